This design comes from an exercise in tuning for a short achievable clock period and few clock cycles on the open sky130 flow, not from production work.
RTL that was checked went through simulation tests only; none was proved equivalent to the original.
Runs are listed by start time; runs that overlapped did not see each other's results, and the first one shown may already differ from the original design.
The series may have gaps, and a smaller design here may also do less where the tests do not look.
Function not checked in runs 3 to 9, 12 to 15, 17 to 27 and 32: the RTL went through the layout flow alone.
Power figures rest on the tool's default switching activity, not on a simulated workload.

<file path="flow/design.v">
`timescale 1ns / 1ps
module io_reg (
    input clk, input rst,
    input wr_en, input logic [7:0] data_in,
    output logic [7:0] io_data
);
    logic wr_en_q;
    logic [7:0] io_data_d;
    logic [7:0] io_data_q;
    always_ff @(posedge clk or posedge rst) begin
        if (rst) begin
            io_data_q <= 8'b0;
            wr_en_q <= 0;
        end else begin
            io_data_q <= io_data_d;  
            wr_en_q <= wr_en;
        end
    end
    always_comb begin
        io_data = io_data_q;  
        if (wr_en_q) begin
            io_data_d = data_in;
        end else begin
            io_data_d = io_data_q;  
        end
    end
endmodule
`timescale 1ns / 1ps
module program_counter (
    input clk, input rst,
    input inc_en, input jmp_en,  
    input call_en, input ret_en,
    input logic [7:0] ld_count,  
    output logic [7:0] count
);
    logic [7:0] count_q; logic [7:0] return_reg_q;
    logic [7:0] count_d; logic [7:0] return_reg_d;
    always_ff @(posedge clk or posedge rst) begin
        if (rst) begin
            count_q <= 8'b0; return_reg_q <= 8'b0;
        end else begin
            count_q <= count_d;
            return_reg_q <= return_reg_d;
        end
    end
    always_comb begin
        count = count_q;
        if (inc_en) begin
            count_d = count_q + 1;
            return_reg_d = return_reg_q;
        end else if (jmp_en) begin
            count_d = ld_count;
            return_reg_d = return_reg_q;
        end else if (call_en) begin
            return_reg_d = count_q + 1;
            count_d = ld_count;
        end else if (ret_en) begin
            count_d = return_reg_q;
            return_reg_d = return_reg_q; 
        end else begin
            count_d = count_q;
            return_reg_d = return_reg_q;
        end
    end
endmodule
`timescale 1ns / 1ps
module register_file (
    input clk, input rst,
    input wr_en, input logic [1:0] wr_addr,
    input logic [1:0] rd_addr, input logic [1:0] rr_addr,
    input logic [7:0] wr_data,
    output logic [7:0] rd_data,
    output logic [7:0] rr_data
);
    logic [7:0] reg_data_q [0:3];
    logic [7:0] reg_data_d [0:3];
    logic wr_en_q; logic [1:0] wr_addr_q;
    logic [1:0] rd_addr_q; logic [1:0] rr_addr_q;
    logic [7:0] wr_data_q;
    logic [1:0] rd_addr_d; logic [1:0] rr_addr_d;
    logic [7:0] wr_data_d; logic [1:0] wr_addr_d;
    always_ff @(posedge clk or posedge rst) begin
        if (rst) begin
            reg_data_q[0] <= 8'b0;
            reg_data_q[1] <= 8'b0;
            reg_data_q[2] <= 8'b0;
            reg_data_q[3] <= 8'b0;
            wr_en_q <= 0;
            wr_addr_q <= 2'b0; wr_data_q <= 8'b0;
            rd_addr_q <= 2'b0; rr_addr_q <= 2'b0;
        end else begin
            wr_en_q <= wr_en;
            reg_data_q[0] <= reg_data_d[0]; reg_data_q[1] <= reg_data_d[1];
            reg_data_q[2] <= reg_data_d[2]; reg_data_q[3] <= reg_data_d[3];
            wr_data_q <= wr_data_d; wr_addr_q <= wr_addr_d;
            rd_addr_q <= rd_addr_d; rr_addr_q <= rr_addr_d;
        end
    end
    always_comb begin
        rd_addr_d = rd_addr; rr_addr_d = rr_addr;
        wr_data_d = wr_data; wr_addr_d = wr_addr;
    end
    always_comb begin
        reg_data_d[0] = (wr_en_q && wr_addr_q == 2'b00) ? wr_data_q : reg_data_q[0];
        reg_data_d[1] = (wr_en_q && wr_addr_q == 2'b01) ? wr_data_q : reg_data_q[1];
        reg_data_d[2] = (wr_en_q && wr_addr_q == 2'b10) ? wr_data_q : reg_data_q[2];
        reg_data_d[3] = (wr_en_q && wr_addr_q == 2'b11) ? wr_data_q : reg_data_q[3];
    end
    always_comb begin
        rd_data = reg_data_q[rd_addr_q];
        rr_data = reg_data_q[rr_addr_q];
    end
endmodule
`timescale 1ns / 1ps
module alu(
    input clk,
    input rst,
    input ci,
    input logic [7:0] data_rd,
    input logic [7:0] data_rr,
    input logic [7:0] opcode,
    output logic [15:0] data_o,
    output logic co,
    output logic zo,
    output logic no 
 );
  logic [7:0] opcode_q;  
  logic [7:0] data_rd_q;  
  logic [7:0] data_rr_q;  
  logic ci_q;  
  logic [15:0] d_data_o;
  logic d_co;
  logic d_zo;
  logic d_no;
  always_ff @(posedge clk or posedge rst) begin
    if (rst) begin
        opcode_q <= 8'b0;
        data_rd_q <= 8'b0;
        data_rr_q <= 8'b0;
        ci_q <= 1'b0;
        data_o <= 16'b0;
        co <= 1'b0;
        zo <= 1'b0;
        no <= 1'b0;
    end else begin
        opcode_q <= opcode;
        data_rd_q <= data_rd;
        data_rr_q <= data_rr;
        ci_q <= ci;
        data_o <= d_data_o;
        co <= d_co;
        zo <= d_zo;
        no <= d_no;
    end
  end
  always_comb begin
    d_zo = zo;
    d_no = no;
    d_co = co;
    casez (opcode_q)
        8'b0000????: 
            begin
                d_data_o[7:0] = data_rd_q & data_rr_q; 
                d_no = d_data_o[7];
                d_zo = ~(d_data_o[7] | d_data_o[6] | d_data_o[5]| d_data_o[4]| d_data_o[3]| d_data_o[2]| d_data_o[1] | d_data_o[0]);  
                d_co = d_co + 0;
                d_data_o[15:8] = 8'b0;  
            end
        8'b0001????: 
            begin
                d_data_o[7:0] = data_rd_q | data_rr_q;
                d_no = d_data_o[7];
                d_zo = ~(d_data_o[7] | d_data_o[6] | d_data_o[5]| d_data_o[4]| d_data_o[3]| d_data_o[2]| d_data_o[1] | d_data_o[0]);  
                d_co = d_co;
                d_data_o[15:8] = 8'b0;  
            end
        8'b0010????:
            begin
                d_data_o[7:0] = data_rd_q ^ data_rr_q;
                d_no = d_data_o[7];
                d_zo = ~(d_data_o[7] | d_data_o[6] | d_data_o[5]| d_data_o[4]| d_data_o[3]| d_data_o[2]| d_data_o[1] | d_data_o[0]);  
                d_co = d_co;
                d_data_o[15:8] = 8'b0;  
            end
        8'b0011????:
            begin
                d_data_o = data_rd_q * data_rr_q;
                d_zo = ~(d_data_o[15] | d_data_o[14] | d_data_o[13]| d_data_o[12]| d_data_o[11]| d_data_o[10]| d_data_o[9] | d_data_o[8] |
                d_data_o[7] | d_data_o[6] | d_data_o[5] | d_data_o[4] | d_data_o[3] | d_data_o[2] | d_data_o[1] | d_data_o[0]);  
                d_co = d_data_o[15];
            end
        8'b0100????:
            begin
                d_data_o[7:0] = data_rd_q + data_rr_q;
                d_no = d_data_o[7];
                d_zo = ~(d_data_o[7] | d_data_o[6] | d_data_o[5]| d_data_o[4]| d_data_o[3]| d_data_o[2]| d_data_o[1] | d_data_o[0]);
                d_co = (data_rd_q[7] & ~d_data_o[7]) | (data_rr_q[7] & ~d_data_o[7]) | (data_rr_q[7] & data_rd_q[7]);
                d_data_o[15:8] = 8'b0;  
            end
        8'b0101????:
            begin
                d_data_o[7:0] = data_rd_q + data_rr_q + ci_q;
                d_no = d_data_o[7];
                d_zo = ~(d_data_o[7] | d_data_o[6] | d_data_o[5]| d_data_o[4]| d_data_o[3]| d_data_o[2]| d_data_o[1] | d_data_o[0]);
                d_co = (data_rd_q[7] & ~d_data_o[7]) | (data_rr_q[7] & ~d_data_o[7]) | (data_rr_q[7] & data_rd_q[7]);
                d_data_o[15:8] = 8'b0;  
            end
        8'b0110????:
            begin
                d_data_o[7:0] = data_rd_q - data_rr_q;
                d_no = d_data_o[7];
                d_zo = ~(d_data_o[7] | d_data_o[6] | d_data_o[5]| d_data_o[4]| d_data_o[3]| d_data_o[2]| d_data_o[1] | d_data_o[0]);
                if (data_rr_q > data_rd_q) begin
                    d_co = 1'b1;  
                end else begin
                    d_co = (~data_rd_q[7] & data_rr_q[7]) | (~data_rd_q[7] & d_data_o[7]) | (data_rr_q[7] & d_data_o[7]);  
                end
                 d_data_o[15:8] = 8'b0;  
            end
        8'b0111????:
            begin
                d_data_o[7:0] = data_rd_q - data_rr_q - ci_q;
                d_no = d_data_o[7];
                d_zo = ~(d_data_o[7] | d_data_o[6] | d_data_o[5]| d_data_o[4]| d_data_o[3]| d_data_o[2]| d_data_o[1] | d_data_o[0]);
                if ((data_rr_q == data_rd_q) & (ci_q == 1'b1)) begin
                    d_co = 1'b1;
                end else if (data_rr_q > data_rd_q) begin
                    d_co = 1'b1;
                end else begin
                    d_co = (~data_rd_q[7] & data_rr_q[7]) | (~data_rd_q[7] & d_data_o[7]) | (data_rr_q[7] & d_data_o[7]);
                end
                d_data_o[15:8] = 8'b0;  
            end
        8'b1000??00:
            begin
                d_co = data_rd_q[7];
                d_data_o[7:0] = data_rd_q << 1;
                d_zo = ~(d_data_o[7] | d_data_o[6] | d_data_o[5]| d_data_o[4]| d_data_o[3]| d_data_o[2]| d_data_o[1] | d_data_o[0]);
                d_no = d_data_o[7];
                d_data_o[15:8] = 8'b0;            
            end
        8'b1000??01:
            begin
                d_co = data_rd_q[0];
                d_data_o[7:0] = {data_rd_q[7], data_rd_q[7:1]};
                d_zo = ~(d_data_o[7] | d_data_o[6] | d_data_o[5]| d_data_o[4]| d_data_o[3]| d_data_o[2]| d_data_o[1] | d_data_o[0]);
                d_no = d_data_o[7];
                d_data_o[15:8] = 8'b0;
            end
        8'b1000??10:
            begin
                d_data_o[7:0] = {data_rd_q[6:0], ci_q};
                d_zo = ~(d_data_o[7] | d_data_o[6] | d_data_o[5]| d_data_o[4]| d_data_o[3]| d_data_o[2]| d_data_o[1] | d_data_o[0]);
                d_no = d_data_o[7];
                d_co = data_rd_q[7];
                d_data_o[15:8] = 8'b0;
            end
        8'b1000??11:
            begin
                d_data_o[7:0] = {ci_q, data_rd_q[7:1]};
                d_zo = ~(d_data_o[7] | d_data_o[6] | d_data_o[5]| d_data_o[4]| d_data_o[3]| d_data_o[2]| d_data_o[1] | d_data_o[0]);
                d_no = d_data_o[7];
                d_co = data_rd_q[0];
                d_data_o[15:8] = 8'b0;
            end
        8'b1001??00:
            begin
                d_data_o[7:0] = ~data_rd_q + 1;
                d_zo = ~(d_data_o[7] | d_data_o[6] | d_data_o[5]| d_data_o[4]| d_data_o[3]| d_data_o[2]| d_data_o[1] | d_data_o[0]);
                d_no = d_data_o[7];
                d_data_o[15:8] = 8'b0;
                d_co = ~d_data_o[7] & ~data_rd_q[7];
            end
        default: 
            begin 
                d_data_o = data_o;
                d_zo = zo;
                d_no = no;
                d_co = co;
            end
    endcase
  end
endmodule
`timescale 1ns / 1ps
module control_logic(
    input clk, input rst,
    input zo_flag, input co_flag,
    input no_flag, input logic [7:0] instruction,
    output logic [1:0] select,  
    output logic wr_en_regFile, output logic wr_en_dmem, output logic wr_en_io,
    output logic inc_en, output logic jmp_en, output logic call_en, output logic ret_en,  
    output logic use_strd_addr,  
    output logic [1:0] wr_addr,  
    output logic [7:0] opcode,  
    output logic halted  
);
    logic no_q; logic no_d;
    logic co_q; logic co_d;
    logic zo_q; logic zo_d;
    logic alu_op_q; logic alu_op_d;  
    logic [1:0] c_flow_reg_q; logic [1:0] c_flow_reg_d;  
    logic wr_en_rf_q; logic wr_en_rf_d; 
    logic wr_en_dmem_q; logic wr_en_dmem_d;
    logic wr_en_io_q; logic wr_en_io_d;
    logic inc_en_q; logic inc_en_d;
    logic jmp_en_q; logic jmp_en_d;
    logic call_en_q; logic call_en_d;
    logic ret_en_q; logic ret_en_d;
    logic [1:0] wr_addr_d; logic [1:0] wr_addr_q;
    logic use_strd_addr_d; logic use_strd_addr_q;
    logic [7:0] opcode_reg_q; logic [7:0] opcode_reg_d;
    logic [2:0] state_reg_q; logic [2:0] state_reg_d;
    logic [1:0] select_q; logic [1:0] select_d;
    logic [1:0] down_count_q; logic [1:0] down_count_d;
    enum {clear, reset, decode, wait_state, setup1, setup2, write_back, write, writeIO, control_flow}curr_state, next_state;
    always_ff @(posedge clk or posedge rst) begin
        if (rst) begin
            no_q <= 0; zo_q <= 0; co_q <= 0; alu_op_q <=0;
            select_q <= 2'b0;
            c_flow_reg_q <= 0;
            state_reg_q <= 3'b0; down_count_q <=2'b0;
            opcode_reg_q <= 8'b0; wr_addr_q <= 0;
            use_strd_addr_q <= 0;
            wr_en_rf_q <= 0; wr_en_io_q <= 0;
            wr_en_dmem_q <= 0;
            inc_en_q <= 0; jmp_en_q <= 0;
            call_en_q <= 0; ret_en_q <= 0;
            curr_state <= reset;  
        end else begin
            no_q <= no_d; zo_q <= zo_d; co_q <= co_d; alu_op_q <= alu_op_d;
            select_q <= select_d;
            c_flow_reg_q <= c_flow_reg_d;
            state_reg_q <= state_reg_d; down_count_q <= down_count_d;
            opcode_reg_q <= opcode_reg_d; wr_addr_q <= wr_addr_d;
            use_strd_addr_q <= use_strd_addr_d;
            curr_state <= next_state; 
            wr_en_rf_q <= wr_en_rf_d; wr_en_io_q <= wr_en_io_d;
            wr_en_dmem_q <= wr_en_dmem_d;
            inc_en_q <= inc_en_d; jmp_en_q <= jmp_en_d;
            call_en_q <= call_en_d; ret_en_q <= ret_en_d;
        end
    end
    always_comb begin
        opcode = opcode_reg_q;
        wr_addr = wr_addr_q;
        use_strd_addr = use_strd_addr_q;
        select = select_q;
        opcode_reg_d = instruction;
        wr_en_regFile = wr_en_rf_q;
        wr_en_io = wr_en_io_q; wr_en_dmem = wr_en_dmem_q;
        inc_en = inc_en_q; jmp_en = jmp_en_q;
        call_en = call_en_q; ret_en = ret_en_q;
        halted = (curr_state == decode) && (opcode_reg_q == 8'hFF);
    end
    always_comb begin
        alu_op_d = alu_op_q;
        if (alu_op_q) begin
            no_d = no_flag; co_d = co_flag; zo_d = zo_flag;
        end else begin
            no_d = no_q; co_d = co_q; zo_d = zo_q; 
        end
        use_strd_addr_d = use_strd_addr_q; 
        wr_addr_d = wr_addr_q;
        down_count_d = down_count_q;
        state_reg_d = state_reg_q;
        c_flow_reg_d = c_flow_reg_q;
        select_d = select_q;
        wr_en_rf_d = wr_en_rf_q;
        wr_en_dmem_d = wr_en_dmem_q; wr_en_io_d = wr_en_io_q;
        inc_en_d = inc_en_q; jmp_en_d = jmp_en_q; call_en_d = call_en_q;
        ret_en_d = ret_en_q;
        next_state = curr_state;  
        case (curr_state)
            reset: 
                begin
                    next_state = wait_state;
                    state_reg_d = 3'b000;
                end
            clear:
                begin
                    wr_en_rf_d = 0; wr_en_dmem_d = 0;
                    wr_en_io_d = 0;  
                    c_flow_reg_d = 2'b0; alu_op_d = 0;
                    next_state = decode;
                end
            decode: 
                begin
                    casez (opcode_reg_q)
                        8'b1001??11: begin  
                            inc_en_d = 1;  
                            next_state = setup2;
                            select_d = 2'b10;  
                            wr_addr_d = opcode_reg_q[3:2];
                        end
                        8'b1010????: begin  
                            inc_en_d = 1;
                            wr_en_dmem_d = 1;  
                            next_state = write;
                        end
                        8'b1011????: begin  
                            inc_en_d = 1;  
                            next_state = setup2;
                            select_d = 2'b01;  
                        end
                        8'b11000000: begin  
                             inc_en_d = 1;
                             c_flow_reg_d = 2'b11; 
                             down_count_d = 2'b11;
                             state_reg_d = 3'b111; 
                             next_state = wait_state;
                        end
                        8'b11001???: begin  
                            if (zo_q & opcode_reg_q[1]) begin  
                                inc_en_d = 1;
                                c_flow_reg_d = 2'b11; 
                                down_count_d = 2'b11;
                                state_reg_d = 3'b111; 
                                next_state = wait_state;
                            end else if (co_q & opcode_reg_q[2]) begin  
                                inc_en_d = 1;
                                c_flow_reg_d = 2'b11; 
                                down_count_d = 2'b11;
                                state_reg_d = 3'b111; 
                                next_state = wait_state;
                            end else if (no_q & opcode_reg_q[0]) begin  
                                inc_en_d = 1;
                                c_flow_reg_d = 2'b11; 
                                down_count_d = 2'b11;
                                state_reg_d = 3'b111; 
                                next_state = wait_state;
                            end else begin
                                inc_en_d = 1;  
                                c_flow_reg_d = 2'b00; 
                                down_count_d = 2'b11;  
                                state_reg_d = 3'b111; 
                                next_state = wait_state;
                            end
                        end
                        8'b11010000: begin  
                             inc_en_d = 1;
                             c_flow_reg_d = 2'b01; 
                             down_count_d = 2'b11;
                             state_reg_d = 3'b111; 
                             next_state = wait_state;
                        end
                        8'b11011000: begin  
                            c_flow_reg_d = 2'b10;  
                            ret_en_d = 1; 
                            next_state = control_flow;
                        end
                        8'b111000??: begin  
                            inc_en_d = 1;
                            next_state = setup2;
                        end
                        8'b11110000: begin  
                            inc_en_d = 1;  
                            down_count_d = 2'b11;  
                            state_reg_d = 3'b000;  
                            next_state = wait_state;
                        end
                        8'b11111111: begin  
                            inc_en_d = 0;
                            next_state = curr_state;  
                        end
                        default: begin
                            inc_en_d = 1;  
                            next_state = setup1;  
                        end
                    endcase
                end
            wait_state: 
                begin
                    inc_en_d = 0;
                    if (down_count_q != 2'b0) begin
                        down_count_d = down_count_q - 1;
                        next_state = wait_state;
                    end else begin
                        case (state_reg_q)
                            3'b000: begin  
                                next_state = clear;  
                            end
                            3'b001: begin  
                                next_state = wait_state;
                            end
                            3'b010: begin
                                next_state = setup1;  
                            end
                            3'b011: begin  
                                next_state = setup2;
                            end
                            3'b100: begin
                                next_state = write_back;
                                wr_en_rf_d = 1;  
                            end
                            3'b101: begin
                                next_state = write;
                            end
                            3'b110: begin
                                wr_en_io_d = 1;  
                                next_state = writeIO;
                            end
                            3'b111: begin
                                case (c_flow_reg_q)
                                    2'b11: begin
                                        jmp_en_d = 1;
                                    end
                                    2'b01: begin
                                        call_en_d = 1;
                                    end
                                    2'b00: begin
                                        inc_en_d = 1;
                                    end
                                endcase
                                next_state = control_flow;
                            end
                            default: begin
                                next_state = clear;
                            end
                        endcase
                    end
                end
            setup1: 
                begin
                    inc_en_d = 0;
                    select_d = 2'b00;  
                    alu_op_d = 1'b1;
                    state_reg_d = 3'b100;  
                    next_state = wait_state;
                end
            setup2: 
                begin
                    inc_en_d = 0;
                    if (opcode_reg_q[7:2] == 6'b111000) begin  
                        next_state = wait_state;
                        state_reg_d = 3'b110;  
                    end else begin
                        case (select_q)
                            2'b01: begin  
                                next_state = wait_state;
                                state_reg_d = 3'b100;  
                            end
                            2'b10: begin  
                                state_reg_d = 3'b100;  
                                next_state = wait_state;
                                down_count_d = 2'b10;
                                use_strd_addr_d = 1; 
                            end
                            default: begin
                                down_count_d = 2'b11;
                                state_reg_d = 3'b000;  
                                next_state = wait_state;
                            end
                        endcase
                    end
                end
            write_back: 
                begin
                    wr_en_rf_d = 0;  
                    use_strd_addr_d = 0; 
                    state_reg_d = 3'b000;  
                    next_state = wait_state;
                    if (select_q == 2'b10) begin
                        inc_en_d = 1;
                        down_count_d = 2'b11;
                    end else begin
                    end
                end
            write: 
                begin
                    inc_en_d = 0;
                    wr_en_dmem_d = 0;
                    next_state = wait_state;
                    state_reg_d = 3'b000; 
                    down_count_d = 2'b01;
                end
            writeIO: 
                begin
                    wr_en_io_d = 0;
                    next_state = wait_state;
                    state_reg_d = 3'b000;
                end
            control_flow: 
                begin
                    next_state = wait_state;
                    down_count_d = 2'b10;  
                    state_reg_d = 3'b000;  
                    jmp_en_d = 0; call_en_d = 0; ret_en_d = 0; inc_en_d = 0;
                end
        endcase
    end
endmodule
`timescale 1ns / 1ps
module cpu_wrapper(
    clk, rst, carry_in,
    imem_addr, imem_data,
    dmem_addr, dmem_we, dmem_wdata, dmem_rdata,
    io_out, halted
    );
    input clk; input rst;
    input carry_in;  
    output wire [7:0] imem_addr;   
    input wire [7:0] imem_data;    
    output wire [7:0] dmem_addr;   
    output wire dmem_we;           
    output wire [7:0] dmem_wdata;  
    input wire [7:0] dmem_rdata;   
    output wire [7:0] io_out;      
    output wire halted;            
    wire [7:0] opcode;  
    wire inc_en; wire jmp_en; wire call_en; wire ret_en;
    wire [7:0] count;
    program_counter inst_pc(
        .clk(clk), .rst(rst), .inc_en(inc_en), .jmp_en(jmp_en),
        .call_en(call_en), .ret_en(ret_en), .ld_count(opcode),
        .count(count)
    );
    reg [7:0] instruction;
    assign imem_addr = count;
    always @(posedge clk or posedge rst) begin
        if (rst) instruction <= 8'b0;
        else instruction <= imem_data;
    end
    wire wr_en_rf; reg [1:0] wr_addr_rf;
    reg [7:0] wr_data; wire [7:0] rd_data; wire [7:0] rr_data;  
    register_file inst_regFile(
        .clk(clk), .rst(rst), .wr_en(wr_en_rf), .wr_data(wr_data),
        .rd_addr(opcode[3:2]), .rr_addr(opcode[1:0]), .wr_addr(wr_addr_rf),  
        .rd_data(rd_data), .rr_data(rr_data)
    );
    wire [15:0] alu_result;
    wire co; wire no; wire zo;
    alu inst_alu(
        .clk(clk), .rst(rst), .opcode(opcode),
        .data_rd(rd_data), .data_rr(rr_data), .ci(carry_in),
        .data_o(alu_result), .co(co), .no(no), .zo(zo)
    );
    wire wr_en_dmem; reg [7:0] dmem_data;
    assign dmem_we = wr_en_dmem;
    assign dmem_wdata = rd_data;
    assign dmem_addr = rr_data;
    always @(posedge clk or posedge rst) begin
        if (rst) dmem_data <= 8'b0;
        else dmem_data <= dmem_rdata;
    end
    wire wr_en_io; wire [7:0] io_data;
    io_reg inst_io_reg(
        .clk(clk), .rst(rst), .wr_en(wr_en_io), .data_in(dmem_data),
        .io_data(io_data)
    );
    assign io_out = io_data;
    wire [1:0] select; wire use_strd_addr; wire [1:0] wr_addr;
    control_logic inst_control(
        .clk(clk), .rst(rst), .zo_flag(zo), .no_flag(no),
        .co_flag(co), .instruction(instruction),
        .select(select), .wr_en_regFile(wr_en_rf), .wr_en_dmem(wr_en_dmem),
        .wr_en_io(wr_en_io), .jmp_en(jmp_en), .call_en(call_en), .inc_en(inc_en),
        .ret_en(ret_en), .use_strd_addr(use_strd_addr), .wr_addr(wr_addr),
        .opcode(opcode), .halted(halted)
    );
    always @(*) begin
        case (select)
            2'b00: begin  
                wr_data = alu_result[7:0];
            end
            2'b01: begin  
                wr_data = dmem_data;
            end
            2'b10: begin  
                wr_data = opcode;
            end
            default: begin  
                wr_data = opcode;
            end
        endcase
        if (use_strd_addr) begin
            wr_addr_rf = wr_addr;
        end else begin
            wr_addr_rf = opcode[3:2];
        end
    end
endmodule
</file>
<file path="flow/run.sh">
#!/bin/bash
# synth_recipe.tcl (not shown) runs the flow's synth.tcl, then flattens the netlist and writes it again
# the make line also repeats each setting of config.mk as NAME=value (left out here)
make -C /OpenROAD-flow-scripts/flow DESIGN_CONFIG=/design/flow/config.mk WORK_HOME=/design/flow/orfs CLKGATE_MAP_FILE= SYNTH_SCRIPT=/design/flow/synth_recipe.tcl finish
</file>
<file path="flow/config.mk">
export PLATFORM = sky130hd
export DESIGN_NAME = cpu_wrapper
export DESIGN_NICKNAME = cpu_wrapper
export VERILOG_FILES = /design/flow/design.v
export SDC_FILE = /design/flow/constraint.sdc
export NUM_CORES = 4
export LEC_CHECK = 0
export CAP_MARGIN = 20
export CORE_MARGIN = 2
export CORE_UTILIZATION = 40
export SLEW_MARGIN = 20
</file>
<file path="flow/constraint.sdc">
create_clock -name core_clock -period 6.5 [get_ports {clk}]
set_input_delay 1.3000 -clock core_clock [delete_from_list [all_inputs] [get_ports {clk}]]
set_output_delay 1.3000 -clock core_clock [all_outputs]
set_load 0.01 [all_outputs]
</file>
==> results of run 1 <==
logic make-up (layout without fill, tap and decap cells):
group	after synthesis	in the layout	share of synthesized area, %
xor+xnor	40	40	3.32
simple gates	351	351	15.4
fa+ha+maj	111	111	15.6
mux	81	81	9.95
buf+inv	136	180	4.95
compound gates	245	245	14.8
flops	155	155	36.0
worst paths after layout:
path | to | cells past startpoint | startpoint | slack [ns]
worst max-delay path | inst_alu.zo | 17 | inst_alu.data_rd_q[3] | 0.80
worst min-delay path | inst_control.opcode_reg_q[0] | 0 | instruction[0] | 0.35
worst max register to register | inst_alu.zo | 17 | inst_alu.data_rd_q[3] | 0.80
worst min register to register | inst_control.opcode_reg_q[0] | 0 | instruction[0] | 0.35
max in group asynchronous | inst_control.select_q[1] | 3 | rst | 4.01
min in group asynchronous | inst_regFile.reg_data_q[3][0] | 2 | rst | 1.44
final cells by class:
cell class | instances | area, um^2 | share of cell area (%)
clock buffer | 19 | 443 | 3.64
clock inverter | 12 | 140 | 1.15
inverter | 92 | 353 | 2.90
multi-input combinational | 828 | 6380 | 52.4
sequential | 155 | 3880 | 31.9
tap | 341 | 427 | 3.50
timing repair buffer | 57 | 558 | 4.58
state kept, by name, indices dropped and copies added, names as in the netlist, 2 cells and up:
signal and cells:
inst_control.down_count_q 2, inst_pc.return_reg_q 8, inst_regFile.reg_data_q 32, instruction 8, inst_control.state_reg_q 3, dmem_data 8
inst_pc.count_q 8, inst_regFile.wr_addr_q 2, inst_alu.opcode_q 8, inst_io_reg.io_data_q 8, inst_alu.data_rr_q 8, inst_alu.data_o 8
inst_control.opcode_reg_q 8, inst_control.wr_addr_q 2, inst_control.select_q 2, inst_regFile.wr_data_q 8, inst_control.curr_state 4, inst_control.c_flow_reg_q 2
inst_alu.data_rd_q 8
cells in the final DEF (no fill, tap or decap), types with 17 or more instances in the layout:
master	n
clkdlybuf4s50_1	52
ha_1	72
nor2_1	124
xnor2_1	25
clkbuf_16	17
a21oi_1	66
dfrtp_1	154
nand2_1	100
a31oi_1	18
o21ai_0	55
nor3_1	22
nand3_1	22
mux2_2	50
inv_1	86
fa_1	39
layer usage:
layer	vias up	GRT usage [%]
li1	4038	-
met1	4229	28.8
met2	303	34.2
met3	75	4.23
met4	0	9.78
met5	-	0
metrics by stage:
stage	setup WS, ns	cell area, um^2
after global routing	0.307	12200
after global placement	0.977	11600
final	0.798	12200
after floorplan	1.02	10800
after detailed placement	0.722	11600
after CTS	0.713	12200
worst reg2reg max path, stage by stage (launching register included):
cell and delay (ns):
dfrtp_1 0.54, clkinv_1 0.37, nor2_1 0.24, fa_1 0.41, inv_1 0.08, fa_1 0.43
fa_1 0.51, fa_1 0.54, inv_1 0.04, ha_1 0.34, a2111oi_0 0.55, o21ai_0 0.26
a31o_2 0.25, a21o_1 0.17, a21oi_1 0.16, xnor2_1 0.15, or4b_1 0.48, nand4b_1 0.11
==> impl_metrics.ini, run 1 <==
[sta]
finalSetupTns_ns = 0
drv_slew = 0
relSlewSlack_pct = 30.6
report.final.hold_viol_count = 0
skew_ns = 0.0141
rsz0062_at_grt = no
period_minus_slack_ns = 5.70
fin_crit_sh_pct = 87.7
finalSetupViolCount = 0
clock.fmax_mhz = 175
worstMarginPinSlew_ns = 1.04
whs_ns = 0.349

[detailed_routing]
post_drt_wl_per_cell_um = 19.7
dr.max_layer_used = met4
routed-wl-met2_um = 13500
via_per_inst = 5.75
vias = 8645
post-route-drc-count = 0
drtIter0Drc = 740
drt_first_pass_iters = 7
drt-total-wl_um = 29600
met1Wirelength_um = 13200
ant_nets = 0
wl_met3_um = 1700

[logic_synthesis]
syn_area_per_cell_um2 = 9.64
yosys.cell_count.top_type = dfrtp_1
ys.flop_type = dfrtp_1
syn_area_mm2 = 0.0108
synth-seq-cells = 155
syn_inst = 1119
async_reset_ff_share_pct = 100
yosysWarnings = 8
synth_top_area_share_pct = 35.7
synthTopCellsByArea = dfrtp_1, ha_1, fa_1
synth_commonest_cells = dfrtp_1, nor2_1, nand2_1
synth_edf_count = 0
synth_cell_types = 80
synth_seq_area_share_pct = 36.0
syn_nets = 1249
synth_area_leader_cell = dfrtp_1

[clock_tree]
ctsHtreeMaxLevel = 4
clk_path_buf_depth = 2
clock_latency_ns = 0.43
cts.sinks = 155
cts_tree = yes
cts-root-buf = clkbuf_16
cts_hold_buffers = 0
cts-resized-gates = 0
cts_made_buffers = 17
clkTransAtPathRegs_ns = 0.06
post-cts-setup-buffer-count = 0

[global_routing]
track_usage_pct = 21.6
first_global_vias = 8705
antenna_found_initial = 0
overflow = 0
grt_pass1_wl_um = 47800
grt_max_degree = 114

[finish]
antenna_cells = 0
final_nets = 1281
fillerInstances = 2593
final_cells = 1504
drive_gt1_share_pct = 10.3
finish.utilization_pct = 45.6
area_delta_synth_final_pct = 12.9

[setup_path]
crit_slowest_cell = a2111oi_0
path_buf_inv = 3
critical-path-top-delay-family = adder cells
cp-start-kind = register
required_ns = 6.86
cp.arrival_ns = 6.06
cpPeakStageDelay_ns = 0.55
path_class = register to register
path_max_fanout = 10
cp_common_cell = fa_1
cp-end-kind = register
path_cells = clkinv_1, nor2_1, fa_1, inv_1, fa_1, fa_1, fa_1, inv_1, ha_1, a2111oi_0, o21ai_0, a31o_2, a21o_1, a21oi_1, xnor2_1, or4b_1, nand4b_1

[job]
cap_violations = 0

[floorplanning]
chipHeight_um = 168
die_width_um = 168
io_pins = 53
rows = 60
die_area_mm2 = 0.0283
start_util_pct = 40.4
core-area_mm2 = 0.0267

[place]
dpl.cell_count = 1473
place_congestion = 0.987
post-dp-hpwl_um = 22300
portBuffers = 52

[hold_path]
hold_class = register to register

[status]
status = timing/DRC/antenna clean
Testbench counts, summed over its fixed seeds: cycles 103,388.
Power of run 1 is not shown: the default activity estimate is doubtful for this run.
==> run 2, diff against run 1 <==
==> flow/design.v (replaced) <==
`timescale 1ns / 1ps
module cpu_wrapper(
    clk, rst, carry_in,
    imem_addr, imem_data,
    dmem_addr, dmem_we, dmem_wdata, dmem_rdata,
    io_out, halted
    );
    input clk; input rst;
    input carry_in;
    output wire [7:0] imem_addr;
    input wire [7:0] imem_data;
    output wire [7:0] dmem_addr;
    output wire dmem_we;
    output wire [7:0] dmem_wdata;
    input wire [7:0] dmem_rdata;
    output wire [7:0] io_out;
    output wire halted;
    reg [7:0] fa_q;      
    reg       dv_q;      
    reg [7:0] ir_q;      
    reg       ir_v;      
    reg [7:0] r0, r1, r2, r3;
    reg       z_q, c_q, n_q;
    reg [7:0] ret_q;
    reg [7:0] io_q;
    reg       ld_pend;   
    reg [1:0] ld_dst;
    reg       io_pend;   
    reg       ci_q;      
    wire [1:0] fd = ir_q[3:2];
    wire [1:0] fr = ir_q[1:0];
    wire op_alu2  = ~ir_q[7];                                    
    wire op_shift = (ir_q[7:4] == 4'b1000);
    wire op_neg   = (ir_q[7:4] == 4'b1001) & (ir_q[1:0] == 2'b00);
    wire op_ld    = (ir_q[7:4] == 4'b1001) & (ir_q[1:0] == 2'b11);
    wire op_wr    = (ir_q[7:4] == 4'b1010);
    wire op_rd    = (ir_q[7:4] == 4'b1011);
    wire op_jmp   = (ir_q[7:3] == 5'b11000);
    wire op_jcc   = (ir_q[7:3] == 5'b11001);
    wire op_call  = (ir_q[7:3] == 5'b11010);
    wire op_wrio  = (ir_q[7:4] == 4'b1110);
    wire op_brk   = (ir_q == 8'hFF);
    wire op_two   = op_ld | op_jmp | op_jcc | op_call;
    reg [7:0] rd_val, rr_val;
    always @(*) begin
        case (fd)
            2'd0: rd_val = r0; 2'd1: rd_val = r1; 2'd2: rd_val = r2; default: rd_val = r3;
        endcase
        case (fr)
            2'd0: rr_val = r0; 2'd1: rr_val = r1; 2'd2: rr_val = r2; default: rr_val = r3;
        endcase
    end
    wire uses_rd = op_alu2 | op_shift | op_neg | op_wr;
    wire uses_rr = op_alu2 | op_wr | op_rd | op_wrio;
    wire hazard  = ld_pend & ((uses_rd & (fd == ld_dst)) | (uses_rr & (fr == ld_dst)));
    wire exec  = ir_v & ~hazard & ~op_brk;
    wire stall = ir_v & (hazard | op_brk);
    wire       is_sub = ir_q[5];                  
    wire       use_ci = ir_q[4] & ci_q;           
    wire [7:0] b_op   = is_sub ? ~rr_val : rr_val;
    wire [8:0] sum    = {1'b0, rd_val} + {1'b0, b_op} + {8'b0, is_sub ^ use_ci};
    wire [15:0] prod  = rd_val * rr_val;
    wire [7:0] negv   = ~rd_val + 8'd1;
    reg [7:0] alu_y;
    reg       alu_c;
    always @(*) begin
        alu_c = c_q;
        alu_y = sum[7:0];
        if (op_alu2) begin
            case (ir_q[6:4])
                3'd0: alu_y = rd_val & rr_val;
                3'd1: alu_y = rd_val | rr_val;
                3'd2: alu_y = rd_val ^ rr_val;
                3'd3: begin alu_y = prod[7:0]; alu_c = prod[15]; end
                default: begin alu_y = sum[7:0]; alu_c = sum[8] ^ is_sub; end
            endcase
        end else if (op_shift) begin
            case (ir_q[1:0])
                2'd0: begin alu_y = {rd_val[6:0], 1'b0};   alu_c = rd_val[7]; end
                2'd1: begin alu_y = {rd_val[7], rd_val[7:1]}; alu_c = rd_val[0]; end
                2'd2: begin alu_y = {rd_val[6:0], ci_q};   alu_c = rd_val[7]; end
                default: begin alu_y = {ci_q, rd_val[7:1]}; alu_c = rd_val[0]; end
            endcase
        end else begin
            alu_y = negv;
            alu_c = ~negv[7] & ~rd_val[7];
        end
    end
    wire is_mult = op_alu2 & (ir_q[6:4] == 3'd3);
    wire alu_z   = is_mult ? ((rd_val == 8'd0) | (rr_val == 8'd0)) : (alu_y == 8'd0);
    wire alu_n   = is_mult ? n_q : alu_y[7];
    wire alu_we  = exec & (op_alu2 | op_shift | op_neg);
    wire taken = exec & (op_jmp | op_call |
                 (op_jcc & ((z_q & ir_q[1]) | (c_q & ir_q[2]) | (n_q & ir_q[0]))));
    wire accept   = dv_q & ~stall & ~(exec & op_two);
    wire early_ret = accept & (imem_data == 8'hD8);
    wire [7:0] fa_seq = fa_q + 8'd1;
    assign imem_addr = taken     ? imem_data :
                       stall     ? fa_q      :
                       early_ret ? ret_q     : fa_seq;
    assign dmem_addr  = rr_val;
    assign dmem_wdata = rd_val;
    assign dmem_we    = exec & op_wr;
    assign io_out     = io_q;
    assign halted     = ir_v & op_brk & ~io_pend;
    wire       ld_we = exec & op_ld;
    wire [7:0] wb_val = ld_we ? imem_data : alu_y;
    wire       wb_en  = alu_we | ld_we;
    always @(posedge clk or posedge rst) begin
        if (rst) begin
            fa_q <= 8'hFF; dv_q <= 1'b0;
            ir_q <= 8'h00; ir_v <= 1'b0;
            r0 <= 8'h00; r1 <= 8'h00; r2 <= 8'h00; r3 <= 8'h00;
            z_q <= 1'b0; c_q <= 1'b0; n_q <= 1'b0;
            ret_q <= 8'h00; io_q <= 8'h00;
            ld_pend <= 1'b0; ld_dst <= 2'd0; io_pend <= 1'b0;
            ci_q <= 1'b0;
        end else begin
            ci_q <= carry_in;
            fa_q <= imem_addr;
            dv_q <= stall ? dv_q : 1'b1;
            if (!stall) begin
                ir_q <= imem_data;
                ir_v <= accept;
            end
            if (exec & op_call) ret_q <= fa_seq;
            if (alu_we) begin
                z_q <= alu_z; n_q <= alu_n; c_q <= alu_c;
            end
            if (wb_en && fd == 2'd0) r0 <= wb_val; else if (ld_pend && ld_dst == 2'd0) r0 <= dmem_rdata;
            if (wb_en && fd == 2'd1) r1 <= wb_val; else if (ld_pend && ld_dst == 2'd1) r1 <= dmem_rdata;
            if (wb_en && fd == 2'd2) r2 <= wb_val; else if (ld_pend && ld_dst == 2'd2) r2 <= dmem_rdata;
            if (wb_en && fd == 2'd3) r3 <= wb_val; else if (ld_pend && ld_dst == 2'd3) r3 <= dmem_rdata;
            ld_pend <= exec & op_rd;
            ld_dst  <= fd;
            io_pend <= exec & op_wrio;
            if (io_pend) io_q <= dmem_rdata;
        end
    end
endmodule
==> impl_metrics.ini, run 2 <==
[status]
status = timing/DRC/antenna clean

[floorplanning]
core-area_mm2 = 0.0180
chipHeight_um = 139
io_pins = 53
die_width_um = 139
rows = 49
start_util_pct = 40.8
die_area_mm2 = 0.0194

[logic_synthesis]
synth_xor_area_share_pct = 3.23
synthTopCellsByArea = dfrtp_1, ha_1, mux2i_1
synth_adder_area_share_pct = 21.0
synth_edf_count = 0
syn_inst = 761
ys.flop_type = dfrtp_1
synth_top_area_share_pct = 22.5
synth_commonest_cells = inv_1, mux2i_1, nand2_1
synth-seq-cells = 74
yosysWarnings = 1
synth_top_family_by_area = adder cells
yosys.cell_count.top_type = inv_1
syn_area_mm2 = 0.00733
post_synth_mux_area_share_pct = 19.6
syn_area_per_cell_um2 = 9.63
synth_cell_types = 75
synth_area_leader_cell = dfrtp_1
syn_nets = 880
async_reset_ff_share_pct = 100
synth_simple_gate_area_share_pct = 13.9
synth_seq_area_share_pct = 25.4
synth-compound-area-share_pct = 9.85

[global_routing]
grt_max_degree = 75
first_global_vias = 5822
overflow = 0
grt_pass1_wl_um = 32400
track_usage_pct = 21.3
antenna_found_initial = 0

[clock_tree]
clk_path_buf_depth = 2
clock_latency_ns = 0.34
cts-resized-gates = 0
post-cts-setup-buffer-count = 0
cts_made_buffers = 9
cts.sinks = 74
cts-root-buf = clkbuf_16
cts_tree = yes
clkTransAtPathRegs_ns = 0.06
ctsHtreeMaxLevel = 3
cts_hold_buffers = 0

[setup_path]
rr_startpoint = ir_q[3]
cp-end-kind = register
cp-start-kind = register
path_buf_inv = 3
cp_common_cell = fa_1
r2r_end = c_q
required_ns = 6.75
crit_start = ir_q[3]
critical-path-top-delay-family = adder cells
r2r_cells = 15
cpPeakStageDelay_ns = 0.83
path_max_fanout = 19
cp.arrival_ns = 6.12
crit_end = c_q
path_cells = mux4_2, clkinv_1, nor2_1, fa_1, fa_1, fa_1, inv_1, fa_1, inv_1, ha_1, a2111oi_0, o211ai_1, xnor2_1, o221ai_1, o21ai_0
path_class = register to register
crit_cells = 15
crit_slowest_cell = dfrtp_1
reg2reg_slack_ns = 0.63

[detailed_routing]
drt-total-wl_um = 20200
met1Wirelength_um = 9200
routed-wl-met2_um = 9490
wl_met3_um = 1090
post_drt_wl_per_cell_um = 19.7
ant_nets = 0
drt_first_pass_iters = 5
via_per_inst = 5.67
post-route-drc-count = 0
drtIter0Drc = 378
vias = 5823
dr.max_layer_used = met4

[finish]
area_delta_synth_final_pct = 14.5
final_common_cell = inv_1
antenna_cells = 0
finish.utilization_pct = 46.7
fillerInstances = 1753
drive_gt1_share_pct = 10.4
layout_common_cells = inv_1, mux2i_1, nand2_1
final_cell_area_mm2 = 0.00839
final_nets = 912

[sta]
clock.fmax_mhz = 170
worstMarginPinSlew_ns = 0.932
period_minus_slack_ns = 5.87
finalSetupViolCount = 0
drv_slew = 0
fin_ws_ns = 0.635
report.final.hold_viol_count = 0
finalSetupTns_ns = 0
rsz0062_at_grt = no
relSlewSlack_pct = 37.9
skew_ns = 0.00641
fin_crit_sh_pct = 90.2

[place]
portBuffers = 52
pre_cts_ws_ns = 0.641
place_congestion = 0.931
post-dp-hpwl_um = 15200
place_area_mm2 = 0.00803

[job]
cap_violations = 0

[hold_path]
worstHoldPathCells = 1
hold_class = register to register
-- run 2: changes by cell type after synthesis, sizes merged, moves of 27 or more --
cell | previous run | this run
nor2 | 125 | 55
mux2 | 50 | 18
dfrtp | 154 | 66
o21ai | 56 | 25
nand2 | 101 | 74
a21oi | 66 | 16
mux2i | 15 | 78
-- run 2: worst min path at each step --
stage	slack, ns	from	to
floorplan	0.35	ir_q[3]	ld_dst[1]
global placement	0.47	ret_q[7]	ret_q[7]
detailed placement	0.48	ret_q[7]	ret_q[7]
CTS	0.49	ret_q[7]	ret_q[7]
global route	0.52	dv_q	dv_q
finish	0.49	ret_q[7]	ret_q[7]
-- run 2: through the flow --
stage | hold slack, ns | cells
after floorplan | 0.349 | 761
after global placement | 0.474 | 1011
after detailed placement | 0.481 | 1011
after CTS | 0.494 | 1027
after global routing | 0.516 | 1027
final | 0.494 | 1027
-- run 2: cells by family (layout without fill, tap and decap cells) --
| group | count (synthesis) | after routing |
|---|---|---|
| AOI/OAI and AO/OA | 105 | 105 |
| xor gates and xnor gates | 27 | 27 |
| adders and majority gates | 100 | 100 |
| buffers and inverters | 129 | 166 |
| DFF | 74 | 74 |
| muxes | 116 | 116 |
| and+or+nand+nor | 210 | 210 |
-- run 2: worst register-to-register path, cell delays in order (launching register included) --
cell       delay (ns)
dfrtp_1          0.83
mux4_2           0.56
clkinv_1         0.37
nor2_1           0.21
fa_1             0.47
fa_1             0.52
fa_1             0.54
inv_1            0.08
fa_1             0.53
inv_1            0.04
ha_1             0.21
a2111oi_0        0.54
o211ai_1         0.24
xnor2_1          0.30
o221ai_1         0.18
o21ai_0          0.18
-- run 2: cell type report --
type / count / area, um^2 / share of cell area (%)
clock inverter: 7 / 141 / 1.68
inverter: 89 / 334 / 3.98
tap: 229 / 287 / 3.41
sequential: 74 / 1860 / 22.2
multi-input combinational: 558 / 4950 / 59.0
clock buffer: 9 / 225 / 2.68
timing repair buffer: 61 / 588 / 7.01
-- run 2: layer usage --
layer	GRT usage (%)	up-vias
li1	-	2720
met1	29.8	2878
met2	34.0	195
met3	3.27	30
met4	7.07	0
met5	0	-
Testbench counts for the RTL of run 2, summed over its fixed seeds: cycles 19,247.
Power of run 2 is not shown: the default activity estimate is doubtful for this run.
==> run 3, diff against run 2 <==
--- a/flow/design.v
+++ b/flow/design.v
@@ -28,4 +28,7 @@
     reg       io_pend;   
     reg       ci_q;      
+    reg  [15:0] mul_s, mul_c;
+    reg         mul_z;
+    reg         mul_ph;    
     wire [1:0] fd = ir_q[3:2];
     wire [1:0] fr = ir_q[1:0];
@@ -42,4 +45,5 @@
     wire op_brk   = (ir_q == 8'hFF);
     wire op_two   = op_ld | op_jmp | op_jcc | op_call;
+    wire is_mult  = op_alu2 & (ir_q[6:4] == 3'd3);
     reg [7:0] rd_val, rr_val;
     always @(*) begin
@@ -53,40 +57,57 @@
     wire uses_rd = op_alu2 | op_shift | op_neg | op_wr;
     wire uses_rr = op_alu2 | op_wr | op_rd | op_wrio;
-    wire hazard  = ld_pend & ((uses_rd & (fd == ld_dst)) | (uses_rr & (fr == ld_dst)));
+    wire hazard  = (ld_pend & ((uses_rd & (fd == ld_dst)) | (uses_rr & (fr == ld_dst)))) |
+                   (is_mult & ~mul_ph);
     wire exec  = ir_v & ~hazard & ~op_brk;
     wire stall = ir_v & (hazard | op_brk);
-    wire       is_sub = ir_q[5];                  
-    wire       use_ci = ir_q[4] & ci_q;           
-    wire [7:0] b_op   = is_sub ? ~rr_val : rr_val;
-    wire [8:0] sum    = {1'b0, rd_val} + {1'b0, b_op} + {8'b0, is_sub ^ use_ci};
-    wire [15:0] prod  = rd_val * rr_val;
-    wire [7:0] negv   = ~rd_val + 8'd1;
+    wire       is_sub  = ir_q[5];                 
+    wire       use_ci  = ir_q[4] & ci_q;          
+    wire [7:0] b_op    = is_sub ? ~rr_val : rr_val;
+    wire       cin     = is_sub ^ use_ci;
+    wire [8:0] sum     = {1'b0, rd_val} + {1'b0, b_op} + {8'b0, cin};
+    wire       sum_z   = ((rd_val ^ b_op) == {rd_val[6:0] | b_op[6:0], cin});
+    wire [15:0] pp0 = rr_val[0] ? {8'b0, rd_val}       : 16'd0;
+    wire [15:0] pp1 = rr_val[1] ? {7'b0, rd_val, 1'b0} : 16'd0;
+    wire [15:0] pp2 = rr_val[2] ? {6'b0, rd_val, 2'b0} : 16'd0;
+    wire [15:0] pp3 = rr_val[3] ? {5'b0, rd_val, 3'b0} : 16'd0;
+    wire [15:0] pp4 = rr_val[4] ? {4'b0, rd_val, 4'b0} : 16'd0;
+    wire [15:0] pp5 = rr_val[5] ? {3'b0, rd_val, 5'b0} : 16'd0;
+    wire [15:0] pp6 = rr_val[6] ? {2'b0, rd_val, 6'b0} : 16'd0;
+    wire [15:0] pp7 = rr_val[7] ? {1'b0, rd_val, 7'b0} : 16'd0;
+    wire [15:0] s1a = pp0 ^ pp1 ^ pp2, c1a = ((pp0 & pp1) | (pp0 & pp2) | (pp1 & pp2)) << 1;
+    wire [15:0] s1b = pp3 ^ pp4 ^ pp5, c1b = ((pp3 & pp4) | (pp3 & pp5) | (pp4 & pp5)) << 1;
+    wire [15:0] s2a = s1a ^ c1a ^ s1b, c2a = ((s1a & c1a) | (s1a & s1b) | (c1a & s1b)) << 1;
+    wire [15:0] s2b = c1b ^ pp6 ^ pp7, c2b = ((c1b & pp6) | (c1b & pp7) | (pp6 & pp7)) << 1;
+    wire [15:0] s3  = s2a ^ c2a ^ s2b, c3  = ((s2a & c2a) | (s2a & s2b) | (c2a & s2b)) << 1;
+    wire [15:0] s4  = s3 ^ c3 ^ c2b,   c4  = ((s3 & c3) | (s3 & c2b) | (c3 & c2b)) << 1;
+    wire [15:0] prod = mul_s + mul_c;
     reg [7:0] alu_y;
     reg       alu_c;
+    reg       alu_z;
     always @(*) begin
         alu_c = c_q;
         alu_y = sum[7:0];
+        alu_z = sum_z;
         if (op_alu2) begin
             case (ir_q[6:4])
-                3'd0: alu_y = rd_val & rr_val;
-                3'd1: alu_y = rd_val | rr_val;
-                3'd2: alu_y = rd_val ^ rr_val;
-                3'd3: begin alu_y = prod[7:0]; alu_c = prod[15]; end
-                default: begin alu_y = sum[7:0]; alu_c = sum[8] ^ is_sub; end
+                3'd0: begin alu_y = rd_val & rr_val; alu_z = ((rd_val & rr_val) == 8'd0); end
+                3'd1: begin alu_y = rd_val | rr_val; alu_z = ((rd_val | rr_val) == 8'd0); end
+                3'd2: begin alu_y = rd_val ^ rr_val; alu_z = (rd_val == rr_val); end
+                3'd3: begin alu_y = prod[7:0]; alu_c = prod[15]; alu_z = mul_z; end
+                default: begin alu_y = sum[7:0]; alu_c = sum[8] ^ is_sub; alu_z = sum_z; end
             endcase
         end else if (op_shift) begin
             case (ir_q[1:0])
-                2'd0: begin alu_y = {rd_val[6:0], 1'b0};   alu_c = rd_val[7]; end
-                2'd1: begin alu_y = {rd_val[7], rd_val[7:1]}; alu_c = rd_val[0]; end
-                2'd2: begin alu_y = {rd_val[6:0], ci_q};   alu_c = rd_val[7]; end
-                default: begin alu_y = {ci_q, rd_val[7:1]}; alu_c = rd_val[0]; end
+                2'd0: begin alu_y = {rd_val[6:0], 1'b0};      alu_c = rd_val[7]; alu_z = (rd_val[6:0] == 7'd0); end
+                2'd1: begin alu_y = {rd_val[7], rd_val[7:1]}; alu_c = rd_val[0]; alu_z = (rd_val[7:1] == 7'd0); end
+                2'd2: begin alu_y = {rd_val[6:0], ci_q};      alu_c = rd_val[7]; alu_z = (rd_val[6:0] == 7'd0) & ~ci_q; end
+                default: begin alu_y = {ci_q, rd_val[7:1]};   alu_c = rd_val[0]; alu_z = (rd_val[7:1] == 7'd0) & ~ci_q; end
             endcase
         end else begin
-            alu_y = negv;
-            alu_c = ~negv[7] & ~rd_val[7];
+            alu_y = ~rd_val + 8'd1;
+            alu_c = ~alu_y[7] & ~rd_val[7];
+            alu_z = (rd_val == 8'd0);
         end
     end
-    wire is_mult = op_alu2 & (ir_q[6:4] == 3'd3);
-    wire alu_z   = is_mult ? ((rd_val == 8'd0) | (rr_val == 8'd0)) : (alu_y == 8'd0);
     wire alu_n   = is_mult ? n_q : alu_y[7];
     wire alu_we  = exec & (op_alu2 | op_shift | op_neg);
@@ -116,5 +137,8 @@
             ld_pend <= 1'b0; ld_dst <= 2'd0; io_pend <= 1'b0;
             ci_q <= 1'b0;
+            mul_s <= 16'd0; mul_c <= 16'd0; mul_z <= 1'b0; mul_ph <= 1'b0;
         end else begin
+            mul_s <= s4; mul_c <= c4; mul_z <= (rd_val == 8'd0) | (rr_val == 8'd0);
+            mul_ph <= ir_v & is_mult & ~mul_ph & ~(ld_pend & ((fd == ld_dst) | (fr == ld_dst)));
             ci_q <= carry_in;
             fa_q <= imem_addr;
--- a/flow/config.mk
+++ b/flow/config.mk
@@ -6,6 +6,8 @@
 export NUM_CORES = 4
 export LEC_CHECK = 0
+export ABC_CLOCK_PERIOD_IN_PS = 4000
 export CAP_MARGIN = 20
 export CORE_MARGIN = 2
 export CORE_UTILIZATION = 40
+export SETUP_SLACK_MARGIN = 2.5
 export SLEW_MARGIN = 20
==> impl_metrics.ini, run 3 <==
[floorplanning]
rows = 52
chipHeight_um = 148
start_util_pct = 40.9
die_width_um = 148
io_pins = 53
core-area_mm2 = 0.0203
die_area_mm2 = 0.0219

[detailed_routing]
drtIter0Drc = 555
post-route-drc-count = 0
drt_first_pass_iters = 5
vias = 6529
ant_nets = 0
wl_met3_um = 1150
routed-wl-met2_um = 11200
met1Wirelength_um = 10800
post_drt_wl_per_cell_um = 20.6
dr.max_layer_used = met4
drt-total-wl_um = 23700
via_per_inst = 5.67

[finish]
final_nets = 994
layout_common_cells = nand2_1, dfrtp_1, mux2i_1
drive_gt1_share_pct = 18.3
antenna_cells = 0
area_delta_synth_final_pct = 17.6
max_flop_register = mul_s
largest_register_ff_count = 15
reg.largest.list = mul_s x15, mul_c x11

[logic_synthesis]
synth_seq_area_share_pct = 30.9
async_reset_ff_share_pct = 100
synth_area_leader_cell = dfrtp_1
synth-seq-cells = 102
synth_commonest_cells = dfrtp_1, nand2_1, mux2i_1
syn_inst = 820
syn_area_per_cell_um2 = 10.1
ys.flop_type = dfrtp_1
yosysWarnings = 1
synth_edf_count = 0
synth_cell_types = 73
synthTopCellsByArea = dfrtp_1, fa_1, mux2i_1
yosys.cell_count.top_type = dfrtp_1
syn_nets = 938
synth_top_area_share_pct = 28.3
syn_area_mm2 = 0.00830

[sta]
fin_crit_sh_pct = 68.4
worstMarginPinSlew_ns = 1.04
period_minus_slack_ns = 4.44
finalSetupViolCount = 0
finalSetupTns_ns = 0
skew_ns = 0.0123
drv_slew = 0
rsz0062_at_grt = yes
clock.fmax_mhz = 225
relSlewSlack_pct = 30.4
report.final.hold_viol_count = 0

[global_routing]
track_usage_pct = 22.2
antenna_found_initial = 0
grt_pass1_wl_um = 37400
overflow = 0
first_global_vias = 6583
grt_max_degree = 58

[setup_path]
path_buf_inv = 3
path_cells = buf_8, nor4bb_4, nand4_1, a211oi_4, buf_6, mux2_4, mux2_4, mux2_4, buf_6
cp.arrival_ns = 3.14
critical-path-top-delay-family = multiplexers
path_max_fanout = 2
path_class = input port to output port
required_ns = 5.20
cpPeakStageDelay_ns = 0.29
crit_slowest_cell = mux2_4
cp_common_cell = mux2_4
cp-end-kind = output port
cp-start-kind = input port

[clock_tree]
cts_made_buffers = 9
cts.sinks = 102
clk_path_buf_depth = 2
cts-root-buf = clkbuf_16
clkTransAtPathRegs_ns = 0.08
ctsHtreeMaxLevel = 3
cts_tree = yes
clock_latency_ns = 0.36

[status]
status = timing/DRC/antenna clean

[place]
portBuffers = 52
place_congestion = 0.880
post-dp-hpwl_um = 16800

[job]
cap_violations = 0

[hold_path]
hold_class = register to register
==> run 3: cell types whose count changed in the layout (fill, tap and decap cells not counted), moves of 7 or more <==
cell,before,now
buf_2,0,8
buf_4,9,37
buf_6,0,10
clkdlybuf4s50_1,52,36
dfrtp_1,66,88
inv_1,83,70
mux2_4,0,11
nand2_1,74,88
nor3_1,8,15
xnor2_1,14,26
xor2_1,13,4
==> run 3: cells by family (layout without fill, tap and decap cells) <==
kind of cell             count (synthesis)  count (layout)  share of synthesized area [%]
AND/OR/NAND/NOR                        228             228                           13.2
flip-flops                             102             102                           30.9
adder cells (fa/ha/maj)                 99              99                           18.6
AO/OA/AOI/OAI                          114             114                           9.70
multiplexers                           117             117                           18.0
XOR/XNOR                                31              31                           3.27
buffers and inverters                  129             190                           6.36
==> run 3: repair_timing <==
item                                    4_1_cts  5_1_grt
buffers inserted                             22       14
endpoints found under the setup margin       65       29
hold buffers                                  0        0
hold endpoints to repair                      0        0
pin swaps                                     8       13
gates resized for setup                      77       27
==> run 3: path summary, 6_finish.rpt <==
kind                            slack [ns]            to          from  cells past startpoint
worst max-delay path                  2.06  imem_addr[1]  imem_data[5]                      9
worst min-delay path                  0.46        mul_ph        mul_ph                      1
worst max register to register        2.62         r2[6]       ir_q[2]                     11
worst min register to register        0.46        mul_ph        mul_ph                      1
max in group asynchronous             3.86       ir_q[0]           rst                      3
min in group asynchronous             1.35       io_q[5]           rst                      2
==> run 3: worst reg2reg max path: stages (launching register included) <==
cell and delay [ns]:
dfrtp_4 0.43, buf_4 0.27, mux4_2 0.77, fa_2 0.46, inv_1 0.10, fa_1 0.23
nor2b_2 0.06, o2111a_1 0.25, or3_1 0.32, a311o_1 0.41, a31oi_4 0.29, mux2i_1 0.12
==> run 3: final cells by class <==
type / instances / area [um^2]
multi-input combinational: 589 / 5340
clock inverter: 7 / 88.8
timing repair buffer: 99 / 897
sequential: 102 / 2580
fill: 1941 / 10500
inverter: 75 / 295
tap: 270 / 338
clock buffer: 9 / 225
==> run 3: metal layers <==
| metal | vias up | GRT usage, % |
|---|---|---|
| li1 | 2973 | - |
| met1 | 3349 | 30.9 |
| met2 | 178 | 35.5 |
| met3 | 29 | 4.36 |
| met4 | 0 | 6.52 |
| met5 | - | 0 |
==> run 3: through the flow <==
step | cell area, um^2 | hold slack, ns | util [%] | setup WS (ns) | std cells
3_5_place_dp | 9030 | 0.449 | 44.5 | 0.995 | 1099
4_1_cts | 9590 | 0.462 | 47.2 | 1.95 | 1137
3_3_place_gp | 9030 | 0.435 | 44.5 | 1.02 | 1099
6_report | 9760 | 0.461 | 48.1 | 2.06 | 1151
2_1_floorplan | 8340 | 0.374 | - | 2.38 | 820
5_1_grt | 9760 | 0.489 | 48.1 | 1.99 | 1151
Power of run 3 is not shown: the default activity estimate is doubtful for this run.
==> run 4, diff against run 3 <==
--- a/flow/config.mk
+++ b/flow/config.mk
@@ -6,8 +6,8 @@
 export NUM_CORES = 4
 export LEC_CHECK = 0
-export ABC_CLOCK_PERIOD_IN_PS = 4000
+export ABC_CLOCK_PERIOD_IN_PS = 3000
 export CAP_MARGIN = 20
 export CORE_MARGIN = 2
 export CORE_UTILIZATION = 40
-export SETUP_SLACK_MARGIN = 2.5
+export SETUP_SLACK_MARGIN = 3.5
 export SLEW_MARGIN = 20
==> impl_metrics.ini, run 4 <==
[finish]
finish.utilization_pct = 57.6
ff_latch_area_mm2 = 0.00258
largest_register_ff_count = 15
area_delta_synth_final_pct = 40.7
reg.largest.list = mul_s x15, mul_c x11
final_common_cell = dfrtp_1
final_cells = 1253
multiInputGateArea_mm2 = 0.00613
antenna_cells = 0
max_flop_register = mul_s
fillerInstances = 1693
drive_gt1_share_pct = 42.0
layout_common_cells = dfrtp_1, buf_4, nand2_1
final_nets = 1096

[global_routing]
overflow = 0
first_global_vias = 7258
track_usage_pct = 26.0
grt_max_degree = 47
antenna_found_initial = 0
grt_pass1_wl_um = 43000

[hold_path]
min_to = mul_ph
worstHoldStart = mul_ph
worstHoldPathCells = 1
hold_class = register to register

[job]
cap_violations = 0

[logic_synthesis]
syn_nets = 938
synth_area_leader_cell = dfrtp_1
async_reset_ff_share_pct = 100
yosys.cell_count.top_type = dfrtp_1
synthTopCellsByArea = dfrtp_1, fa_1, mux2i_1
syn_area_per_cell_um2 = 10.1
synth_edf_count = 0
ys.flop_type = dfrtp_1
yosysWarnings = 1
syn_area_mm2 = 0.00830
syn_inst = 820
synth_seq_area_share_pct = 30.9
synth_top_area_share_pct = 28.3
synth_cell_types = 73
synth-seq-cells = 102
synth_commonest_cells = dfrtp_1, nand2_1, mux2i_1

[setup_path]
cp_common_cell = mux2_4
cp.arrival_ns = 3.26
path_max_fanout = 3
cp-start-kind = input port
reg2reg_slack_ns = 2.65
cpPeakStageDelay_ns = 0.29
r2r_end = mul_s[5]
crit_slowest_cell = dlygate4sd2_1
cp-end-kind = output port
path_cells = dlygate4sd2_1, nor2_1, nand4_1, a211oi_4, buf_4, mux2_4, mux2_4, mux2_4, buf_6
path_class = input port to output port
required_ns = 5.20
rr_startpoint = ir_q[0]
r2r_cells = 15

[floorplanning]
core-area_mm2 = 0.0203
io_pins = 53
die_area_mm2 = 0.0219
chipHeight_um = 148
die_width_um = 148
start_util_pct = 40.9
rows = 52

[clock_tree]
clk_path_buf_depth = 2
cts_tree = yes
clock_latency_ns = 0.38
clkTransAtPathRegs_ns = 0.08
cts.sinks = 102
cts-root-buf = clkbuf_16
cts_made_buffers = 9
cts_hold_buffers = 0
ctsHtreeMaxLevel = 3

[place]
portBuffers = 52
place_congestion = 0.882
post-dp-hpwl_um = 17000
dpl.cell_count = 1099

[detailed_routing]
drt-total-wl_um = 28500
post_drt_wl_per_cell_um = 22.7
post-route-drc-count = 0
ant_nets = 0
drt_first_pass_iters = 6
drtIter0Drc = 683
via_per_inst = 5.83
vias = 7304

[sta]
rsz0062_at_grt = yes
finalSetupViolCount = 0
drv_slew = 0
worstMarginPinSlew_ns = 0.681
relSlewSlack_pct = 54.5
report.final.hold_viol_count = 0
fin_crit_sh_pct = 70.2
period_minus_slack_ns = 4.56
clock.fmax_mhz = 219
skew_ns = 0.0127
finalSetupTns_ns = 0
whs_ns = 0.491

[status]
status = timing/DRC/antenna clean
-- run 4: cell type report --
type,count,share of cell area (%)
inverters,75,2.84
multi-input cells,590,52.4
well taps,270,2.89
clock inverters,6,0.578
repair buffers,200,17.2
clock buffers,10,1.96
flip-flops and latches,102,22.1
-- run 4: what timing repair did --
item,in CTS,in global routing
gates cloned,5,0
setup buffers,108,25
gates resized for setup,277,101
endpoints found under the setup margin,98,90
pin swaps,60,59
-- run 4: worst max-delay path by stage --
| stage | depth (start not counted) | end | slack, ns | start |
|---|---|---|---|---|
| 4_1_cts | 9 | imem_addr[1] | 1.88 | imem_data[0] |
| 3_5_place_dp | 9 | imem_addr[5] | 0.96 | imem_data[6] |
| 5_1_grt | 9 | imem_addr[1] | 1.87 | imem_data[5] |
| 3_3_place_gp | 9 | imem_addr[5] | 0.92 | imem_data[6] |
| 6_report | 9 | imem_addr[1] | 1.94 | imem_data[2] |
| 2_1_floorplan | 6 | imem_addr[1] | 2.38 | imem_data[5] |
-- run 4: cell families (layout without fill, tap and decap cells) --
kind of cell	Yosys count	in the layout	share of synthesized area (%)
compound gates	114	114	9.70
flops	102	102	30.9
mux	117	118	18.0
buf+inv	129	291	6.36
xor+xnor	31	31	3.27
fa+ha+maj	99	99	18.6
simple gates	228	228	13.2
-- run 4: layer usage --
layer / vias to the layer above / part of all wire (%) / GRT usage [%]
met5: - / 0 / 0
met4: 0 / 3.8 / 10.0
met3: 74 / 8.0 / 5.98
met2: 351 / 46 / 39.9
met1: 3681 / 42 / 35.8
li1: 3198 / - / -
-- run 4: critical path, delay by kind of cell --
kind            cells  cell delay (ns)
mux                 3             0.80
buf+inv             3             0.58
simple gates        2             0.30
compound gates      1             0.27
-- run 4: per-stage QoR --
step           cell area, um^2  setup slack, ns
2_1_floorplan             8650             2.38
3_3_place_gp              9230            0.924
3_5_place_dp              9230            0.959
4_1_cts                  11200             1.88
5_1_grt                  11700             1.87
6_report                 11700             1.94
Power of run 4 is not shown: the default activity estimate is doubtful for this run.
==> run 5, diff against run 4 <==
==> flow/design.v (replaced) <==
`timescale 1ns / 1ps
module cpu_wrapper(
    clk, rst, carry_in,
    imem_addr, imem_data,
    dmem_addr, dmem_we, dmem_wdata, dmem_rdata,
    io_out, halted
    );
    input clk; input rst;
    input carry_in;
    output wire [7:0] imem_addr;
    input wire [7:0] imem_data;
    output wire [7:0] dmem_addr;
    output wire dmem_we;
    output wire [7:0] dmem_wdata;
    input wire [7:0] dmem_rdata;
    output wire [7:0] io_out;
    output wire halted;
    reg [7:0] fa_q;      
    reg [7:0] fa1_q;     
    reg [7:0] alt_q;     
    reg       dv_q;      
    reg [7:0] ir_q;      
    reg       ir_v;      
    reg [7:0] opa, opb;  
    reg [7:0] r0, r1, r2, r3;
    reg       z_q, c_q, n_q;
    reg [7:0] ret_q;
    reg [7:0] io_q;
    reg       hz_q;      
    reg       pend_v;    
    reg       pend_mul;  
    reg [1:0] pend_dst;
    reg       io_pend;   
    reg       ci_q;      
    reg [15:0] mul_s, mul_c;
    reg        mul_z;
    reg k_alu;     
    reg k_cwe;     
    reg k_mult, k_ld, k_wr, k_rd, k_jmp, k_jcc, k_call, k_ret, k_wrio, k_brk, k_two;
    reg k_and, k_or, k_xor, k_sum, k_shl, k_shr, k_neg;
    reg k_sub, k_usec, k_fillc;
    wire [7:0] b = imem_data;
    wire b_alu2  = ~b[7];
    wire b_mult  = (b[7:4] == 4'b0011);
    wire b_shift = (b[7:4] == 4'b1000);
    wire b_neg   = (b[7:4] == 4'b1001) & (b[1:0] == 2'b00);
    wire b_ld    = (b[7:4] == 4'b1001) & (b[1:0] == 2'b11);
    wire b_wr    = (b[7:4] == 4'b1010);
    wire b_rd    = (b[7:4] == 4'b1011);
    wire b_jmp   = (b[7:3] == 5'b11000);
    wire b_jcc   = (b[7:3] == 5'b11001);
    wire b_call  = (b[7:3] == 5'b11010);
    wire b_ret   = (b[7:3] == 5'b11011);
    wire b_wrio  = (b[7:4] == 4'b1110);
    wire b_brk   = (b == 8'hFF);
    wire b_rdrd  = b_alu2 | b_shift | b_neg | b_wr;         
    wire b_rdrr  = b_alu2 | b_wr | b_rd | b_wrio;           
    wire [1:0] fd = ir_q[3:2];
    wire exec  = ir_v & ~hz_q & ~k_brk;
    wire stall = ir_v & (hz_q | k_brk);
    wire       cin   = k_sub ^ (k_usec & ci_q);
    wire [7:0] b_op  = k_sub ? ~opb : opb;
    wire [8:0] sum   = {1'b0, opa} + {1'b0, b_op} + {8'b0, cin};
    wire       sum_z = ((opa ^ b_op) == {opa[6:0] | b_op[6:0], cin});
    wire [7:0] negv  = ~opa + 8'd1;
    wire       fill  = k_fillc ? ci_q : 1'b0;                  
    wire       fillr = k_fillc ? ci_q : opa[7];                
    wire [7:0] shl   = {opa[6:0], fill};
    wire [7:0] shr   = {fillr, opa[7:1]};
    wire [7:0] alu_y = ({8{k_and}} & (opa & opb)) |
                       ({8{k_or }} & (opa | opb)) |
                       ({8{k_xor}} & (opa ^ opb)) |
                       ({8{k_sum}} & sum[7:0]) |
                       ({8{k_shl}} & shl) |
                       ({8{k_shr}} & shr) |
                       ({8{k_neg}} & negv);
    wire alu_z = (k_and & ((opa & opb) == 8'd0)) |
                 (k_or  & ((opa | opb) == 8'd0)) |
                 (k_xor & (opa == opb)) |
                 (k_sum & sum_z) |
                 (k_shl & (shl == 8'd0)) |
                 (k_shr & (shr == 8'd0)) |
                 (k_neg & (opa == 8'd0));
    wire alu_c = (k_sum & (sum[8] ^ k_sub)) |
                 (k_shl & opa[7]) |
                 (k_shr & opa[0]) |
                 (k_neg & ~negv[7] & ~opa[7]);
    wire alu_we = exec & k_alu;
    wire [15:0] pp0 = opb[0] ? {8'b0, opa}       : 16'd0;
    wire [15:0] pp1 = opb[1] ? {7'b0, opa, 1'b0} : 16'd0;
    wire [15:0] pp2 = opb[2] ? {6'b0, opa, 2'b0} : 16'd0;
    wire [15:0] pp3 = opb[3] ? {5'b0, opa, 3'b0} : 16'd0;
    wire [15:0] pp4 = opb[4] ? {4'b0, opa, 4'b0} : 16'd0;
    wire [15:0] pp5 = opb[5] ? {3'b0, opa, 5'b0} : 16'd0;
    wire [15:0] pp6 = opb[6] ? {2'b0, opa, 6'b0} : 16'd0;
    wire [15:0] pp7 = opb[7] ? {1'b0, opa, 7'b0} : 16'd0;
    wire [15:0] s1a = pp0 ^ pp1 ^ pp2, c1a = ((pp0 & pp1) | (pp0 & pp2) | (pp1 & pp2)) << 1;
    wire [15:0] s1b = pp3 ^ pp4 ^ pp5, c1b = ((pp3 & pp4) | (pp3 & pp5) | (pp4 & pp5)) << 1;
    wire [15:0] s2a = s1a ^ c1a ^ s1b, c2a = ((s1a & c1a) | (s1a & s1b) | (c1a & s1b)) << 1;
    wire [15:0] s2b = c1b ^ pp6 ^ pp7, c2b = ((c1b & pp6) | (c1b & pp7) | (pp6 & pp7)) << 1;
    wire [15:0] s3  = s2a ^ c2a ^ s2b, c3  = ((s2a & c2a) | (s2a & s2b) | (c2a & s2b)) << 1;
    wire [15:0] s4  = s3 ^ c3 ^ c2b,   c4  = ((s3 & c3) | (s3 & c2b) | (c3 & c2b)) << 1;
    wire [15:0] prod = mul_s + mul_c;
    wire taken = exec & (k_jmp | k_call |
                 (k_jcc & ((z_q & ir_q[1]) | (c_q & ir_q[2]) | (n_q & ir_q[0]))));
    wire late_ret = exec & k_ret;
    wire accept = dv_q & ~stall & ~(exec & k_two) & ~late_ret;
    assign imem_addr = taken ? imem_data : alt_q;
    assign dmem_addr  = opb;
    assign dmem_wdata = opa;
    assign dmem_we    = exec & k_wr;
    assign io_out     = io_q;
    assign halted     = ir_v & k_brk & ~io_pend;
    wire       ld_we    = exec & k_ld;
    wire [7:0] wb_val   = ld_we ? imem_data : alu_y;
    wire       wb_en    = alu_we | ld_we;
    wire [7:0] pend_val = pend_mul ? prod[7:0] : dmem_rdata;
    wire [7:0] r0_n = (wb_en && fd == 2'd0) ? wb_val : (pend_v && pend_dst == 2'd0) ? pend_val : r0;
    wire [7:0] r1_n = (wb_en && fd == 2'd1) ? wb_val : (pend_v && pend_dst == 2'd1) ? pend_val : r1;
    wire [7:0] r2_n = (wb_en && fd == 2'd2) ? wb_val : (pend_v && pend_dst == 2'd2) ? pend_val : r2;
    wire [7:0] r3_n = (wb_en && fd == 2'd3) ? wb_val : (pend_v && pend_dst == 2'd3) ? pend_val : r3;
    wire [7:0] nir = stall ? ir_q : imem_data;
    reg  [7:0] opa_n, opb_n;
    always @(*) begin
        case (nir[3:2])
            2'd0: opa_n = r0_n; 2'd1: opa_n = r1_n; 2'd2: opa_n = r2_n; default: opa_n = r3_n;
        endcase
        case (nir[1:0])
            2'd0: opb_n = r0_n; 2'd1: opb_n = r1_n; 2'd2: opb_n = r2_n; default: opb_n = r3_n;
        endcase
    end
    wire       pend_v_n = exec & (k_rd | k_mult);
    wire       hz_n  = ~stall & accept & pend_v_n &
                       ((b_rdrd & (b[3:2] == fd)) | (b_rdrr & (b[1:0] == fd)) | (k_mult & b_jcc));
    wire       ir_v_n  = stall ? ir_v : accept;
    wire       brk_n   = stall ? k_brk : b_brk;
    wire       ret_n   = stall ? k_ret : b_ret;
    wire       stall_n = ir_v_n & (hz_n | brk_n);
    wire       lret_n  = ir_v_n & ~hz_n & ~brk_n & ret_n;
    wire [7:0] ret_nq  = (exec & k_call) ? fa1_q : ret_q;
    wire [7:0] fa1_n   = imem_addr + 8'd1;
    wire [7:0] alt_n   = stall_n ? imem_addr : lret_n ? ret_nq : fa1_n;
    always @(posedge clk or posedge rst) begin
        if (rst) begin
            fa_q <= 8'hFF; fa1_q <= 8'h00; alt_q <= 8'h00; dv_q <= 1'b0;
            ir_q <= 8'h00; ir_v <= 1'b0; opa <= 8'h00; opb <= 8'h00;
            r0 <= 8'h00; r1 <= 8'h00; r2 <= 8'h00; r3 <= 8'h00;
            z_q <= 1'b0; c_q <= 1'b0; n_q <= 1'b0;
            ret_q <= 8'h00; io_q <= 8'h00; hz_q <= 1'b0;
            pend_v <= 1'b0; pend_mul <= 1'b0; pend_dst <= 2'd0; io_pend <= 1'b0;
            ci_q <= 1'b0;
            mul_s <= 16'd0; mul_c <= 16'd0; mul_z <= 1'b0;
            k_alu <= 1'b0; k_cwe <= 1'b0; k_mult <= 1'b0; k_ld <= 1'b0; k_wr <= 1'b0;
            k_rd <= 1'b0; k_jmp <= 1'b0; k_jcc <= 1'b0; k_call <= 1'b0; k_ret <= 1'b0;
            k_wrio <= 1'b0; k_brk <= 1'b0; k_two <= 1'b0;
            k_and <= 1'b0; k_or <= 1'b0; k_xor <= 1'b0; k_sum <= 1'b0; k_shl <= 1'b0;
            k_shr <= 1'b0; k_neg <= 1'b0; k_sub <= 1'b0; k_usec <= 1'b0; k_fillc <= 1'b0;
        end else begin
            ci_q  <= carry_in;
            fa_q  <= imem_addr;
            fa1_q <= fa1_n;
            alt_q <= alt_n;
            dv_q  <= stall ? dv_q : 1'b1;
            ir_v  <= ir_v_n;
            hz_q  <= hz_n;
            opa   <= opa_n;
            opb   <= opb_n;
            if (!stall) begin
                ir_q    <= imem_data;
                k_alu   <= (b_alu2 & ~b_mult) | b_shift | b_neg;
                k_cwe   <= (b_alu2 & (b[6:4] >= 3'd4)) | b_shift | b_neg;
                k_mult  <= b_mult;
                k_ld    <= b_ld;
                k_wr    <= b_wr;
                k_rd    <= b_rd;
                k_jmp   <= b_jmp;
                k_jcc   <= b_jcc;
                k_call  <= b_call;
                k_ret   <= b_ret;
                k_wrio  <= b_wrio;
                k_brk   <= b_brk;
                k_two   <= b_ld | b_jmp | b_jcc | b_call;
                k_and   <= b_alu2 & (b[6:4] == 3'd0);
                k_or    <= b_alu2 & (b[6:4] == 3'd1);
                k_xor   <= b_alu2 & (b[6:4] == 3'd2);
                k_sum   <= b_alu2 & (b[6:4] >= 3'd4);
                k_shl   <= b_shift & ~b[0];
                k_shr   <= b_shift & b[0];
                k_neg   <= b_neg;
                k_sub   <= b[5];
                k_usec  <= b[4];
                k_fillc <= b[1];
            end
            if (exec & k_call) ret_q <= fa1_q;
            if (alu_we) begin z_q <= alu_z; n_q <= alu_y[7]; end
            else if (pend_v & pend_mul) z_q <= mul_z;
            if (alu_we & k_cwe) c_q <= alu_c;
            else if (pend_v & pend_mul) c_q <= prod[15];
            r0 <= r0_n; r1 <= r1_n; r2 <= r2_n; r3 <= r3_n;
            pend_v   <= pend_v_n;
            pend_mul <= k_mult;
            pend_dst <= fd;
            io_pend  <= exec & k_wrio;
            if (io_pend) io_q <= dmem_rdata;
            mul_s <= s4; mul_c <= c4; mul_z <= (opa == 8'd0) | (opb == 8'd0);
        end
    end
endmodule
--- a/flow/config.mk
+++ b/flow/config.mk
@@ -6,8 +6,8 @@
 export NUM_CORES = 4
 export LEC_CHECK = 0
-export ABC_CLOCK_PERIOD_IN_PS = 3000
+export ABC_CLOCK_PERIOD_IN_PS = 2500
 export CAP_MARGIN = 20
 export CORE_MARGIN = 2
 export CORE_UTILIZATION = 40
-export SETUP_SLACK_MARGIN = 3.5
+export SETUP_SLACK_MARGIN = 4.0
 export SLEW_MARGIN = 20
==> impl_metrics.ini, run 5 <==
[status]
status = timing/DRC/antenna clean

[power]
intPower_mw = 4.09
p_clk_share_pct = 15.0
vdd_drop_max_mv = 0.272
p_seq_share_pct = 20.6
switching_share_pct = 42.5
netSwitchingPower_mw = 3.02
pwr-share-comb_pct = 64.4
power_density_mw_per_mm2 = 494
p_leak_nw = 6.31

[logic_synthesis]
synthTopCellsByArea = dfrtp_1, fa_1, ha_1
yosys.cell_count.top_type = dfrtp_1
ys.flop_type = dfrtp_1
async_reset_ff_share_pct = 100
synth_cell_types = 80
syn_area_per_cell_um2 = 9.66
synth-seq-cells = 146
syn_inst = 1009
synth_area_leader_cell = dfrtp_1
synth_edf_count = 0
synth_seq_area_share_pct = 37.5
synth_top_area_share_pct = 37.5
yosysWarnings = 1
syn_nets = 1125
synth_commonest_cells = dfrtp_1, nor2_1, nand2_1
syn_area_mm2 = 0.00975

[clock_tree]
ctsHtreeMaxLevel = 4
clk_path_buf_depth = 2
cts_tree = yes
cts_made_buffers = 17
clkTransAtPathRegs_ns = 0.06
cts-root-buf = clkbuf_16
cts.sinks = 146
clock_latency_ns = 0.43
cts_hold_buffers = 0

[global_routing]
antenna_found_initial = 0
overflow = 0
first_global_vias = 8951
grt_pass1_wl_um = 51200
track_usage_pct = 25.7
grt_max_degree = 65

[finish]
area_delta_synth_final_pct = 47.8
antenna_cells = 0
final_nets = 1335
final_common_cell = dfrtp_1
drive_gt1_share_pct = 45.4
largest_register_ff_count = 15
layout_common_cells = dfrtp_1, buf_4, buf_6
max_flop_register = mul_s
final_cell_area_mm2 = 0.0144
reg.largest.list = mul_s x15, mul_c x11

[sta]
worstMarginPinSlew_ns = 0.897
clock.fmax_mhz = 279
drv_slew = 0
skew_ns = 0.0116
report.final.hold_viol_count = 0
fin_crit_sh_pct = 55.2
finalSetupViolCount = 0
rsz0062_at_grt = yes
period_minus_slack_ns = 3.59
whs_ns = 0.459
finalSetupTns_ns = 0
relSlewSlack_pct = 40.1

[hold_path]
worstHoldPathCells = 2
hold_class = register to register
min_to = k_jcc
worstHoldStart = k_jcc

[detailed_routing]
ant_nets = 0
drt-total-wl_um = 34800
via_per_inst = 5.92
vias = 9209
drtIter0Drc = 975
drt_first_pass_iters = 7
post-route-drc-count = 0
post_drt_wl_per_cell_um = 22.3

[floorplanning]
io_pins = 53
die_width_um = 160
die_area_mm2 = 0.0256
start_util_pct = 40.5
chipHeight_um = 160
core-area_mm2 = 0.0241
rows = 57

[place]
portBuffers = 52
place_congestion = 0.869
place_area_mm2 = 0.0107
post-dp-hpwl_um = 19800

[setup_path]
r2r_end = alt_q[6]
path_max_fanout = 5
rr_startpoint = ir_q[2]
crit_slowest_cell = dfrtp_2
cp-start-kind = register
r2r_cells = 23
required_ns = 5.20
cp-end-kind = output port
path_class = register to output port
path_buf_inv = 4
reg2reg_slack_ns = 3.16
critical-path-top-delay-family = compound AO/OA/AOI/OAI gates
cp.arrival_ns = 2.29
path_cells = a222oi_1, nor2b_1, o31ai_4, buf_6, buf_16, buf_6, mux2_4, buf_6
cpPeakStageDelay_ns = 0.43
cp_common_cell = buf_6

[job]
cap_violations = 0
==> run 5: how the worst max path moves through the flow <==
stage | depth (start not counted) | slack, ns | start | endpoint
5_1_grt | 8 | 2.82 | ir_q[2] | imem_addr[2]
2_1_floorplan | 3 | 3.31 | imem_data[7] | imem_addr[7]
3_3_place_gp | 3 | 2.16 | imem_data[4] | imem_addr[4]
4_1_cts | 8 | 2.88 | ir_q[2] | imem_addr[2]
6_report | 8 | 2.91 | ir_q[2] | imem_addr[2]
3_5_place_dp | 3 | 2.13 | imem_data[4] | imem_addr[4]
==> run 5: logic make-up (layout without fill, tap and decap cells) <==
group / after synthesis / after routing / share of synthesized area (%)
simple gates: 309 / 309 / 15.0
compound gates: 201 / 201 / 14.6
mux: 72 / 72 / 7.92
buf+inv: 147 / 370 / 6.06
flops: 146 / 146 / 37.5
xor+xnor: 37 / 37 / 3.32
fa+ha+maj: 97 / 97 / 15.6
==> run 5: worst reg2reg max path, delay by kind of cell (launching register included) <==
kind | cells | cell delay (ns)
DFF | 1 | 0.43
muxes | 1 | 0.28
xor gates and xnor gates | 1 | 0.12
adders and majority gates | 1 | 0.16
buffers and inverters | 11 | 1.20
and+or+nand+nor | 6 | 0.37
AOI/OAI and AO/OA | 3 | 0.67
==> run 5: what timing repair did <==
item | 4_1_cts | 5_1_grt
endpoints found under the setup margin | 126 | 229
cloned | 2 | 0
buffers inserted | 145 | 33
gates resized for setup | 437 | 128
pin swaps | 100 | 67
==> run 5: final cells by class <==
cell class,count,area (um^2)
Fill cell,1933,9700
Multi-Input combinational cell,716,6920
Sequential cell,146,3690
Timing Repair Buffer,244,2350
Clock buffer,17,425
Inverter,94,424
Tap cell,324,405
Clock inverter,15,198
==> run 5: power by group through the flow <==
stage / Clock [mW] / Sequential [mW] / Combinational (mW)
6_report: 1.07 / 1.46 / 4.58
5_1_grt: 1.12 / 1.49 / 4.93
4_1_cts: 1.08 / 1.47 / 3.86
3_5_place_dp: 0 / 1.55 / 2.63
3_3_place_gp: 0 / 1.54 / 2.58
2_1_floorplan: 0 / 1.41 / 1.98
==> run 5: routing by layer <==
layer,vias to the layer above,global-route usage (%),wire length (um)
li1,3928,-,-
met1,4581,34.1,14000
met4,0,9.34,1850
met5,-,0,0
met2,538,41.6,16200
met3,162,5.66,2770
==> run 5: stage by stage <==
| stage | instances | util, % | setup WS (ns) | power [mW] |
|---|---|---|---|---|
| global route | 1556 | 59.8 | 2.82 | 7.54 |
| global placement | 1344 | 44.5 | 2.16 | 4.12 |
| detailed placement | 1344 | 44.5 | 2.13 | 4.18 |
| finish | 1556 | 59.8 | 2.91 | 7.11 |
| CTS | 1523 | 56.5 | 2.88 | 6.40 |
| floorplan | 1009 | - | 3.31 | 3.39 |
==> run 6, diff against run 5 <==
--- a/flow/config.mk
+++ b/flow/config.mk
@@ -6,8 +6,8 @@
 export NUM_CORES = 4
 export LEC_CHECK = 0
-export ABC_CLOCK_PERIOD_IN_PS = 2500
+export ABC_CLOCK_PERIOD_IN_PS = 3000
 export CAP_MARGIN = 20
 export CORE_MARGIN = 2
 export CORE_UTILIZATION = 40
-export SETUP_SLACK_MARGIN = 4.0
+export SETUP_SLACK_MARGIN = 3.5
 export SLEW_MARGIN = 20
==> impl_metrics.ini, run 6 <==
[hold_path]
hold_class = register to register
worstHoldStart = k_jcc

[setup_path]
cp-end-kind = output port
cp-start-kind = input port
path_class = input port to output port
rr_startpoint = k_sub
required_ns = 5.20
path_max_fanout = 10
crit_start = imem_data[3]
cp.arrival_ns = 2.29

[finish]
fillerInstances = 2151
antenna_cells = 0
final_common_cell = dfrtp_1
drive_gt1_share_pct = 31.2
final_nets = 1267
ff_latch_area_mm2 = 0.00368
max_flop_register = mul_s
largest_register_ff_count = 15
area_delta_synth_final_pct = 32.5
layout_common_cells = dfrtp_1, buf_4, nor2_1
multiInputGateArea_mm2 = 0.00622
reg.largest.list = mul_s x15, mul_c x11

[sta]
clock.fmax_mhz = 278
finalSetupViolCount = 0
drv_slew = 0
whs_ns = 0.466
fin_crit_sh_pct = 55.3
finalSetupTns_ns = 0
skew_ns = 0.0120
worstMarginPinSlew_ns = 0.925
period_minus_slack_ns = 3.59
rsz0062_at_grt = yes
report.final.hold_viol_count = 0
relSlewSlack_pct = 38.3

[clock_tree]
cts-root-buf = clkbuf_16
clkTransAtPathRegs_ns = 0.06
cts_tree = yes
cts_made_buffers = 17
ctsHtreeMaxLevel = 4
cts_hold_buffers = 0
cts.sinks = 146
clock_latency_ns = 0.43
clk_path_buf_depth = 2

[job]
cap_violations = 0

[detailed_routing]
post-route-drc-count = 0
post_drt_wl_per_cell_um = 20.3
ant_nets = 0
via_per_inst = 5.71
vias = 8486
drtIter0Drc = 670
drt-total-wl_um = 30200
drt_first_pass_iters = 6

[power]
power_density_mw_per_mm2 = 465
p_leak_nw = 5.76
vdd_drop_max_mv = 0.267

[logic_synthesis]
ys.flop_type = dfrtp_1
synth_seq_area_share_pct = 37.5
syn_nets = 1125
syn_inst = 1009
syn_area_per_cell_um2 = 9.66
synth_top_area_share_pct = 37.5
synth_cell_types = 80
syn_area_mm2 = 0.00975
yosysWarnings = 1
yosys.cell_count.top_type = dfrtp_1
async_reset_ff_share_pct = 100
synth_commonest_cells = dfrtp_1, nor2_1, nand2_1
synthTopCellsByArea = dfrtp_1, fa_1, ha_1
synth_edf_count = 0
synth-seq-cells = 146
synth_area_leader_cell = dfrtp_1

[floorplanning]
die_width_um = 160
core-area_mm2 = 0.0241
start_util_pct = 40.5
chipHeight_um = 160
io_pins = 53
die_area_mm2 = 0.0256
rows = 57

[global_routing]
antenna_found_initial = 0
first_global_vias = 8632
overflow = 0
track_usage_pct = 24.0
grt_max_degree = 147
grt_pass1_wl_um = 47800

[place]
place_congestion = 0.922
post-dp-hpwl_um = 19500
portBuffers = 52

[status]
status = timing/DRC/antenna clean
==> run 6: cell counts after synthesis <==
No cell type changed its count.
==> run 6: cells by family (layout without fill, tap and decap cells) <==
family	after synthesis	count (layout)	share of synthesized area, %
multiplexers	72	72	7.92
flip-flops	146	146	37.5
XOR/XNOR	37	37	3.32
adder cells (fa/ha/maj)	97	97	15.6
AND/OR/NAND/NOR	309	309	15.0
buffers and inverters	147	301	6.06
AO/OA/AOI/OAI	201	201	14.6
==> run 6: routing by layer <==
metal,GRT usage [%],routed length (um),vias to the layer above
li1,-,-,3804
met1,31.3,12600,4207
met2,39.0,14400,376
met3,4.36,2050,99
met4,11.1,1240,0
met5,0,0,-
==> run 6: final timing paths <==
path | end | depth (start not counted) | slack [ns]
worst max-delay path | imem_addr[3] | 3 | 2.91
worst min-delay path | k_jcc | 2 | 0.47
worst max register to register | opa[4] | 11 | 3.35
worst min register to register | k_jcc | 2 | 0.47
max in group asynchronous | opa[2] | 3 | 4.32
min in group asynchronous | ci_q | 3 | 1.32
==> run 6: per-stage QoR <==
step           setup WS [ns]  instances  total power, mW  instance area [um^2]  util (%)
6_report                2.91       1487             6.01                 12900      53.6
5_1_grt                 2.86       1487             6.44                 12900      53.6
4_1_cts                 2.93       1458             5.66                 12300      51.1
3_5_place_dp            2.16       1342             4.11                 10600      43.9
3_3_place_gp            2.19       1342             4.05                 10600      43.9
2_1_floorplan           3.31       1009             3.29                  9870         -
==> run 6: power by group <==
part           leakage (nW)  switching [mW]  internal [mW]
clock                 0.272           0.402          0.603
combinational          3.68            1.85           1.67
sequential             1.80           0.238           1.24
==> run 6: repair_timing <==
action / 4_1_cts / 5_1_grt
gates resized for setup: 181 / 76
setup buffers: 85 / 29
pin swaps: 24 / 50
setup endpoints to repair: 77 / 40
==> run 6: cell type report <==
cell class | count | area share, %
tap | 324 | 3.14
clock inverter | 12 | 1.23
timing repair buffer | 176 | 12.6
inverter | 94 | 3.12
sequential | 146 | 28.5
multi-input combinational | 716 | 48.1
clock buffer | 19 | 3.35
==> run 6: critical path, stage by stage <==
cell             delay (ns)
clkdlybuf4s15_1        0.45
mux2_4                 0.42
buf_6                  0.12
==> run 7, diff against run 6 <==
--- a/flow/design.v
+++ b/flow/design.v
@@ -19,4 +19,6 @@
     reg [7:0] fa1_q;     
     reg [7:0] alt_q;     
+    reg       we_q;      
+    reg       halt_q;    
     reg       dv_q;      
     reg [7:0] ir_q;      
@@ -106,28 +108,36 @@
     wire late_ret = exec & k_ret;
     wire accept = dv_q & ~stall & ~(exec & k_two) & ~late_ret;
-    assign imem_addr = taken ? imem_data : alt_q;
+    assign imem_addr = alt_q;
     assign dmem_addr  = opb;
     assign dmem_wdata = opa;
-    assign dmem_we    = exec & k_wr;
+    assign dmem_we    = we_q;
     assign io_out     = io_q;
-    assign halted     = ir_v & k_brk & ~io_pend;
+    assign halted     = halt_q;
     wire       ld_we    = exec & k_ld;
-    wire [7:0] wb_val   = ld_we ? imem_data : alu_y;
-    wire       wb_en    = alu_we | ld_we;
     wire [7:0] pend_val = pend_mul ? prod[7:0] : dmem_rdata;
-    wire [7:0] r0_n = (wb_en && fd == 2'd0) ? wb_val : (pend_v && pend_dst == 2'd0) ? pend_val : r0;
-    wire [7:0] r1_n = (wb_en && fd == 2'd1) ? wb_val : (pend_v && pend_dst == 2'd1) ? pend_val : r1;
-    wire [7:0] r2_n = (wb_en && fd == 2'd2) ? wb_val : (pend_v && pend_dst == 2'd2) ? pend_val : r2;
-    wire [7:0] r3_n = (wb_en && fd == 2'd3) ? wb_val : (pend_v && pend_dst == 2'd3) ? pend_val : r3;
+    wire [3:0] wsel = {fd == 2'd3, fd == 2'd2, fd == 2'd1, fd == 2'd0};
+    wire [3:0] psel = {4{pend_v}} & {pend_dst == 2'd3, pend_dst == 2'd2, pend_dst == 2'd1, pend_dst == 2'd0};
+    wire [3:0] asel = {4{alu_we}} & wsel;
+    wire [3:0] lsel = {4{ld_we}} & wsel;
+    wire [7:0] r0_o = lsel[0] ? imem_data : psel[0] ? pend_val : r0;
+    wire [7:0] r1_o = lsel[1] ? imem_data : psel[1] ? pend_val : r1;
+    wire [7:0] r2_o = lsel[2] ? imem_data : psel[2] ? pend_val : r2;
+    wire [7:0] r3_o = lsel[3] ? imem_data : psel[3] ? pend_val : r3;
+    wire [7:0] r0_n = asel[0] ? alu_y : r0_o;
+    wire [7:0] r1_n = asel[1] ? alu_y : r1_o;
+    wire [7:0] r2_n = asel[2] ? alu_y : r2_o;
+    wire [7:0] r3_n = asel[3] ? alu_y : r3_o;
     wire [7:0] nir = stall ? ir_q : imem_data;
-    reg  [7:0] opa_n, opb_n;
+    reg  [7:0] opa_o, opb_o;
     always @(*) begin
         case (nir[3:2])
-            2'd0: opa_n = r0_n; 2'd1: opa_n = r1_n; 2'd2: opa_n = r2_n; default: opa_n = r3_n;
+            2'd0: opa_o = r0_o; 2'd1: opa_o = r1_o; 2'd2: opa_o = r2_o; default: opa_o = r3_o;
         endcase
         case (nir[1:0])
-            2'd0: opb_n = r0_n; 2'd1: opb_n = r1_n; 2'd2: opb_n = r2_n; default: opb_n = r3_n;
+            2'd0: opb_o = r0_o; 2'd1: opb_o = r1_o; 2'd2: opb_o = r2_o; default: opb_o = r3_o;
         endcase
     end
+    wire [7:0] opa_n = (alu_we & (fd == nir[3:2])) ? alu_y : opa_o;
+    wire [7:0] opb_n = (alu_we & (fd == nir[1:0])) ? alu_y : opb_o;
     wire       pend_v_n = exec & (k_rd | k_mult);
     wire       hz_n  = ~stall & accept & pend_v_n &
@@ -140,8 +150,10 @@
     wire [7:0] ret_nq  = (exec & k_call) ? fa1_q : ret_q;
     wire [7:0] fa1_n   = imem_addr + 8'd1;
-    wire [7:0] alt_n   = stall_n ? imem_addr : lret_n ? ret_nq : fa1_n;
+    wire [7:0] alt_n   = taken ? imem_data : stall_n ? imem_addr : lret_n ? ret_nq : fa1_n;
+    wire       exec_n  = ir_v_n & ~hz_n & ~brk_n;
+    wire       wr_n    = stall ? k_wr : b_wr;
     always @(posedge clk or posedge rst) begin
         if (rst) begin
-            fa_q <= 8'hFF; fa1_q <= 8'h00; alt_q <= 8'h00; dv_q <= 1'b0;
+            fa_q <= 8'hFF; fa1_q <= 8'h00; alt_q <= 8'h00; dv_q <= 1'b0; we_q <= 1'b0; halt_q <= 1'b0;
             ir_q <= 8'h00; ir_v <= 1'b0; opa <= 8'h00; opb <= 8'h00;
             r0 <= 8'h00; r1 <= 8'h00; r2 <= 8'h00; r3 <= 8'h00;
@@ -161,5 +173,7 @@
             fa1_q <= fa1_n;
             alt_q <= alt_n;
-            dv_q  <= stall ? dv_q : 1'b1;
+            dv_q  <= stall ? dv_q : ~taken;
+            we_q  <= exec_n & wr_n;
+            halt_q <= ir_v_n & brk_n & ~(exec & k_wrio);
             ir_v  <= ir_v_n;
             hz_q  <= hz_n;
--- a/flow/config.mk
+++ b/flow/config.mk
@@ -6,8 +6,8 @@
 export NUM_CORES = 4
 export LEC_CHECK = 0
-export ABC_CLOCK_PERIOD_IN_PS = 3000
+export ABC_CLOCK_PERIOD_IN_PS = 2500
 export CAP_MARGIN = 20
 export CORE_MARGIN = 2
 export CORE_UTILIZATION = 40
-export SETUP_SLACK_MARGIN = 3.5
+export SETUP_SLACK_MARGIN = 4.0
 export SLEW_MARGIN = 20
==> impl_metrics.ini, run 7 <==
[sta]
whs_ns = 0.471
drv_slew = 0
report.final.hold_viol_count = 0
fin_crit_sh_pct = 44.7
finalSetupViolCount = 0
clock.fmax_mhz = 344
skew_ns = 0.0142
period_minus_slack_ns = 2.91
worstMarginPinSlew_ns = 0.925
relSlewSlack_pct = 38.3
finalSetupTns_ns = 0
rsz0062_at_grt = yes

[place]
post-dp-hpwl_um = 20400
portBuffers = 52
place_congestion = 0.917

[floorplanning]
io_pins = 53
start_util_pct = 40.6
die_area_mm2 = 0.0258
core-area_mm2 = 0.0242
rows = 57
die_width_um = 161
chipHeight_um = 161

[setup_path]
r2r_end = opa[6]
path_buf_inv = 2
cp-end-kind = register
path_max_fanout = 6
reg2reg_slack_ns = 3.59
crit_cells = 11
path_class = register to register
cp-start-kind = register
rr_startpoint = k_sub
critical-path-top-delay-family = compound AO/OA/AOI/OAI gates
r2r_cells = 11
cp.arrival_ns = 3.19
cpPeakStageDelay_ns = 0.58
crit_slowest_cell = dfrtp_4
required_ns = 6.78
path_cells = xor2_4, fa_2, inv_2, fa_2, a21o_1, a211oi_2, nor2_1, mux2_4, a221oi_4, buf_6, o221ai_2
cp_common_cell = fa_2

[global_routing]
antenna_found_initial = 1
first_global_vias = 8543
track_usage_pct = 24.0
grt_max_degree = 64
overflow = 0
grt_pass1_wl_um = 47600

[hold_path]
min_to = k_wrio
worstHoldPathCells = 2
worstHoldStart = k_wrio
hold_class = register to register

[logic_synthesis]
yosysWarnings = 1
syn_nets = 1130
yosys.cell_count.top_type = dfrtp_1
async_reset_ff_share_pct = 100
synth_edf_count = 0
syn_inst = 1014
syn_area_mm2 = 0.00982
ys.flop_type = dfrtp_1
synth_seq_area_share_pct = 37.7
synth_area_leader_cell = dfrtp_1
synthTopCellsByArea = dfrtp_1, fa_1, ha_1
synth_top_area_share_pct = 37.7
synth_cell_types = 68
syn_area_per_cell_um2 = 9.68
synth_commonest_cells = dfrtp_1, nand2_1, nor2_1
synth-seq-cells = 148

[finish]
antenna_cells = 0
layout_common_cells = dfrtp_1, nand2_1, nor2_1
max_flop_register = mul_s
reg.largest.list = mul_s x15, mul_c x11
area_delta_synth_final_pct = 28.5
largest_register_ff_count = 15
drive_gt1_share_pct = 29.6
final_nets = 1243
final_common_cell = dfrtp_1

[clock_tree]
clkTransAtPathRegs_ns = 0.06
clock_latency_ns = 0.43
cts.sinks = 148
clk_path_buf_depth = 2
cts_hold_buffers = 0
cts-root-buf = clkbuf_16
ctsHtreeMaxLevel = 4
cts_made_buffers = 17
cts_tree = yes

[detailed_routing]
drt_first_pass_iters = 7
post-route-drc-count = 0
via_per_inst = 5.62
drt-total-wl_um = 30300
ant_nets = 0
vias = 8231
post_drt_wl_per_cell_um = 20.7
drtIter0Drc = 635

[status]
status = timing/DRC/antenna clean

[job]
cap_violations = 0
[run 7: tightest hold or removal path, delay by kind of cell, from the launching register on]
kind / cells / cell delay, ns
and+or+nand+nor: 1 / 0.05
DFF: 1 / 0.33
AOI/OAI and AO/OA: 1 / 0.06
[run 7: through the flow]
stage / cell area (um^2) / setup WS, ns / instances / util [%]
finish: 12600 / 3.59 / 1464 / 52.2
global route: 12600 / 3.50 / 1464 / 52.2
CTS: 12300 / 3.60 / 1449 / 51.1
detailed placement: 10600 / 2.61 / 1329 / 43.8
global placement: 10600 / 2.70 / 1329 / 43.8
floorplan: 10000 / 3.34 / 1014 / -
[run 7: kinds of logic after synthesis]
family / synth area share, %
DFF: 37.7
muxes: 8.43
adders and majority gates: 15.5
AOI/OAI and AO/OA: 15.5
buffers and inverters: 5.95
and+or+nand+nor: 13.5
xor gates and xnor gates: 3.39
[run 7: final cells by class]
| type | instances | area [um^2] |
|---|---|---|
| clock buffer | 19 | 443 |
| clock inverter | 13 | 140 |
| fill | 2112 | 11600 |
| inverter | 79 | 323 |
| multi-input combinational | 723 | 6140 |
| sequential | 148 | 3740 |
| tap | 324 | 405 |
| timing repair buffer | 157 | 1420 |
| timing repair inverter | 1 | 7.51 |
[run 7: worst max-delay path by stage]
stage,to,start
2_1_floorplan,alt_q[0],rst
3_3_place_gp,alt_q[3],imem_data[6]
3_5_place_dp,alt_q[4],imem_data[6]
4_1_cts,opa[6],k_sub
5_1_grt,opa[6],k_sub
6_report,opa[6],k_sub
[run 7: what timing repair did]
item | 4_1_cts | 5_1_grt
cloned | 1 | 0
buffers inserted | 87 | 15
gates resized for setup | 276 | 47
pin swaps | 52 | 20
endpoints found under the setup margin | 243 | 152
[run 7: per-layer routing]
layer  vias to the layer above  wire length, um  GRT usage, %
met5                         -                0             0
met1                      4130            12800          29.9
li1                       3756                -             -
met2                       290            15200          41.7
met3                        55             1620          4.44
met4                         0              754          8.44
Power of run 7 is not shown: the default activity estimate is doubtful for this run.
==> run 8, diff against run 7 <==
==> flow/design.v (replaced) <==
`timescale 1ns / 1ps
module cpu_wrapper(
    clk, rst, carry_in,
    imem_addr, imem_data,
    dmem_addr, dmem_we, dmem_wdata, dmem_rdata,
    io_out, halted
    );
    input clk; input rst;
    input carry_in;
    output wire [7:0] imem_addr;
    input wire [7:0] imem_data;
    output wire [7:0] dmem_addr;
    output wire dmem_we;
    output wire [7:0] dmem_wdata;
    input wire [7:0] dmem_rdata;
    output wire [7:0] io_out;
    output wire halted;
    reg [7:0] alt_q;     
    reg [7:0] fa1_q;     
    reg       we_q;      
    reg       halt_q;    
    reg       dv_q;      
    reg       ir_v;      
    reg       hz_q;      
    reg [7:0] r0, r1, r2, r3;
    reg       z_q, c_q, n_q;
    reg [7:0] ret_q;
    reg [7:0] io_q;
    reg       pend_v;    
    reg       io_pend;   
    reg [7:0] ir_q;      
    reg [7:0] opa, opb;  
    reg [7:0] ma, mb;    
    reg [7:0] da_q, dw_q;  
    reg       pend_mul;  
    reg [1:0] pend_dst;
    reg [15:0] mul_s, mul_c;
    reg        mul_z;
    reg k_alu;     
    reg k_cwe;     
    reg k_mult, k_ld, k_wr, k_rd, k_jmp, k_jcc, k_call, k_ret, k_wrio, k_brk, k_two;
    reg k_and, k_or, k_xor, k_add, k_sub, k_shl, k_shr, k_neg;
    reg k_ca;      
    reg k_cs;      
    reg k_fl;      
    reg k_ror;     
    wire [7:0] b = imem_data;
    wire b_alu2  = ~b[7];
    wire b_mult  = (b[7:4] == 4'b0011);
    wire b_shift = (b[7:4] == 4'b1000);
    wire b_neg   = (b[7:4] == 4'b1001) & (b[1:0] == 2'b00);
    wire b_ld    = (b[7:4] == 4'b1001) & (b[1:0] == 2'b11);
    wire b_wr    = (b[7:4] == 4'b1010);
    wire b_rd    = (b[7:4] == 4'b1011);
    wire b_jmp   = (b[7:3] == 5'b11000);
    wire b_jcc   = (b[7:3] == 5'b11001);
    wire b_call  = (b[7:3] == 5'b11010);
    wire b_ret   = (b[7:3] == 5'b11011);
    wire b_wrio  = (b[7:4] == 4'b1110);
    wire b_brk   = (b == 8'hFF);
    wire b_rdrd  = b_alu2 | b_shift | b_neg | b_wr;         
    wire b_rdrr  = b_alu2 | b_wr | b_rd | b_wrio;           
    wire [1:0] fd = ir_q[3:2];
    wire exec  = ir_v & ~hz_q & ~k_brk;
    wire stall = ir_v & (hz_q | k_brk);
    wire [8:0] sa  = {1'b0, opa} + {1'b0, opb} + {8'b0, k_ca};
    wire [8:0] ss  = {1'b0, opa} + {1'b0, ~opb} + {8'b0, k_cs};
    wire       za  = ((opa ^ opb)  == {opa[6:0] | opb[6:0], k_ca});
    wire       zs  = ((opa ^ ~opb) == {opa[6:0] | ~opb[6:0], k_cs});
    wire [7:0] negv = ~opa + 8'd1;
    wire [7:0] shl  = {opa[6:0], k_fl};
    wire [7:0] shr  = {k_ror ? k_fl : opa[7], opa[7:1]};
    wire [7:0] alu_y = ({8{k_and}} & (opa & opb)) |
                       ({8{k_or }} & (opa | opb)) |
                       ({8{k_xor}} & (opa ^ opb)) |
                       ({8{k_add}} & sa[7:0]) |
                       ({8{k_sub}} & ss[7:0]) |
                       ({8{k_shl}} & shl) |
                       ({8{k_shr}} & shr) |
                       ({8{k_neg}} & negv);
    wire alu_z = (k_and & ((opa & opb) == 8'd0)) |
                 (k_or  & ((opa | opb) == 8'd0)) |
                 (k_xor & (opa == opb)) |
                 (k_add & za) |
                 (k_sub & zs) |
                 (k_shl & (shl == 8'd0)) |
                 (k_shr & (shr == 8'd0)) |
                 (k_neg & (opa == 8'd0));
    wire alu_c = (k_add & sa[8]) |
                 (k_sub & ~ss[8]) |
                 (k_shl & opa[7]) |
                 (k_shr & opa[0]) |
                 (k_neg & ~negv[7] & ~opa[7]);
    wire alu_we = exec & k_alu;
    wire [15:0] pp0 = mb[0] ? {8'b0, ma}       : 16'd0;
    wire [15:0] pp1 = mb[1] ? {7'b0, ma, 1'b0} : 16'd0;
    wire [15:0] pp2 = mb[2] ? {6'b0, ma, 2'b0} : 16'd0;
    wire [15:0] pp3 = mb[3] ? {5'b0, ma, 3'b0} : 16'd0;
    wire [15:0] pp4 = mb[4] ? {4'b0, ma, 4'b0} : 16'd0;
    wire [15:0] pp5 = mb[5] ? {3'b0, ma, 5'b0} : 16'd0;
    wire [15:0] pp6 = mb[6] ? {2'b0, ma, 6'b0} : 16'd0;
    wire [15:0] pp7 = mb[7] ? {1'b0, ma, 7'b0} : 16'd0;
    wire [15:0] s1a = pp0 ^ pp1 ^ pp2, c1a = ((pp0 & pp1) | (pp0 & pp2) | (pp1 & pp2)) << 1;
    wire [15:0] s1b = pp3 ^ pp4 ^ pp5, c1b = ((pp3 & pp4) | (pp3 & pp5) | (pp4 & pp5)) << 1;
    wire [15:0] s2a = s1a ^ c1a ^ s1b, c2a = ((s1a & c1a) | (s1a & s1b) | (c1a & s1b)) << 1;
    wire [15:0] s2b = c1b ^ pp6 ^ pp7, c2b = ((c1b & pp6) | (c1b & pp7) | (pp6 & pp7)) << 1;
    wire [15:0] s3  = s2a ^ c2a ^ s2b, c3  = ((s2a & c2a) | (s2a & s2b) | (c2a & s2b)) << 1;
    wire [15:0] s4  = s3 ^ c3 ^ c2b,   c4  = ((s3 & c3) | (s3 & c2b) | (c3 & c2b)) << 1;
    wire [15:0] prod = mul_s + mul_c;
    wire taken = exec & (k_jmp | k_call |
                 (k_jcc & ((z_q & ir_q[1]) | (c_q & ir_q[2]) | (n_q & ir_q[0]))));
    wire late_ret = exec & k_ret;
    wire accept = dv_q & ~stall & ~(exec & k_two) & ~late_ret;
    assign imem_addr  = alt_q;
    assign dmem_addr  = da_q;
    assign dmem_wdata = dw_q;
    assign dmem_we    = we_q;
    assign io_out     = io_q;
    assign halted     = halt_q;
    wire       ld_we    = exec & k_ld;
    wire [7:0] pend_val = pend_mul ? prod[7:0] : dmem_rdata;
    wire [3:0] wsel = {fd == 2'd3, fd == 2'd2, fd == 2'd1, fd == 2'd0};
    wire [3:0] psel = {4{pend_v}} & {pend_dst == 2'd3, pend_dst == 2'd2, pend_dst == 2'd1, pend_dst == 2'd0};
    wire [3:0] asel = {4{alu_we}} & wsel;
    wire [3:0] lsel = {4{ld_we}} & wsel;
    wire [7:0] r0_o = lsel[0] ? imem_data : psel[0] ? pend_val : r0;
    wire [7:0] r1_o = lsel[1] ? imem_data : psel[1] ? pend_val : r1;
    wire [7:0] r2_o = lsel[2] ? imem_data : psel[2] ? pend_val : r2;
    wire [7:0] r3_o = lsel[3] ? imem_data : psel[3] ? pend_val : r3;
    wire [7:0] r0_n = asel[0] ? alu_y : r0_o;
    wire [7:0] r1_n = asel[1] ? alu_y : r1_o;
    wire [7:0] r2_n = asel[2] ? alu_y : r2_o;
    wire [7:0] r3_n = asel[3] ? alu_y : r3_o;
    wire [7:0] nir = stall ? ir_q : imem_data;
    reg  [7:0] opa_o, opb_o;
    always @(*) begin
        case (nir[3:2])
            2'd0: opa_o = r0_o; 2'd1: opa_o = r1_o; 2'd2: opa_o = r2_o; default: opa_o = r3_o;
        endcase
        case (nir[1:0])
            2'd0: opb_o = r0_o; 2'd1: opb_o = r1_o; 2'd2: opb_o = r2_o; default: opb_o = r3_o;
        endcase
    end
    wire [7:0] opa_n = (alu_we & (fd == nir[3:2])) ? alu_y : opa_o;
    wire [7:0] opb_n = (alu_we & (fd == nir[1:0])) ? alu_y : opb_o;
    wire       pend_v_n = exec & (k_rd | k_mult);
    wire       hz_n  = ~stall & accept & pend_v_n &
                       ((b_rdrd & (b[3:2] == fd)) | (b_rdrr & (b[1:0] == fd)) | (k_mult & b_jcc));
    wire       ir_v_n  = stall ? ir_v : accept;
    wire       brk_n   = stall ? k_brk : b_brk;
    wire       ret_n   = stall ? k_ret : b_ret;
    wire       stall_n = ir_v_n & (hz_n | brk_n);
    wire       lret_n  = ir_v_n & ~hz_n & ~brk_n & ret_n;
    wire [7:0] ret_nq  = (exec & k_call) ? alt_q : ret_q;
    wire [7:0] alt_n   = taken ? imem_data : stall_n ? alt_q : lret_n ? ret_nq : fa1_q;
    wire       exec_n  = ir_v_n & ~hz_n & ~brk_n;
    wire       wr_n    = stall ? k_wr : b_wr;
    wire       mem_n   = stall ? (k_wr | k_rd | k_wrio) : (b_wr | b_rd | b_wrio);
    always @(posedge clk or posedge rst) begin
        if (rst) begin
            alt_q <= 8'h00; fa1_q <= 8'h01; we_q <= 1'b0; halt_q <= 1'b0; dv_q <= 1'b0;
            ir_v <= 1'b0; hz_q <= 1'b0;
            r0 <= 8'h00; r1 <= 8'h00; r2 <= 8'h00; r3 <= 8'h00;
            z_q <= 1'b0; c_q <= 1'b0; n_q <= 1'b0;
            ret_q <= 8'h00; io_q <= 8'h00;
            pend_v <= 1'b0; io_pend <= 1'b0;
        end else begin
            alt_q <= alt_n;
            fa1_q <= alt_n + 8'd1;
            dv_q  <= stall ? dv_q : ~taken;
            we_q  <= exec_n & wr_n;
            halt_q <= ir_v_n & brk_n & ~(exec & k_wrio);
            ir_v  <= ir_v_n;
            hz_q  <= hz_n;
            if (exec & k_call) ret_q <= alt_q;
            if (alu_we) begin z_q <= alu_z; n_q <= alu_y[7]; end
            else if (pend_v & pend_mul) z_q <= mul_z;
            if (alu_we & k_cwe) c_q <= alu_c;
            else if (pend_v & pend_mul) c_q <= prod[15];
            r0 <= r0_n; r1 <= r1_n; r2 <= r2_n; r3 <= r3_n;
            pend_v  <= pend_v_n;
            io_pend <= exec & k_wrio;
            if (io_pend) io_q <= dmem_rdata;
        end
    end
    always @(posedge clk) begin
        opa <= opa_n; opb <= opb_n;
        ma  <= opa_n; mb  <= opb_n;
        if (mem_n) begin da_q <= opb_n; dw_q <= opa_n; end
        pend_mul <= k_mult;
        pend_dst <= fd;
        mul_s <= s4; mul_c <= c4; mul_z <= (ma == 8'd0) | (mb == 8'd0);
        if (!stall) begin
            ir_q    <= imem_data;
            k_alu   <= (b_alu2 & ~b_mult) | b_shift | b_neg;
            k_cwe   <= (b_alu2 & (b[6:4] >= 3'd4)) | b_shift | b_neg;
            k_mult  <= b_mult;
            k_ld    <= b_ld;
            k_wr    <= b_wr;
            k_rd    <= b_rd;
            k_jmp   <= b_jmp;
            k_jcc   <= b_jcc;
            k_call  <= b_call;
            k_ret   <= b_ret;
            k_wrio  <= b_wrio;
            k_brk   <= b_brk;
            k_two   <= b_ld | b_jmp | b_jcc | b_call;
            k_and   <= b_alu2 & (b[6:4] == 3'd0);
            k_or    <= b_alu2 & (b[6:4] == 3'd1);
            k_xor   <= b_alu2 & (b[6:4] == 3'd2);
            k_add   <= b_alu2 & (b[6:5] == 2'b10);
            k_sub   <= b_alu2 & (b[6:5] == 2'b11);
            k_ca    <= b[4] & carry_in;
            k_cs    <= ~(b[4] & carry_in);
            k_shl   <= b_shift & ~b[0];
            k_shr   <= b_shift & b[0];
            k_neg   <= b_neg;
            k_fl    <= b[1] & carry_in;
            k_ror   <= b[1];
        end
    end
endmodule
==> impl_metrics.ini, run 8 <==
[logic_synthesis]
synth_cell_types = 75
synth_top_area_share_pct = 17.8
syn_area_per_cell_um2 = 9.54
yosysWarnings = 1
async_reset_ff_share_pct = 44.8
syn_inst = 1074
ys.flop_type = dfrtp_1
synthTopCellsByArea = dfrtp_1, edfxtp_1, dfxtp_1
synth_area_leader_cell = dfrtp_1
synth_commonest_cells = nor2_1, nand2_1, inv_1
synth_edf_count = 38
syn_area_mm2 = 0.0102
synth-seq-cells = 165
synth_seq_area_share_pct = 39.6
syn_nets = 1192
yosys.cell_count.top_type = nor2_1

[setup_path]
path_class = input port to register
cp-end-kind = register
crit_slowest_cell = or4_4
cp_common_cell = buf_4
path_cells = buf_12, or4_4, a211o_1, a31o_4, inv_6, o21ai_4, a31oi_4, o2111ai_4, buf_4, buf_4, buf_4, xnor2_1
required_ns = 6.87
cpPeakStageDelay_ns = 0.53
reg2reg_slack_ns = 3.64
rr_startpoint = hz_q
cp.arrival_ns = 3.61
r2r_end = fa1_q[3]
cp-start-kind = input port
r2r_cells = 10
path_max_fanout = 5

[clock_tree]
cts_hold_buffers = 0
clock_latency_ns = 0.45
clkTransAtPathRegs_ns = 0.08
cts_made_buffers = 17
cts.sinks = 165
ctsHtreeMaxLevel = 4
cts_tree = yes
clk_path_buf_depth = 2
cts-root-buf = clkbuf_16

[sta]
skew_ns = 0.0134
report.final.hold_viol_count = 0
fin_crit_sh_pct = 49.8
fin_ws_ns = 3.26
finalSetupTns_ns = 0
rsz0062_at_grt = yes
worstMarginPinSlew_ns = 0.753
drv_slew = 0
whs_ns = 0.490
finalSetupViolCount = 0
period_minus_slack_ns = 3.24
clock.fmax_mhz = 309
relSlewSlack_pct = 49.7

[floorplanning]
die_area_mm2 = 0.0269
rows = 58
die_width_um = 164
io_pins = 53
chipHeight_um = 164
start_util_pct = 40.7
core-area_mm2 = 0.0252

[finish]
max_flop_register = mul_s
area_delta_synth_final_pct = 44.5
layout_common_cells = buf_4, nand2_1, nor2_1
final_common_cell = buf_4
final_cells = 1614
multiInputGateArea_mm2 = 0.00700
reg.largest.list = mul_s x15, mul_c x11
final_nets = 1389
drive_gt1_share_pct = 41.3
ff_latch_area_mm2 = 0.00412
fillerInstances = 1986
largest_register_ff_count = 15
antenna_cells = 0

[global_routing]
overflow = 0
track_usage_pct = 26.3
first_global_vias = 9493
grt_max_degree = 45
grt_pass1_wl_um = 53200
antenna_found_initial = 0

[hold_path]
hold_class = register to register
worstHoldStart = k_mult
min_to = pend_mul
worstHoldPathCells = 0

[place]
portBuffers = 52
dpl.cell_count = 1407
post-dp-hpwl_um = 22600
pre_cts_ws_ns = 1.84
place_congestion = 0.940

[detailed_routing]
ant_nets = 0
drtIter0Drc = 816
post_drt_wl_per_cell_um = 22.0
drt_first_pass_iters = 8
drt-total-wl_um = 35400
vias = 9278
post-route-drc-count = 0
via_per_inst = 5.75

[job]
cap_violations = 0

[status]
status = timing/DRC/antenna clean
==> run 8: cell types whose count changed after synthesis, moves of 19 or more <==
cell / delta
edfxtp_1: +38
nand2_1: -19
mux2i_1: -21
dfxtp_1: +53
dfrtp_1: -75
nor2_1: +32
==> run 8: cell type report <==
class                           instances  share of cell area, %
Multi-Input combinational cell        764                   47.3
Inverter                               88                   3.38
Tap cell                              330                   2.79
Clock buffer                           18                   2.97
Timing Repair inverter                  2                 0.0845
Timing Repair Buffer                  233                   14.5
Sequential cell                       165                   27.8
Clock inverter                         14                   1.24
==> run 8: kinds of logic (layout without fill, tap and decap cells) <==
family / after synthesis / after routing / share of synthesized area, %
simple gates: 328 / 328 / 14.3
xor+xnor: 41 / 41 / 3.50
compound gates: 239 / 239 / 16.2
buf+inv: 145 / 355 / 5.40
mux: 57 / 57 / 5.80
flops: 165 / 165 / 39.6
fa+ha+maj: 99 / 99 / 15.2
==> run 8: worst max path at each step <==
| stage | startpoint | end | slack [ns] | cells past startpoint |
|---|---|---|---|---|
| 2_1_floorplan | imem_data[6] | fa1_q[7] | 3.08 | 10 |
| 3_3_place_gp | imem_data[7] | fa1_q[7] | 1.90 | 10 |
| 3_5_place_dp | imem_data[7] | fa1_q[7] | 1.84 | 10 |
| 4_1_cts | imem_data[1] | fa1_q[7] | 3.27 | 11 |
| 5_1_grt | imem_data[1] | fa1_q[3] | 3.23 | 12 |
| 6_report | imem_data[1] | fa1_q[3] | 3.26 | 12 |
==> run 8: worst max-delay path: cells and delay by family <==
family                 cells  cell delay (ns)
XOR/XNOR                   1             0.15
AO/OA/AOI/OAI              5             1.02
buffers and inverters      5             0.60
AND/OR/NAND/NOR            1             0.53
==> run 8: metrics by stage <==
step | utilization (%) | instance area [um^2]
2_1_floorplan | - | 10800
3_3_place_gp | 45.3 | 11400
3_5_place_dp | 45.3 | 11400
4_1_cts | 55.4 | 13900
5_1_grt | 58.8 | 14800
6_report | 58.8 | 14800
==> run 8: layer usage <==
layer  track usage [%]  routed length [um]  share of wire [%]  up-vias
met5                 0                   0                  0        -
met3              6.46                2780                7.8      126
met2              44.5               17400                 49      470
met4              12.0                1520                4.3        0
met1              31.7               13700                 39     4534
li1                  -                   -                  -     4148
==> run 8: repair_timing <==
item,CTS,global route
setup buffers,128,43
resized for setup,323,126
endpoints found under the setup margin,167,149
pin swaps,86,56
cloned,2,2
Power of run 8 is not shown: the default activity estimate is doubtful for this run.
==> run 9, diff against run 8 <==
--- a/flow/config.mk
+++ b/flow/config.mk
@@ -6,8 +6,8 @@
 export NUM_CORES = 4
 export LEC_CHECK = 0
-export ABC_CLOCK_PERIOD_IN_PS = 2500
+export ABC_CLOCK_PERIOD_IN_PS = 2000
 export CAP_MARGIN = 20
 export CORE_MARGIN = 2
 export CORE_UTILIZATION = 40
-export SETUP_SLACK_MARGIN = 4.0
+export SETUP_SLACK_MARGIN = 4.4
 export SLEW_MARGIN = 20
==> impl_metrics.ini, run 9 <==
[finish]
layout_common_cells = buf_4, nand2_1, nor2_1
final_common_cell = buf_4
largest_register_ff_count = 15
multiInputGateArea_mm2 = 0.00749
antenna_cells = 0
ff_latch_area_mm2 = 0.00412
fillerInstances = 1854
max_flop_register = mul_s
reg.largest.list = mul_s x15, mul_c x11
drive_gt1_share_pct = 50.6
final_nets = 1459
area_delta_synth_final_pct = 56.2

[floorplanning]
io_pins = 53
die_area_mm2 = 0.0269
start_util_pct = 40.7
core-area_mm2 = 0.0252
rows = 58
die_width_um = 164
chipHeight_um = 164

[global_routing]
use_met2_pct = 46.0
grtUsageMet1_pct = 38.0
busiest_layer = met2
grt_use_met3_pct = 8.28
grt_pass1_wl_um = 58700
grt_max_degree = 35
track_usage_pct = 29.5
overflow = 0
antenna_found_initial = 0
first_global_vias = 9859

[detailed_routing]
drt-total-wl_um = 39500
post-route-drc-count = 0
post_drt_wl_per_cell_um = 23.5
drtIter0Drc = 1145
via_per_inst = 5.81
ant_nets = 0
vias = 9787
drt_first_pass_iters = 8

[setup_path]
path_max_fanout = 15
reg2reg_slack_ns = 3.66
cp.arrival_ns = 3.50
required_ns = 6.83
path_class = input port to register
cp-start-kind = input port
cp-end-kind = register

[sta]
period_minus_slack_ns = 3.17
finalSetupViolCount = 0
finalSetupTns_ns = 0
relSlewSlack_pct = 52.3
drv_slew = 0
fin_crit_sh_pct = 48.7
whs_ns = 0.481
skew_ns = 0.0122
worstMarginPinSlew_ns = 0.711
report.final.hold_viol_count = 0
rsz0062_at_grt = yes
clock.fmax_mhz = 316

[clock_tree]
cts.sinks = 165
cts-root-buf = clkbuf_16
clk_path_buf_depth = 2
clkTransAtPathRegs_ns = 0.08
clock_latency_ns = 0.44
cts_tree = yes
cts_made_buffers = 17
ctsHtreeMaxLevel = 4

[logic_synthesis]
synthTopCellsByArea = dfrtp_1, edfxtp_1, dfxtp_1
synth_area_leader_cell = dfrtp_1
synth-seq-cells = 165
yosys.cell_count.top_type = nor2_1
ys.flop_type = dfrtp_1
synth_edf_count = 38
synth_cell_types = 75
synth_top_area_share_pct = 17.8
synth_seq_area_share_pct = 39.6
synth_commonest_cells = nor2_1, nand2_1, inv_1
syn_nets = 1192
syn_area_mm2 = 0.0102
async_reset_ff_share_pct = 44.8
yosysWarnings = 1
syn_inst = 1074
syn_area_per_cell_um2 = 9.54

[status]
status = timing/DRC/antenna clean

[place]
place_congestion = 0.927
portBuffers = 52
post-dp-hpwl_um = 23400

[hold_path]
hold_class = register to register

[job]
cap_violations = 0
run 9: cell count changes in the layout (fill, tap and decap cells not counted), moves of 8 or more:
cell and delta:
ha_4 +11, nand2_1 -8, buf_2 +30, nor2_4 +8
dlygate4sd2_1 -33, buf_4 +19, nor2_1 -8, buf_6 +40
a211oi_1 -11, ha_1 -8, buf_8 +10
run 9: timing repair:
action	in CTS	in global routing
cloned	6	0
endpoints found under the setup margin	220	160
resized for setup	522	123
pin swaps	96	73
hold buffers	0	0
buffers inserted	183	56
run 9: critical path, stage by stage:
cell     delay [ns]
buf_8          0.16
nand3_1        0.11
or4_4          0.54
a21oi_4        0.28
buf_6          0.15
mux2i_1        0.07
o21ai_1        0.27
o21a_1         0.22
ha_4           0.17
nand4_1        0.09
xnor2_1        0.14
run 9: through the flow:
stage	std cells	util (%)	setup WS (ns)	area, um^2
6_report	1684	63.6	3.33	16000
4_1_cts	1628	59.3	3.32	14900
3_5_place_dp	1407	46.2	1.81	11600
5_1_grt	1684	63.6	3.26	16000
2_1_floorplan	1074	-	3.08	11100
3_3_place_gp	1407	46.2	1.89	11600
run 9: cell families (layout without fill, tap and decap cells):
logic type      Yosys count  count (layout)  share of synthesized area [%]
simple gates            328             328                           14.3
compound gates          239             239                           16.2
flops                   165             165                           39.6
buf+inv                 145             425                           5.40
fa+ha+maj                99              99                           15.2
mux                      57              57                           5.80
xor+xnor                 41              41                           3.50
run 9: path summary, 6_finish.rpt:
check                        startpoint  endpoint  cells past startpoint
min                                 n_q       n_q                      2
min in group asynchronous           rst     r3[4]                      2
min reg2reg                         n_q       n_q                      2
max reg2reg                       mb[0]   dw_q[4]                     12
max                        imem_data[4]  fa1_q[6]                     11
max in group asynchronous           rst       z_q                      2
run 9: cell type report:
class                   instances  share of cell area (%)
flip-flops and latches        165                    25.7
repair inverters                3                   0.109
clock buffers                  17                    2.66
clock inverters                15                   0.969
well taps                     330                    2.58
repair buffers                302                    18.0
inverters                      88                    3.17
multi-input cells             764                    46.8
run 9: per-layer routing:
layer / wire length (um) / part of all wire (%)
met1: 15700 / 40
met2: 18100 / 46
met3: 3970 / 10
met4: 1770 / 4.5
met5: 0 / 0
Power of run 9 is not shown: the default activity estimate is doubtful for this run.
==> run 10, diff against run 9 <==
==> flow/design.v (replaced) <==
`timescale 1ns / 1ps
module cpu_wrapper(
    clk, rst, carry_in,
    imem_addr, imem_data,
    dmem_addr, dmem_we, dmem_wdata, dmem_rdata,
    io_out, halted
    );
    input clk; input rst;
    input carry_in;
    output wire [7:0] imem_addr;
    input wire [7:0] imem_data;
    output wire [7:0] dmem_addr;
    output wire dmem_we;
    output wire [7:0] dmem_wdata;
    input wire [7:0] dmem_rdata;
    output wire [7:0] io_out;
    output wire halted;
    reg [7:0] fa_q;      
    reg [7:0] fa1_q;     
    reg [7:0] alt_q;     
    reg       we_q;      
    reg       halt_q;    
    reg       dv_q;      
    reg [7:0] ir_q;      
    reg       ir_v;      
    reg [7:0] opa, opb;  
    reg [7:0] r0, r1, r2, r3;
    reg       z_q, c_q, n_q;
    reg [7:0] ret_q;
    reg [7:0] io_q;
    reg       hz_q;      
    reg       pend_v;    
    reg       pend_mul;  
    reg [1:0] pend_dst;
    reg       io_pend;   
    reg       ci_q;      
    reg [15:0] mul_s, mul_c;
    reg        mul_z;
    reg k_alu;     
    reg k_cwe;     
    reg k_mult, k_ld, k_wr, k_rd, k_jmp, k_jcc, k_call, k_ret, k_wrio, k_brk, k_two;
    reg k_and, k_or, k_xor, k_sum, k_shl, k_shr, k_neg;
    reg k_sub, k_usec, k_fillc;
    wire [7:0] b = imem_data;
    wire b_alu2  = ~b[7];
    wire b_mult  = (b[7:4] == 4'b0011);
    wire b_shift = (b[7:4] == 4'b1000);
    wire b_neg   = (b[7:4] == 4'b1001) & (b[1:0] == 2'b00);
    wire b_ld    = (b[7:4] == 4'b1001) & (b[1:0] == 2'b11);
    wire b_wr    = (b[7:4] == 4'b1010);
    wire b_rd    = (b[7:4] == 4'b1011);
    wire b_jmp   = (b[7:3] == 5'b11000);
    wire b_jcc   = (b[7:3] == 5'b11001);
    wire b_call  = (b[7:3] == 5'b11010);
    wire b_ret   = (b[7:3] == 5'b11011);
    wire b_wrio  = (b[7:4] == 4'b1110);
    wire b_brk   = (b == 8'hFF);
    wire b_rdrd  = b_alu2 | b_shift | b_neg | b_wr;         
    wire b_rdrr  = b_alu2 | b_wr | b_rd | b_wrio;           
    wire [1:0] fd = ir_q[3:2];
    wire exec  = ir_v & ~hz_q & ~k_brk;
    wire stall = ir_v & (hz_q | k_brk);
    wire       cin   = k_sub ^ (k_usec & ci_q);
    wire [7:0] b_op  = k_sub ? ~opb : opb;
    wire [8:0] sum   = {1'b0, opa} + {1'b0, b_op} + {8'b0, cin};
    wire       sum_z = ((opa ^ b_op) == {opa[6:0] | b_op[6:0], cin});
    wire [7:0] negv  = ~opa + 8'd1;
    wire       fill  = k_fillc ? ci_q : 1'b0;                  
    wire       fillr = k_fillc ? ci_q : opa[7];                
    wire [7:0] shl   = {opa[6:0], fill};
    wire [7:0] shr   = {fillr, opa[7:1]};
    wire [7:0] alu_y = ({8{k_and}} & (opa & opb)) |
                       ({8{k_or }} & (opa | opb)) |
                       ({8{k_xor}} & (opa ^ opb)) |
                       ({8{k_sum}} & sum[7:0]) |
                       ({8{k_shl}} & shl) |
                       ({8{k_shr}} & shr) |
                       ({8{k_neg}} & negv);
    wire alu_z = (k_and & ((opa & opb) == 8'd0)) |
                 (k_or  & ((opa | opb) == 8'd0)) |
                 (k_xor & (opa == opb)) |
                 (k_sum & sum_z) |
                 (k_shl & (shl == 8'd0)) |
                 (k_shr & (shr == 8'd0)) |
                 (k_neg & (opa == 8'd0));
    wire alu_c = (k_sum & (sum[8] ^ k_sub)) |
                 (k_shl & opa[7]) |
                 (k_shr & opa[0]) |
                 (k_neg & ~negv[7] & ~opa[7]);
    wire alu_we = exec & k_alu;
    wire [15:0] pp0 = opb[0] ? {8'b0, opa}       : 16'd0;
    wire [15:0] pp1 = opb[1] ? {7'b0, opa, 1'b0} : 16'd0;
    wire [15:0] pp2 = opb[2] ? {6'b0, opa, 2'b0} : 16'd0;
    wire [15:0] pp3 = opb[3] ? {5'b0, opa, 3'b0} : 16'd0;
    wire [15:0] pp4 = opb[4] ? {4'b0, opa, 4'b0} : 16'd0;
    wire [15:0] pp5 = opb[5] ? {3'b0, opa, 5'b0} : 16'd0;
    wire [15:0] pp6 = opb[6] ? {2'b0, opa, 6'b0} : 16'd0;
    wire [15:0] pp7 = opb[7] ? {1'b0, opa, 7'b0} : 16'd0;
    wire [15:0] s1a = pp0 ^ pp1 ^ pp2, c1a = ((pp0 & pp1) | (pp0 & pp2) | (pp1 & pp2)) << 1;
    wire [15:0] s1b = pp3 ^ pp4 ^ pp5, c1b = ((pp3 & pp4) | (pp3 & pp5) | (pp4 & pp5)) << 1;
    wire [15:0] s2a = s1a ^ c1a ^ s1b, c2a = ((s1a & c1a) | (s1a & s1b) | (c1a & s1b)) << 1;
    wire [15:0] s2b = c1b ^ pp6 ^ pp7, c2b = ((c1b & pp6) | (c1b & pp7) | (pp6 & pp7)) << 1;
    wire [15:0] s3  = s2a ^ c2a ^ s2b, c3  = ((s2a & c2a) | (s2a & s2b) | (c2a & s2b)) << 1;
    wire [15:0] s4  = s3 ^ c3 ^ c2b,   c4  = ((s3 & c3) | (s3 & c2b) | (c3 & c2b)) << 1;
    wire [15:0] prod = mul_s + mul_c;
    reg  tk_a, tk_z, tk_c, tk_n;    
    wire taken = tk_a | (tk_z & z_q) | (tk_c & c_q) | (tk_n & n_q);
    wire late_ret = exec & k_ret;
    wire accept = dv_q & ~stall & ~(exec & k_two) & ~late_ret;
    assign imem_addr = taken ? imem_data : alt_q;
    assign dmem_addr  = opb;
    assign dmem_wdata = opa;
    assign dmem_we    = we_q;
    assign io_out     = io_q;
    assign halted     = halt_q;
    wire       ld_we    = exec & k_ld;
    wire [7:0] pend_val = pend_mul ? prod[7:0] : dmem_rdata;
    wire [3:0] wsel = {fd == 2'd3, fd == 2'd2, fd == 2'd1, fd == 2'd0};
    wire [3:0] psel = {4{pend_v}} & {pend_dst == 2'd3, pend_dst == 2'd2, pend_dst == 2'd1, pend_dst == 2'd0};
    wire [3:0] asel = {4{alu_we}} & wsel;
    wire [3:0] lsel = {4{ld_we}} & wsel;
    wire [7:0] r0_o = lsel[0] ? imem_data : psel[0] ? pend_val : r0;
    wire [7:0] r1_o = lsel[1] ? imem_data : psel[1] ? pend_val : r1;
    wire [7:0] r2_o = lsel[2] ? imem_data : psel[2] ? pend_val : r2;
    wire [7:0] r3_o = lsel[3] ? imem_data : psel[3] ? pend_val : r3;
    wire [7:0] r0_n = asel[0] ? alu_y : r0_o;
    wire [7:0] r1_n = asel[1] ? alu_y : r1_o;
    wire [7:0] r2_n = asel[2] ? alu_y : r2_o;
    wire [7:0] r3_n = asel[3] ? alu_y : r3_o;
    wire [7:0] nir = stall ? ir_q : imem_data;
    reg  [7:0] opa_o, opb_o;
    always @(*) begin
        case (nir[3:2])
            2'd0: opa_o = r0_o; 2'd1: opa_o = r1_o; 2'd2: opa_o = r2_o; default: opa_o = r3_o;
        endcase
        case (nir[1:0])
            2'd0: opb_o = r0_o; 2'd1: opb_o = r1_o; 2'd2: opb_o = r2_o; default: opb_o = r3_o;
        endcase
    end
    wire [7:0] opa_n = (alu_we & (fd == nir[3:2])) ? alu_y : opa_o;
    wire [7:0] opb_n = (alu_we & (fd == nir[1:0])) ? alu_y : opb_o;
    wire       pend_v_n = exec & (k_rd | k_mult);
    wire       hz_n  = ~stall & accept & pend_v_n &
                       ((b_rdrd & (b[3:2] == fd)) | (b_rdrr & (b[1:0] == fd)) | (k_mult & b_jcc));
    wire       ir_v_n  = stall ? ir_v : accept;
    wire       brk_n   = stall ? k_brk : b_brk;
    wire       ret_n   = stall ? k_ret : b_ret;
    wire       stall_n = ir_v_n & (hz_n | brk_n);
    wire       lret_n  = ir_v_n & ~hz_n & ~brk_n & ret_n;
    wire [7:0] ret_nq  = (exec & k_call) ? fa1_q : ret_q;
    wire [7:0] fa1_n   = imem_addr + 8'd1;
    wire [7:0] alt_n   = stall_n ? imem_addr : lret_n ? ret_nq : fa1_n;
    wire       exec_n  = ir_v_n & ~hz_n & ~brk_n;
    wire       wr_n    = stall ? k_wr : b_wr;
    always @(posedge clk or posedge rst) begin
        if (rst) begin
            fa_q <= 8'hFF; fa1_q <= 8'h00; alt_q <= 8'h00; dv_q <= 1'b0; we_q <= 1'b0; halt_q <= 1'b0;
            tk_a <= 1'b0; tk_z <= 1'b0; tk_c <= 1'b0; tk_n <= 1'b0;
            ir_q <= 8'h00; ir_v <= 1'b0; opa <= 8'h00; opb <= 8'h00;
            r0 <= 8'h00; r1 <= 8'h00; r2 <= 8'h00; r3 <= 8'h00;
            z_q <= 1'b0; c_q <= 1'b0; n_q <= 1'b0;
            ret_q <= 8'h00; io_q <= 8'h00; hz_q <= 1'b0;
            pend_v <= 1'b0; pend_mul <= 1'b0; pend_dst <= 2'd0; io_pend <= 1'b0;
            ci_q <= 1'b0;
            mul_s <= 16'd0; mul_c <= 16'd0; mul_z <= 1'b0;
            k_alu <= 1'b0; k_cwe <= 1'b0; k_mult <= 1'b0; k_ld <= 1'b0; k_wr <= 1'b0;
            k_rd <= 1'b0; k_jmp <= 1'b0; k_jcc <= 1'b0; k_call <= 1'b0; k_ret <= 1'b0;
            k_wrio <= 1'b0; k_brk <= 1'b0; k_two <= 1'b0;
            k_and <= 1'b0; k_or <= 1'b0; k_xor <= 1'b0; k_sum <= 1'b0; k_shl <= 1'b0;
            k_shr <= 1'b0; k_neg <= 1'b0; k_sub <= 1'b0; k_usec <= 1'b0; k_fillc <= 1'b0;
        end else begin
            ci_q  <= carry_in;
            fa_q  <= imem_addr;
            fa1_q <= fa1_n;
            alt_q <= alt_n;
            dv_q  <= stall ? dv_q : 1'b1;
            tk_a <= exec_n & ((stall ? k_jmp : b_jmp) | (stall ? k_call : b_call));
            tk_z <= exec_n & (stall ? k_jcc : b_jcc) & nir[1];
            tk_c <= exec_n & (stall ? k_jcc : b_jcc) & nir[2];
            tk_n <= exec_n & (stall ? k_jcc : b_jcc) & nir[0];
            we_q  <= exec_n & wr_n;
            halt_q <= ir_v_n & brk_n & ~(exec & k_wrio);
            ir_v  <= ir_v_n;
            hz_q  <= hz_n;
            opa   <= opa_n;
            opb   <= opb_n;
            if (!stall) begin
                ir_q    <= imem_data;
                k_alu   <= (b_alu2 & ~b_mult) | b_shift | b_neg;
                k_cwe   <= (b_alu2 & (b[6:4] >= 3'd4)) | b_shift | b_neg;
                k_mult  <= b_mult;
                k_ld    <= b_ld;
                k_wr    <= b_wr;
                k_rd    <= b_rd;
                k_jmp   <= b_jmp;
                k_jcc   <= b_jcc;
                k_call  <= b_call;
                k_ret   <= b_ret;
                k_wrio  <= b_wrio;
                k_brk   <= b_brk;
                k_two   <= b_ld | b_jmp | b_jcc | b_call;
                k_and   <= b_alu2 & (b[6:4] == 3'd0);
                k_or    <= b_alu2 & (b[6:4] == 3'd1);
                k_xor   <= b_alu2 & (b[6:4] == 3'd2);
                k_sum   <= b_alu2 & (b[6:4] >= 3'd4);
                k_shl   <= b_shift & ~b[0];
                k_shr   <= b_shift & b[0];
                k_neg   <= b_neg;
                k_sub   <= b[5];
                k_usec  <= b[4];
                k_fillc <= b[1];
            end
            if (exec & k_call) ret_q <= fa1_q;
            if (alu_we) begin z_q <= alu_z; n_q <= alu_y[7]; end
            else if (pend_v & pend_mul) z_q <= mul_z;
            if (alu_we & k_cwe) c_q <= alu_c;
            else if (pend_v & pend_mul) c_q <= prod[15];
            r0 <= r0_n; r1 <= r1_n; r2 <= r2_n; r3 <= r3_n;
            pend_v   <= pend_v_n;
            pend_mul <= k_mult;
            pend_dst <= fd;
            io_pend  <= exec & k_wrio;
            if (io_pend) io_q <= dmem_rdata;
            mul_s <= s4; mul_c <= c4; mul_z <= (opa == 8'd0) | (opb == 8'd0);
        end
    end
endmodule
--- a/flow/config.mk
+++ b/flow/config.mk
@@ -6,8 +6,8 @@
 export NUM_CORES = 4
 export LEC_CHECK = 0
-export ABC_CLOCK_PERIOD_IN_PS = 2000
+export ABC_CLOCK_PERIOD_IN_PS = 3000
 export CAP_MARGIN = 20
 export CORE_MARGIN = 2
 export CORE_UTILIZATION = 40
-export SETUP_SLACK_MARGIN = 4.4
+export SETUP_SLACK_MARGIN = 3.5
 export SLEW_MARGIN = 20
==> impl_metrics.ini, run 10 <==
[sta]
rsz0062_at_grt = yes
period_minus_slack_ns = 3.10
relSlewSlack_pct = 43.3
finalSetupViolCount = 0
report.final.hold_viol_count = 0
fin_crit_sh_pct = 47.7
whs_ns = 0.481
finalSetupTns_ns = 0
fin_ws_ns = 3.40
skew_ns = 0.0147
worstMarginPinSlew_ns = 0.850
drv_slew = 0
clock.fmax_mhz = 322

[logic_synthesis]
synth_seq_area_share_pct = 37.8
synth_area_leader_cell = dfrtp_1
syn_area_mm2 = 0.0101
yosys.cell_count.top_type = dfrtp_1
async_reset_ff_share_pct = 100
synth_commonest_cells = dfrtp_1, nand2_1, nor2_1
ys.flop_type = dfrtp_1
syn_inst = 1050
synth-seq-cells = 152
syn_nets = 1166
synth_edf_count = 0
synth_cell_types = 74
synth_top_area_share_pct = 37.8
syn_area_per_cell_um2 = 9.59
synthTopCellsByArea = dfrtp_1, fa_1, ha_1
yosysWarnings = 1

[setup_path]
path_max_fanout = 2
cp-start-kind = input port
cpPeakStageDelay_ns = 0.27
path_cells = buf_12, mux2_4, buf_6
critical-path-top-delay-family = multiplexers
crit_start = imem_data[2]
cp-end-kind = output port
required_ns = 5.20
path_buf_inv = 2
path_class = input port to output port
rr_startpoint = opa[4]
crit_slowest_cell = mux2_4
cp.arrival_ns = 1.80

[finish]
reg.largest.list = mul_s x15, mul_c x11
largest_register_ff_count = 15
area_delta_synth_final_pct = 20.0
max_flop_register = mul_s
drive_gt1_share_pct = 16.4
final_nets = 1230
antenna_cells = 0
final_common_cell = dfrtp_1
finish.utilization_pct = 48.4
layout_common_cells = dfrtp_1, nand2_1, nor2_1

[floorplanning]
rows = 58
die_area_mm2 = 0.0265
io_pins = 53
die_width_um = 163
core-area_mm2 = 0.0250
start_util_pct = 40.3
chipHeight_um = 163

[detailed_routing]
drt-total-wl_um = 31000
post-route-drc-count = 0
post_drt_wl_per_cell_um = 21.3
via_per_inst = 5.71
ant_nets = 0
drt_first_pass_iters = 7
drtIter0Drc = 725
vias = 8324

[place]
portBuffers = 52
post-dp-hpwl_um = 21400
pre_cts_ws_ns = 2.07
place_congestion = 0.909

[clock_tree]
cts_made_buffers = 17
ctsHtreeMaxLevel = 4
cts.sinks = 152
clk_path_buf_depth = 2
clkTransAtPathRegs_ns = 0.08
cts-root-buf = clkbuf_16
cts_tree = yes
clock_latency_ns = 0.43

[global_routing]
grt_max_degree = 153
overflow = 0
antenna_found_initial = 0
first_global_vias = 8055
grt_pass1_wl_um = 47200
track_usage_pct = 23.6

[hold_path]
hold_class = register to register
worstHoldStart = k_wr

[job]
cap_violations = 0

[power]
vdd_drop_max_mv = 0.312
p_leak_nw = 5.42
power_density_mw_per_mm2 = 494
power_mw = 5.97

[status]
status = timing/DRC/antenna clean
==> run 10: cell types whose count changed in the layout (fill, tap and decap cells not counted), moves of 24 or more <==
cell	change
buf_4	-101
buf_6	-70
dfrtp_1	+65
edfxtp_1	-38
dfxtp_1	-34
clkdlybuf4s50_1	+33
nand2_1	+32
a21oi_2	-31
a21oi_1	+30
buf_2	-29
nor2_4	-27
fa_2	-25
o21ai_0	+25
inv_1	+24
==> run 10: tightest hold or removal path: cells and delay by family, from the launching register on <==
kind,cells,cell delay (ns)
AND/OR/NAND/NOR,1,0.05
flip-flops,1,0.33
AO/OA/AOI/OAI,1,0.07
==> run 10: power breakdown <==
part	internal (mW)	total, mW	leakage (nW)	switching (mW)
combinational	1.48	3.37	3.26	1.89
sequential	1.31	1.61	1.87	0.301
clock	0.515	0.987	0.282	0.473
total	3.31	5.97	5.42	2.66
==> run 10: stage by stage <==
step	cells	area [um^2]
floorplan	1050	10200
global placement	1375	10800
detailed placement	1376	10800
CTS	1437	11800
global route	1457	12100
finish	1457	12100
==> run 10: what timing repair did <==
item / in CTS / in global routing
hold buffers: 0 / 0
setup buffers: 29 / 19
pin swaps: 4 / 6
resized for setup: 143 / 20
setup endpoints to repair: 89 / 36
cloned: 0 / 1
==> run 10: final timing paths <==
path / endpoint / slack (ns) / cells after the start
worst max register to register: mul_s[8] / 3.58 / 7
min in group asynchronous: r0[0] / 1.42 / 3
worst max-delay path: imem_addr[2] / 3.40 / 3
max in group asynchronous: opa[2] / 4.36 / 3
worst min-delay path: k_wr / 0.48 / 2
worst min register to register: k_wr / 0.48 / 2
==> run 10: cell type report <==
type                    count  area, um^2
well taps                 330         413
inverters                  76         304
flip-flops and latches    152        3830
fillers                  2339       12900
clock inverters            14         154
clock buffers              18         429
multi-input cells         758        5870
repair buffers            109        1080
==> run 10: kinds of logic after synthesis <==
family,count (synthesis),share of synthesized area [%]
compound gates,218,14.7
xor+xnor,42,3.65
fa+ha+maj,97,15.1
buf+inv,141,5.63
flops,152,37.8
mux,81,8.54
simple gates,319,14.6
==> run 10: per-layer routing <==
metal  wire (um)  up-vias  GRT usage [%]  part of all wire [%]
li1            -     3779              -                     -
met1       13400     4110           31.9                    43
met2       14300      378           37.5                    46
met3        2380       57           4.63                   7.7
met4         929        0           9.41                   3.0
met5           0        -              0                     0
Testbench counts for the RTL of run 10, summed over its fixed seeds: cycles 19,688.
==> run 11, diff against run 10 <==
==> flow/design.v (replaced) <==
`timescale 1ns / 1ps
module cpu_wrapper(
    clk, rst, carry_in,
    imem_addr, imem_data,
    dmem_addr, dmem_we, dmem_wdata, dmem_rdata,
    io_out, halted
    );
    input clk; input rst;
    input carry_in;
    output wire [7:0] imem_addr;
    input wire [7:0] imem_data;
    output wire [7:0] dmem_addr;
    output wire dmem_we;
    output wire [7:0] dmem_wdata;
    input wire [7:0] dmem_rdata;
    output wire [7:0] io_out;
    output wire halted;
    reg [7:0] alt_q;     
    reg       we_q;      
    reg       halt_q;    
    reg       dv_q;      
    reg       ir_v;      
    reg       hz_q;      
    reg [7:0] r0, r1, r2, r3;
    reg       z_q, c_q, n_q;
    reg [7:0] ret_q;
    reg [7:0] io_q;
    reg       pend_v;    
    reg       io_pend;   
    reg [7:0] ir_q;      
    reg [7:0] opa, opb;  
    reg [7:0] ma_n, mb_n;  
    reg [7:0] da_n, dw_n;  
    wire [7:0] ma = ~ma_n, mb = ~mb_n;
    reg       pend_mul;  
    reg [1:0] pend_dst;
    reg [15:0] mul_s, mul_c;
    reg        mul_z;
    reg k_alu;     
    reg k_cwe;     
    reg k_mult, k_ld, k_wr, k_rd, k_jmp, k_jcc, k_call, k_ret, k_wrio, k_brk, k_two;
    reg k_and, k_or, k_xor, k_add, k_sub, k_shl, k_shr, k_neg;
    reg k_ca;      
    reg k_cs;      
    reg k_fl;      
    reg k_ror;     
    wire [7:0] b = imem_data;
    wire b_alu2  = ~b[7];
    wire b_mult  = (b[7:4] == 4'b0011);
    wire b_shift = (b[7:4] == 4'b1000);
    wire b_neg   = (b[7:4] == 4'b1001) & (b[1:0] == 2'b00);
    wire b_ld    = (b[7:4] == 4'b1001) & (b[1:0] == 2'b11);
    wire b_wr    = (b[7:4] == 4'b1010);
    wire b_rd    = (b[7:4] == 4'b1011);
    wire b_jmp   = (b[7:3] == 5'b11000);
    wire b_jcc   = (b[7:3] == 5'b11001);
    wire b_call  = (b[7:3] == 5'b11010);
    wire b_ret   = (b[7:3] == 5'b11011);
    wire b_wrio  = (b[7:4] == 4'b1110);
    wire b_brk   = (b == 8'hFF);
    wire b_rdrd  = b_alu2 | b_shift | b_neg | b_wr;         
    wire b_rdrr  = b_alu2 | b_wr | b_rd | b_wrio;           
    wire [1:0] fd = ir_q[3:2];
    wire [7:0] nir;
    wire n_alu2  = ~nir[7];
    wire n_mult  = (nir[7:4] == 4'b0011);
    wire n_shift = (nir[7:4] == 4'b1000);
    wire n_neg   = (nir[7:4] == 4'b1001) & (nir[1:0] == 2'b00);
    wire n_ld    = (nir[7:4] == 4'b1001) & (nir[1:0] == 2'b11);
    wire n_wr    = (nir[7:4] == 4'b1010);
    wire n_rd    = (nir[7:4] == 4'b1011);
    wire n_jmp   = (nir[7:3] == 5'b11000);
    wire n_jcc   = (nir[7:3] == 5'b11001);
    wire n_call  = (nir[7:3] == 5'b11010);
    wire n_ret   = (nir[7:3] == 5'b11011);
    wire n_wrio  = (nir[7:4] == 4'b1110);
    wire n_brk   = (nir == 8'hFF);
    wire exec  = ir_v & ~hz_q & ~k_brk;
    wire stall = ir_v & (hz_q | k_brk);
    wire [8:0] sa  = {1'b0, opa} + {1'b0, opb} + {8'b0, k_ca};
    wire [8:0] ss  = {1'b0, opa} + {1'b0, ~opb} + {8'b0, k_cs};
    wire       za  = ((opa ^ opb)  == {opa[6:0] | opb[6:0], k_ca});
    wire       zs  = ((opa ^ ~opb) == {opa[6:0] | ~opb[6:0], k_cs});
    wire [7:0] lo_or = {|opa[6:0], |opa[5:0], |opa[4:0], |opa[3:0], |opa[2:0], |opa[1:0], opa[0], 1'b0};
    wire [7:0] negv = opa ^ lo_or;
    wire [7:0] shl  = {opa[6:0], k_fl};
    wire [7:0] shr  = {k_ror ? k_fl : opa[7], opa[7:1]};
    wire [7:0] alu_o = ({8{k_and}} & (opa & opb)) |
                       ({8{k_or }} & (opa | opb)) |
                       ({8{k_xor}} & (opa ^ opb)) |
                       ({8{k_shl}} & shl) |
                       ({8{k_shr}} & shr) |
                       ({8{k_neg}} & negv);
    wire [7:0] alu_y = k_add ? sa[7:0] : k_sub ? ss[7:0] : alu_o;
    wire alu_z = (k_and & ((opa & opb) == 8'd0)) |
                 (k_or  & ((opa | opb) == 8'd0)) |
                 (k_xor & (opa == opb)) |
                 (k_add & za) |
                 (k_sub & zs) |
                 (k_shl & (shl == 8'd0)) |
                 (k_shr & (shr == 8'd0)) |
                 (k_neg & (opa == 8'd0));
    wire alu_c = (k_add & sa[8]) |
                 (k_sub & ~ss[8]) |
                 (k_shl & opa[7]) |
                 (k_shr & opa[0]) |
                 (k_neg & ~negv[7] & ~opa[7]);
    wire alu_we = exec & k_alu;
    wire [15:0] pp0 = mb[0] ? {8'b0, ma}       : 16'd0;
    wire [15:0] pp1 = mb[1] ? {7'b0, ma, 1'b0} : 16'd0;
    wire [15:0] pp2 = mb[2] ? {6'b0, ma, 2'b0} : 16'd0;
    wire [15:0] pp3 = mb[3] ? {5'b0, ma, 3'b0} : 16'd0;
    wire [15:0] pp4 = mb[4] ? {4'b0, ma, 4'b0} : 16'd0;
    wire [15:0] pp5 = mb[5] ? {3'b0, ma, 5'b0} : 16'd0;
    wire [15:0] pp6 = mb[6] ? {2'b0, ma, 6'b0} : 16'd0;
    wire [15:0] pp7 = mb[7] ? {1'b0, ma, 7'b0} : 16'd0;
    wire [15:0] s1a = pp0 ^ pp1 ^ pp2, c1a = ((pp0 & pp1) | (pp0 & pp2) | (pp1 & pp2)) << 1;
    wire [15:0] s1b = pp3 ^ pp4 ^ pp5, c1b = ((pp3 & pp4) | (pp3 & pp5) | (pp4 & pp5)) << 1;
    wire [15:0] s2a = s1a ^ c1a ^ s1b, c2a = ((s1a & c1a) | (s1a & s1b) | (c1a & s1b)) << 1;
    wire [15:0] s2b = c1b ^ pp6 ^ pp7, c2b = ((c1b & pp6) | (c1b & pp7) | (pp6 & pp7)) << 1;
    wire [15:0] s3  = s2a ^ c2a ^ s2b, c3  = ((s2a & c2a) | (s2a & s2b) | (c2a & s2b)) << 1;
    wire [15:0] s4  = s3 ^ c3 ^ c2b,   c4  = ((s3 & c3) | (s3 & c2b) | (c3 & c2b)) << 1;
    wire [15:0] prod = mul_s + mul_c;
    wire taken = exec & (k_jmp | k_call |
                 (k_jcc & ((z_q & ir_q[1]) | (c_q & ir_q[2]) | (n_q & ir_q[0]))));
    wire late_ret = exec & k_ret;
    wire accept = dv_q & ~stall & ~(exec & k_two) & ~late_ret;
    assign imem_addr  = alt_q;
    assign dmem_addr  = ~da_n;
    assign dmem_wdata = ~dw_n;
    assign dmem_we    = we_q;
    assign io_out     = io_q;
    assign halted     = halt_q;
    wire       ld_we    = exec & k_ld;
    wire [7:0] pend_val = pend_mul ? prod[7:0] : dmem_rdata;
    wire [3:0] wsel = {fd == 2'd3, fd == 2'd2, fd == 2'd1, fd == 2'd0};
    wire [3:0] psel = {4{pend_v}} & {pend_dst == 2'd3, pend_dst == 2'd2, pend_dst == 2'd1, pend_dst == 2'd0};
    wire [3:0] asel = {4{alu_we}} & wsel;
    wire [3:0] lsel = {4{ld_we}} & wsel;
    wire [7:0] r0_o = lsel[0] ? imem_data : psel[0] ? pend_val : r0;
    wire [7:0] r1_o = lsel[1] ? imem_data : psel[1] ? pend_val : r1;
    wire [7:0] r2_o = lsel[2] ? imem_data : psel[2] ? pend_val : r2;
    wire [7:0] r3_o = lsel[3] ? imem_data : psel[3] ? pend_val : r3;
    wire [7:0] r0_n = asel[0] ? alu_y : r0_o;
    wire [7:0] r1_n = asel[1] ? alu_y : r1_o;
    wire [7:0] r2_n = asel[2] ? alu_y : r2_o;
    wire [7:0] r3_n = asel[3] ? alu_y : r3_o;
    assign nir = stall ? ir_q : imem_data;
    reg  [7:0] opa_o, opb_o;
    always @(*) begin
        case (nir[3:2])
            2'd0: opa_o = r0_o; 2'd1: opa_o = r1_o; 2'd2: opa_o = r2_o; default: opa_o = r3_o;
        endcase
        case (nir[1:0])
            2'd0: opb_o = r0_o; 2'd1: opb_o = r1_o; 2'd2: opb_o = r2_o; default: opb_o = r3_o;
        endcase
    end
    wire [7:0] opa_n = (alu_we & (fd == nir[3:2])) ? alu_y : opa_o;
    wire [7:0] opb_n = (alu_we & (fd == nir[1:0])) ? alu_y : opb_o;
    wire       pend_v_n = exec & (k_rd | k_mult);
    wire [3:0] pd    = {4{pend_v_n}} & wsel;       
    wire       hz_n  = accept & ((b_rdrd & pd[b[3:2]]) | (b_rdrr & pd[b[1:0]]) | (exec & k_mult & b_jcc));
    wire       ir_v_n  = stall ? ir_v : accept;
    wire       brk_n   = stall ? k_brk : b_brk;
    wire       ret_n   = stall ? k_ret : b_ret;
    wire       stall_n = ir_v_n & (hz_n | brk_n);
    wire       lret_n  = ir_v_n & ~hz_n & ~brk_n & ret_n;
    wire [7:0] ret_nq  = (exec & k_call) ? alt_q : ret_q;
    wire       hold_n  = (stall & k_brk) | (accept & (hz_n | b_brk));
    wire       sret_n  = accept & b_ret;
    wire [7:0] alt_n   = taken ? imem_data : hold_n ? alt_q : sret_n ? ret_nq : alt_q + 8'd1;
    wire       exec_n  = ir_v_n & ~hz_n & ~brk_n;
    wire       wr_n    = stall ? k_wr : b_wr;
    always @(posedge clk or posedge rst) begin
        if (rst) begin
            alt_q <= 8'h00; we_q <= 1'b0; halt_q <= 1'b0; dv_q <= 1'b0;
            ir_v <= 1'b0; hz_q <= 1'b0;
            r0 <= 8'h00; r1 <= 8'h00; r2 <= 8'h00; r3 <= 8'h00;
            z_q <= 1'b0; c_q <= 1'b0; n_q <= 1'b0;
            ret_q <= 8'h00; io_q <= 8'h00;
            pend_v <= 1'b0; io_pend <= 1'b0;
        end else begin
            alt_q <= alt_n;
            dv_q  <= stall ? dv_q : ~taken;
            we_q  <= exec_n & wr_n;
            halt_q <= ir_v_n & brk_n & ~(exec & k_wrio);
            ir_v  <= ir_v_n;
            hz_q  <= hz_n;
            if (exec & k_call) ret_q <= alt_q;
            if (alu_we) begin z_q <= alu_z; n_q <= alu_y[7]; end
            else if (pend_v & pend_mul) z_q <= mul_z;
            if (alu_we & k_cwe) c_q <= alu_c;
            else if (pend_v & pend_mul) c_q <= prod[15];
            r0 <= r0_n; r1 <= r1_n; r2 <= r2_n; r3 <= r3_n;
            pend_v  <= pend_v_n;
            io_pend <= exec & k_wrio;
            if (io_pend) io_q <= dmem_rdata;
        end
    end
    always @(posedge clk) begin
        opa <= opa_n; opb <= opb_n;
        ma_n <= ~opa_n; mb_n <= ~opb_n;
        da_n <= ~opb_n; dw_n <= ~opa_n;
        pend_mul <= k_mult;
        pend_dst <= fd;
        mul_s <= s4; mul_c <= c4; mul_z <= (ma == 8'd0) | (mb == 8'd0);
        ir_q    <= nir;
        k_alu   <= (n_alu2 & ~n_mult) | n_shift | n_neg;
        k_cwe   <= (n_alu2 & (nir[6:4] >= 3'd4)) | n_shift | n_neg;
        k_mult  <= n_mult;
        k_ld    <= n_ld;
        k_wr    <= n_wr;
        k_rd    <= n_rd;
        k_jmp   <= n_jmp;
        k_jcc   <= n_jcc;
        k_call  <= n_call;
        k_ret   <= n_ret;
        k_wrio  <= n_wrio;
        k_brk   <= n_brk;
        k_two   <= n_ld | n_jmp | n_jcc | n_call;
        k_and   <= n_alu2 & (nir[6:4] == 3'd0);
        k_or    <= n_alu2 & (nir[6:4] == 3'd1);
        k_xor   <= n_alu2 & (nir[6:4] == 3'd2);
        k_add   <= n_alu2 & (nir[6:5] == 2'b10);
        k_sub   <= n_alu2 & (nir[6:5] == 2'b11);
        k_ca    <= nir[4] & carry_in;
        k_cs    <= ~(nir[4] & carry_in);
        k_shl   <= n_shift & ~nir[0];
        k_shr   <= n_shift & nir[0];
        k_neg   <= n_neg;
        k_fl    <= nir[1] & carry_in;
        k_ror   <= nir[1];
    end
endmodule
--- a/flow/config.mk
+++ b/flow/config.mk
@@ -6,8 +6,8 @@
 export NUM_CORES = 4
 export LEC_CHECK = 0
-export ABC_CLOCK_PERIOD_IN_PS = 3000
+export ABC_CLOCK_PERIOD_IN_PS = 2200
 export CAP_MARGIN = 20
 export CORE_MARGIN = 2
 export CORE_UTILIZATION = 40
-export SETUP_SLACK_MARGIN = 3.5
+export SETUP_SLACK_MARGIN = 4.2
 export SLEW_MARGIN = 20
==> impl_metrics.ini, run 11 <==
[detailed_routing]
post-route-drc-count = 0
drt_first_pass_iters = 5
drt-total-wl_um = 35000
vias = 9521
post_drt_wl_per_cell_um = 21.5
drtIter0Drc = 767
ant_nets = 0
via_per_inst = 5.86

[setup_path]
cp-start-kind = register
path_max_fanout = 4
path_class = register to register
required_ns = 6.88
cp-end-kind = register
cp.arrival_ns = 3.03
reg2reg_slack_ns = 3.85

[logic_synthesis]
synth_seq_area_share_pct = 34.4
yosysWarnings = 1
synthTopCellsByArea = dfxtp_1, dfrtp_1, fa_1
ys.flop_type = dfxtp_1
synth-compound-area-share_pct = 16.1
syn_nets = 1245
syn_inst = 1125
synth-seq-cells = 160
yosys.cell_count.top_type = nand2_1
synth_top_family_by_area = simple AND/OR/NAND/NOR gates
synth_edf_count = 0
async_reset_ff_share_pct = 41.3
synth_adder_area_share_pct = 15.4
post_synth_mux_area_share_pct = 8.86
synth_top_area_share_pct = 18.3
syn_area_per_cell_um2 = 9.13
synth_cell_types = 75
synth_commonest_cells = nand2_1, nor2_1, dfxtp_1
synth_simple_gate_area_share_pct = 16.4
synth_xor_area_share_pct = 2.89
syn_area_mm2 = 0.0103
synth_area_leader_cell = dfxtp_1

[finish]
drive_gt1_share_pct = 41.1
final_cell_area_mm2 = 0.0145
final_nets = 1401
antenna_cells = 0
multiInputGateArea_mm2 = 0.00754
max_flop_register = mul_s
area_delta_synth_final_pct = 40.9
ff_latch_area_mm2 = 0.00363
reg.largest.list = mul_s x15, mul_c x11
largest_register_ff_count = 15
final_common_cell = buf_4
finish.utilization_pct = 57.5
fillerInstances = 2080
layout_common_cells = buf_4, nand2_1, nor2_1

[floorplanning]
die_area_mm2 = 0.0270
core-area_mm2 = 0.0252
die_width_um = 164
chipHeight_um = 164
io_pins = 53
rows = 58
start_util_pct = 40.8

[global_routing]
track_usage_pct = 25.6
first_global_vias = 9366
overflow = 0
antenna_found_initial = 0
grt_pass1_wl_um = 52800
grt_max_degree = 67

[clock_tree]
clock_latency_ns = 0.44
cts_tree = yes
cts.sinks = 160
cts_made_buffers = 17
ctsHtreeMaxLevel = 4
clk_path_buf_depth = 2
cts-root-buf = clkbuf_16
clkTransAtPathRegs_ns = 0.07
cts_hold_buffers = 0

[status]
status = timing/DRC/antenna clean

[place]
post-dp-hpwl_um = 22600
place_congestion = 0.892
place_area_mm2 = 0.0114
portBuffers = 52

[sta]
finalSetupViolCount = 0
skew_ns = 0.0150
fin_crit_sh_pct = 40.8
report.final.hold_viol_count = 0
clock.fmax_mhz = 377
relSlewSlack_pct = 49.9
finalSetupTns_ns = 0
whs_ns = 0.387
worstMarginPinSlew_ns = 0.746
drv_slew = 0
rsz0062_at_grt = yes
period_minus_slack_ns = 2.65

[power]
vdd_drop_max_mv = 0.223
power_mw = 7.29
power_density_mw_per_mm2 = 504
p_leak_nw = 6.14

[job]
cap_violations = 0

[hold_path]
hold_class = register to register
==> run 11: logic make-up (layout without fill, tap and decap cells) <==
kind of cell    after synthesis  count (layout)
simple gates                357             359
compound gates              232             233
flops                       160             160
buf+inv                     155             321
fa+ha+maj                   101             101
mux                          87              87
xor+xnor                     33              33
==> run 11: layout make-up <==
type | instances | share of cell area, %
multi-input combinational | 813 | 52.1
sequential | 160 | 25.1
timing repair buffer | 199 | 12.7
clock buffer | 20 | 3.22
inverter | 89 | 2.93
tap | 330 | 2.85
clock inverter | 12 | 1.02
timing repair inverter | 1 | 0.0519
==> run 11: final timing paths <==
path                       startpoint  endpoint  cells after the start
setup / recovery              dw_n[2]  mul_s[7]                      7
hold / removal                 k_mult  pend_mul                      0
setup reg to reg              dw_n[2]  mul_s[7]                      7
hold reg to reg                k_mult  pend_mul                      0
max in group asynchronous         rst      hz_q                      3
min in group asynchronous         rst     r2[1]                      3
==> run 11: timing repair <==
action,CTS,global route
setup endpoints to repair,157,111
gates resized for setup,442,121
buffers inserted,105,34
pin swaps,72,70
gates cloned,3,2
hold endpoints to repair,0,0
==> run 11: where the power goes <==
part	switching [mW]	internal (mW)
Combinational	2.38	2.18
Clock	0.441	0.607
Sequential	0.283	1.40
Total	3.11	4.19
==> run 11: metrics by stage <==
stage	std cells	setup slack, ns
2_1_floorplan	1125	3.81
3_3_place_gp	1448	2.28
3_5_place_dp	1448	2.24
4_1_cts	1588	3.82
5_1_grt	1624	3.77
6_report	1624	3.85
==> run 11: metal layers <==
| layer | track usage (%) | vias up | part of all wire (%) |
|---|---|---|---|
| li1 | - | 4287 | - |
| met1 | 35.1 | 4721 | 43 |
| met2 | 40.9 | 421 | 47 |
| met3 | 3.43 | 92 | 6.2 |
| met4 | 10.5 | 0 | 3.8 |
| met5 | 0 | - | 0 |
==> run 11: worst max-delay path, stage by stage, from the launching register on <==
cell and delay (ns):
dfxtp_4 0.37, inv_6 0.08, nand2_4 0.05, fa_1 0.56, fa_2 0.45, fa_1 0.51, inv_2 0.05, fa_2 0.53
Testbench counts for the RTL of run 11, summed over its fixed seeds: cycles 21,532.
==> run 12, diff against run 11 <==
--- a/flow/design.v
+++ b/flow/design.v
@@ -25,4 +25,13 @@
     reg       z_q, c_q, n_q;
     reg [7:0] ret_q;
+    localparam NE = 8;
+    reg [NE-1:0] e_v;                    
+    reg [7:0]    e_tag [0:NE-1];
+    reg [7:0]    e_tgt [0:NE-1];
+    reg [NE-1:0] e_ret;                  
+    reg [NE-1:0] e_jcc;                  
+    reg [NE-1:0] e_t;                    
+    reg [2:0]    e_wp;                   
+    reg          pq_q;                   
     reg [7:0] io_q;
     reg       pend_v;    
@@ -35,6 +44,12 @@
     reg       pend_mul;  
     reg [1:0] pend_dst;
+    reg [7:0] pa_q;      
+    reg [7:0] ipa_q;     
+    reg [7:0] pq_oth, ir_oth;   
+    reg       pq_dir, ir_dir;   
+    reg [NE-1:0] pq_mv, ir_mv;  
     reg [15:0] mul_s, mul_c;
     reg        mul_z;
+    reg k_p;       
     reg k_alu;     
     reg k_cwe;     
@@ -122,8 +137,13 @@
     wire [15:0] s4  = s3 ^ c3 ^ c2b,   c4  = ((s3 & c3) | (s3 & c2b) | (c3 & c2b)) << 1;
     wire [15:0] prod = mul_s + mul_c;
-    wire taken = exec & (k_jmp | k_call |
-                 (k_jcc & ((z_q & ir_q[1]) | (c_q & ir_q[2]) | (n_q & ir_q[0]))));
-    wire late_ret = exec & k_ret;
-    wire accept = dv_q & ~stall & ~(exec & k_two) & ~late_ret;
+    wire cond  = (z_q & ir_q[1]) | (c_q & ir_q[2]) | (n_q & ir_q[0]);
+    wire taken = exec & ~k_p & (k_jmp | k_call | (k_jcc & cond));
+    wire late_ret = exec & ~k_p & k_ret;
+    wire mis_jcc = exec & k_p & k_jcc & (cond != ir_dir);
+    wire mis_ret = exec & k_p & k_ret & (ir_oth != ret_q);
+    wire mispred = mis_jcc | mis_ret;
+    wire accept = dv_q & ~stall & ~(exec & k_two) & ~late_ret & ~mispred;
+    wire pok    = pq_q & accept;
+    wire recov  = pq_q & ~accept;
     assign imem_addr  = alt_q;
     assign dmem_addr  = ~da_n;
@@ -166,8 +186,30 @@
     wire       stall_n = ir_v_n & (hz_n | brk_n);
     wire       lret_n  = ir_v_n & ~hz_n & ~brk_n & ret_n;
-    wire [7:0] ret_nq  = (exec & k_call) ? alt_q : ret_q;
+    wire [7:0] ipa2    = ipa_q + 8'd2;
+    wire [7:0] ret_nq  = (exec & k_call) ? ipa2 : ret_q;
+    reg  [NE-1:0] mv;
+    reg  [7:0]    m_tgt;
+    reg           m_ret, m_jcc, m_t;
+    integer i;
+    always @(*) begin
+        m_tgt = 8'd0; m_ret = 1'b0; m_jcc = 1'b0; m_t = 1'b0;
+        for (i = 0; i < NE; i = i + 1) begin
+            mv[i] = e_v[i] & (e_tag[i] == alt_q);
+            m_tgt = m_tgt | ({8{mv[i]}} & e_tgt[i]);
+            m_ret = m_ret | (mv[i] & e_ret[i]);
+            m_jcc = m_jcc | (mv[i] & e_jcc[i]);
+            m_t   = m_t   | (mv[i] & e_t[i]);
+        end
+    end
+    wire       hit     = |mv;
+    wire [7:0] alt2    = alt_q + 8'd2;
+    wire [7:0] p_addr  = m_ret ? ret_nq : (m_jcc & ~m_t) ? alt2 : m_tgt;
+    wire [7:0] p_oth   = m_ret ? ret_nq : m_t ? alt2 : m_tgt;
     wire       hold_n  = (stall & k_brk) | (accept & (hz_n | b_brk));
-    wire       sret_n  = accept & b_ret;
-    wire [7:0] alt_n   = taken ? imem_data : hold_n ? alt_q : sret_n ? ret_nq : alt_q + 8'd1;
+    wire       sret_n  = accept & b_ret & ~pq_q;
+    wire       redir   = taken | mispred | recov;
+    wire [7:0] redir_a = taken ? imem_data : mis_jcc ? ir_oth : mis_ret ? ret_q : pa_q + 8'd1;
+    wire       use_p   = hit & ~redir & ~hold_n & ~sret_n;
+    wire [7:0] alt_n   = redir ? redir_a : hold_n ? alt_q : sret_n ? ret_nq : hit ? p_addr : alt_q + 8'd1;
     wire       exec_n  = ir_v_n & ~hz_n & ~brk_n;
     wire       wr_n    = stall ? k_wr : b_wr;
@@ -180,12 +222,18 @@
             ret_q <= 8'h00; io_q <= 8'h00;
             pend_v <= 1'b0; io_pend <= 1'b0;
+            e_v <= {NE{1'b0}}; e_wp <= 3'd0; pq_q <= 1'b0;
         end else begin
             alt_q <= alt_n;
-            dv_q  <= stall ? dv_q : ~taken;
+            dv_q  <= stall ? dv_q : ~redir;
+            pq_q  <= use_p;
             we_q  <= exec_n & wr_n;
             halt_q <= ir_v_n & brk_n & ~(exec & k_wrio);
             ir_v  <= ir_v_n;
             hz_q  <= hz_n;
-            if (exec & k_call) ret_q <= alt_q;
+            if (exec & k_call) ret_q <= ipa2;
+            if (exec & ~k_p & (k_jmp | k_call | k_jcc | k_ret)) begin
+                e_v[e_wp] <= 1'b1;
+                e_wp <= e_wp + 3'd1;
+            end             
             if (alu_we) begin z_q <= alu_z; n_q <= alu_y[7]; end
             else if (pend_v & pend_mul) z_q <= mul_z;
@@ -206,4 +254,23 @@
         mul_s <= s4; mul_c <= c4; mul_z <= (ma == 8'd0) | (mb == 8'd0);
         ir_q    <= nir;
+        pa_q    <= alt_q;
+        if (!stall) begin
+            ipa_q  <= pa_q;
+            ir_oth <= pq_oth;
+            ir_dir <= pq_dir;
+            ir_mv  <= pq_mv;
+        end
+        pq_oth <= p_oth;
+        pq_dir <= m_t;
+        pq_mv  <= mv;
+        k_p     <= stall ? k_p : pok;
+        if (exec & ~k_p & (k_jmp | k_call | k_jcc | k_ret)) begin
+            e_tag[e_wp] <= ipa_q;
+            e_tgt[e_wp] <= imem_data;
+            e_ret[e_wp] <= k_ret;
+            e_jcc[e_wp] <= k_jcc;
+            e_t[e_wp]   <= cond;
+        end
+        if (exec & k_p & k_jcc) e_t <= (e_t & ~ir_mv) | ({NE{cond}} & ir_mv);
         k_alu   <= (n_alu2 & ~n_mult) | n_shift | n_neg;
         k_cwe   <= (n_alu2 & (nir[6:4] >= 3'd4)) | n_shift | n_neg;
@@ -218,5 +285,5 @@
         k_wrio  <= n_wrio;
         k_brk   <= n_brk;
-        k_two   <= n_ld | n_jmp | n_jcc | n_call;
+        k_two   <= n_ld | ((n_jmp | n_jcc | n_call) & ~(stall ? k_p : pok));
         k_and   <= n_alu2 & (nir[6:4] == 3'd0);
         k_or    <= n_alu2 & (nir[6:4] == 3'd1);
==> impl_metrics.ini, run 12 <==
[floorplanning]
rows = 79
core-area_mm2 = 0.0468
die_width_um = 222
chipHeight_um = 222
io_pins = 53
die_area_mm2 = 0.0494
start_util_pct = 40.7

[hold_path]
worstHoldPathCells = 0
worstHoldStart = k_mult
min_to = pend_mul
hold_class = register to register

[finish]
area_delta_synth_final_pct = 42.5
reg.largest.list = e_tag x64, e_tgt x64, mul_s x15
finish.utilization_pct = 58.1
final_cells = 2788
antenna_cells = 0
layout_common_cells = buf_4, edfxtp_1, nand2_1
drive_gt1_share_pct = 41.8
final_nets = 2275
final_common_cell = buf_4

[global_routing]
grt_max_degree = 49
track_usage_pct = 24.7
grt_pass1_wl_um = 93800
antenna_found_initial = 1
overflow = 0
first_global_vias = 15500

[place]
post-dp-hpwl_um = 37100
dpl.cell_count = 2403
place_congestion = 0.912
portBuffers = 52

[setup_path]
path_max_fanout = 8
rr_startpoint = alt_q[1]
r2r_cells = 13
r2r_end = alt_q[3]
required_ns = 5.20
path_class = register to output port
cp.arrival_ns = 1.43
reg2reg_slack_ns = 3.78
cp-end-kind = output port
cp-start-kind = register

[sta]
fin_crit_sh_pct = 42.0
report.final.hold_viol_count = 0
finalSetupViolCount = 0
clock.fmax_mhz = 366
relSlewSlack_pct = 35.0
finalSetupTns_ns = 0
drv_slew = 0
whs_ns = 0.391
skew_ns = 0.0349
period_minus_slack_ns = 2.73
worstMarginPinSlew_ns = 0.969
rsz0062_at_grt = yes

[power]
p_clk_share_pct = 19.0
netSwitchingPower_mw = 4.98
pwr-share-comb_pct = 51.0
p_leak_nw = 10.8
power_density_mw_per_mm2 = 463
p_seq_share_pct = 29.9
vdd_drop_max_mv = 0.371
switching_share_pct = 39.6
intPower_mw = 7.60

[clock_tree]
cts-root-buf = clkbuf_16
clk_path_buf_depth = 3
ctsHtreeMaxLevel = 2
cts_hold_buffers = 0
cts_tree = yes
cts.sinks = 375
clock_latency_ns = 0.60
cts_made_buffers = 42
clkTransAtPathRegs_ns = 0.06

[logic_synthesis]
synth-seq-cells = 375
syn_area_per_cell_um2 = 10.4
synth_edf_count = 177
syn_nets = 1956
synthTopCellsByArea = edfxtp_1, dfxtp_1, dfrtp_1
syn_area_mm2 = 0.0190
ys.flop_type = edfxtp_1
synth_top_area_share_pct = 27.9
yosys.cell_count.top_type = nand2_1
yosysWarnings = 1
async_reset_ff_share_pct = 20.8
synth_area_leader_cell = edfxtp_1
synth_cell_types = 77
synth_commonest_cells = nand2_1, edfxtp_1, nor2_1
syn_inst = 1829
synth_seq_area_share_pct = 50.8

[job]
cap_violations = 0

[detailed_routing]
drtIter0Drc = 1666
wl_met3_um = 5350
routed-wl-met2_um = 30300
via_per_inst = 5.75
post-route-drc-count = 0
met1Wirelength_um = 26900
drt_first_pass_iters = 5
ant_nets = 0
post_drt_wl_per_cell_um = 23.2
drt-total-wl_um = 64700
vias = 16000
dr.max_layer_used = met5

[status]
status = timing/DRC/antenna clean
run 12: cell types whose count changed after synthesis, moves of 26 or more:
cell	change
xnor2_1	+79
o21ai_0	+40
edfxtp_1	+177
a22oi_1	+44
nand2_1	+65
a21oi_1	+57
nand3_1	+28
dfxtp_1	+26
nor2_1	+63
clkbuf_1	+45
run 12: per-stage QoR:
step | power, mW | setup slack (ns) | area [um^2]
3_3_place_gp | 7.76 | 2.46 | 20600
4_1_cts | 11.6 | 3.81 | 25300
2_1_floorplan | 6.61 | 3.40 | 19800
6_report | 12.6 | 3.77 | 27100
3_5_place_dp | 7.84 | 2.39 | 20600
5_1_grt | 13.3 | 3.72 | 27100
run 12: worst max-delay path by stage:
stage | startpoint | endpoint | slack [ns]
final | alt_q[7] | imem_addr[7] | 3.77
after detailed placement | imem_data[6] | alt_q[5] | 2.39
after CTS | dw_n[5] | mul_s[7] | 3.81
after global placement | imem_data[3] | alt_q[5] | 2.46
after global routing | alt_q[1] | alt_q[3] | 3.72
after floorplan | hz_q | e_tag[0][0] | 3.40
run 12: logic make-up (layout without fill, tap and decap cells):
kind of cell	count (synthesis)	count (layout)	synth area share, %
DFF	375	375	50.8
buffers and inverters	214	557	4.36
and+or+nand+nor	542	548	12.8
muxes	73	74	4.05
adders and majority gates	108	108	8.79
xor gates and xnor gates	124	124	5.70
AOI/OAI and AO/OA	393	395	13.5
run 12: routing by layer:
layer | track usage, % | vias to the layer above
li1 | - | 7130
met1 | 34.1 | 7967
met2 | 39.0 | 777
met3 | 4.40 | 154
met4 | 9.18 | 2
met5 | 0 | -
run 12: repair_timing:
action / in CTS / in global routing
hold endpoints to repair: 0 / 0
setup buffers: 196 / 97
pin swaps: 149 / 118
setup endpoints to repair: 388 / 300
gates cloned: 10 / 5
gates resized for setup: 626 / 234
run 12: power by group through the flow:
stage	sequential [mW]	combinational [mW]	clock, mW
final	3.77	6.42	2.39
after floorplan	3.43	3.18	0
after global routing	3.82	6.93	2.53
after detailed placement	3.92	3.92	0
after CTS	3.76	5.44	2.43
after global placement	3.91	3.85	0
run 12: critical path, stage by stage, from the launching register on:
cell     delay (ns)
dfrtp_4        0.56
buf_4          0.16
buf_6          0.11
run 12: area by class of cell:
type	count	area, um^2
well taps	607	759
repair inverters	3	22.5
clock inverters	19	221
inverters	104	507
clock buffers	58	1170
multi-input cells	1249	10900
flip-flops and latches	375	9810
repair buffers	373	3720
fillers	3733	19600
==> run 13, diff against run 12 <==
--- a/flow/design.v
+++ b/flow/design.v
@@ -39,7 +39,5 @@
     reg [7:0] ir_q;      
     reg [7:0] opa, opb;  
-    reg [7:0] ma_n, mb_n;  
     reg [7:0] da_n, dw_n;  
-    wire [7:0] ma = ~ma_n, mb = ~mb_n;
     reg       pend_mul;  
     reg [1:0] pend_dst;
@@ -77,4 +75,5 @@
     wire b_rdrr  = b_alu2 | b_wr | b_rd | b_wrio;           
     wire [1:0] fd = ir_q[3:2];
+    reg  [7:0] opa_o, opb_o;      
     wire [7:0] nir;
     wire n_alu2  = ~nir[7];
@@ -122,16 +121,18 @@
                  (k_neg & ~negv[7] & ~opa[7]);
     wire alu_we = exec & k_alu;
-    wire [15:0] pp0 = mb[0] ? {8'b0, ma}       : 16'd0;
-    wire [15:0] pp1 = mb[1] ? {7'b0, ma, 1'b0} : 16'd0;
-    wire [15:0] pp2 = mb[2] ? {6'b0, ma, 2'b0} : 16'd0;
-    wire [15:0] pp3 = mb[3] ? {5'b0, ma, 3'b0} : 16'd0;
-    wire [15:0] pp4 = mb[4] ? {4'b0, ma, 4'b0} : 16'd0;
-    wire [15:0] pp5 = mb[5] ? {3'b0, ma, 5'b0} : 16'd0;
-    wire [15:0] pp6 = mb[6] ? {2'b0, ma, 6'b0} : 16'd0;
-    wire [15:0] pp7 = mb[7] ? {1'b0, ma, 7'b0} : 16'd0;
-    wire [15:0] s1a = pp0 ^ pp1 ^ pp2, c1a = ((pp0 & pp1) | (pp0 & pp2) | (pp1 & pp2)) << 1;
-    wire [15:0] s1b = pp3 ^ pp4 ^ pp5, c1b = ((pp3 & pp4) | (pp3 & pp5) | (pp4 & pp5)) << 1;
+    wire [7:0]  ma_o = opa_o, mb_o = opb_o;
+    wire [15:0] pp0 = mb_o[0] ? {8'b0, ma_o}       : 16'd0;
+    wire [15:0] pp1 = mb_o[1] ? {7'b0, ma_o, 1'b0} : 16'd0;
+    wire [15:0] pp2 = mb_o[2] ? {6'b0, ma_o, 2'b0} : 16'd0;
+    wire [15:0] pp3 = mb_o[3] ? {5'b0, ma_o, 3'b0} : 16'd0;
+    wire [15:0] pp4 = mb_o[4] ? {4'b0, ma_o, 4'b0} : 16'd0;
+    wire [15:0] pp5 = mb_o[5] ? {3'b0, ma_o, 5'b0} : 16'd0;
+    wire [15:0] pp6 = mb_o[6] ? {2'b0, ma_o, 6'b0} : 16'd0;
+    wire [15:0] pp7 = mb_o[7] ? {1'b0, ma_o, 7'b0} : 16'd0;
+    wire [15:0] s1a_n = pp0 ^ pp1 ^ pp2, c1a_n = ((pp0 & pp1) | (pp0 & pp2) | (pp1 & pp2)) << 1;
+    wire [15:0] s1b_n = pp3 ^ pp4 ^ pp5, c1b_n = ((pp3 & pp4) | (pp3 & pp5) | (pp4 & pp5)) << 1;
+    reg  [15:0] s1a, c1a, s1b, c1b, p6, p7;
     wire [15:0] s2a = s1a ^ c1a ^ s1b, c2a = ((s1a & c1a) | (s1a & s1b) | (c1a & s1b)) << 1;
-    wire [15:0] s2b = c1b ^ pp6 ^ pp7, c2b = ((c1b & pp6) | (c1b & pp7) | (pp6 & pp7)) << 1;
+    wire [15:0] s2b = c1b ^ p6 ^ p7,   c2b = ((c1b & p6) | (c1b & p7) | (p6 & p7)) << 1;
     wire [15:0] s3  = s2a ^ c2a ^ s2b, c3  = ((s2a & c2a) | (s2a & s2b) | (c2a & s2b)) << 1;
     wire [15:0] s4  = s3 ^ c3 ^ c2b,   c4  = ((s3 & c3) | (s3 & c2b) | (c3 & c2b)) << 1;
@@ -167,5 +168,4 @@
     wire [7:0] r3_n = asel[3] ? alu_y : r3_o;
     assign nir = stall ? ir_q : imem_data;
-    reg  [7:0] opa_o, opb_o;
     always @(*) begin
         case (nir[3:2])
@@ -180,5 +180,6 @@
     wire       pend_v_n = exec & (k_rd | k_mult);
     wire [3:0] pd    = {4{pend_v_n}} & wsel;       
-    wire       hz_n  = accept & ((b_rdrd & pd[b[3:2]]) | (b_rdrr & pd[b[1:0]]) | (exec & k_mult & b_jcc));
+    wire       hz_n  = accept & ((b_rdrd & pd[b[3:2]]) | (b_rdrr & pd[b[1:0]]) | (exec & k_mult & b_jcc) |
+                                 (b_mult & alu_we & ((b[3:2] == fd) | (b[1:0] == fd))));
     wire       ir_v_n  = stall ? ir_v : accept;
     wire       brk_n   = stall ? k_brk : b_brk;
@@ -248,9 +249,9 @@
     always @(posedge clk) begin
         opa <= opa_n; opb <= opb_n;
-        ma_n <= ~opa_n; mb_n <= ~opb_n;
+        s1a <= s1a_n; c1a <= c1a_n; s1b <= s1b_n; c1b <= c1b_n; p6 <= pp6; p7 <= pp7;
         da_n <= ~opb_n; dw_n <= ~opa_n;
         pend_mul <= k_mult;
         pend_dst <= fd;
-        mul_s <= s4; mul_c <= c4; mul_z <= (ma == 8'd0) | (mb == 8'd0);
+        mul_s <= s4; mul_c <= c4; mul_z <= (opa == 8'd0) | (opb == 8'd0);
         ir_q    <= nir;
         pa_q    <= alt_q;
==> flow/flow/run.sh (new file) <==
#!/bin/bash
# The standard layout (standard.sh), with one change: synthesis leaves
# adders as plain gates for abc instead of mapping them onto the library's
# full/half adder cells (ADDER_MAP_FILE empty), which gives faster carry logic.
# Registers are the standard synthesis's: the adder step never touches them.
set -euo pipefail
bash standard.sh ADDER_MAP_FILE= finish > standard_finish.log 2>&1
==> flow/standard.sh (new file) <==
#!/bin/bash
# synth_recipe.tcl (not shown) runs the flow's synth.tcl, then flattens the netlist and writes it again
# the make line also repeats each setting of config.mk as NAME=value (left out here)
make -C /OpenROAD-flow-scripts/flow DESIGN_CONFIG=/design/flow/config.mk WORK_HOME=/design/flow/orfs CLKGATE_MAP_FILE= SYNTH_SCRIPT=/design/flow/synth_recipe.tcl "${@:-finish}"
removed: flow/run.sh
==> impl_metrics.ini, run 13 <==
[status]
status = timing/DRC/antenna clean

[floorplanning]
core-area_mm2 = 0.0527
die_area_mm2 = 0.0552
io_pins = 53
rows = 84
start_util_pct = 40.5
chipHeight_um = 235
die_width_um = 235

[logic_synthesis]
yosysWarnings = 1
syn_area_mm2 = 0.0213
yosys.cell_count.top_type = nand2_1
synth_edf_count = 177
synth_top_area_share_pct = 24.9
synthTopCellsByArea = edfxtp_1, dfxtp_1, dfrtp_1
syn_inst = 1988
ys.flop_type = edfxtp_1
synth-seq-cells = 427
synth_commonest_cells = nand2_1, edfxtp_1, dfxtp_1
synth_cell_types = 100
syn_nets = 2007
synth_area_leader_cell = edfxtp_1
synth_seq_area_share_pct = 50.2
syn_area_per_cell_um2 = 10.7
async_reset_ff_share_pct = 18.3

[place]
dpl.cell_count = 2653
place_area_mm2 = 0.0229
pre_cts_ws_ns = 2.15
place_congestion = 0.918
portBuffers = 52
post-dp-hpwl_um = 40900

[clock_tree]
cts_tree = yes
cts.sinks = 427
cts-root-buf = clkbuf_16
clock_latency_ns = 0.61
clk_path_buf_depth = 3
cts_hold_buffers = 0
clkTransAtPathRegs_ns = 0.07
cts_made_buffers = 46
ctsHtreeMaxLevel = 2

[hold_path]
hold_class = register to register
min_to = mul_s[0]
worstHoldPathCells = 0
worstHoldStart = s1a[0]

[global_routing]
grt_max_degree = 54
track_usage_pct = 23.9
first_global_vias = 16900
antenna_found_initial = 0
grt_pass1_wl_um = 103000
overflow = 0

[setup_path]
crit_cells = 13
reg2reg_slack_ns = 3.36
cp_common_cell = buf_12
cp-end-kind = register
r2r_end = alt_q[5]
cp-start-kind = register
path_max_fanout = 6
path_class = register to register
required_ns = 6.99
cp.arrival_ns = 3.63
cpPeakStageDelay_ns = 0.45
rr_startpoint = alt_q[5]
path_cells = buf_12, buf_8, xor2_4, nor4_4, nand4_1, and4_4, a2111oi_4, buf_4, buf_12, buf_6, nand4b_1, a21oi_2, o31ai_1
path_buf_inv = 5
crit_slowest_cell = dfrtp_2
critical-path-top-delay-family = simple AND/OR/NAND/NOR gates
r2r_cells = 13

[sta]
rsz0062_at_grt = yes
skew_ns = 0.0261
fin_ws_ns = 3.36
relSlewSlack_pct = 31.9
finalSetupViolCount = 0
drv_slew = 0
report.final.hold_viol_count = 0
period_minus_slack_ns = 3.14
finalSetupTns_ns = 0
worstMarginPinSlew_ns = 1.02
whs_ns = 0.328
clock.fmax_mhz = 319
fin_crit_sh_pct = 48.3

[detailed_routing]
post_drt_wl_per_cell_um = 22.8
routed-wl-met2_um = 32500
ant_nets = 0
dr.max_layer_used = met4
drtIter0Drc = 1601
met1Wirelength_um = 28800
drt_first_pass_iters = 8
wl_met3_um = 5820
post-route-drc-count = 0
via_per_inst = 5.73
drt-total-wl_um = 69000
vias = 17300

[power]
vdd_drop_max_mv = 0.275
power_mw = 13.3
p_clk_share_pct = 20.1
p_seq_share_pct = 31.5
intPower_mw = 8.26
p_leak_nw = 11.7
netSwitchingPower_mw = 5.09
power_density_mw_per_mm2 = 456
pwr-share-comb_pct = 48.4
switching_share_pct = 38.1

[finish]
ff_latch_area_mm2 = 0.0108
area_delta_synth_final_pct = 37.4
final_cells = 3028
final_nets = 2320
reg.largest.list = e_tag x64, e_tgt x64, mul_s x15
final_common_cell = buf_4
layout_common_cells = buf_4, edfxtp_1, nand2_1
fillerInstances = 4174
multiInputGateArea_mm2 = 0.0121
final_cell_area_mm2 = 0.0293
drive_gt1_share_pct = 39.6
finish.utilization_pct = 55.6

[job]
cap_violations = 0
==> run 13: final cells by class <==
type                       instances  share of cell area [%]
inverter                          71                    1.01
tap                              688                    2.94
timing repair inverter             2                  0.0342
timing repair buffer             362                    12.6
multi-input combinational       1391                    41.3
clock buffer                      63                    4.51
clock inverter                    23                   0.744
antenna                            1                 0.00855
sequential                       427                    36.8
==> run 13: worst max path at each step <==
stage | slack, ns | to | startpoint
4_1_cts | 3.41 | alt_q[3] | alt_q[1]
3_3_place_gp | 2.32 | alt_q[1] | imem_data[5]
5_1_grt | 3.25 | alt_q[5] | alt_q[5]
2_1_floorplan | 3.45 | s1a[7] | imem_data[1]
3_5_place_dp | 2.15 | alt_q[1] | imem_data[5]
6_report | 3.36 | alt_q[5] | alt_q[5]
==> run 13: kinds of logic (layout without fill, tap and decap cells) <==
logic type	Yosys count	count (layout)	share of synthesized area [%]
fa+ha+maj	30	30	1.41
xor+xnor	216	216	9.01
compound gates	360	361	11.8
buf+inv	176	521	3.67
mux	188	192	9.42
flops	427	427	50.2
simple gates	591	592	14.4
other cells	0	1	0
==> run 13: what timing repair did <==
action / CTS / global route
setup buffers: 217 / 59
pin swaps: 112 / 70
resized for setup: 599 / 182
cloned: 10 / 2
setup endpoints to repair: 432 / 267
==> run 13: power groups by stage <==
stage	Clock [mW]	Combinational (mW)	Sequential, mW
after global placement	0	4.13	4.27
after CTS	2.71	5.75	4.17
after detailed placement	0	4.22	4.28
after floorplan	0	3.42	3.88
after global routing	2.83	6.89	4.28
final	2.68	6.47	4.20
==> run 13: routing by layer <==
layer | track usage (%) | vias to the layer above
met2 | 38.4 | 768
li1 | - | 7858
met3 | 4.65 | 146
met5 | 0 | -
met1 | 32.6 | 8567
met4 | 7.46 | 0
==> run 14, diff against run 13 <==
--- a/flow/config.mk
+++ b/flow/config.mk
@@ -6,8 +6,8 @@
 export NUM_CORES = 4
 export LEC_CHECK = 0
-export ABC_CLOCK_PERIOD_IN_PS = 2200
+export ABC_CLOCK_PERIOD_IN_PS = 1800
 export CAP_MARGIN = 20
 export CORE_MARGIN = 2
 export CORE_UTILIZATION = 40
-export SETUP_SLACK_MARGIN = 4.2
+export SETUP_SLACK_MARGIN = 4.5
 export SLEW_MARGIN = 20
==> impl_metrics.ini, run 14 <==
[status]
status = timing/DRC/antenna clean

[setup_path]
required_ns = 7.02
cpPeakStageDelay_ns = 0.52
crit_start = alt_q[5]
r2r_end = alt_q[2]
path_cells = buf_6, xnor2_2, nand4_1, or3_4, o2111a_2, buf_6, a2111oi_4, buf_4, mux2i_4, o221ai_2, o21ai_1
cp-end-kind = register
rr_startpoint = alt_q[5]
r2r_cells = 11
cp-start-kind = register
path_class = register to register
cp_common_cell = buf_6
path_max_fanout = 4
crit_slowest_cell = dfrtp_4
cp.arrival_ns = 3.56
crit_end = alt_q[2]
reg2reg_slack_ns = 3.46

[place]
place_congestion = 0.889
portBuffers = 52
pre_cts_ws_ns = 2.19
post-dp-hpwl_um = 41100

[sta]
worstMarginPinSlew_ns = 0.783
skew_ns = 0.0315
clock.fmax_mhz = 329
relSlewSlack_pct = 47.7
whs_ns = 0.333
finalSetupTns_ns = 0
fin_crit_sh_pct = 46.8
finalSetupViolCount = 0
drv_slew = 0
report.final.hold_viol_count = 0
fin_ws_ns = 3.46
rsz0062_at_grt = yes
period_minus_slack_ns = 3.04

[logic_synthesis]
syn_area_mm2 = 0.0213
synth_commonest_cells = nand2_1, edfxtp_1, dfxtp_1
synth_seq_area_share_pct = 50.2
synth_top_area_share_pct = 24.9
synth_edf_count = 177
yosysWarnings = 1
async_reset_ff_share_pct = 18.3
synth-compound-area-share_pct = 11.8
synth_simple_gate_area_share_pct = 14.4
synth_cell_types = 100
synthTopCellsByArea = edfxtp_1, dfxtp_1, dfrtp_1
synth_top_family_by_area = simple AND/OR/NAND/NOR gates
synth_area_leader_cell = edfxtp_1
syn_nets = 2007
syn_inst = 1988
synth_xor_area_share_pct = 9.01
post_synth_mux_area_share_pct = 9.42
synth_adder_area_share_pct = 1.41
syn_area_per_cell_um2 = 10.7
synth-seq-cells = 427
ys.flop_type = edfxtp_1
yosys.cell_count.top_type = nand2_1

[floorplanning]
rows = 84
core-area_mm2 = 0.0527
die_width_um = 235
die_area_mm2 = 0.0552
start_util_pct = 40.5
chipHeight_um = 235
io_pins = 53

[clock_tree]
cts_tree = yes
clk_path_buf_depth = 3
cts-root-buf = clkbuf_16
clock_latency_ns = 0.62
clkTransAtPathRegs_ns = 0.06
cts_made_buffers = 48
cts.sinks = 427
ctsHtreeMaxLevel = 2

[global_routing]
overflow = 0
grt_max_degree = 58
track_usage_pct = 25.6
first_global_vias = 17800
grt_pass1_wl_um = 109000
antenna_found_initial = 0

[detailed_routing]
via_per_inst = 5.92
post-route-drc-count = 0
drt_first_pass_iters = 6
routed-wl-met2_um = 35800
drt-total-wl_um = 78200
ant_nets = 0
drtIter0Drc = 2127
wl_met3_um = 7580
post_drt_wl_per_cell_um = 24.8
met1Wirelength_um = 31500
vias = 18700
dr.max_layer_used = met4

[power]
p_clk_share_pct = 19.5
p_leak_nw = 12.6
netSwitchingPower_mw = 5.53
p_seq_share_pct = 29.8
vdd_drop_max_mv = 0.249
intPower_mw = 8.79
pwr-share-comb_pct = 50.6
power_density_mw_per_mm2 = 456
power_mw = 14.3
switching_share_pct = 38.6

[hold_path]
hold_class = register to register

[finish]
area_delta_synth_final_pct = 47.4
layout_common_cells = buf_4, edfxtp_1, buf_6
final_common_cell = buf_4
final_nets = 2445
drive_gt1_share_pct = 46.1
reg.largest.list = e_tag x64, e_tgt x64, mul_s x15
antenna_cells = 0

[job]
cap_violations = 0
[run 14: layer usage]
metal	track usage, %	vias up
met2	40.2	1033
met4	8.13	0
met3	6.34	264
met1	34.6	9260
met5	0	-
li1	-	8107
[run 14: layout make-up]
class | instances | area, um^2
Fill cell | 3925 | 21200
Multi-Input combinational cell | 1401 | 12800
Sequential cell | 427 | 10800
Timing Repair Buffer | 472 | 4960
Clock buffer | 64 | 1290
Tap cell | 688 | 861
Clock inverter | 26 | 313
Inverter | 71 | 309
Timing Repair inverter | 5 | 35.0
[run 14: critical path: cells and delay by family (launching register included)]
| kind | cells | cell delay (ns) |
|---|---|---|
| AOI/OAI and AO/OA | 4 | 0.94 |
| and+or+nand+nor | 2 | 0.64 |
| DFF | 1 | 0.52 |
| buffers and inverters | 3 | 0.51 |
| muxes | 1 | 0.24 |
| xor gates and xnor gates | 1 | 0.12 |
[run 14: worst min path at each step]
| stage | cells after the start | to | slack [ns] | startpoint |
|---|---|---|---|---|
| finish | 0 | mul_s[0] | 0.33 | s1a[0] |
| global route | 0 | mul_s[0] | 0.35 | s1a[0] |
| floorplan | 0 | mul_s[0] | 0.31 | s1a[0] |
| global placement | 0 | mul_s[0] | 0.32 | s1a[0] |
| detailed placement | 0 | mul_s[0] | 0.32 | s1a[0] |
| CTS | 0 | mul_s[0] | 0.34 | s1a[0] |
[run 14: cell families (layout without fill, tap and decap cells)]
group	after synthesis	after routing
AO/OA/AOI/OAI	360	363
XOR/XNOR	216	216
adder cells (fa/ha/maj)	30	30
buffers and inverters	176	638
flip-flops	427	427
multiplexers	188	193
AND/OR/NAND/NOR	591	599
[run 14: power by group through the flow]
stage / logic (mW) / registers (mW) / clock network, mW
finish: 7.25 / 4.27 / 2.80
floorplan: 3.47 / 3.88 / 0
CTS: 6.18 / 4.22 / 2.82
global placement: 4.14 / 4.30 / 0
detailed placement: 4.23 / 4.31 / 0
global route: 7.61 / 4.34 / 2.94
[run 14: timing repair]
| action | in CTS | in global routing |
|---|---|---|
| resized for setup | 739 | 227 |
| hold buffers | 0 | 0 |
| setup buffers | 279 | 104 |
| pin swaps | 141 | 107 |
| setup endpoints to repair | 479 | 370 |
| gates cloned | 26 | 5 |
[run 14: stage by stage]
| step | cells | cell area (um^2) | utilization, % |
|---|---|---|---|
| 5_1_grt | 3154 | 31400 | 59.7 |
| 2_1_floorplan | 1988 | 22200 | - |
| 3_3_place_gp | 2650 | 23100 | 43.8 |
| 3_5_place_dp | 2650 | 23100 | 43.8 |
| 4_1_cts | 3045 | 29500 | 56.0 |
| 6_report | 3154 | 31400 | 59.7 |
==> run 15, diff against run 14 <==
--- a/flow/design.v
+++ b/flow/design.v
@@ -16,5 +16,7 @@
     output wire [7:0] io_out;
     output wire halted;
-    reg [7:0] alt_q;     
+    reg [7:0] ia_q;      
+    reg [7:0] alt_i;     
+    wire [7:0] alt_q = ~alt_i;
     reg       we_q;      
     reg       halt_q;    
@@ -38,6 +40,7 @@
     reg       io_pend;   
     reg [7:0] ir_q;      
-    reg [7:0] opa, opb;  
-    reg [7:0] da_n, dw_n;  
+    reg [7:0] opa_i, opb_i;  
+    wire [7:0] opa = ~opa_i, opb = ~opb_i;
+    reg [7:0] da_q, dw_q;  
     reg       pend_mul;  
     reg [1:0] pend_dst;
@@ -147,7 +150,7 @@
     wire pok    = pq_q & accept;
     wire recov  = pq_q & ~accept;
-    assign imem_addr  = alt_q;
-    assign dmem_addr  = ~da_n;
-    assign dmem_wdata = ~dw_n;
+    assign imem_addr  = ia_q;
+    assign dmem_addr  = da_q;
+    assign dmem_wdata = dw_q;
     assign dmem_we    = we_q;
     assign io_out     = io_q;
@@ -189,20 +192,30 @@
     wire [7:0] ipa2    = ipa_q + 8'd2;
     wire [7:0] ret_nq  = (exec & k_call) ? ipa2 : ret_q;
-    reg  [NE-1:0] mv;
-    reg  [7:0]    m_tgt;
-    reg           m_ret, m_jcc, m_t;
+    wire [7:0] alt1 = alt_q + 8'd1;
+    wire [7:0] alt2 = alt_q + 8'd2;
+    reg  [NE-1:0] l1_mv, l2_mv;
+    reg  [7:0]    l1_tgt, l2_tgt;
+    reg           l1_ret, l1_jcc, l1_t, l2_ret, l2_jcc, l2_t;
     integer i;
     always @(*) begin
-        m_tgt = 8'd0; m_ret = 1'b0; m_jcc = 1'b0; m_t = 1'b0;
+        l1_tgt = 8'd0; l1_ret = 1'b0; l1_jcc = 1'b0; l1_t = 1'b0;
+        l2_tgt = 8'd0; l2_ret = 1'b0; l2_jcc = 1'b0; l2_t = 1'b0;
         for (i = 0; i < NE; i = i + 1) begin
-            mv[i] = e_v[i] & (e_tag[i] == alt_q);
-            m_tgt = m_tgt | ({8{mv[i]}} & e_tgt[i]);
-            m_ret = m_ret | (mv[i] & e_ret[i]);
-            m_jcc = m_jcc | (mv[i] & e_jcc[i]);
-            m_t   = m_t   | (mv[i] & e_t[i]);
+            l1_mv[i] = e_v[i] & (e_tag[i] == alt1);
+            l1_tgt = l1_tgt | ({8{l1_mv[i]}} & e_tgt[i]);
+            l1_ret = l1_ret | (l1_mv[i] & e_ret[i]);
+            l1_jcc = l1_jcc | (l1_mv[i] & e_jcc[i]);
+            l1_t   = l1_t   | (l1_mv[i] & e_t[i]);
+            l2_mv[i] = e_v[i] & (e_tag[i] == alt2);
+            l2_tgt = l2_tgt | ({8{l2_mv[i]}} & e_tgt[i]);
+            l2_ret = l2_ret | (l2_mv[i] & e_ret[i]);
+            l2_jcc = l2_jcc | (l2_mv[i] & e_jcc[i]);
+            l2_t   = l2_t   | (l2_mv[i] & e_t[i]);
         end
     end
+    reg  [NE-1:0] mv;
+    reg  [7:0]    m_tgt;
+    reg           m_ret, m_jcc, m_t;
     wire       hit     = |mv;
-    wire [7:0] alt2    = alt_q + 8'd2;
     wire [7:0] p_addr  = m_ret ? ret_nq : (m_jcc & ~m_t) ? alt2 : m_tgt;
     wire [7:0] p_oth   = m_ret ? ret_nq : m_t ? alt2 : m_tgt;
@@ -212,10 +225,12 @@
     wire [7:0] redir_a = taken ? imem_data : mis_jcc ? ir_oth : mis_ret ? ret_q : pa_q + 8'd1;
     wire       use_p   = hit & ~redir & ~hold_n & ~sret_n;
-    wire [7:0] alt_n   = redir ? redir_a : hold_n ? alt_q : sret_n ? ret_nq : hit ? p_addr : alt_q + 8'd1;
+    wire [7:0] alt_n   = redir ? redir_a : hold_n ? alt_q : sret_n ? ret_nq : hit ? p_addr : alt1;
+    wire       seq_n   = ~redir & ~hold_n & ~sret_n & ~hit;      
+    wire       skip_n  = use_p & m_jcc & ~m_t;                    
     wire       exec_n  = ir_v_n & ~hz_n & ~brk_n;
     wire       wr_n    = stall ? k_wr : b_wr;
     always @(posedge clk or posedge rst) begin
         if (rst) begin
-            alt_q <= 8'h00; we_q <= 1'b0; halt_q <= 1'b0; dv_q <= 1'b0;
+            ia_q <= 8'h00; alt_i <= 8'hFF; we_q <= 1'b0; halt_q <= 1'b0; dv_q <= 1'b0;
             ir_v <= 1'b0; hz_q <= 1'b0;
             r0 <= 8'h00; r1 <= 8'h00; r2 <= 8'h00; r3 <= 8'h00;
@@ -223,9 +238,11 @@
             ret_q <= 8'h00; io_q <= 8'h00;
             pend_v <= 1'b0; io_pend <= 1'b0;
-            e_v <= {NE{1'b0}}; e_wp <= 3'd0; pq_q <= 1'b0;
+            e_v <= {NE{1'b0}}; e_wp <= 3'd0; pq_q <= 1'b0; mv <= {NE{1'b0}};
         end else begin
-            alt_q <= alt_n;
+            ia_q  <= alt_n;
+            alt_i <= ~alt_n;
             dv_q  <= stall ? dv_q : ~redir;
             pq_q  <= use_p;
+            if (!hold_n) mv <= seq_n ? l1_mv : skip_n ? l2_mv : {NE{1'b0}};
             we_q  <= exec_n & wr_n;
             halt_q <= ir_v_n & brk_n & ~(exec & k_wrio);
@@ -248,7 +265,7 @@
     end
     always @(posedge clk) begin
-        opa <= opa_n; opb <= opb_n;
+        opa_i <= ~opa_n; opb_i <= ~opb_n;
         s1a <= s1a_n; c1a <= c1a_n; s1b <= s1b_n; c1b <= c1b_n; p6 <= pp6; p7 <= pp7;
-        da_n <= ~opb_n; dw_n <= ~opa_n;
+        da_q <= opb_n; dw_q <= opa_n;
         pend_mul <= k_mult;
         pend_dst <= fd;
@@ -265,4 +282,10 @@
         pq_dir <= m_t;
         pq_mv  <= mv;
+        if (!hold_n) begin
+            m_tgt <= skip_n ? l2_tgt : l1_tgt;
+            m_ret <= skip_n ? l2_ret : l1_ret;
+            m_jcc <= skip_n ? l2_jcc : l1_jcc;
+            m_t   <= skip_n ? l2_t   : l1_t;
+        end
         k_p     <= stall ? k_p : pok;
         if (exec & ~k_p & (k_jmp | k_call | k_jcc | k_ret)) begin
--- a/flow/config.mk
+++ b/flow/config.mk
@@ -6,8 +6,8 @@
 export NUM_CORES = 4
 export LEC_CHECK = 0
-export ABC_CLOCK_PERIOD_IN_PS = 1800
+export ABC_CLOCK_PERIOD_IN_PS = 2200
 export CAP_MARGIN = 20
 export CORE_MARGIN = 2
 export CORE_UTILIZATION = 40
-export SETUP_SLACK_MARGIN = 4.5
+export SETUP_SLACK_MARGIN = 4.2
 export SLEW_MARGIN = 20
==> impl_metrics.ini, run 15 <==
[floorplanning]
rows = 90
io_pins = 53
chipHeight_um = 251
core-area_mm2 = 0.0604
start_util_pct = 40.5
die_width_um = 251
die_area_mm2 = 0.0631

[logic_synthesis]
synth_commonest_cells = nand2_1, edfxtp_1, dfxtp_1
yosys.cell_count.top_type = nand2_1
synth_seq_area_share_pct = 46.9
async_reset_ff_share_pct = 20.7
synth_cell_types = 107
syn_inst = 2445
yosysWarnings = 1
ys.flop_type = edfxtp_1
synthTopCellsByArea = edfxtp_1, dfxtp_1, dfrtp_1
syn_area_per_cell_um2 = 9.99
syn_area_mm2 = 0.0244
syn_nets = 2464
synth_area_leader_cell = edfxtp_1
synth_top_area_share_pct = 23.1
synth_edf_count = 188
synth-seq-cells = 454

[power]
vdd_drop_max_mv = 0.282
switching_share_pct = 42.1
power_density_mw_per_mm2 = 478
netSwitchingPower_mw = 7.08
p_leak_nw = 13.7
intPower_mw = 9.72
power_mw = 16.8
pwr-share-comb_pct = 53.8
p_seq_share_pct = 28.6
p_clk_share_pct = 17.5

[sta]
fin_crit_sh_pct = 49.8
whs_ns = 0.328
rsz0062_at_grt = yes
fin_ws_ns = 3.27
clock.fmax_mhz = 309
relSlewSlack_pct = 26.2
drv_slew = 0
report.final.hold_viol_count = 0
period_minus_slack_ns = 3.23
finalSetupTns_ns = 0
finalSetupViolCount = 0
skew_ns = 0.0591
worstMarginPinSlew_ns = 1.11

[global_routing]
track_usage_pct = 27.8
antenna_found_initial = 1
grt_max_degree = 48
first_global_vias = 21800
overflow = 0
grt_pass1_wl_um = 134000

[clock_tree]
clk_path_buf_depth = 3
cts_made_buffers = 51
cts_hold_buffers = 0
cts-root-buf = clkbuf_16
cts.sinks = 454
ctsHtreeMaxLevel = 2
cts_tree = yes
clkTransAtPathRegs_ns = 0.06
clock_latency_ns = 0.64

[finish]
final_common_cell = buf_4
drive_gt1_share_pct = 40.5
final_cell_area_mm2 = 0.0351
reg.largest.list = e_tag x64, e_tgt x64, mul_s x15
layout_common_cells = buf_4, nand2_1, edfxtp_1
finish.utilization_pct = 58.2
antenna_cells = 0
fillerInstances = 4688
final_cells = 3703
final_nets = 2897
area_delta_synth_final_pct = 43.8

[status]
status = timing/DRC/antenna clean

[place]
post-dp-hpwl_um = 52400
dpl.cell_count = 3167
place_area_mm2 = 0.0258
pre_cts_ws_ns = 1.61
place_congestion = 0.910
portBuffers = 52

[setup_path]
cp.arrival_ns = 3.61
cp-end-kind = register
path_class = register to register
required_ns = 6.88
path_max_fanout = 8
cp-start-kind = register

[detailed_routing]
via_per_inst = 6.25
post-route-drc-count = 0
drt-total-wl_um = 96800
ant_nets = 0
vias = 23100
drt_first_pass_iters = 5
post_drt_wl_per_cell_um = 26.1
drtIter0Drc = 3041

[hold_path]
hold_class = register to register

[job]
cap_violations = 0
run 15: final timing paths:
path                       startpoint       end  slack [ns]  cells past startpoint
max                          alt_i[3]  m_tgt[5]        3.27                     11
min                            s1a[0]  mul_s[0]        0.33                      0
max reg2reg                  alt_i[3]  m_tgt[5]        3.27                     11
min reg2reg                    s1a[0]  mul_s[0]        0.33                      0
max in group asynchronous         rst   io_q[2]        4.41                      3
min in group asynchronous         rst    e_v[2]        1.15                      2
run 15: power by group through the flow:
stage               Clock (mW)  Combinational [mW]  Sequential (mW)
detailed placement           0                5.49             4.85
CTS                       2.95                7.67             4.76
finish                    2.94                9.04             4.81
global placement             0                5.38             4.82
floorplan                    0                4.39             4.29
global route              3.08                9.52             4.87
run 15: critical path: stages, from the launching register on:
cell     delay, ns
dfstp_4       0.50
buf_12        0.15
or4_4         0.64
or3_1         0.41
nand3_1       0.10
a21oi_2       0.08
o21a_4        0.25
buf_4         0.15
buf_4         0.13
a22oi_1       0.15
nand4_1       0.15
mux2_2        0.29
run 15: layer usage:
metal | GRT usage, % | share of wire [%]
met2 | 45.6 | 47
met3 | 5.42 | 10
met4 | 11.9 | 5.6
met5 | 0 | 0
met1 | 35.9 | 38
run 15: kinds of logic after synthesis:
group | Yosys count | share of synthesized area, %
adders and majority gates | 19 | 0.779
xor gates and xnor gates | 238 | 8.73
buffers and inverters | 210 | 3.80
and+or+nand+nor | 771 | 16.0
DFF | 454 | 46.9
AOI/OAI and AO/OA | 590 | 16.7
muxes | 163 | 7.10
run 15: final cells by class:
class                      instances  area, um^2  area share, %
clock buffer                      72        1500           4.26
multi-input combinational       1796       15300           43.5
inverter                          65         359           1.02
timing repair inverter             6        52.6          0.150
clock inverter                    24         213          0.606
sequential                       454       11500           32.9
tap                              782         978           2.79
timing repair buffer             504        5220           14.9
run 15: timing repair:
| item | in CTS | in global routing |
|---|---|---|
| cloned | 27 | 4 |
| pin swaps | 162 | 138 |
| resized for setup | 793 | 256 |
| setup endpoints to repair | 462 | 259 |
| setup buffers | 255 | 154 |
==> run 16, diff against run 15 <==
==> flow/design.v: back to that of run 11 <==
==> impl_metrics.ini, run 16 <==
[sta]
rsz0062_at_grt = yes
drv_slew = 0
clock.fmax_mhz = 409
fin_ws_ns = 4.05
worstMarginPinSlew_ns = 0.887
report.final.hold_viol_count = 0
relSlewSlack_pct = 40.9
whs_ns = 0.391
finalSetupTns_ns = 0
period_minus_slack_ns = 2.45
skew_ns = 0.0134
finalSetupViolCount = 0
fin_crit_sh_pct = 37.6

[detailed_routing]
drt_first_pass_iters = 5
via_per_inst = 6.02
drtIter0Drc = 1091
ant_nets = 0
drt-total-wl_um = 37100
post_drt_wl_per_cell_um = 20.6
vias = 10900
post-route-drc-count = 0

[setup_path]
path_max_fanout = 6
cp-start-kind = input port
path_cells = buf_12, xnor2_2, nand2_2, o32ai_2, o21ai_1, a21o_2, clkinvlp_4, o31a_1, a21oi_1
critical-path-top-delay-family = compound AO/OA/AOI/OAI gates
cp-end-kind = register
path_buf_inv = 2
required_ns = 6.87
path_class = input port to register
cp.arrival_ns = 2.82
crit_slowest_cell = o31a_1
cpPeakStageDelay_ns = 0.33

[clock_tree]
cts.sinks = 160
ctsHtreeMaxLevel = 4
cts_tree = yes
clock_latency_ns = 0.44
cts_hold_buffers = 0
cts-root-buf = clkbuf_16
clkTransAtPathRegs_ns = 0.07
cts_made_buffers = 17
clk_path_buf_depth = 2

[floorplanning]
die_width_um = 169
start_util_pct = 40.7
core-area_mm2 = 0.0269
die_area_mm2 = 0.0287
io_pins = 53
chipHeight_um = 169
rows = 60

[logic_synthesis]
synth_top_area_share_pct = 17.2
synth_area_leader_cell = dfxtp_1
syn_inst = 1339
post_synth_mux_area_share_pct = 9.44
synth_cell_types = 89
synthTopCellsByArea = dfxtp_1, dfrtp_1, xnor2_1
synth_edf_count = 0
synth_adder_area_share_pct = 2.59
synth_commonest_cells = nor2_1, nand2_1, dfxtp_1
async_reset_ff_share_pct = 41.3
ys.flop_type = dfxtp_1
syn_nets = 1358
synth-seq-cells = 160
syn_area_per_cell_um2 = 8.17
synth_xor_area_share_pct = 9.64
yosys.cell_count.top_type = nor2_1
yosysWarnings = 1
synth_simple_gate_area_share_pct = 19.4
synth_seq_area_share_pct = 32.3
syn_area_mm2 = 0.0109
synth_top_family_by_area = compound AO/OA/AOI/OAI gates
synth-compound-area-share_pct = 20.9

[finish]
largest_register_ff_count = 15
ff_latch_area_mm2 = 0.00365
final_nets = 1468
drive_gt1_share_pct = 34.8
final_common_cell = nor2_1
area_delta_synth_final_pct = 32.4
antenna_cells = 0
finish.utilization_pct = 53.9
max_flop_register = mul_s
multiInputGateArea_mm2 = 0.00792
layout_common_cells = nor2_1, nand2_1, buf_4
fillerInstances = 2437
reg.largest.list = mul_s x15, mul_c x11

[hold_path]
hold_class = register to register

[status]
status = timing/DRC/antenna clean

[global_routing]
track_usage_pct = 24.8
overflow = 0
use_met2_pct = 41.5
grt_pass1_wl_um = 55800
busiest_layer = met2
antenna_found_initial = 0
grt_max_degree = 67
grt_use_met3_pct = 4.29
grtUsageMet1_pct = 32.7
first_global_vias = 9974

[power]
vdd_drop_max_mv = 0.494
power_density_mw_per_mm2 = 530
p_leak_nw = 5.79

[place]
portBuffers = 52
place_congestion = 0.912
post-dp-hpwl_um = 23300
pre_cts_ws_ns = 2.32

[job]
cap_violations = 0
## run 16: worst paths after layout
check | from | endpoint | slack [ns] | cells after the start
worst min-delay path | k_mult | pend_mul | 0.39 | 0
worst max register to register | hz_q | dw_n[3] | 4.12 | 9
min in group asynchronous | rst | io_q[0] | 1.41 | 3
worst min register to register | k_mult | pend_mul | 0.39 | 0
worst max-delay path | imem_data[3] | alt_q[1] | 4.05 | 9
max in group asynchronous | rst | ir_v | 4.60 | 3
## run 16: metrics by stage
| stage | cell area [um^2] | std cells | total power, mW |
|---|---|---|---|
| after global routing | 14500 | 1803 | 8.14 |
| final | 14500 | 1803 | 7.67 |
| after detailed placement | 11600 | 1641 | 5.47 |
| after global placement | 11600 | 1641 | 5.42 |
| after CTS | 13600 | 1755 | 7.02 |
| after floorplan | 11200 | 1339 | 4.62 |
## run 16: power breakdown
| part | switching, mW | internal (mW) | total, mW |
|---|---|---|---|
| Clock | 0.453 | 0.541 | 0.994 |
| Sequential | 0.404 | 1.41 | 1.81 |
| Combinational | 2.57 | 2.29 | 4.87 |
| Total | 3.43 | 4.24 | 7.67 |
## run 16: kinds of logic after synthesis
family,count (synthesis)
AO/OA/AOI/OAI,335
XOR/XNOR,113
adder cells (fa/ha/maj),28
buffers and inverters,152
flip-flops,160
multiplexers,95
AND/OR/NAND/NOR,456
## run 16: timing repair
| action | in CTS | in global routing |
|---|---|---|
| endpoints found under the setup margin | 153 | 104 |
| resized for setup | 462 | 139 |
| pin swaps | 56 | 76 |
| cloned | 3 | 4 |
| buffers inserted | 79 | 44 |
## run 16: routing by layer
layer	vias to the layer above	share of wire, %	wire length (um)
met1	5240	42	15600
met3	88	7.1	2610
li1	5021	-	-
met4	0	3.0	1110
met5	-	0	0
met2	501	48	17700
## run 16: cell type report
cell class	instances	share of cell area, %
multi-input combinational	1029	54.7
sequential	160	25.2
timing repair buffer	183	11.4
clock buffer	18	2.97
tap	341	2.95
inverter	55	1.60
clock inverter	14	0.985
timing repair inverter	3	0.138
Testbench counts for the RTL of run 16, summed over its fixed seeds: cycles 21,532.
==> run 17, diff against run 16 <==
--- a/flow/design.v
+++ b/flow/design.v
@@ -16,5 +16,7 @@
     output wire [7:0] io_out;
     output wire halted;
-    reg [7:0] alt_q;     
+    reg [7:0] ia_q;      
+    reg [7:0] alt_i;     
+    wire [7:0] alt_q = ~alt_i;
     reg       we_q;      
     reg       halt_q;    
@@ -25,16 +27,32 @@
     reg       z_q, c_q, n_q;
     reg [7:0] ret_q;
+    localparam NE = 8;
+    reg [NE-1:0] e_v;                    
+    reg [7:0]    e_tag [0:NE-1];
+    reg [7:0]    e_tm1 [0:NE-1];         
+    reg [7:0]    e_tm2 [0:NE-1];         
+    reg [7:0]    e_tgt [0:NE-1];
+    reg [NE-1:0] e_ret;                  
+    reg [NE-1:0] e_jcc;                  
+    reg [NE-1:0] e_t;                    
+    reg [2:0]    e_wp;                   
+    reg          pq_q;                   
     reg [7:0] io_q;
     reg       pend_v;    
     reg       io_pend;   
     reg [7:0] ir_q;      
-    reg [7:0] opa, opb;  
-    reg [7:0] ma_n, mb_n;  
-    reg [7:0] da_n, dw_n;  
-    wire [7:0] ma = ~ma_n, mb = ~mb_n;
+    reg [7:0] opa_i, opb_i;  
+    wire [7:0] opa = ~opa_i, opb = ~opb_i;
+    reg [7:0] da_q, dw_q;  
     reg       pend_mul;  
     reg [1:0] pend_dst;
+    reg [7:0] pa_q;      
+    reg [7:0] ipa_q;     
+    reg [7:0] pq_oth, ir_oth;   
+    reg       pq_dir, ir_dir;   
+    reg [NE-1:0] pq_mv, ir_mv;  
     reg [15:0] mul_s, mul_c;
     reg        mul_z;
+    reg k_p;       
     reg k_alu;     
     reg k_cwe;     
@@ -62,4 +80,5 @@
     wire b_rdrr  = b_alu2 | b_wr | b_rd | b_wrio;           
     wire [1:0] fd = ir_q[3:2];
+    reg  [7:0] opa_o, opb_o;      
     wire [7:0] nir;
     wire n_alu2  = ~nir[7];
@@ -107,26 +126,33 @@
                  (k_neg & ~negv[7] & ~opa[7]);
     wire alu_we = exec & k_alu;
-    wire [15:0] pp0 = mb[0] ? {8'b0, ma}       : 16'd0;
-    wire [15:0] pp1 = mb[1] ? {7'b0, ma, 1'b0} : 16'd0;
-    wire [15:0] pp2 = mb[2] ? {6'b0, ma, 2'b0} : 16'd0;
-    wire [15:0] pp3 = mb[3] ? {5'b0, ma, 3'b0} : 16'd0;
-    wire [15:0] pp4 = mb[4] ? {4'b0, ma, 4'b0} : 16'd0;
-    wire [15:0] pp5 = mb[5] ? {3'b0, ma, 5'b0} : 16'd0;
-    wire [15:0] pp6 = mb[6] ? {2'b0, ma, 6'b0} : 16'd0;
-    wire [15:0] pp7 = mb[7] ? {1'b0, ma, 7'b0} : 16'd0;
-    wire [15:0] s1a = pp0 ^ pp1 ^ pp2, c1a = ((pp0 & pp1) | (pp0 & pp2) | (pp1 & pp2)) << 1;
-    wire [15:0] s1b = pp3 ^ pp4 ^ pp5, c1b = ((pp3 & pp4) | (pp3 & pp5) | (pp4 & pp5)) << 1;
+    wire [7:0]  ma_o = opa_o, mb_o = opb_o;
+    wire [15:0] pp0 = mb_o[0] ? {8'b0, ma_o}       : 16'd0;
+    wire [15:0] pp1 = mb_o[1] ? {7'b0, ma_o, 1'b0} : 16'd0;
+    wire [15:0] pp2 = mb_o[2] ? {6'b0, ma_o, 2'b0} : 16'd0;
+    wire [15:0] pp3 = mb_o[3] ? {5'b0, ma_o, 3'b0} : 16'd0;
+    wire [15:0] pp4 = mb_o[4] ? {4'b0, ma_o, 4'b0} : 16'd0;
+    wire [15:0] pp5 = mb_o[5] ? {3'b0, ma_o, 5'b0} : 16'd0;
+    wire [15:0] pp6 = mb_o[6] ? {2'b0, ma_o, 6'b0} : 16'd0;
+    wire [15:0] pp7 = mb_o[7] ? {1'b0, ma_o, 7'b0} : 16'd0;
+    wire [15:0] s1a_n = pp0 ^ pp1 ^ pp2, c1a_n = ((pp0 & pp1) | (pp0 & pp2) | (pp1 & pp2)) << 1;
+    wire [15:0] s1b_n = pp3 ^ pp4 ^ pp5, c1b_n = ((pp3 & pp4) | (pp3 & pp5) | (pp4 & pp5)) << 1;
+    reg  [15:0] s1a, c1a, s1b, c1b, p6, p7;
     wire [15:0] s2a = s1a ^ c1a ^ s1b, c2a = ((s1a & c1a) | (s1a & s1b) | (c1a & s1b)) << 1;
-    wire [15:0] s2b = c1b ^ pp6 ^ pp7, c2b = ((c1b & pp6) | (c1b & pp7) | (pp6 & pp7)) << 1;
+    wire [15:0] s2b = c1b ^ p6 ^ p7,   c2b = ((c1b & p6) | (c1b & p7) | (p6 & p7)) << 1;
     wire [15:0] s3  = s2a ^ c2a ^ s2b, c3  = ((s2a & c2a) | (s2a & s2b) | (c2a & s2b)) << 1;
     wire [15:0] s4  = s3 ^ c3 ^ c2b,   c4  = ((s3 & c3) | (s3 & c2b) | (c3 & c2b)) << 1;
     wire [15:0] prod = mul_s + mul_c;
-    wire taken = exec & (k_jmp | k_call |
-                 (k_jcc & ((z_q & ir_q[1]) | (c_q & ir_q[2]) | (n_q & ir_q[0]))));
-    wire late_ret = exec & k_ret;
-    wire accept = dv_q & ~stall & ~(exec & k_two) & ~late_ret;
-    assign imem_addr  = alt_q;
-    assign dmem_addr  = ~da_n;
-    assign dmem_wdata = ~dw_n;
+    wire cond  = (z_q & ir_q[1]) | (c_q & ir_q[2]) | (n_q & ir_q[0]);
+    wire taken = exec & ~k_p & (k_jmp | k_call | (k_jcc & cond));
+    wire late_ret = exec & ~k_p & k_ret;
+    wire mis_jcc = exec & k_p & k_jcc & (cond != ir_dir);
+    wire mis_ret = exec & k_p & k_ret & (ir_oth != ret_q);
+    wire mispred = mis_jcc | mis_ret;
+    wire accept = dv_q & ~stall & ~(exec & k_two) & ~late_ret & ~mispred;
+    wire pok    = pq_q & accept;
+    wire recov  = pq_q & ~accept;
+    assign imem_addr  = ia_q;
+    assign dmem_addr  = da_q;
+    assign dmem_wdata = dw_q;
     assign dmem_we    = we_q;
     assign io_out     = io_q;
@@ -147,5 +173,4 @@
     wire [7:0] r3_n = asel[3] ? alu_y : r3_o;
     assign nir = stall ? ir_q : imem_data;
-    reg  [7:0] opa_o, opb_o;
     always @(*) begin
         case (nir[3:2])
@@ -160,5 +185,6 @@
     wire       pend_v_n = exec & (k_rd | k_mult);
     wire [3:0] pd    = {4{pend_v_n}} & wsel;       
-    wire       hz_n  = accept & ((b_rdrd & pd[b[3:2]]) | (b_rdrr & pd[b[1:0]]) | (exec & k_mult & b_jcc));
+    wire       hz_n  = accept & ((b_rdrd & pd[b[3:2]]) | (b_rdrr & pd[b[1:0]]) | (exec & k_mult & b_jcc) |
+                                 (b_mult & alu_we & ((b[3:2] == fd) | (b[1:0] == fd))));
     wire       ir_v_n  = stall ? ir_v : accept;
     wire       brk_n   = stall ? k_brk : b_brk;
@@ -166,13 +192,59 @@
     wire       stall_n = ir_v_n & (hz_n | brk_n);
     wire       lret_n  = ir_v_n & ~hz_n & ~brk_n & ret_n;
-    wire [7:0] ret_nq  = (exec & k_call) ? alt_q : ret_q;
+    wire [7:0] ipa2    = ipa_q + 8'd2;
+    wire [7:0] ret_nq  = (exec & k_call) ? ipa2 : ret_q;
+    wire [7:0] alt1 = alt_q + 8'd1;
+    wire [7:0] alt2 = alt_q + 8'd2;
+    reg  [NE-1:0] l0_mv, l1_mv, l2_mv;
+    reg  [7:0]    l0_tgt, l1_tgt, l2_tgt;
+    reg           l0_ret, l0_jcc, l0_t, l1_ret, l1_jcc, l1_t, l2_ret, l2_jcc, l2_t;
+    integer i;
+    always @(*) begin
+        l0_tgt = 8'd0; l0_ret = 1'b0; l0_jcc = 1'b0; l0_t = 1'b0;
+        l1_tgt = 8'd0; l1_ret = 1'b0; l1_jcc = 1'b0; l1_t = 1'b0;
+        l2_tgt = 8'd0; l2_ret = 1'b0; l2_jcc = 1'b0; l2_t = 1'b0;
+        for (i = 0; i < NE; i = i + 1) begin
+            l0_mv[i] = e_v[i] & (e_tag[i] == alt_q);
+            l0_tgt = l0_tgt | ({8{l0_mv[i]}} & e_tgt[i]);
+            l0_ret = l0_ret | (l0_mv[i] & e_ret[i]);
+            l0_jcc = l0_jcc | (l0_mv[i] & e_jcc[i]);
+            l0_t   = l0_t   | (l0_mv[i] & e_t[i]);
+            l1_mv[i] = e_v[i] & (e_tm1[i] == alt_q);
+            l1_tgt = l1_tgt | ({8{l1_mv[i]}} & e_tgt[i]);
+            l1_ret = l1_ret | (l1_mv[i] & e_ret[i]);
+            l1_jcc = l1_jcc | (l1_mv[i] & e_jcc[i]);
+            l1_t   = l1_t   | (l1_mv[i] & e_t[i]);
+            l2_mv[i] = e_v[i] & (e_tm2[i] == alt_q);
+            l2_tgt = l2_tgt | ({8{l2_mv[i]}} & e_tgt[i]);
+            l2_ret = l2_ret | (l2_mv[i] & e_ret[i]);
+            l2_jcc = l2_jcc | (l2_mv[i] & e_jcc[i]);
+            l2_t   = l2_t   | (l2_mv[i] & e_t[i]);
+        end
+    end
+    reg  [NE-1:0] q0_mv, q1_mv, q2_mv;
+    reg  [7:0]    q0_tgt, q1_tgt, q2_tgt;
+    reg           q0_ret, q0_jcc, q0_t, q1_ret, q1_jcc, q1_t, q2_ret, q2_jcc, q2_t;
+    reg  [2:0]    qsel;      
+    wire [NE-1:0] mv    = ({NE{qsel[0]}} & q0_mv) | ({NE{qsel[1]}} & q1_mv) | ({NE{qsel[2]}} & q2_mv);
+    wire [7:0]    m_tgt = ({8{qsel[0]}} & q0_tgt) | ({8{qsel[1]}} & q1_tgt) | ({8{qsel[2]}} & q2_tgt);
+    wire          m_ret = (qsel[0] & q0_ret) | (qsel[1] & q1_ret) | (qsel[2] & q2_ret);
+    wire          m_jcc = (qsel[0] & q0_jcc) | (qsel[1] & q1_jcc) | (qsel[2] & q2_jcc);
+    wire          m_t   = (qsel[0] & q0_t)   | (qsel[1] & q1_t)   | (qsel[2] & q2_t);
+    wire       hit     = |mv;
+    wire [7:0] p_addr  = m_ret ? ret_nq : (m_jcc & ~m_t) ? alt2 : m_tgt;
+    wire [7:0] p_oth   = m_ret ? ret_nq : m_t ? alt2 : m_tgt;
     wire       hold_n  = (stall & k_brk) | (accept & (hz_n | b_brk));
-    wire       sret_n  = accept & b_ret;
-    wire [7:0] alt_n   = taken ? imem_data : hold_n ? alt_q : sret_n ? ret_nq : alt_q + 8'd1;
+    wire       sret_n  = accept & b_ret & ~pq_q;
+    wire       redir   = taken | mispred | recov;
+    wire [7:0] redir_a = taken ? imem_data : mis_jcc ? ir_oth : mis_ret ? ret_q : pa_q + 8'd1;
+    wire       use_p   = hit & ~redir & ~hold_n & ~sret_n;
+    wire [7:0] alt_n   = redir ? redir_a : hold_n ? alt_q : sret_n ? ret_nq : hit ? p_addr : alt1;
+    wire       seq_n   = ~redir & ~hold_n & ~sret_n & ~hit;      
+    wire       skip_n  = use_p & m_jcc & ~m_t;                    
     wire       exec_n  = ir_v_n & ~hz_n & ~brk_n;
     wire       wr_n    = stall ? k_wr : b_wr;
     always @(posedge clk or posedge rst) begin
         if (rst) begin
-            alt_q <= 8'h00; we_q <= 1'b0; halt_q <= 1'b0; dv_q <= 1'b0;
+            ia_q <= 8'h00; alt_i <= 8'hFF; we_q <= 1'b0; halt_q <= 1'b0; dv_q <= 1'b0;
             ir_v <= 1'b0; hz_q <= 1'b0;
             r0 <= 8'h00; r1 <= 8'h00; r2 <= 8'h00; r3 <= 8'h00;
@@ -180,12 +252,20 @@
             ret_q <= 8'h00; io_q <= 8'h00;
             pend_v <= 1'b0; io_pend <= 1'b0;
+            e_v <= {NE{1'b0}}; e_wp <= 3'd0; pq_q <= 1'b0; qsel <= 3'b000;
         end else begin
-            alt_q <= alt_n;
-            dv_q  <= stall ? dv_q : ~taken;
+            ia_q  <= alt_n;
+            alt_i <= ~alt_n;
+            dv_q  <= stall ? dv_q : ~redir;
+            pq_q  <= use_p;
+            qsel <= {skip_n, seq_n, ~redir & hold_n};
             we_q  <= exec_n & wr_n;
             halt_q <= ir_v_n & brk_n & ~(exec & k_wrio);
             ir_v  <= ir_v_n;
             hz_q  <= hz_n;
-            if (exec & k_call) ret_q <= alt_q;
+            if (exec & k_call) ret_q <= ipa2;
+            if (exec & ~k_p & (k_jmp | k_call | k_jcc | k_ret)) begin
+                e_v[e_wp] <= 1'b1;
+                e_wp <= e_wp + 3'd1;
+            end             
             if (alu_we) begin z_q <= alu_z; n_q <= alu_y[7]; end
             else if (pend_v & pend_mul) z_q <= mul_z;
@@ -199,11 +279,35 @@
     end
     always @(posedge clk) begin
-        opa <= opa_n; opb <= opb_n;
-        ma_n <= ~opa_n; mb_n <= ~opb_n;
-        da_n <= ~opb_n; dw_n <= ~opa_n;
+        opa_i <= ~opa_n; opb_i <= ~opb_n;
+        s1a <= s1a_n; c1a <= c1a_n; s1b <= s1b_n; c1b <= c1b_n; p6 <= pp6; p7 <= pp7;
+        da_q <= opb_n; dw_q <= opa_n;
         pend_mul <= k_mult;
         pend_dst <= fd;
-        mul_s <= s4; mul_c <= c4; mul_z <= (ma == 8'd0) | (mb == 8'd0);
+        mul_s <= s4; mul_c <= c4; mul_z <= (opa == 8'd0) | (opb == 8'd0);
         ir_q    <= nir;
+        pa_q    <= alt_q;
+        if (!stall) begin
+            ipa_q  <= pa_q;
+            ir_oth <= pq_oth;
+            ir_dir <= pq_dir;
+            ir_mv  <= pq_mv;
+        end
+        pq_oth <= p_oth;
+        pq_dir <= m_t;
+        pq_mv  <= mv;
+        q0_mv <= l0_mv; q0_tgt <= l0_tgt; q0_ret <= l0_ret; q0_jcc <= l0_jcc; q0_t <= l0_t;
+        q1_mv <= l1_mv; q1_tgt <= l1_tgt; q1_ret <= l1_ret; q1_jcc <= l1_jcc; q1_t <= l1_t;
+        q2_mv <= l2_mv; q2_tgt <= l2_tgt; q2_ret <= l2_ret; q2_jcc <= l2_jcc; q2_t <= l2_t;
+        k_p     <= stall ? k_p : pok;
+        if (exec & ~k_p & (k_jmp | k_call | k_jcc | k_ret)) begin
+            e_tag[e_wp] <= ipa_q;
+            e_tm1[e_wp] <= ipa_q - 8'd1;
+            e_tm2[e_wp] <= ipa_q - 8'd2;
+            e_tgt[e_wp] <= imem_data;
+            e_ret[e_wp] <= k_ret;
+            e_jcc[e_wp] <= k_jcc;
+            e_t[e_wp]   <= cond;
+        end
+        if (exec & k_p & k_jcc) e_t <= (e_t & ~ir_mv) | ({NE{cond}} & ir_mv);
         k_alu   <= (n_alu2 & ~n_mult) | n_shift | n_neg;
         k_cwe   <= (n_alu2 & (nir[6:4] >= 3'd4)) | n_shift | n_neg;
@@ -218,5 +322,5 @@
         k_wrio  <= n_wrio;
         k_brk   <= n_brk;
-        k_two   <= n_ld | n_jmp | n_jcc | n_call;
+        k_two   <= n_ld | ((n_jmp | n_jcc | n_call) & ~(stall ? k_p : pok));
         k_and   <= n_alu2 & (nir[6:4] == 3'd0);
         k_or    <= n_alu2 & (nir[6:4] == 3'd1);
==> impl_metrics.ini, run 17 <==
[status]
status = timing/DRC/antenna clean

[logic_synthesis]
synth_seq_area_share_pct = 55.0
synth_commonest_cells = edfxtp_1, dfxtp_1, nand2_1
syn_area_per_cell_um2 = 11.1
syn_inst = 2575
yosysWarnings = 1
ys.flop_type = edfxtp_1
synth_edf_count = 297
syn_area_mm2 = 0.0286
synth_area_leader_cell = edfxtp_1
async_reset_ff_share_pct = 14.5
synth_top_area_share_pct = 31.1
syn_nets = 2594
yosys.cell_count.top_type = edfxtp_1
synth_cell_types = 85
synth-seq-cells = 615
synthTopCellsByArea = edfxtp_1, dfxtp_1, dfrtp_1

[sta]
drv_slew = 0
clock.fmax_mhz = 340
rsz0062_at_grt = yes
report.final.hold_viol_count = 0
relSlewSlack_pct = 25.8
fin_crit_sh_pct = 45.2
finalSetupTns_ns = 0
period_minus_slack_ns = 2.94
finalSetupViolCount = 0
skew_ns = 0.0361
worstMarginPinSlew_ns = 1.11
whs_ns = 0.343

[clock_tree]
cts_hold_buffers = 0
cts-root-buf = clkbuf_16
ctsHtreeMaxLevel = 3
cts_made_buffers = 69
clock_latency_ns = 0.63
cts_tree = yes
cts.sinks = 615
clkTransAtPathRegs_ns = 0.06
clk_path_buf_depth = 3

[setup_path]
crit_start = n_q
cp.arrival_ns = 3.48
rr_startpoint = n_q
path_max_fanout = 5
r2r_end = alt_i[4]
required_ns = 7.04
cp-end-kind = register
reg2reg_slack_ns = 3.56
crit_end = alt_i[4]
cp-start-kind = register
r2r_cells = 7
path_class = register to register

[power]
vdd_drop_max_mv = 0.330
power_density_mw_per_mm2 = 484
p_leak_nw = 14.7

[detailed_routing]
drt_first_pass_iters = 9
via_per_inst = 5.98
drt-total-wl_um = 100000
post-route-drc-count = 0
vias = 23500
post_drt_wl_per_cell_um = 25.5
ant_nets = 0
drtIter0Drc = 2622

[floorplanning]
io_pins = 53
die_width_um = 272
rows = 98
chipHeight_um = 272
core-area_mm2 = 0.0711
die_area_mm2 = 0.0737
start_util_pct = 40.3

[finish]
final_common_cell = edfxtp_1
final_nets = 2932
final_cell_area_mm2 = 0.0388
final_cells = 3920
finish.utilization_pct = 54.5
layout_common_cells = edfxtp_1, buf_4, dfxtp_1
drive_gt1_share_pct = 34.4
area_delta_synth_final_pct = 35.4
reg.largest.list = e_tag x64, e_tgt x64, e_tm1 x64

[place]
portBuffers = 52
place_area_mm2 = 0.0307
post-dp-hpwl_um = 58500
dpl.cell_count = 3469
place_congestion = 0.900

[hold_path]
hold_class = register to register

[job]
cap_violations = 0

[global_routing]
antenna_found_initial = 2
grt_pass1_wl_um = 144000
overflow = 0
grt_max_degree = 51
track_usage_pct = 25.6
first_global_vias = 22900
[run 17: cell types whose count changed after synthesis, moves of 60 or more]
cell | previous run | this run
xnor2_1 | 73 | 133
edfxtp_1 | 0 | 297
xor2_1 | 35 | 205
dfxtp_1 | 94 | 229
a22oi_1 | 6 | 106
nand2_1 | 135 | 208
[run 17: worst min path at each step]
| stage | from | to | slack, ns | cells after the start |
|---|---|---|---|---|
| floorplan | s1a[0] | mul_s[0] | 0.31 | 0 |
| global placement | s1a[0] | mul_s[0] | 0.34 | 0 |
| detailed placement | s1a[1] | mul_s[1] | 0.33 | 0 |
| CTS | s1a[1] | mul_s[1] | 0.35 | 0 |
| global route | s1a[1] | mul_s[1] | 0.35 | 0 |
| finish | s1a[1] | mul_s[1] | 0.34 | 0 |
[run 17: cells by family after synthesis]
group | Yosys count | synth area share [%]
fa+ha+maj | 22 | 0.769
buf+inv | 228 | 3.20
compound gates | 579 | 14.2
simple gates | 654 | 11.2
xor+xnor | 340 | 10.5
mux | 137 | 5.15
flops | 615 | 55.0
[run 17: timing repair]
action,4_1_cts,5_1_grt
resized for setup,645,214
setup buffers,165,134
pin swaps,95,100
setup endpoints to repair,691,476
gates cloned,14,10
[run 17: critical path, cell delays in order, from the launching register on]
cell and delay, ns:
dfrtp_1 0.38, a222oi_1 0.65, xor2_1 0.29, nor2_4 0.08
or3_4 0.36, or4_4 0.57, a22o_1 0.24, a221o_1 0.29
[run 17: layout make-up]
cell class,instances,area [um^2]
well taps,950,1190
fillers,5856,32400
diodes,1,2.50
repair inverters,4,36.3
inverters,68,292
repair buffers,416,4350
clock buffers,97,2050
flip-flops and latches,615,15800
clock inverters,30,393
multi-input cells,1739,14600
[run 17: metrics by stage]
stage | setup slack [ns] | power (mW)
global route | 3.48 | 19.6
detailed placement | 1.62 | 12.0
floorplan | 3.41 | 10.1
finish | 3.56 | 18.8
global placement | 1.73 | 11.8
CTS | 3.59 | 17.5
[run 17: report_power, final]
part | internal [mW] | switching, mW | total, mW
logic | 3.96 | 4.64 | 8.60
registers | 5.14 | 0.891 | 6.03
clock network | 2.47 | 1.66 | 4.13
total | 11.6 | 7.18 | 18.8
[run 17: per-layer routing]
layer / global-route usage, % / vias to the layer above / share of wire [%]
li1: - / 10200 / -
met1: 33.8 / 11700 / 40
met2: 41.4 / 1275 / 47
met3: 5.21 / 304 / 9.2
met4: 10.1 / 4 / 4.1
met5: 0 / - / 0.026
==> run 18, diff against run 17 <==
--- a/flow/config.mk
+++ b/flow/config.mk
@@ -6,8 +6,8 @@
 export NUM_CORES = 4
 export LEC_CHECK = 0
-export ABC_CLOCK_PERIOD_IN_PS = 2200
+export ABC_CLOCK_PERIOD_IN_PS = 1800
 export CAP_MARGIN = 20
 export CORE_MARGIN = 2
-export CORE_UTILIZATION = 40
-export SETUP_SLACK_MARGIN = 4.2
+export CORE_UTILIZATION = 50
+export SETUP_SLACK_MARGIN = 4.5
 export SLEW_MARGIN = 20
==> impl_metrics.ini, run 18 <==
[setup_path]
required_ns = 7.05
r2r_end = alt_i[4]
rr_startpoint = n_q
crit_start = n_q
reg2reg_slack_ns = 3.33
path_max_fanout = 5
cp-start-kind = register
path_class = register to register
cp-end-kind = register
crit_end = alt_i[4]
cp.arrival_ns = 3.72
r2r_cells = 7

[finish]
final_cell_area_mm2 = 0.0409
final_nets = 3069
fillerInstances = 3684
final_common_cell = edfxtp_1
finish.utilization_pct = 72.5
ff_latch_area_mm2 = 0.0159
reg.largest.list = e_tag x64, e_tgt x64, e_tm1 x64
antenna_cells = 0
drive_gt1_share_pct = 41.7
multiInputGateArea_mm2 = 0.0156
layout_common_cells = edfxtp_1, buf_4, buf_6
area_delta_synth_final_pct = 43.0
final_cells = 3858

[power]
p_leak_nw = 15.8
power_mw = 19.8
power_density_mw_per_mm2 = 482
vdd_drop_max_mv = 0.366

[logic_synthesis]
async_reset_ff_share_pct = 14.5
synth_cell_types = 85
synth_edf_count = 297
synth_seq_area_share_pct = 55.0
synth_commonest_cells = edfxtp_1, dfxtp_1, nand2_1
syn_nets = 2594
synth-seq-cells = 615
syn_area_per_cell_um2 = 11.1
yosys.cell_count.top_type = edfxtp_1
synth_area_leader_cell = edfxtp_1
synth_top_area_share_pct = 31.1
syn_area_mm2 = 0.0286
yosysWarnings = 1
syn_inst = 2575
ys.flop_type = edfxtp_1
synthTopCellsByArea = edfxtp_1, dfxtp_1, dfrtp_1

[detailed_routing]
post_drt_wl_per_cell_um = 29.0
vias = 24800
ant_nets = 0
drtIter0Drc = 3149
drt_first_pass_iters = 7
via_per_inst = 6.43
drt-total-wl_um = 112000
post-route-drc-count = 0

[hold_path]
hold_class = register to register
worstHoldPathCells = 0

[floorplanning]
core-area_mm2 = 0.0565
die_width_um = 243
rows = 87
start_util_pct = 50.7
die_area_mm2 = 0.0592
io_pins = 53
chipHeight_um = 243

[status]
status = timing/DRC/antenna clean

[sta]
relSlewSlack_pct = 41.2
fin_crit_sh_pct = 48.7
period_minus_slack_ns = 3.17
finalSetupTns_ns = 0
clock.fmax_mhz = 316
worstMarginPinSlew_ns = 0.882
drv_slew = 0
finalSetupViolCount = 0
skew_ns = 0.0330
report.final.hold_viol_count = 0
rsz0062_at_grt = yes

[global_routing]
grt_pass1_wl_um = 156000
antenna_found_initial = 2
first_global_vias = 23600
overflow = 0
grt_max_degree = 50
track_usage_pct = 35.6

[clock_tree]
cts.sinks = 615
cts_tree = yes
cts_made_buffers = 67
clkTransAtPathRegs_ns = 0.07
cts-root-buf = clkbuf_16
clk_path_buf_depth = 3
ctsHtreeMaxLevel = 3
clock_latency_ns = 0.63

[place]
post-dp-hpwl_um = 59100
portBuffers = 52
dpl.cell_count = 3282
place_congestion = 0.943
place_area_mm2 = 0.0307

[job]
cap_violations = 0
run 18: cell types whose count changed in the layout (fill, tap and decap cells not counted), moves of 12 or more:
| cell | delta |
|---|---|
| buf_8 | +12 |
| o21ai_0 | -14 |
| buf_6 | +100 |
| nor3_4 | +14 |
| nor2_1 | -13 |
| nor3_1 | -14 |
| buf_12 | +15 |
| a22oi_2 | +24 |
| buf_4 | +17 |
| a21oi_1 | -13 |
| nand2_1 | -21 |
| a22oi_1 | -24 |
run 18: worst max-delay path: stages (launching register included):
cell      delay [ns]
dfrtp_1         0.39
a222oi_1        0.80
xor2_1          0.28
nor2_4          0.08
or3_4           0.34
or4_4           0.61
a22o_4          0.30
a221o_1         0.30
run 18: area by class of cell:
class | instances | area share, %
repair buffers | 557 | 14.9
flip-flops and latches | 615 | 38.7
multi-input cells | 1739 | 38.0
well taps | 756 | 2.31
clock inverters | 23 | 0.550
repair inverters | 2 | 0.0336
clock buffers | 98 | 4.81
inverters | 68 | 0.746
run 18: worst min-delay path by stage:
stage               end  startpoint  slack [ns]
2_1_floorplan  mul_s[0]      s1a[0]        0.31
3_3_place_gp   mul_s[1]      s1a[1]        0.32
3_5_place_dp   mul_s[0]      s1a[0]        0.32
4_1_cts        mul_s[0]      s1a[0]        0.33
5_1_grt        mul_s[0]      s1a[0]        0.35
6_report       mul_s[0]      s1a[0]        0.33
run 18: metrics by stage:
step	worst slack, ns	hold WS (ns)
2_1_floorplan	3.43	0.310
3_3_place_gp	1.88	0.317
3_5_place_dp	1.76	0.319
4_1_cts	3.44	0.326
5_1_grt	3.38	0.347
6_report	3.33	0.329
run 18: repair_timing:
action | in CTS | in global routing
resized for setup | 847 | 305
hold buffers | 0 | 0
pin swaps | 167 | 149
setup buffers | 320 | 108
gates cloned | 24 | 3
setup endpoints to repair | 741 | 633
run 18: logic make-up after synthesis:
kind of cell,synth area share (%)
flip-flops,55.0
AND/OR/NAND/NOR,11.2
XOR/XNOR,10.5
AO/OA/AOI/OAI,14.2
adder cells (fa/ha/maj),0.769
multiplexers,5.15
buffers and inverters,3.20
run 18: metal layers:
layer | vias to the layer above | track usage, % | share of wire [%]
met5 | - | 0 | 0.011
met4 | 2 | 18.9 | 7.1
met3 | 491 | 10.1 | 11
met2 | 1695 | 56.2 | 46
met1 | 12200 | 44.3 | 36
li1 | 10400 | - | -
run 18: power breakdown:
group          switching [mW]  internal [mW]  total [mW]
logic                    5.29           4.62        9.91
clock network            1.58           2.26        3.84
registers               0.860           5.15        6.01
total                    7.73           12.0        19.8
==> run 19, diff against run 18 <==
--- a/flow/design.v
+++ b/flow/design.v
@@ -149,7 +149,8 @@
     wire mis_ret = exec & k_p & k_ret & (ir_oth != ret_q);
     wire mispred = mis_jcc | mis_ret;
-    wire accept = dv_q & ~stall & ~(exec & k_two) & ~late_ret & ~mispred;
+    wire a_nm   = dv_q & ~stall & ~(exec & k_two) & ~late_ret;
+    wire accept = a_nm & ~mispred;
     wire pok    = pq_q & accept;
-    wire recov  = pq_q & ~accept;
+    wire recov  = pq_q & ~a_nm;
     assign imem_addr  = ia_q;
     assign dmem_addr  = da_q;
@@ -185,5 +186,5 @@
     wire       pend_v_n = exec & (k_rd | k_mult);
     wire [3:0] pd    = {4{pend_v_n}} & wsel;       
-    wire       hz_n  = accept & ((b_rdrd & pd[b[3:2]]) | (b_rdrr & pd[b[1:0]]) | (exec & k_mult & b_jcc) |
+    wire       hz_n  = a_nm & ((b_rdrd & pd[b[3:2]]) | (b_rdrr & pd[b[1:0]]) | (exec & k_mult & b_jcc) |
                                  (b_mult & alu_we & ((b[3:2] == fd) | (b[1:0] == fd))));
     wire       ir_v_n  = stall ? ir_v : accept;
@@ -234,10 +235,11 @@
     wire [7:0] p_addr  = m_ret ? ret_nq : (m_jcc & ~m_t) ? alt2 : m_tgt;
     wire [7:0] p_oth   = m_ret ? ret_nq : m_t ? alt2 : m_tgt;
-    wire       hold_n  = (stall & k_brk) | (accept & (hz_n | b_brk));
-    wire       sret_n  = accept & b_ret & ~pq_q;
+    wire       hold_n  = (stall & k_brk) | (a_nm & (hz_n | b_brk));
+    wire       sret_n  = a_nm & b_ret & ~pq_q;
     wire       redir   = taken | mispred | recov;
     wire [7:0] redir_a = taken ? imem_data : mis_jcc ? ir_oth : mis_ret ? ret_q : pa_q + 8'd1;
     wire       use_p   = hit & ~redir & ~hold_n & ~sret_n;
-    wire [7:0] alt_n   = redir ? redir_a : hold_n ? alt_q : sret_n ? ret_nq : hit ? p_addr : alt1;
+    wire [7:0] alt_s   = hold_n ? alt_q : sret_n ? ret_nq : hit ? p_addr : alt1;
+    wire [7:0] alt_n   = taken ? imem_data : mis_jcc ? ir_oth : mis_ret ? ret_q : recov ? pa_q + 8'd1 : alt_s;
     wire       seq_n   = ~redir & ~hold_n & ~sret_n & ~hit;      
     wire       skip_n  = use_p & m_jcc & ~m_t;                    
--- a/flow/config.mk
+++ b/flow/config.mk
@@ -6,8 +6,8 @@
 export NUM_CORES = 4
 export LEC_CHECK = 0
-export ABC_CLOCK_PERIOD_IN_PS = 1800
+export ABC_CLOCK_PERIOD_IN_PS = 2200
 export CAP_MARGIN = 20
 export CORE_MARGIN = 2
-export CORE_UTILIZATION = 50
-export SETUP_SLACK_MARGIN = 4.5
+export CORE_UTILIZATION = 40
+export SETUP_SLACK_MARGIN = 4.2
 export SLEW_MARGIN = 20
==> impl_metrics.ini, run 19 <==
[status]
status = timing/DRC/antenna clean

[clock_tree]
cts-root-buf = clkbuf_16
clk_path_buf_depth = 3
cts.sinks = 615
clkTransAtPathRegs_ns = 0.06
cts_hold_buffers = 0
clock_latency_ns = 0.63
ctsHtreeMaxLevel = 3
cts_made_buffers = 68
cts_tree = yes

[sta]
finalSetupTns_ns = 0
clock.fmax_mhz = 340
relSlewSlack_pct = 27.3
fin_ws_ns = 3.56
period_minus_slack_ns = 2.94
drv_slew = 0
whs_ns = 0.326
skew_ns = 0.0380
worstMarginPinSlew_ns = 1.09
fin_crit_sh_pct = 45.2
finalSetupViolCount = 0
rsz0062_at_grt = yes
report.final.hold_viol_count = 0

[setup_path]
required_ns = 7.03
reg2reg_slack_ns = 3.56
path_max_fanout = 5
crit_start = hz_q
rr_startpoint = hz_q
cp-start-kind = register
cp-end-kind = register
path_class = register to register
cp.arrival_ns = 3.47

[finish]
area_delta_synth_final_pct = 39.4
layout_common_cells = edfxtp_1, buf_4, dfxtp_1
final_cells = 4014
final_cell_area_mm2 = 0.0401
multiInputGateArea_mm2 = 0.0150
ff_latch_area_mm2 = 0.0158
fillerInstances = 5653
final_common_cell = edfxtp_1
finish.utilization_pct = 56.3
reg.largest.list = e_tag x64, e_tgt x64, e_tm1 x64
drive_gt1_share_pct = 37.2
final_nets = 3026

[power]
vdd_drop_max_mv = 0.315
p_leak_nw = 15.3
power_mw = 19.5
power_density_mw_per_mm2 = 485

[place]
portBuffers = 52
dpl.cell_count = 3480
place_congestion = 0.897
pre_cts_ws_ns = 1.74
place_area_mm2 = 0.0306
post-dp-hpwl_um = 58400

[logic_synthesis]
synth_area_leader_cell = edfxtp_1
yosys.cell_count.top_type = edfxtp_1
ys.flop_type = edfxtp_1
synth_edf_count = 297
synth_top_area_share_pct = 31.0
syn_area_mm2 = 0.0288
synth_cell_types = 96
synth_seq_area_share_pct = 54.7
syn_area_per_cell_um2 = 11.1
synthTopCellsByArea = edfxtp_1, dfxtp_1, dfrtp_1
async_reset_ff_share_pct = 14.5
syn_inst = 2588
synth_commonest_cells = edfxtp_1, dfxtp_1, nand2_1
synth-seq-cells = 615
yosysWarnings = 1
syn_nets = 2607

[detailed_routing]
drt-total-wl_um = 107000
drt_first_pass_iters = 8
ant_nets = 0
vias = 24500
post-route-drc-count = 0
drtIter0Drc = 2756
post_drt_wl_per_cell_um = 26.8
via_per_inst = 6.09

[global_routing]
antenna_found_initial = 2
first_global_vias = 23500
grt_pass1_wl_um = 149000
grt_max_degree = 63
overflow = 0
track_usage_pct = 26.5

[floorplanning]
io_pins = 53
core-area_mm2 = 0.0714
die_area_mm2 = 0.0742
chipHeight_um = 272
die_width_um = 272
rows = 98
start_util_pct = 40.4

[hold_path]
hold_class = register to register
worstHoldStart = s1a[0]

[job]
cap_violations = 0
-- run 19: cell types whose count changed in the layout (fill, tap and decap cells not counted), sizes merged, moves of 6 or more --
| cell | before | now |
|---|---|---|
| a22oi | 106 | 95 |
| clkbuf | 100 | 108 |
| nor3 | 45 | 55 |
| mux2i | 73 | 85 |
| nand3 | 74 | 86 |
| a32oi | 2 | 9 |
| buf | 547 | 470 |
| mux2 | 64 | 54 |
| inv | 64 | 70 |
| a22o | 26 | 34 |
| a21oi | 81 | 95 |
| o21ai | 114 | 107 |
| a31oi | 33 | 17 |
-- run 19: area by class of cell --
class                           instances  area share [%]
Multi-Input combinational cell       1759            37.3
Clock inverter                         32            1.03
Timing Repair Buffer                  489            13.4
Timing Repair inverter                  3          0.0561
Clock buffer                           94            5.04
Inverter                               71           0.804
Sequential cell                       615            39.5
Antenna cell                            1         0.00623
Tap cell                              950            2.96
-- run 19: worst paths after layout --
| path | end | depth (start not counted) |
|---|---|---|
| max in group asynchronous | io_q[0] | 3 |
| max reg2reg | s1a[3] | 13 |
| min in group asynchronous | n_q | 2 |
| min | mul_s[0] | 0 |
| min reg2reg | mul_s[0] | 0 |
| max | s1a[3] | 13 |
-- run 19: kinds of logic (layout without fill, tap and decap cells) --
kind of cell,after synthesis,count (layout),share of synthesized area (%)
simple gates,681,688,11.7
flops,615,615,54.7
compound gates,572,575,14.1
xor+xnor,339,339,10.4
buf+inv,225,689,3.25
mux,138,139,5.27
fa+ha+maj,18,18,0.634
other cells,0,1,0
-- run 19: critical path, cell delays in order, from the launching register on --
cell and delay (ns):
dfrtp_2 0.42, buf_6 0.13, and4bb_4 0.43, buf_12 0.13
nand3_4 0.15, buf_12 0.21, buf_6 0.12, mux2i_1 0.21
mux2i_1 0.10, mux2_4 0.34, buf_12 0.18, nand2_8 0.07
xor2_2 0.18, xnor2_1 0.18
-- run 19: layer usage --
metal  track usage [%]  vias to the layer above  share of wire, %  routed length (um)
met5                 0                        -             0.012                  13
met4              10.9                        2               5.6                5990
met3              5.91                      395                10               10900
met2              43.1                     1541                46               49800
met1              34.2                    12100                38               40700
li1                  -                    10400                 -                   -
-- run 19: power by group --
part	leakage, nW	switching (mW)	total (mW)	internal (mW)
Clock	1.19	1.69	4.12	2.42
Combinational	8.43	5.09	9.36	4.27
Sequential	5.68	0.852	5.98	5.13
Total	15.3	7.64	19.5	11.8
-- run 19: repair_timing --
action                     in CTS  in global routing
setup buffers                 259                113
setup endpoints to repair     638                501
pin swaps                     114                116
gates resized for setup       747                239
gates cloned                   18                 17
==> run 20, diff against run 19 <==
--- a/flow/design.v
+++ b/flow/design.v
@@ -95,6 +95,5 @@
     wire n_wrio  = (nir[7:4] == 4'b1110);
     wire n_brk   = (nir == 8'hFF);
-    wire exec  = ir_v & ~hz_q & ~k_brk;
-    wire stall = ir_v & (hz_q | k_brk);
+    reg  exec, stall;
     wire [8:0] sa  = {1'b0, opa} + {1'b0, opb} + {8'b0, k_ca};
     wire [8:0] ss  = {1'b0, opa} + {1'b0, ~opb} + {8'b0, k_cs};
@@ -126,5 +125,5 @@
                  (k_neg & ~negv[7] & ~opa[7]);
     wire alu_we = exec & k_alu;
-    wire [7:0]  ma_o = opa_o, mb_o = opb_o;
+    reg  [7:0]  ma_o, mb_o;
     wire [15:0] pp0 = mb_o[0] ? {8'b0, ma_o}       : 16'd0;
     wire [15:0] pp1 = mb_o[1] ? {7'b0, ma_o, 1'b0} : 16'd0;
@@ -169,4 +168,8 @@
     wire [7:0] r2_o = lsel[2] ? imem_data : psel[2] ? pend_val : r2;
     wire [7:0] r3_o = lsel[3] ? imem_data : psel[3] ? pend_val : r3;
+    wire [7:0] r0_m = lsel[0] ? imem_data : (psel[0] & ~pend_mul) ? dmem_rdata : r0;
+    wire [7:0] r1_m = lsel[1] ? imem_data : (psel[1] & ~pend_mul) ? dmem_rdata : r1;
+    wire [7:0] r2_m = lsel[2] ? imem_data : (psel[2] & ~pend_mul) ? dmem_rdata : r2;
+    wire [7:0] r3_m = lsel[3] ? imem_data : (psel[3] & ~pend_mul) ? dmem_rdata : r3;
     wire [7:0] r0_n = asel[0] ? alu_y : r0_o;
     wire [7:0] r1_n = asel[1] ? alu_y : r1_o;
@@ -181,4 +184,10 @@
             2'd0: opb_o = r0_o; 2'd1: opb_o = r1_o; 2'd2: opb_o = r2_o; default: opb_o = r3_o;
         endcase
+        case (nir[3:2])
+            2'd0: ma_o = r0_m; 2'd1: ma_o = r1_m; 2'd2: ma_o = r2_m; default: ma_o = r3_m;
+        endcase
+        case (nir[1:0])
+            2'd0: mb_o = r0_m; 2'd1: mb_o = r1_m; 2'd2: mb_o = r2_m; default: mb_o = r3_m;
+        endcase
     end
     wire [7:0] opa_n = (alu_we & (fd == nir[3:2])) ? alu_y : opa_o;
@@ -186,6 +195,9 @@
     wire       pend_v_n = exec & (k_rd | k_mult);
     wire [3:0] pd    = {4{pend_v_n}} & wsel;       
-    wire       hz_n  = a_nm & ((b_rdrd & pd[b[3:2]]) | (b_rdrr & pd[b[1:0]]) | (exec & k_mult & b_jcc) |
-                                 (b_mult & alu_we & ((b[3:2] == fd) | (b[1:0] == fd))));
+    wire       hz_a  = a_nm & ((b_rdrd & pd[b[3:2]]) | (b_rdrr & pd[b[1:0]]) | (exec & k_mult & b_jcc) |
+                                 (b_mult & alu_we & ((b[3:2] == fd) | (b[1:0] == fd))) |
+                                 (b_mult & pend_v & pend_mul & ((b[3:2] == pend_dst) | (b[1:0] == pend_dst))));
+    wire       hzs   = stall & k_mult & pend_v & pend_mul & ((fd == pend_dst) | (ir_q[1:0] == pend_dst));
+    wire       hz_n  = hz_a | hzs;
     wire       ir_v_n  = stall ? ir_v : accept;
     wire       brk_n   = stall ? k_brk : b_brk;
@@ -232,8 +244,10 @@
     wire          m_jcc = (qsel[0] & q0_jcc) | (qsel[1] & q1_jcc) | (qsel[2] & q2_jcc);
     wire          m_t   = (qsel[0] & q0_t)   | (qsel[1] & q1_t)   | (qsel[2] & q2_t);
-    wire       hit     = |mv;
-    wire [7:0] p_addr  = m_ret ? ret_nq : (m_jcc & ~m_t) ? alt2 : m_tgt;
-    wire [7:0] p_oth   = m_ret ? ret_nq : m_t ? alt2 : m_tgt;
-    wire       hold_n  = (stall & k_brk) | (a_nm & (hz_n | b_brk));
+    reg  [7:0]    q0_pa, q1_pa, q2_pa;
+    reg           q0_hit, q1_hit, q2_hit;
+    wire       hit     = (qsel[0] & q0_hit) | (qsel[1] & q1_hit) | (qsel[2] & q2_hit);
+    wire [7:0] p_addr  = ({8{qsel[0]}} & q0_pa) | ({8{qsel[1]}} & q1_pa) | ({8{qsel[2]}} & q2_pa);
+    wire [7:0] p_oth   = m_ret ? p_addr : m_t ? alt2 : m_tgt;    
+    wire       hold_n  = (stall & (k_brk | hzs)) | (a_nm & (hz_a | b_brk));
     wire       sret_n  = a_nm & b_ret & ~pq_q;
     wire       redir   = taken | mispred | recov;
@@ -249,5 +263,5 @@
         if (rst) begin
             ia_q <= 8'h00; alt_i <= 8'hFF; we_q <= 1'b0; halt_q <= 1'b0; dv_q <= 1'b0;
-            ir_v <= 1'b0; hz_q <= 1'b0;
+            ir_v <= 1'b0; hz_q <= 1'b0; exec <= 1'b0; stall <= 1'b0;
             r0 <= 8'h00; r1 <= 8'h00; r2 <= 8'h00; r3 <= 8'h00;
             z_q <= 1'b0; c_q <= 1'b0; n_q <= 1'b0;
@@ -262,4 +276,6 @@
             qsel <= {skip_n, seq_n, ~redir & hold_n};
             we_q  <= exec_n & wr_n;
+            exec  <= exec_n;
+            stall <= stall_n;
             halt_q <= ir_v_n & brk_n & ~(exec & k_wrio);
             ir_v  <= ir_v_n;
@@ -298,4 +314,8 @@
         pq_dir <= m_t;
         pq_mv  <= mv;
+        q0_hit <= |l0_mv; q1_hit <= |l1_mv; q2_hit <= |l2_mv;
+        q0_pa <= l0_ret ? ret_nq : (l0_jcc & ~l0_t) ? alt2 : l0_tgt;
+        q1_pa <= l1_ret ? ret_nq : (l1_jcc & ~l1_t) ? alt_q + 8'd3 : l1_tgt;
+        q2_pa <= l2_ret ? ret_nq : (l2_jcc & ~l2_t) ? alt_q + 8'd4 : l2_tgt;
         q0_mv <= l0_mv; q0_tgt <= l0_tgt; q0_ret <= l0_ret; q0_jcc <= l0_jcc; q0_t <= l0_t;
         q1_mv <= l1_mv; q1_tgt <= l1_tgt; q1_ret <= l1_ret; q1_jcc <= l1_jcc; q1_t <= l1_t;
==> impl_metrics.ini, run 20 <==
[power]
power_mw = 20.2
power_density_mw_per_mm2 = 473
p_leak_nw = 16.4
vdd_drop_max_mv = 0.289

[logic_synthesis]
synth_cell_types = 110
syn_area_mm2 = 0.0313
syn_area_per_cell_um2 = 10.8
synth_top_area_share_pct = 28.5
synth-seq-cells = 643
synthTopCellsByArea = edfxtp_1, dfxtp_1, dfrtp_1
synth_seq_area_share_pct = 52.1
syn_nets = 2916
yosysWarnings = 1
yosys.cell_count.top_type = edfxtp_1
synth_edf_count = 297
syn_inst = 2897
ys.flop_type = edfxtp_1
synth_commonest_cells = edfxtp_1, nand2_1, dfxtp_1
async_reset_ff_share_pct = 14.0
synth_area_leader_cell = edfxtp_1

[sta]
rsz0062_at_grt = yes
worstMarginPinSlew_ns = 0.935
drv_slew = 0
clock.fmax_mhz = 342
skew_ns = 0.0420
report.final.hold_viol_count = 0
period_minus_slack_ns = 2.92
relSlewSlack_pct = 37.2
finalSetupTns_ns = 0
finalSetupViolCount = 0
fin_crit_sh_pct = 44.9

[floorplanning]
start_util_pct = 40.4
core-area_mm2 = 0.0775
die_width_um = 284
io_pins = 53
die_area_mm2 = 0.0804
rows = 102
chipHeight_um = 284

[place]
post-dp-hpwl_um = 68300
portBuffers = 52
place_congestion = 0.932

[setup_path]
crit_slowest_cell = or4_4
cp.arrival_ns = 3.44
crit_start = imem_data[2]
path_class = input port to register
cpPeakStageDelay_ns = 0.56
cp-start-kind = input port
required_ns = 7.02
cp-end-kind = register
path_max_fanout = 5
reg2reg_slack_ns = 3.67
path_cells = buf_8, buf_12, xnor2_4, nand4_1, a21oi_1, or4_4, o21ai_4, buf_6, nand3_4, nor4b_4, nor3b_2

[global_routing]
first_global_vias = 25300
antenna_found_initial = 2
overflow = 0
track_usage_pct = 26.8
grt_max_degree = 56
grt_pass1_wl_um = 164000

[clock_tree]
cts.sinks = 643
cts_made_buffers = 71
cts-root-buf = clkbuf_16
clkTransAtPathRegs_ns = 0.06
cts_tree = yes
ctsHtreeMaxLevel = 3
clock_latency_ns = 0.63
clk_path_buf_depth = 3

[job]
cap_violations = 0

[finish]
fillerInstances = 6309
antenna_cells = 0
drive_gt1_share_pct = 36.0
area_delta_synth_final_pct = 36.8
final_nets = 3291
final_common_cell = edfxtp_1
layout_common_cells = edfxtp_1, nand2_1, buf_4
reg.largest.list = e_tag x64, e_tgt x64, e_tm1 x64

[status]
status = timing/DRC/antenna clean

[hold_path]
hold_class = register to register
worstHoldStart = s1a[0]

[detailed_routing]
via_per_inst = 5.97
post_drt_wl_per_cell_um = 25.9
drt_first_pass_iters = 8
post-route-drc-count = 0
drtIter0Drc = 2922
vias = 26100
drt-total-wl_um = 113000
ant_nets = 0
[run 20: worst max-delay path, delay by kind of cell]
family	cells	cell delay (ns)
AOI/OAI and AO/OA	2	0.31
and+or+nand+nor	5	1.29
xor gates and xnor gates	1	0.13
buffers and inverters	3	0.38
[run 20: what timing repair did]
action                                  4_1_cts  5_1_grt
gates resized for setup                     785      289
hold buffers                                  0        0
endpoints found under the hold margin         0        0
endpoints found under the setup margin      644      328
buffers inserted                            261       94
pin swaps                                   156      144
cloned                                       16        2
[run 20: layer usage]
metal / vias to the layer above / wire [um] / global-route usage [%]
met5: - / 18 / 0
met4: 2 / 6380 / 12.3
met3: 389 / 9150 / 4.08
met2: 1430 / 53900 / 44.9
met1: 12900 / 43800 / 34.2
li1: 11400 / - / -
[run 20: cell families (layout without fill, tap and decap cells)]
family | count (synthesis) | after routing | share of synthesized area (%)
AO/OA/AOI/OAI | 638 | 639 | 14.1
XOR/XNOR | 348 | 348 | 9.75
adder cells (fa/ha/maj) | 30 | 30 | 0.980
buffers and inverters | 251 | 677 | 3.71
flip-flops | 643 | 643 | 52.1
multiplexers | 186 | 187 | 6.47
AND/OR/NAND/NOR | 801 | 807 | 12.8
[run 20: cell type report]
class | count | area, um^2 | area share, %
Timing Repair Buffer | 465 | 5230 | 12.2
Timing Repair inverter | 2 | 16.3 | 0.0380
Tap cell | 1040 | 1300 | 3.04
Sequential cell | 643 | 16400 | 38.4
Multi-Input combinational cell | 2011 | 16900 | 39.6
Clock buffer | 97 | 2040 | 4.77
Inverter | 78 | 345 | 0.807
Clock inverter | 35 | 485 | 1.13
[run 20: stage by stage]
stage | setup slack [ns] | util [%] | cells | hold WS (ns) | area (um^2)
after global routing | 3.54 | 55.2 | 4371 | 0.348 | 42800
after floorplan | 3.43 | - | 2897 | 0.310 | 31900
after detailed placement | 1.57 | 42.7 | 3866 | 0.318 | 33100
final | 3.58 | 55.2 | 4371 | 0.335 | 42800
after CTS | 3.67 | 52.5 | 4275 | 0.339 | 40700
after global placement | 1.78 | 42.7 | 3863 | 0.327 | 33000
[run 20: path summary, 6_finish.rpt]
path / to / cells past startpoint
min in group asynchronous: e_wp[0] / 2
max in group asynchronous: io_q[7] / 3
min: mul_s[0] / 0
max: qsel[2] / 11
min reg2reg: mul_s[0] / 0
max reg2reg: q0_pa[6] / 11
[run 20: report_power, final]
part	switching, mW	internal (mW)	leakage, nW	total, mW
sequential	1.00	5.38	5.92	6.38
combinational	5.11	4.41	9.26	9.51
clock	1.73	2.62	1.24	4.35
==> run 21, diff against run 20 <==
--- a/flow/design.v
+++ b/flow/design.v
@@ -27,5 +27,5 @@
     reg       z_q, c_q, n_q;
     reg [7:0] ret_q;
-    localparam NE = 8;
+    localparam NE = 2;
     reg [NE-1:0] e_v;                    
     reg [7:0]    e_tag [0:NE-1];
@@ -36,5 +36,5 @@
     reg [NE-1:0] e_jcc;                  
     reg [NE-1:0] e_t;                    
-    reg [2:0]    e_wp;                   
+    reg [0:0]    e_wp;                   
     reg          pq_q;                   
     reg [7:0] io_q;
@@ -268,5 +268,5 @@
             ret_q <= 8'h00; io_q <= 8'h00;
             pend_v <= 1'b0; io_pend <= 1'b0;
-            e_v <= {NE{1'b0}}; e_wp <= 3'd0; pq_q <= 1'b0; qsel <= 3'b000;
+            e_v <= {NE{1'b0}}; e_wp <= 1'd0; pq_q <= 1'b0; qsel <= 3'b000;
         end else begin
             ia_q  <= alt_n;
@@ -284,5 +284,5 @@
             if (exec & ~k_p & (k_jmp | k_call | k_jcc | k_ret)) begin
                 e_v[e_wp] <= 1'b1;
-                e_wp <= e_wp + 3'd1;
+                e_wp <= e_wp + 1'd1;
             end             
             if (alu_we) begin z_q <= alu_z; n_q <= alu_y[7]; end
==> impl_metrics.ini, run 21 <==
[status]
status = timing/DRC/antenna clean

[setup_path]
cp-end-kind = register
path_class = input port to register
cp.arrival_ns = 3.23
required_ns = 7.02
path_max_fanout = 6
cp-start-kind = input port

[logic_synthesis]
ys.flop_type = dfxtp_1
synth_commonest_cells = nand2_1, dfxtp_1, nor2_1
synthTopCellsByArea = dfxtp_1, edfxtp_1, dfrtp_1
yosysWarnings = 1
synth-seq-cells = 401
syn_inst = 2246
syn_area_mm2 = 0.0208
syn_area_per_cell_um2 = 9.24
synth_cell_types = 94
synth_top_area_share_pct = 22.4
synth_edf_count = 87
synth_area_leader_cell = dfxtp_1
synth_seq_area_share_pct = 44.9
async_reset_ff_share_pct = 20.4
syn_nets = 2265
yosys.cell_count.top_type = nand2_1

[clock_tree]
clock_latency_ns = 0.60
ctsHtreeMaxLevel = 2
cts_hold_buffers = 0
cts.sinks = 401
cts_tree = yes
cts-root-buf = clkbuf_16
cts_made_buffers = 46
clk_path_buf_depth = 3
clkTransAtPathRegs_ns = 0.06

[power]
switching_share_pct = 41.2
power_density_mw_per_mm2 = 479
netSwitchingPower_mw = 5.63
vdd_drop_max_mv = 0.300
pwr-share-comb_pct = 50.0
p_seq_share_pct = 31.3
intPower_mw = 8.05
p_leak_nw = 11.2
p_clk_share_pct = 18.7

[floorplanning]
chipHeight_um = 232
io_pins = 53
start_util_pct = 40.5
core-area_mm2 = 0.0513
die_area_mm2 = 0.0537
rows = 83
die_width_um = 232

[sta]
clock.fmax_mhz = 369
relSlewSlack_pct = 16.0
finalSetupViolCount = 0
skew_ns = 0.0260
finalSetupTns_ns = 0
drv_slew = 0
rsz0062_at_grt = yes
fin_crit_sh_pct = 41.7
worstMarginPinSlew_ns = 1.26
report.final.hold_viol_count = 0
period_minus_slack_ns = 2.71

[job]
cap_violations = 0

[finish]
reg.largest.list = e_tag x16, e_tgt x16, e_tm1 x16
final_cell_area_mm2 = 0.0286
final_nets = 2514
final_common_cell = nand2_1
drive_gt1_share_pct = 34.7
area_delta_synth_final_pct = 37.7
finish.utilization_pct = 55.7
fillerInstances = 4389
layout_common_cells = nand2_1, dfxtp_1, buf_4
antenna_cells = 0

[detailed_routing]
post-route-drc-count = 0
drtIter0Drc = 1674
via_per_inst = 5.96
drt-total-wl_um = 74500
post_drt_wl_per_cell_um = 23.2
drt_first_pass_iters = 5
vias = 19200
ant_nets = 0

[global_routing]
antenna_found_initial = 0
grt_pass1_wl_um = 108000
track_usage_pct = 26.1
grt_max_degree = 47
first_global_vias = 18500
overflow = 0

[hold_path]
hold_class = register to register

[place]
place_congestion = 0.952
portBuffers = 52
post-dp-hpwl_um = 45600
place_area_mm2 = 0.0222
[run 21: through the flow]
step,setup WS (ns),std cells,total power [mW],hold slack (ns)
2_1_floorplan,3.56,2246,7.91,0.310
3_3_place_gp,1.93,2864,9.22,0.314
3_5_place_dp,1.86,2865,9.37,0.322
4_1_cts,3.88,3137,13.0,0.336
5_1_grt,3.78,3213,14.4,0.331
6_report,3.79,3213,13.7,0.327
[run 21: power by group through the flow]
stage	clock (mW)	sequential, mW	combinational, mW
after global placement	0	4.34	4.88
after global routing	2.70	4.35	7.34
after floorplan	0	3.81	4.10
after CTS	2.60	4.27	6.09
final	2.56	4.28	6.84
after detailed placement	0	4.36	5.01
[run 21: worst paths after layout]
path                              start        to  slack (ns)  cells past startpoint
max reg2reg                       k_ret  register        3.92                      7
min                              s1a[0]  mul_s[0]        0.33                      0
max in group asynchronous           rst    pend_v        4.37                      3
min in group asynchronous           rst      exec        1.25                      2
min reg2reg                      s1a[0]  mul_s[0]        0.33                      0
max                        imem_data[5]  register        3.79                     10
[run 21: timing repair]
item,CTS,global route
pin swaps,127,124
endpoints found under the hold margin,0,0
gates resized for setup,636,239
gates cloned,13,6
endpoints found under the setup margin,358,261
setup buffers,173,70
[run 21: critical path: stages]
cell and delay, ns:
buf_6 0.09, buf_12 0.13, nor4bb_4 0.15, and2_1 0.17, a32oi_2 0.23, a41o_1 0.26
o21ai_4 0.12, and3_4 0.25, buf_8 0.15, a2111o_1 0.36
[run 21: routing by layer]
layer  up-vias  global-route usage [%]  part of all wire (%)
met5         -                       0                     0
met4         0                    12.8                   5.4
met3       256                    2.82                   6.6
met2       884                    44.7                    48
met1      9414                    32.7                    40
li1       8604                       -                     -
[run 21: kinds of logic after synthesis]
| group | share of synthesized area, % |
|---|---|
| and+or+nand+nor | 16.3 |
| AOI/OAI and AO/OA | 19.1 |
| DFF | 44.9 |
| xor gates and xnor gates | 9.07 |
| buffers and inverters | 4.10 |
| muxes | 5.45 |
| adders and majority gates | 1.11 |
[run 21: layout make-up]
type	instances	area (um^2)	area share, %
multi-input combinational	1650	13000	45.6
timing repair inverter	5	38.8	0.136
clock buffer	71	1360	4.75
tap	680	851	2.98
sequential	401	9430	33.0
inverter	59	300	1.05
clock inverter	15	125	0.438
timing repair buffer	332	3450	12.1
==> run 22, diff against run 21 <==
--- a/flow/design.v
+++ b/flow/design.v
@@ -195,7 +195,7 @@
     wire       pend_v_n = exec & (k_rd | k_mult);
     wire [3:0] pd    = {4{pend_v_n}} & wsel;       
-    wire       hz_a  = a_nm & ((b_rdrd & pd[b[3:2]]) | (b_rdrr & pd[b[1:0]]) | (exec & k_mult & b_jcc) |
-                                 (b_mult & alu_we & ((b[3:2] == fd) | (b[1:0] == fd))) |
-                                 (b_mult & pend_v & pend_mul & ((b[3:2] == pend_dst) | (b[1:0] == pend_dst))));
+    wire [3:0] pdm   = pd | asel | ({4{pend_mul}} & psel);
+    wire [3:0] hv    = b_mult ? pdm : pd;
+    wire       hz_a  = a_nm & ((b_rdrd & hv[b[3:2]]) | (b_rdrr & hv[b[1:0]]) | (exec & k_mult & b_jcc));
     wire       hzs   = stall & k_mult & pend_v & pend_mul & ((fd == pend_dst) | (ir_q[1:0] == pend_dst));
     wire       hz_n  = hz_a | hzs;
==> impl_metrics.ini, run 22 <==
[status]
status = timing/DRC/antenna clean

[finish]
final_common_cell = nand2_1
drive_gt1_share_pct = 33.6
reg.largest.list = e_tag x16, e_tgt x16, e_tm1 x16
antenna_cells = 0
layout_common_cells = nand2_1, dfxtp_1, buf_4
final_cells = 3184
area_delta_synth_final_pct = 35.5
final_nets = 2486
fillerInstances = 4440

[global_routing]
grt_max_degree = 43
first_global_vias = 18300
overflow = 0
grt_pass1_wl_um = 106000
track_usage_pct = 25.2
antenna_found_initial = 0

[logic_synthesis]
async_reset_ff_share_pct = 20.4
syn_area_mm2 = 0.0209
yosys.cell_count.top_type = nand2_1
syn_nets = 2260
synth-seq-cells = 401
ys.flop_type = dfxtp_1
syn_inst = 2241
synth_top_area_share_pct = 22.2
synthTopCellsByArea = dfxtp_1, edfxtp_1, dfrtp_1
synth_seq_area_share_pct = 44.5
synth_cell_types = 102
yosysWarnings = 1
synth_commonest_cells = nand2_1, dfxtp_1, nor2_1
synth_edf_count = 87
synth_area_leader_cell = dfxtp_1
syn_area_per_cell_um2 = 9.34

[setup_path]
cp-end-kind = register
cp.arrival_ns = 3.47
path_class = input port to register
path_max_fanout = 5
required_ns = 7.00
cp-start-kind = input port

[floorplanning]
rows = 83
core-area_mm2 = 0.0515
die_area_mm2 = 0.0542
die_width_um = 233
io_pins = 53
chipHeight_um = 233
start_util_pct = 40.6

[sta]
drv_slew = 0
skew_ns = 0.0357
worstMarginPinSlew_ns = 0.845
relSlewSlack_pct = 43.3
rsz0062_at_grt = yes
clock.fmax_mhz = 337
period_minus_slack_ns = 2.97
finalSetupTns_ns = 0
fin_crit_sh_pct = 45.7
report.final.hold_viol_count = 0
finalSetupViolCount = 0

[place]
post-dp-hpwl_um = 43600
place_congestion = 0.911
dpl.cell_count = 2871
portBuffers = 52

[detailed_routing]
via_per_inst = 5.79
post-route-drc-count = 0
drtIter0Drc = 1888
ant_nets = 0
post_drt_wl_per_cell_um = 22.4
vias = 18400
drt-total-wl_um = 71400
drt_first_pass_iters = 8

[clock_tree]
ctsHtreeMaxLevel = 2
clk_path_buf_depth = 3
cts_tree = yes
clkTransAtPathRegs_ns = 0.06
cts_hold_buffers = 0
clock_latency_ns = 0.59
cts-root-buf = clkbuf_16
cts.sinks = 401
cts_made_buffers = 46

[hold_path]
hold_class = register to register

[job]
cap_violations = 0
-- run 22: cell type report --
| type | count | area (um^2) | area share [%] |
|---|---|---|---|
| multi-input cells | 1631 | 12800 | 45.0 |
| flip-flops and latches | 401 | 9430 | 33.3 |
| repair buffers | 308 | 3260 | 11.5 |
| clock buffers | 67 | 1450 | 5.10 |
| well taps | 680 | 851 | 3.00 |
| inverters | 75 | 342 | 1.20 |
| clock inverters | 18 | 205 | 0.724 |
| repair inverters | 4 | 46.3 | 0.163 |
-- run 22: worst max-delay path, stage by stage --
cell and delay, ns:
buf_12 0.11, and4bb_4 0.35, o21ai_1 0.09, nor3b_1 0.15, a311o_1 0.32, o22ai_4 0.18
o22ai_4 0.11, buf_12 0.16, a221oi_4 0.29, a211oi_2 0.07, a2111o_1 0.32
-- run 22: cells by family after synthesis --
family / share of synthesized area [%]
AOI/OAI and AO/OA: 17.5
muxes: 7.35
DFF: 44.5
and+or+nand+nor: 15.7
buffers and inverters: 4.50
adders and majority gates: 1.46
xor gates and xnor gates: 9.00
-- run 22: repair_timing --
item                                    in CTS  in global routing
gates resized for setup                    604                222
cloned                                      11                  3
pin swaps                                  130                112
endpoints found under the hold margin        0                  0
buffers inserted                           161                 53
endpoints found under the setup margin     323                208
-- run 22: routing by layer --
metal	part of all wire (%)	GRT usage [%]	vias up
met4	4.3	9.36	0
met2	49	43.6	738
met1	40	31.5	9072
met3	6.5	3.91	189
met5	0	0	-
li1	-	-	8447
-- run 22: path summary, 6_finish.rpt --
path | start | to | slack (ns) | depth (start not counted)
max | imem_data[7] | register | 3.53 | 11
max in group asynchronous | rst | r0[7] | 4.39 | 3
max reg2reg | exec | register | 3.64 | 8
min | s1a[1] | mul_s[1] | 0.33 | 0
min in group asynchronous | rst | we_q | 1.28 | 2
min reg2reg | s1a[1] | mul_s[1] | 0.33 | 0
-- run 22: per-stage QoR --
step | hold slack (ns) | instance area [um^2] | utilization (%) | setup slack [ns]
after floorplan | 0.310 | 21500 | - | 3.31
after global placement | 0.315 | 22300 | 43.3 | 1.87
after detailed placement | 0.316 | 22300 | 43.3 | 1.79
after CTS | 0.334 | 26900 | 52.2 | 3.54
after global routing | 0.335 | 28400 | 55.0 | 3.50
final | 0.331 | 28400 | 55.0 | 3.53
Power of run 22 is not shown: the default activity estimate is doubtful for this run.
==> run 23, diff against run 22 <==
--- a/flow/design.v
+++ b/flow/design.v
@@ -197,5 +197,7 @@
     wire [3:0] pdm   = pd | asel | ({4{pend_mul}} & psel);
     wire [3:0] hv    = b_mult ? pdm : pd;
-    wire       hz_a  = a_nm & ((b_rdrd & hv[b[3:2]]) | (b_rdrr & hv[b[1:0]]) | (exec & k_mult & b_jcc));
+    wire       q_rdrd = ~b[7] | ~b[6];
+    wire       q_rdrr = ~b[7] | (b[7:5] == 3'b101) | (b[7:4] == 4'b1110);
+    wire       hz_a  = a_nm & ((q_rdrd & hv[b[3:2]]) | (q_rdrr & hv[b[1:0]]) | (exec & k_mult & b_jcc));
     wire       hzs   = stall & k_mult & pend_v & pend_mul & ((fd == pend_dst) | (ir_q[1:0] == pend_dst));
     wire       hz_n  = hz_a | hzs;
==> impl_metrics.ini, run 23 <==
[detailed_routing]
post-route-drc-count = 0
ant_nets = 0
drt-total-wl_um = 76500
drtIter0Drc = 1942
drt_first_pass_iters = 6
vias = 19600
post_drt_wl_per_cell_um = 23.5
via_per_inst = 6.01

[logic_synthesis]
async_reset_ff_share_pct = 20.4
syn_nets = 2301
syn_inst = 2282
yosysWarnings = 1
syn_area_mm2 = 0.0210
synth_seq_area_share_pct = 44.4
synth_commonest_cells = nand2_1, dfxtp_1, nor2_1
synth_edf_count = 87
synth_area_leader_cell = dfxtp_1
synthTopCellsByArea = dfxtp_1, edfxtp_1, dfrtp_1
yosys.cell_count.top_type = nand2_1
synth_top_area_share_pct = 22.1
ys.flop_type = dfxtp_1
synth_cell_types = 92
syn_area_per_cell_um2 = 9.21
synth-seq-cells = 401

[setup_path]
cp.arrival_ns = 3.53
crit_slowest_cell = nor4_4
cp-start-kind = input port
cp-end-kind = register
r2r_cells = 9
cpPeakStageDelay_ns = 0.34
path_max_fanout = 5
path_cells = buf_6, buf_12, nand4bb_4, nor4_4, buf_4, a2111oi_4, nor3_2, a211oi_4, buf_6, buf_6, buf_6, o21a_1, and2_4, nor2b_4
path_class = input port to register
crit_end = we_q
crit_start = imem_data[7]
required_ns = 6.98
rr_startpoint = ir_q[2]
cp_common_cell = buf_6
reg2reg_slack_ns = 3.65

[global_routing]
grt_max_degree = 75
track_usage_pct = 26.9
overflow = 0
antenna_found_initial = 1
grt_pass1_wl_um = 112000
first_global_vias = 19200

[sta]
skew_ns = 0.0275
relSlewSlack_pct = 43.8
rsz0062_at_grt = yes
fin_crit_sh_pct = 47.0
finalSetupTns_ns = 0
clock.fmax_mhz = 327
report.final.hold_viol_count = 0
drv_slew = 0
worstMarginPinSlew_ns = 0.837
finalSetupViolCount = 0
period_minus_slack_ns = 3.06

[place]
portBuffers = 52
place_congestion = 0.898
post-dp-hpwl_um = 45000

[clock_tree]
cts_made_buffers = 45
ctsHtreeMaxLevel = 2
clock_latency_ns = 0.61
clkTransAtPathRegs_ns = 0.06
cts-root-buf = clkbuf_16
cts.sinks = 401
clk_path_buf_depth = 3
cts_tree = yes

[job]
cap_violations = 0

[finish]
layout_common_cells = nand2_1, dfxtp_1, buf_4
multiInputGateArea_mm2 = 0.0132
drive_gt1_share_pct = 33.9
area_delta_synth_final_pct = 38.5
fillerInstances = 4249
ff_latch_area_mm2 = 0.00944
final_common_cell = nand2_1
antenna_cells = 0
reg.largest.list = e_tag x16, e_tgt x16, e_tm1 x16
final_nets = 2562

[floorplanning]
chipHeight_um = 233
core-area_mm2 = 0.0516
rows = 83
io_pins = 53
die_width_um = 233
start_util_pct = 40.7
die_area_mm2 = 0.0544

[hold_path]
hold_class = register to register

[status]
status = timing/DRC/antenna clean
-- run 23: cell count changes after synthesis, moves of 10 or more --
cell      before  now
clkbuf_1      67   94
o21ai_1       14    4
nor2_1       151  163
buf_2         44   34
nand2_1      288  275
buf_4         16    3
o21ai_0      129  139
mux2i_1      123  102
-- run 23: what timing repair did --
action,CTS,global route
setup buffers,187,70
gates resized for setup,649,195
gates cloned,16,1
pin swaps,141,83
setup endpoints to repair,269,192
hold buffers,0,0
-- run 23: worst max-delay path: cells and delay by family --
kind,cells,cell delay (ns)
simple gates,5,1.14
compound gates,3,0.32
buf+inv,6,0.78
-- run 23: routing by layer --
metal	up-vias	global-route usage [%]	part of all wire, %
met2	977	44.8	48
li1	8749	-	-
met1	9613	33.0	39
met4	2	12.8	5.2
met5	-	0	0.014
met3	267	5.74	7.9
-- run 23: worst min-delay path by stage --
stage	endpoint	cells after the start	startpoint
5_1_grt	mul_s[1]	0	s1a[1]
2_1_floorplan	mul_s[0]	0	s1a[0]
3_3_place_gp	mul_s[1]	0	s1a[1]
3_5_place_dp	mul_s[1]	0	s1a[1]
4_1_cts	mul_s[1]	0	s1a[1]
6_report	mul_s[1]	0	s1a[1]
-- run 23: cell type report --
type / count / area share, %
clock buffer: 64 / 4.65
sequential: 401 / 32.4
timing repair inverter: 6 / 0.211
inverter: 69 / 1.16
timing repair buffer: 353 / 12.5
clock inverter: 20 / 0.709
tap: 680 / 2.92
multi-input combinational: 1667 / 45.5
-- run 23: stage by stage --
step	setup WS [ns]	std cells	utilization, %	instance area [um^2]	hold WS [ns]
after floorplan	3.36	2282	-	21800	0.310
after global placement	1.96	2902	43.7	22600	0.313
after detailed placement	1.89	2902	43.7	22600	0.317
after CTS	3.50	3189	53.6	27700	0.331
after global routing	3.37	3260	56.4	29100	0.346
final	3.44	3260	56.4	29100	0.330
-- run 23: logic make-up (layout without fill, tap and decap cells) --
group / count (synthesis) / count (layout) / synth area share, %
AND/OR/NAND/NOR: 719 / 720 / 16.3
AO/OA/AOI/OAI: 585 / 587 / 19.1
flip-flops: 401 / 401 / 44.4
buffers and inverters: 218 / 512 / 4.26
XOR/XNOR: 210 / 210 / 8.76
multiplexers: 127 / 128 / 6.20
adder cells (fa/ha/maj): 22 / 22 / 1.05
Power of run 23 is not shown: the default activity estimate is doubtful for this run.
==> run 24, diff against run 23 <==
==> flow/design.v (replaced) <==
`timescale 1ns / 1ps
module cpu_wrapper(
    clk, rst, carry_in,
    imem_addr, imem_data,
    dmem_addr, dmem_we, dmem_wdata, dmem_rdata,
    io_out, halted
    );
    input clk; input rst;
    input carry_in;
    output wire [7:0] imem_addr;
    input wire [7:0] imem_data;
    output wire [7:0] dmem_addr;
    output wire dmem_we;
    output wire [7:0] dmem_wdata;
    input wire [7:0] dmem_rdata;
    output wire [7:0] io_out;
    output wire halted;
    reg [7:0] ia_q;      
    reg [7:0] alt_i;     
    wire [7:0] alt_q = ~alt_i;
    reg       we_q;      
    reg       halt_q;    
    reg       dv_q;      
    reg       ir_v;      
    reg       hz_q;      
    reg [7:0] r0, r1, r2, r3;
    reg       z_q, c_q, n_q;
    reg [7:0] ret_q;
    reg [7:0] io_q;
    reg       pend_v;    
    reg       io_pend;   
    reg [7:0] ir_q;      
    reg [7:0] opa_i, opb_i;  
    wire [7:0] opa = ~opa_i, opb = ~opb_i;
    reg [7:0] da_q, dw_q;  
    wire [7:0] ma = opa, mb = opb;
    reg       pend_mul;  
    reg [1:0] pend_dst;
    reg [15:0] mul_s, mul_c;
    reg        mul_z;
    reg k_alu;     
    reg k_cwe;     
    reg k_mult, k_ld, k_wr, k_rd, k_jmp, k_jcc, k_call, k_ret, k_wrio, k_brk, k_two;
    reg k_and, k_or, k_xor, k_add, k_sub, k_shl, k_shr, k_neg;
    reg k_ca;      
    reg k_cs;      
    reg k_fl;      
    reg k_ror;     
    wire [7:0] b = imem_data;
    wire b_alu2  = ~b[7];
    wire b_mult  = (b[7:4] == 4'b0011);
    wire b_shift = (b[7:4] == 4'b1000);
    wire b_neg   = (b[7:4] == 4'b1001) & (b[1:0] == 2'b00);
    wire b_ld    = (b[7:4] == 4'b1001) & (b[1:0] == 2'b11);
    wire b_wr    = (b[7:4] == 4'b1010);
    wire b_rd    = (b[7:4] == 4'b1011);
    wire b_jmp   = (b[7:3] == 5'b11000);
    wire b_jcc   = (b[7:3] == 5'b11001);
    wire b_call  = (b[7:3] == 5'b11010);
    wire b_ret   = (b[7:3] == 5'b11011);
    wire b_wrio  = (b[7:4] == 4'b1110);
    wire b_brk   = (b == 8'hFF);
    wire b_rdrd  = b_alu2 | b_shift | b_neg | b_wr;         
    wire b_rdrr  = b_alu2 | b_wr | b_rd | b_wrio;           
    wire [1:0] fd = ir_q[3:2];
    wire [7:0] nir;
    wire n_alu2  = ~nir[7];
    wire n_mult  = (nir[7:4] == 4'b0011);
    wire n_shift = (nir[7:4] == 4'b1000);
    wire n_neg   = (nir[7:4] == 4'b1001) & (nir[1:0] == 2'b00);
    wire n_ld    = (nir[7:4] == 4'b1001) & (nir[1:0] == 2'b11);
    wire n_wr    = (nir[7:4] == 4'b1010);
    wire n_rd    = (nir[7:4] == 4'b1011);
    wire n_jmp   = (nir[7:3] == 5'b11000);
    wire n_jcc   = (nir[7:3] == 5'b11001);
    wire n_call  = (nir[7:3] == 5'b11010);
    wire n_ret   = (nir[7:3] == 5'b11011);
    wire n_wrio  = (nir[7:4] == 4'b1110);
    wire n_brk   = (nir == 8'hFF);
    reg  exec, stall;
    wire [8:0] sa  = {1'b0, opa} + {1'b0, opb} + {8'b0, k_ca};
    wire [8:0] ss  = {1'b0, opa} + {1'b0, ~opb} + {8'b0, k_cs};
    wire       za  = ((opa ^ opb)  == {opa[6:0] | opb[6:0], k_ca});
    wire       zs  = ((opa ^ ~opb) == {opa[6:0] | ~opb[6:0], k_cs});
    wire [7:0] lo_or = {|opa[6:0], |opa[5:0], |opa[4:0], |opa[3:0], |opa[2:0], |opa[1:0], opa[0], 1'b0};
    wire [7:0] negv = opa ^ lo_or;
    wire [7:0] shl  = {opa[6:0], k_fl};
    wire [7:0] shr  = {k_ror ? k_fl : opa[7], opa[7:1]};
    wire [7:0] alu_o = ({8{k_and}} & (opa & opb)) |
                       ({8{k_or }} & (opa | opb)) |
                       ({8{k_xor}} & (opa ^ opb)) |
                       ({8{k_shl}} & shl) |
                       ({8{k_shr}} & shr) |
                       ({8{k_neg}} & negv);
    wire [7:0] alu_y = k_add ? sa[7:0] : k_sub ? ss[7:0] : alu_o;
    wire alu_z = (k_and & ((opa & opb) == 8'd0)) |
                 (k_or  & ((opa | opb) == 8'd0)) |
                 (k_xor & (opa == opb)) |
                 (k_add & za) |
                 (k_sub & zs) |
                 (k_shl & (shl == 8'd0)) |
                 (k_shr & (shr == 8'd0)) |
                 (k_neg & (opa == 8'd0));
    wire alu_c = (k_add & sa[8]) |
                 (k_sub & ~ss[8]) |
                 (k_shl & opa[7]) |
                 (k_shr & opa[0]) |
                 (k_neg & ~negv[7] & ~opa[7]);
    wire alu_we = exec & k_alu;
    wire [15:0] pp0 = mb[0] ? {8'b0, ma}       : 16'd0;
    wire [15:0] pp1 = mb[1] ? {7'b0, ma, 1'b0} : 16'd0;
    wire [15:0] pp2 = mb[2] ? {6'b0, ma, 2'b0} : 16'd0;
    wire [15:0] pp3 = mb[3] ? {5'b0, ma, 3'b0} : 16'd0;
    wire [15:0] pp4 = mb[4] ? {4'b0, ma, 4'b0} : 16'd0;
    wire [15:0] pp5 = mb[5] ? {3'b0, ma, 5'b0} : 16'd0;
    wire [15:0] pp6 = mb[6] ? {2'b0, ma, 6'b0} : 16'd0;
    wire [15:0] pp7 = mb[7] ? {1'b0, ma, 7'b0} : 16'd0;
    wire [15:0] s1a = pp0 ^ pp1 ^ pp2, c1a = ((pp0 & pp1) | (pp0 & pp2) | (pp1 & pp2)) << 1;
    wire [15:0] s1b = pp3 ^ pp4 ^ pp5, c1b = ((pp3 & pp4) | (pp3 & pp5) | (pp4 & pp5)) << 1;
    wire [15:0] s2a = s1a ^ c1a ^ s1b, c2a = ((s1a & c1a) | (s1a & s1b) | (c1a & s1b)) << 1;
    wire [15:0] s2b = c1b ^ pp6 ^ pp7, c2b = ((c1b & pp6) | (c1b & pp7) | (pp6 & pp7)) << 1;
    wire [15:0] s3  = s2a ^ c2a ^ s2b, c3  = ((s2a & c2a) | (s2a & s2b) | (c2a & s2b)) << 1;
    wire [15:0] s4  = s3 ^ c3 ^ c2b,   c4  = ((s3 & c3) | (s3 & c2b) | (c3 & c2b)) << 1;
    wire [15:0] prod = mul_s + mul_c;
    wire taken = exec & (k_jmp | k_call |
                 (k_jcc & ((z_q & ir_q[1]) | (c_q & ir_q[2]) | (n_q & ir_q[0]))));
    wire late_ret = exec & k_ret;
    wire accept = dv_q & ~stall & ~(exec & k_two) & ~late_ret;
    assign imem_addr  = ia_q;
    assign dmem_addr  = da_q;
    assign dmem_wdata = dw_q;
    assign dmem_we    = we_q;
    assign io_out     = io_q;
    assign halted     = halt_q;
    wire       ld_we    = exec & k_ld;
    wire [7:0] pend_val = pend_mul ? prod[7:0] : dmem_rdata;
    wire [3:0] wsel = {fd == 2'd3, fd == 2'd2, fd == 2'd1, fd == 2'd0};
    wire [3:0] psel = {4{pend_v}} & {pend_dst == 2'd3, pend_dst == 2'd2, pend_dst == 2'd1, pend_dst == 2'd0};
    wire [3:0] asel = {4{alu_we}} & wsel;
    wire [3:0] lsel = {4{ld_we}} & wsel;
    wire [7:0] r0_o = lsel[0] ? imem_data : psel[0] ? pend_val : r0;
    wire [7:0] r1_o = lsel[1] ? imem_data : psel[1] ? pend_val : r1;
    wire [7:0] r2_o = lsel[2] ? imem_data : psel[2] ? pend_val : r2;
    wire [7:0] r3_o = lsel[3] ? imem_data : psel[3] ? pend_val : r3;
    wire [7:0] r0_n = asel[0] ? alu_y : r0_o;
    wire [7:0] r1_n = asel[1] ? alu_y : r1_o;
    wire [7:0] r2_n = asel[2] ? alu_y : r2_o;
    wire [7:0] r3_n = asel[3] ? alu_y : r3_o;
    assign nir = stall ? ir_q : imem_data;
    reg  [7:0] opa_o, opb_o;
    always @(*) begin
        case (nir[3:2])
            2'd0: opa_o = r0_o; 2'd1: opa_o = r1_o; 2'd2: opa_o = r2_o; default: opa_o = r3_o;
        endcase
        case (nir[1:0])
            2'd0: opb_o = r0_o; 2'd1: opb_o = r1_o; 2'd2: opb_o = r2_o; default: opb_o = r3_o;
        endcase
    end
    wire [7:0] opa_n = (alu_we & (fd == nir[3:2])) ? alu_y : opa_o;
    wire [7:0] opb_n = (alu_we & (fd == nir[1:0])) ? alu_y : opb_o;
    wire       pend_v_n = exec & (k_rd | k_mult);
    wire [3:0] pd    = {4{pend_v_n}} & wsel;       
    wire       hz_n  = accept & ((b_rdrd & pd[b[3:2]]) | (b_rdrr & pd[b[1:0]]) | (exec & k_mult & b_jcc));
    wire       ir_v_n  = stall ? ir_v : accept;
    wire       brk_n   = stall ? k_brk : b_brk;
    wire       ret_n   = stall ? k_ret : b_ret;
    wire       stall_n = ir_v_n & (hz_n | brk_n);
    wire       lret_n  = ir_v_n & ~hz_n & ~brk_n & ret_n;
    wire [7:0] ret_nq  = (exec & k_call) ? alt_q : ret_q;
    wire       hold_n  = (stall & k_brk) | (accept & (hz_n | b_brk));
    wire       sret_n  = accept & b_ret;
    wire [7:0] alt_n   = taken ? imem_data : hold_n ? alt_q : sret_n ? ret_nq : alt_q + 8'd1;
    wire       exec_n  = ir_v_n & ~hz_n & ~brk_n;
    wire       wr_n    = stall ? k_wr : b_wr;
    always @(posedge clk or posedge rst) begin
        if (rst) begin
            ia_q <= 8'h00; alt_i <= 8'hFF; we_q <= 1'b0; halt_q <= 1'b0; dv_q <= 1'b0;
            ir_v <= 1'b0; hz_q <= 1'b0; exec <= 1'b0; stall <= 1'b0;
            r0 <= 8'h00; r1 <= 8'h00; r2 <= 8'h00; r3 <= 8'h00;
            z_q <= 1'b0; c_q <= 1'b0; n_q <= 1'b0;
            ret_q <= 8'h00; io_q <= 8'h00;
            pend_v <= 1'b0; io_pend <= 1'b0;
        end else begin
            ia_q  <= alt_n;
            alt_i <= ~alt_n;
            dv_q  <= stall ? dv_q : ~taken;
            we_q  <= exec_n & wr_n;
            exec  <= exec_n;
            stall <= stall_n;
            halt_q <= ir_v_n & brk_n & ~(exec & k_wrio);
            ir_v  <= ir_v_n;
            hz_q  <= hz_n;
            if (exec & k_call) ret_q <= alt_q;
            if (alu_we) begin z_q <= alu_z; n_q <= alu_y[7]; end
            else if (pend_v & pend_mul) z_q <= mul_z;
            if (alu_we & k_cwe) c_q <= alu_c;
            else if (pend_v & pend_mul) c_q <= prod[15];
            r0 <= r0_n; r1 <= r1_n; r2 <= r2_n; r3 <= r3_n;
            pend_v  <= pend_v_n;
            io_pend <= exec & k_wrio;
            if (io_pend) io_q <= dmem_rdata;
        end
    end
    always @(posedge clk) begin
        opa_i <= ~opa_n; opb_i <= ~opb_n;
        da_q <= opb_n; dw_q <= opa_n;
        pend_mul <= k_mult;
        pend_dst <= fd;
        mul_s <= s4; mul_c <= c4; mul_z <= (ma == 8'd0) | (mb == 8'd0);
        ir_q    <= nir;
        k_alu   <= (n_alu2 & ~n_mult) | n_shift | n_neg;
        k_cwe   <= (n_alu2 & (nir[6:4] >= 3'd4)) | n_shift | n_neg;
        k_mult  <= n_mult;
        k_ld    <= n_ld;
        k_wr    <= n_wr;
        k_rd    <= n_rd;
        k_jmp   <= n_jmp;
        k_jcc   <= n_jcc;
        k_call  <= n_call;
        k_ret   <= n_ret;
        k_wrio  <= n_wrio;
        k_brk   <= n_brk;
        k_two   <= n_ld | n_jmp | n_jcc | n_call;
        k_and   <= n_alu2 & (nir[6:4] == 3'd0);
        k_or    <= n_alu2 & (nir[6:4] == 3'd1);
        k_xor   <= n_alu2 & (nir[6:4] == 3'd2);
        k_add   <= n_alu2 & (nir[6:5] == 2'b10);
        k_sub   <= n_alu2 & (nir[6:5] == 2'b11);
        k_ca    <= nir[4] & carry_in;
        k_cs    <= ~(nir[4] & carry_in);
        k_shl   <= n_shift & ~nir[0];
        k_shr   <= n_shift & nir[0];
        k_neg   <= n_neg;
        k_fl    <= nir[1] & carry_in;
        k_ror   <= nir[1];
    end
endmodule
--- a/flow/config.mk
+++ b/flow/config.mk
@@ -6,8 +6,8 @@
 export NUM_CORES = 4
 export LEC_CHECK = 0
-export ABC_CLOCK_PERIOD_IN_PS = 2200
+export ABC_CLOCK_PERIOD_IN_PS = 2400
 export CAP_MARGIN = 20
 export CORE_MARGIN = 2
 export CORE_UTILIZATION = 40
-export SETUP_SLACK_MARGIN = 4.2
+export SETUP_SLACK_MARGIN = 4.0
 export SLEW_MARGIN = 20
==> impl_metrics.ini, run 24 <==
[global_routing]
grt_pass1_wl_um = 51700
track_usage_pct = 23.4
overflow = 0
grt_use_met3_pct = 3.59
busiest_layer = met2
antenna_found_initial = 0
grt_max_degree = 76
first_global_vias = 9210
grtUsageMet1_pct = 31.9
use_met2_pct = 37.8

[setup_path]
r2r_cells = 11
r2r_end = dw_q[7]
cp-end-kind = register
path_max_fanout = 5
required_ns = 6.89
rr_startpoint = opa_i[0]
cp-start-kind = input port
crit_start = imem_data[5]
path_class = input port to register
cp.arrival_ns = 3.07
reg2reg_slack_ns = 3.98

[logic_synthesis]
async_reset_ff_share_pct = 44.4
synth_seq_area_share_pct = 35.7
synth-seq-cells = 169
synth_edf_count = 0
syn_area_per_cell_um2 = 8.33
yosysWarnings = 1
yosys.cell_count.top_type = nor2_1
syn_inst = 1268
synthTopCellsByArea = dfxtp_1, dfrtp_1, xnor2_1
synth_area_leader_cell = dfxtp_1
ys.flop_type = dfxtp_1
syn_area_mm2 = 0.0106
synth_cell_types = 81
synth_top_area_share_pct = 17.8
synth_commonest_cells = nor2_1, nand2_1, dfxtp_1
syn_nets = 1287

[hold_path]
worstHoldStart = k_mult
min_to = pend_mul
hold_class = register to register
worstHoldPathCells = 0

[clock_tree]
cts.sinks = 169
cts-root-buf = clkbuf_16
cts_made_buffers = 17
cts_tree = yes
clk_path_buf_depth = 2
cts_hold_buffers = 0
ctsHtreeMaxLevel = 4
clkTransAtPathRegs_ns = 0.08
clock_latency_ns = 0.45

[finish]
reg.largest.list = mul_s x15, mul_c x11
largest_register_ff_count = 15
drive_gt1_share_pct = 23.4
max_flop_register = mul_s
final_common_cell = nor2_1
layout_common_cells = nor2_1, nand2_1, xnor2_1
antenna_cells = 0
final_nets = 1349
area_delta_synth_final_pct = 25.1

[floorplanning]
chipHeight_um = 167
core-area_mm2 = 0.0260
die_area_mm2 = 0.0277
start_util_pct = 40.7
io_pins = 53
die_width_um = 167
rows = 59

[sta]
worstMarginPinSlew_ns = 1.06
whs_ns = 0.389
rsz0062_at_grt = yes
finalSetupTns_ns = 0
clock.fmax_mhz = 373
skew_ns = 0.0170
fin_crit_sh_pct = 41.2
relSlewSlack_pct = 29.0
period_minus_slack_ns = 2.68
finalSetupViolCount = 0
report.final.hold_viol_count = 0
drv_slew = 0

[place]
place_congestion = 0.941
post-dp-hpwl_um = 21300
portBuffers = 52

[status]
status = timing/DRC/antenna clean

[detailed_routing]
post_drt_wl_per_cell_um = 19.7
ant_nets = 0
drt_first_pass_iters = 7
drt-total-wl_um = 33100
post-route-drc-count = 0
drtIter0Drc = 1032
via_per_inst = 5.80
vias = 9732

[power]
vdd_drop_max_mv = 0.242
p_leak_nw = 5.32
power_mw = 7.08
power_density_mw_per_mm2 = 536

[job]
cap_violations = 0
-- run 24: cell types whose count changed after synthesis, moves of 47 or more --
cell	change
nand2_1	-131
dfxtp_1	-138
clkbuf_1	-47
o21ai_0	-64
edfxtp_1	-87
xor2_1	-72
-- run 24: worst max-delay path: stages --
cell,delay [ns]
buf_12,0.10
buf_6,0.10
a21boi_4,0.13
o2111ai_2,0.25
a31oi_4,0.14
a221oi_4,0.31
buf_12,0.16
buf_6,0.10
o21ai_4,0.05
a22oi_2,0.23
mux2_4,0.18
-- run 24: cells by family after synthesis --
logic type / count (synthesis) / synth area share, %
compound gates: 305 / 19.1
xor+xnor: 117 / 9.83
fa+ha+maj: 31 / 3.06
buf+inv: 120 / 4.94
flops: 169 / 35.7
mux: 96 / 9.51
simple gates: 430 / 17.9
-- run 24: worst max path at each step --
stage	end	cells after the start	slack [ns]
5_1_grt	ia_q[5]	11	3.74
4_1_cts	ia_q[1]	11	3.86
6_report	ia_q[5]	11	3.82
3_5_place_dp	register	9	2.22
3_3_place_gp	ia_q[5]	9	2.24
2_1_floorplan	opb_i[4]	8	3.59
-- run 24: layout make-up --
class / instances / area (um^2)
Fill cell: 2356 / 12800
Multi-Input combinational cell: 980 / 7000
Inverter: 34 / 131
Sequential cell: 169 / 3820
Clock inverter: 15 / 218
Tap cell: 335 / 419
Clock buffer: 17 / 425
Timing Repair Buffer: 128 / 1210
-- run 24: per-layer routing --
layer / up-vias / share of wire, %
met3: 66 / 6.6
li1: 4581 / -
met5: - / 0
met4: 0 / 2.6
met1: 4687 / 44
met2: 398 / 46
-- run 24: repair_timing --
| action | in CTS | in global routing |
|---|---|---|
| gates cloned | 3 | 2 |
| pin swaps | 21 | 33 |
| buffers inserted | 37 | 21 |
| resized for setup | 199 | 75 |
| setup endpoints to repair | 149 | 66 |
-- run 24: metrics by stage --
step	setup WS, ns	utilization [%]	instance area [um^2]	std cells
2_1_floorplan	3.59	-	10800	1268
5_1_grt	3.74	50.9	13200	1678
3_3_place_gp	2.24	43.8	11400	1583
4_1_cts	3.86	49.2	12800	1655
3_5_place_dp	2.22	43.8	11400	1583
6_report	3.82	50.9	13200	1678
-- run 24: where the power goes --
part,leakage [nW],total (mW),switching [mW],internal [mW]
Clock,0.311,1.11,0.564,0.545
Sequential,1.68,1.83,0.350,1.48
Combinational,3.33,4.14,2.24,1.90
Total,5.32,7.08,3.15,3.93
==> run 25, diff against run 24 <==
--- a/flow/config.mk
+++ b/flow/config.mk
@@ -6,8 +6,8 @@
 export NUM_CORES = 4
 export LEC_CHECK = 0
-export ABC_CLOCK_PERIOD_IN_PS = 2400
+export ABC_CLOCK_PERIOD_IN_PS = 2200
 export CAP_MARGIN = 20
 export CORE_MARGIN = 2
 export CORE_UTILIZATION = 40
-export SETUP_SLACK_MARGIN = 4.0
+export SETUP_SLACK_MARGIN = 4.2
 export SLEW_MARGIN = 20
==> impl_metrics.ini, run 25 <==
[logic_synthesis]
synth_area_leader_cell = dfxtp_1
syn_inst = 1268
synth_cell_types = 81
synth_commonest_cells = nor2_1, nand2_1, dfxtp_1
synth_seq_area_share_pct = 35.7
yosys.cell_count.top_type = nor2_1
synth_top_area_share_pct = 17.8
synth-seq-cells = 169
synth_edf_count = 0
syn_area_per_cell_um2 = 8.33
synthTopCellsByArea = dfxtp_1, dfrtp_1, xnor2_1
async_reset_ff_share_pct = 44.4
syn_nets = 1287
ys.flop_type = dfxtp_1
syn_area_mm2 = 0.0106
yosysWarnings = 1

[clock_tree]
clk_path_buf_depth = 2
cts_hold_buffers = 0
cts_tree = yes
cts-root-buf = clkbuf_16
cts.sinks = 169
clkTransAtPathRegs_ns = 0.08
cts_made_buffers = 17
clock_latency_ns = 0.44
ctsHtreeMaxLevel = 4

[sta]
report.final.hold_viol_count = 0
finalSetupTns_ns = 0
relSlewSlack_pct = 41.2
drv_slew = 0
skew_ns = 0.0140
rsz0062_at_grt = yes
finalSetupViolCount = 0
worstMarginPinSlew_ns = 0.879
fin_ws_ns = 3.95
clock.fmax_mhz = 392
period_minus_slack_ns = 2.55
fin_crit_sh_pct = 39.3

[global_routing]
track_usage_pct = 23.6
grt_max_degree = 54
first_global_vias = 9630
antenna_found_initial = 0
overflow = 0
grt_pass1_wl_um = 52600

[detailed_routing]
ant_nets = 0
post-route-drc-count = 0
post_drt_wl_per_cell_um = 19.7
via_per_inst = 5.79
drtIter0Drc = 1013
vias = 9812
drt-total-wl_um = 33400
drt_first_pass_iters = 6

[place]
pre_cts_ws_ns = 2.65
place_congestion = 0.912
post-dp-hpwl_um = 21600
place_area_mm2 = 0.0114
portBuffers = 52

[floorplanning]
core-area_mm2 = 0.0260
start_util_pct = 40.7
die_area_mm2 = 0.0277
die_width_um = 167
chipHeight_um = 167
rows = 59
io_pins = 53

[hold_path]
worstHoldStart = k_mult
hold_class = register to register
min_to = pend_mul
worstHoldPathCells = 0

[setup_path]
cp-end-kind = register
path_max_fanout = 11
cp-start-kind = input port
crit_start = imem_data[6]
r2r_cells = 8
reg2reg_slack_ns = 3.99
r2r_end = ia_q[7]
required_ns = 6.83
path_class = input port to register
cp.arrival_ns = 2.88

[job]
cap_violations = 0

[power]
power_density_mw_per_mm2 = 539
power_mw = 7.42
p_leak_nw = 5.50
vdd_drop_max_mv = 0.294

[finish]
drive_gt1_share_pct = 31.6
fillerInstances = 2307
layout_common_cells = nand2_1, nor2_1, xnor2_1, dfxtp_1, dfrtp_1
area_delta_synth_final_pct = 30.2
final_nets = 1367
multiInputGateArea_mm2 = 0.00735
final_cell_area_mm2 = 0.0138
largest_register_ff_count = 15
antenna_cells = 0
reg.largest.list = mul_s x15, mul_c x11
max_flop_register = mul_s
ff_latch_area_mm2 = 0.00382

[status]
status = timing/DRC/antenna clean
==> run 25: how the worst max path moves through the flow <==
| stage | endpoint | slack, ns | cells after the start |
|---|---|---|---|
| 2_1_floorplan | opb_i[4] | 3.59 | 8 |
| 3_3_place_gp | ia_q[4] | 2.76 | 7 |
| 3_5_place_dp | ia_q[3] | 2.65 | 7 |
| 4_1_cts | ia_q[1] | 4.01 | 10 |
| 5_1_grt | ia_q[7] | 3.87 | 8 |
| 6_report | ia_q[1] | 3.95 | 10 |
==> run 25: kinds of logic after synthesis <==
| kind of cell | count (synthesis) | share of synthesized area, % |
|---|---|---|
| buffers and inverters | 120 | 4.94 |
| XOR/XNOR | 117 | 9.83 |
| flip-flops | 169 | 35.7 |
| multiplexers | 96 | 9.51 |
| AO/OA/AOI/OAI | 305 | 19.1 |
| AND/OR/NAND/NOR | 430 | 17.9 |
| adder cells (fa/ha/maj) | 31 | 3.06 |
==> run 25: metal layers <==
metal | up-vias | global-route usage, % | routed length (um)
met4 | 0 | 8.28 | 964
met5 | - | 0 | 0
li1 | 4619 | - | -
met1 | 4768 | 31.9 | 14600
met3 | 62 | 4.18 | 2140
met2 | 363 | 38.0 | 15700
==> run 25: final cells by class <==
class	count	area share, %
repair buffers	146	10.1
inverters	34	1.01
clock inverters	15	1.53
well taps	335	3.05
clock buffers	17	3.09
multi-input cells	980	53.4
flip-flops and latches	169	27.8
==> run 25: per-stage QoR <==
stage / util (%) / hold WS [ns] / cells
2_1_floorplan: - / 0.326 / 1268
3_3_place_gp: 44.0 / 0.395 / 1589
3_5_place_dp: 44.0 / 0.390 / 1589
4_1_cts: 50.8 / 0.400 / 1679
5_1_grt: 52.9 / 0.426 / 1696
6_report: 52.9 / 0.398 / 1696
==> run 25: worst max-delay path: stages <==
cell	delay, ns
buf_8	0.14
nand2_2	0.09
nor3_4	0.19
nand4b_1	0.19
a31oi_4	0.28
a221oi_4	0.06
buf_6	0.18
a21boi_2	0.13
a21oi_2	0.05
mux2_4	0.26
==> run 25: report_power, final <==
group	leakage [nW]	total, mW	internal, mW	switching (mW)
clock	0.309	1.08	0.566	0.518
combinational	3.52	4.53	2.09	2.45
sequential	1.68	1.80	1.49	0.308
==> run 25: repair_timing <==
action	in CTS	in global routing
setup buffers	53	15
cloned	5	2
resized for setup	391	95
endpoints found under the setup margin	217	100
pin swaps	48	37
==> run 26, diff against run 25 <==
--- a/flow/design.v
+++ b/flow/design.v
@@ -16,7 +16,5 @@
     output wire [7:0] io_out;
     output wire halted;
-    reg [7:0] ia_q;      
-    reg [7:0] alt_i;     
-    wire [7:0] alt_q = ~alt_i;
+    reg [7:0] alt_q;     
     reg       we_q;      
     reg       halt_q;    
@@ -31,8 +29,8 @@
     reg       io_pend;   
     reg [7:0] ir_q;      
-    reg [7:0] opa_i, opb_i;  
-    wire [7:0] opa = ~opa_i, opb = ~opb_i;
-    reg [7:0] da_q, dw_q;  
-    wire [7:0] ma = opa, mb = opb;
+    reg [7:0] opa, opb;  
+    reg [7:0] ma_n, mb_n;  
+    reg [7:0] da_n, dw_n;  
+    wire [7:0] ma = ~ma_n, mb = ~mb_n;
     reg       pend_mul;  
     reg [1:0] pend_dst;
@@ -78,5 +76,6 @@
     wire n_wrio  = (nir[7:4] == 4'b1110);
     wire n_brk   = (nir == 8'hFF);
-    reg  exec, stall;
+    wire exec  = ir_v & ~hz_q & ~k_brk;
+    wire stall = ir_v & (hz_q | k_brk);
     wire [8:0] sa  = {1'b0, opa} + {1'b0, opb} + {8'b0, k_ca};
     wire [8:0] ss  = {1'b0, opa} + {1'b0, ~opb} + {8'b0, k_cs};
@@ -127,7 +126,7 @@
     wire late_ret = exec & k_ret;
     wire accept = dv_q & ~stall & ~(exec & k_two) & ~late_ret;
-    assign imem_addr  = ia_q;
-    assign dmem_addr  = da_q;
-    assign dmem_wdata = dw_q;
+    assign imem_addr  = alt_q;
+    assign dmem_addr  = ~da_n;
+    assign dmem_wdata = ~dw_n;
     assign dmem_we    = we_q;
     assign io_out     = io_q;
@@ -168,5 +167,5 @@
     wire       lret_n  = ir_v_n & ~hz_n & ~brk_n & ret_n;
     wire [7:0] ret_nq  = (exec & k_call) ? alt_q : ret_q;
-    wire       hold_n  = (stall & k_brk) | (accept & (hz_n | b_brk));
+    wire       hold_n  = accept & hz_n;
     wire       sret_n  = accept & b_ret;
     wire [7:0] alt_n   = taken ? imem_data : hold_n ? alt_q : sret_n ? ret_nq : alt_q + 8'd1;
@@ -175,6 +174,6 @@
     always @(posedge clk or posedge rst) begin
         if (rst) begin
-            ia_q <= 8'h00; alt_i <= 8'hFF; we_q <= 1'b0; halt_q <= 1'b0; dv_q <= 1'b0;
-            ir_v <= 1'b0; hz_q <= 1'b0; exec <= 1'b0; stall <= 1'b0;
+            alt_q <= 8'h00; we_q <= 1'b0; halt_q <= 1'b0; dv_q <= 1'b0;
+            ir_v <= 1'b0; hz_q <= 1'b0;
             r0 <= 8'h00; r1 <= 8'h00; r2 <= 8'h00; r3 <= 8'h00;
             z_q <= 1'b0; c_q <= 1'b0; n_q <= 1'b0;
@@ -182,10 +181,7 @@
             pend_v <= 1'b0; io_pend <= 1'b0;
         end else begin
-            ia_q  <= alt_n;
-            alt_i <= ~alt_n;
+            alt_q <= alt_n;
             dv_q  <= stall ? dv_q : ~taken;
             we_q  <= exec_n & wr_n;
-            exec  <= exec_n;
-            stall <= stall_n;
             halt_q <= ir_v_n & brk_n & ~(exec & k_wrio);
             ir_v  <= ir_v_n;
@@ -203,6 +199,7 @@
     end
     always @(posedge clk) begin
-        opa_i <= ~opa_n; opb_i <= ~opb_n;
-        da_q <= opb_n; dw_q <= opa_n;
+        opa <= opa_n; opb <= opb_n;
+        ma_n <= ~opa_n; mb_n <= ~opb_n;
+        da_n <= ~opb_n; dw_n <= ~opa_n;
         pend_mul <= k_mult;
         pend_dst <= fd;
--- a/flow/config.mk
+++ b/flow/config.mk
@@ -9,5 +9,5 @@
 export CAP_MARGIN = 20
 export CORE_MARGIN = 2
-export CORE_UTILIZATION = 40
+export CORE_UTILIZATION = 55
 export SETUP_SLACK_MARGIN = 4.2
 export SLEW_MARGIN = 20
==> impl_metrics.ini, run 26 <==
[logic_synthesis]
synth_cell_types = 79
async_reset_ff_share_pct = 41.3
synth-seq-cells = 160
yosys.cell_count.top_type = nor2_1
synth_edf_count = 0
synth_top_area_share_pct = 18.3
syn_nets = 1299
syn_inst = 1280
synth_commonest_cells = nor2_1, nand2_1, dfxtp_1
synthTopCellsByArea = dfxtp_1, dfrtp_1, xnor2_1
synth_area_leader_cell = dfxtp_1
ys.flop_type = dfxtp_1
syn_area_mm2 = 0.0103
synth_seq_area_share_pct = 34.4
syn_area_per_cell_um2 = 8.02
yosysWarnings = 1

[sta]
worstMarginPinSlew_ns = 0.779
finalSetupViolCount = 0
rsz0062_at_grt = yes
drv_slew = 0
finalSetupTns_ns = 0
period_minus_slack_ns = 2.63
skew_ns = 0.0107
clock.fmax_mhz = 380
relSlewSlack_pct = 48.0
report.final.hold_viol_count = 0
fin_crit_sh_pct = 40.4

[setup_path]
cp-end-kind = register
required_ns = 6.83
cpPeakStageDelay_ns = 0.30
crit_start = imem_data[0]
rr_startpoint = opb[0]
path_max_fanout = 4
crit_end = alt_q[0]
reg2reg_slack_ns = 4.03
path_buf_inv = 2
crit_slowest_cell = o31a_1
critical-path-top-delay-family = compound AO/OA/AOI/OAI gates
cp-start-kind = input port
path_cells = buf_12, o31a_1, o21ai_1, o2bb2ai_1, nand2_1, a21oi_4, buf_6, mux2i_1, o21ai_1, o21a_1
r2r_cells = 10
cp.arrival_ns = 2.96
crit_cells = 10
cp_common_cell = o21ai_1
r2r_end = r2[7]
path_class = input port to register

[clock_tree]
ctsHtreeMaxLevel = 4
clk_path_buf_depth = 2
clkTransAtPathRegs_ns = 0.07
cts.sinks = 160
cts_tree = yes
cts-root-buf = clkbuf_16
cts_made_buffers = 17
clock_latency_ns = 0.43

[detailed_routing]
drt_first_pass_iters = 6
post-route-drc-count = 0
drtIter0Drc = 1044
post_drt_wl_per_cell_um = 20.3
vias = 10200
ant_nets = 0
via_per_inst = 6.19
drt-total-wl_um = 33600

[finish]
area_delta_synth_final_pct = 35.6
finish.utilization_pct = 76.7
multiInputGateArea_mm2 = 0.00749
antenna_cells = 0
final_common_cell = nor2_1
layout_common_cells = nor2_1, nand2_1, buf_4
reg.largest.list = mul_s x15, mul_c x11
ff_latch_area_mm2 = 0.00363
drive_gt1_share_pct = 36.5
final_nets = 1432
final_cells = 1655
largest_register_ff_count = 15
max_flop_register = mul_s
fillerInstances = 1304

[place]
portBuffers = 52
post-dp-hpwl_um = 20500
dpl.cell_count = 1487
place_congestion = 0.953

[power]
p_seq_share_pct = 22.7
intPower_mw = 4.34
pwr-share-comb_pct = 64.6
power_density_mw_per_mm2 = 564
p_clk_share_pct = 12.7
vdd_drop_max_mv = 0.405
power_mw = 7.85
netSwitchingPower_mw = 3.51
switching_share_pct = 44.7
p_leak_nw = 5.64

[floorplanning]
die_area_mm2 = 0.0198
chipHeight_um = 141
core-area_mm2 = 0.0181
start_util_pct = 56.6
io_pins = 53
die_width_um = 141
rows = 49

[global_routing]
grt_max_degree = 67
first_global_vias = 9540
grt_pass1_wl_um = 51600
track_usage_pct = 32.9
antenna_found_initial = 0
overflow = 0

[hold_path]
worstHoldStart = k_mult
hold_class = register to register

[status]
status = timing/DRC/antenna clean

[job]
cap_violations = 0
[run 26: area by class of cell]
| class | count | area share, % |
|---|---|---|
| Multi-Input combinational cell | 994 | 53.8 |
| Sequential cell | 160 | 26.1 |
| Timing Repair Buffer | 194 | 12.3 |
| Clock buffer | 20 | 3.51 |
| Tap cell | 229 | 2.06 |
| Inverter | 45 | 1.41 |
| Clock inverter | 12 | 0.692 |
| Timing Repair inverter | 1 | 0.0360 |
[run 26: how the worst min path moves through the flow]
stage             endpoint  depth (start not counted)
2_1_floorplan  pend_dst[1]                          0
3_3_place_gp      pend_mul                          0
3_5_place_dp      pend_mul                          0
4_1_cts           pend_mul                          0
5_1_grt           pend_mul                          0
6_report          pend_mul                          0
[run 26: per-stage QoR]
step / setup slack, ns / instance area [um^2] / hold WS [ns]
2_1_floorplan: 3.70 / 10500 / 0.326
3_3_place_gp: 2.77 / 10900 / 0.390
3_5_place_dp: 2.70 / 10900 / 0.384
4_1_cts: 4.00 / 13000 / 0.393
5_1_grt: 3.80 / 13900 / 0.412
6_report: 3.87 / 13900 / 0.392
[run 26: what timing repair did]
action	in CTS	in global routing
resized for setup	446	152
pin swaps	55	50
buffers inserted	98	33
gates cloned	4	1
endpoints found under the setup margin	150	103
hold buffers	0	0
[run 26: power by group through the flow]
| stage | registers, mW | clock network (mW) | logic [mW] |
|---|---|---|---|
| floorplan | 1.56 | 0 | 3.08 |
| global placement | 1.87 | 0 | 3.57 |
| detailed placement | 1.87 | 0 | 3.61 |
| CTS | 1.74 | 1.00 | 4.48 |
| global route | 1.81 | 1.05 | 5.49 |
| finish | 1.78 | 0.999 | 5.07 |
[run 26: metal layers]
metal	track usage [%]	share of wire [%]	vias up
met2	51.0	46	463
met3	7.24	7.6	79
met4	11.0	3.1	0
met5	0	0	-
met1	45.9	44	4930
li1	-	-	4771
[run 26: logic make-up after synthesis]
family	count (synthesis)	synth area share, %
adders and majority gates	25	2.47
muxes	69	7.18
AOI/OAI and AO/OA	338	21.8
xor gates and xnor gates	118	10.2
and+or+nand+nor	443	19.0
buffers and inverters	127	4.89
DFF	160	34.4
==> run 27, diff against run 26 <==
--- a/flow/config.mk
+++ b/flow/config.mk
@@ -9,5 +9,5 @@
 export CAP_MARGIN = 20
 export CORE_MARGIN = 2
-export CORE_UTILIZATION = 55
+export CORE_UTILIZATION = 40
 export SETUP_SLACK_MARGIN = 4.2
 export SLEW_MARGIN = 20
==> impl_metrics.ini, run 27 <==
[status]
status = timing/DRC/antenna clean

[logic_synthesis]
syn_area_per_cell_um2 = 8.02
async_reset_ff_share_pct = 41.3
synth_seq_area_share_pct = 34.4
syn_inst = 1280
syn_nets = 1299
synth_edf_count = 0
syn_area_mm2 = 0.0103
synth_area_leader_cell = dfxtp_1
synth_top_area_share_pct = 18.3
synthTopCellsByArea = dfxtp_1, dfrtp_1, xnor2_1
ys.flop_type = dfxtp_1
yosys.cell_count.top_type = nor2_1
yosysWarnings = 1
synth-seq-cells = 160
synth_commonest_cells = nor2_1, nand2_1, dfxtp_1
synth_cell_types = 79

[power]
power_density_mw_per_mm2 = 557
p_leak_nw = 5.55
power_mw = 7.74
vdd_drop_max_mv = 0.297

[floorplanning]
chipHeight_um = 164
start_util_pct = 40.8
rows = 58
die_area_mm2 = 0.0270
die_width_um = 164
io_pins = 53
core-area_mm2 = 0.0252

[sta]
fin_ws_ns = 4.00
finalSetupViolCount = 0
rsz0062_at_grt = yes
worstMarginPinSlew_ns = 0.725
fin_crit_sh_pct = 38.5
period_minus_slack_ns = 2.50
whs_ns = 0.396
finalSetupTns_ns = 0
skew_ns = 0.0149
clock.fmax_mhz = 400
drv_slew = 0
relSlewSlack_pct = 51.6
report.final.hold_viol_count = 0

[hold_path]
hold_class = register to register

[global_routing]
grt_use_met3_pct = 6.26
overflow = 0
antenna_found_initial = 0
grt_pass1_wl_um = 52600
first_global_vias = 9596
busiest_layer = met2
grt_max_degree = 67
use_met2_pct = 38.2
track_usage_pct = 25.0
grtUsageMet1_pct = 33.8

[finish]
layout_common_cells = nor2_1, nand2_1, buf_4
largest_register_ff_count = 15
antenna_cells = 0
final_nets = 1433
final_common_cell = nor2_1
area_delta_synth_final_pct = 35.2
finish.utilization_pct = 55.1
final_cells = 1757
drive_gt1_share_pct = 35.7
reg.largest.list = mul_s x15, mul_c x11
final_cell_area_mm2 = 0.0139
max_flop_register = mul_s

[place]
portBuffers = 52
place_area_mm2 = 0.0110
post-dp-hpwl_um = 21600
pre_cts_ws_ns = 2.69
dpl.cell_count = 1590
place_congestion = 0.935

[detailed_routing]
post-route-drc-count = 0
drt_first_pass_iters = 5
drtIter0Drc = 865
ant_nets = 0
vias = 10100
post_drt_wl_per_cell_um = 19.3
drt-total-wl_um = 33800
via_per_inst = 5.76

[setup_path]
cpPeakStageDelay_ns = 0.41
required_ns = 6.79
cp-end-kind = register
r2r_cells = 10
path_buf_inv = 2
crit_slowest_cell = a2111o_1
reg2reg_slack_ns = 4.00
crit_cells = 10
cp-start-kind = register
path_class = register to register
r2r_end = r2[7]
rr_startpoint = opb[0]
path_cells = o21bai_4, a31oi_4, a221oi_2, nor2_2, maj3_2, a2111o_1, a211oi_4, buf_4, buf_12, mux2i_1
crit_start = opb[0]
crit_end = r2[7]
cp.arrival_ns = 2.78
path_max_fanout = 5
critical-path-top-delay-family = compound AO/OA/AOI/OAI gates

[clock_tree]
cts_hold_buffers = 0
cts_made_buffers = 17
ctsHtreeMaxLevel = 4
clk_path_buf_depth = 2
clkTransAtPathRegs_ns = 0.06
cts_tree = yes
cts-root-buf = clkbuf_16
cts.sinks = 160
clock_latency_ns = 0.43

[job]
cap_violations = 0
==> run 27: cell count changes in the layout (fill, tap and decap cells not counted), sizes merged <==
cell,delta
bufinv,+2
clkdlybuf4s15,-1
clkinv,-2
buf,+4
clkbuf,-4
dlygate4sd2,+1
clkinvlp,+1
==> run 27: report_power, final <==
| group | total, mW | switching [mW] | internal (mW) |
|---|---|---|---|
| sequential | 1.78 | 0.361 | 1.42 |
| combinational | 4.97 | 2.63 | 2.33 |
| clock | 0.993 | 0.427 | 0.567 |
==> run 27: cell type report <==
type / instances / area (um^2)
timing repair buffer: 195 / 1680
fill: 2243 / 11300
timing repair inverter: 1 / 5.00
clock buffer: 19 / 433
tap: 330 / 413
inverter: 45 / 191
sequential: 160 / 3640
clock inverter: 13 / 135
multi-input combinational: 994 / 7390
==> run 27: routing by layer <==
layer	wire length, um	vias up
li1	-	4778
met1	15200	4900
met2	15300	368
met5	0	-
met3	2190	69
met4	1110	0
==> run 27: how the worst min path moves through the flow <==
| stage | startpoint | endpoint | slack [ns] | cells after the start |
|---|---|---|---|---|
| after global placement | k_mult | pend_mul | 0.39 | 0 |
| after global routing | k_mult | pend_mul | 0.40 | 0 |
| after CTS | k_mult | pend_mul | 0.39 | 0 |
| after detailed placement | k_mult | pend_mul | 0.38 | 0 |
| final | k_mult | pend_mul | 0.40 | 0 |
| after floorplan | ir_q[3] | pend_dst[1] | 0.33 | 0 |
==> run 27: repair_timing <==
| item | in CTS | in global routing |
|---|---|---|
| gates resized for setup | 445 | 140 |
| buffers inserted | 102 | 28 |
| pin swaps | 60 | 45 |
| endpoints found under the setup margin | 151 | 103 |
| cloned | 5 | 0 |
==> run 27: cell families (layout without fill, tap and decap cells) <==
logic type | Yosys count | in the layout | share of synthesized area [%]
adder cells (fa/ha/maj) | 25 | 25 | 2.47
flip-flops | 160 | 160 | 34.4
XOR/XNOR | 118 | 118 | 10.2
multiplexers | 69 | 69 | 7.18
AO/OA/AOI/OAI | 338 | 338 | 21.8
buffers and inverters | 127 | 273 | 4.89
AND/OR/NAND/NOR | 443 | 444 | 19.0
==> run 28, diff against run 27 <==
--- a/flow/design.v
+++ b/flow/design.v
@@ -167,5 +167,5 @@
     wire       lret_n  = ir_v_n & ~hz_n & ~brk_n & ret_n;
     wire [7:0] ret_nq  = (exec & k_call) ? alt_q : ret_q;
-    wire       hold_n  = accept & hz_n;
+    wire       hold_n  = (stall & k_brk) | (accept & (hz_n | b_brk));
     wire       sret_n  = accept & b_ret;
     wire [7:0] alt_n   = taken ? imem_data : hold_n ? alt_q : sret_n ? ret_nq : alt_q + 8'd1;
--- a/flow/config.mk
+++ b/flow/config.mk
@@ -9,5 +9,6 @@
 export CAP_MARGIN = 20
 export CORE_MARGIN = 2
-export CORE_UTILIZATION = 40
-export SETUP_SLACK_MARGIN = 4.2
+export CORE_UTILIZATION = 35
+export PLACE_DENSITY_LB_ADDON = 0.2
+export SETUP_SLACK_MARGIN = 4.3
 export SLEW_MARGIN = 20
==> impl_metrics.ini, run 28 <==
[status]
status = timing/DRC/antenna clean

[global_routing]
grt_max_degree = 67
grt_pass1_wl_um = 58400
track_usage_pct = 22.6
overflow = 0
antenna_found_initial = 0
first_global_vias = 10200

[clock_tree]
cts-root-buf = clkbuf_16
clk_path_buf_depth = 2
cts_tree = yes
cts.sinks = 160
clock_latency_ns = 0.44
cts_made_buffers = 17
cts_hold_buffers = 0
clkTransAtPathRegs_ns = 0.07
ctsHtreeMaxLevel = 4

[logic_synthesis]
yosys.cell_count.top_type = nor2_1
synth_xor_area_share_pct = 9.64
synth-seq-cells = 160
syn_area_mm2 = 0.0109
synthTopCellsByArea = dfxtp_1, dfrtp_1, xnor2_1
yosysWarnings = 1
synth_area_leader_cell = dfxtp_1
syn_inst = 1339
synth_edf_count = 0
synth_adder_area_share_pct = 2.59
synth-compound-area-share_pct = 20.9
synth_simple_gate_area_share_pct = 19.4
syn_nets = 1358
post_synth_mux_area_share_pct = 9.44
ys.flop_type = dfxtp_1
syn_area_per_cell_um2 = 8.17
synth_top_area_share_pct = 17.2
synth_commonest_cells = nor2_1, nand2_1, dfxtp_1
async_reset_ff_share_pct = 41.3
synth_cell_types = 89
synth_top_family_by_area = compound AO/OA/AOI/OAI gates
synth_seq_area_share_pct = 32.3

[place]
portBuffers = 52
post-dp-hpwl_um = 23800
place_congestion = 0.856

[finish]
final_common_cell = buf_4
antenna_cells = 0
max_flop_register = mul_s
area_delta_synth_final_pct = 42.3
drive_gt1_share_pct = 40.6
reg.largest.list = mul_s x15, mul_c x11
layout_common_cells = buf_4, nand2_1, nor2_1
final_nets = 1521
fillerInstances = 2749
largest_register_ff_count = 15

[floorplanning]
die_width_um = 181
start_util_pct = 35.6
chipHeight_um = 181
core-area_mm2 = 0.0307
die_area_mm2 = 0.0327
io_pins = 53
rows = 64

[detailed_routing]
via_per_inst = 5.70
post_drt_wl_per_cell_um = 20.0
ant_nets = 0
drtIter0Drc = 944
drt-total-wl_um = 38200
drt_first_pass_iters = 6
post-route-drc-count = 0
vias = 10900

[setup_path]
cp-end-kind = register
r2r_cells = 8
cp-start-kind = input port
crit_start = imem_data[3]
rr_startpoint = hz_q
path_class = input port to register
cp.arrival_ns = 2.80
path_max_fanout = 6
required_ns = 6.81
crit_end = alt_q[5]
reg2reg_slack_ns = 4.08
r2r_end = opa[2]

[sta]
drv_slew = 0
report.final.hold_viol_count = 0
finalSetupViolCount = 0
finalSetupTns_ns = 0
period_minus_slack_ns = 2.49
skew_ns = 0.0167
rsz0062_at_grt = yes
fin_crit_sh_pct = 38.3
relSlewSlack_pct = 50.1
worstMarginPinSlew_ns = 0.748
clock.fmax_mhz = 401

[power]
power_mw = 8.34
p_leak_nw = 6.29
power_density_mw_per_mm2 = 536
vdd_drop_max_mv = 0.476

[job]
cap_violations = 0

[hold_path]
hold_class = register to register
==> run 28: how the worst min path moves through the flow <==
stage                        from     endpoint  depth (start not counted)
after floorplan           ir_q[3]  pend_dst[1]                          0
after global placement     k_mult     pend_mul                          0
after detailed placement   k_mult     pend_mul                          0
after CTS                  k_mult     pend_mul                          0
after global routing       k_mult     pend_mul                          0
final                      k_mult     pend_mul                          0
==> run 28: logic make-up (layout without fill, tap and decap cells) <==
| family | count (synthesis) | in the layout |
|---|---|---|
| AO/OA/AOI/OAI | 335 | 335 |
| XOR/XNOR | 113 | 114 |
| adder cells (fa/ha/maj) | 28 | 28 |
| buffers and inverters | 152 | 326 |
| flip-flops | 160 | 160 |
| multiplexers | 95 | 95 |
| AND/OR/NAND/NOR | 456 | 457 |
==> run 28: area by class of cell <==
| cell class | count | area [um^2] | area share [%] |
|---|---|---|---|
| Clock inverter | 9 | 120 | 0.772 |
| Timing Repair inverter | 3 | 22.5 | 0.145 |
| Clock buffer | 23 | 500 | 3.22 |
| Inverter | 55 | 241 | 1.55 |
| Timing Repair Buffer | 236 | 2190 | 14.1 |
| Multi-Input combinational cell | 1029 | 8340 | 53.6 |
| Sequential cell | 160 | 3650 | 23.5 |
| Tap cell | 396 | 495 | 3.18 |
==> run 28: per-stage QoR <==
| stage | utilization [%] | setup slack [ns] | instances | hold slack (ns) | instance area [um^2] |
|---|---|---|---|---|---|
| 5_1_grt | 50.7 | 3.93 | 1911 | 0.400 | 15600 |
| 2_1_floorplan | - | 3.72 | 1339 | 0.329 | 11200 |
| 3_5_place_dp | 38.3 | 2.40 | 1695 | 0.393 | 11700 |
| 4_1_cts | 47.0 | 4.11 | 1854 | 0.400 | 14400 |
| 3_3_place_gp | 38.3 | 2.42 | 1695 | 0.393 | 11700 |
| 6_report | 50.7 | 4.01 | 1911 | 0.395 | 15600 |
==> run 28: routing by layer <==
metal / global-route usage (%) / vias to the layer above / wire [um]
met5: 0 / - / 0
met4: 6.81 / 0 / 1060
met3: 3.83 / 81 / 2480
met2: 36.1 / 443 / 17900
met1: 31.2 / 5276 / 16700
li1: - / 5100 / -
==> run 28: power by group <==
| group | switching (mW) | internal (mW) | total, mW |
|---|---|---|---|
| sequential | 0.428 | 1.41 | 1.84 |
| clock | 0.428 | 0.629 | 1.06 |
| combinational | 2.77 | 2.68 | 5.44 |
| total | 3.62 | 4.72 | 8.34 |
==> run 28: timing repair <==
action | 4_1_cts | 5_1_grt
setup endpoints to repair | 156 | 194
setup buffers | 123 | 56
gates resized for setup | 561 | 148
pin swaps | 101 | 78
gates cloned | 4 | 1
==> run 28: critical path, stage by stage <==
cell and delay [ns]:
buf_12 0.12, xnor2_4 0.11, nand2_2 0.12, o32ai_2 0.09, o21ai_1 0.16, a21o_2 0.25, clkinvlp_4 0.22, o31ai_1 0.32
a22oi_1 0.11
Testbench counts for the RTL of run 28, summed over its fixed seeds: cycles 21,532.
==> run 29, diff against run 28 <==
==> flow/config.mk (replaced) <==
export PLATFORM = sky130hd
export DESIGN_NAME = cpu_wrapper
export DESIGN_NICKNAME = cpu_wrapper
export VERILOG_FILES = /design/flow/design.v
export SDC_FILE = /design/flow/constraint.sdc
export NUM_CORES = 4
export LEC_CHECK = 0
export ABC_CLOCK_PERIOD_IN_PS = 1800
export CAP_MARGIN = 20
export CORE_MARGIN = 2
export CORE_UTILIZATION = 40
export SETUP_SLACK_MARGIN = 4.6
export SLEW_MARGIN = 20
==> impl_metrics.ini, run 29 <==
[finish]
reg.largest.list = mul_s x15, mul_c x11
max_flop_register = mul_s
layout_common_cells = buf_4, nand2_1, nor2_1
area_delta_synth_final_pct = 51.3
antenna_cells = 0
final_common_cell = buf_4
final_nets = 1559
fillerInstances = 2143
final_cell_area_mm2 = 0.0165
largest_register_ff_count = 15
drive_gt1_share_pct = 47.8
final_cells = 1894

[sta]
report.final.hold_viol_count = 0
fin_crit_sh_pct = 38.5
skew_ns = 0.0103
relSlewSlack_pct = 54.5
rsz0062_at_grt = yes
worstMarginPinSlew_ns = 0.678
period_minus_slack_ns = 2.50
whs_ns = 0.409
finalSetupTns_ns = 0
clock.fmax_mhz = 399
drv_slew = 0
finalSetupViolCount = 0

[hold_path]
worstHoldStart = k_mult
hold_class = register to register

[logic_synthesis]
yosysWarnings = 1
synth_area_leader_cell = dfxtp_1
synth_seq_area_share_pct = 32.3
ys.flop_type = dfxtp_1
synth_cell_types = 89
synth_edf_count = 0
synth_commonest_cells = nor2_1, nand2_1, dfxtp_1
synth_top_area_share_pct = 17.2
synthTopCellsByArea = dfxtp_1, dfrtp_1, xnor2_1
syn_area_per_cell_um2 = 8.17
yosys.cell_count.top_type = nor2_1
async_reset_ff_share_pct = 41.3
syn_area_mm2 = 0.0109
syn_nets = 1358
syn_inst = 1339
synth-seq-cells = 160

[detailed_routing]
drt_first_pass_iters = 8
ant_nets = 0
via_per_inst = 6.08
wl_met3_um = 3080
met1Wirelength_um = 16600
post-route-drc-count = 0
post_drt_wl_per_cell_um = 21.3
dr.max_layer_used = met4
vias = 11500
drt-total-wl_um = 40400
routed-wl-met2_um = 19400
drtIter0Drc = 1313

[place]
place_congestion = 0.920
place_area_mm2 = 0.0120
post-dp-hpwl_um = 23600
dpl.cell_count = 1640
portBuffers = 52

[setup_path]
cp-start-kind = input port
cpPeakStageDelay_ns = 0.30
cp-end-kind = register
crit_slowest_cell = mux2_4
reg2reg_slack_ns = 4.12
required_ns = 6.81
path_buf_inv = 1
critical-path-top-delay-family = multiplexers
cp.arrival_ns = 2.81
path_max_fanout = 4
rr_startpoint = hz_q
path_class = input port to register
path_cells = buf_6, mux2_4, mux2_4, mux2i_4, nand2_1, nand3_1, nand3_1, a21boi_2
crit_start = dmem_rdata[1]

[global_routing]
grt_max_degree = 67
first_global_vias = 11000
antenna_found_initial = 0
grt_pass1_wl_um = 61200
overflow = 0
track_usage_pct = 27.3

[job]
cap_violations = 0

[floorplanning]
rows = 60
die_area_mm2 = 0.0287
io_pins = 53
chipHeight_um = 169
core-area_mm2 = 0.0269
die_width_um = 169
start_util_pct = 40.7

[clock_tree]
clkTransAtPathRegs_ns = 0.07
clock_latency_ns = 0.44
ctsHtreeMaxLevel = 4
cts.sinks = 160
cts_made_buffers = 17
clk_path_buf_depth = 2
cts_tree = yes
cts_hold_buffers = 0
cts-root-buf = clkbuf_16

[power]
p_leak_nw = 6.62
power_density_mw_per_mm2 = 546
vdd_drop_max_mv = 0.613

[status]
status = timing/DRC/antenna clean
## run 29: cell counts after synthesis
No cell type changed its count.
## run 29: worst paths after layout
| kind | endpoint | cells after the start |
|---|---|---|
| hold / removal | pend_mul | 0 |
| hold reg to reg | pend_mul | 0 |
| setup reg to reg | opa[1] | 9 |
| min in group asynchronous | io_q[4] | 3 |
| max in group asynchronous | hz_q | 3 |
| setup / recovery | opa[1] | 8 |
## run 29: repair_timing
| item | CTS | global route |
|---|---|---|
| gates cloned | 7 | 0 |
| setup endpoints to repair | 231 | 141 |
| gates resized for setup | 641 | 147 |
| hold endpoints to repair | 0 | 0 |
| buffers inserted | 167 | 48 |
| pin swaps | 159 | 88 |
## run 29: area by class of cell
type / instances / area [um^2] / area share (%)
Clock buffer: 20 / 457 / 2.76
Clock inverter: 12 / 121 / 0.734
Inverter: 55 / 256 / 1.55
Multi-Input combinational cell: 1030 / 8930 / 54.0
Sequential cell: 160 / 3650 / 22.1
Tap cell: 341 / 427 / 2.58
Timing Repair Buffer: 273 / 2680 / 16.2
Timing Repair inverter: 3 / 20.0 / 0.121
## run 29: per-stage QoR
| stage | setup slack, ns | util (%) | power, mW |
|---|---|---|---|
| after detailed placement | 2.27 | 44.6 | 5.77 |
| after global placement | 2.43 | 44.5 | 5.72 |
| final | 4.00 | 61.5 | 9.03 |
| after global routing | 4.00 | 61.5 | 9.51 |
| after floorplan | 3.72 | - | 4.97 |
| after CTS | 4.15 | 57.5 | 8.19 |
## run 29: kinds of logic (layout without fill, tap and decap cells)
group	Yosys count	after routing	synth area share, %
AND/OR/NAND/NOR	456	458	19.4
buffers and inverters	152	363	5.65
multiplexers	95	95	9.44
AO/OA/AOI/OAI	335	336	20.9
XOR/XNOR	113	113	9.64
flip-flops	160	160	32.3
adder cells (fa/ha/maj)	28	28	2.59
## run 29: power breakdown
group | leakage, nW | total (mW) | internal [mW] | switching [mW]
sequential | 1.59 | 1.84 | 1.41 | 0.424
combinational | 4.75 | 6.19 | 3.08 | 3.11
clock | 0.281 | 1.00 | 0.557 | 0.446
total | 6.62 | 9.03 | 5.05 | 3.98
## run 29: metal layers
metal	vias to the layer above	GRT usage (%)
met5	-	0
met4	0	9.51
met3	108	4.59
met2	578	44.7
met1	5638	36.4
li1	5191	-
==> run 30, diff against run 29 <==
--- a/flow/config.mk
+++ b/flow/config.mk
@@ -10,4 +10,4 @@
 export CORE_MARGIN = 2
 export CORE_UTILIZATION = 40
-export SETUP_SLACK_MARGIN = 4.6
+export SETUP_SLACK_MARGIN = 4.4
 export SLEW_MARGIN = 20
==> impl_metrics.ini, run 30 <==
[power]
p_leak_nw = 6.69
vdd_drop_max_mv = 0.541
p_seq_share_pct = 20.2
power_mw = 9.04
intPower_mw = 5.04
p_clk_share_pct = 10.9
switching_share_pct = 44.2
pwr-share-comb_pct = 68.9
power_density_mw_per_mm2 = 547
netSwitchingPower_mw = 4.00

[sta]
relSlewSlack_pct = 46.3
rsz0062_at_grt = yes
finalSetupViolCount = 0
worstMarginPinSlew_ns = 0.804
clock.fmax_mhz = 412
fin_ws_ns = 4.07
skew_ns = 0.0147
whs_ns = 0.382
report.final.hold_viol_count = 0
fin_crit_sh_pct = 37.4
finalSetupTns_ns = 0
drv_slew = 0
period_minus_slack_ns = 2.43

[status]
status = timing/DRC/antenna clean

[finish]
largest_register_ff_count = 15
area_delta_synth_final_pct = 51.1
max_flop_register = mul_s
final_cells = 1900
final_common_cell = buf_4
ff_latch_area_mm2 = 0.00365
antenna_cells = 0
final_cell_area_mm2 = 0.0165
layout_common_cells = buf_4, nand2_1, nor2_1
fillerInstances = 2098
finish.utilization_pct = 61.5
multiInputGateArea_mm2 = 0.00888
reg.largest.list = mul_s x15, mul_c x11
drive_gt1_share_pct = 47.2
final_nets = 1565

[detailed_routing]
vias = 11500
drtIter0Drc = 1040
drt_first_pass_iters = 5
via_per_inst = 6.04
ant_nets = 0
drt-total-wl_um = 40700
post-route-drc-count = 0
post_drt_wl_per_cell_um = 21.4

[global_routing]
first_global_vias = 10700
overflow = 0
track_usage_pct = 26.5
grt_max_degree = 67
grt_pass1_wl_um = 59700
antenna_found_initial = 0

[logic_synthesis]
synth_area_leader_cell = dfxtp_1
ys.flop_type = dfxtp_1
synth_cell_types = 89
synth-seq-cells = 160
synth_edf_count = 0
syn_inst = 1339
synthTopCellsByArea = dfxtp_1, dfrtp_1, xnor2_1
synth_seq_area_share_pct = 32.3
yosys.cell_count.top_type = nor2_1
syn_area_per_cell_um2 = 8.17
synth_commonest_cells = nor2_1, nand2_1, dfxtp_1
synth_top_area_share_pct = 17.2
async_reset_ff_share_pct = 41.3
yosysWarnings = 1
syn_nets = 1358
syn_area_mm2 = 0.0109

[floorplanning]
core-area_mm2 = 0.0269
chipHeight_um = 169
die_width_um = 169
io_pins = 53
die_area_mm2 = 0.0287
start_util_pct = 40.7
rows = 60

[place]
portBuffers = 52
pre_cts_ws_ns = 2.34
place_congestion = 0.915
dpl.cell_count = 1640
post-dp-hpwl_um = 23300
place_area_mm2 = 0.0117

[clock_tree]
ctsHtreeMaxLevel = 4
cts_made_buffers = 17
cts.sinks = 160
cts_tree = yes
clock_latency_ns = 0.45
clk_path_buf_depth = 2
cts-root-buf = clkbuf_16
clkTransAtPathRegs_ns = 0.07
cts_hold_buffers = 0

[setup_path]
path_max_fanout = 4
cp.arrival_ns = 2.75
path_class = input port to register
required_ns = 6.82
cp-end-kind = register
cp-start-kind = input port

[job]
cap_violations = 0

[hold_path]
hold_class = register to register
## run 30: cell counts after synthesis
No cell type changed its count.
## run 30: critical path, cell delays in order
cell,delay [ns]
buf_6,0.09
mux2_4,0.30
mux2_4,0.29
mux2i_4,0.20
nand2_1,0.13
o211ai_1,0.15
nand3_4,0.10
a21boi_2,0.16
## run 30: cell type report
type,instances,area share (%)
multi-input cells,1028,53.8
flip-flops and latches,160,22.1
repair buffers,283,16.5
clock buffers,19,2.74
well taps,341,2.58
inverters,55,1.55
clock inverters,13,0.697
repair inverters,1,0.0530
## run 30: metal layers
metal	wire length, um	share of wire (%)	up-vias	track usage (%)
met5	0	0	-	0
met4	1550	3.8	0	10.4
li1	-	-	5198	-
met2	19600	48	536	43.1
met3	2910	7.2	123	4.64
met1	16700	41	5613	35.2
## run 30: final timing paths
| check | depth (start not counted) | slack, ns | start | endpoint |
|---|---|---|---|---|
| setup / recovery | 8 | 4.07 | dmem_rdata[1] | opb[1] |
| hold reg to reg | 0 | 0.38 | k_mult | pend_mul |
| setup reg to reg | 10 | 4.16 | hz_q | da_n[5] |
| hold / removal | 0 | 0.38 | k_mult | pend_mul |
| min in group asynchronous | 3 | 1.39 | rst | io_q[4] |
| max in group asynchronous | 3 | 4.60 | rst | hz_q |
## run 30: power groups by stage
stage | clock (mW) | sequential [mW] | combinational (mW)
after floorplan | 0 | 1.55 | 3.11
after global placement | 0 | 1.92 | 3.53
after detailed placement | 0 | 1.92 | 3.59
after CTS | 0.991 | 1.79 | 5.16
after global routing | 1.04 | 1.85 | 6.62
final | 0.987 | 1.83 | 6.23
## run 30: timing repair
action,CTS,global route
resized for setup,650,188
pin swaps,148,100
cloned,3,3
setup endpoints to repair,228,131
buffers inserted,149,73
endpoints found under the hold margin,0,0
## run 30: cell families (layout without fill, tap and decap cells)
| logic type | Yosys count | in the layout | synth area share (%) |
|---|---|---|---|
| compound gates | 335 | 336 | 20.9 |
| xor+xnor | 113 | 113 | 9.64 |
| fa+ha+maj | 28 | 28 | 2.59 |
| flops | 160 | 160 | 32.3 |
| simple gates | 456 | 456 | 19.4 |
| mux | 95 | 95 | 9.44 |
| buf+inv | 152 | 371 | 5.65 |
==> run 31, diff against run 30 <==
--- a/flow/config.mk
+++ b/flow/config.mk
@@ -6,5 +6,5 @@
 export NUM_CORES = 4
 export LEC_CHECK = 0
-export ABC_CLOCK_PERIOD_IN_PS = 1800
+export ABC_CLOCK_PERIOD_IN_PS = 2000
 export CAP_MARGIN = 20
 export CORE_MARGIN = 2
==> impl_metrics.ini, run 31 <==
[logic_synthesis]
synth_xor_area_share_pct = 9.64
syn_area_mm2 = 0.0109
synth_seq_area_share_pct = 32.3
syn_area_per_cell_um2 = 8.17
post_synth_mux_area_share_pct = 9.44
synthTopCellsByArea = dfxtp_1, dfrtp_1, xnor2_1
async_reset_ff_share_pct = 41.3
synth_commonest_cells = nor2_1, nand2_1, dfxtp_1
synth-seq-cells = 160
synth_cell_types = 89
synth_edf_count = 0
synth_top_family_by_area = compound AO/OA/AOI/OAI gates
synth_area_leader_cell = dfxtp_1
syn_nets = 1358
ys.flop_type = dfxtp_1
yosysWarnings = 1
synth-compound-area-share_pct = 20.9
synth_top_area_share_pct = 17.2
synth_simple_gate_area_share_pct = 19.4
synth_adder_area_share_pct = 2.59
syn_inst = 1339
yosys.cell_count.top_type = nor2_1

[sta]
finalSetupTns_ns = 0
finalSetupViolCount = 0
clock.fmax_mhz = 412
drv_slew = 0
worstMarginPinSlew_ns = 0.804
rsz0062_at_grt = yes
fin_crit_sh_pct = 37.4
skew_ns = 0.0147
relSlewSlack_pct = 46.3
period_minus_slack_ns = 2.43
fin_ws_ns = 4.07
report.final.hold_viol_count = 0

[power]
vdd_drop_max_mv = 0.541
pwr-share-comb_pct = 68.9
p_seq_share_pct = 20.2
p_leak_nw = 6.69
switching_share_pct = 44.2
power_density_mw_per_mm2 = 547
intPower_mw = 5.04
netSwitchingPower_mw = 4.00
p_clk_share_pct = 10.9

[global_routing]
grt_max_degree = 67
antenna_found_initial = 0
track_usage_pct = 26.5
grt_pass1_wl_um = 59700
overflow = 0
first_global_vias = 10700

[setup_path]
r2r_end = da_n[5]
crit_end = opb[1]
rr_startpoint = hz_q
path_cells = buf_6, mux2_4, mux2_4, mux2i_4, nand2_1, o211ai_1, nand3_4, a21boi_2
cp.arrival_ns = 2.75
required_ns = 6.82
cp_common_cell = mux2_4
cpPeakStageDelay_ns = 0.30
path_max_fanout = 4
cp-start-kind = input port
path_class = input port to register
r2r_cells = 10
reg2reg_slack_ns = 4.16
crit_start = dmem_rdata[1]
crit_slowest_cell = mux2_4
cp-end-kind = register

[detailed_routing]
ant_nets = 0
vias = 11500
post-route-drc-count = 0
post_drt_wl_per_cell_um = 21.4
drt-total-wl_um = 40700
drt_first_pass_iters = 5
drtIter0Drc = 1040
via_per_inst = 6.04

[clock_tree]
cts_made_buffers = 17
clkTransAtPathRegs_ns = 0.07
cts.sinks = 160
cts_tree = yes
clock_latency_ns = 0.45
cts_hold_buffers = 0
cts-root-buf = clkbuf_16
clk_path_buf_depth = 2
ctsHtreeMaxLevel = 4

[job]
cap_violations = 0

[finish]
reg.largest.list = mul_s x15, mul_c x11
drive_gt1_share_pct = 47.2
layout_common_cells = buf_4, nand2_1, nor2_1
antenna_cells = 0
final_common_cell = buf_4
max_flop_register = mul_s
multiInputGateArea_mm2 = 0.00888
final_nets = 1565
largest_register_ff_count = 15
ff_latch_area_mm2 = 0.00365
area_delta_synth_final_pct = 51.1
finish.utilization_pct = 61.5
fillerInstances = 2098

[floorplanning]
start_util_pct = 40.7
die_width_um = 169
io_pins = 53
chipHeight_um = 169
core-area_mm2 = 0.0269
die_area_mm2 = 0.0287
rows = 60

[status]
status = timing/DRC/antenna clean

[place]
post-dp-hpwl_um = 23300
place_congestion = 0.915
pre_cts_ws_ns = 2.34
portBuffers = 52

[hold_path]
hold_class = register to register
run 31: cell counts after synthesis:
Identical to the previous run, type by type.
run 31: kinds of logic after synthesis:
kind of cell,after synthesis
xor+xnor,113
flops,160
fa+ha+maj,28
simple gates,456
mux,95
compound gates,335
buf+inv,152
run 31: worst min-delay path by stage:
stage                     cells after the start           to  slack, ns    start
after global placement                        0     pend_mul       0.39   k_mult
after floorplan                               0  pend_dst[1]       0.33  ir_q[3]
final                                         0     pend_mul       0.38   k_mult
after CTS                                     0     pend_mul       0.39   k_mult
after global routing                          0     pend_mul       0.39   k_mult
after detailed placement                      0     pend_mul       0.38   k_mult
run 31: power groups by stage:
stage,Sequential [mW],Clock [mW],Combinational (mW)
2_1_floorplan,1.55,0,3.11
3_3_place_gp,1.92,0,3.53
3_5_place_dp,1.92,0,3.59
4_1_cts,1.79,0.991,5.16
5_1_grt,1.85,1.04,6.62
6_report,1.83,0.987,6.23
run 31: critical path: cells and delay by family:
family / cells / cell delay, ns
mux: 3 / 0.79
compound gates: 2 / 0.31
simple gates: 2 / 0.23
buf+inv: 1 / 0.09
run 31: layout make-up:
cell class / count / share of cell area, %
clock buffers: 19 / 2.74
multi-input cells: 1028 / 53.8
well taps: 341 / 2.58
clock inverters: 13 / 0.697
repair buffers: 283 / 16.5
flip-flops and latches: 160 / 22.1
repair inverters: 1 / 0.0530
inverters: 55 / 1.55
run 31: per-stage QoR:
stage	cell area, um^2	instances	hold slack (ns)	total power, mW
floorplan	11300	1339	0.329	4.66
global placement	11700	1640	0.388	5.46
detailed placement	11700	1640	0.385	5.52
CTS	15000	1824	0.387	7.94
global route	16500	1900	0.391	9.50
finish	16500	1900	0.382	9.04
run 31: routing by layer:
layer	vias to the layer above	GRT usage, %	wire (um)
met4	0	10.4	1550
met5	-	0	0
met1	5613	35.2	16700
met2	536	43.1	19600
li1	5198	-	-
met3	123	4.64	2910
run 31: timing repair:
item | CTS | global route
pin swaps | 148 | 100
resized for setup | 650 | 188
setup buffers | 149 | 73
cloned | 3 | 3
endpoints found under the setup margin | 228 | 131
==> run 32, diff against run 31 <==
--- a/flow/design.v
+++ b/flow/design.v
@@ -16,5 +16,7 @@
     output wire [7:0] io_out;
     output wire halted;
-    reg [7:0] alt_q;     
+    reg [7:0] ia_q;      
+    reg [7:0] alt_i;     
+    wire [7:0] alt_q = ~alt_i;
     reg       we_q;      
     reg       halt_q;    
@@ -25,16 +27,32 @@
     reg       z_q, c_q, n_q;
     reg [7:0] ret_q;
+    localparam NE = 2;
+    reg [NE-1:0] e_v;                    
+    reg [7:0]    e_tag [0:NE-1];
+    reg [7:0]    e_tm1 [0:NE-1];         
+    reg [7:0]    e_tm2 [0:NE-1];         
+    reg [7:0]    e_tgt [0:NE-1];
+    reg [NE-1:0] e_ret;                  
+    reg [NE-1:0] e_jcc;                  
+    reg [NE-1:0] e_t;                    
+    reg [0:0]    e_wp;                   
+    reg          pq_q;                   
     reg [7:0] io_q;
     reg       pend_v;    
     reg       io_pend;   
     reg [7:0] ir_q;      
-    reg [7:0] opa, opb;  
-    reg [7:0] ma_n, mb_n;  
-    reg [7:0] da_n, dw_n;  
-    wire [7:0] ma = ~ma_n, mb = ~mb_n;
+    reg [7:0] opa_i, opb_i;  
+    wire [7:0] opa = ~opa_i, opb = ~opb_i;
+    reg [7:0] da_q, dw_q;  
     reg       pend_mul;  
     reg [1:0] pend_dst;
+    reg [7:0] pa_q;      
+    reg [7:0] ipa_q;     
+    reg [7:0] pq_oth, ir_oth;   
+    reg       pq_dir, ir_dir;   
+    reg [NE-1:0] pq_mv, ir_mv;  
     reg [15:0] mul_s, mul_c;
     reg        mul_z;
+    reg k_p;       
     reg k_alu;     
     reg k_cwe;     
@@ -62,4 +80,5 @@
     wire b_rdrr  = b_alu2 | b_wr | b_rd | b_wrio;           
     wire [1:0] fd = ir_q[3:2];
+    reg  [7:0] opa_o, opb_o;      
     wire [7:0] nir;
     wire n_alu2  = ~nir[7];
@@ -76,6 +95,5 @@
     wire n_wrio  = (nir[7:4] == 4'b1110);
     wire n_brk   = (nir == 8'hFF);
-    wire exec  = ir_v & ~hz_q & ~k_brk;
-    wire stall = ir_v & (hz_q | k_brk);
+    reg  exec, stall;
     wire [8:0] sa  = {1'b0, opa} + {1'b0, opb} + {8'b0, k_ca};
     wire [8:0] ss  = {1'b0, opa} + {1'b0, ~opb} + {8'b0, k_cs};
@@ -107,26 +125,34 @@
                  (k_neg & ~negv[7] & ~opa[7]);
     wire alu_we = exec & k_alu;
-    wire [15:0] pp0 = mb[0] ? {8'b0, ma}       : 16'd0;
-    wire [15:0] pp1 = mb[1] ? {7'b0, ma, 1'b0} : 16'd0;
-    wire [15:0] pp2 = mb[2] ? {6'b0, ma, 2'b0} : 16'd0;
-    wire [15:0] pp3 = mb[3] ? {5'b0, ma, 3'b0} : 16'd0;
-    wire [15:0] pp4 = mb[4] ? {4'b0, ma, 4'b0} : 16'd0;
-    wire [15:0] pp5 = mb[5] ? {3'b0, ma, 5'b0} : 16'd0;
-    wire [15:0] pp6 = mb[6] ? {2'b0, ma, 6'b0} : 16'd0;
-    wire [15:0] pp7 = mb[7] ? {1'b0, ma, 7'b0} : 16'd0;
-    wire [15:0] s1a = pp0 ^ pp1 ^ pp2, c1a = ((pp0 & pp1) | (pp0 & pp2) | (pp1 & pp2)) << 1;
-    wire [15:0] s1b = pp3 ^ pp4 ^ pp5, c1b = ((pp3 & pp4) | (pp3 & pp5) | (pp4 & pp5)) << 1;
+    reg  [7:0]  ma_o, mb_o;
+    wire [15:0] pp0 = mb_o[0] ? {8'b0, ma_o}       : 16'd0;
+    wire [15:0] pp1 = mb_o[1] ? {7'b0, ma_o, 1'b0} : 16'd0;
+    wire [15:0] pp2 = mb_o[2] ? {6'b0, ma_o, 2'b0} : 16'd0;
+    wire [15:0] pp3 = mb_o[3] ? {5'b0, ma_o, 3'b0} : 16'd0;
+    wire [15:0] pp4 = mb_o[4] ? {4'b0, ma_o, 4'b0} : 16'd0;
+    wire [15:0] pp5 = mb_o[5] ? {3'b0, ma_o, 5'b0} : 16'd0;
+    wire [15:0] pp6 = mb_o[6] ? {2'b0, ma_o, 6'b0} : 16'd0;
+    wire [15:0] pp7 = mb_o[7] ? {1'b0, ma_o, 7'b0} : 16'd0;
+    wire [15:0] s1a_n = pp0 ^ pp1 ^ pp2, c1a_n = ((pp0 & pp1) | (pp0 & pp2) | (pp1 & pp2)) << 1;
+    wire [15:0] s1b_n = pp3 ^ pp4 ^ pp5, c1b_n = ((pp3 & pp4) | (pp3 & pp5) | (pp4 & pp5)) << 1;
+    reg  [15:0] s1a, c1a, s1b, c1b, p6, p7;
     wire [15:0] s2a = s1a ^ c1a ^ s1b, c2a = ((s1a & c1a) | (s1a & s1b) | (c1a & s1b)) << 1;
-    wire [15:0] s2b = c1b ^ pp6 ^ pp7, c2b = ((c1b & pp6) | (c1b & pp7) | (pp6 & pp7)) << 1;
+    wire [15:0] s2b = c1b ^ p6 ^ p7,   c2b = ((c1b & p6) | (c1b & p7) | (p6 & p7)) << 1;
     wire [15:0] s3  = s2a ^ c2a ^ s2b, c3  = ((s2a & c2a) | (s2a & s2b) | (c2a & s2b)) << 1;
     wire [15:0] s4  = s3 ^ c3 ^ c2b,   c4  = ((s3 & c3) | (s3 & c2b) | (c3 & c2b)) << 1;
     wire [15:0] prod = mul_s + mul_c;
-    wire taken = exec & (k_jmp | k_call |
-                 (k_jcc & ((z_q & ir_q[1]) | (c_q & ir_q[2]) | (n_q & ir_q[0]))));
-    wire late_ret = exec & k_ret;
-    wire accept = dv_q & ~stall & ~(exec & k_two) & ~late_ret;
-    assign imem_addr  = alt_q;
-    assign dmem_addr  = ~da_n;
-    assign dmem_wdata = ~dw_n;
+    wire cond  = (z_q & ir_q[1]) | (c_q & ir_q[2]) | (n_q & ir_q[0]);
+    wire taken = exec & ~k_p & (k_jmp | k_call | (k_jcc & cond));
+    wire late_ret = exec & ~k_p & k_ret;
+    wire mis_jcc = exec & k_p & k_jcc & (cond != ir_dir);
+    wire mis_ret = exec & k_p & k_ret & (ir_oth != ret_q);
+    wire mispred = mis_jcc | mis_ret;
+    wire a_nm   = dv_q & ~stall & ~(exec & k_two) & ~late_ret;
+    wire accept = a_nm & ~mispred;
+    wire pok    = pq_q & accept;
+    wire recov  = pq_q & ~a_nm;
+    assign imem_addr  = ia_q;
+    assign dmem_addr  = da_q;
+    assign dmem_wdata = dw_q;
     assign dmem_we    = we_q;
     assign io_out     = io_q;
@@ -142,4 +168,8 @@
     wire [7:0] r2_o = lsel[2] ? imem_data : psel[2] ? pend_val : r2;
     wire [7:0] r3_o = lsel[3] ? imem_data : psel[3] ? pend_val : r3;
+    wire [7:0] r0_m = lsel[0] ? imem_data : (psel[0] & ~pend_mul) ? dmem_rdata : r0;
+    wire [7:0] r1_m = lsel[1] ? imem_data : (psel[1] & ~pend_mul) ? dmem_rdata : r1;
+    wire [7:0] r2_m = lsel[2] ? imem_data : (psel[2] & ~pend_mul) ? dmem_rdata : r2;
+    wire [7:0] r3_m = lsel[3] ? imem_data : (psel[3] & ~pend_mul) ? dmem_rdata : r3;
     wire [7:0] r0_n = asel[0] ? alu_y : r0_o;
     wire [7:0] r1_n = asel[1] ? alu_y : r1_o;
@@ -147,5 +177,4 @@
     wire [7:0] r3_n = asel[3] ? alu_y : r3_o;
     assign nir = stall ? ir_q : imem_data;
-    reg  [7:0] opa_o, opb_o;
     always @(*) begin
         case (nir[3:2])
@@ -155,4 +184,10 @@
             2'd0: opb_o = r0_o; 2'd1: opb_o = r1_o; 2'd2: opb_o = r2_o; default: opb_o = r3_o;
         endcase
+        case (nir[3:2])
+            2'd0: ma_o = r0_m; 2'd1: ma_o = r1_m; 2'd2: ma_o = r2_m; default: ma_o = r3_m;
+        endcase
+        case (nir[1:0])
+            2'd0: mb_o = r0_m; 2'd1: mb_o = r1_m; 2'd2: mb_o = r2_m; default: mb_o = r3_m;
+        endcase
     end
     wire [7:0] opa_n = (alu_we & (fd == nir[3:2])) ? alu_y : opa_o;
@@ -160,5 +195,9 @@
     wire       pend_v_n = exec & (k_rd | k_mult);
     wire [3:0] pd    = {4{pend_v_n}} & wsel;       
-    wire       hz_n  = accept & ((b_rdrd & pd[b[3:2]]) | (b_rdrr & pd[b[1:0]]) | (exec & k_mult & b_jcc));
+    wire       hz_a  = a_nm & ((b_rdrd & pd[b[3:2]]) | (b_rdrr & pd[b[1:0]]) | (exec & k_mult & b_jcc) |
+                                 (b_mult & alu_we & ((b[3:2] == fd) | (b[1:0] == fd))) |
+                                 (b_mult & pend_v & pend_mul & ((b[3:2] == pend_dst) | (b[1:0] == pend_dst))));
+    wire       hzs   = stall & k_mult & pend_v & pend_mul & ((fd == pend_dst) | (ir_q[1:0] == pend_dst));
+    wire       hz_n  = hz_a | hzs;
     wire       ir_v_n  = stall ? ir_v : accept;
     wire       brk_n   = stall ? k_brk : b_brk;
@@ -166,26 +205,85 @@
     wire       stall_n = ir_v_n & (hz_n | brk_n);
     wire       lret_n  = ir_v_n & ~hz_n & ~brk_n & ret_n;
-    wire [7:0] ret_nq  = (exec & k_call) ? alt_q : ret_q;
-    wire       hold_n  = (stall & k_brk) | (accept & (hz_n | b_brk));
-    wire       sret_n  = accept & b_ret;
-    wire [7:0] alt_n   = taken ? imem_data : hold_n ? alt_q : sret_n ? ret_nq : alt_q + 8'd1;
+    wire [7:0] ipa2    = ipa_q + 8'd2;
+    wire [7:0] ret_nq  = (exec & k_call) ? ipa2 : ret_q;
+    wire [7:0] alt1 = alt_q + 8'd1;
+    wire [7:0] alt2 = alt_q + 8'd2;
+    reg  [NE-1:0] l0_mv, l1_mv, l2_mv;
+    reg  [7:0]    l0_tgt, l1_tgt, l2_tgt;
+    reg           l0_ret, l0_jcc, l0_t, l1_ret, l1_jcc, l1_t, l2_ret, l2_jcc, l2_t;
+    integer i;
+    always @(*) begin
+        l0_tgt = 8'd0; l0_ret = 1'b0; l0_jcc = 1'b0; l0_t = 1'b0;
+        l1_tgt = 8'd0; l1_ret = 1'b0; l1_jcc = 1'b0; l1_t = 1'b0;
+        l2_tgt = 8'd0; l2_ret = 1'b0; l2_jcc = 1'b0; l2_t = 1'b0;
+        for (i = 0; i < NE; i = i + 1) begin
+            l0_mv[i] = e_v[i] & (e_tag[i] == alt_q);
+            l0_tgt = l0_tgt | ({8{l0_mv[i]}} & e_tgt[i]);
+            l0_ret = l0_ret | (l0_mv[i] & e_ret[i]);
+            l0_jcc = l0_jcc | (l0_mv[i] & e_jcc[i]);
+            l0_t   = l0_t   | (l0_mv[i] & e_t[i]);
+            l1_mv[i] = e_v[i] & (e_tm1[i] == alt_q);
+            l1_tgt = l1_tgt | ({8{l1_mv[i]}} & e_tgt[i]);
+            l1_ret = l1_ret | (l1_mv[i] & e_ret[i]);
+            l1_jcc = l1_jcc | (l1_mv[i] & e_jcc[i]);
+            l1_t   = l1_t   | (l1_mv[i] & e_t[i]);
+            l2_mv[i] = e_v[i] & (e_tm2[i] == alt_q);
+            l2_tgt = l2_tgt | ({8{l2_mv[i]}} & e_tgt[i]);
+            l2_ret = l2_ret | (l2_mv[i] & e_ret[i]);
+            l2_jcc = l2_jcc | (l2_mv[i] & e_jcc[i]);
+            l2_t   = l2_t   | (l2_mv[i] & e_t[i]);
+        end
+    end
+    reg  [NE-1:0] q0_mv, q1_mv, q2_mv;
+    reg  [7:0]    q0_tgt, q1_tgt, q2_tgt;
+    reg           q0_ret, q0_jcc, q0_t, q1_ret, q1_jcc, q1_t, q2_ret, q2_jcc, q2_t;
+    reg  [2:0]    qsel;      
+    wire [NE-1:0] mv    = ({NE{qsel[0]}} & q0_mv) | ({NE{qsel[1]}} & q1_mv) | ({NE{qsel[2]}} & q2_mv);
+    wire [7:0]    m_tgt = ({8{qsel[0]}} & q0_tgt) | ({8{qsel[1]}} & q1_tgt) | ({8{qsel[2]}} & q2_tgt);
+    wire          m_ret = (qsel[0] & q0_ret) | (qsel[1] & q1_ret) | (qsel[2] & q2_ret);
+    wire          m_jcc = (qsel[0] & q0_jcc) | (qsel[1] & q1_jcc) | (qsel[2] & q2_jcc);
+    wire          m_t   = (qsel[0] & q0_t)   | (qsel[1] & q1_t)   | (qsel[2] & q2_t);
+    reg  [7:0]    q0_pa, q1_pa, q2_pa;
+    reg           q0_hit, q1_hit, q2_hit;
+    wire       hit     = (qsel[0] & q0_hit) | (qsel[1] & q1_hit) | (qsel[2] & q2_hit);
+    wire [7:0] p_addr  = ({8{qsel[0]}} & q0_pa) | ({8{qsel[1]}} & q1_pa) | ({8{qsel[2]}} & q2_pa);
+    wire [7:0] p_oth   = m_ret ? p_addr : m_t ? alt2 : m_tgt;    
+    wire       hold_n  = (stall & hzs) | (a_nm & hz_a);
+    wire       sret_n  = a_nm & b_ret & ~pq_q;
+    wire       redir   = taken | mispred | recov;
+    wire [7:0] redir_a = taken ? imem_data : mis_jcc ? ir_oth : mis_ret ? ret_q : pa_q + 8'd1;
+    wire       use_p   = hit & ~redir & ~hold_n & ~sret_n;
+    wire [7:0] alt_s   = hold_n ? alt_q : sret_n ? ret_nq : hit ? p_addr : alt1;
+    wire [7:0] alt_n   = taken ? imem_data : mis_jcc ? ir_oth : mis_ret ? ret_q : recov ? pa_q + 8'd1 : alt_s;
+    wire       seq_n   = ~redir & ~hold_n & ~sret_n & ~hit;      
+    wire       skip_n  = use_p & m_jcc & ~m_t;                    
     wire       exec_n  = ir_v_n & ~hz_n & ~brk_n;
     wire       wr_n    = stall ? k_wr : b_wr;
     always @(posedge clk or posedge rst) begin
         if (rst) begin
-            alt_q <= 8'h00; we_q <= 1'b0; halt_q <= 1'b0; dv_q <= 1'b0;
-            ir_v <= 1'b0; hz_q <= 1'b0;
+            ia_q <= 8'h00; alt_i <= 8'hFF; we_q <= 1'b0; halt_q <= 1'b0; dv_q <= 1'b0;
+            ir_v <= 1'b0; hz_q <= 1'b0; exec <= 1'b0; stall <= 1'b0;
             r0 <= 8'h00; r1 <= 8'h00; r2 <= 8'h00; r3 <= 8'h00;
             z_q <= 1'b0; c_q <= 1'b0; n_q <= 1'b0;
             ret_q <= 8'h00; io_q <= 8'h00;
             pend_v <= 1'b0; io_pend <= 1'b0;
+            e_v <= {NE{1'b0}}; e_wp <= 1'd0; pq_q <= 1'b0; qsel <= 3'b000;
         end else begin
-            alt_q <= alt_n;
-            dv_q  <= stall ? dv_q : ~taken;
+            ia_q  <= alt_n;
+            alt_i <= ~alt_n;
+            dv_q  <= stall ? dv_q : ~redir;
+            pq_q  <= use_p;
+            qsel <= {skip_n, seq_n, ~redir & hold_n};
             we_q  <= exec_n & wr_n;
+            exec  <= exec_n;
+            stall <= stall_n;
             halt_q <= ir_v_n & brk_n & ~(exec & k_wrio);
             ir_v  <= ir_v_n;
             hz_q  <= hz_n;
-            if (exec & k_call) ret_q <= alt_q;
+            if (exec & k_call) ret_q <= ipa2;
+            if (exec & ~k_p & (k_jmp | k_call | k_jcc | k_ret)) begin
+                e_v[e_wp] <= 1'b1;
+                e_wp <= e_wp + 1'd1;
+            end             
             if (alu_we) begin z_q <= alu_z; n_q <= alu_y[7]; end
             else if (pend_v & pend_mul) z_q <= mul_z;
@@ -199,11 +297,39 @@
     end
     always @(posedge clk) begin
-        opa <= opa_n; opb <= opb_n;
-        ma_n <= ~opa_n; mb_n <= ~opb_n;
-        da_n <= ~opb_n; dw_n <= ~opa_n;
+        opa_i <= ~opa_n; opb_i <= ~opb_n;
+        s1a <= s1a_n; c1a <= c1a_n; s1b <= s1b_n; c1b <= c1b_n; p6 <= pp6; p7 <= pp7;
+        da_q <= opb_n; dw_q <= opa_n;
         pend_mul <= k_mult;
         pend_dst <= fd;
-        mul_s <= s4; mul_c <= c4; mul_z <= (ma == 8'd0) | (mb == 8'd0);
+        mul_s <= s4; mul_c <= c4; mul_z <= (opa == 8'd0) | (opb == 8'd0);
         ir_q    <= nir;
+        pa_q    <= alt_q;
+        if (!stall) begin
+            ipa_q  <= pa_q;
+            ir_oth <= pq_oth;
+            ir_dir <= pq_dir;
+            ir_mv  <= pq_mv;
+        end
+        pq_oth <= p_oth;
+        pq_dir <= m_t;
+        pq_mv  <= mv;
+        q0_hit <= |l0_mv; q1_hit <= |l1_mv; q2_hit <= |l2_mv;
+        q0_pa <= l0_ret ? ret_nq : (l0_jcc & ~l0_t) ? alt2 : l0_tgt;
+        q1_pa <= l1_ret ? ret_nq : (l1_jcc & ~l1_t) ? alt_q + 8'd3 : l1_tgt;
+        q2_pa <= l2_ret ? ret_nq : (l2_jcc & ~l2_t) ? alt_q + 8'd4 : l2_tgt;
+        q0_mv <= l0_mv; q0_tgt <= l0_tgt; q0_ret <= l0_ret; q0_jcc <= l0_jcc; q0_t <= l0_t;
+        q1_mv <= l1_mv; q1_tgt <= l1_tgt; q1_ret <= l1_ret; q1_jcc <= l1_jcc; q1_t <= l1_t;
+        q2_mv <= l2_mv; q2_tgt <= l2_tgt; q2_ret <= l2_ret; q2_jcc <= l2_jcc; q2_t <= l2_t;
+        k_p     <= stall ? k_p : pok;
+        if (exec & ~k_p & (k_jmp | k_call | k_jcc | k_ret)) begin
+            e_tag[e_wp] <= ipa_q;
+            e_tm1[e_wp] <= ipa_q - 8'd1;
+            e_tm2[e_wp] <= ipa_q - 8'd2;
+            e_tgt[e_wp] <= imem_data;
+            e_ret[e_wp] <= k_ret;
+            e_jcc[e_wp] <= k_jcc;
+            e_t[e_wp]   <= cond;
+        end
+        if (exec & k_p & k_jcc) e_t <= (e_t & ~ir_mv) | ({NE{cond}} & ir_mv);
         k_alu   <= (n_alu2 & ~n_mult) | n_shift | n_neg;
         k_cwe   <= (n_alu2 & (nir[6:4] >= 3'd4)) | n_shift | n_neg;
@@ -218,5 +344,5 @@
         k_wrio  <= n_wrio;
         k_brk   <= n_brk;
-        k_two   <= n_ld | n_jmp | n_jcc | n_call;
+        k_two   <= n_ld | ((n_jmp | n_jcc | n_call) & ~(stall ? k_p : pok));
         k_and   <= n_alu2 & (nir[6:4] == 3'd0);
         k_or    <= n_alu2 & (nir[6:4] == 3'd1);
==> impl_metrics.ini, run 32 <==
[logic_synthesis]
synth_commonest_cells = nand2_1, dfxtp_1, nor2_1
syn_area_mm2 = 0.0212
synth-seq-cells = 401
syn_area_per_cell_um2 = 9.39
yosysWarnings = 1
syn_nets = 2276
ys.flop_type = dfxtp_1
synth_seq_area_share_pct = 44.0
synth_top_area_share_pct = 21.9
yosys.cell_count.top_type = nand2_1
async_reset_ff_share_pct = 20.4
synth_edf_count = 87
synthTopCellsByArea = dfxtp_1, edfxtp_1, dfrtp_1
synth_cell_types = 90
syn_inst = 2257
synth_area_leader_cell = dfxtp_1

[power]
switching_share_pct = 41.0
intPower_mw = 8.33
p_seq_share_pct = 30.0
netSwitchingPower_mw = 5.80
power_density_mw_per_mm2 = 471
pwr-share-comb_pct = 51.4
vdd_drop_max_mv = 0.245
p_leak_nw = 11.8
p_clk_share_pct = 18.6

[sta]
report.final.hold_viol_count = 0
clock.fmax_mhz = 347
finalSetupViolCount = 0
skew_ns = 0.0182
drv_slew = 0
finalSetupTns_ns = 0
worstMarginPinSlew_ns = 0.884
fin_crit_sh_pct = 44.3
period_minus_slack_ns = 2.88
rsz0062_at_grt = yes
relSlewSlack_pct = 41.0

[clock_tree]
clock_latency_ns = 0.60
clkTransAtPathRegs_ns = 0.06
cts_made_buffers = 46
clk_path_buf_depth = 3
ctsHtreeMaxLevel = 2
cts-root-buf = clkbuf_16
cts.sinks = 401
cts_tree = yes
cts_hold_buffers = 0

[floorplanning]
chipHeight_um = 234
die_width_um = 234
start_util_pct = 40.4
core-area_mm2 = 0.0524
rows = 84
io_pins = 53
die_area_mm2 = 0.0549

[global_routing]
overflow = 0
antenna_found_initial = 2
first_global_vias = 19100
grt_max_degree = 44
grt_pass1_wl_um = 113000
track_usage_pct = 26.8

[setup_path]
cp-end-kind = register
cp-start-kind = input port
path_class = input port to register
reg2reg_slack_ns = 3.78
rr_startpoint = pend_v
r2r_cells = 8
required_ns = 6.96
r2r_end = s1b[9]
cp.arrival_ns = 3.34
path_max_fanout = 34

[status]
status = timing/DRC/antenna clean

[detailed_routing]
post-route-drc-count = 0
drtIter0Drc = 2336
drt_first_pass_iters = 7
via_per_inst = 6.09
ant_nets = 0
drt-total-wl_um = 79100
post_drt_wl_per_cell_um = 23.9
vias = 20100

[hold_path]
worstHoldPathCells = 0
min_to = mul_s[1]
worstHoldStart = s1a[1]
hold_class = register to register

[finish]
reg.largest.list = e_tag x16, e_tgt x16, e_tm1 x16
final_nets = 2605
layout_common_cells = buf_4, nand2_1, dfxtp_1
final_cells = 3310
drive_gt1_share_pct = 37.3
area_delta_synth_final_pct = 41.6
final_common_cell = buf_4

[place]
dpl.cell_count = 2885
post-dp-hpwl_um = 47100
place_congestion = 0.899
portBuffers = 52

[job]
cap_violations = 0
-- run 32: cell count changes in the layout (fill, tap and decap cells not counted), moves of 54 or more --
cell,previous run,this run
edfxtp_1,0,87
nand2_1,119,207
mux2i_1,27,99
buf_4,160,214
xor2_1,21,94
dfxtp_1,59,197
xnor2_1,33,93
-- run 32: what timing repair did --
action | CTS | global route
cloned | 12 | 2
buffers inserted | 207 | 120
endpoints found under the hold margin | 0 | 0
resized for setup | 584 | 324
pin swaps | 118 | 122
endpoints found under the setup margin | 351 | 244
-- run 32: layout make-up --
class                   count  area (um^2)
fillers                  4228        22400
multi-input cells        1650        13600
flip-flops and latches    401         9430
repair buffers            422         4270
clock buffers              69         1350
well taps                 688          861
inverters                  62          290
clock inverters            14          158
repair inverters            3         18.8
diodes                      1         2.50
-- run 32: metal layers --
| metal | part of all wire (%) | GRT usage, % | routed length, um |
|---|---|---|---|
| met1 | 40 | 33.9 | 31500 |
| met2 | 47 | 44.3 | 37200 |
| met3 | 7.2 | 3.50 | 5690 |
| met4 | 6.0 | 14.8 | 4730 |
| met5 | 0.015 | 0 | 12 |
-- run 32: kinds of logic after synthesis --
| logic type | share of synthesized area, % |
|---|---|
| compound gates | 18.0 |
| mux | 7.44 |
| buf+inv | 4.17 |
| simple gates | 16.2 |
| xor+xnor | 8.95 |
| flops | 44.0 |
| fa+ha+maj | 1.23 |
-- run 32: how the worst max path moves through the flow --
stage | endpoint | start | slack, ns
finish | s1b[9] | imem_data[3] | 3.62
global route | s1b[9] | imem_data[3] | 3.63
CTS | s1a[6] | imem_data[1] | 3.84
detailed placement | c1a[6] | imem_data[2] | 2.07
global placement | s1a[6] | imem_data[2] | 2.17
floorplan | c1a[6] | imem_data[3] | 3.45
-- run 32: power by group through the flow --
stage	combinational (mW)	clock, mW	sequential [mW]
after global placement	4.95	0	4.28
after floorplan	4.12	0	3.76
after CTS	6.19	2.65	4.19
after detailed placement	5.04	0	4.30
final	7.27	2.62	4.24
after global routing	7.75	2.75	4.30
-- run 32: stage by stage --
| step | instance area [um^2] | power, mW | setup WS (ns) | utilization [%] | hold slack, ns |
|---|---|---|---|---|---|
| 2_1_floorplan | 22000 | 7.88 | 3.45 | - | 0.310 |
| 3_3_place_gp | 22800 | 9.24 | 2.17 | 43.5 | 0.316 |
| 3_5_place_dp | 22800 | 9.34 | 2.07 | 43.5 | 0.314 |
| 4_1_cts | 27700 | 13.0 | 3.84 | 52.8 | 0.328 |
| 5_1_grt | 30000 | 14.8 | 3.63 | 57.2 | 0.328 |
| 6_report | 30000 | 14.1 | 3.62 | 57.2 | 0.326 |
-- run 32: worst max-delay path, stage by stage --
cell      delay (ns)
buf_6           0.10
buf_12          0.13
mux2i_4         0.17
buf_6           0.13
buf_12          0.11
inv_12          0.07
nor2_2          0.20
a221oi_4        0.14
buf_4           0.19
nor4_4          0.37
xor3_1          0.39
==> run 33, diff against run 32 <==
==> flow/design.v: back to that of run 11 <==
--- a/flow/config.mk
+++ b/flow/config.mk
@@ -9,5 +9,5 @@
 export CAP_MARGIN = 20
 export CORE_MARGIN = 2
-export CORE_UTILIZATION = 40
+export CORE_UTILIZATION = 45
 export SETUP_SLACK_MARGIN = 4.4
 export SLEW_MARGIN = 20
==> impl_metrics.ini, run 33 <==
[status]
status = timing/DRC/antenna clean

[finish]
final_common_cell = buf_4
layout_common_cells = buf_4, nor2_1, nand2_1
reg.largest.list = mul_s x15, mul_c x11
area_delta_synth_final_pct = 49.9
max_flop_register = mul_s
final_nets = 1550
drive_gt1_share_pct = 45.4
antenna_cells = 0
largest_register_ff_count = 15

[floorplanning]
io_pins = 53
core-area_mm2 = 0.0241
die_width_um = 160
chipHeight_um = 160
die_area_mm2 = 0.0256
rows = 57
start_util_pct = 45.4

[global_routing]
grt_pass1_wl_um = 59300
overflow = 0
track_usage_pct = 29.2
grt_max_degree = 67
antenna_found_initial = 0
first_global_vias = 10500

[hold_path]
worstHoldPathCells = 0
min_to = pend_mul
hold_class = register to register
worstHoldStart = k_mult

[clock_tree]
clock_latency_ns = 0.43
cts_tree = yes
clkTransAtPathRegs_ns = 0.07
cts_made_buffers = 17
cts.sinks = 160
cts-root-buf = clkbuf_16
ctsHtreeMaxLevel = 4
clk_path_buf_depth = 2

[logic_synthesis]
synth_top_area_share_pct = 17.2
synth_commonest_cells = nor2_1, nand2_1, dfxtp_1
synth_area_leader_cell = dfxtp_1
synth-seq-cells = 160
synth_cell_types = 89
synth_edf_count = 0
synth_seq_area_share_pct = 32.3
ys.flop_type = dfxtp_1
syn_inst = 1339
synthTopCellsByArea = dfxtp_1, dfrtp_1, xnor2_1
async_reset_ff_share_pct = 41.3
syn_area_mm2 = 0.0109
yosys.cell_count.top_type = nor2_1
syn_area_per_cell_um2 = 8.17
syn_nets = 1358
yosysWarnings = 1

[sta]
rsz0062_at_grt = yes
fin_ws_ns = 4.05
fin_crit_sh_pct = 37.7
drv_slew = 0
clock.fmax_mhz = 409
report.final.hold_viol_count = 0
worstMarginPinSlew_ns = 0.667
period_minus_slack_ns = 2.45
finalSetupTns_ns = 0
relSlewSlack_pct = 55.2
skew_ns = 0.00676
finalSetupViolCount = 0

[place]
portBuffers = 52
post-dp-hpwl_um = 23200
pre_cts_ws_ns = 2.65
place_congestion = 0.893

[power]
vdd_drop_max_mv = 0.542
p_leak_nw = 6.61
power_density_mw_per_mm2 = 545

[setup_path]
r2r_cells = 8
cp-end-kind = register
crit_cells = 9
path_class = input port to register
crit_slowest_cell = o31a_1
cp_common_cell = o21ai_1
cpPeakStageDelay_ns = 0.31
rr_startpoint = opa[0]
cp.arrival_ns = 2.79
critical-path-top-delay-family = compound AO/OA/AOI/OAI gates
reg2reg_slack_ns = 4.09
cp-start-kind = input port
required_ns = 6.84
path_buf_inv = 3
path_max_fanout = 7
path_cells = buf_12, o31a_1, o32ai_2, o21ai_1, a21o_2, clkinvlp_4, buf_8, o21ai_1, a31oi_1
r2r_end = r1[7]

[detailed_routing]
drt-total-wl_um = 40200
post-route-drc-count = 0
ant_nets = 0
via_per_inst = 6.05
post_drt_wl_per_cell_um = 21.5
vias = 11300
drtIter0Drc = 1090
drt_first_pass_iters = 6

[job]
cap_violations = 0
## run 33: changes by cell type after synthesis, moves of 30 or more
cell / before / now
xnor2_1: 103 / 73
xor2_1: 98 / 35
and2_1: 43 / 9
o21ai_0: 115 / 79
edfxtp_1: 87 / 0
a22o_1: 40 / 4
nand2_1: 234 / 135
a21oi_1: 102 / 66
dfxtp_1: 232 / 94
mux2i_1: 114 / 48
nor2_1: 189 / 150
## run 33: worst max-delay path by stage
stage	startpoint	end	slack, ns
global route	imem_data[5]	alt_q[0]	4.03
CTS	imem_data[5]	alt_q[0]	4.12
finish	imem_data[5]	alt_q[0]	4.05
global placement	imem_data[3]	alt_q[0]	2.72
detailed placement	imem_data[3]	alt_q[0]	2.65
floorplan	imem_data[0]	alt_q[4]	3.72
## run 33: worst reg2reg max path, cell delays in order, from the launching register on
cell	delay, ns
dfxtp_4	0.41
maj3_2	0.28
a221o_1	0.26
a21oi_2	0.10
o31a_2	0.41
a21oi_4	0.18
mux2i_4	0.35
clkbuf_16	0.21
a31oi_1	0.09
## run 33: cell families after synthesis
family / share of synthesized area [%]
AND/OR/NAND/NOR: 19.4
AO/OA/AOI/OAI: 20.9
flip-flops: 32.3
buffers and inverters: 5.65
XOR/XNOR: 9.64
multiplexers: 9.44
adder cells (fa/ha/maj): 2.59
## run 33: per-layer routing
| metal | GRT usage [%] | share of wire [%] |
|---|---|---|
| met4 | 10.8 | 3.6 |
| met1 | 38.6 | 40 |
| met3 | 4.78 | 7.1 |
| met2 | 48.4 | 49 |
| met5 | 0 | 0 |
## run 33: final cells by class
type	instances	area (um^2)
Tap cell	324	405
Clock inverter	12	181
Timing Repair Buffer	269	2680
Sequential cell	160	3650
Inverter	55	239
Fill cell	1817	7720
Clock buffer	20	447
Multi-Input combinational cell	1028	8790
## run 33: through the flow
step | hold WS, ns | util (%) | power, mW | instance area, um^2 | cells
floorplan | 0.329 | - | 4.66 | 11300 | 1339
global placement | 0.385 | 48.4 | 5.49 | 11700 | 1623
detailed placement | 0.382 | 48.4 | 5.52 | 11700 | 1623
CTS | 0.394 | 61.8 | 7.88 | 14900 | 1792
global route | 0.400 | 68.0 | 9.42 | 16400 | 1868
finish | 0.388 | 68.0 | 8.93 | 16400 | 1868
## run 33: report_power, final
group	leakage (nW)	switching, mW	total [mW]	internal (mW)
sequential	1.59	0.441	1.85	1.41
combinational	4.73	3.04	5.99	2.95
clock	0.293	0.430	1.09	0.656
total	6.61	3.91	8.93	5.02
## run 33: repair_timing
item | CTS | global route
hold endpoints to repair | 0 | 0
hold buffers | 0 | 0
resized for setup | 639 | 171
endpoints found under the setup margin | 228 | 132
cloned | 2 | 1
pin swaps | 127 | 114
setup buffers | 135 | 75
Testbench counts for the RTL of run 33, summed over its fixed seeds: cycles 21,532.
==> run 34, diff against run 33 <==
--- a/flow/config.mk
+++ b/flow/config.mk
@@ -9,5 +9,6 @@
 export CAP_MARGIN = 20
 export CORE_MARGIN = 2
-export CORE_UTILIZATION = 45
-export SETUP_SLACK_MARGIN = 4.4
+export CORE_UTILIZATION = 40
+export CTS_CLUSTER_SIZE = 20
+export SETUP_SLACK_MARGIN = 4.5
 export SLEW_MARGIN = 20
==> impl_metrics.ini, run 34 <==
[status]
status = timing/DRC/antenna clean

[sta]
skew_ns = 0.0117
finalSetupTns_ns = 0
fin_ws_ns = 4.11
rsz0062_at_grt = yes
clock.fmax_mhz = 418
fin_crit_sh_pct = 36.8
finalSetupViolCount = 0
report.final.hold_viol_count = 0
worstMarginPinSlew_ns = 0.685
drv_slew = 0
relSlewSlack_pct = 54.4
period_minus_slack_ns = 2.39

[logic_synthesis]
async_reset_ff_share_pct = 41.3
synth_simple_gate_area_share_pct = 19.4
synth_commonest_cells = nor2_1, nand2_1, dfxtp_1
syn_area_per_cell_um2 = 8.17
synth_cell_types = 89
post_synth_mux_area_share_pct = 9.44
synth-seq-cells = 160
synth_xor_area_share_pct = 9.64
syn_area_mm2 = 0.0109
synth_area_leader_cell = dfxtp_1
yosysWarnings = 1
syn_nets = 1358
syn_inst = 1339
synth_adder_area_share_pct = 2.59
synthTopCellsByArea = dfxtp_1, dfrtp_1, xnor2_1
synth_top_area_share_pct = 17.2
synth_top_family_by_area = compound AO/OA/AOI/OAI gates
ys.flop_type = dfxtp_1
yosys.cell_count.top_type = nor2_1
synth_seq_area_share_pct = 32.3
synth_edf_count = 0
synth-compound-area-share_pct = 20.9

[floorplanning]
io_pins = 53
rows = 60
start_util_pct = 40.7
die_area_mm2 = 0.0287
core-area_mm2 = 0.0269
chipHeight_um = 169
die_width_um = 169

[setup_path]
cpPeakStageDelay_ns = 0.29
required_ns = 6.82
path_max_fanout = 5
cp-end-kind = register
critical-path-top-delay-family = compound AO/OA/AOI/OAI gates
path_buf_inv = 2
cp.arrival_ns = 2.71
cp-start-kind = input port
path_cells = buf_12, xnor2_2, nand2_2, o32ai_2, o21ai_1, a21o_2, buf_6, a31oi_4, a22oi_2
crit_slowest_cell = a21o_2
path_class = input port to register

[detailed_routing]
post-route-drc-count = 0
drtIter0Drc = 988
ant_nets = 0
via_per_inst = 6.07
vias = 11500
post_drt_wl_per_cell_um = 21.6
drt-total-wl_um = 40900
drt_first_pass_iters = 5

[place]
pre_cts_ws_ns = 2.69
portBuffers = 52
post-dp-hpwl_um = 23400
place_congestion = 0.927

[finish]
area_delta_synth_final_pct = 51.9
reg.largest.list = mul_s x15, mul_c x11
ff_latch_area_mm2 = 0.00366
largest_register_ff_count = 15
final_common_cell = buf_4
drive_gt1_share_pct = 47.9
final_nets = 1558
antenna_cells = 0
multiInputGateArea_mm2 = 0.00898
fillerInstances = 2086
layout_common_cells = buf_4, nand2_1, nor2_1
max_flop_register = mul_s

[global_routing]
grt_pass1_wl_um = 60500
grt_max_degree = 67
antenna_found_initial = 0
overflow = 0
first_global_vias = 10800
track_usage_pct = 26.9

[clock_tree]
clkTransAtPathRegs_ns = 0.07
cts_made_buffers = 17
cts-root-buf = clkbuf_16
clk_path_buf_depth = 2
cts_hold_buffers = 0
clock_latency_ns = 0.44
cts_tree = yes
cts.sinks = 160
ctsHtreeMaxLevel = 4

[power]
power_density_mw_per_mm2 = 555
vdd_drop_max_mv = 0.518
p_leak_nw = 6.64

[hold_path]
hold_class = register to register

[job]
cap_violations = 0
[run 34: cell counts after synthesis]
Identical to the previous run, type by type.
[run 34: power breakdown]
part	switching (mW)	internal [mW]	total [mW]
clock network	0.456	0.541	0.998
logic	3.20	3.18	6.38
registers	0.427	1.41	1.84
total	4.08	5.14	9.22
[run 34: metrics by stage]
| step | instances | cell area [um^2] | power [mW] | hold slack [ns] | util, % |
|---|---|---|---|---|---|
| CTS | 1839 | 15300 | 8.08 | 0.404 | 57.0 |
| global route | 1893 | 16600 | 9.72 | 0.407 | 61.8 |
| detailed placement | 1641 | 11800 | 5.57 | 0.395 | 43.9 |
| global placement | 1641 | 11800 | 5.52 | 0.393 | 43.9 |
| finish | 1893 | 16600 | 9.22 | 0.400 | 61.8 |
| floorplan | 1339 | 11400 | 4.74 | 0.329 | - |
[run 34: routing by layer]
layer	vias up	track usage (%)	wire length, um
met5	-	0	0
met3	142	4.76	2890
met4	0	12.7	1810
li1	5190	-	-
met1	5586	35.2	16700
met2	566	43.1	19600
[run 34: layout make-up]
class / instances / area share (%)
inverter: 55 / 1.44
sequential: 160 / 22.0
tap: 341 / 2.57
timing repair inverter: 3 / 0.136
clock buffer: 18 / 2.58
multi-input combinational: 1029 / 54.1
clock inverter: 14 / 0.874
timing repair buffer: 273 / 16.3
[run 34: worst reg2reg max path, stage by stage (launching register included)]
cell and delay (ns):
dfxtp_4 0.37, maj3_2 0.36, a221o_1 0.42, a21oi_2 0.18
o31a_2 0.22, a21oi_4 0.08, mux2i_4 0.20, buf_6 0.14
buf_16 0.13, a31o_1 0.17
[run 34: what timing repair did]
action | in CTS | in global routing
gates resized for setup | 649 | 193
endpoints found under the setup margin | 230 | 143
buffers inserted | 160 | 53
cloned | 6 | 1
pin swaps | 124 | 105
[run 34: kinds of logic (layout without fill, tap and decap cells)]
| kind of cell | count (synthesis) | after routing |
|---|---|---|
| mux | 95 | 95 |
| compound gates | 335 | 336 |
| flops | 160 | 160 |
| buf+inv | 152 | 363 |
| fa+ha+maj | 28 | 28 |
| simple gates | 456 | 457 |
| xor+xnor | 113 | 113 |
[run 34: final timing paths]
kind	start	to	slack, ns	depth (start not counted)
max in group asynchronous	rst	ir_v	4.68	3
worst min register to register	k_mult	pend_mul	0.40	0
min in group asynchronous	rst	io_q[4]	1.40	3
worst max register to register	opb[0]	da_n[7]	4.13	9
worst min-delay path	k_mult	pend_mul	0.40	0
worst max-delay path	imem_data[2]	alt_q[5]	4.11	9

[port drivers added, routing unchanged]
How much do the figures lean on ideal ports? The routed layouts below were timed once more, with nothing changed but the port constraints. Step 1 assumes that a clkbuf_16 drives the clock port and a buf_2 every other input. Step 2 times the ports against the registers' clock, not the clock port: input delays grow and output delays shrink by t, the midpoint of the rising clock arrivals with the driver on. Three values: ideal, step 1, step 2; two values: the first two.
run | t, ns | slack for setup (ns) | latest minus earliest clock arrival (ns)
run 1 | 0.465 | 0.798 / 0.798 / 0.798 | 0.015 / 0.015
run 2 | 0.377 | 0.635 / 0.635 / 0.635 | 0.006 / 0.006
run 3 | 0.405 | 2.056 / 2.017 / 2.017 | 0.013 / 0.013
run 4 | 0.419 | 1.936 / 1.912 / 1.912 | 0.013 / 0.013
run 5 | 0.471 | 2.911 / 2.864 / 3.027 | 0.011 / 0.012
run 6 | 0.472 | 2.907 / 2.870 / 2.884 | 0.014 / 0.014
run 7 | 0.468 | 3.592 / 3.592 / 3.259 | 0.015 / 0.015
run 8 | 0.486 | 3.265 / 3.265 / 2.778 | 0.015 / 0.015
run 9 | 0.479 | 3.332 / 3.326 / 2.846 | 0.015 / 0.015
run 10 | 0.470 | 3.398 / 3.346 / 3.125 | 0.015 / 0.015
run 11 | 0.480 | 3.849 / 3.849 / 3.627 | 0.016 / 0.015
run 12 | 0.631 | 3.769 / 3.717 / 3.207 | 0.036 / 0.037
run 13 | 0.653 | 3.362 / 3.362 / 3.110 | 0.030 / 0.029
run 14 | 0.659 | 3.461 / 3.461 / 3.016 | 0.032 / 0.032
run 15 | 0.672 | 3.266 / 3.266 / 2.797 | 0.062 / 0.063
run 16 | 0.484 | 4.055 / 4.056 / 3.572 | 0.013 / 0.013
run 17 | 0.683 | 3.562 / 3.562 / 2.991 | 0.037 / 0.036
run 18 | 0.666 | 3.331 / 3.331 / 2.915 | 0.033 / 0.034
run 19 | 0.674 | 3.563 / 3.563 / 2.987 | 0.042 / 0.042
run 20 | 0.681 | 3.580 / 3.584 / 2.903 | 0.042 / 0.042
run 21 | 0.643 | 3.787 / 3.813 / 3.170 | 0.026 / 0.026
run 22 | 0.639 | 3.529 / 3.533 / 2.893 | 0.043 / 0.043
run 23 | 0.655 | 3.443 / 3.467 / 2.812 | 0.028 / 0.029
run 24 | 0.488 | 3.822 / 3.819 / 3.331 | 0.018 / 0.017
run 25 | 0.487 | 3.948 / 3.949 / 3.462 | 0.015 / 0.016
run 26 | 0.471 | 3.871 / 3.869 / 3.398 | 0.010 / 0.010
run 27 | 0.474 | 4.000 / 4.000 / 3.596 | 0.015 / 0.015
run 28 | 0.483 | 4.007 / 4.011 / 3.527 | 0.018 / 0.017
run 29 | 0.485 | 3.996 / 4.019 / 3.534 | 0.012 / 0.012
run 30 | 0.494 | 4.070 / 4.091 / 3.597 | 0.017 / 0.016
run 31 | 0.494 | 4.070 / 4.091 / 3.597 | 0.017 / 0.016
run 32 | 0.657 | 3.622 / 3.654 / 2.997 | 0.019 / 0.019
run 33 | 0.474 | 4.052 / 4.045 / 3.570 | 0.009 / 0.009
run 34 | 0.488 | 4.105 / 4.105 / 3.617 | 0.011 / 0.012
After both steps every run listed still meets setup and hold. The setup slack of run 20, which loses most, moves by +0.004 ns with the drivers and by -0.677 ns with both steps.
